Source: an optimization exercise on an open RTL-to-GDS flow (aim: small area). Production flows keep margins and buffers that such runs may drop.
Where RTL was checked, it was by simulation tests only, not by an equivalence proof against the original.
Order is by start time. A run may have started before the one above it ended, and the first run may already hold edits.
Not every run is shown, and edits may drop behaviour that the tests do not exercise.
No functional check of the RTL was part of runs 1 to 16.

$ cat flow/design.v
module fetch
#(
    M_WIDTH = 8,
    INST_WIDTH = 16
)
(
    input rst,
    input en,
    input clk,
    input [M_WIDTH-1:0] data_in,
    input [M_WIDTH-1:0] pc,
    input mem_ready,
    output reg [M_WIDTH-1:0] addr,
    output reg [INST_WIDTH-1:0] inst_out,
    output reg mem_req,
    output reg ready
);
reg cache_we;
wire cache_hit;
wire [INST_WIDTH-1:0] cache_inst;
cache #(
    .DATA_WIDTH(INST_WIDTH),
    .ADDR_WIDTH(M_WIDTH),
    .CELL_CNT(32)
) ICache (
    .rst(rst),
    .clk(clk),
    .we(cache_we),
    .addr(pc),
    .data_in(inst_out),
    .data_out(cache_inst),
    .hit(cache_hit)
);
reg [1:0] cycle;
always @ (*) begin
    mem_req = 0;
    cache_we = 0;
    addr = pc;
    ready = cycle == 3;
    inst_out = cache_hit ? cache_inst : data_in;
    if (~rst & en) begin
        case (cycle)
            1: mem_req = 1;
            2: cache_we = 1;
            3: cache_we = 0;
        endcase
    end
end
always @ (posedge clk) begin
    if (~rst & en) begin
        case (cycle)
            0: cycle <= cache_hit ? 2 : 1;
            1: cycle <= mem_ready ? 2 : 1;
            2: cycle <= 3;
        endcase
    end
    else
        cycle <= 0;
end
endmodule
module decode
#(
    parameter M_WIDTH = 8,
    parameter OP_WIDTH = 7,
    parameter REG_ADDR_WIDTH = 4,
    parameter INST_WIDTH = 16,
    parameter OP_LUI = 7'b0110111,
    parameter OP_AUIPC = 7'b0010111,
    parameter OP_JAL = 7'b1101111,
    parameter OP_JALR = 7'b1100111,
    parameter OP_LOAD = 7'b0000011,
    parameter OP_STORE = 7'b0100011,
    parameter OP_BRANCH = 7'b1100011,
    parameter OP_INTEGER_IMM = 7'b0010011,
    parameter OP_INTEGER = 7'b0110011
)
(
    input en,
    input clk,
    input [INST_WIDTH-1:0] inst,
    output reg [OP_WIDTH-1:0] op,
    output reg [REG_ADDR_WIDTH-1:0] rd,
    output reg [REG_ADDR_WIDTH-1:0] rs1,
    output reg [REG_ADDR_WIDTH-1:0] rs2,
    output reg [M_WIDTH-1:0] imm,
    output reg [2:0] funct3,
    output reg [6:0] funct7,
    output reg ready
);
reg [M_WIDTH-1:0] imms, immi, immb, immu, immj;
always @ (*) begin
    op = inst[6:0];
    funct7 = inst[31:25];
    funct3 = inst[14:12];
    rd = inst[11:7];
    rs1 = inst[19:15];
    rs2 = inst[24:20];
    imms = {{21{inst[31]}}, inst[30:25], inst[11:7]};
    immi = {{21{inst[31]}}, inst[30:20]};
    immb = {{20{inst[31]}}, inst[7], inst[30:25], inst[11:8], 1'b0};
    immu = {inst[31:12], 12'b0};
    immj = {{12{inst[31]}}, inst[19:12], inst[20], inst[30:21], 1'b0};
    case (op)
        OP_LUI, OP_AUIPC:
            imm = immu;
        OP_JAL:
            imm = immj;
        OP_JALR, OP_LOAD, OP_INTEGER_IMM:
            imm = immi;
        OP_BRANCH:
            imm = immb;
        default:
            imm = imms;
    endcase
end
always @ (posedge clk) begin
    ready <= en;
end
endmodule
module writeback
#(
    parameter M_WIDTH = 8,
    parameter REG_CNT = 16,
    parameter REG_ADDR_WIDTH = 4,
    parameter OP_LUI = 7'b0110111,
    parameter OP_AUIPC = 7'b0010111,
    parameter OP_JAL = 7'b1101111,
    parameter OP_JALR = 7'b1100111,
    parameter OP_LOAD = 7'b0000011,
    parameter OP_BRANCH = 7'b1100011,
    parameter OP_INTEGER_IMM = 7'b0010011,
    parameter OP_INTEGER = 7'b0110011,
    parameter MEM_ACC_8 = 2'b00,
    parameter MEM_ACC_16 = 2'b01,
    parameter MEM_ACC_32 = 2'b10
)
(
    input rst,
    input clk,
    input en,
    input [6:0] op,
    input [2:0] funct3,
    input [REG_ADDR_WIDTH-1:0] reg_addr,
    input [M_WIDTH-1:0] val,
    output wire [M_WIDTH*REG_CNT-1:0] regs,
    output reg ready
);
reg [M_WIDTH-1:0] reg_file [0:REG_CNT-1];
genvar i;
generate
    for (i = 0; i < REG_CNT; i = i + 1) begin
        assign regs[M_WIDTH*i +: M_WIDTH] = reg_file[i];
    end
endgenerate
wire needs_writeback;
assign needs_writeback =
    (op == OP_LUI) ||
    (op == OP_AUIPC) ||
    (op == OP_JAL) ||
    (op == OP_JALR) ||
    (op == OP_INTEGER_IMM) ||
    (op == OP_INTEGER) ||
    (op == OP_LOAD);
integer j;
always @ (posedge clk) begin
    reg_file[0] <= 0;
    if (rst) begin
        for (j = 1; j < REG_CNT; j = j + 1)
            reg_file[j] <= 0;
        ready <= 0;
    end else begin
        if (en && needs_writeback && reg_addr != 0) begin
            casez ({op, funct3[1:0]})
                {OP_LOAD, MEM_ACC_8}: reg_file[reg_addr] <= {{24{~funct3[2] & val[7]}}, val[7:0]};
                {OP_LOAD, MEM_ACC_16}: reg_file[reg_addr] <= {{16{~funct3[2] & val[15]}}, val[15:0]};
                default: reg_file[reg_addr] <= val;
            endcase
        end
        ready <= en;
    end
end
endmodule
module cache
#(
    parameter ADDR_WIDTH = 8,
    parameter DATA_WIDTH = 8,
    parameter CELL_CNT = 4
)
(
    input rst,
    input clk,
    input we,
    input [ADDR_WIDTH-1:0] addr,
    input [DATA_WIDTH-1:0] data_in,
    output [DATA_WIDTH-1:0] data_out,
    output hit
);
reg [CELL_CNT-1:0] enables;
reg [ADDR_WIDTH+DATA_WIDTH-1:0] d_shiftin;
wire [(ADDR_WIDTH+DATA_WIDTH)*CELL_CNT-1:0] reg_data_packed;
reg [ADDR_WIDTH+DATA_WIDTH-1:0] reg_data [0:CELL_CNT-1];
integer i;
always @ (*) begin
    for (i = 0; i < CELL_CNT; i = i + 1) begin
        reg_data[i] = reg_data_packed[(ADDR_WIDTH+DATA_WIDTH)*i +: (ADDR_WIDTH+DATA_WIDTH)];
    end
end
en_shift_reg #(
    .LENGTH(CELL_CNT),
    .WIDTH(ADDR_WIDTH+DATA_WIDTH)
) ShiftReg (
    .rst(rst),
    .clk(clk),
    .en(enables),
    .d(d_shiftin),
    .q_packed(reg_data_packed)
);
reg [CELL_CNT-1:0] cmp_results;
wire [$clog2(CELL_CNT)-1:0] hit_idx;
wire [CELL_CNT-1:0] temp_enables;
prio_enabler #(
    .CELL_CNT(CELL_CNT)
) PrioEnabler (
    .cmp_results(cmp_results),
    .hit_idx(hit_idx),
    .enables(temp_enables)
);
assign hit = |cmp_results;
assign data_out = hit ? reg_data[hit_idx][DATA_WIDTH-1:0] : {DATA_WIDTH{1'b0}};
integer j;
always @ (*) begin
    for (j = 0; j < CELL_CNT; j = j + 1)
        cmp_results[j] = addr == reg_data[j][ADDR_WIDTH+DATA_WIDTH-1:DATA_WIDTH];
    enables = {CELL_CNT{1'b0}};
    d_shiftin = {addr, data_in};
    if (we)
        enables = temp_enables;
    else if (hit && |temp_enables[CELL_CNT-1:1]) begin
        d_shiftin = {addr, data_out};
        enables = temp_enables;
    end
end
endmodule
module en_shift_reg
#(
    parameter LENGTH = 8,
    parameter WIDTH = 8
)
(
    input rst,
    input clk,
    input [LENGTH-1:0] en,
    input [WIDTH-1:0] d,
    output reg [LENGTH * WIDTH - 1:0] q_packed
);
reg [WIDTH-1:0] ds [LENGTH-1:0];
reg [WIDTH-1:0] q [0:LENGTH-1];
integer i;
always @ (*) begin
    for (i = 0; i < LENGTH; i = i + 1)
        q_packed[WIDTH*i +: WIDTH] = q[i];
    ds[0] = d;
    for (i = 1; i < LENGTH; i = i + 1)
        ds[i] = q[i-1];
end
integer j;
always @ (posedge clk) begin
    if (rst) begin
        for (j = 0; j < LENGTH; j = j + 1)
            q[j] <= {WIDTH{1'b1}};
    end
    else begin
        for (j = 0; j < LENGTH; j = j + 1) begin
            if (en[j])
                q[j] <= ds[j];
        end
    end
end
endmodule
module prio_enabler
#(
    parameter CELL_CNT = 4
)
(
    input [CELL_CNT-1:0] cmp_results,
    output wire [$clog2(CELL_CNT)-1:0] hit_idx,
    output wire [CELL_CNT-1:0] enables
);
genvar i, j, k;
generate
    assign hit_idx[$clog2(CELL_CNT)-1] = |cmp_results[CELL_CNT-1:CELL_CNT/2];
    for (j = $clog2(CELL_CNT)-2; j >= 0; j = j - 1) begin
        localparam groupsize = 2**j;
        wire grouped[(CELL_CNT/(groupsize*2))-1:0];
        for (k = 0; k < CELL_CNT/(groupsize*2); k = k + 1)
            assign grouped[k] = |cmp_results[groupsize*(1+2*k) +: groupsize];
        assign hit_idx[j] = grouped[hit_idx[$clog2(CELL_CNT)-1:j+1]];
    end
    assign enables = |cmp_results ? {CELL_CNT{1'b1}} >> (CELL_CNT - 1 - hit_idx) : {CELL_CNT{1'b1}};
endgenerate
endmodule
module adder
#(
    parameter M_WIDTH = 32
)
(
    input cin,
    input [M_WIDTH-1:0] in1,
    input [M_WIDTH-1:0] in2,
    output [M_WIDTH-1:0] out
);
assign out = in1 + in2 + cin;
endmodule
module alu
#(
    parameter M_WIDTH = 32,
    parameter F3_ADD = 3'b000,
    parameter F3_SLL = 3'b001,
    parameter F3_SLT = 3'b010,
    parameter F3_SLTU = 3'b011,
    parameter F3_XOR = 3'b100,
    parameter F3_SR = 3'b101,
    parameter F3_OR = 3'b110,
    parameter F3_AND = 3'b111
)
(
    input [2:0] funct3,
    input modifier,
    input [M_WIDTH-1:0] in1,
    input [M_WIDTH-1:0] in2,
    output reg [M_WIDTH-1:0] out
);
wire [M_WIDTH-1:0] adder_out;
wire [M_WIDTH-1:0] sra_out = $signed(in1) >>> in2[4:0];
adder #(
    .M_WIDTH(M_WIDTH)
) Adder (
    .cin(modifier),
    .in1(in1),
    .in2(in2 ^ {M_WIDTH{modifier}}),
    .out(adder_out)
);
always @ (*) begin
    case (funct3)
        F3_ADD: out = adder_out;
        F3_SLL: out = in1 << in2[4:0];
        F3_SLT: out = $signed(in1) < $signed(in2);
        F3_SLTU: out = {1'b0, in1} < {1'b0, in2};
        F3_XOR: out = in1 ^ in2;
        F3_SR: out = modifier ? sra_out : (in1 >> in2[4:0]);
        F3_OR: out = in1 | in2;
        F3_AND: out = in1 & in2;
    endcase
end
endmodule
module exec
#(
    parameter M_WIDTH = 8,
    parameter OP_WIDTH = 7,
    parameter OP_LUI = 7'b0110111,
    parameter OP_AUIPC = 7'b0010111,
    parameter OP_JAL = 7'b1101111,
    parameter OP_JALR = 7'b1100111,
    parameter OP_LOAD = 7'b0000011,
    parameter OP_STORE = 7'b0100011,
    parameter OP_BRANCH = 7'b1100011,
    parameter OP_INTEGER_IMM = 7'b0010011,
    parameter OP_INTEGER = 7'b0110011,
    parameter F3_ADD = 3'b000,
    parameter F3_SLL = 3'b001,
    parameter F3_SLT = 3'b010,
    parameter F3_SLTU = 3'b011,
    parameter F3_XOR = 3'b100,
    parameter F3_SR = 3'b101,
    parameter F3_OR = 3'b110,
    parameter F3_AND = 3'b111,
    parameter F3_EQ = 3'b000,
    parameter F3_NE = 3'b001,
    parameter F3_LT = 3'b100,
    parameter F3_GE = 3'b101,
    parameter F3_LTU = 3'b110,
    parameter F3_GEU = 3'b111,
    parameter MEM_ACC_8 = 2'b00,
    parameter MEM_ACC_16 = 2'b01,
    parameter MEM_ACC_32 = 2'b10
)
(
    input en,
    input clk,
    input [OP_WIDTH-1:0] op,
    input [6:0] funct7,
    input [2:0] funct3,
    input [M_WIDTH-1:0] pc_in,
    input [M_WIDTH-1:0] rs1,
    input [M_WIDTH-1:0] rs2,
    input [M_WIDTH-1:0] imm,
    input [M_WIDTH-1:0] mem_data_in,
    input mem_ready,
    output reg [M_WIDTH-1:0] pc_out,
    output reg [M_WIDTH-1:0] val_out,
    output reg [M_WIDTH-1:0] mem_addr,
    output reg [M_WIDTH-1:0] mem_data_out,
    output reg [1:0] mem_acc_width,
    output reg mem_req,
    output reg mem_we,
    output reg flush_pipeline,
    output reg ready
);
reg [M_WIDTH-1:0] alu_in1, alu_in2;
reg [2:0] alu_funct3;
reg alu_modifier;
wire [M_WIDTH-1:0] alu_out;
alu #(
    .M_WIDTH(M_WIDTH),
    .F3_ADD(F3_ADD),
    .F3_SLL(F3_SLL),
    .F3_SLT(F3_SLT),
    .F3_SLTU(F3_SLTU),
    .F3_XOR(F3_XOR),
    .F3_SR(F3_SR),
    .F3_OR(F3_OR),
    .F3_AND(F3_AND)
) ALU (
    .funct3(alu_funct3),
    .in1(alu_in1),
    .in2(alu_in2),
    .modifier(alu_modifier),
    .out(alu_out)
);
reg [M_WIDTH-1:0] aux_adder_in1;
reg [M_WIDTH-1:0] aux_adder_in2;
wire [M_WIDTH-1:0] aux_adder_out;
adder #(
    .M_WIDTH(M_WIDTH)
) AuxAdder (
    .cin(1'b0),
    .in1(aux_adder_in1),
    .in2(aux_adder_in2),
    .out(aux_adder_out)
);
reg [M_WIDTH-1:0] val_temp;
reg cycle;
always @ (*) begin
    flush_pipeline = 0;
    alu_modifier = 0;
    val_temp = alu_out;
    alu_in1 = 0;
    alu_in2 = 0;
    alu_funct3 = F3_ADD;
    mem_req = 0;
    mem_addr = 0;
    mem_we = 0;
    mem_data_out = 0;
    mem_acc_width = funct3[1:0];
    aux_adder_in1 = imm;
    aux_adder_in2 = rs1;
    pc_out = aux_adder_out;
    ready = cycle == 1;
    if (en) begin
        if (op == OP_LOAD || op == OP_STORE) begin
            if (cycle == 0) begin
                mem_addr = aux_adder_out;
                mem_we = op == OP_STORE;
                mem_data_out = rs2;
                mem_req = 1;
                val_temp = mem_data_in;
            end else
                mem_req = 0;
        end
        else begin
            case (op)
                OP_LUI: begin
                    alu_in1 = imm;
                    alu_in2 = 0;
                end
                OP_AUIPC: begin
                    alu_in1 = imm;
                    alu_in2 = pc_in;
                end
                OP_JAL: begin
                    alu_in1 = 4;
                    alu_in2 = pc_in;
                    aux_adder_in1 = pc_in;
                    aux_adder_in2 = imm;
                    pc_out = aux_adder_out;
                    flush_pipeline = 1;
                end
                OP_JALR: begin
                    alu_in1 = 4;
                    alu_in2 = pc_in;
                    pc_out = {aux_adder_out[M_WIDTH-1:1], 1'b0};
                    flush_pipeline = 1;
                end
                OP_INTEGER_IMM: begin
                    alu_in1 = rs1;
                    alu_in2 = imm;
                    alu_funct3 = funct3;
                    alu_modifier = (funct3 == F3_SR) & imm[10];
                end
                OP_INTEGER: begin
                    alu_in1 = rs1;
                    alu_in2 = rs2;
                    alu_funct3 = funct3;
                    alu_modifier = funct7[5];
                end
                OP_BRANCH: begin
                    alu_in1 = rs1;
                    alu_in2 = rs2;
                    aux_adder_in1 = pc_in;
                    aux_adder_in2 = imm;
                    pc_out = aux_adder_out;
                    case (funct3)
                        F3_EQ: begin
                            alu_modifier = 1;
                            flush_pipeline = ~|alu_out;
                        end
                        F3_NE: begin
                            alu_modifier = 1;
                            flush_pipeline = |alu_out;
                        end
                        F3_LT: begin
                            alu_funct3 = F3_SLT;
                            flush_pipeline = |alu_out;
                        end
                        F3_GE: begin
                            alu_funct3 = F3_SLT;
                            flush_pipeline = ~|alu_out;
                        end
                        F3_LTU: begin
                            alu_funct3 = F3_SLTU;
                            flush_pipeline = |alu_out;
                        end
                        F3_GEU: begin
                            alu_funct3 = F3_SLTU;
                            flush_pipeline = ~|alu_out;
                        end
                    endcase
                end
            endcase
        end
    end
end
always @ (posedge clk) begin
    if (en) begin
        if (op == OP_LOAD || op == OP_STORE) begin
            if (cycle == 0 && mem_ready) begin
                cycle <= 1;
                val_out <= val_temp;  
            end
        end else begin
            val_out <= val_temp;
            cycle <= 1;
        end
    end else
        cycle <= 0;
end
endmodule
module mem_mux
#(
    parameter M_WIDTH = 8,
    parameter CLIENT_CNT = 2,
    parameter MEM_ACC_8 = 2'b00,
    parameter MEM_ACC_16 = 2'b01,
    parameter MEM_ACC_32 = 2'b10
)
(
    input rst,
    input clk,
    input [M_WIDTH-1:0] mem_data_in,
    input [CLIENT_CNT-1:0] client_requests,
    input [CLIENT_CNT*M_WIDTH-1:0] client_addrs_packed,
    input [CLIENT_CNT-1:0] client_wes,
    input [2*CLIENT_CNT-1:0] client_data_widths_packed,
    input [CLIENT_CNT*M_WIDTH-1:0] client_data_outs_packed,
    input mem_ready,
    output reg mem_request,
    output wire [M_WIDTH*CLIENT_CNT-1:0] client_data_ins_packed,
    output reg [CLIENT_CNT-1:0] client_readies,
    output reg [M_WIDTH-1:0] mem_data_out,
    output reg [M_WIDTH-1:0] mem_addr,
    output reg [1:0] mem_data_width,
    output reg mem_we_out
);
wire [M_WIDTH-1:0] client_addrs [0:CLIENT_CNT-1];
wire [M_WIDTH-1:0] client_data_outs [0:CLIENT_CNT-1];
wire [1:0] client_data_widths [0:CLIENT_CNT-1];
reg [$clog2(CLIENT_CNT)-1:0] mem_mux_holder;
reg [$clog2(CLIENT_CNT)-1:0] mem_mux_holder_temp;
genvar i;
generate
    for (i = 0; i < CLIENT_CNT; i = i + 1) begin
        assign client_addrs[i] = client_addrs_packed[M_WIDTH * i +: M_WIDTH];
        assign client_data_outs[i] = client_data_outs_packed[M_WIDTH * i +: M_WIDTH];
        assign client_data_widths[i] = client_data_widths_packed[2*i +: 2];
        assign client_data_ins_packed[M_WIDTH * i +: M_WIDTH] = mem_data_in;
    end
endgenerate
reg [1:0] cycle;
integer j;
always @ (*) begin
    if (rst) begin
        mem_request = 0;
        mem_data_out = 0;
        mem_addr = 0;
        mem_data_width = 0;
        mem_we_out = 0;
        client_readies = 0;
        mem_mux_holder_temp = 0;
    end else begin
        mem_mux_holder_temp = 0;
        for (j = 0; j < CLIENT_CNT; j = j + 1) begin
            if (client_requests[j])
                mem_mux_holder_temp = j;
        end
        mem_request = 0;
        mem_data_out = client_data_outs[mem_mux_holder];
        mem_addr = client_addrs[mem_mux_holder];
        mem_data_width = client_data_widths[mem_mux_holder];
        mem_we_out = client_wes[mem_mux_holder];
        client_readies = 0;
        client_readies[mem_mux_holder] = mem_ready;
        case (cycle)
            0: begin
                if (client_requests) begin
                    mem_data_out = client_data_outs[mem_mux_holder_temp];
                    mem_addr = client_addrs[mem_mux_holder_temp];
                    mem_data_width = client_data_widths[mem_mux_holder_temp];
                    mem_we_out = client_wes[mem_mux_holder_temp];
                    mem_request = 1;
                end
            end
            1: mem_request = 1;
            2: mem_request = 0;
        endcase
    end
end
always @ (posedge clk) begin
    if (rst) begin
        mem_mux_holder <= 0;
        cycle <= 0;
    end else begin
        case (cycle)
            0: if (client_requests) begin
                mem_mux_holder <= mem_mux_holder_temp;
                cycle <= 1;
            end
            1: cycle <= mem_ready ? 2 : 1;
            2: cycle <= 0;
            3: cycle <= 0;
        endcase
    end
end
endmodule
module mem_if
#(
    parameter M_WIDTH = 8,
    parameter CLIENT_CNT = 2,
    parameter MEM_ACC_8 = 2'b00,
    parameter MEM_ACC_16 = 2'b01,
    parameter MEM_ACC_32 = 2'b10
)
(
    input rst,
    input clk,
    input [CLIENT_CNT-1:0] client_requests,
    input [M_WIDTH-1:0] mem_data_in,
    input [CLIENT_CNT*M_WIDTH-1:0] client_addrs_packed,
    input [CLIENT_CNT-1:0] client_wes,
    input [2*CLIENT_CNT-1:0] client_data_widths_packed,
    input [CLIENT_CNT*M_WIDTH-1:0] client_data_outs_packed,
    output [M_WIDTH*CLIENT_CNT-1:0] client_data_ins_packed,
    output [CLIENT_CNT-1:0] client_readies,
    output reg [M_WIDTH-1:0] mem_data_out,
    output reg [M_WIDTH-$clog2(M_WIDTH/8)-1:0] mem_addr,
    output reg [M_WIDTH/8-1:0] mem_we_outs
);
reg [M_WIDTH-1:0] client_data_in;
reg client_ready;
wire client_we;
wire client_request;
wire [M_WIDTH-1:0] client_addr;
wire [1:0] client_data_width;
wire [M_WIDTH-1:0] client_data_out;
mem_mux #(
    .M_WIDTH(M_WIDTH),
    .CLIENT_CNT(CLIENT_CNT),
    .MEM_ACC_8(MEM_ACC_8),
    .MEM_ACC_16(MEM_ACC_16),
    .MEM_ACC_32(MEM_ACC_32)
) MemMux (
    .rst(rst),
    .clk(clk),
    .mem_data_in(client_data_in),
    .client_requests(client_requests),
    .client_addrs_packed(client_addrs_packed),
    .client_wes(client_wes),
    .client_data_widths_packed(client_data_widths_packed),
    .client_data_outs_packed(client_data_outs_packed),
    .mem_ready(client_ready),
    .mem_request(client_request),
    .client_data_ins_packed(client_data_ins_packed),
    .client_readies(client_readies),
    .mem_data_out(client_data_out),
    .mem_addr(client_addr),
    .mem_data_width(client_data_width),
    .mem_we_out(client_we)
);
localparam MEM_IDLE = 3'b000;
localparam MEM_ACC_H_1 = 3'b001;
localparam MEM_ACC_H_2 = 3'b010;
localparam MEM_ACC_L_1 = 3'b011;
localparam MEM_ACC_L_2 = 3'b100;
localparam MEM_READY = 3'b101;
localparam BANK_SEL_WIDTH = $clog2(M_WIDTH/8);
localparam ADDR_WIDTH = M_WIDTH-BANK_SEL_WIDTH;
reg [2:0] mem_cycle;
wire single_cycle_acc;
reg [M_WIDTH-1:0] hi_data_in;
reg [M_WIDTH-1:0] client_data_in_held;
wire [BANK_SEL_WIDTH-1:0] shift_amt_temp;
reg [BANK_SEL_WIDTH-1:0] shift_amt_lo;
reg [BANK_SEL_WIDTH-1:0] shift_amt_hi;
assign shift_amt_temp = client_addr[BANK_SEL_WIDTH-1:0];
assign single_cycle_acc = (client_data_width == MEM_ACC_8)
    || (client_data_width == MEM_ACC_16 && shift_amt_temp != 3)
    || (client_data_width == MEM_ACC_32 && shift_amt_temp == 0);
always @ (*) begin
    mem_we_outs = 0;
    mem_addr = 0;
    mem_data_out = 0;
    client_data_in = client_data_in_held;
    client_ready = 0;
    if (!rst) begin
        mem_addr = client_addr[M_WIDTH-1:BANK_SEL_WIDTH];
        case (mem_cycle)
            MEM_IDLE: if (client_request)
                client_data_in = 0;
            MEM_ACC_H_1, MEM_ACC_H_2: begin
                mem_addr = client_addr[M_WIDTH-1:BANK_SEL_WIDTH] + 1;
                mem_data_out = client_data_out >> (8*shift_amt_hi);
                client_data_in = 0;
                case (client_data_width)
                    MEM_ACC_16: mem_we_outs = {2{client_we}} >> shift_amt_hi;
                    MEM_ACC_32: mem_we_outs = {4{client_we}} >> shift_amt_hi;
                    default: mem_we_outs = 0;
                endcase
            end
            MEM_ACC_L_1, MEM_ACC_L_2: begin
                client_data_in = hi_data_in | (mem_data_in >> (8*shift_amt_lo));
                mem_data_out = client_data_out << (8*shift_amt_lo);
                case (client_data_width)
                    MEM_ACC_8: mem_we_outs = client_we << shift_amt_lo;
                    MEM_ACC_16: mem_we_outs = {2{client_we}} << shift_amt_lo;
                    MEM_ACC_32: mem_we_outs = {4{client_we}} << shift_amt_lo;
                    default: mem_we_outs = 0;
                endcase
                client_ready = mem_cycle == MEM_ACC_L_2;
            end
            default: ;
        endcase
    end
end
always @ (posedge clk) begin
    if (rst) begin
        mem_cycle <= MEM_IDLE;
        hi_data_in <= 0;
        client_data_in_held <= 0;
        shift_amt_lo <= 0;
        shift_amt_hi <= 0;
    end else begin
        client_data_in_held <= client_data_in;
        case (mem_cycle)
            MEM_IDLE: begin
                if (client_request) begin
                    mem_cycle <= single_cycle_acc ? MEM_ACC_L_1 : MEM_ACC_H_1;
                    shift_amt_lo <= shift_amt_temp;
                    shift_amt_hi <= ~shift_amt_temp + 1;
                    hi_data_in <= 0;
                end
            end
            MEM_ACC_H_1: mem_cycle <= MEM_ACC_H_2;
            MEM_ACC_H_2: begin
                mem_cycle <= MEM_ACC_L_1;
                hi_data_in <= mem_data_in << (8*shift_amt_hi);
            end
            MEM_ACC_L_1: mem_cycle <= MEM_ACC_L_2;
            MEM_ACC_L_2: mem_cycle <= MEM_READY;
            default: mem_cycle <= MEM_IDLE;
        endcase
    end
end
endmodule
module clockgen
#(
    parameter CLK_FREQ = 50000000,
    parameter BAUD_RATE = 115200,
    parameter RX_CLKS_PER_BIT = 8
) (
    input rst,
    input main_clk,
    output tx_clk_posedge,
    output rx_clk_posedge
);
reg [$clog2(CLK_FREQ/(RX_CLKS_PER_BIT*BAUD_RATE))-1:0] rx_clk_ctr;
reg [$clog2(RX_CLKS_PER_BIT)-1:0] tx_clk_ctr;
reg tx_clk, tx_clk_prev;
reg rx_clk, rx_clk_prev;
always @ (posedge main_clk) begin
    if (rst) begin
        rx_clk_ctr <= 0;
        rx_clk <= 0;
        rx_clk_prev <= 0;
        tx_clk_prev <= 0;
        tx_clk_ctr <= 0;
        tx_clk <= 0;
    end else begin
        rx_clk_prev <= rx_clk;
        tx_clk_prev <= tx_clk;
        if (rx_clk_ctr == (CLK_FREQ / (BAUD_RATE * RX_CLKS_PER_BIT)) - 1) begin
            rx_clk_ctr <= 0;
            rx_clk <= 0;
        end else
            rx_clk_ctr <= rx_clk_ctr + 1;
        if (rx_clk_ctr == CLK_FREQ / (2 * BAUD_RATE * RX_CLKS_PER_BIT)) begin
            rx_clk <= 1;
            if (tx_clk_ctr == RX_CLKS_PER_BIT - 1) begin
                tx_clk_ctr <= 0;
                tx_clk <= 0;
            end else
                tx_clk_ctr <= tx_clk_ctr + 1;
            if (tx_clk_ctr == RX_CLKS_PER_BIT/2)
                tx_clk <= 1;
        end
    end
end
assign tx_clk_posedge = ~tx_clk_prev & tx_clk;
assign rx_clk_posedge = ~rx_clk_prev & rx_clk;
endmodule
module fifo
#(
    parameter DATA_WIDTH = 8,
    parameter FIFO_DEPTH = 8
) (
    input rst,
    input clk,
    input write_en,
    input read_en,
    input [DATA_WIDTH-1:0] data_in,
    output reg [DATA_WIDTH-1:0] data_out,
    output reg full,
    output reg empty
);
localparam ADDR_WIDTH = $clog2(FIFO_DEPTH);
reg [DATA_WIDTH-1:0] fifo_mem [0:FIFO_DEPTH-1];
reg [ADDR_WIDTH-1:0] wr_ptr;
reg [ADDR_WIDTH-1:0] rd_ptr;
reg [ADDR_WIDTH:0] buffered_cnt;
wire do_write = write_en && !full;
wire do_read = read_en && !empty;
wire [ADDR_WIDTH:0] next_cnt = buffered_cnt + do_write - do_read;
always @ (posedge clk) begin
    if (rst) begin
        wr_ptr <= 0;
        rd_ptr <= 0;
        buffered_cnt <= 0;
        full <= 0;
        empty <= 1;
        data_out <= 0;
    end else begin
        if (do_write) begin
            fifo_mem[wr_ptr] <= data_in;
            wr_ptr <= wr_ptr + 1;
        end
        if (do_read) begin
            data_out <= fifo_mem[rd_ptr];
            rd_ptr <= rd_ptr + 1;
        end
        buffered_cnt <= next_cnt;
        full <= (next_cnt == FIFO_DEPTH);
        empty <= (next_cnt == 0);
    end
end
endmodule
module tx_serializer
(
    input rst,
    input clk,
    input ser_clk_posedge,
    input data_available,
    input [7:0] data,
    output reg req,
    output wire tx,
    output wire busy
);
reg [9:0] tx_byte_buf;
reg [3:0] bit_cnt;
reg data_read;
always @ (posedge clk) begin
    if (rst) begin
        bit_cnt <= 0;
        data_read <= 0;
        req <= 0;
        tx_byte_buf <= 10'b1;
    end else begin
        if (data_available & ~busy & ~data_read) begin
            req <= 1;
            data_read <= 1;
        end else
            req <= 0;
        if (ser_clk_posedge) begin
            if (bit_cnt == 0 && data_read && ~req) begin
                tx_byte_buf <= {1'b1, data, 1'b0};
                data_read <= 0;
                bit_cnt <= 10;
            end else if (bit_cnt != 0) begin
                tx_byte_buf <= {1'b1, tx_byte_buf[9:1]};
                bit_cnt <= bit_cnt - 1;
            end
        end
    end
end
assign busy = bit_cnt != 0;
assign tx = tx_byte_buf[0];
endmodule
module tx_manager
#(
    parameter M_WIDTH = 32,
    parameter MEM_ACC_8 = 2'b00,
    parameter MEM_ACC_16 = 2'b01,
    parameter MEM_ACC_32 = 2'b10
)
(
    input rst,
    input clk,
    input en,
    input ser_clk_posedge,
    input ptr_rst,
    input [M_WIDTH-1:0] dma_buf_start,
    input [M_WIDTH-1:0] ptr_rst_val,
    input [M_WIDTH-1:0] dma_buf_end,
    output wire done,
    input [M_WIDTH-1:0] mem_data_in,
    input mem_ready,
    output reg mem_req,
    output wire [M_WIDTH-1:0] mem_addr,
    output wire [1:0] mem_width,
    output wire tx
);
reg [M_WIDTH-1:0] ptr;
reg [1:0] mem_cycle;
wire tx_should_req;
localparam TX_MEM_IDLE = 0;
localparam TX_MEM_WAITING = 1;
localparam TX_MEM_READY = 2;
wire [7:0] tx_data;
wire tx_fifo_full;
wire tx_fifo_empty;
reg tx_fifo_write_en;
wire tx_phy_data_req;
wire tx_busy;
tx_serializer TX_Ser (
    .rst(rst),
    .clk(clk),
    .ser_clk_posedge(ser_clk_posedge),
    .data(tx_data),
    .data_available(~tx_fifo_empty),
    .busy(tx_busy),
    .req(tx_phy_data_req),
    .tx(tx)
);
fifo #(
    .DATA_WIDTH(8),
    .FIFO_DEPTH(8)
) TXFIFO (
    .rst(rst),
    .clk(clk),
    .data_in(mem_data_in[7:0]),
    .write_en(tx_fifo_write_en),
    .read_en(tx_phy_data_req),
    .data_out(tx_data),
    .full(tx_fifo_full),
    .empty(tx_fifo_empty)
);
assign mem_addr = ptr;
assign mem_width = MEM_ACC_8;
assign tx_should_req = ~tx_fifo_full & (mem_cycle == TX_MEM_IDLE) & (ptr != dma_buf_end);
assign done = en & (ptr == dma_buf_end) & ~tx_busy;
always @ (*) begin
    mem_req = 0;
    tx_fifo_write_en = 0;
    if (en & ~done) begin
        case (mem_cycle)
            TX_MEM_WAITING: mem_req = 1;
            TX_MEM_READY: tx_fifo_write_en = 1;
        endcase
    end
end
always @ (posedge clk) begin
    if (rst) begin
        mem_cycle <= TX_MEM_IDLE;
        ptr <= 0;
    end else begin
        if (ptr_rst) begin
            ptr <= ptr_rst_val;
            mem_cycle <= TX_MEM_IDLE;
        end else begin
            if (en & ~done) begin
                case (mem_cycle)
                    TX_MEM_IDLE: mem_cycle <= tx_should_req ? TX_MEM_WAITING : TX_MEM_IDLE;
                    TX_MEM_WAITING: mem_cycle <= mem_ready ? TX_MEM_READY : TX_MEM_WAITING;
                    TX_MEM_READY: begin
                        mem_cycle <= TX_MEM_IDLE;
                        ptr <= ptr + 1;
                    end
                endcase
            end else
                mem_cycle <= TX_MEM_IDLE;
        end
    end
end
endmodule
module rx_deserializer
#(
    RX_CLKS_PER_BIT = 8
)
(
    input rst,
    input clk,
    input rx,
    input deser_clk_posedge,
    output reg [7:0] data,
    output reg latch_data
);
localparam BITS_TO_READ = 9;  
reg [$clog2(RX_CLKS_PER_BIT)-1:0] clk_count;
reg [$clog2(BITS_TO_READ)-1:0] bit_idx;
reg line_active;
reg rx_prev;
reg data_latched;
wire should_latch_data;
assign should_latch_data = (clk_count == (RX_CLKS_PER_BIT-1)/2) && (bit_idx < BITS_TO_READ);
always @ (posedge clk) begin
    if (rst) begin
        data <= 'b0;
        latch_data <= 'b0;
        clk_count <= 'b0;
        bit_idx <= 'b0;
        line_active <= 'b0;
        rx_prev <= 'b1;
    end else begin
        rx_prev <= rx;
        if (~line_active & rx_prev & ~rx) begin
            line_active <= 'b1;
            clk_count <= 'b0;
            bit_idx <= 'b0;
            latch_data <= 'b0;
            data_latched <= 'b0;
        end
        if (deser_clk_posedge & line_active) begin
            if (should_latch_data) begin
                data <= {rx, data[7:1]};
                clk_count <= clk_count + 1'b1;
            end
            if (clk_count == RX_CLKS_PER_BIT-1) begin
                clk_count <= 'b0;
                bit_idx <= bit_idx + 1'b1;
            end else
                clk_count <= clk_count + 1'b1;
        end
    end
    if (bit_idx == BITS_TO_READ && !data_latched) begin
        latch_data <= 1'b1;
        data_latched <= 1'b1;
        line_active <= 'b0;
        clk_count <= 'b0;
        bit_idx <= 'b0;
    end else
        latch_data <= 1'b0;
end
endmodule
module rx_manager
#(
    parameter M_WIDTH = 32,
    parameter MEM_ACC_8 = 2'b00,
    parameter MEM_ACC_16 = 2'b01,
    parameter MEM_ACC_32 = 2'b10,
    parameter RX_CLKS_PER_BIT = 8
)
(
    input rst,
    input clk,
    input en,
    input deser_clk_posedge,
    input ptr_rst,
    input [M_WIDTH-1:0] dma_buf_start,
    input [M_WIDTH-1:0] ptr_rst_val,
    input [M_WIDTH-1:0] dma_buf_end,
    output wire dma_buf_full,
    output reg [M_WIDTH-1:0] ptr,
    input mem_ready,
    output reg mem_req,
    output wire [M_WIDTH-1:0] mem_addr,
    output wire [1:0] mem_width,
    output wire [M_WIDTH-1:0] mem_data_out,
    input rx
);
reg [1:0] mem_cycle;
wire should_req;
localparam RX_IDLE = 0;
localparam RX_DATA_READY = 1;
localparam RX_MEM_WAITING = 2;
localparam RX_MEM_READY = 3;
wire [7:0] deser_data;
wire [7:0] fifo_data_out;
wire fifo_full;
wire fifo_empty;
wire fifo_write_en;
reg fifo_read_en;
rx_deserializer #(
    .RX_CLKS_PER_BIT(RX_CLKS_PER_BIT)
) RX_Deser (
    .rst(rst),
    .clk(clk),
    .deser_clk_posedge(deser_clk_posedge),
    .data(deser_data),
    .latch_data(fifo_write_en),
    .rx(rx)
);
fifo #(
    .DATA_WIDTH(8),
    .FIFO_DEPTH(8)
) RXFIFO (
    .rst(~en | rst),
    .clk(clk),
    .data_in(deser_data),
    .write_en(fifo_write_en),
    .read_en(fifo_read_en),
    .data_out(fifo_data_out),
    .full(fifo_full),
    .empty(fifo_empty)
);
assign mem_addr = ptr;
assign mem_width = MEM_ACC_8;
assign mem_data_out = {24'b0, fifo_data_out};
assign dma_buf_full = en & (ptr == dma_buf_end);
assign should_req = en & ~fifo_empty & ~dma_buf_full;
always @ (*) begin
    mem_req = 0;
    fifo_read_en = 0;
    if (en) begin
        case (mem_cycle)
            RX_IDLE: fifo_read_en = should_req;
            RX_MEM_WAITING: mem_req = 1;
        endcase
    end
end
always @ (posedge clk) begin
    if (rst) begin
        mem_cycle <= RX_IDLE;
        ptr <= 0;
    end else begin
        if (ptr_rst) begin
            ptr <= ptr_rst_val;
            mem_cycle <= RX_IDLE;
        end else begin
            if (en) begin
                case (mem_cycle)
                    RX_IDLE: mem_cycle <= should_req ? RX_DATA_READY : RX_IDLE;
                    RX_DATA_READY: mem_cycle <= RX_MEM_WAITING;
                    RX_MEM_WAITING: mem_cycle <= mem_ready ? RX_MEM_READY : RX_MEM_WAITING;
                    RX_MEM_READY: begin
                        mem_cycle <= RX_IDLE;
                        ptr <= ptr + 1;
                    end
                endcase
            end else
                mem_cycle <= RX_IDLE;
        end
    end
end
endmodule
module uart #(
    parameter M_WIDTH = 32,
    parameter CLK_FREQ = 50000000,
    parameter BAUD_RATE = 1562500,
    parameter MEM_ACC_8 = 2'b00,
    parameter MEM_ACC_16 = 2'b01,
    parameter MEM_ACC_32 = 2'b10
) (
    input rst,
    input clk,
    input reg_req,
    input reg_we,
    input [M_WIDTH-1:0] reg_data_in,
    input [2:0] reg_select,
    output reg [M_WIDTH-1:0] reg_data_out,
    output reg reg_ready,
    input [M_WIDTH-1:0] tx_mem_data_in,
    input tx_mem_ready,
    output wire tx_mem_req,
    output wire [M_WIDTH-1:0] tx_mem_addr,
    output wire [1:0] tx_mem_width,
    input rx_mem_ready,
    output wire rx_mem_req,
    output wire [M_WIDTH-1:0] rx_mem_addr,
    output wire [1:0] rx_mem_width,
    output wire [M_WIDTH-1:0] rx_mem_data_out,
    input rx,
    output wire tx
);
localparam GENERAL_CFG_ADDR = 3'b000;
localparam TX_DMA_BUF_START_ADDR = 3'b001;
localparam TX_DMA_BUF_END_ADDR = 3'b010;
localparam RX_DMA_BUF_START_ADDR = 3'b011;
localparam RX_DMA_BUF_END_ADDR = 3'b100;
localparam RX_DMA_BUF_PTR_ADDR = 3'b101;
localparam TX_EN_BIT = 1;
localparam TX_DONE_BIT = 3;
localparam RX_EN_BIT = 2;
localparam RX_DMA_BUF_FULL_BIT = 4;
localparam RX_PTR_RST_BIT = 5;
localparam RX_CLKS_PER_BIT = 8;
wire [M_WIDTH-1:0] general_cfg;
reg [M_WIDTH-1:0] tx_dma_buf_start;
reg [M_WIDTH-1:0] tx_dma_buf_end;
reg [M_WIDTH-1:0] rx_dma_buf_start;
reg [M_WIDTH-1:0] rx_dma_buf_end;
reg tx_en;
wire tx_done;
reg rx_en;
wire rx_dma_buf_full;
wire tx_clk_posedge;
wire rx_clk_posedge;
clockgen #(
    .CLK_FREQ(CLK_FREQ),
    .BAUD_RATE(BAUD_RATE),
    .RX_CLKS_PER_BIT(RX_CLKS_PER_BIT)
) ClkGen (
    .rst(rst),
    .main_clk(clk),
    .tx_clk_posedge(tx_clk_posedge),
    .rx_clk_posedge(rx_clk_posedge)
);
wire tx_ptr_rst;
tx_manager #(
    .M_WIDTH(M_WIDTH),
    .MEM_ACC_8(MEM_ACC_8),
    .MEM_ACC_16(MEM_ACC_16),
    .MEM_ACC_32(MEM_ACC_32)
) TX_Manager (
    .rst(rst),
    .clk(clk),
    .en(tx_en),
    .ser_clk_posedge(tx_clk_posedge),
    .ptr_rst(tx_ptr_rst),
    .dma_buf_start(tx_dma_buf_start),
    .ptr_rst_val(reg_data_in),
    .dma_buf_end(tx_dma_buf_end),
    .done(tx_done),
    .mem_data_in(tx_mem_data_in),
    .mem_ready(tx_mem_ready),
    .mem_req(tx_mem_req),
    .mem_addr(tx_mem_addr),
    .mem_width(tx_mem_width),
    .tx(tx)
);
wire rx_ptr_rst;
wire [M_WIDTH-1:0] rx_ptr;
rx_manager #(
    .M_WIDTH(M_WIDTH),
    .MEM_ACC_8(MEM_ACC_8),
    .MEM_ACC_16(MEM_ACC_16),
    .MEM_ACC_32(MEM_ACC_32),
    .RX_CLKS_PER_BIT(RX_CLKS_PER_BIT)
) RX_Manager (
    .rst(rst),
    .clk(clk),
    .en(rx_en),
    .deser_clk_posedge(rx_clk_posedge),
    .ptr_rst(rx_ptr_rst),
    .dma_buf_start(rx_dma_buf_start),
    .ptr_rst_val((reg_select == RX_DMA_BUF_START_ADDR) ? reg_data_in : rx_dma_buf_start),
    .dma_buf_end(rx_dma_buf_end),
    .dma_buf_full(rx_dma_buf_full),
    .ptr(rx_ptr),
    .mem_ready(rx_mem_ready),
    .mem_req(rx_mem_req),
    .mem_addr(rx_mem_addr),
    .mem_width(rx_mem_width),
    .mem_data_out(rx_mem_data_out),
    .rx(rx)
);
assign general_cfg = 0 |
    (tx_en << TX_EN_BIT) |
    (rx_en << RX_EN_BIT) |
    (tx_done << TX_DONE_BIT) |
    (rx_dma_buf_full << RX_DMA_BUF_FULL_BIT);
assign tx_ptr_rst = reg_req & reg_we & (reg_select == TX_DMA_BUF_START_ADDR);
assign rx_ptr_rst = reg_req & reg_we &
    ((reg_select == RX_DMA_BUF_START_ADDR) |
    ((reg_select == GENERAL_CFG_ADDR) & reg_data_in[RX_PTR_RST_BIT]));
always @ (posedge clk) begin
    if (rst) begin
        tx_en <= 0;
        rx_en <= 0;
        tx_dma_buf_start <= 0;
        tx_dma_buf_end <= 0;
        rx_dma_buf_start <= 0;
        rx_dma_buf_end <= 0;
        reg_data_out <= 0;
        reg_ready <= 0;
    end else begin
        reg_ready <= reg_req;
        if (reg_req) begin
            case (reg_select)
                GENERAL_CFG_ADDR: begin
                    reg_data_out <= general_cfg;
                    if (reg_we) begin
                        tx_en <= reg_data_in[TX_EN_BIT];
                        rx_en <= reg_data_in[RX_EN_BIT];
                    end
                end
                TX_DMA_BUF_START_ADDR: begin
                    reg_data_out <= tx_dma_buf_start;
                    if (reg_we)
                        tx_dma_buf_start <= reg_data_in;
                end
                TX_DMA_BUF_END_ADDR: begin
                    reg_data_out <= tx_dma_buf_end;
                    if (reg_we)
                        tx_dma_buf_end <= reg_data_in;
                end
                RX_DMA_BUF_START_ADDR: begin
                    reg_data_out <= rx_dma_buf_start;
                    if (reg_we)
                        rx_dma_buf_start <= reg_data_in;
                end
                RX_DMA_BUF_END_ADDR: begin
                    reg_data_out <= rx_dma_buf_end;
                    if (reg_we)
                        rx_dma_buf_end <= reg_data_in;
                end
                RX_DMA_BUF_PTR_ADDR: reg_data_out <= rx_ptr;
                default: reg_data_out <= 0;
            endcase
        end
    end
end
endmodule
module bf8b
#(
    parameter M_WIDTH = 32,
    parameter REG_CNT = 32,
    parameter OP_LUI = 7'b0110111,
    parameter OP_AUIPC = 7'b0010111,
    parameter OP_JAL = 7'b1101111,
    parameter OP_JALR = 7'b1100111,
    parameter OP_LOAD = 7'b0000011,
    parameter OP_STORE = 7'b0100011,
    parameter OP_BRANCH = 7'b1100011,
    parameter OP_INTEGER_IMM = 7'b0010011,
    parameter OP_INTEGER = 7'b0110011,
    parameter UART_BASE_ADDR = 32'hFFFF0000
)
(
    input rst,
    input clk,
    input rx,
    input [M_WIDTH-1:0] data_in,
    output [M_WIDTH-1:0] data_out,
    output [M_WIDTH-$clog2(M_WIDTH/8)-1:0] addr,
    output [M_WIDTH/8-1:0] wes,
    output tx
);
localparam INST_WIDTH = M_WIDTH;
localparam REG_ADDR_WIDTH = $clog2(REG_CNT);
localparam OP_WIDTH = 7;
localparam STATE_IDLE = 2'b00;
localparam STATE_BUSY = 2'b10;
localparam STATE_COMPLETE = 2'b11;
localparam STATE_RESETTING = 2'b01;
localparam MEM_ACC_8 = 2'b00;
localparam MEM_ACC_16 = 2'b01;
localparam MEM_ACC_32 = 2'b10;
wire [M_WIDTH-1:0] reg_file [REG_CNT-1:0];
wire [M_WIDTH*REG_CNT-1:0] packed_reg_file;
reg [M_WIDTH-1:0] pc, pc_next;
reg fetch_en, fetch_en_next;
reg [M_WIDTH-1:0] fetch_pc, fetch_pc_next;
wire [M_WIDTH-1:0] fetch_mem_data_in;
wire fetch_mem_ready;
wire fetch_mem_req;
wire fetch_ready;
wire [M_WIDTH-1:0] fetch_addr;
wire [INST_WIDTH-1:0] fetch_inst;
wire [1:0] fetch_state;
assign fetch_state = {fetch_en, fetch_ready};
fetch #(
    .M_WIDTH(M_WIDTH),
    .INST_WIDTH(INST_WIDTH)
) Fetch (
    .rst(rst),
    .en(fetch_en),
    .clk(clk),
    .data_in(fetch_mem_data_in),
    .pc(fetch_pc),
    .mem_ready(fetch_mem_ready),
    .addr(fetch_addr),
    .inst_out(fetch_inst),
    .mem_req(fetch_mem_req),
    .ready(fetch_ready)
);
reg decode_en, decode_en_next;
reg [INST_WIDTH-1:0] decode_inst, decode_inst_next;
reg [M_WIDTH-1:0] decode_pc, decode_pc_next;
wire decode_ready;
wire [OP_WIDTH-1:0] decode_op;
wire [REG_ADDR_WIDTH-1:0] decode_rd, decode_rs1, decode_rs2;
wire [M_WIDTH-1:0] decode_imm;
wire [6:0] decode_funct7;
wire [2:0] decode_funct3;
wire [1:0] decode_state;
assign decode_state = {decode_en, decode_ready};
decode #(
    .M_WIDTH(M_WIDTH),
    .OP_WIDTH(OP_WIDTH),
    .REG_ADDR_WIDTH(REG_ADDR_WIDTH),
    .INST_WIDTH(INST_WIDTH),
    .OP_LUI(OP_LUI),
    .OP_AUIPC(OP_AUIPC),
    .OP_JAL(OP_JAL),
    .OP_JALR(OP_JALR),
    .OP_LOAD(OP_LOAD),
    .OP_STORE(OP_STORE),
    .OP_BRANCH(OP_BRANCH),
    .OP_INTEGER_IMM(OP_INTEGER_IMM),
    .OP_INTEGER(OP_INTEGER)
) Decode (
    .en(decode_en),
    .clk(clk),
    .inst(decode_inst),
    .op(decode_op),
    .rd(decode_rd),
    .rs1(decode_rs1),
    .rs2(decode_rs2),
    .imm(decode_imm),
    .funct7(decode_funct7),
    .funct3(decode_funct3),
    .ready(decode_ready)
);
reg exec_en, exec_en_next;
reg [OP_WIDTH-1:0] exec_op, exec_op_next;
reg [REG_ADDR_WIDTH-1:0] exec_wb_addr, exec_wb_addr_next;
reg [M_WIDTH-1:0] exec_pc_in, exec_pc_in_next;
reg [M_WIDTH-1:0] exec_rs1_in, exec_rs1_in_next;
reg [M_WIDTH-1:0] exec_rs2_in, exec_rs2_in_next;
reg [M_WIDTH-1:0] exec_imm_in, exec_imm_in_next;
reg [2:0] exec_funct3, exec_funct3_next;
reg [6:0] exec_funct7, exec_funct7_next;
wire [M_WIDTH-1:0] exec_data_out;
wire exec_ready;
wire [M_WIDTH-1:0] exec_mem_data_in;
wire [M_WIDTH-1:0] exec_mem_addr;
wire exec_mem_we, exec_mem_req;
wire exec_mem_ready;
wire [1:0] exec_mem_acc_width;
wire [M_WIDTH-1:0] exec_pc_out;
wire exec_flush_pipeline;
wire [M_WIDTH-1:0] exec_val_out;
wire [1:0] exec_state;
assign exec_state = {exec_en, exec_ready};
exec #(
    .M_WIDTH(M_WIDTH),
    .OP_WIDTH(OP_WIDTH),
    .OP_LUI(OP_LUI),
    .OP_AUIPC(OP_AUIPC),
    .OP_JAL(OP_JAL),
    .OP_JALR(OP_JALR),
    .OP_LOAD(OP_LOAD),
    .OP_STORE(OP_STORE),
    .OP_BRANCH(OP_BRANCH),
    .OP_INTEGER_IMM(OP_INTEGER_IMM),
    .OP_INTEGER(OP_INTEGER),
    .MEM_ACC_8(MEM_ACC_8),
    .MEM_ACC_16(MEM_ACC_16),
    .MEM_ACC_32(MEM_ACC_32)
) Execute (
    .en(exec_en),
    .clk(clk),
    .pc_in(exec_pc_in),
    .op(exec_op),
    .rs1(exec_rs1_in),
    .rs2(exec_rs2_in),
    .imm(exec_imm_in),
    .funct3(exec_funct3),
    .funct7(exec_funct7),
    .mem_ready(exec_mem_ready),
    .mem_data_in(exec_mem_data_in),
    .val_out(exec_val_out),
    .mem_addr(exec_mem_addr),
    .mem_data_out(exec_data_out),
    .mem_req(exec_mem_req),
    .mem_we(exec_mem_we),
    .mem_acc_width(exec_mem_acc_width),
    .pc_out(exec_pc_out),
    .flush_pipeline(exec_flush_pipeline),
    .ready(exec_ready)
);
reg wb_en, wb_en_next;
reg [6:0] wb_op, wb_op_next;
reg [M_WIDTH-1:0] wb_val, wb_val_next;
reg [REG_ADDR_WIDTH-1:0] wb_reg_addr, wb_reg_addr_next;
reg [2:0] wb_funct3, wb_funct3_next;
wire wb_ready;
wire [1:0] wb_state;
assign wb_state = {wb_en, wb_ready};
writeback #(
    .M_WIDTH(M_WIDTH),
    .REG_CNT(REG_CNT),
    .REG_ADDR_WIDTH(REG_ADDR_WIDTH),
    .OP_LUI(OP_LUI),
    .OP_AUIPC(OP_AUIPC),
    .OP_JAL(OP_JAL),
    .OP_JALR(OP_JALR),
    .OP_LOAD(OP_LOAD),
    .OP_BRANCH(OP_BRANCH),
    .OP_INTEGER_IMM(OP_INTEGER_IMM),
    .OP_INTEGER(OP_INTEGER),
    .MEM_ACC_8(MEM_ACC_8),
    .MEM_ACC_16(MEM_ACC_16),
    .MEM_ACC_32(MEM_ACC_32)
) Writeback (
    .rst(rst),
    .clk(clk),
    .en(wb_en),
    .op(wb_op),
    .funct3(wb_funct3),
    .reg_addr(wb_reg_addr),
    .val(wb_val),
    .regs(packed_reg_file),
    .ready(wb_ready)
);
wire [M_WIDTH-1:0] uart_reg_data_in;
wire uart_reg_ready;
wire [M_WIDTH-1:0] uart_tx_mem_data_in;
wire uart_tx_mem_ready;
wire uart_tx_mem_req;
wire [M_WIDTH-1:0] uart_tx_mem_addr;
wire [1:0] uart_tx_mem_acc_width;
wire uart_rx_mem_req;
wire [1:0] uart_rx_mem_acc_width;
wire [M_WIDTH-1:0] uart_rx_mem_addr;
wire [M_WIDTH-1:0] uart_rx_mem_data_in;  
wire [M_WIDTH-1:0] uart_rx_mem_data_out;
wire uart_rx_mem_ready;
wire uart_selected;
assign uart_selected = (exec_mem_addr >= UART_BASE_ADDR) && (exec_mem_addr < UART_BASE_ADDR + 'h100);
uart UART (
    .rst(rst),
    .clk(clk),
    .reg_req(uart_selected & exec_mem_req),
    .reg_we(exec_mem_we),
    .reg_data_in(exec_data_out),
    .reg_data_out(uart_reg_data_in),
    .reg_select(exec_mem_addr[4:2]),
    .reg_ready(uart_reg_ready),
    .tx_mem_req(uart_tx_mem_req),
    .tx_mem_width(uart_tx_mem_acc_width),
    .tx_mem_data_in(uart_tx_mem_data_in),
    .tx_mem_addr(uart_tx_mem_addr),
    .tx_mem_ready(uart_tx_mem_ready),
    .rx_mem_req(uart_rx_mem_req),
    .rx_mem_width(uart_rx_mem_acc_width),
    .rx_mem_addr(uart_rx_mem_addr),
    .rx_mem_data_out(uart_rx_mem_data_out),
    .rx_mem_ready(uart_rx_mem_ready),
    .rx(rx),
    .tx(tx)
);
wire [M_WIDTH-1:0] exec_mem_data_in_muxed;
wire exec_mem_ready_muxed;
assign exec_mem_data_in = uart_selected ? uart_reg_data_in : exec_mem_data_in_muxed;
assign exec_mem_ready = uart_selected ? uart_reg_ready : exec_mem_ready_muxed;
mem_if #(
    .M_WIDTH(M_WIDTH),
    .CLIENT_CNT(4)
) MemoryInterface (
    .rst(rst),
    .clk(clk),
    .mem_data_in(data_in),
    .client_requests({~uart_selected & exec_mem_req, fetch_mem_req, uart_rx_mem_req, uart_tx_mem_req}),
    .client_addrs_packed({exec_mem_addr, fetch_addr, uart_rx_mem_addr, uart_tx_mem_addr}),
    .client_wes({exec_mem_we, 1'b0, 1'b1, 1'b0}),
    .client_data_widths_packed({exec_mem_acc_width, MEM_ACC_32, uart_rx_mem_acc_width, uart_tx_mem_acc_width}),
    .client_data_outs_packed({exec_data_out, {M_WIDTH{1'b0}}, uart_rx_mem_data_out, {M_WIDTH{1'b0}}}),
    .client_readies({exec_mem_ready_muxed, fetch_mem_ready, uart_rx_mem_ready, uart_tx_mem_ready}),
    .client_data_ins_packed({exec_mem_data_in_muxed, fetch_mem_data_in, uart_rx_mem_data_in, uart_tx_mem_data_in}),
    .mem_data_out(data_out),
    .mem_addr(addr),
    .mem_we_outs(wes)
);
genvar i;
generate
    for (i = 0; i < REG_CNT; i = i + 1) begin
        assign reg_file[i] = packed_reg_file[M_WIDTH*i +: M_WIDTH];
    end
endgenerate
reg fetch_should_start;
reg decode_should_start;
reg exec_should_start;
reg wb_should_start;
always @ (*) begin
    fetch_should_start = fetch_state == STATE_IDLE;
    decode_should_start =
        fetch_state == STATE_COMPLETE &&
        decode_state == STATE_IDLE;
    exec_should_start =
        decode_state == STATE_COMPLETE &&
        exec_state == STATE_IDLE;
    wb_should_start =
    exec_state == STATE_COMPLETE &&
    (wb_state == STATE_IDLE || wb_state == STATE_RESETTING);
end
always @ (*) begin
    pc_next = pc;
    fetch_en_next = fetch_en;
    fetch_pc_next = fetch_pc;
    if (fetch_should_start) begin
        fetch_en_next = 1;
        fetch_pc_next = pc;
    end
    decode_en_next = decode_en;
    decode_inst_next = decode_inst;
    decode_pc_next = decode_pc;
    if (decode_should_start) begin
        decode_en_next = 1;
        decode_inst_next = fetch_inst;
        decode_pc_next = fetch_pc;
        fetch_en_next = 0;
        pc_next = pc + (INST_WIDTH / 8);
    end
    exec_en_next = exec_en;
    exec_op_next = exec_op;
    exec_pc_in_next = exec_pc_in;
    exec_wb_addr_next = exec_wb_addr;
    exec_rs1_in_next = exec_rs1_in;
    exec_rs2_in_next = exec_rs2_in;
    exec_imm_in_next = exec_imm_in;
    exec_funct3_next = exec_funct3;
    exec_funct7_next = exec_funct7;
    if (exec_should_start) begin
        exec_en_next = 1;
        exec_op_next = decode_op;
        exec_pc_in_next = decode_pc;
        exec_wb_addr_next = decode_rd;
        exec_rs1_in_next = reg_file[decode_rs1];
        exec_rs2_in_next = reg_file[decode_rs2];
        exec_imm_in_next = decode_imm;
        exec_funct3_next = decode_funct3;
        exec_funct7_next = decode_funct7;
        decode_en_next = 0;
    end
    wb_en_next = wb_en;
    wb_op_next = wb_op;
    wb_funct3_next = wb_funct3;
    wb_reg_addr_next = wb_reg_addr;
    wb_val_next = wb_val;
    if (wb_should_start) begin
        wb_op_next = exec_op;
        wb_funct3_next = exec_funct3;
        wb_reg_addr_next = exec_wb_addr;
        wb_val_next = exec_val_out;
        wb_en_next = 1;
        exec_en_next = 0;
        if (exec_flush_pipeline) begin
            pc_next = exec_pc_out;
            fetch_en_next = 0;
            decode_en_next = 0;
            exec_en_next = 1;  
        end
    end
    if (wb_state == STATE_COMPLETE) begin
        wb_en_next = 0;
        if (exec_flush_pipeline)
            exec_en_next = 0;  
    end
end
always @ (posedge clk) begin
    if (rst) begin
        pc <= 0;
        fetch_en <= 0;
        fetch_pc <= 0;
        decode_en <= 0;
        decode_inst <= 0;
        decode_pc <= 0;
        exec_en <= 0;
        exec_op <= 0;
        exec_pc_in <= 0;
        exec_wb_addr <= 0;
        exec_rs1_in <= 0;
        exec_rs2_in <= 0;
        exec_imm_in <= 0;
        exec_funct3 <= 0;
        exec_funct7 <= 0;
        wb_en <= 0;
        wb_op <= 0;
        wb_funct3 <= 0;
        wb_reg_addr <= 0;
        wb_val <= 0;
    end else begin
        pc <= pc_next;
        fetch_en <= fetch_en_next;
        fetch_pc <= fetch_pc_next;
        decode_en <= decode_en_next;
        decode_inst <= decode_inst_next;
        decode_pc <= decode_pc_next;
        exec_en <= exec_en_next;
        exec_op <= exec_op_next;
        exec_pc_in <= exec_pc_in_next;
        exec_wb_addr <= exec_wb_addr_next;
        exec_rs1_in <= exec_rs1_in_next;
        exec_rs2_in <= exec_rs2_in_next;
        exec_imm_in <= exec_imm_in_next;
        exec_funct3 <= exec_funct3_next;
        exec_funct7 <= exec_funct7_next;
        wb_en <= wb_en_next;
        wb_op <= wb_op_next;
        wb_funct3 <= wb_funct3_next;
        wb_reg_addr <= wb_reg_addr_next;
        wb_val <= wb_val_next;
    end
end
endmodule
$ cat flow/run.sh
#!/bin/bash
# synth_recipe.tcl (not shown) runs the flow's synth.tcl, then flattens the netlist and writes it again
# the make line also repeats each setting of config.mk as NAME=value (left out here)
make -C /OpenROAD-flow-scripts/flow DESIGN_CONFIG=/design/flow/config.mk WORK_HOME=/design/flow/orfs CLKGATE_MAP_FILE= SYNTH_SCRIPT=/design/flow/synth_recipe.tcl finish
$ cat flow/config.mk
export PLATFORM = sky130hd
export DESIGN_NAME = bf8b
export DESIGN_NICKNAME = bf8b
export VERILOG_FILES = /design/flow/design.v
export SDC_FILE = /design/flow/constraint.sdc
export NUM_CORES = 8
export LEC_CHECK = 0
export CAP_MARGIN = 20
export CORE_MARGIN = 2
export CORE_UTILIZATION = 35
export SLEW_MARGIN = 20
$ cat flow/constraint.sdc
create_clock -name core_clock -period 14.0 [get_ports {clk}]
set_input_delay 2.8000 -clock core_clock [delete_from_list [all_inputs] [get_ports {clk}]]
set_output_delay 2.8000 -clock core_clock [all_outputs]
set_load 0.01 [all_outputs]
==> metrics.md, run 1 <==
| Metric | Value |
|---|---|
| Max incr delay on CP | `0.62 ns` |
| All-Layer GR Usage | `0.338` |
| Filler cell count | `54300` |
| Final setup fails | `0` |
| PortBufs | `101` |
| Setup Skew | `0.156 ns` |
| Worst Setup Start Kind | `flop` |
| Tcrit/Tclk final | `0.950` |
| Netlist cell types | `109` |
| Max Slew Vio Count | `0` |
| Critical path peak fanout | `37` |
| Initial drt markers | `32500` |
| Drt pass-1 iters | `14` |
| Detailed placement HPWL | `639 mm` |
| Final hold viol count | `0` |
| Initial antenna violation count | `78` |
| Largest net degree at the start of global routing | `226` |
| DIE AREA | `0.556 mm^2` |
| Clock latency on the worst-skew pair | `1.15 ns` |
| Die Y-Extent | `745 um` |
| Via-per-instance ratio | `6.42` |
| Num CTS Buffers | `417` |
| Final min period | `13.30 ns` |
| Die width | `745 um` |
| Number of flops mapped to enable cells by yosys | `1152` |
| Buf/Inv on CP | `8` |
| Io pins | `102` |
| Crit path max-delay cell type | `nor2b_1` |
| Critical Path Source | `exec_op[4]$_SDFFE_PP0P_` |
| Yosys Warn Count | `21` |
| Setup TNS | `0 ns` |
| Share of post-route cells with drive strength above 1 | `0.0934` |
| Register area share after synthesis | `0.471` |
| HP Class | `reg -> reg` |
| R2r endpoint | `Fetch.ICache.ShiftReg.q[25][46]$_SDFFE_PP1P_` |
| Worst setup EP type | `primary output` |
| Leading cell type in the layout, fill and taps excluded | `nand2_1` |
| Fin cells | `28600` |
| Worst flop-to-flop path startpoint | `fetch_pc[31]$_SDFFE_PP0N_` |
| CP most frequent cell | `buf_4` |
| Post-Synthesis Cells | `21400` |
| Cell taking the most area after synthesis | `dfxtp_1` |
| CTS tree | `done` |
| Syn Std Cell Area | `0.192 mm^2` |
| Starting density of the core | `0.351` |
| Unrepaired setup endpoints after global routing | `no` |
| FMAX | `75.2 MHz` |
| H-tree depth | `5` |
| Yosys top cell area share | `0.291` |
| Max-slew headroom | `0.138` |
| CTS Buffer Depth | `4` |
| Reg2reg setup slack | `3.83 ns` |
| Placed cells | `27800` |
| CP top delay family | `compound AO/OA/AOI/OAI gates` |
| Vias in the first global route | `167000` |
| Worst R2R Path Depth | `21` |
| CP arrival | `10.50 ns` |
| Synth Register Bits | `3949` |
| First-pass GRT wire length | `1350 mm` |
| Area of the multi-input gates | `0.0956 mm^2` |
| Status | `timing/DRC/antenna clean` |
| Final WL | `992 mm` |
| Final nets | `21200` |
| Root Buffer | `clkbuf_16` |
| Clock sink count | `3949` |
| Most frequent cells in the layout | `nand2_1, dfxtp_1, nor2_1` |
| Data required, critical path | `11.20 ns` |
| Grt ovf | `0` |
| Final RePlAce weighted congestion | `1.03` |
| Routed wire per std cell | `34.7 um` |
| Final ANT Viol Nets | `0` |
| DR DRC count | `0` |
| Dominant cells by area after synthesis | `dfxtp_1, edfxtp_1, nand2_1` |
| Core Rows | `272` |
| Crit path kind | `reg -> out` |
| Avg Inst Size Synth | `8.98 um^2` |
| Synthesis-to-finish area growth | `13.1%` |
| Worst setup path end | `addr[18]` |
| Max cap viols | `0` |
| Register Area | `0.0907 mm^2` |
| CP Depth | `31` |
| Core area | `0.548 mm^2` |
| Worst-path clk slew | `0.06 ns` |
| Async S/R FF share, synth | `0` |
| Vias after detailed routing | `184000` |
| Dominant synthesized flop cell | `dfxtp_1` |
| Worst Tran Pin Value | `1.28 ns` |
| Worst hold slack | `0.401 ns` |
metrics by stage:
step / util / worst slack [ns] / area (um^2)
floorplan: - / 3.93 / 193000
global placement: 0.370 / 1.46 / 203000
detailed placement: 0.370 / 1.41 / 203000
CTS: 0.396 / 0.299 / 217000
global route: 0.397 / 0.252 / 217000
finish: 0.397 / 0.699 / 218000
routing by layer:
layer,vias to the layer above,share of wire,track usage
li1,75600,-,-
met1,88900,0.38,0.439
met2,15300,0.40,0.478
met3,4019,0.14,0.123
met4,38,0.074,0.200
met5,-,0.00030,0.000429
state kept, by name (all words and copies together) (netlist names), 64 cells and up:
name	flops
UART.TX_Manager.TXFIFO.fifo_mem	64
UART.RX_Manager.RXFIFO.fifo_mem	64
Fetch.ICache.ShiftReg.q	2048
Writeback.reg_file	1024
cell families after synthesis:
kind of cell / after synthesis / share of synthesized area
buffers and inverters: 2043 / 0.0431
XOR/XNOR: 1300 / 0.0592
multiplexers: 1248 / 0.0677
flip-flops: 3949 / 0.471
adder cells (fa/ha/maj): 212 / 0.0139
AND/OR/NAND/NOR: 8714 / 0.198
AO/OA/AOI/OAI: 3966 / 0.147
other: 1 / 0.0000195
Yosys cell counts (all sizes together) (58+ instances only):
library cell  instances
a21oi              1046
nor4                156
nand4               440
nand3              1293
a22oi               274
ha                  208
inv                 202
a21o                 82
a221oi              595
a211oi              196
mux2i              1116
nor3                312
mux2                100
a31oi                85
xnor2               965
nor2b                60
dfxtp              2797
a22o                515
o21ai               423
clkbuf             1473
and2                 74
nand2              4170
nor2               1698
a222oi              131
o211ai              130
and3                284
edfxtp             1152
o22ai                58
o221ai               86
xor2                335
buf                 365
how the worst min path moves through the flow:
stage                                                        from                                           end  slack (ns)  cells past startpoint
2_1_floorplan                                decode_en$_SDFF_PP0_                          Decode.ready$_DFF_P_        0.37                      0
3_3_place_gp   UART.RX_Manager.RX_Deser.data_latched$_SDFFE_PP1P_   UART.RX_Manager.RX_Deser.latch_data$_DFF_P_        0.42                      1
3_5_place_dp   UART.RX_Manager.RX_Deser.data_latched$_SDFFE_PP1P_   UART.RX_Manager.RX_Deser.latch_data$_DFF_P_        0.42                      1
4_1_cts               Fetch.ICache.ShiftReg.q[9][40]$_SDFFE_PP1P_  Fetch.ICache.ShiftReg.q[10][40]$_SDFFE_PP1P_        0.42                      2
5_1_grt                                decode_pc[25]$_SDFFE_PP0P_                   exec_pc_in[25]$_SDFFE_PP0P_        0.42                      2
6_report              Fetch.ICache.ShiftReg.q[9][40]$_SDFFE_PP1P_  Fetch.ICache.ShiftReg.q[10][40]$_SDFFE_PP1P_        0.40                      2
tightest hold or removal path: stages (launching register included):
cell     delay [ns]
dfxtp_1        0.33
nand2_1        0.07
nand3_1        0.06
final cells by class:
type | instances | share of cell area
antenna | 89 | 0.00102
timing repair buffer | 874 | 0.0324
clock buffer | 604 | 0.0555
clock inverter | 170 | 0.00963
sequential | 3949 | 0.417
inverter | 205 | 0.00357
multi-input combinational | 15500 | 0.439
tap | 7261 | 0.0417
what timing repair did:
| action | in CTS | in global routing |
|---|---|---|
| resized for setup | 0 | 2 |
| setup buffers | 0 | 6 |
| hold buffers | 0 | 0 |
| setup endpoints to repair | 0 | 6 |
| endpoints found under the hold margin | 0 | 0 |
Power of run 1 is not shown: the default activity estimate is doubtful for this run.
==> inputs of run 2 (changes only) <==
==> flow/design.v (replaced) <==
module uart (
    input rst,
    input clk,
    input [1:0] t,
    input st_go,                 
    input [2:0] sel,             
    input [7:0] st_byte,
    input dma_pass,
    input dma_rx,                
    input [7:0] ptr_byte,
    input dma_done,              
    input txcap,                 
    input [7:0] tx_in,
    output [7:0] rd_byte,        
    output [7:0] ptr_tap,        
    output reg [7:0] rx_byte,
    output dma_req,
    output rx_need,
    input rx,
    output tx
);
reg [7:0] u0 [0:3];
reg [7:0] u1 [0:3];
reg [7:0] u2 [0:3];
reg [7:0] u3 [0:3];
reg [7:0] u4 [0:3];
reg [7:0] u5 [0:3];
wire [7:0] tx_start = u0[0];
wire [7:0] tx_end = u1[0];
wire [7:0] rx_start = u2[0];
wire [7:0] rx_end = u3[0];
wire [7:0] tx_ptr = u4[0];
wire [7:0] rx_ptr = u5[0];
reg tx_en, rx_en;
reg [1:0] clr_cnt;
wire clr = rst | (clr_cnt != 0);
reg ptrrst;                      
wire ptrrst_now = (t == 0) ? st_byte[5] : ptrrst;
wire st_cfg = st_go & (sel == 3'd0);
wire w0 = st_go & (sel == 3'd1);
wire w1 = st_go & (sel == 3'd2);
wire w2 = st_go & (sel == 3'd3);
wire w3 = st_go & (sel == 3'd4);
wire w4 = w0 | (dma_pass & ~dma_rx);
wire w5 = w2 | (st_cfg & ptrrst_now) | (dma_pass & dma_rx);
wire [7:0] d4 = dma_pass ? ptr_byte : st_byte;
wire [7:0] d5 = dma_pass ? ptr_byte : (st_cfg ? rx_start : st_byte);
integer k;
always @(posedge clk) begin
    for (k = 0; k < 3; k = k + 1) begin
        u0[k] <= u0[k+1];
        u1[k] <= u1[k+1];
        u2[k] <= u2[k+1];
        u3[k] <= u3[k+1];
        u4[k] <= u4[k+1];
        u5[k] <= u5[k+1];
    end
    u0[3] <= clr ? 8'd0 : w0 ? st_byte : u0[0];
    u1[3] <= clr ? 8'd0 : w1 ? st_byte : u1[0];
    u2[3] <= clr ? 8'd0 : w2 ? st_byte : u2[0];
    u3[3] <= clr ? 8'd0 : w3 ? st_byte : u3[0];
    u4[3] <= clr ? 8'd0 : w4 ? d4 : u4[0];
    u5[3] <= clr ? 8'd0 : w5 ? d5 : u5[0];
end
reg txeq_acc, rxeq_acc, tx_eq, rx_eq;
wire txeq_now = (tx_ptr == tx_end) & ((t == 0) | txeq_acc);
wire rxeq_now = (rx_ptr == rx_end) & ((t == 0) | rxeq_acc);
reg [8:0] txs;
reg [3:0] txcnt;
reg [4:0] txbaud;
wire tx_busy = txcnt != 0;
wire tx_need = tx_en & ~tx_eq & ~tx_busy & ~txcap;
wire tx_done = tx_en & tx_eq & ~tx_busy & ~txcap;
assign tx = txs[0];
reg rx_prev, ract, rvalid;
reg [4:0] rbaud;
reg [3:0] rbit;
wire rx_full = rx_en & rx_eq;
assign rx_need = rvalid;
assign dma_req = rvalid | tx_need;
assign ptr_tap = dma_rx ? rx_ptr : tx_ptr;
always @(posedge clk) begin
    txeq_acc <= txeq_now;
    rxeq_acc <= rxeq_now;
    if (t == 2'd3) begin
        tx_eq <= txeq_now;
        rx_eq <= rxeq_now;
    end
    if (t == 0)
        ptrrst <= st_byte[5];
    if (rst) begin
        clr_cnt <= 2'd3;
        txs <= 9'h1ff;
        txcnt <= 0;
        rx_prev <= 1'b1;
        ract <= 0;
        rvalid <= 0;
        tx_en <= 0;
        rx_en <= 0;
    end else begin
        if (clr_cnt != 0)
            clr_cnt <= clr_cnt - 1'b1;
        if (txcap) begin
            txs <= {tx_in, 1'b0};
            txcnt <= 4'd10;
            txbaud <= 0;
        end else if (tx_busy) begin
            txbaud <= txbaud + 1'b1;
            if (txbaud == 5'd31) begin
                txs <= {1'b1, txs[8:1]};
                txcnt <= txcnt - 1'b1;
            end
        end
        rx_prev <= rx;
        if (!ract) begin
            if (rx_prev & ~rx) begin
                ract <= 1'b1;
                rbaud <= 0;
                rbit <= 0;
            end
        end else begin
            rbaud <= rbaud + 1'b1;
            if (rbaud == 5'd15) begin
                rbit <= rbit + 1'b1;
                if (rbit != 0)
                    rx_byte <= {rx, rx_byte[7:1]};
                if (rbit == 4'd8) begin
                    ract <= 0;
                    rvalid <= rx_en & ~rx_eq;
                end
            end
        end
        if (dma_done & dma_rx)
            rvalid <= 0;
        if (st_cfg && t == 0) begin
            tx_en <= st_byte[1];
            rx_en <= st_byte[2];
        end
    end
end
reg [7:0] rdb;
always @(*) begin
    case (sel)
        3'd0: rdb = (t == 0) ? {3'b0, rx_full, tx_done, rx_en, tx_en, 1'b0} : 8'd0;
        3'd1: rdb = tx_start;
        3'd2: rdb = tx_end;
        3'd3: rdb = rx_start;
        3'd4: rdb = rx_end;
        3'd5: rdb = rx_ptr;
        default: rdb = 8'd0;
    endcase
end
assign rd_byte = rdb;
endmodule
module bf8b (
    input rst,
    input clk,
    input rx,
    input [31:0] data_in,
    output [31:0] data_out,
    output [29:0] addr,
    output [3:0] wes,
    output tx
);
localparam P_FETCH = 2'd0;      
localparam P_EX    = 2'd1;      
localparam P_EX2   = 2'd2;      
localparam P_DMA   = 2'd3;      
localparam K_SLT   = 2'd0;
localparam K_SR    = 2'd1;
localparam K_LOAD  = 2'd2;
localparam K_STORE = 2'd3;
reg [1:0] t;
reg [1:0] pass;
reg [1:0] k2;
reg [29:0] pc;
reg [31:0] a;
reg [4:0] rlo;                   
reg [2:0] rf3;                   
reg c;                           
reg cc;                          
reg zacc;                        
reg flag;                        
reg spanf;                       
reg [1:0] off;                   
reg dsel;                        
reg txcap;                       
reg pcinc;                       
reg uflag;                       
wire t0 = t == 2'd0;
wire t3 = t == 2'd3;
wire [31:0] ir = data_in;
wire [4:0] opc = ir[6:2];
wire [2:0] f3 = ir[14:12];
wire [4:0] rd = ir[11:7];
wire [4:0] rs1 = ir[19:15];
wire [4:0] rs2 = ir[24:20];
wire is_load  = opc == 5'b00000;
wire is_opimm = opc == 5'b00100;
wire is_auipc = opc == 5'b00101;
wire is_store = opc == 5'b01000;
wire is_op    = opc == 5'b01100;
wire is_lui   = opc == 5'b01101;
wire is_br    = opc == 5'b11000;
wire is_jalr  = opc == 5'b11001;
wire is_jal   = opc == 5'b11011;
wire is_alu   = is_op | is_opimm;
wire is_slt   = is_alu & (f3[2:1] == 2'b01);
wire is_sr    = is_alu & (f3 == 3'b101);
wire is_sll   = is_alu & (f3 == 3'b001);
reg [31:0] imm;
always @(*) begin
    if (is_store)
        imm = {{20{ir[31]}}, ir[31:25], ir[11:7]};
    else if (is_br)
        imm = {{19{ir[31]}}, ir[31], ir[7], ir[30:25], ir[11:8], 1'b0};
    else if (is_lui | is_auipc)
        imm = {ir[31:12], 12'b0};
    else if (is_jal)
        imm = {{11{ir[31]}}, ir[31], ir[19:12], ir[20], ir[30:21], 1'b0};
    else
        imm = {{20{ir[31]}}, ir[31:20]};
end
wire [7:0] immb = imm[8*t +: 8];
wire [4:0] rs2x = (pass == P_EX) ? rs2 : rlo;
reg [7:0] rf [1:31][0:3];
reg [7:0] p1, p2;
integer r, j;
always @(*) begin
    p1 = 8'd0;
    p2 = 8'd0;
    for (r = 1; r < 32; r = r + 1) begin
        p1 = p1 | ({8{rs1 == r}} & rf[r][0]);
        p2 = p2 | ({8{rs2x == r}} & rf[r][0]);
    end
end
reg wen;
reg [4:0] wreg;
reg [7:0] wbyte;
always @(posedge clk) begin
    for (r = 1; r < 32; r = r + 1) begin
        for (j = 0; j < 3; j = j + 1)
            rf[r][j] <= rf[r][j+1];
        rf[r][3] <= (wen && wreg == r) ? wbyte : rf[r][0];
    end
end
wire inc_a;                      
wire [29:0] inc = (inc_a ? a[31:2] : pc) + 1'b1;
wire [31:0] pcw = {pc, 2'b00};
wire [31:0] incw = {inc, 2'b00};
wire [7:0] pcb = pcw[8*t +: 8];
wire [7:0] incb = incw[8*t +: 8];
wire [7:0] uart_ptr;
wire in_dma = pass == P_DMA;
wire use_pc = is_auipc | is_jal | is_br;
wire [7:0] ain = in_dma ? uart_ptr : use_pc ? pcb : is_lui ? 8'd0 : p1;
wire [7:0] bin = in_dma ? 8'd0 : is_op ? p2 : immb;
wire sub = ~in_dma & is_op & ir[30] & (f3 == 3'b000);
wire cin = t0 ? (sub | in_dma) : c;
wire [8:0] sum = {1'b0, ain} + {1'b0, bin ^ {8{sub}}} + cin;
wire [7:0] cb = (is_op | is_br) ? p2 : immb;
wire ccin = t0 ? 1'b1 : cc;
wire [8:0] cdiff = {1'b0, p1} + {1'b0, ~cb} + ccin;
wire ltu = ~cdiff[8];
wire lt = ltu ^ p1[7] ^ cb[7];
wire eq = (p1 == cb) & (t0 | zacc);
wire cond = f3[2] ? (f3[1] ? ltu : lt) : eq;
wire taken = cond ^ f3[0];
wire [4:0] sh = (pass == P_EX) ? ((is_op & t0) ? p2[4:0] : (is_op ? rlo : rs2)) : rlo;
wire [1:0] q = sh[4:3];
wire [2:0] rr = sh[2:0];
wire fill = ir[30] & a[31];
reg [7:0] whi, wlo;
always @(*) begin
    if (pass == P_EX) begin
        case (q)
            2'd0: begin whi = p1; wlo = a[31:24]; end
            2'd1: begin whi = a[31:24]; wlo = a[23:16]; end
            2'd2: begin whi = a[23:16]; wlo = a[15:8]; end
            default: begin whi = a[15:8]; wlo = 8'd0; end
        endcase
        if (t < q) whi = 8'd0;
        if (t < q + 1) wlo = 8'd0;
    end else begin
        case (q)
            2'd0: begin whi = a[15:8]; wlo = a[7:0]; end
            2'd1: begin whi = a[23:16]; wlo = a[15:8]; end
            2'd2: begin whi = a[31:24]; wlo = a[23:16]; end
            default: begin whi = {8{fill}}; wlo = a[31:24]; end
        endcase
    end
end
wire [3:0] samt = (pass == P_EX) ? (4'd8 - rr) : {1'b0, rr};
wire [15:0] win = {whi, wlo};
wire [15:0] wsh = win >> samt;
wire [7:0] shout = wsh[7:0];
reg [7:0] alub;
always @(*) begin
    case (f3)
        3'b001: alub = shout;
        3'b100: alub = p1 ^ bin;
        3'b110: alub = p1 | bin;
        3'b111: alub = p1 & bin;
        default: alub = sum[7:0];
    endcase
end
wire [1:0] aoff = a[1:0];
reg [31:0] ldrot;
always @(*) begin
    case (t0 ? aoff : off)
        2'd0: ldrot = data_in;
        2'd1: ldrot = {data_in[7:0], data_in[31:8]};
        2'd2: ldrot = {data_in[15:0], data_in[31:16]};
        default: ldrot = {data_in[23:0], data_in[31:24]};
    endcase
end
reg [31:0] ldmerge;
always @(*) begin
    for (j = 0; j < 4; j = j + 1)
        ldmerge[8*j +: 8] = (j + off < 4) ? a[8*j +: 8] : ldrot[8*j +: 8];
end
wire span_now = (rf3[1:0] == 2'b10 && aoff != 0) || (rf3[1:0] == 2'b01 && aoff == 2'd3);
wire [31:0] ldv = t0 ? ldrot : (t == 2'd1 && spanf) ? ldmerge : a;
reg [7:0] ldb;
always @(*) begin
    case (t)
        2'd0: ldb = ldv[7:0];
        2'd1: ldb = (rf3[1:0] == 2'b00) ? {8{ldv[7] & ~rf3[2]}} : ldv[15:8];
        2'd2: ldb = (rf3[1:0] == 2'b00) ? {8{ldv[7] & ~rf3[2]}} :
                    (rf3[1:0] == 2'b01) ? {8{ldv[15] & ~rf3[2]}} : ldv[23:16];
        default: ldb = (rf3[1:0] == 2'b00) ? {8{ldv[7] & ~rf3[2]}} :
                       (rf3[1:0] == 2'b01) ? {8{ldv[15] & ~rf3[2]}} : ldv[31:24];
    endcase
end
wire uart_ea = sum[7:0] == 8'hFF && a[31:24] == 8'hFF && a[23:16] == 8'h00;
wire [29:0] ea_now = {sum[7:0], a[31:10]};
wire [2:0] sbyte = {1'b0, aoff} + {1'b0, t};
wire [2:0] ssize = (rf3[1:0] == 2'b00) ? 3'd1 : (rf3[1:0] == 2'b01) ? 3'd2 : 3'd4;
wire b3done = rf3[1:0] == 2'b10 && aoff == 2'd0;
wire st_now = {1'b0, t} < ssize && !(t3 && b3done);
wire [7:0] uart_rd;
wire [7:0] rx_byte;
wire dma_req, rx_need;
wire dma_rx = t0 ? rx_need : dsel;
wire k_uart = pass == P_EX2 && (k2 == K_LOAD || k2 == K_STORE) && uflag;
uart UART (
    .rst(rst),
    .clk(clk),
    .t(t),
    .st_go(k_uart && k2 == K_STORE),
    .sel(a[4:2]),
    .st_byte(p2),
    .dma_pass(in_dma),
    .dma_rx(dma_rx),
    .ptr_byte(sum[7:0]),
    .dma_done(in_dma & t3),
    .txcap(txcap),
    .tx_in(ldrot[7:0]),
    .rd_byte(uart_rd),
    .ptr_tap(uart_ptr),
    .rx_byte(rx_byte),
    .dma_req(dma_req),
    .rx_need(rx_need),
    .rx(rx),
    .tx(tx)
);
reg [1:0] npass;
reg [1:0] nk2;
reg [29:0] npc;
reg [31:0] na;
reg [1:0] amux;                  
reg inc_a_r;
reg [3:0] wes_r;
reg [7:0] dbyte;
assign inc_a = inc_a_r;
task automatic advance_to(input [29:0] target, input use_inc);
    begin
        npc = target;
        if (dma_req)
            npass = P_DMA;
        else begin
            npass = P_EX;
            amux = use_inc ? 2'd1 : 2'd3;
        end
    end
endtask
always @(*) begin
    npass = pass;
    nk2 = k2;
    npc = pc;
    na = a;
    amux = 2'd0;
    inc_a_r = 1'b0;
    wes_r = 4'b0;
    wen = 1'b0;
    wreg = rd;
    wbyte = alub;
    dbyte = p2;
    case (pass)
        P_FETCH: begin
            if (t0 && pcinc)
                npc = inc;
            if (t3)
                npass = dma_req ? P_DMA : P_EX;
        end
        P_EX: begin
            if (is_alu) begin
                if (is_sll || is_sr)
                    na = {p1, a[31:8]};
                if (is_slt) begin
                    if (t3) begin
                        nk2 = K_SLT;
                        npass = P_EX2;
                    end
                end else if (is_sr) begin
                    if (t3) begin
                        nk2 = K_SR;
                        npass = P_EX2;
                    end
                end else begin
                    wen = 1'b1;
                    if (t3)
                        advance_to(inc, 1'b1);
                end
            end else if (is_lui | is_auipc) begin
                wen = 1'b1;
                wbyte = sum[7:0];
                if (t3)
                    advance_to(inc, 1'b1);
            end else if (is_jal | is_jalr | is_br) begin
                na = {sum[7:0], a[31:8]};
                if (!is_br) begin
                    wen = 1'b1;
                    wbyte = incb;
                end
                if (t3) begin
                    if (is_br && !taken)
                        advance_to(inc, 1'b1);
                    else
                        advance_to(ea_now, 1'b0);
                end
            end else begin
                na = {sum[7:0], a[31:8]};
                if (t3) begin
                    nk2 = is_load ? K_LOAD : K_STORE;
                    npass = P_EX2;
                    if (is_load)
                        amux = 2'd3;
                    else if (f3[1:0] == 2'b10 && a[9:8] == 2'b00 && !uart_ea) begin
                        amux = 2'd3;
                        wes_r = 4'b1000;
                    end
                end
            end
        end
        P_EX2: begin
            case (k2)
                K_SLT: begin
                    wen = 1'b1;
                    wbyte = t0 ? {7'b0, flag} : 8'd0;
                    if (t3)
                        advance_to(inc, 1'b1);
                end
                K_SR: begin
                    wen = 1'b1;
                    wbyte = shout;
                    na = {{8{fill}}, a[31:8]};
                    if (t3)
                        advance_to(inc, 1'b1);
                end
                K_LOAD: begin
                    wen = 1'b1;
                    wreg = rlo;
                    if (uflag) begin
                        wbyte = uart_rd;
                    end else begin
                        wbyte = ldb;
                        if (t0) begin
                            na = ldrot;
                            if (span_now) begin
                                inc_a_r = 1'b1;
                                amux = 2'd1;
                            end
                        end else if (t == 2'd1 && spanf)
                            na = ldmerge;
                    end
                    if (t3)
                        advance_to(inc, 1'b1);
                end
                default: begin
                    if (!uflag && st_now) begin
                        inc_a_r = sbyte[2];
                        amux = sbyte[2] ? 2'd1 : 2'd2;
                        wes_r = 4'b0001 << sbyte[1:0];
                    end
                    if (t3) begin
                        if (!uflag && st_now) begin
                            npass = P_FETCH;
                        end else
                            advance_to(inc, 1'b1);
                    end
                end
            endcase
        end
        default: begin
            na = {uart_ptr, a[31:8]};
            if (t3) begin
                amux = 2'd3;
                if (dsel) begin
                    wes_r = 4'b0001 << a[9:8];
                    dbyte = rx_byte;
                end
                npass = P_FETCH;
            end
        end
    endcase
end
wire [29:0] dma_ea = {uart_ptr, a[31:10]};
assign addr = (amux == 2'd0) ? pc : (amux == 2'd1) ? inc : (amux == 2'd2) ? a[31:2] :
              in_dma ? dma_ea : ea_now;
assign wes = rst ? 4'b0 : wes_r;
assign data_out = {4{dbyte}};
always @(posedge clk) begin
    if (rst) begin
        t <= 2'd0;
        pass <= P_FETCH;
        pc <= 30'd0;
        txcap <= 1'b0;
        pcinc <= 1'b0;
    end else begin
        t <= t + 1'b1;
        pass <= npass;
        pc <= npc;
        txcap <= in_dma && t3 && !dsel;
        if (pass == P_EX2 && k2 == K_STORE && t3 && !uflag && st_now)
            pcinc <= 1'b1;
        else if (pass == P_FETCH && t0)
            pcinc <= 1'b0;
    end
    k2 <= nk2;
    a <= na;
    c <= sum[8];
    cc <= cdiff[8];
    zacc <= eq;
    if (pass == P_EX && t3) begin
        flag <= f3[0] ? ltu : lt;
        uflag <= uart_ea;
    end
    if (pass == P_EX) begin
        rf3 <= f3;
        if (is_load)
            rlo <= rd;
        else if (is_op & is_sr)
            rlo <= t0 ? p2[4:0] : rlo;
        else if (is_op & is_sll)
            rlo <= t0 ? p2[4:0] : rlo;
        else
            rlo <= rs2;
    end
    if (pass == P_EX2 && t0) begin
        spanf <= span_now;
        off <= aoff;
    end
    if (in_dma && t0)
        dsel <= rx_need;
end
endmodule
==> metrics.md, run 2 <==
| Metric | Value |
|---|---|
| Via-per-instance ratio | `5.87 (-8.5%)` |
| Share of post-route cells with drive strength above 1 | `0.131 (+0.0375)` |
| Status | `timing/DRC/antenna clean` |
| Worst Tran Pin Value | `1.25 ns (-0.0312 ns)` |
| Register area share after synthesis | `0.544 (+0.0734)` |
| Yosys top cell area share | `0.501 (+0.210)` |
| Hold_sp | `rf[39][2]$_DFF_P_` |
| Most frequent cell after synthesis | `dfxtp_1` |
| Cell taking the most area after synthesis | `dfxtp_1` |
| Setup TNS | `0 ns (unchanged)` |
| FMAX | `74.1 MHz (-1.5%)` |
| First-pass GRT wire length | `310 mm (-77%)` |
| All-Layer GR Usage | `0.302 (-0.0354)` |
| Drt pass-1 iters | `7 (-7)` |
| Initial drt markers | `4858 (-85%)` |
| Final min period | `13.50 ns (+0.199 ns)` |
| PortBufs | `101 (unchanged)` |
| Io pins | `102 (unchanged)` |
| Flip-flop count of the largest register after layout | `992 (-52%)` |
| Syn Std Cell Area | `0.0498 mm^2 (-74%)` |
| CP most frequent cell | `buf_4` |
| Worst-path clk slew | `0.08 ns (+0.02 ns)` |
| Final ANT Viol Nets | `0 (unchanged)` |
| Grt ovf | `0 (unchanged)` |
| Critical Path Source | `data_in[21]` |
| Yosys Warn Count | `9 (-57%)` |
| Tcrit/Tclk final | `0.964 (+0.0142)` |
| Number of flops mapped to enable cells by yosys | `72 (-94%)` |
| Max Slew Vio Count | `0 (unchanged)` |
| CTS Hold Bufs | `0 (unchanged)` |
| Leading cell type in the layout, fill and taps excluded | `dfxtp_1` |
| Worst flop-to-flop path startpoint | `pass[0]$_SDFFE_PP0P_` |
| Avg Inst Size Synth | `10.1 um^2 (+13%)` |
| Worst setup EP type | `primary output` |
| Final nets | `5106 (-76%)` |
| Synthesis-to-finish area growth | `16.2%` |
| R2r endpoint | `rf[59][5]$_DFF_P_` |
| Largest net degree at the start of global routing | `66 (-71%)` |
| CP top delay family | `compound AO/OA/AOI/OAI gates` |
| Dominant synthesized flop cell | `dfxtp_1` |
| Crit path max-delay cell type | `a21boi_0` |
| Unrepaired setup endpoints after global routing | `no` |
| Final WL | `227 mm (-77%)` |
| Data required, critical path | `11.20 ns (about the same)` |
| H-tree depth | `4 (-1)` |
| Core Rows | `138 (-49%)` |
| Post-cts sizing count | `0 (unchanged)` |
| Vias after detailed routing | `41100 (-78%)` |
| HP Class | `reg -> reg` |
| Post-Synthesis Cells | `4930 (-77%)` |
| Most frequent cells in the layout | `dfxtp_1, nor2_1, a21oi_1` |
| Max-slew headroom | `0.165 (+0.0267)` |
| Die width | `381 um (-49%)` |
| Vias in the first global route | `38600 (-77%)` |
| Worst R2R Path Depth | `27 (+29%)` |
| Routed wire per std cell | `32.4 um (-6.4%)` |
| Root Buffer | `clkbuf_16` |
| # Post-CTS Setup Buffers | `0 (unchanged)` |
| Worst hold stages | `0 (-2)` |
| Max incr delay on CP | `0.70 ns (+0.08 ns)` |
| Synth top cells by count | `dfxtp_1, nor2_1, a21oi_1` |
| Num CTS Buffers | `131 (-69%)` |
| Clock latency on the worst-skew pair | `0.77 ns (-0.38 ns)` |
| Critical path peak fanout | `11 (-70%)` |
| Netlist cell types | `102 (-6.4%)` |
| Final hold viol count | `0 (unchanged)` |
| DIE AREA | `0.145 mm^2 (-74%)` |
| Starting density of the core | `0.352 (+0.00130)` |
| Reg2reg setup slack | `4.90 ns (+1.07 ns)` |
| Hold endpoint | `rf[38][2]$_DFF_P_` |
| Synth Register Bits | `1318 (-67%)` |
| Final setup fails | `0 (unchanged)` |
| Clock sink count | `1318 (-67%)` |
| Max cap viols | `0 (unchanged)` |
| CTS Buffer Depth | `3 (-1)` |
| CP arrival | `10.70 ns (+0.20 ns)` |
| Dominant cells by area after synthesis | `dfxtp_1, edfxtp_1, mux2i_1` |
| Buf/Inv on CP | `8 (unchanged)` |
| Setup Skew | `0.0337 ns (-0.123 ns)` |
| DR DRC count | `0 (unchanged)` |
| Initial antenna violation count | `18 (-77%)` |
| Detailed placement HPWL | `170 mm (-73%)` |
| Worst Setup Start Kind | `input pin` |
| Crit path kind | `in -> out` |
| Largest reg by FF count | `rf` |
| Async S/R FF share, synth | `0 (unchanged)` |
| Final RePlAce weighted congestion | `1.10 (+7.6%)` |
| CTS tree | `done` |
| Core area | `0.141 mm^2 (-74%)` |
| Die Y-Extent | `381 um (-49%)` |
[run 2: per-layer routing]
metal,share of wire,GRT usage,wire [um]
met3,0.083,0.0680,18900
met5,0.00057,0,129
met2,0.43,0.462,98600
met1,0.41,0.387,93200
met4,0.072,0.186,16200
[run 2: worst max path at each step]
| stage | cells past startpoint | slack (ns) | end |
|---|---|---|---|
| floorplan | 26 | 2.82 | addr[11] |
| global placement | 29 | 0.71 | addr[28] |
| detailed placement | 29 | 0.81 | addr[28] |
| CTS | 29 | 0.78 | addr[28] |
| global route | 29 | 0.16 | addr[28] |
| finish | 29 | 0.50 | addr[28] |
[run 2: logic make-up (layout without fill, tap and decap cells)]
kind of cell / Yosys count / after routing / synth area share
flops: 1318 / 1318 / 0.544
compound gates: 1316 / 1316 / 0.178
simple gates: 1288 / 1288 / 0.127
buf+inv: 506 / 684 / 0.0419
mux: 349 / 349 / 0.0781
xor+xnor: 94 / 94 / 0.0165
fa+ha+maj: 59 / 59 / 0.0151
other cells: 0 / 4 / 0
[run 2: area by class of cell]
cell class                      count  area [um^2]
Tap cell                         1890         2360
Timing Repair Buffer              332         2730
Fill cell                       13700        83500
Sequential cell                  1318        27100
Clock buffer                      176         3700
Antenna cell                        4         10.0
Inverter                          123          462
Clock inverter                     53          677
Multi-Input combinational cell   3106        20800
[run 2: per-stage QoR]
stage,std cells,util,hold slack [ns],cell area [um^2],setup WS [ns]
2_1_floorplan,4930,-,0.310,49800,2.82
3_3_place_gp,6767,0.378,0.309,53400,0.712
3_5_place_dp,6768,0.378,0.312,53500,0.811
4_1_cts,6997,0.409,0.307,57800,0.782
5_1_grt,6998,0.409,0.319,57900,0.163
6_report,7002,0.409,0.303,57900,0.499
Power of run 2 is not shown: the default activity estimate is doubtful for this run.
==> inputs of run 3 (changes only) <==
--- a/flow/design.v
+++ b/flow/design.v
@@ -169,3 +169,3 @@
 localparam K_SLT   = 2'd0;
-localparam K_SR    = 2'd1;
+localparam K_SH    = 2'd1;
 localparam K_LOAD  = 2'd2;
@@ -183,4 +183,2 @@
 reg flag;                        
-reg spanf;                       
-reg [1:0] off;                   
 reg dsel;                        
@@ -190,2 +188,3 @@
 wire t0 = t == 2'd0;
+wire t1 = t == 2'd1;
 wire t3 = t == 2'd3;
@@ -208,4 +207,3 @@
 wire is_slt   = is_alu & (f3[2:1] == 2'b01);
-wire is_sr    = is_alu & (f3 == 3'b101);
-wire is_sll   = is_alu & (f3 == 3'b001);
+wire is_sh    = is_alu & (f3[1:0] == 2'b01);
 reg [31:0] imm;
@@ -246,3 +244,3 @@
 end
-wire inc_a;                      
+reg inc_a;                       
 wire [29:0] inc = (inc_a ? a[31:2] : pc) + 1'b1;
@@ -268,29 +266,16 @@
 wire taken = cond ^ f3[0];
-wire [4:0] sh = (pass == P_EX) ? ((is_op & t0) ? p2[4:0] : (is_op ? rlo : rs2)) : rlo;
-wire [1:0] q = sh[4:3];
-wire [2:0] rr = sh[2:0];
-wire fill = ir[30] & a[31];
-reg [7:0] whi, wlo;
-always @(*) begin
-    if (pass == P_EX) begin
-        case (q)
-            2'd0: begin whi = p1; wlo = a[31:24]; end
-            2'd1: begin whi = a[31:24]; wlo = a[23:16]; end
-            2'd2: begin whi = a[23:16]; wlo = a[15:8]; end
-            default: begin whi = a[15:8]; wlo = 8'd0; end
-        endcase
-        if (t < q) whi = 8'd0;
-        if (t < q + 1) wlo = 8'd0;
-    end else begin
-        case (q)
-            2'd0: begin whi = a[15:8]; wlo = a[7:0]; end
-            2'd1: begin whi = a[23:16]; wlo = a[15:8]; end
-            2'd2: begin whi = a[31:24]; wlo = a[23:16]; end
-            default: begin whi = {8{fill}}; wlo = a[31:24]; end
-        endcase
-    end
-end
-wire [3:0] samt = (pass == P_EX) ? (4'd8 - rr) : {1'b0, rr};
-wire [15:0] win = {whi, wlo};
-wire [15:0] wsh = win >> samt;
+wire left = ~f3[2];
+wire [1:0] q = rlo[4:3];
+wire [2:0] rr = rlo[2:0];
+wire fill = ir[30] & flag;
+wire [1:0] hi_i = left ? -q : q + 2'd1;
+wire [1:0] lo_i = left ? ~q : q;
+wire [7:0] hi_b = a[8*hi_i +: 8];
+wire [7:0] lo_b = a[8*lo_i +: 8];
+wire hi_ok = left ? (t >= q) : ({1'b0, t} + q < 3'd3);
+wire lo_ok = left ? ({1'b0, t} >= q + 3'd1) : ({1'b0, t} + q < 3'd4);
+wire [7:0] hi_v = hi_ok ? hi_b : {8{fill}};
+wire [7:0] lo_v = lo_ok ? lo_b : {8{fill}};
+wire [15:0] win = left ? {1'b0, hi_v, lo_v[7:1]} : {hi_v, lo_v};
+wire [15:0] wsh = win >> (left ? ~rr : rr);
 wire [7:0] shout = wsh[7:0];
@@ -298,7 +283,6 @@
 always @(*) begin
-    case (f3)
-        3'b001: alub = shout;
-        3'b100: alub = p1 ^ bin;
-        3'b110: alub = p1 | bin;
-        3'b111: alub = p1 & bin;
+    case ({is_alu, f3})
+        4'b1100: alub = p1 ^ bin;
+        4'b1110: alub = p1 | bin;
+        4'b1111: alub = p1 & bin;
         default: alub = sum[7:0];
@@ -307,31 +291,12 @@
 wire [1:0] aoff = a[1:0];
-reg [31:0] ldrot;
-always @(*) begin
-    case (t0 ? aoff : off)
-        2'd0: ldrot = data_in;
-        2'd1: ldrot = {data_in[7:0], data_in[31:8]};
-        2'd2: ldrot = {data_in[15:0], data_in[31:16]};
-        default: ldrot = {data_in[23:0], data_in[31:24]};
-    endcase
-end
-reg [31:0] ldmerge;
-always @(*) begin
-    for (j = 0; j < 4; j = j + 1)
-        ldmerge[8*j +: 8] = (j + off < 4) ? a[8*j +: 8] : ldrot[8*j +: 8];
-end
-wire span_now = (rf3[1:0] == 2'b10 && aoff != 0) || (rf3[1:0] == 2'b01 && aoff == 2'd3);
-wire [31:0] ldv = t0 ? ldrot : (t == 2'd1 && spanf) ? ldmerge : a;
-reg [7:0] ldb;
-always @(*) begin
-    case (t)
-        2'd0: ldb = ldv[7:0];
-        2'd1: ldb = (rf3[1:0] == 2'b00) ? {8{ldv[7] & ~rf3[2]}} : ldv[15:8];
-        2'd2: ldb = (rf3[1:0] == 2'b00) ? {8{ldv[7] & ~rf3[2]}} :
-                    (rf3[1:0] == 2'b01) ? {8{ldv[15] & ~rf3[2]}} : ldv[23:16];
-        default: ldb = (rf3[1:0] == 2'b00) ? {8{ldv[7] & ~rf3[2]}} :
-                       (rf3[1:0] == 2'b01) ? {8{ldv[15] & ~rf3[2]}} : ldv[31:24];
-    endcase
-end
+wire [1:0] lm = aoff + t;
+wire [7:0] lraw = data_in[8*lm +: 8];
+wire [1:0] sgn_i = aoff + {1'b0, rf3[0]};
+wire lsgn = data_in[8*sgn_i + 7] & ~rf3[2];
+wire lext = (rf3[1:0] == 2'b00) ? ~t0 : (rf3[1:0] == 2'b01) ? t[1] : 1'b0;
+wire [7:0] ldb = lext ? {8{lsgn}} : lraw;
+wire [1:0] lsz = (rf3[1:0] == 2'b00) ? 2'd0 : (rf3[1:0] == 2'b01) ? 2'd1 : 2'd3;
+wire [1:0] tn = t + 2'd1;
+wire [2:0] lnext = {1'b0, aoff} + {1'b0, (tn < lsz) ? tn : lsz};
 wire uart_ea = sum[7:0] == 8'hFF && a[31:24] == 8'hFF && a[23:16] == 8'h00;
-wire [29:0] ea_now = {sum[7:0], a[31:10]};
 wire [2:0] sbyte = {1'b0, aoff} + {1'b0, t};
@@ -357,3 +322,3 @@
     .txcap(txcap),
-    .tx_in(ldrot[7:0]),
+    .tx_in(lraw),
     .rd_byte(uart_rd),
@@ -368,18 +333,12 @@
 reg [1:0] nk2;
-reg [29:0] npc;
+reg pc_we;                       
 reg [31:0] na;
 reg [1:0] amux;                  
-reg inc_a_r;
 reg [3:0] wes_r;
 reg [7:0] dbyte;
-assign inc_a = inc_a_r;
-task automatic advance_to(input [29:0] target, input use_inc);
+task automatic advance(input jump);
     begin
-        npc = target;
-        if (dma_req)
-            npass = P_DMA;
-        else begin
-            npass = P_EX;
-            amux = use_inc ? 2'd1 : 2'd3;
-        end
+        pc_we = 1'b1;
+        amux = jump ? 2'd3 : 2'd1;
+        npass = dma_req ? P_DMA : P_EX;
     end
@@ -389,6 +348,6 @@
     nk2 = k2;
-    npc = pc;
+    pc_we = 1'b0;
     na = a;
     amux = 2'd0;
-    inc_a_r = 1'b0;
+    inc_a = 1'b0;
     wes_r = 4'b0;
@@ -400,4 +359,6 @@
         P_FETCH: begin
-            if (t0 && pcinc)
-                npc = inc;
+            if (t0 && pcinc) begin
+                amux = 2'd1;
+                pc_we = 1'b1;
+            end
             if (t3)
@@ -406,25 +367,12 @@
         P_EX: begin
-            if (is_alu) begin
-                if (is_sll || is_sr)
-                    na = {p1, a[31:8]};
-                if (is_slt) begin
-                    if (t3) begin
-                        nk2 = K_SLT;
-                        npass = P_EX2;
-                    end
-                end else if (is_sr) begin
-                    if (t3) begin
-                        nk2 = K_SR;
-                        npass = P_EX2;
-                    end
-                end else begin
-                    wen = 1'b1;
-                    if (t3)
-                        advance_to(inc, 1'b1);
+            if (is_alu & (is_slt | is_sh)) begin
+                na = {p1, a[31:8]};
+                if (t3) begin
+                    nk2 = is_slt ? K_SLT : K_SH;
+                    npass = P_EX2;
                 end
-            end else if (is_lui | is_auipc) begin
+            end else if (is_alu | is_lui | is_auipc) begin
                 wen = 1'b1;
-                wbyte = sum[7:0];
                 if (t3)
-                    advance_to(inc, 1'b1);
+                    advance(1'b0);
             end else if (is_jal | is_jalr | is_br) begin
@@ -435,8 +383,4 @@
                 end
-                if (t3) begin
-                    if (is_br && !taken)
-                        advance_to(inc, 1'b1);
-                    else
-                        advance_to(ea_now, 1'b0);
-                end
+                if (t3)
+                    advance(!is_br || taken);
             end else begin
@@ -459,12 +403,12 @@
                     wen = 1'b1;
-                    wbyte = t0 ? {7'b0, flag} : 8'd0;
+                    wbyte = {7'b0, flag & t0};
                     if (t3)
-                        advance_to(inc, 1'b1);
+                        advance(1'b0);
                 end
-                K_SR: begin
+                K_SH: begin
                     wen = 1'b1;
                     wbyte = shout;
-                    na = {{8{fill}}, a[31:8]};
+                    na = {a[7:0], a[31:8]};
                     if (t3)
-                        advance_to(inc, 1'b1);
+                        advance(1'b0);
                 end
@@ -473,17 +417,13 @@
                     wreg = rlo;
-                    if (uflag) begin
+                    if (uflag)
                         wbyte = uart_rd;
-                    end else begin
+                    else begin
                         wbyte = ldb;
-                        if (t0) begin
-                            na = ldrot;
-                            if (span_now) begin
-                                inc_a_r = 1'b1;
-                                amux = 2'd1;
-                            end
-                        end else if (t == 2'd1 && spanf)
-                            na = ldmerge;
+                        if (!t3) begin
+                            inc_a = lnext[2];
+                            amux = lnext[2] ? 2'd1 : 2'd2;
+                        end
                     end
                     if (t3)
-                        advance_to(inc, 1'b1);
+                        advance(1'b0);
                 end
@@ -491,3 +431,3 @@
                     if (!uflag && st_now) begin
-                        inc_a_r = sbyte[2];
+                        inc_a = sbyte[2];
                         amux = sbyte[2] ? 2'd1 : 2'd2;
@@ -496,6 +436,6 @@
                     if (t3) begin
-                        if (!uflag && st_now) begin
-                            npass = P_FETCH;
-                        end else
-                            advance_to(inc, 1'b1);
+                        if (!uflag && st_now)
+                            npass = P_FETCH;     
+                        else
+                            advance(1'b0);
                     end
@@ -517,5 +457,4 @@
 end
-wire [29:0] dma_ea = {uart_ptr, a[31:10]};
-assign addr = (amux == 2'd0) ? pc : (amux == 2'd1) ? inc : (amux == 2'd2) ? a[31:2] :
-              in_dma ? dma_ea : ea_now;
+wire [29:0] ea = {in_dma ? uart_ptr : sum[7:0], a[31:10]};
+assign addr = (amux == 2'd0) ? pc : (amux == 2'd1) ? inc : (amux == 2'd2) ? a[31:2] : ea;
 assign wes = rst ? 4'b0 : wes_r;
@@ -532,3 +471,4 @@
         pass <= npass;
-        pc <= npc;
+        if (pc_we)
+            pc <= addr;
         txcap <= in_dma && t3 && !dsel;
@@ -545,3 +485,3 @@
     if (pass == P_EX && t3) begin
-        flag <= f3[0] ? ltu : lt;
+        flag <= is_slt ? (f3[0] ? ltu : lt) : p1[7];
         uflag <= uart_ea;
@@ -552,5 +492,3 @@
             rlo <= rd;
-        else if (is_op & is_sr)
-            rlo <= t0 ? p2[4:0] : rlo;
-        else if (is_op & is_sll)
+        else if (is_op & is_sh)
             rlo <= t0 ? p2[4:0] : rlo;
@@ -559,6 +497,2 @@
     end
-    if (pass == P_EX2 && t0) begin
-        spanf <= span_now;
-        off <= aoff;
-    end
     if (in_dma && t0)
==> metrics.md, run 3 <==
| Metric | Value |
|---|---|
| Die Y-Extent | `364 um (-4.5%)` |
| Synth Register Bits | `1315 (-0.23%)` |
| Worst setup EP type | `primary output` |
| Routed wire per std cell | `28.3 um (-13%)` |
| Yosys top cell area share | `0.549 (+0.0483)` |
| Drt pass-1 iters | `9 (+2)` |
| Synth top cells by count | `dfxtp_1, nand2_1, nor2_1` |
| Tcrit/Tclk final | `0.970 (+0.00529)` |
| Grt ovf | `0 (unchanged)` |
| Placed cells | `5928 (-12%)` |
| Syn Std Cell Area | `0.0454 mm^2 (-8.8%)` |
| Fin cells | `6148 (-12%)` |
| Via-per-instance ratio | `5.54 (-5.8%)` |
| Setup Skew | `0.0621 ns (+0.0284 ns)` |
| Final WL | `174 mm (-23%)` |
| Detailed placement HPWL | `128 mm (-25%)` |
| Netlist cell types | `109 (+6.9%)` |
| Critical path peak fanout | `19 (+8)` |
| # Post-CTS Setup Buffers | `0 (unchanged)` |
| Async S/R FF share, synth | `0 (unchanged)` |
| Flip-flop count of the largest register after layout | `992 (unchanged)` |
| Final hold viol count | `0 (unchanged)` |
| H-tree depth | `3 (-1)` |
| Post-cts sizing count | `0 (unchanged)` |
| Max Slew Vio Count | `0 (unchanged)` |
| Worst-path clk slew | `0.06 ns (-0.02 ns)` |
| Status | `timing/DRC/antenna clean` |
| Most frequent cells in the layout | `dfxtp_1, nand2_1, nor2_1` |
| All-Layer GR Usage | `0.257 (-0.0456)` |
| Initial antenna violation count | `9 (-9)` |
| Worst Setup Start Kind | `input pin` |
| HP Class | `reg -> reg` |
| Final ANT Viol Nets | `0 (unchanged)` |
| CTS Buffer Depth | `3 (unchanged)` |
| Core Rows | `132 (-4.3%)` |
| Vias after detailed routing | `34000 (-17%)` |
| Final nets | `4409 (-14%)` |
| Avg Inst Size Synth | `10.8 um^2 (+6.9%)` |
| DIE AREA | `0.133 mm^2 (-8.7%)` |
| CTS tree | `done` |
| Synthesis-to-finish area growth | `15.8%` |
| Starting density of the core | `0.352 (-0.000484)` |
| Most frequent cell after synthesis | `dfxtp_1` |
| Die width | `364 um (-4.5%)` |
| Number of flops mapped to enable cells by yosys | `69 (-4.2%)` |
| Register area share after synthesis | `0.595 (+0.0505)` |
| DR DRC count | `0 (unchanged)` |
| Num CTS Buffers | `121 (-7.6%)` |
| Io pins | `102 (unchanged)` |
| Final setup fails | `0 (unchanged)` |
| Root Buffer | `clkbuf_16` |
| First-pass GRT wire length | `244 mm (-21%)` |
| Crit path max-delay cell type | `clkdlybuf4s50_1` |
| CTS Hold Bufs | `0 (unchanged)` |
| Data required, critical path | `11.20 ns (about the same)` |
| Leading cell type in the layout, fill and taps excluded | `dfxtp_1` |
| Setup TNS | `0 ns (unchanged)` |
| Largest reg by FF count | `rf` |
| Post-Synthesis Cells | `4205 (-15%)` |
| Max cap viols | `0 (unchanged)` |
| Final min period | `13.57 ns (+0.0740 ns)` |
| FMAX | `73.7 MHz (-0.55%)` |
| Initial drt markers | `4035 (-17%)` |
| Core area | `0.129 mm^2 (-8.7%)` |
| Dominant cells by area after synthesis | `dfxtp_1, edfxtp_1, nand2_1` |
| Largest net degree at the start of global routing | `61 (-7.6%)` |
| PortBufs | `101 (unchanged)` |
| Vias in the first global route | `32200 (-17%)` |
| Max incr delay on CP | `0.80 ns (+0.10 ns)` |
| Worst Tran Pin Value | `1.23 ns (-0.0131 ns)` |
| Max-slew headroom | `0.177 (+0.0118)` |
| Cell taking the most area after synthesis | `dfxtp_1` |
| Unrepaired setup endpoints after global routing | `no` |
| CP arrival | `10.77 ns (+0.07 ns)` |
| Share of post-route cells with drive strength above 1 | `0.124 (-0.00691)` |
| Yosys Warn Count | `9 (unchanged)` |
| Clock latency on the worst-skew pair | `0.77 ns (about the same)` |
| Dominant synthesized flop cell | `dfxtp_1` |
| Clock sink count | `1315 (-0.23%)` |
| Final RePlAce weighted congestion | `0.997 (-9.7%)` |
| Worst hold slack | `0.297 ns (-0.00613 ns)` |
| Crit path kind | `in -> out` |
-- run 3: layer usage --
layer	track usage	vias up	part of all wire
met2	0.400	1787	0.44
met4	0.123	8	0.055
met3	0.0490	444	0.079
li1	-	15300	-
met5	0	-	0.00025
met1	0.342	16500	0.43
-- run 3: worst max-delay path, delay by kind of cell --
family | cells | cell delay [ns]
AND/OR/NAND/NOR | 10 | 3.02
buffers and inverters | 4 | 1.73
AO/OA/AOI/OAI | 9 | 2.24
adder cells (fa/ha/maj) | 1 | 0.44
multiplexers | 1 | 0.28
XOR/XNOR | 1 | 0.23
-- run 3: path summary, 6_finish.rpt --
path / to / slack [ns] / depth (start not counted) / start
min reg2reg: rf[70][3]$_DFF_P_ / 0.30 / 0 / rf[71][3]$_DFF_P_
max: addr[20] / 0.43 / 26 / data_in[22]
max reg2reg: rf[31][6]$_DFF_P_ / 6.03 / 26 / pass[1]$_SDFFE_PP0P_
min: rf[70][3]$_DFF_P_ / 0.30 / 0 / rf[71][3]$_DFF_P_
-- run 3: cell type report --
class                           count  area (um^2)
Sequential cell                  1315        27000
Fill cell                       12400        76600
Multi-Input combinational cell   2560        17100
Clock inverter                     40          507
Clock buffer                      175         3520
Antenna cell                        5         12.5
Inverter                           77          289
Timing Repair Buffer              234         2000
Tap cell                         1742         2180
-- run 3: per-stage QoR --
step | util | instance area (um^2) | setup slack (ns)
2_1_floorplan | - | 45400 | 2.83
3_3_place_gp | 0.376 | 48500 | 0.722
3_5_place_dp | 0.376 | 48600 | 0.717
4_1_cts | 0.407 | 52600 | 0.688
5_1_grt | 0.407 | 52600 | 0.133
6_report | 0.407 | 52600 | 0.425
-- run 3: cells by family after synthesis --
kind of cell,Yosys count,share of synthesized area
xor+xnor,86,0.0167
buf+inv,330,0.0321
flops,1315,0.595
simple gates,1190,0.126
compound gates,980,0.146
fa+ha+maj,65,0.0186
mux,239,0.0660
Power of run 3 is not shown: the default activity estimate is doubtful for this run.
==> inputs of run 4 (changes only) <==
--- a/flow/config.mk
+++ b/flow/config.mk
@@ -10,2 +10,3 @@
 export CORE_UTILIZATION = 35
+export CTS_BUF_LIST = sky130_fd_sc_hd__clkbuf_4
 export SLEW_MARGIN = 20
==> metrics.md, run 4 <==
| Metric | Value |
|---|---|
| Status | `timing/DRC/antenna clean` |
| CP arrival | `10.64 ns (-0.13 ns)` |
| Synth Register Bits | `1315 (unchanged)` |
| Max Slew Vio Count | `0 (unchanged)` |
| Final nets | `4618 (+4.7%)` |
| Detailed placement HPWL | `128 mm (unchanged)` |
| Leading cell type in the layout, fill and taps excluded | `dfxtp_1` |
| Via-per-instance ratio | `5.40 (-2.4%)` |
| Share of post-route cells with drive strength above 1 | `0.180 (+0.0559)` |
| HP Class | `reg -> reg` |
| Core Rows | `132 (unchanged)` |
| Root Buffer | `clkbuf_4` |
| Most frequent cells in the layout | `dfxtp_1, clkbuf_4, nand2_1` |
| H-tree depth | `5 (+2)` |
| Crit path kind | `in -> out` |
| Unrepaired setup endpoints after global routing | `no` |
| Yosys top cell area share | `0.549 (unchanged)` |
| Worst setup EP type | `primary output` |
| Setup TNS | `0 ns (unchanged)` |
| Clock latency on the worst-skew pair | `1.34 ns (+0.57 ns)` |
| Post-Synthesis Cells | `4205 (unchanged)` |
| Final hold viol count | `0 (unchanged)` |
| Worst-path clk slew | `0.07 ns (about the same)` |
| CTS tree | `done` |
| Max-slew headroom | `0.211 (+0.0346)` |
| Cell taking the most area after synthesis | `dfxtp_1` |
| Largest net degree at the start of global routing | `61 (unchanged)` |
| Critical path peak fanout | `19 (unchanged)` |
| Final min period | `13.44 ns (-0.136 ns)` |
| Max incr delay on CP | `1.11 ns (+0.31 ns)` |
| Worst slack at placement | `0.717 ns (unchanged)` |
| Num CTS Buffers | `330 (+170%)` |
| Final RePlAce weighted congestion | `0.997 (unchanged)` |
| Clock sink count | `1315 (unchanged)` |
| CP Depth | `25 (-3.8%)` |
| Buf/Inv on CP | `4 (unchanged)` |
| Worst Setup Start Kind | `input pin` |
| Avg Inst Size Synth | `10.8 um^2 (unchanged)` |
| Register area share after synthesis | `0.595 (unchanged)` |
| First-pass GRT wire length | `247 mm (+1.3%)` |
| Vias after detailed routing | `35000 (+2.9%)` |
| Filler cell count | `12700 (+1.7%)` |
| Number of flops mapped to enable cells by yosys | `69 (unchanged)` |
| Worst hold slack | `0.227 ns (-0.0700 ns)` |
| PortBufs | `101 (unchanged)` |
| Initial antenna violation count | `9 (unchanged)` |
| Async S/R FF share, synth | `0 (unchanged)` |
| Yosys Warn Count | `9 (unchanged)` |
| Post-cts sizing count | `0 (unchanged)` |
| Netlist cell types | `109 (unchanged)` |
| FMAX | `74.4 MHz (+1.0%)` |
| Tcrit/Tclk final | `0.960 (-0.00970)` |
| Final setup fails | `0 (unchanged)` |
| CTS Hold Bufs | `0 (unchanged)` |
| Util after Layout | `0.407 (about the same)` |
| Register Area | `0.0270 mm^2 (unchanged)` |
| Grt ovf | `0 (unchanged)` |
| Final ANT Viol Nets | `0 (unchanged)` |
| Data required, critical path | `11.20 ns (about the same)` |
| Final WL | `175 mm (+0.85%)` |
| Worst Tran Pin Value | `1.18 ns (-0.0563 ns)` |
| DR DRC count | `0 (unchanged)` |
| Flip-flop count of the largest register after layout | `992 (unchanged)` |
| DIE AREA | `0.133 mm^2 (unchanged)` |
| Worst hold stages | `0 (unchanged)` |
| Setup Skew | `0.198 ns (+0.135 ns)` |
| Initial drt markers | `3838 (-4.9%)` |
| Drt pass-1 iters | `8 (-1)` |
| Crit path max-delay cell type | `clkdlybuf4s50_1` |
| All-Layer GR Usage | `0.260 (+0.00307)` |
| Syn Std Cell Area | `0.0454 mm^2 (unchanged)` |
| Starting density of the core | `0.352 (unchanged)` |
| Max cap viols | `0 (unchanged)` |
| Synth top cells by count | `dfxtp_1, nand2_1, nor2_1` |
| Largest reg by FF count | `rf` |
| Die width | `364 um (unchanged)` |
| Worst R2R Path Depth | `26 (unchanged)` |
| Io pins | `102 (unchanged)` |
| Area of the multi-input gates | `0.0171 mm^2 (unchanged)` |
| Synthesis-to-finish area growth | `15.7% (about the same)` |
| Die Y-Extent | `364 um (unchanged)` |
| Dominant cells by area after synthesis | `dfxtp_1, edfxtp_1, nand2_1` |
| Most frequent cell after synthesis | `dfxtp_1` |
| Dominant synthesized flop cell | `dfxtp_1` |
| # Post-CTS Setup Buffers | `0 (unchanged)` |
| Worst setup margin | `0.561 ns (+0.136 ns)` |
| Core area | `0.129 mm^2 (unchanged)` |
| CP top delay family | `compound AO/OA/AOI/OAI gates` |
| Vias in the first global route | `33900 (+5.4%)` |
| CTS Buffer Depth | `4 (+1)` |
| Routed wire per std cell | `27.1 um (-4.4%)` |
-- run 4: cell types whose count changed in the layout (fill, tap and decap cells not counted), sizes merged --
cell	delta
clkbuf	+299
clkinv	+32
diode	+13
inv	-7
clkinvlp	-2
-- run 4: final cells by class --
class                      count  area share
antenna                       18    0.000857
clock buffer                 474      0.0677
clock inverter                63     0.00771
inverter                      77     0.00550
multi-input combinational   2560       0.325
sequential                  1315       0.514
tap                         1742      0.0415
timing repair buffer         234      0.0380
-- run 4: logic make-up after synthesis --
group,count (synthesis),synth area share
AOI/OAI and AO/OA,980,0.146
and+or+nand+nor,1190,0.126
adders and majority gates,65,0.0186
xor gates and xnor gates,86,0.0167
DFF,1315,0.595
buffers and inverters,330,0.0321
muxes,239,0.0660
-- run 4: metal layers --
layer	routed length, um	up-vias	GRT usage
met5	35	-	0
met4	9300	6	0.138
met3	12900	441	0.0562
met2	77700	1734	0.403
met1	75500	17000	0.339
li1	-	15900	-
-- run 4: stage by stage --
stage                     cells  instance area [um^2]
after global routing       6471                 52500
after global placement     5928                 48500
final                      6483                 52600
after floorplan            4205                 45400
after detailed placement   5928                 48600
after CTS                  6465                 52500
-- run 4: final timing paths --
kind,start,to,slack (ns)
worst min-delay path,rf[33][4]$_DFF_P_,rf[32][4]$_DFF_P_,0.23
worst max register to register,pass[1]$_SDFFE_PP0P_,rf[31][6]$_DFF_P_,6.10
worst max-delay path,data_in[15],addr[20],0.56
worst min register to register,rf[33][4]$_DFF_P_,rf[32][4]$_DFF_P_,0.23
Power of run 4 is not shown: the default activity estimate is doubtful for this run.
==> inputs of run 5 (changes only) <==
--- a/flow/design.v
+++ b/flow/design.v
@@ -67,12 +67,12 @@
 wire rxeq_now = (rx_ptr == rx_end) & ((t == 0) | rxeq_acc);
-reg [8:0] txs;
-reg [3:0] txcnt;
-reg [4:0] txbaud;
-wire tx_busy = txcnt != 0;
+reg [9:0] txs;
+reg [2:0] txc;
+wire tx_busy = txs != 0;
 wire tx_need = tx_en & ~tx_eq & ~tx_busy & ~txcap;
 wire tx_done = tx_en & tx_eq & ~tx_busy & ~txcap;
-assign tx = txs[0];
-reg rx_prev, ract, rvalid;
-reg [4:0] rbaud;
-reg [3:0] rbit;
+assign tx = txs[0] | ~tx_busy;
+reg rx_prev, rvalid;
+reg [9:0] rs;
+reg [2:0] rc;
+wire rx_idle = rs[0];
 wire rx_full = rx_en & rx_eq;
@@ -81,2 +81,3 @@
 assign ptr_tap = dma_rx ? rx_ptr : tx_ptr;
+always @(*) rx_byte = rs[9:2];
 always @(posedge clk) begin
@@ -92,6 +93,5 @@
         clr_cnt <= 2'd3;
-        txs <= 9'h1ff;
-        txcnt <= 0;
+        txs <= 10'd0;
         rx_prev <= 1'b1;
-        ract <= 0;
+        rs[0] <= 1'b1;
         rvalid <= 0;
@@ -103,29 +103,21 @@
         if (txcap) begin
-            txs <= {tx_in, 1'b0};
-            txcnt <= 4'd10;
-            txbaud <= 0;
-        end else if (tx_busy) begin
-            txbaud <= txbaud + 1'b1;
-            if (txbaud == 5'd31) begin
-                txs <= {1'b1, txs[8:1]};
-                txcnt <= txcnt - 1'b1;
-            end
+            txs <= {1'b1, tx_in, 1'b0};
+            txc <= 0;
+        end else if (tx_busy && t == 0) begin
+            txc <= txc + 1'b1;
+            if (txc == 3'd7)
+                txs <= {1'b0, txs[9:1]};
         end
         rx_prev <= rx;
-        if (!ract) begin
+        if (rx_idle) begin
             if (rx_prev & ~rx) begin
-                ract <= 1'b1;
-                rbaud <= 0;
-                rbit <= 0;
+                rs <= 10'b1000000000;
+                rc <= 0;
             end
-        end else begin
-            rbaud <= rbaud + 1'b1;
-            if (rbaud == 5'd15) begin
-                rbit <= rbit + 1'b1;
-                if (rbit != 0)
-                    rx_byte <= {rx, rx_byte[7:1]};
-                if (rbit == 4'd8) begin
-                    ract <= 0;
+        end else if (t == 0) begin
+            rc <= rc + 1'b1;
+            if (rc == 3'd3) begin
+                rs <= {rx, rs[9:1]};
+                if (rs[1])
                     rvalid <= rx_en & ~rx_eq;
-                end
             end
--- a/flow/config.mk
+++ b/flow/config.mk
@@ -10,3 +10,4 @@
 export CORE_UTILIZATION = 35
-export CTS_BUF_LIST = sky130_fd_sc_hd__clkbuf_4
+export CTS_CLUSTER_DIAMETER = 60
+export CTS_CLUSTER_SIZE = 25
 export SLEW_MARGIN = 20
==> metrics.md, run 5 <==
| Metric | Value |
|---|---|
| Status | `timing/DRC/antenna clean` |
| Netlist cell types | `107 (-1.8%)` |
| Most frequent cell after synthesis | `dfxtp_1` |
| Final nets | `4264 (-7.7%)` |
| Clock latency on the worst-skew pair | `0.72 ns (-0.62 ns)` |
| Post-synthesis adder-cell area fraction | `0.0175 (-0.00107)` |
| Yosys Warn Count | `9 (unchanged)` |
| Avg Inst Size Synth | `11.0 um^2 (+2.1%)` |
| Worst-path clk slew | `0.09 ns (+0.02 ns)` |
| Leading cell type in the layout, fill and taps excluded | `dfxtp_1` |
| HP Class | `reg -> reg` |
| Die width | `364 um (about the same)` |
| H-tree depth | `3 (-2)` |
| DIE AREA | `0.132 mm^2 (-0.20%)` |
| Simple logic cell fraction of the synthesized area | `0.120 (-0.00620)` |
| Vias in the first global route | `31200 (-8.1%)` |
| Final setup fails | `0 (unchanged)` |
| Worst Setup Start Kind | `input pin` |
| Async S/R FF share, synth | `0 (unchanged)` |
| Starting density of the core | `0.351 (about the same)` |
| Register area share after synthesis | `0.590 (-0.00476)` |
| Initial drt markers | `4114 (+7.2%)` |
| Clock sink count | `1305 (-0.76%)` |
| Initial antenna violation count | `5 (-4)` |
| Critical path peak fanout | `15 (-4)` |
| Data required, critical path | `11.20 ns (about the same)` |
| Setup TNS | `0 ns (unchanged)` |
| Tcrit/Tclk final | `0.982 (+0.0216)` |
| Final hold viol count | `0 (unchanged)` |
| Max-slew headroom | `0.172 (-0.0397)` |
| All-Layer GR Usage | `0.250 (-0.00966)` |
| Drt pass-1 iters | `8 (unchanged)` |
| Vias after detailed routing | `33600 (-4.0%)` |
| Most frequent cells in the layout | `dfxtp_1, nand2_1, nor2_1` |
| Yosys top cell area share | `0.549 (about the same)` |
| CTS Hold Bufs | `0 (unchanged)` |
| Mux cell area share after synthesis | `0.0803 (+0.0142)` |
| CTS Buffer Depth | `3 (-1)` |
| Largest net degree at the start of global routing | `53 (-13%)` |
| Cell taking the most area after synthesis | `dfxtp_1` |
| FMAX | `72.8 MHz (-2.2%)` |
| Worst Tran Pin Value | `1.23 ns (+0.0534 ns)` |
| Via-per-instance ratio | `5.63 (+4.3%)` |
| Setup Skew | `0.0375 ns (-0.160 ns)` |
| Synth top cells by count | `dfxtp_1, nand2_1, nor2_1` |
| Post-synthesis xor/xnor area fraction | `0.0172 (+0.000448)` |
| PortBufs | `101 (unchanged)` |
| Filler cell count | `12400 (-1.7%)` |
| Max Slew Vio Count | `0 (unchanged)` |
| Complex-gate fraction of the synthesized area | `0.145 (-0.000617)` |
| Crit path kind | `in -> out` |
| Synthesis-to-finish area growth | `13.1%` |
| Detailed placement HPWL | `126 mm (-1.9%)` |
| Worst setup EP type | `primary output` |
| Dominant synthesized flop cell | `dfxtp_1` |
| DR DRC count | `0 (unchanged)` |
| Max cap viols | `0 (unchanged)` |
| Post-cts sizing count | `0 (unchanged)` |
| CP arrival | `10.94 ns (+0.30 ns)` |
| Share of post-route cells with drive strength above 1 | `0.128 (-0.0516)` |
| Post-Synthesis Cells | `4112 (-2.2%)` |
| Final WL | `169 mm (-3.4%)` |
| Combinational family with the most area after synthesis | `compound AO/OA/AOI/OAI gates` |
| Die Y-Extent | `364 um (about the same)` |
| Final RePlAce weighted congestion | `1.03 (+2.9%)` |
| CTS tree | `done` |
| Largest reg by FF count | `rf` |
| Root Buffer | `clkbuf_16` |
| Worst flop-to-flop path startpoint | `pass[0]$_SDFFE_PP0P_` |
| Synth Register Bits | `1305 (-0.76%)` |
| Flip-flop count of the largest register after layout | `992 (unchanged)` |
| Core area | `0.129 mm^2 (-0.13%)` |
| Final min period | `13.74 ns (+0.303 ns)` |
| First-pass GRT wire length | `238 mm (-3.6%)` |
| Unrepaired setup endpoints after global routing | `no` |
| Syn Std Cell Area | `0.0453 mm^2 (-0.20%)` |
| Dominant cells by area after synthesis | `dfxtp_1, mux2_2, edfxtp_1` |
| Hold_sp | `rf[22][5]$_DFF_P_` |
| Grt ovf | `0 (unchanged)` |
| Number of flops mapped to enable cells by yosys | `62 (-10%)` |
| # Post-CTS Setup Buffers | `0 (unchanged)` |
| Num CTS Buffers | `85 (-74%)` |
| Final ANT Viol Nets | `0 (unchanged)` |
| Critical Path Source | `data_in[24]` |
| Io pins | `102 (unchanged)` |
| Routed wire per std cell | `28.4 um (+4.9%)` |
| Core Rows | `132 (unchanged)` |
-- run 5: cell count changes after synthesis, sizes merged, moves of 19 or more --
cell and delta:
a21oi -51, nor2 -27, a22o -54, mux2 +37, a22oi +29, mux2i +25, nand2 -30, a31oi +30
o21ai -75, nor3 -27, a32o +25, nand3 -19
-- run 5: layer usage --
metal  global-route usage  vias to the layer above  routed length (um)
li1                     -                    15000                   -
met1                0.345                    16600               74500
met2                0.385                     1663               73600
met3               0.0421                      387               12900
met4                0.111                        0                8380
met5                    0                        -                   0
-- run 5: worst paths after layout --
path              slack, ns  cells after the start                 end
hold / removal         0.30                      0   rf[21][5]$_DFF_P_
setup / recovery       0.26                     22            addr[22]
setup reg to reg       5.88                     22  pc[7]$_SDFFE_PP0P_
hold reg to reg        0.30                      0   rf[21][5]$_DFF_P_
-- run 5: kinds of logic after synthesis --
family / Yosys count
AO/OA/AOI/OAI: 930
XOR/XNOR: 89
adder cells (fa/ha/maj): 61
buffers and inverters: 314
flip-flops: 1305
multiplexers: 300
AND/OR/NAND/NOR: 1113
-- run 5: critical path: stages --
cell	delay (ns)
clkdlybuf4s50_1	0.90
nand4_1	0.35
nand2_1	0.37
buf_4	0.32
a32oi_1	0.21
nand2_1	0.07
nor4_1	0.41
buf_4	0.21
or4b_2	0.67
o211ai_1	0.36
xor2_1	0.13
ha_1	0.46
a21oi_1	0.15
xnor2_1	0.77
and4_1	0.34
and4_4	0.26
o211ai_4	0.12
or3_1	0.36
a32o_1	0.35
or2_1	0.28
a311oi_1	0.40
clkdlybuf4s50_1	0.61
-- run 5: metrics by stage --
stage	std cells	utilization	setup WS [ns]	hold slack (ns)	area, um^2
floorplan	4112	-	2.53	0.310	45300
global placement	5823	0.375	0.325	0.310	48400
detailed placement	5823	0.375	0.364	0.312	48400
CTS	5965	0.397	0.345	0.308	51300
global route	5965	0.398	0.0372	0.309	51300
finish	5966	0.398	0.258	0.305	51300
-- run 5: final cells by class --
cell class	count	area (um^2)	share of cell area
clock inverter	42	572	0.0112
timing repair buffer	218	1900	0.0371
multi-input combinational	2493	17400	0.339
sequential	1305	26700	0.522
tap	1742	2180	0.0425
clock buffer	100	2270	0.0442
inverter	65	244	0.00476
antenna	1	2.50	0.0000488
Power of run 5 is not shown: the default activity estimate is doubtful for this run.
==> inputs of run 6 (changes only) <==
--- a/flow/config.mk
+++ b/flow/config.mk
@@ -10,4 +10,4 @@
 export CORE_UTILIZATION = 35
-export CTS_CLUSTER_DIAMETER = 60
-export CTS_CLUSTER_SIZE = 25
+export CTS_CLUSTER_DIAMETER = 40
+export CTS_CLUSTER_SIZE = 30
 export SLEW_MARGIN = 20
==> metrics.md, run 6 <==
| Metric | Value |
|---|---|
| Synthesis-to-finish area growth | `17.8%` |
| Share of post-route cells with drive strength above 1 | `0.150 (+0.0219)` |
| Core Rows | `132 (unchanged)` |
| Util after Layout | `0.414 (+0.0164)` |
| Number of flops mapped to enable cells by yosys | `62 (unchanged)` |
| HP Class | `reg -> reg` |
| Leading cell type in the layout, fill and taps excluded | `dfxtp_1` |
| Worst setup EP type | `primary output` |
| Critical path peak fanout | `19 (+4)` |
| CP most frequent cell | `buf_4` |
| Yosys Warn Count | `9 (unchanged)` |
| Crit path max-delay cell type | `clkdlybuf4s50_1` |
| Area of the multi-input gates | `0.0174 mm^2 (about the same)` |
| Largest reg by FF count | `rf` |
| Clock sink count | `1305 (unchanged)` |
| Final WL | `171 mm (+1.0%)` |
| Initial drt markers | `4003 (-2.7%)` |
| First-pass GRT wire length | `241 mm (+1.3%)` |
| Max Slew Vio Count | `0 (unchanged)` |
| Syn Std Cell Area | `0.0453 mm^2 (unchanged)` |
| All-Layer GR Usage | `0.253 (+0.00310)` |
| Clock latency on the worst-skew pair | `0.77 ns (+0.05 ns)` |
| DR DRC count | `0 (unchanged)` |
| Final hold viol count | `0 (unchanged)` |
| Setup TNS | `0 ns (unchanged)` |
| Register Area | `0.0267 mm^2 (unchanged)` |
| Final nets | `4316 (+1.2%)` |
| PortBufs | `101 (unchanged)` |
| FMAX | `72.7 MHz (about the same)` |
| Die Y-Extent | `364 um (unchanged)` |
| Status | `timing/DRC/antenna clean` |
| Max-slew headroom | `0.181 (+0.00895)` |
| Unrepaired setup endpoints after global routing | `no` |
| CTS tree | `done` |
| Most frequent cells in the layout | `dfxtp_1, nand2_1, nor2_1` |
| Worst-path clk slew | `0.07 ns (-0.02 ns)` |
| Core area | `0.129 mm^2 (unchanged)` |
| Drt pass-1 iters | `6 (-2)` |
| Netlist cell types | `107 (unchanged)` |
| Root Buffer | `clkbuf_16` |
| CP top delay family | `simple AND/OR/NAND/NOR gates` |
| Vias in the first global route | `32100 (+2.9%)` |
| Post-Synthesis Cells | `4112 (unchanged)` |
| Max incr delay on CP | `0.91 ns (about the same)` |
| Synth Register Bits | `1305 (unchanged)` |
| Detailed placement HPWL | `126 mm (unchanged)` |
| Avg Inst Size Synth | `11.0 um^2 (unchanged)` |
| Initial antenna violation count | `4 (-1)` |
| Async S/R FF share, synth | `0 (unchanged)` |
| Dominant synthesized flop cell | `dfxtp_1` |
| Worst Tran Pin Value | `1.22 ns (-0.0133 ns)` |
| Final RePlAce weighted congestion | `1.03 (unchanged)` |
| Most frequent cell after synthesis | `dfxtp_1` |
| Final setup fails | `0 (unchanged)` |
| Crit path kind | `in -> out` |
| Data required, critical path | `11.20 ns (about the same)` |
| Yosys top cell area share | `0.549 (unchanged)` |
| CP arrival | `10.95 ns (about the same)` |
| Vias after detailed routing | `34200 (+1.6%)` |
| Dominant cells by area after synthesis | `dfxtp_1, mux2_2, edfxtp_1` |
| Filler cell count | `12200 (-1.6%)` |
| Die width | `364 um (unchanged)` |
| Routed wire per std cell | `28.2 um (-0.80%)` |
| CTS Hold Bufs | `0 (unchanged)` |
| Buf/Inv on CP | `5 (+1)` |
| Final min period | `13.75 ns (+0.00623 ns)` |
| Final ANT Viol Nets | `0 (unchanged)` |
| Io pins | `102 (unchanged)` |
| H-tree depth | `4 (+1)` |
| Register area share after synthesis | `0.590 (unchanged)` |
| Cell taking the most area after synthesis | `dfxtp_1` |
| DIE AREA | `0.132 mm^2 (unchanged)` |
| Worst Setup Start Kind | `input pin` |
| CTS Buffer Depth | `3 (unchanged)` |
| Via-per-instance ratio | `5.62 (-0.20%)` |
| Diode count | `0 (-1)` |
| Largest net degree at the start of global routing | `53 (unchanged)` |
| Grt ovf | `0 (unchanged)` |
| Starting density of the core | `0.351 (unchanged)` |
| Num CTS Buffers | `137 (+61%)` |
| Tcrit/Tclk final | `0.982 (about the same)` |
| Max cap viols | `0 (unchanged)` |
| Flip-flop count of the largest register after layout | `992 (unchanged)` |
| CP Cell Sequence | `clkdlybuf4s50_1 > nand4_1 > nand2_1 > buf_4 > a32oi_1 > nand2_1 > nor4_1 > buf_4 > or4b_2 > o211ai_1 > xor2_1 > ha_1 > a21oi_1 > xnor2_1 > and4_1 > and4_4 > o211ai_4 > or3_1 > a32o_1 > buf_4 > o21bai_1 > o221a_2 > clkdlybuf4s50_1` |
| Synth top cells by count | `dfxtp_1, nand2_1, nor2_1` |
| Setup Skew | `0.0466 ns (+0.00907 ns)` |
-- run 6: cell families after synthesis --
group	count (synthesis)	share of synthesized area
buffers and inverters	314	0.0300
AOI/OAI and AO/OA	930	0.145
and+or+nand+nor	1113	0.120
xor gates and xnor gates	89	0.0172
DFF	1305	0.590
muxes	300	0.0803
adders and majority gates	61	0.0175
-- run 6: what timing repair did --
| item | in CTS | in global routing |
|---|---|---|
| buffers inserted | 0 | 0 |
| endpoints found under the hold margin | 0 | 0 |
| setup endpoints to repair | 0 | 20 |
| resized for setup | 0 | 2 |
-- run 6: layout make-up --
| type | count | area share |
|---|---|---|
| clock inverter | 93 | 0.0234 |
| sequential | 1305 | 0.501 |
| tap | 1742 | 0.0408 |
| timing repair buffer | 218 | 0.0356 |
| inverter | 65 | 0.00457 |
| clock buffer | 160 | 0.0695 |
| multi-input combinational | 2493 | 0.325 |
-- run 6: final timing paths --
check | start | end | slack (ns) | depth (start not counted)
max | data_in[24] | addr[5] | 0.25 | 23
min | rf[42][7]$_DFF_P_ | rf[41][7]$_DFF_P_ | 0.30 | 0
max reg2reg | pass[0]$_SDFFE_PP0P_ | pc[7]$_SDFFE_PP0P_ | 5.87 | 22
min reg2reg | rf[42][7]$_DFF_P_ | rf[41][7]$_DFF_P_ | 0.30 | 0
-- run 6: per-stage QoR --
stage                     cells  hold WS (ns)  instance area (um^2)  setup slack (ns)
after detailed placement   5823         0.312                 48400             0.364
after CTS                  6076         0.298                 53400             0.345
after global routing       6076         0.311                 53400            0.0483
after global placement     5823         0.310                 48400             0.325
after floorplan            4112         0.310                 45300              2.53
final                      6076         0.304                 53400             0.252
-- run 6: metal layers --
layer  share of wire  vias to the layer above  GRT usage
met1            0.43                    16700      0.344
met4           0.052                        0      0.122
met3           0.081                      396     0.0485
met5               0                        -          0
met2            0.43                     1856      0.386
li1                -                    15200          -
Power of run 6 is not shown: the default activity estimate is doubtful for this run.
==> inputs of run 7 (changes only) <==
--- a/flow/config.mk
+++ b/flow/config.mk
@@ -10,4 +10,4 @@
 export CORE_UTILIZATION = 35
-export CTS_CLUSTER_DIAMETER = 40
-export CTS_CLUSTER_SIZE = 30
+export CTS_CLUSTER_DIAMETER = 80
+export CTS_CLUSTER_SIZE = 20
 export SLEW_MARGIN = 20
==> metrics.md, run 7 <==
| Metric | Value |
|---|---|
| Async S/R FF share, synth | `0 (unchanged)` |
| Clock latency on the worst-skew pair | `0.69 ns (-0.08 ns)` |
| CP arrival | `10.95 ns (about the same)` |
| Worst hold stages | `0 (unchanged)` |
| Unrepaired setup endpoints after global routing | `no` |
| Final WL | `169 mm (-1.0%)` |
| Placed cell area | `0.0484 mm^2 (unchanged)` |
| Final hold viol count | `0 (unchanged)` |
| Register area share after synthesis | `0.590 (unchanged)` |
| Detailed placement HPWL | `126 mm (unchanged)` |
| Via-per-instance ratio | `5.63 (+0.20%)` |
| Hold_sp | `rf[41][3]$_DFF_P_` |
| Yosys Warn Count | `9 (unchanged)` |
| Post-cts sizing count | `0 (unchanged)` |
| Vias in the first global route | `31300 (-2.3%)` |
| Max cap viols | `0 (unchanged)` |
| DR DRC count | `0 (unchanged)` |
| Util after Layout | `0.395 (-0.0194)` |
| Data required, critical path | `11.20 ns (about the same)` |
| Drt pass-1 iters | `6 (unchanged)` |
| Final RePlAce weighted congestion | `1.03 (unchanged)` |
| Max-slew headroom | `0.205 (+0.0242)` |
| First-pass GRT wire length | `238 mm (-1.1%)` |
| Most frequent cells in the layout | `dfxtp_1, nand2_1, nor2_1` |
| Tcrit/Tclk final | `0.982 (about the same)` |
| CTS Hold Bufs | `0 (unchanged)` |
| Initial antenna violation count | `5 (+1)` |
| Clock sink count | `1305 (unchanged)` |
| Root Buffer | `clkbuf_16` |
| Max Slew Vio Count | `0 (unchanged)` |
| Dominant synthesized flop cell | `dfxtp_1` |
| Number of flops mapped to enable cells by yosys | `62 (unchanged)` |
| Synth top cells by count | `dfxtp_1, nand2_1, nor2_1` |
| Share of post-route cells with drive strength above 1 | `0.123 (-0.0267)` |
| # Post-CTS Setup Buffers | `0 (unchanged)` |
| Worst Setup Start Kind | `input pin` |
| Area of the multi-input gates | `0.0174 mm^2 (unchanged)` |
| Io pins | `102 (unchanged)` |
| Max incr delay on CP | `0.89 ns (-0.02 ns)` |
| Final ANT Viol Nets | `0 (unchanged)` |
| Filler cell count | `12500 (+1.9%)` |
| Core Rows | `132 (unchanged)` |
| H-tree depth | `3 (-1)` |
| Setup Skew | `0.0418 ns (-0.00480 ns)` |
| Flip-flop count of the largest register after layout | `992 (unchanged)` |
| Final instance area | `0.0509 mm^2 (-4.7%)` |
| Vias after detailed routing | `33500 (-2.1%)` |
| Initial drt markers | `4203 (+5.0%)` |
| Netlist cell types | `107 (unchanged)` |
| Worst Tran Pin Value | `1.18 ns (-0.0360 ns)` |
| Worst R2R Path Depth | `22 (unchanged)` |
| Hold endpoint | `rf[40][3]$_DFF_P_` |
| Cell taking the most area after synthesis | `dfxtp_1` |
| Register Area | `0.0267 mm^2 (unchanged)` |
| Die width | `364 um (unchanged)` |
| CP Cell Sequence | `clkdlybuf4s50_1 > nand4_1 > nand2_1 > buf_4 > a32oi_1 > nand2_1 > nor4_1 > buf_4 > or4b_2 > o211ai_1 > xor2_1 > ha_1 > a21oi_1 > xnor2_1 > and4_1 > and4_4 > o211ai_4 > or3_1 > a32o_1 > or2_1 > a311oi_1 > clkdlybuf4s50_1` |
| Num CTS Buffers | `83 (-39%)` |
| Status | `timing/DRC/antenna clean` |
| Starting density of the core | `0.351 (unchanged)` |
| FMAX | `72.7 MHz (about the same)` |
| DIE AREA | `0.132 mm^2 (unchanged)` |
| Post-Synthesis Cells | `4112 (unchanged)` |
| Core area | `0.129 mm^2 (unchanged)` |
| Final setup fails | `0 (unchanged)` |
| Most frequent cell after synthesis | `dfxtp_1` |
| Synthesis-to-finish area growth | `12.3%` |
| R2r endpoint | `pc[3]$_SDFFE_PP0P_` |
| Final min period | `13.75 ns (+0.00586 ns)` |
| Die Y-Extent | `364 um (unchanged)` |
| Leading cell type in the layout, fill and taps excluded | `dfxtp_1` |
| Worst setup EP type | `primary output` |
| Yosys top cell area share | `0.549 (unchanged)` |
| PortBufs | `101 (unchanged)` |
| Dominant cells by area after synthesis | `dfxtp_1, mux2_2, edfxtp_1` |
| Synth Register Bits | `1305 (unchanged)` |
| Critical path peak fanout | `15 (-4)` |
| Routed wire per std cell | `28.5 um (+1.2%)` |
| Final nets | `4262 (-1.3%)` |
| Syn Std Cell Area | `0.0453 mm^2 (unchanged)` |
| All-Layer GR Usage | `0.250 (-0.00329)` |
| Largest net degree at the start of global routing | `53 (unchanged)` |
| Reg2reg setup slack | `5.89 ns (+0.02 ns)` |
| Worst-path clk slew | `0.08 ns (about the same)` |
| Grt ovf | `0 (unchanged)` |
| Crit path max-delay cell type | `clkdlybuf4s50_1` |
| CTS tree | `done` |
| Worst hold slack | `0.310 ns (+0.00596 ns)` |
| CTS Buffer Depth | `3 (unchanged)` |
| HP Class | `reg -> reg` |
| Setup TNS | `0 ns (unchanged)` |
| Crit path kind | `in -> out` |
| Largest reg by FF count | `rf` |
| Avg Inst Size Synth | `11.0 um^2 (unchanged)` |
| Worst flop-to-flop path startpoint | `pass[0]$_SDFFE_PP0P_` |
-- run 7: changes by cell type in the layout (fill, tap and decap cells not counted), sizes merged --
| cell | before | now |
|---|---|---|
| diode | 0 | 2 |
| clkinvlp | 9 | 1 |
| clkbuf | 160 | 89 |
| bufinv | 6 | 2 |
| inv | 104 | 71 |
| clkinv | 39 | 16 |
-- run 7: cell families (layout without fill, tap and decap cells) --
logic type	Yosys count	after routing	share of synthesized area
xor gates and xnor gates	89	89	0.0172
other	0	2	0
and+or+nand+nor	1113	1113	0.120
AOI/OAI and AO/OA	930	930	0.145
adders and majority gates	61	61	0.0175
buffers and inverters	314	397	0.0300
DFF	1305	1305	0.590
muxes	300	300	0.0803
-- run 7: area by class of cell --
type	count	share of cell area
timing repair buffer	218	0.0374
clock inverter	25	0.00659
clock buffer	89	0.0416
multi-input combinational	2493	0.341
sequential	1305	0.526
tap	1742	0.0428
inverter	65	0.00479
antenna	2	0.0000983
-- run 7: worst max-delay path: cells and delay by family --
| family | cells | cell delay [ns] |
|---|---|---|
| xor gates and xnor gates | 2 | 0.94 |
| and+or+nand+nor | 9 | 3.10 |
| adders and majority gates | 1 | 0.47 |
| AOI/OAI and AO/OA | 6 | 1.59 |
| buffers and inverters | 4 | 2.02 |
-- run 7: worst max path at each step --
stage	startpoint	endpoint	slack, ns	cells past startpoint
after detailed placement	data_in[18]	addr[7]	0.36	22
after global placement	data_in[18]	addr[5]	0.33	22
after global routing	data_in[23]	addr[5]	0.05	25
after CTS	data_in[18]	addr[7]	0.34	22
after floorplan	data_in[21]	addr[22]	2.53	25
final	data_in[24]	addr[22]	0.25	22
-- run 7: per-layer routing --
layer  global-route usage  share of wire  routed length (um)
met5                    0              0                   0
met4                0.116          0.050                8550
met3               0.0402          0.078               13300
met2                0.385           0.43               73400
met1                0.343           0.44               74100
-- run 7: per-stage QoR --
stage	worst slack, ns	std cells
floorplan	2.53	4112
global placement	0.325	5823
detailed placement	0.364	5823
CTS	0.345	5937
global route	0.0482	5937
finish	0.246	5939
Power of run 7 is not shown: the default activity estimate is doubtful for this run.
==> inputs of run 8 (changes only) <==
--- a/flow/config.mk
+++ b/flow/config.mk
@@ -9,5 +9,5 @@
 export CORE_MARGIN = 2
-export CORE_UTILIZATION = 35
-export CTS_CLUSTER_DIAMETER = 80
-export CTS_CLUSTER_SIZE = 20
+export CORE_UTILIZATION = 50
+export CTS_CLUSTER_DIAMETER = 40
+export CTS_CLUSTER_SIZE = 25
 export SLEW_MARGIN = 20
==> metrics.md, run 8 <==
| Metric | Value |
|---|---|
| Leading cell type in the layout, fill and taps excluded | `dfxtp_1` |
| Share of post-route cells with drive strength above 1 | `0.146 (+0.0229)` |
| Data required, critical path | `11.20 ns (about the same)` |
| Grt ovf | `0 (unchanged)` |
| Initial antenna violation count | `7 (+2)` |
| DR DRC count | `0 (unchanged)` |
| CP arrival | `10.98 ns (+0.03 ns)` |
| Post-Synthesis Cells | `4112 (unchanged)` |
| Max-slew headroom | `0.179 (-0.0257)` |
| Netlist cell types | `107 (unchanged)` |
| Worst setup EP type | `primary output` |
| Reg2reg setup slack | `5.90 ns (about the same)` |
| First-pass GRT wire length | `238 mm (-0.13%)` |
| R2r endpoint | `pc[19]$_SDFFE_PP0P_` |
| WL met3 | `14.8 mm (+11%)` |
| Most frequent cell after synthesis | `dfxtp_1` |
| Core area | `0.0899 mm^2 (-30%)` |
| Worst hold slack | `0.303 ns (-0.00635 ns)` |
| Detailed placement HPWL | `124 mm (-1.2%)` |
| Synthesis-to-finish area growth | `15.0%` |
| Worst R2R Path Depth | `23 (+4.5%)` |
| H-tree depth | `3 (unchanged)` |
| Setup Skew | `0.0327 ns (-0.00910 ns)` |
| Max layer used | `met5` |
| Initial drt markers | `4130 (-1.7%)` |
| Register area share after synthesis | `0.590 (unchanged)` |
| CTS Buffer Depth | `3 (unchanged)` |
| Metal2 WL | `73.8 mm (+0.42%)` |
| Most frequent cells in the layout | `dfxtp_1, nand2_1, nor2_1` |
| Status | `timing/DRC/antenna clean` |
| Met1 wire length | `67.5 mm (-8.9%)` |
| Met1 usage | `0.454 (+0.111)` |
| Unrepaired setup endpoints after global routing | `no` |
| Final setup fails | `0 (unchanged)` |
| CTS Hold Bufs | `0 (unchanged)` |
| Flip-flop count of the largest register after layout | `992 (unchanged)` |
| Synth top cells by count | `dfxtp_1, nand2_1, nor2_1` |
| Filler cell count | `7568 (-39%)` |
| Dominant cells by area after synthesis | `dfxtp_1, mux2_2, edfxtp_1` |
| Setup TNS | `0 ns (unchanged)` |
| Worst-path clk slew | `0.08 ns (about the same)` |
| Worst flop-to-flop path startpoint | `pass[0]$_SDFFE_PP0P_` |
| Worst hold stages | `0 (unchanged)` |
| Drt pass-1 iters | `8 (+2)` |
| Syn Std Cell Area | `0.0453 mm^2 (unchanged)` |
| GR peak layer | `met2` |
| Clock latency on the worst-skew pair | `0.74 ns (+0.05 ns)` |
| Critical path peak fanout | `19 (+4)` |
| Max cap viols | `0 (unchanged)` |
| FMAX | `72.6 MHz (-0.18%)` |
| Max Slew Vio Count | `0 (unchanged)` |
| Final min period | `13.78 ns (+0.0253 ns)` |
| Largest reg by FF count | `rf` |
| Num CTS Buffers | `118 (+42%)` |
| Met3 Use GR | `0.0824 (+0.0422)` |
| Die width | `305 um (-16%)` |
| Synth Register Bits | `1305 (unchanged)` |
| Post-cts sizing count | `0 (unchanged)` |
| Die Y-Extent | `305 um (-16%)` |
| Io pins | `102 (unchanged)` |
| Final hold viol count | `0 (unchanged)` |
| Vias in the first global route | `31900 (+1.8%)` |
| Final nets | `4295 (+0.77%)` |
| DIE AREA | `0.0931 mm^2 (-30%)` |
| HP Class | `reg -> reg` |
| Vias after detailed routing | `34200 (+2.1%)` |
| Starting density of the core | `0.504 (+0.153)` |
| All-Layer GR Usage | `0.356 (+0.106)` |
| PortBufs | `101 (unchanged)` |
| Avg Inst Size Synth | `11.0 um^2 (unchanged)` |
| Final WL | `168 mm (-0.54%)` |
| Placed cells | `5254 (-9.8%)` |
| Number of flops mapped to enable cells by yosys | `62 (unchanged)` |
| # Post-CTS Setup Buffers | `0 (unchanged)` |
| Async S/R FF share, synth | `0 (unchanged)` |
| Fin cells | `5483 (-7.7%)` |
| Util after Layout | `0.580 (+0.186)` |
| Final RePlAce weighted congestion | `1.07 (+4.3%)` |
| Cell taking the most area after synthesis | `dfxtp_1` |
| Root Buffer | `clkbuf_16` |
| Hold endpoint | `UART.u2[2][0]$_DFF_P_` |
| Via-per-instance ratio | `6.23 (+11%)` |
| Routed wire per std cell | `30.7 um (+7.7%)` |
| Largest net degree at the start of global routing | `53 (unchanged)` |
| Met2 GRT Util | `0.545 (+0.160)` |
| Yosys top cell area share | `0.549 (unchanged)` |
| Worst Tran Pin Value | `1.23 ns (+0.0439 ns)` |
| Dominant synthesized flop cell | `dfxtp_1` |
| Hold_sp | `UART.u2[3][0]$_SDFF_PP0_` |
| CTS tree | `done` |
| Clock sink count | `1305 (unchanged)` |
| Yosys Warn Count | `9 (unchanged)` |
| Final ANT Viol Nets | `0 (unchanged)` |
| Worst Setup Start Kind | `input pin` |
| Crit path kind | `in -> out` |
| Tcrit/Tclk final | `0.984 (+0.00180)` |
| Core Rows | `110 (-17%)` |
run 8: changes by cell type in the layout (fill, tap and decap cells not counted), moves of 2 or more:
| cell | delta |
|---|---|
| dlymetal6s2s_1 | -2 |
| clkinvlp_4 | +9 |
| inv_6 | +14 |
| clkinv_8 | +18 |
| bufinv_16 | +5 |
| clkdlybuf4s50_1 | +2 |
| inv_8 | +13 |
| clkinv_4 | +5 |
| inv_12 | +12 |
| clkbuf_16 | +36 |
| inv_16 | +2 |
| a2bb2oi_2 | -2 |
run 8: how the worst max path moves through the flow:
stage | startpoint | slack [ns] | end
after CTS | data_in[24] | 0.42 | addr[19]
after floorplan | data_in[21] | 2.53 | addr[22]
final | data_in[22] | 0.22 | addr[19]
after global placement | data_in[22] | 0.63 | addr[22]
after detailed placement | data_in[24] | 0.50 | addr[12]
after global routing | data_in[24] | 0.09 | addr[19]
run 8: stage by stage:
stage               instance area, um^2  worst slack [ns]
floorplan                         45300              2.53
global placement                  47700             0.634
detailed placement                47700             0.500
CTS                               52100             0.417
global route                      52100            0.0942
finish                            52100             0.221
run 8: cells by family (layout without fill, tap and decap cells):
logic type      count (synthesis)  count (layout)  share of synthesized area
flops                        1305            1305                      0.590
mux                           300             300                     0.0803
simple gates                 1113            1113                      0.120
fa+ha+maj                      61              61                     0.0175
xor+xnor                       89              89                     0.0172
other cells                     0               2                          0
compound gates                930             930                      0.145
buf+inv                       314             507                     0.0300
run 8: cell type report:
cell class | count | area, um^2 | share of cell area
diodes | 2 | 5.00 | 0.0000960
clock inverters | 101 | 1380 | 0.0265
flip-flops and latches | 1305 | 26700 | 0.513
multi-input cells | 2493 | 17400 | 0.333
well taps | 1176 | 1470 | 0.0282
clock buffers | 125 | 3030 | 0.0581
repair buffers | 216 | 1870 | 0.0359
inverters | 65 | 244 | 0.00468
run 8: worst max-delay path, cell delays in order:
cell,delay (ns)
clkdlybuf4s50_1,0.82
nand3b_1,0.50
a22oi_2,0.39
a22oi_1,0.54
nand4_1,0.18
a2111oi_1,0.85
buf_4,0.28
nand2_1,0.19
mux2_2,0.32
nand2_1,0.15
xor2_1,0.21
ha_1,0.30
o21ai_0,0.15
o21ba_2,0.22
nor3_1,0.33
buf_4,0.24
and4_4,0.25
o211ai_4,0.12
or3_1,0.48
a32o_1,0.38
buf_4,0.25
o21bai_1,0.22
a32o_1,0.22
clkdlybuf4s50_1,0.54
Power of run 8 is not shown: the default activity estimate is doubtful for this run.
==> inputs of run 9 (changes only) <==
--- a/flow/config.mk
+++ b/flow/config.mk
@@ -9,5 +9,5 @@
 export CORE_MARGIN = 2
-export CORE_UTILIZATION = 50
-export CTS_CLUSTER_DIAMETER = 40
-export CTS_CLUSTER_SIZE = 25
+export CORE_UTILIZATION = 35
+export CTS_CLUSTER_DIAMETER = 90
+export CTS_CLUSTER_SIZE = 35
 export SLEW_MARGIN = 20
==> metrics.md, run 9 <==
| Metric | Value |
|---|---|
| Most frequent cell after synthesis | `dfxtp_1` |
| Via-per-instance ratio | `5.63 (-9.6%)` |
| HP Class | `reg -> reg` |
| H-tree depth | `2 (-1)` |
| Core Rows | `132 (+20%)` |
| Most frequent cells in the layout | `dfxtp_1, nand2_1, nor2_1` |
| Async S/R FF share, synth | `0 (unchanged)` |
| Fin cells | `5902 (+7.6%)` |
| Synth top cells by count | `dfxtp_1, nand2_1, nor2_1` |
| Number of flops mapped to enable cells by yosys | `62 (unchanged)` |
| Die Y-Extent | `364 um (+19%)` |
| Final RePlAce weighted congestion | `1.03 (-4.1%)` |
| All-Layer GR Usage | `0.248 (-0.108)` |
| Max cap viols | `0 (unchanged)` |
| Initial drt markers | `4018 (-2.7%)` |
| CTS Hold Bufs | `0 (unchanged)` |
| Final nets | `4232 (-1.5%)` |
| Post-cts sizing count | `0 (unchanged)` |
| Initial antenna violation count | `7 (unchanged)` |
| Tcrit/Tclk final | `0.985 (+0.00110)` |
| Final ANT Viol Nets | `0 (unchanged)` |
| Status | `timing/DRC/antenna clean` |
| FMAX | `72.5 MHz (-0.11%)` |
| Io pins | `102 (unchanged)` |
| Worst Tran Pin Value | `1.29 ns (+0.0641 ns)` |
| Avg Inst Size Synth | `11.0 um^2 (unchanged)` |
| Synth Register Bits | `1305 (unchanged)` |
| # Post-CTS Setup Buffers | `0 (unchanged)` |
| Critical path peak fanout | `11 (-8)` |
| Core area | `0.129 mm^2 (+44%)` |
| Clock latency on the worst-skew pair | `0.72 ns (-0.02 ns)` |
| Buf/Inv on CP | `3 (-2)` |
| Num CTS Buffers | `53 (-55%)` |
| Worst setup EP type | `primary output` |
| Dominant cells by area after synthesis | `dfxtp_1, mux2_2, edfxtp_1` |
| Final hold viol count | `0 (unchanged)` |
| Netlist cell types | `107 (unchanged)` |
| Clock sink count | `1305 (unchanged)` |
| Setup Skew | `0.0446 ns (+0.0119 ns)` |
| Syn Std Cell Area | `0.0453 mm^2 (unchanged)` |
| Max-slew headroom | `0.132 (-0.0470)` |
| CTS Buffer Depth | `3 (unchanged)` |
| Yosys Warn Count | `9 (unchanged)` |
| Flip-flop count of the largest register after layout | `992 (unchanged)` |
| Share of post-route cells with drive strength above 1 | `0.116 (-0.0302)` |
| CP arrival | `10.99 ns (about the same)` |
| Final setup fails | `0 (unchanged)` |
| Worst-path clk slew | `0.12 ns (+0.04 ns)` |
| Final WL | `168 mm (-0.20%)` |
| Routed wire per std cell | `28.5 um (-7.3%)` |
| Cell taking the most area after synthesis | `dfxtp_1` |
| Largest net degree at the start of global routing | `53 (unchanged)` |
| Final min period | `13.79 ns (+0.0154 ns)` |
| Detailed placement HPWL | `126 mm (+1.2%)` |
| First-pass GRT wire length | `237 mm (-0.59%)` |
| Crit path max-delay cell type | `xnor2_1` |
| Register area share after synthesis | `0.590 (unchanged)` |
| Synthesis-to-finish area growth | `10.7%` |
| Setup TNS | `0 ns (unchanged)` |
| DIE AREA | `0.132 mm^2 (+42%)` |
| Unrepaired setup endpoints after global routing | `no` |
| Max Slew Vio Count | `0 (unchanged)` |
| Root Buffer | `clkbuf_16` |
| Filler cell count | `12500 (+66%)` |
| Data required, critical path | `11.20 ns (about the same)` |
| Grt ovf | `0 (unchanged)` |
| Worst Setup Start Kind | `input pin` |
| Starting density of the core | `0.351 (-0.153)` |
| Crit path kind | `in -> out` |
| Max incr delay on CP | `0.79 ns (-0.06 ns)` |
| CTS tree | `done` |
| CP top delay family | `simple AND/OR/NAND/NOR gates` |
| PortBufs | `101 (unchanged)` |
| Drt pass-1 iters | `10 (+2)` |
| Placed cells | `5823 (+11%)` |
| Vias after detailed routing | `33200 (-2.7%)` |
| CP most frequent cell | `clkdlybuf4s50_1` |
| DR DRC count | `0 (unchanged)` |
| Yosys top cell area share | `0.549 (unchanged)` |
| Dominant synthesized flop cell | `dfxtp_1` |
| Vias in the first global route | `30900 (-3.0%)` |
| Largest reg by FF count | `rf` |
| Die width | `364 um (+19%)` |
| CP Cell Sequence | `clkdlybuf4s50_1 > nand3b_1 > a22oi_1 > a32oi_1 > nand2_1 > nor4_1 > buf_4 > or4b_2 > o211ai_1 > xor2_1 > ha_1 > a21oi_1 > xnor2_1 > and4_1 > and4_4 > o211ai_4 > or3_1 > a32o_1 > or2_1 > a311oi_1 > clkdlybuf4s50_1` |
| Post-Synthesis Cells | `4112 (unchanged)` |
| Leading cell type in the layout, fill and taps excluded | `dfxtp_1` |
run 9: cell families after synthesis:
kind of cell | Yosys count | synth area share
flip-flops | 1305 | 0.590
AND/OR/NAND/NOR | 1113 | 0.120
AO/OA/AOI/OAI | 930 | 0.145
buffers and inverters | 314 | 0.0300
multiplexers | 300 | 0.0803
XOR/XNOR | 89 | 0.0172
adder cells (fa/ha/maj) | 61 | 0.0175
run 9: final timing paths:
| kind | startpoint | end | slack, ns | depth (start not counted) |
|---|---|---|---|---|
| worst max-delay path | data_in[23] | addr[22] | 0.21 | 21 |
| worst min register to register | rf[27][3]$_DFF_P_ | rf[26][3]$_DFF_P_ | 0.30 | 0 |
| worst min-delay path | rf[27][3]$_DFF_P_ | rf[26][3]$_DFF_P_ | 0.30 | 0 |
| worst max register to register | pass[0]$_SDFFE_PP0P_ | pc[7]$_SDFFE_PP0P_ | 5.80 | 22 |
run 9: cell type report:
cell class / instances / area [um^2] / share of cell area
Antenna cell: 1 / 2.50 / 0.0000499
Clock buffer: 59 / 1390 / 0.0277
Clock inverter: 19 / 342 / 0.00681
Inverter: 65 / 244 / 0.00486
Multi-Input combinational cell: 2493 / 17400 / 0.346
Sequential cell: 1305 / 26700 / 0.533
Tap cell: 1742 / 2180 / 0.0434
Timing Repair Buffer: 218 / 1900 / 0.0379
run 9: per-layer routing:
layer / up-vias / routed length [um] / global-route usage
met5: - / 18 / 0
met4: 2 / 8690 / 0.114
met3: 367 / 13200 / 0.0379
met2: 1694 / 72500 / 0.381
met1: 16300 / 73600 / 0.342
li1: 14800 / - / -
run 9: through the flow:
| stage | setup WS, ns | hold WS, ns | utilization | cell area (um^2) |
|---|---|---|---|---|
| 2_1_floorplan | 2.53 | 0.310 | - | 45300 |
| 3_3_place_gp | 0.325 | 0.310 | 0.375 | 48400 |
| 3_5_place_dp | 0.364 | 0.312 | 0.375 | 48400 |
| 4_1_cts | 0.345 | 0.292 | 0.389 | 50200 |
| 5_1_grt | 0.0466 | 0.294 | 0.389 | 50200 |
| 6_report | 0.206 | 0.295 | 0.389 | 50200 |
Power of run 9 is not shown: the default activity estimate is doubtful for this run.
==> inputs of run 10 (changes only) <==
--- a/flow/config.mk
+++ b/flow/config.mk
@@ -10,4 +10,4 @@
 export CORE_UTILIZATION = 35
-export CTS_CLUSTER_DIAMETER = 90
-export CTS_CLUSTER_SIZE = 35
+export CTS_CLUSTER_DIAMETER = 120
+export CTS_CLUSTER_SIZE = 28
 export SLEW_MARGIN = 20
==> metrics.md, run 10 <==
| Metric | Value |
|---|---|
| Status | `timing/DRC/antenna clean` |
| Metal2 WL | `72.8 mm (+0.45%)` |
| Setup Skew | `0.0373 ns (-0.00728 ns)` |
| CP most frequent cell | `clkdlybuf4s50_1` |
| Synth Register Bits | `1305 (unchanged)` |
| PortBufs | `101 (unchanged)` |
| HP Class | `reg -> reg` |
| Core Rows | `132 (unchanged)` |
| First-pass GRT wire length | `237 mm (+0.25%)` |
| Starting density of the core | `0.351 (unchanged)` |
| Yosys top cell area share | `0.549 (unchanged)` |
| Filler cell count | `12500 (-0.032%)` |
| Complex-gate fraction of the synthesized area | `0.145 (unchanged)` |
| DR DRC count | `0 (unchanged)` |
| Die Y-Extent | `364 um (unchanged)` |
| Worst R2R Path Depth | `22 (unchanged)` |
| Post-Synthesis Cells | `4112 (unchanged)` |
| GR peak layer | `met2` |
| Simple logic cell fraction of the synthesized area | `0.120 (unchanged)` |
| Largest net degree at the start of global routing | `53 (unchanged)` |
| Final hold viol count | `0 (unchanged)` |
| Share of post-route cells with drive strength above 1 | `0.116 (-0.000481)` |
| Worst hold stages | `0 (unchanged)` |
| Most frequent cells in the layout | `dfxtp_1, nand2_1, nor2_1` |
| Dominant synthesized flop cell | `dfxtp_1` |
| Number of flops mapped to enable cells by yosys | `62 (unchanged)` |
| Worst setup EP type | `primary output` |
| Crit path kind | `in -> out` |
| Largest reg by FF count | `rf` |
| DIE AREA | `0.132 mm^2 (unchanged)` |
| Met1 usage | `0.342 (about the same)` |
| Max cap viols | `0 (unchanged)` |
| Detailed placement HPWL | `126 mm (unchanged)` |
| Synthesis-to-finish area growth | `10.6% (about the same)` |
| Met2 GRT Util | `0.383 (+0.00172)` |
| Final nets | `4236 (+0.095%)` |
| Final min period | `13.79 ns (-0.00404 ns)` |
| Yosys Warn Count | `9 (unchanged)` |
| Worst Setup Start Kind | `input pin` |
| Grt ovf | `0 (unchanged)` |
| Unrepaired setup endpoints after global routing | `no` |
| Post-synthesis adder-cell area fraction | `0.0175 (unchanged)` |
| Io pins | `102 (unchanged)` |
| Worst flop-to-flop path startpoint | `pass[0]$_SDFFE_PP0P_` |
| CTS Hold Bufs | `0 (unchanged)` |
| Setup TNS | `0 ns (unchanged)` |
| Drt pass-1 iters | `8 (-2)` |
| Netlist cell types | `107 (unchanged)` |
| Combinational family with the most area after synthesis | `compound AO/OA/AOI/OAI gates` |
| Leading cell type in the layout, fill and taps excluded | `dfxtp_1` |
| Most frequent cell after synthesis | `dfxtp_1` |
| Met1 wire length | `74.0 mm (+0.46%)` |
| Die width | `364 um (unchanged)` |
| Syn Std Cell Area | `0.0453 mm^2 (unchanged)` |
| Data required, critical path | `11.20 ns (about the same)` |
| Clock latency on the worst-skew pair | `0.71 ns (about the same)` |
| Final RePlAce weighted congestion | `1.03 (unchanged)` |
| R2r endpoint | `pc[7]$_SDFFE_PP0P_` |
| CP top delay family | `simple AND/OR/NAND/NOR gates` |
| Clock sink count | `1305 (unchanged)` |
| Async S/R FF share, synth | `0 (unchanged)` |
| Max layer used | `met5` |
| Met3 Use GR | `0.0395 (+0.00152)` |
| Avg Inst Size Synth | `11.0 um^2 (unchanged)` |
| WL met3 | `13.3 mm (+0.70%)` |
| CTS tree | `done` |
| Worst Tran Pin Value | `1.27 ns (-0.0172 ns)` |
| Dominant cells by area after synthesis | `dfxtp_1, mux2_2, edfxtp_1` |
| Critical path peak fanout | `11 (unchanged)` |
| CTS Buffer Depth | `3 (unchanged)` |
| Register area share after synthesis | `0.590 (unchanged)` |
==> run 10: cell count changes in the layout (fill, tap and decap cells not counted), sizes merged <==
cell	change
clkbuf	+5
inv	-3
bufinv	-1
clkinv	-1
diode	+1
==> run 10: through the flow <==
step                setup slack [ns]  hold slack [ns]  instance area [um^2]   util  instances
CTS                            0.345            0.305                 50100  0.389       5901
global route                  0.0466            0.306                 50100  0.389       5901
finish                         0.210            0.304                 50100  0.389       5903
floorplan                       2.53            0.310                 45300      -       4112
global placement               0.325            0.310                 48400  0.375       5823
detailed placement             0.364            0.312                 48400  0.375       5823
==> run 10: worst max path at each step <==
stage	startpoint	slack, ns	depth (start not counted)	to
final	data_in[23]	0.21	21	addr[22]
after global routing	data_in[23]	0.05	25	addr[5]
after CTS	data_in[18]	0.34	22	addr[7]
after detailed placement	data_in[18]	0.36	22	addr[7]
after global placement	data_in[18]	0.33	22	addr[5]
after floorplan	data_in[21]	2.53	25	addr[22]
==> run 10: timing repair <==
action | 4_1_cts | 5_1_grt
setup buffers | 0 | 0
gates resized for setup | 0 | 2
setup endpoints to repair | 0 | 18
==> run 10: worst reg2reg max path, cell delays in order (launching register included) <==
cell and delay (ns):
dfxtp_1 0.48, ha_2 0.67, nand3b_1 0.63, nand2_1 0.38, and2_0 0.43, a221o_1 0.44
a2111oi_1 0.78, buf_4 0.30, nand2_1 0.08, mux2_2 0.27, nand2_1 0.23, xor2_1 0.19
ha_1 0.41, o21ai_0 0.17, nand3b_1 0.13, nand3_1 0.11, or3_1 0.42, a41o_1 0.28
a311o_1 0.45, nor3_4 0.41, buf_4 0.34, a2bb2oi_1 0.30, a311oi_1 0.13
==> run 10: cells by family (layout without fill, tap and decap cells) <==
kind of cell / Yosys count / after routing
XOR/XNOR: 89 / 89
multiplexers: 300 / 300
other: 0 / 2
buffers and inverters: 314 / 361
flip-flops: 1305 / 1305
AO/OA/AOI/OAI: 930 / 930
AND/OR/NAND/NOR: 1113 / 1113
adder cells (fa/ha/maj): 61 / 61
==> run 10: layout make-up <==
cell class / count / area [um^2] / share of cell area
diodes: 2 / 5.00 / 0.0000998
clock buffers: 64 / 1460 / 0.0292
clock inverters: 14 / 229 / 0.00457
inverters: 65 / 244 / 0.00487
multi-input cells: 2493 / 17400 / 0.346
flip-flops and latches: 1305 / 26700 / 0.534
well taps: 1742 / 2180 / 0.0435
repair buffers: 218 / 1900 / 0.0379
Power of run 10 is not shown: the default activity estimate is doubtful for this run.
==> inputs of run 11 (changes only) <==
--- a/flow/config.mk
+++ b/flow/config.mk
@@ -10,4 +10,4 @@
 export CORE_UTILIZATION = 35
-export CTS_CLUSTER_DIAMETER = 120
-export CTS_CLUSTER_SIZE = 28
+export CTS_CLUSTER_DIAMETER = 100
+export CTS_CLUSTER_SIZE = 24
 export SLEW_MARGIN = 20
==> metrics.md, run 11 <==
| Metric | Value |
|---|---|
| Starting density of the core | `0.351 (unchanged)` |
| Io pins | `102 (unchanged)` |
| Max-slew headroom | `0.195` |
| Dominant cells by area after synthesis | `dfxtp_1, mux2_2, edfxtp_1` |
| Detailed placement HPWL | `126 mm (unchanged)` |
| Data required, critical path | `11.20 ns (about the same)` |
| CTS tree | `done` |
| Tcrit/Tclk final | `0.984` |
| Grt ovf | `0 (unchanged)` |
| Max incr delay on CP | `0.89 ns` |
| Synthesis-to-finish area growth | `11.3%` |
| Diode count | `0 (-2)` |
| Status | `timing/DRC/antenna clean` |
| Unrepaired setup endpoints after global routing | `no` |
| Final setup fails | `0` |
| Post-cts sizing count | `0 (unchanged)` |
| Share of post-route cells with drive strength above 1 | `0.119 (+0.00300)` |
| Final nets | `4247 (+0.26%)` |
| Largest net degree at the start of global routing | `53 (unchanged)` |
| Syn Std Cell Area | `0.0453 mm^2 (unchanged)` |
| Final instance area | `0.0505 mm^2 (+0.66%)` |
| FMAX | `72.6 MHz` |
| CTS Hold Bufs | `0 (unchanged)` |
| Flip-flop count of the largest register after layout | `992` |
| Register Area | `0.0267 mm^2 (unchanged)` |
| Vias after detailed routing | `33500` |
| Critical path peak fanout | `15 (+4)` |
| DR DRC count | `0 (unchanged)` |
| Yosys top cell area share | `0.549 (unchanged)` |
| Final hold viol count | `0 (unchanged)` |
| Initial drt markers | `4130` |
| Synth Register Bits | `1305 (unchanged)` |
| Placed cells | `5823 (unchanged)` |
| Die width | `364 um (unchanged)` |
| Avg Inst Size Synth | `11.0 um^2 (unchanged)` |
| Routed wire per std cell | `28.6 um` |
| Worst Setup Start Kind | `input pin` |
| HP Class | `reg -> reg` |
| Final RePlAce weighted congestion | `1.03 (unchanged)` |
| First-pass GRT wire length | `238 mm (+0.23%)` |
| Worst-path clk slew | `0.09 ns` |
| Drt pass-1 iters | `9 (+1)` |
| Clock sink count | `1305 (unchanged)` |
| Cell taking the most area after synthesis | `dfxtp_1` |
| Num CTS Buffers | `68` |
| Final min period | `13.78 ns (-0.0132 ns)` |
| Setup TNS | `0 ns (unchanged)` |
| Filler cell count | `12500 (+0.080%)` |
| Yosys Warn Count | `9 (unchanged)` |
| Root Buffer | `clkbuf_16` |
| CTS Buffer Depth | `3 (unchanged)` |
| PortBufs | `101 (unchanged)` |
| Via-per-instance ratio | `5.66` |
| Most frequent cells in the layout | `dfxtp_1, nand2_1, nor2_1` |
| Synth top cells by count | `dfxtp_1, nand2_1, nor2_1` |
| Crit path kind | `in -> out` |
| Placed cell area | `0.0484 mm^2 (unchanged)` |
| # Post-CTS Setup Buffers | `0 (unchanged)` |
| H-tree depth | `3` |
| Max cap viols | `0 (unchanged)` |
| CP Cell Sequence | `clkdlybuf4s50_1 > nand4_1 > nand2_1 > buf_4 > a32oi_1 > nand2_1 > nor4_1 > buf_4 > or4b_2 > o211ai_1 > xor2_1 > ha_1 > a21oi_1 > xnor2_1 > and4_1 > and4_4 > o211ai_4 > or3_1 > a32o_1 > or2_1 > a311oi_1 > clkdlybuf4s50_1` |
| Crit path max-delay cell type | `clkdlybuf4s50_1` |
| Initial antenna violation count | `6` |
| Max Slew Vio Count | `0` |
| Core Rows | `132 (unchanged)` |
| Number of flops mapped to enable cells by yosys | `62 (unchanged)` |
| CP top delay family | `simple AND/OR/NAND/NOR gates` |
| Register area share after synthesis | `0.590 (unchanged)` |
| Setup Skew | `0.0488 ns (+0.0115 ns)` |
| Clock latency on the worst-skew pair | `0.72 ns (about the same)` |
| Largest reg by FF count | `rf` |
| DIE AREA | `0.132 mm^2 (unchanged)` |
| All-Layer GR Usage | `0.250` |
| Dominant synthesized flop cell | `dfxtp_1` |
| Vias in the first global route | `31000` |
| CP arrival | `10.98 ns` |
| Core area | `0.129 mm^2` |
| Buf/Inv on CP | `4` |
| Die Y-Extent | `364 um (unchanged)` |
| Post-Synthesis Cells | `4112 (unchanged)` |
| Leading cell type in the layout, fill and taps excluded | `dfxtp_1` |
| Final ANT Viol Nets | `0` |
| Fin cells | `5914 (+0.19%)` |
| Area of the multi-input gates | `0.0174 mm^2 (unchanged)` |
| Worst Tran Pin Value | `1.20 ns (-0.0698 ns)` |
| Netlist cell types | `107 (unchanged)` |
| Async S/R FF share, synth | `0 (unchanged)` |
| Final WL | `169 mm` |
| Most frequent cell after synthesis | `dfxtp_1` |
| Worst setup EP type | `primary output` |
## run 11: cell counts after synthesis
Identical to the previous run, type by type.
## run 11: worst register-to-register path: cells and delay by family (launching register included)
kind	cells	cell delay [ns]
compound gates	7	2.53
xor+xnor	1	0.18
fa+ha+maj	2	1.07
buf+inv	2	0.63
flops	1	0.47
mux	1	0.26
simple gates	9	2.83
## run 11: final timing paths
path	slack (ns)	to	from	depth (start not counted)
min	0.29	rf[109][0]$_DFF_P_	rf[110][0]$_DFF_P_	0
min reg2reg	0.29	rf[109][0]$_DFF_P_	rf[110][0]$_DFF_P_	0
max	0.22	addr[22]	data_in[24]	22
max reg2reg	5.91	pc[7]$_SDFFE_PP0P_	pass[0]$_SDFFE_PP0P_	22
## run 11: metal layers
metal,part of all wire,vias to the layer above,routed length [um],global-route usage
li1,-,14900,-,-
met1,0.44,16500,74500,0.343
met2,0.43,1695,73100,0.383
met3,0.076,370,12900,0.0445
met4,0.051,2,8640,0.113
met5,0.000077,-,13,0
## run 11: final cells by class
type / count / area share
Clock inverter: 15 / 0.00459
Multi-Input combinational cell: 2493 / 0.344
Sequential cell: 1305 / 0.530
Timing Repair Buffer: 218 / 0.0377
Clock buffer: 76 / 0.0356
Inverter: 65 / 0.00483
Tap cell: 1742 / 0.0432
## run 11: cells by family (layout without fill, tap and decap cells)
| kind of cell | Yosys count | in the layout | synth area share |
|---|---|---|---|
| compound gates | 930 | 930 | 0.145 |
| xor+xnor | 89 | 89 | 0.0172 |
| fa+ha+maj | 61 | 61 | 0.0175 |
| buf+inv | 314 | 374 | 0.0300 |
| flops | 1305 | 1305 | 0.590 |
| mux | 300 | 300 | 0.0803 |
| simple gates | 1113 | 1113 | 0.120 |
## run 11: metrics by stage
| step | worst slack (ns) | hold slack [ns] | util |
|---|---|---|---|
| floorplan | 2.53 | 0.310 | - |
| global placement | 0.325 | 0.310 | 0.375 |
| detailed placement | 0.364 | 0.312 | 0.375 |
| CTS | 0.345 | 0.289 | 0.391 |
| global route | 0.0466 | 0.292 | 0.391 |
| finish | 0.223 | 0.289 | 0.391 |
Power of run 11 is not shown: the default activity estimate is doubtful for this run.
==> inputs of run 12 (changes only) <==
--- a/flow/design.v
+++ b/flow/design.v
@@ -215,13 +215,17 @@
 wire [4:0] rs2x = (pass == P_EX) ? rs2 : rlo;
+wire [7:0] p1, p2;
 reg [7:0] rf [1:31][0:3];
-reg [7:0] p1, p2;
-integer r, j;
-always @(*) begin
-    p1 = 8'd0;
-    p2 = 8'd0;
-    for (r = 1; r < 32; r = r + 1) begin
-        p1 = p1 | ({8{rs1 == r}} & rf[r][0]);
-        p2 = p2 | ({8{rs2x == r}} & rf[r][0]);
+wire [31:1] sel1, sel2;
+wire [31*8-1:0] taps;
+genvar gr;
+generate
+    for (gr = 1; gr < 32; gr = gr + 1) begin : TAP
+        assign taps[8*(gr-1) +: 8] = rf[gr][0];
     end
-end
+endgenerate
+onehot5 DEC1 (.x(rs1), .y(sel1));
+onehot5 DEC2 (.x(rs2x), .y(sel2));
+rdmux RD1 (.sel(sel1), .taps(taps), .q(p1));
+rdmux RD2 (.sel(sel2), .taps(taps), .q(p2));
+integer r, j;
 reg wen;
@@ -492,2 +496,25 @@
 end
+endmodule
+module onehot5 (
+    input [4:0] x,
+    output [31:1] y
+);
+genvar i;
+generate
+    for (i = 1; i < 32; i = i + 1) begin : D
+        assign y[i] = x == i;
+    end
+endgenerate
+endmodule
+module rdmux (
+    input [31:1] sel,
+    input [31*8-1:0] taps,
+    output reg [7:0] q
+);
+integer i;
+always @(*) begin
+    q = 8'd0;
+    for (i = 1; i < 32; i = i + 1)
+        q = q | ({8{sel[i]}} & taps[8*(i-1) +: 8]);
+end
 endmodule
--- a/flow/config.mk
+++ b/flow/config.mk
@@ -10,4 +10,4 @@
 export CORE_UTILIZATION = 35
-export CTS_CLUSTER_DIAMETER = 100
-export CTS_CLUSTER_SIZE = 24
+export CTS_CLUSTER_DIAMETER = 120
+export CTS_CLUSTER_SIZE = 28
 export SLEW_MARGIN = 20
==> metrics.md, run 12 <==
| Metric | Value |
|---|---|
| Status | `timing/DRC/antenna clean` |
| Largest net degree at the start of global routing | `62 (+17%)` |
| Worst R2R Path Depth | `23 (+4.5%)` |
| Clock latency on the worst-skew pair | `0.74 ns (+0.02 ns)` |
| Reg2reg setup slack | `5.82 ns (-0.09 ns)` |
| Avg Inst Size Synth | `10.7 um^2 (-2.7%)` |
| Synth top cells by count | `dfxtp_1, nor2_1, nand2_1` |
| Async S/R FF share, synth | `0 (unchanged)` |
| PortBufs | `101 (unchanged)` |
| Final setup fails | `0 (unchanged)` |
| Largest reg by FF count | `rf` |
| DR DRC count | `0 (unchanged)` |
| Dominant cells by area after synthesis | `dfxtp_1, edfxtp_1, nor2_1` |
| Final min period | `13.65 ns (-0.129 ns)` |
| Worst flop-to-flop path startpoint | `pass[0]$_SDFFE_PP0P_` |
| Worst Setup Start Kind | `input pin` |
| Number of flops mapped to enable cells by yosys | `62 (unchanged)` |
| Netlist cell types | `95 (-11%)` |
| Yosys top cell area share | `0.558 (+0.00873)` |
| Root Buffer | `clkbuf_16` |
| Via-per-instance ratio | `5.61 (-0.81%)` |
| Hold_sp | `rf[75][0]$_DFF_P_` |
| Vias after detailed routing | `33000 (-1.2%)` |
| Yosys Warn Count | `10 (+1)` |
| Crit path kind | `in -> out` |
| Unrepaired setup endpoints after global routing | `no` |
| Grt ovf | `0 (unchanged)` |
| Initial drt markers | `4070 (-1.5%)` |
| Worst setup margin | `0.351 ns (+0.129 ns)` |
| Final nets | `4309 (+1.5%)` |
| Synthesis-to-finish area growth | `11.2% (about the same)` |
| Leading cell type in the layout, fill and taps excluded | `dfxtp_1` |
| Final WL | `173 mm (+2.1%)` |
| Final hold viol count | `0 (unchanged)` |
| R2r endpoint | `pc[6]$_SDFFE_PP0P_` |
| Cell taking the most area after synthesis | `dfxtp_1` |
| Core area | `0.127 mm^2 (-1.5%)` |
| Io pins | `102 (unchanged)` |
| Post-Synthesis Cells | `4161 (+1.2%)` |
| Drt pass-1 iters | `6 (-3)` |
| CP arrival | `10.85 ns (-0.13 ns)` |
| Flip-flop count of the largest register after layout | `992 (unchanged)` |
| Final ANT Viol Nets | `0 (unchanged)` |
| Final RePlAce weighted congestion | `1.06 (+3.5%)` |
| Dominant synthesized flop cell | `dfxtp_1` |
| Routed wire per std cell | `29.3 um (+2.6%)` |
| Critical path peak fanout | `15 (unchanged)` |
| Max-slew headroom | `0.181 (-0.0132)` |
| First-pass GRT wire length | `241 mm (+1.3%)` |
| Vias in the first global route | `30800 (-0.74%)` |
| Initial antenna violation count | `2 (-4)` |
| Register area share after synthesis | `0.599 (+0.00938)` |
| H-tree depth | `2 (-1)` |
| All-Layer GR Usage | `0.257 (+0.00684)` |
| Worst Tran Pin Value | `1.22 ns (+0.0197 ns)` |
| HP Class | `reg -> reg` |
| Max Slew Vio Count | `0 (unchanged)` |
| Core Rows | `131 (-0.76%)` |
| Die width | `361 um (-0.78%)` |
| FMAX | `73.3 MHz (+0.94%)` |
| Share of post-route cells with drive strength above 1 | `0.111 (-0.00748)` |
| Setup Skew | `0.0571 ns (+0.00830 ns)` |
| CTS Buffer Depth | `3 (unchanged)` |
| Starting density of the core | `0.351 (about the same)` |
| CTS tree | `done` |
| Worst setup EP type | `primary output` |
| Die Y-Extent | `361 um (-0.78%)` |
| Worst-path clk slew | `0.10 ns (about the same)` |
| Clock sink count | `1305 (unchanged)` |
| Worst slack at placement | `0.438 ns (+0.0743 ns)` |
| Data required, critical path | `11.20 ns (about the same)` |
| Num CTS Buffers | `58 (-15%)` |
| Diode count | `0 (unchanged)` |
| Worst hold stages | `0 (unchanged)` |
| Most frequent cell after synthesis | `dfxtp_1` |
| Setup TNS | `0 ns (unchanged)` |
| # Post-CTS Setup Buffers | `0 (unchanged)` |
| Hold endpoint | `rf[74][0]$_DFF_P_` |
| Most frequent cells in the layout | `dfxtp_1, nor2_1, nand2_1` |
| Max cap viols | `0 (unchanged)` |
| Tcrit/Tclk final | `0.975 (-0.00918)` |
| Syn Std Cell Area | `0.0446 mm^2 (-1.6%)` |
| DIE AREA | `0.130 mm^2 (-1.5%)` |
| Detailed placement HPWL | `126 mm (+0.36%)` |
| Synth Register Bits | `1305 (unchanged)` |
==> run 12: metrics by stage <==
stage	instance area (um^2)	utilization	cells	hold slack, ns
after CTS	49600	0.390	5889	0.288
final	49600	0.391	5890	0.285
after global placement	47900	0.377	5811	0.310
after global routing	49600	0.391	5890	0.287
after detailed placement	47900	0.377	5813	0.312
after floorplan	44600	-	4161	0.310
==> run 12: logic make-up (layout without fill, tap and decap cells) <==
logic type,Yosys count,in the layout,share of synthesized area
AOI/OAI and AO/OA,961,961,0.144
xor gates and xnor gates,87,87,0.0172
adders and majority gates,62,62,0.0179
buffers and inverters,330,397,0.0311
DFF,1305,1305,0.599
muxes,242,242,0.0685
and+or+nand+nor,1174,1174,0.122
==> run 12: worst max-delay path, cell delays in order <==
cell and delay [ns]:
clkdlybuf4s50_1 0.85, or3b_2 0.72, nor2_1 0.66, buf_4 0.34, a22oi_1 0.12, nand4_1 0.17, nor2_1 0.08, nand4_1 0.37
a221oi_1 0.18, a21o_1 0.22, fa_1 0.44, xor2_1 0.19, or4_1 0.43, a2111oi_2 0.29, nor4b_2 0.23, nand4_1 0.35
a31o_2 0.49, or3_1 0.65, inv_2 0.22, a221oi_2 0.09, o21ai_0 0.32, clkdlybuf4s50_1 0.61
==> run 12: per-layer routing <==
layer	wire, um	vias to the layer above	global-route usage
li1	-	14800	-
met1	73800	16100	0.345
met2	74700	1703	0.395
met3	13200	435	0.0427
met4	11000	4	0.139
met5	28	-	0
==> run 12: repair_timing <==
| action | CTS | global route |
|---|---|---|
| setup endpoints to repair | 0 | 20 |
| hold buffers | 0 | 0 |
| gates resized for setup | 0 | 2 |
==> run 12: worst max path at each step <==
| stage | start | endpoint | slack (ns) | cells after the start |
|---|---|---|---|---|
| CTS | data_in[17] | addr[2] | 0.43 | 21 |
| floorplan | data_in[24] | addr[23] | 2.42 | 22 |
| global placement | data_in[17] | addr[0] | 0.29 | 20 |
| detailed placement | data_in[17] | addr[2] | 0.44 | 21 |
| global route | data_in[24] | addr[23] | 0.07 | 25 |
| finish | data_in[17] | addr[2] | 0.35 | 22 |
==> run 12: layout make-up <==
cell class                      count  area [um^2]
Fill cell                       12300        77400
Sequential cell                  1305        26700
Multi-Input combinational cell   2526        16700
Timing Repair Buffer              252         2160
Tap cell                         1662         2080
Clock buffer                       61         1470
Inverter                           69          259
Clock inverter                     15          236
Power of run 12 is not shown: the default activity estimate is doubtful for this run.
==> inputs of run 13 (changes only) <==
==> flow/flow/run.sh (new file) <==
#!/bin/bash
# The standard layout, with two of its steps tuned for area:
#  - ports are buffered with buf_2 rather than the resizer's default delay cell;
#  - clock-tree sinks are clustered in larger groups.
set -euo pipefail
export BUFFER_PORTS_ARGS="-buffer_cell sky130_fd_sc_hd__buf_2"
export CTS_ARGS="-sink_clustering_enable -repair_clock_nets -sink_clustering_size 28 -sink_clustering_max_diameter 120"
bash standard.sh > standard.log 2>&1
==> flow/standard.sh (new file) <==
#!/bin/bash
# synth_recipe.tcl (not shown) runs the flow's synth.tcl, then flattens the netlist and writes it again
# the make line also repeats each setting of config.mk as NAME=value (left out here)
make -C /OpenROAD-flow-scripts/flow DESIGN_CONFIG=/design/flow/config.mk WORK_HOME=/design/flow/orfs CLKGATE_MAP_FILE= SYNTH_SCRIPT=/design/flow/synth_recipe.tcl "${@:-finish}"
--- a/flow/config.mk
+++ b/flow/config.mk
@@ -10,4 +10,2 @@
 export CORE_UTILIZATION = 35
-export CTS_CLUSTER_DIAMETER = 120
-export CTS_CLUSTER_SIZE = 28
 export SLEW_MARGIN = 20
removed: flow/run.sh
==> metrics.md, run 13 <==
| Metric | Value |
|---|---|
| Status | `timing/DRC/antenna clean` |
| DR DRC count | `0 (unchanged)` |
| CTS Hold Bufs | `0 (unchanged)` |
| Number of flops mapped to enable cells by yosys | `62 (unchanged)` |
| Die Y-Extent | `361 um (unchanged)` |
| Most frequent cells in the layout | `dfxtp_1, nor2_1, nand2_1` |
| Root Buffer | `clkbuf_16` |
| Dominant synthesized flop cell | `dfxtp_1` |
| FMAX | `75.0 MHz (+2.4%)` |
| Worst hold slack | `0.311 ns (+0.0260 ns)` |
| Setup TNS | `0 ns (unchanged)` |
| Io pins | `102 (unchanged)` |
| Synth Register Bits | `1305 (unchanged)` |
| Detailed placement HPWL | `124 mm (-2.0%)` |
| Avg Inst Size Synth | `10.7 um^2 (unchanged)` |
| Setup Skew | `0.0420 ns (-0.0151 ns)` |
| CP Depth | `25 (+14%)` |
| Final ANT Viol Nets | `0 (unchanged)` |
| Final hold viol count | `0 (unchanged)` |
| Clock latency on the worst-skew pair | `0.71 ns (-0.03 ns)` |
| Initial drt markers | `3952 (-2.9%)` |
| Worst setup EP type | `primary output` |
| Async S/R FF share, synth | `0 (unchanged)` |
| Max Slew Vio Count | `0 (unchanged)` |
| Max incr delay on CP | `0.81 ns (-0.04 ns)` |
| Data required, critical path | `11.20 ns (about the same)` |
| First-pass GRT wire length | `238 mm (-1.1%)` |
| Largest reg by FF count | `rf` |
| Core Rows | `131 (unchanged)` |
| Worst Tran Pin Value | `1.32 ns (+0.0964 ns)` |
| Most frequent cell after synthesis | `dfxtp_1` |
| Die width | `361 um (unchanged)` |
| DIE AREA | `0.130 mm^2 (unchanged)` |
| Via-per-instance ratio | `5.62 (about the same)` |
| Starting density of the core | `0.351 (unchanged)` |
| Leading cell type in the layout, fill and taps excluded | `dfxtp_1` |
| CTS Buffer Depth | `3 (unchanged)` |
| Final setup fails | `0 (unchanged)` |
| Unrepaired setup endpoints after global routing | `no` |
| Critical path peak fanout | `24 (+9)` |
| Synth top cells by count | `dfxtp_1, nor2_1, nand2_1` |
| Final nets | `4288 (-0.49%)` |
| Crit path max-delay cell type | `or3_1` |
| Register area share after synthesis | `0.599 (unchanged)` |
| Routed wire per std cell | `29.0 um (-1.0%)` |
| H-tree depth | `2 (unchanged)` |
| Final RePlAce weighted congestion | `1.04 (-2.2%)` |
| Flip-flop count of the largest register after layout | `992 (unchanged)` |
| Vias in the first global route | `31000 (+0.48%)` |
| Util after Layout | `0.385 (-0.00603)` |
| Drt pass-1 iters | `6 (unchanged)` |
| Initial antenna violation count | `7 (+5)` |
| Worst hold stages | `0 (unchanged)` |
| Clock sink count | `1305 (unchanged)` |
| Max-slew headroom | `0.117 (-0.0645)` |
| Vias after detailed routing | `33000 (-0.25%)` |
| Cell taking the most area after synthesis | `dfxtp_1` |
| Worst-path clk slew | `0.10 ns (about the same)` |
| Worst R2R Path Depth | `26 (+13%)` |
| Worst Setup Start Kind | `input pin` |
| Synthesis-to-finish area growth | `9.52%` |
| Netlist cell types | `95 (unchanged)` |
| HP Class | `reg -> reg` |
| All-Layer GR Usage | `0.253 (-0.00359)` |
| Largest net degree at the start of global routing | `62 (unchanged)` |
| CP top delay family | `simple AND/OR/NAND/NOR gates` |
| Dominant cells by area after synthesis | `dfxtp_1, edfxtp_1, nor2_1` |
| # Post-CTS Setup Buffers | `0 (unchanged)` |
| Num CTS Buffers | `55 (-5.2%)` |
| Syn Std Cell Area | `0.0446 mm^2 (unchanged)` |
| Post-Synthesis Cells | `4161 (unchanged)` |
| Max cap viols | `0 (unchanged)` |
| Grt ovf | `0 (unchanged)` |
| Crit path kind | `in -> out` |
| CTS tree | `done` |
| Final min period | `13.33 ns (-0.318 ns)` |
| PortBufs | `101 (unchanged)` |
| CP arrival | `10.53 ns (-0.32 ns)` |
| Yosys Warn Count | `10 (unchanged)` |
| Core area | `0.127 mm^2 (unchanged)` |
| Yosys top cell area share | `0.558 (unchanged)` |
| Tcrit/Tclk final | `0.952 (-0.0227)` |
| Post-cts sizing count | `0 (unchanged)` |
| Share of post-route cells with drive strength above 1 | `0.128 (+0.0173)` |
| Buf/Inv on CP | `4 (unchanged)` |
| Final WL | `170 mm (-1.3%)` |
==> run 13: cell types whose count changed in the layout (fill, tap and decap cells not counted), sizes merged <==
cell / delta
inv: -5
diode: +3
buf: +82
clkdlybuf4s50: -100
clkbuf: -2
clkinv: +2
==> run 13: final timing paths <==
kind | startpoint | to | slack [ns]
max | data_in[23] | addr[0] | 0.67
min | rf[6][0]$_DFF_P_ | rf[5][0]$_DFF_P_ | 0.31
max reg2reg | pass[0]$_SDFFE_PP0P_ | pc[6]$_SDFFE_PP0P_ | 5.55
min reg2reg | rf[6][0]$_DFF_P_ | rf[5][0]$_DFF_P_ | 0.31
==> run 13: cell families after synthesis <==
kind of cell / Yosys count / share of synthesized area
AOI/OAI and AO/OA: 961 / 0.144
xor gates and xnor gates: 87 / 0.0172
adders and majority gates: 62 / 0.0179
buffers and inverters: 330 / 0.0311
DFF: 1305 / 0.599
muxes: 242 / 0.0685
and+or+nand+nor: 1174 / 0.122
==> run 13: layout make-up <==
type	instances	area (um^2)
flip-flops and latches	1305	26700
clock inverters	12	199
diodes	3	7.51
fillers	12500	78200
clock buffers	59	1390
multi-input cells	2526	16700
well taps	1662	2080
inverters	69	259
repair buffers	234	1520
==> run 13: worst register-to-register path, delay by kind of cell (launching register included) <==
kind	cells	cell delay (ns)
xor gates and xnor gates	1	0.13
muxes	1	0.58
and+or+nand+nor	11	3.58
buffers and inverters	2	0.54
adders and majority gates	2	0.58
DFF	1	0.48
AOI/OAI and AO/OA	9	2.43
==> run 13: stage by stage <==
stage	worst slack, ns	area, um^2	cells
after detailed placement	0.889	47200	5794
final	0.669	48900	5870
after global placement	0.941	47200	5792
after global routing	0.359	48900	5867
after CTS	0.858	48800	5865
after floorplan	2.42	44600	4161
==> run 13: layer usage <==
layer,global-route usage,share of wire,routed length [um]
met1,0.336,0.42,72100
met2,0.393,0.43,73900
met3,0.0511,0.083,14100
met4,0.125,0.060,10200
met5,0,0.00010,17
Power of run 13 is not shown: the default activity estimate is doubtful for this run.
==> inputs of run 14 (changes only) <==
--- a/flow/flow/run.sh
+++ b/flow/flow/run.sh
@@ -6,3 +6,3 @@
 export BUFFER_PORTS_ARGS="-buffer_cell sky130_fd_sc_hd__buf_2"
-export CTS_ARGS="-sink_clustering_enable -repair_clock_nets -sink_clustering_size 28 -sink_clustering_max_diameter 120"
+export CTS_ARGS="-sink_clustering_enable -repair_clock_nets -sink_clustering_size 28 -sink_clustering_max_diameter 120 -dont_use_dummy_load"
 bash standard.sh > standard.log 2>&1
==> metrics.md, run 14 <==
| Metric | Value |
|---|---|
| Num CTS Buffers | `55 (unchanged)` |
| Leading cell type in the layout, fill and taps excluded | `dfxtp_1` |
| PortBufs | `101 (unchanged)` |
| Worst setup EP type | `primary output` |
| Status | `timing/DRC/antenna clean` |
| Routed wire per std cell | `29.1 um (+0.10%)` |
| Worst R2R Path Depth | `23 (-12%)` |
| Largest net degree at the start of global routing | `62 (unchanged)` |
| Number of flops mapped to enable cells by yosys | `62 (unchanged)` |
| Die width | `361 um (unchanged)` |
| R2r endpoint | `pc[6]$_SDFFE_PP0P_` |
| Setup TNS | `0 ns (unchanged)` |
| Vias after detailed routing | `32900 (-0.19%)` |
| Final ANT Viol Nets | `0 (unchanged)` |
| Worst flop-to-flop path startpoint | `pass[0]$_SDFFE_PP0P_` |
| Register Area | `0.0267 mm^2 (unchanged)` |
| Worst setup margin | `0.753 ns (+0.0839 ns)` |
| Register area share after synthesis | `0.599 (unchanged)` |
| CTS Buffer Depth | `3 (unchanged)` |
| DR DRC count | `0 (unchanged)` |
| Worst slack at placement | `0.889 ns (unchanged)` |
| Reg2reg setup slack | `5.63 ns (+0.08 ns)` |
| Via-per-instance ratio | `5.62 (+0.12%)` |
| First-pass GRT wire length | `238 mm (about the same)` |
| Die Y-Extent | `361 um (unchanged)` |
| Clock sink count | `1305 (unchanged)` |
| Worst hold stages | `0 (unchanged)` |
| Setup Skew | `0.0888 ns (+0.0468 ns)` |
| Crit path kind | `in -> out` |
| Buf/Inv on CP | `4 (unchanged)` |
| CP top delay family | `simple AND/OR/NAND/NOR gates` |
| Final RePlAce weighted congestion | `1.04 (unchanged)` |
| Most frequent cells in the layout | `dfxtp_1, nor2_1, nand2_1` |
| Final setup fails | `0 (unchanged)` |
| Final hold viol count | `0 (unchanged)` |
| Max-slew headroom | `0.178 (+0.0615)` |
| Hold_sp | `rf[77][2]$_DFF_P_` |
| Worst Setup Start Kind | `input pin` |
| Initial antenna violation count | `7 (unchanged)` |
| Placed cell area | `0.0472 mm^2 (unchanged)` |
| Core area | `0.127 mm^2 (unchanged)` |
| Netlist cell types | `95 (unchanged)` |
| Post-cts sizing count | `0 (unchanged)` |
| Yosys top cell area share | `0.558 (unchanged)` |
| Flip-flop count of the largest register after layout | `992 (unchanged)` |
| Initial drt markers | `4023 (+1.8%)` |
| Largest reg by FF count | `rf` |
| FMAX | `75.5 MHz (+0.63%)` |
| Worst Tran Pin Value | `1.23 ns (-0.0919 ns)` |
| Crit path max-delay cell type | `nor3_1` |
| Vias in the first global route | `30900 (-0.26%)` |
| Avg Inst Size Synth | `10.7 um^2 (unchanged)` |
| CTS Hold Bufs | `0 (unchanged)` |
| Post-Synthesis Cells | `4161 (unchanged)` |
| Dominant cells by area after synthesis | `dfxtp_1, edfxtp_1, nor2_1` |
| CP arrival | `10.45 ns (-0.08 ns)` |
| Worst-path clk slew | `0.10 ns (about the same)` |
| H-tree depth | `2 (unchanged)` |
| Unrepaired setup endpoints after global routing | `no` |
| Synth Register Bits | `1305 (unchanged)` |
| Hold endpoint | `rf[76][2]$_DFF_P_` |
| Tcrit/Tclk final | `0.946 (-0.00599)` |
| Yosys Warn Count | `10 (unchanged)` |
| Critical path peak fanout | `24 (unchanged)` |
| HP Class | `reg -> reg` |
| Detailed placement HPWL | `124 mm (unchanged)` |
| Data required, critical path | `11.20 ns (about the same)` |
| Drt pass-1 iters | `6 (unchanged)` |
| Max incr delay on CP | `0.89 ns (+0.08 ns)` |
| Worst hold slack | `0.272 ns (-0.0391 ns)` |
| Final min period | `13.25 ns (-0.0839 ns)` |
| Max cap viols | `0 (unchanged)` |
| Synth top cells by count | `dfxtp_1, nor2_1, nand2_1` |
| Clock latency on the worst-skew pair | `0.71 ns (about the same)` |
| # Post-CTS Setup Buffers | `0 (unchanged)` |
| Share of post-route cells with drive strength above 1 | `0.126 (-0.00237)` |
| Async S/R FF share, synth | `0 (unchanged)` |
| Filler cell count | `12500 (+0.18%)` |
| CTS tree | `done` |
| Synthesis-to-finish area growth | `9.04%` |
| CP Cell Sequence | `buf_2 > mux2_2 > nand2_1 > nor3_1 > buf_4 > a22oi_1 > nand4_1 > nor3_2 > a211oi_1 > xor2_1 > fa_1 > nand2b_1 > a21oi_1 > o2111ai_1 > nor4b_2 > nand4_1 > a31o_2 > or3_1 > inv_2 > o31ai_1 > o31ai_1 > buf_2` |
| Final WL | `170 mm (-0.21%)` |
| Syn Std Cell Area | `0.0446 mm^2 (unchanged)` |
| Root Buffer | `clkbuf_16` |
| DIE AREA | `0.130 mm^2 (unchanged)` |
| Area of the multi-input gates | `0.0167 mm^2 (unchanged)` |
| Max Slew Vio Count | `0 (unchanged)` |
| Final instance area | `0.0487 mm^2 (-0.44%)` |
| Cell taking the most area after synthesis | `dfxtp_1` |
| Final nets | `4288 (unchanged)` |
| Io pins | `102 (unchanged)` |
| Dominant synthesized flop cell | `dfxtp_1` |
| Grt ovf | `0 (unchanged)` |
| Starting density of the core | `0.351 (unchanged)` |
| All-Layer GR Usage | `0.253 (-0.000304)` |
| Core Rows | `131 (unchanged)` |
| Most frequent cell after synthesis | `dfxtp_1` |
-- run 14: cell counts after synthesis --
Identical to the previous run, type by type.
-- run 14: stage by stage --
| step | instances | utilization |
|---|---|---|
| floorplan | 4161 | - |
| global route | 5851 | 0.383 |
| global placement | 5792 | 0.372 |
| CTS | 5849 | 0.383 |
| finish | 5852 | 0.383 |
| detailed placement | 5794 | 0.372 |
-- run 14: worst max-delay path by stage --
stage | from | endpoint | cells after the start
6_report | data_in[23] | addr[0] | 22
2_1_floorplan | data_in[24] | addr[23] | 22
3_3_place_gp | data_in[23] | addr[0] | 25
5_1_grt | data_in[23] | addr[0] | 25
4_1_cts | data_in[23] | addr[0] | 25
3_5_place_dp | data_in[23] | addr[0] | 25
-- run 14: layer usage --
metal,GRT usage,wire [um],part of all wire,up-vias
met4,0.128,10300,0.060,2
met2,0.391,73500,0.43,1706
met5,0,17,0.00010,-
met3,0.0501,14100,0.083,403
li1,-,-,-,14800
met1,0.336,72200,0.42,16000
-- run 14: cell families after synthesis --
group | Yosys count | share of synthesized area
AOI/OAI and AO/OA | 961 | 0.144
buffers and inverters | 330 | 0.0311
adders and majority gates | 62 | 0.0179
xor gates and xnor gates | 87 | 0.0172
DFF | 1305 | 0.599
and+or+nand+nor | 1174 | 0.122
muxes | 242 | 0.0685
-- run 14: cell type report --
cell class | instances | share of cell area
timing repair buffer | 234 | 0.0313
antenna | 1 | 0.0000514
sequential | 1305 | 0.550
tap | 1662 | 0.0427
inverter | 69 | 0.00532
clock buffer | 55 | 0.0283
multi-input combinational | 2526 | 0.343
-- run 14: worst reg2reg max path, stage by stage, from the launching register on --
cell       delay, ns
dfxtp_1         0.47
ha_1            0.19
buf_4           0.28
mux2_2          0.58
nor2_1          0.67
nand2_1         0.28
nor2_1          0.61
nand2_1         0.12
o311ai_0        0.15
nor3_2          0.16
a211oi_1        0.45
xor2_1          0.17
fa_1            0.51
nand2b_1        0.24
a21oi_1         0.31
o2111ai_1       0.37
nor4b_2         0.33
nand4_1         0.37
a31o_2          0.52
or3_1           0.82
nand2_1         0.21
a21oi_1         0.06
a221oi_2        0.26
a211oi_1        0.11
Power of run 14 is not shown: the default activity estimate is doubtful for this run.
==> inputs of run 15 (changes only) <==
==> flow/flow/run.sh (replaced) <==
#!/bin/bash
# The standard layout, with three of its steps tuned for area:
#  - synthesis maps the logic with an area-oriented ABC script (flow/abc_area.script)
#    instead of ORFS's delay-oriented one; everything else in the synthesis is the
#    standard one (synth_recipe.tcl), so the registers are the same;
#  - ports are buffered with buf_2 rather than the resizer's default delay cell;
#  - clock-tree sinks are clustered in larger groups.
set -euo pipefail
here=$(pwd)
{
  echo "proc abc {args} {"
  echo "  set i [lsearch -exact \$args -script]"
  echo "  if {\$i >= 0} { lset args [expr {\$i + 1}] $here/flow/abc_area.script }"
  echo "  yosys abc {*}\$args"
  echo "}"
  cat synth_recipe.tcl
} > area_synth.tcl
sed "s#SYNTH_SCRIPT=[^ ]*#SYNTH_SCRIPT=$here/area_synth.tcl#" standard.sh > area_standard.sh
export BUFFER_PORTS_ARGS="-buffer_cell sky130_fd_sc_hd__buf_2"
export CTS_ARGS="-sink_clustering_enable -repair_clock_nets -sink_clustering_size 28 -sink_clustering_max_diameter 120"
bash area_standard.sh > standard.log 2>&1
==> flow/flow/abc_area.script (new file) <==
&get -n
&st
&dch
&nf -R 1000
&put
==> metrics.md, run 15 <==
| Metric | Value |
|---|---|
| Number of flops mapped to enable cells by yosys | `62 (unchanged)` |
| Buf/Inv on CP | `9 (+5)` |
| Io pins | `102 (unchanged)` |
| PortBufs | `101 (unchanged)` |
| Grt ovf | `0 (unchanged)` |
| Synth top cells by count | `dfxtp_1, nor2_1, a21oi_1` |
| Final WL | `126 mm (-26%)` |
| Max Slew Vio Count | `0 (unchanged)` |
| Async S/R FF share, synth | `0 (unchanged)` |
| Worst R2R Path Depth | `47 (+100%)` |
| Yosys Warn Count | `10 (unchanged)` |
| Clock sink count | `1305 (unchanged)` |
| Synth Register Bits | `1305 (unchanged)` |
| Num CTS Buffers | `53 (-3.6%)` |
| Max cap viols | `0 (unchanged)` |
| Largest net degree at the start of global routing | `49 (-21%)` |
| Initial drt markers | `3174 (-21%)` |
| Core area | `0.118 mm^2 (-7.3%)` |
| DR DRC count | `0 (unchanged)` |
| Most frequent cells in the layout | `dfxtp_1, nor2_1, a21oi_1` |
| Max-slew headroom | `0.232 (+0.0538)` |
| Via-per-instance ratio | `5.36 (-4.6%)` |
| Crit path kind | `in -> out` |
| CTS tree | `done` |
| Worst setup margin | `-0.123 ns (-0.876 ns)` |
| Synthesis-to-finish area growth | `15.3%` |
| First-pass GRT wire length | `185 mm (-22%)` |
| Starting density of the core | `0.352 (+0.000997)` |
| Initial antenna violation count | `2 (-5)` |
| Post-Synthesis Cells | `3760 (-9.6%)` |
| Largest reg by FF count | `rf` |
| Cell taking the most area after synthesis | `dfxtp_1` |
| Final RePlAce weighted congestion | `0.977 (-6.1%)` |
| Final nets | `4229 (-1.4%)` |
| Final min period | `14.12 ns (+0.876 ns)` |
| Worst Tran Pin Value | `1.14 ns (-0.0850 ns)` |
| Detailed placement HPWL | `90.4 mm (-27%)` |
| Die Y-Extent | `348 um (-3.5%)` |
| Die width | `348 um (-3.5%)` |
| Final ANT Viol Nets | `0 (unchanged)` |
| Max incr delay on CP | `0.37 ns (-0.52 ns)` |
| Worst hold stages | `0 (unchanged)` |
| CP arrival | `11.32 ns (+0.87 ns)` |
| Avg Inst Size Synth | `11.0 um^2 (+2.9%)` |
| Dominant synthesized flop cell | `dfxtp_1` |
| Worst-path clk slew | `0.11 ns (about the same)` |
| Tcrit/Tclk final | `1.01 (+0.0626)` |
| Crit path max-delay cell type | `a221o_1` |
| Flip-flop count of the largest register after layout | `992 (unchanged)` |
| Filler cell count | `11500 (-8.2%)` |
| CTS Buffer Depth | `3 (unchanged)` |
| Hold_sp | `rf[29][0]$_DFF_P_` |
| Root Buffer | `clkbuf_16` |
| Netlist cell types | `58 (-39%)` |
| DIE AREA | `0.121 mm^2 (-7.0%)` |
| Final hold viol count | `0 (unchanged)` |
| Hold endpoint | `rf[28][0]$_DFF_P_` |
| Clock latency on the worst-skew pair | `0.70 ns (about the same)` |
| HP Class | `reg -> reg` |
| Worst flop-to-flop path startpoint | `pass[0]$_SDFFE_PP0P_` |
| Most frequent cell after synthesis | `dfxtp_1` |
| Vias in the first global route | `28600 (-7.5%)` |
| Core Rows | `126 (-3.8%)` |
| Setup Skew | `0.0518 ns (-0.0369 ns)` |
| Fin cells | `5678 (-3.0%)` |
| FMAX | `70.8 MHz (-6.2%)` |
| CP top delay family | `compound AO/OA/AOI/OAI gates` |
| Fail Reasons | `setup timing` |
| Critical path peak fanout | `9 (-63%)` |
| R2r endpoint | `pc[23]$_SDFFE_PP0P_` |
| Vias after detailed routing | `30400 (-7.5%)` |
| Data required, critical path | `11.20 ns (about the same)` |
| Dominant cells by area after synthesis | `dfxtp_1, a21oi_1, nor2_1` |
| Register area share after synthesis | `0.645 (+0.0453)` |
| Worst Setup Start Kind | `input pin` |
| Reg2reg setup slack | `3.82 ns (-1.81 ns)` |
| Status | `failed layout checks` |
| CP most frequent cell | `a221o_1` |
| Drt pass-1 iters | `8 (+2)` |
| H-tree depth | `2 (unchanged)` |
| Yosys top cell area share | `0.600 (+0.0422)` |
| Worst setup EP type | `primary output` |
| Syn Std Cell Area | `0.0415 mm^2 (-7.0%)` |
| Placed cells | `5572 (-3.8%)` |
| Leading cell type in the layout, fill and taps excluded | `dfxtp_1` |
| Setup TNS | `-1.15 ns (-1.15 ns)` |
| Final setup fails | `23 (+23)` |
| Routed wire per std cell | `22.2 um (-24%)` |
| All-Layer GR Usage | `0.200 (-0.0524)` |
| Share of post-route cells with drive strength above 1 | `0.128 (+0.00191)` |
| Diode count | `0 (-1)` |
| Unrepaired setup endpoints after global routing | `yes` |
[run 15: kinds of logic after synthesis]
logic type | count (synthesis) | share of synthesized area
simple gates | 1049 | 0.111
fa+ha+maj | 62 | 0.0192
flops | 1305 | 0.645
xor+xnor | 66 | 0.0139
compound gates | 1064 | 0.162
buf+inv | 76 | 0.00905
mux | 138 | 0.0401
[run 15: cell type report]
class                      instances  area (um^2)  area share
clock inverter                     6         81.3     0.00170
tap                             1536         1920      0.0402
multi-input combinational       2379        15000       0.314
clock buffer                      59         1370      0.0286
inverter                          51          191     0.00400
sequential                      1305        26700       0.559
timing repair buffer             342         2480      0.0519
[run 15: worst register-to-register path: cells and delay by family, from the launching register on]
kind	cells	cell delay, ns
xor+xnor	2	0.36
flops	1	0.50
fa+ha+maj	2	1.07
buf+inv	7	1.05
simple gates	7	0.80
compound gates	27	5.61
mux	2	0.64
[run 15: timing repair]
item	in CTS	in global routing
endpoints found under the setup margin	30	31
pin swaps	25	49
setup buffers	22	19
gates cloned	2	2
hold buffers	0	0
resized for setup	42	79
[run 15: how the worst max path moves through the flow]
stage	from	to	cells after the start
2_1_floorplan	data_in[20]	addr[16]	41
3_3_place_gp	data_in[22]	addr[4]	41
3_5_place_dp	data_in[22]	addr[16]	41
4_1_cts	data_in[22]	addr[13]	44
5_1_grt	data_in[23]	addr[15]	45
6_report	data_in[24]	addr[8]	45
[run 15: layer usage]
layer,up-vias,part of all wire,routed length [um],track usage
met5,-,0.0015,189,0.00960
met4,6,0.039,4940,0.0762
met3,238,0.069,8730,0.0331
met2,1218,0.45,56200,0.317
met1,14700,0.44,56100,0.273
li1,14300,-,-,-
[run 15: stage by stage]
stage / cell area, um^2 / setup WS (ns) / hold WS [ns] / utilization
3_5_place_dp: 45600 / -0.360 / 0.312 / 0.387
2_1_floorplan: 41700 / -0.00119 / 0.310 / -
5_1_grt: 47800 / -0.430 / 0.318 / 0.406
6_report: 47800 / -0.123 / 0.288 / 0.406
3_3_place_gp: 45600 / -0.361 / 0.309 / 0.387
4_1_cts: 47400 / 0.00105 / 0.316 / 0.403
Power of run 15 is not shown: the default activity estimate is doubtful for this run.
==> inputs of run 16 (changes only) <==
==> flow/flow/abc_area.script (replaced) <==
&get -n
&st
&dch
&nf -R 1000
&st
&syn2
&if -g -K 6
&synch2
&nf -R 1000
&st
&syn2
&if -g -K 6
&synch2
&nf -R 1000
&st
&syn2
&if -g -K 6
&synch2
&nf -R 1000
&st
&syn2
&if -g -K 6
&synch2
&nf -R 1000
&st
&syn2
&if -g -K 6
&synch2
&nf -R 1000
&put
buffer -c
topo
stime -c
upsize -c
dnsize -c
==> metrics.md, run 16 <==
| Metric | Value |
|---|---|
| Status | `timing/DRC/antenna clean` |
| Final min period | `13.10 ns (-1.03 ns)` |
| Starting density of the core | `0.352 (about the same)` |
| Vias in the first global route | `30700 (+7.3%)` |
| Setup TNS | `0 ns (+1.15 ns)` |
| All-Layer GR Usage | `0.248 (+0.0471)` |
| Dominant cells by area after synthesis | `dfxtp_1, edfxtp_1, nor2_1` |
| Die width | `359 um (+3.1%)` |
| Avg Inst Size Synth | `10.6 um^2 (-4.3%)` |
| Clock sink count | `1305 (unchanged)` |
| Buf/Inv on CP | `5 (-4)` |
| Max cap viols | `0 (unchanged)` |
| CTS Buffer Depth | `3 (unchanged)` |
| Worst-path clk slew | `0.10 ns (about the same)` |
| Util after Layout | `0.385 (-0.0215)` |
| CP arrival | `10.30 ns (-1.02 ns)` |
| Initial antenna violation count | `10 (+8)` |
| Grt ovf | `0 (unchanged)` |
| R2r endpoint | `pc[13]$_SDFFE_PP0P_` |
| Vias after detailed routing | `32600 (+7.1%)` |
| Worst Setup Start Kind | `input pin` |
| Cell taking the most area after synthesis | `dfxtp_1` |
| Tcrit/Tclk final | `0.935 (-0.0734)` |
| Routed wire per std cell | `28.2 um (+27%)` |
| Worst setup EP type | `primary output` |
| Worst R2R Path Depth | `32 (-32%)` |
| Post-Synthesis Cells | `4179 (+11%)` |
| Worst flop-to-flop path startpoint | `pass[0]$_SDFFE_PP0P_` |
| Io pins | `102 (unchanged)` |
| HP Class | `reg -> reg` |
| Largest net degree at the start of global routing | `61 (+24%)` |
| Leading cell type in the layout, fill and taps excluded | `dfxtp_1` |
| Core Rows | `130 (+3.2%)` |
| Hold endpoint | `UART.u5[2][0]$_DFF_P_` |
| Crit path max-delay cell type | `o21a_1` |
| Max Slew Vio Count | `0 (unchanged)` |
| Async S/R FF share, synth | `0 (unchanged)` |
| Yosys Warn Count | `10 (unchanged)` |
| First-pass GRT wire length | `233 mm (+26%)` |
| Core area | `0.125 mm^2 (+6.5%)` |
| Dominant synthesized flop cell | `dfxtp_1` |
| Final ANT Viol Nets | `0 (unchanged)` |
| Drt pass-1 iters | `8 (unchanged)` |
| Synthesis-to-finish area growth | `9.25%` |
| Unrepaired setup endpoints after global routing | `no` |
| Yosys top cell area share | `0.564 (-0.0362)` |
| Number of flops mapped to enable cells by yosys | `62 (unchanged)` |
| Die Y-Extent | `359 um (+3.1%)` |
| DR DRC count | `0 (unchanged)` |
| Max incr delay on CP | `0.75 ns (+0.38 ns)` |
| Data required, critical path | `11.20 ns (about the same)` |
| Via-per-instance ratio | `5.56 (+3.6%)` |
| Reg2reg setup slack | `5.55 ns (+1.73 ns)` |
| Setup Skew | `0.0554 ns (+0.00361 ns)` |
| Max-slew headroom | `0.182 (-0.0500)` |
| PortBufs | `101 (unchanged)` |
| Critical path peak fanout | `30 (+21)` |
| Clock latency on the worst-skew pair | `0.70 ns (about the same)` |
| Netlist cell types | `94 (+62%)` |
| CTS tree | `done` |
| Syn Std Cell Area | `0.0442 mm^2 (+6.4%)` |
| Initial drt markers | `4068 (+28%)` |
| Final WL | `165 mm (+31%)` |
| Root Buffer | `clkbuf_16` |
| Final nets | `4299 (+1.7%)` |
| Synth Register Bits | `1305 (unchanged)` |
| Final hold viol count | `0 (unchanged)` |
| DIE AREA | `0.129 mm^2 (+6.3%)` |
| Largest reg by FF count | `rf` |
| Synth top cells by count | `dfxtp_1, nor2_1, nand2_1` |
| FMAX | `76.4 MHz (+7.8%)` |
| Hold_sp | `UART.u5[3][0]$_SDFF_PP0_` |
| CP top delay family | `compound AO/OA/AOI/OAI gates` |
| Num CTS Buffers | `54 (+1.9%)` |
| CTS Hold Bufs | `0 (unchanged)` |
| # Post-CTS Setup Buffers | `0 (-100%)` |
| Worst Tran Pin Value | `1.22 ns (+0.0793 ns)` |
| Worst hold stages | `0 (unchanged)` |
| Register area share after synthesis | `0.606 (-0.0389)` |
| Share of post-route cells with drive strength above 1 | `0.114 (-0.0143)` |
| Most frequent cells in the layout | `dfxtp_1, nor2_1, nand2_1` |
| Final RePlAce weighted congestion | `1.05 (+7.5%)` |
| Crit path kind | `in -> out` |
| Detailed placement HPWL | `120 mm (+33%)` |
| Final setup fails | `0 (-100%)` |
| Post-cts sizing count | `0 (-100%)` |
| Most frequent cell after synthesis | `dfxtp_1` |
| Flip-flop count of the largest register after layout | `992 (unchanged)` |
| H-tree depth | `2 (unchanged)` |
run 16: layout make-up:
cell class	count	area (um^2)
flip-flops and latches	1305	26700
repair buffers	233	1500
inverters	64	240
well taps	1650	2060
fillers	12200	77200
diodes	4	10.0
clock buffers	63	1440
clock inverters	6	108
multi-input cells	2544	16100
run 16: how the worst max path moves through the flow:
stage | start | endpoint | slack, ns | depth (start not counted)
floorplan | data_in[24] | addr[2] | 2.76 | 33
global placement | data_in[23] | addr[23] | 1.34 | 32
detailed placement | data_in[23] | addr[12] | 1.08 | 31
CTS | data_in[23] | addr[12] | 1.07 | 31
global route | data_in[23] | addr[23] | 0.55 | 33
finish | data_in[23] | addr[12] | 0.90 | 31
run 16: kinds of logic (layout without fill, tap and decap cells):
logic type	Yosys count	count (layout)	synth area share
AOI/OAI and AO/OA	984	984	0.146
adders and majority gates	62	62	0.0181
xor gates and xnor gates	94	94	0.0188
other	0	4	0
and+or+nand+nor	1213	1213	0.122
muxes	191	191	0.0562
DFF	1305	1305	0.606
buffers and inverters	330	366	0.0326
run 16: routing by layer:
metal	share of wire	global-route usage	up-vias
met1	0.43	0.330	15800
met4	0.066	0.139	6
met5	0.00022	0	-
li1	-	-	14700
met2	0.43	0.376	1636
met3	0.078	0.0478	462
run 16: through the flow:
| stage | hold slack, ns | instance area [um^2] | std cells | worst slack, ns |
|---|---|---|---|---|
| global placement | 0.310 | 46700 | 5796 | 1.34 |
| finish | 0.315 | 48200 | 5869 | 0.905 |
| CTS | 0.308 | 48200 | 5865 | 1.07 |
| detailed placement | 0.312 | 46700 | 5796 | 1.08 |
| global route | 0.323 | 48200 | 5866 | 0.553 |
| floorplan | 0.310 | 44200 | 4179 | 2.76 |
Power of run 16 is not shown: the default activity estimate is doubtful for this run.
==> inputs of run 17 (changes only) <==
--- a/flow/design.v
+++ b/flow/design.v
@@ -511,10 +511,29 @@
     input [31*8-1:0] taps,
-    output reg [7:0] q
+    output [7:0] q
 );
-integer i;
-always @(*) begin
-    q = 8'd0;
-    for (i = 1; i < 32; i = i + 1)
-        q = q | ({8{sel[i]}} & taps[8*(i-1) +: 8]);
-end
+wire [7:0] l0 [0:31];
+wire [7:0] l1 [0:15];
+wire [7:0] l2 [0:7];
+wire [7:0] l3 [0:3];
+wire [7:0] l4 [0:1];
+genvar i;
+generate
+    assign l0[0] = 8'd0;
+    for (i = 1; i < 32; i = i + 1) begin : L0
+        assign l0[i] = {8{sel[i]}} & taps[8*(i-1) +: 8];
+    end
+    for (i = 0; i < 16; i = i + 1) begin : L1
+        assign l1[i] = l0[2*i] | l0[2*i+1];
+    end
+    for (i = 0; i < 8; i = i + 1) begin : L2
+        assign l2[i] = l1[2*i] | l1[2*i+1];
+    end
+    for (i = 0; i < 4; i = i + 1) begin : L3
+        assign l3[i] = l2[2*i] | l2[2*i+1];
+    end
+    for (i = 0; i < 2; i = i + 1) begin : L4
+        assign l4[i] = l3[2*i] | l3[2*i+1];
+    end
+endgenerate
+assign q = l4[0] | l4[1];
 endmodule
--- a/flow/flow/run.sh
+++ b/flow/flow/run.sh
@@ -19,3 +19,3 @@
 export BUFFER_PORTS_ARGS="-buffer_cell sky130_fd_sc_hd__buf_2"
-export CTS_ARGS="-sink_clustering_enable -repair_clock_nets -sink_clustering_size 28 -sink_clustering_max_diameter 120"
+export CTS_ARGS="-sink_clustering_enable -repair_clock_nets -sink_clustering_size 24 -sink_clustering_max_diameter 100 -dont_use_dummy_load"
 bash area_standard.sh > standard.log 2>&1
==> flow/flow/abc_area.script (replaced) <==
&get -n
&st
&dch
&nf -R 1000
&put
==> metrics.md, run 17 <==
| Metric | Value |
|---|---|
| Placed cell area | `0.0447 mm^2 (-4.2%)` |
| First-pass GRT wire length | `209 mm (-10%)` |
| Synth top cells by count | `dfxtp_1, nor2_1, a21oi_1` |
| Worst Setup Start Kind | `input pin` |
| Fin cells | `5589 (-4.8%)` |
| Share of post-route cells with drive strength above 1 | `0.0850 (-0.0287)` |
| Final min period | `13.61 ns (+0.515 ns)` |
| Dominant synthesized flop cell | `dfxtp_1` |
| Syn Std Cell Area | `0.0414 mm^2 (-6.2%)` |
| Die width | `348 um (-3.1%)` |
| Area of the multi-input gates | `0.0144 mm^2 (-11%)` |
| CP Depth | `31 (unchanged)` |
| Worst Tran Pin Value | `1.15 ns (-0.0726 ns)` |
| CP most frequent cell | `nor2_1` |
| Io pins | `102 (unchanged)` |
| Synthesis-to-finish area growth | `12.1%` |
| Number of flops mapped to enable cells by yosys | `62 (unchanged)` |
| Dominant cells by area after synthesis | `dfxtp_1, a21oi_1, nor2_1` |
| Util after Layout | `0.394 (+0.00972)` |
| Vias after detailed routing | `30500 (-6.4%)` |
| Tcrit/Tclk final | `0.972 (+0.0368)` |
| Num CTS Buffers | `67 (+24%)` |
| Die Y-Extent | `348 um (-3.1%)` |
| Buf/Inv on CP | `4 (-1)` |
| Setup Skew | `0.0788 ns (+0.0233 ns)` |
| Simple logic cell fraction of the synthesized area | `0.108 (-0.0143)` |
| Reg2reg setup slack | `4.33 ns (-1.22 ns)` |
| CTS Buffer Depth | `3 (unchanged)` |
| Max cap viols | `0 (unchanged)` |
| Filler cell count | `11600 (-5.6%)` |
| Yosys Warn Count | `10 (unchanged)` |
| Hold_sp | `rf[89][0]$_DFF_P_` |
| Setup TNS | `0 ns (unchanged)` |
| Netlist cell types | `55 (-41%)` |
| Final setup fails | `0 (unchanged)` |
| Worst R2R Path Depth | `33 (+3.1%)` |
| Initial drt markers | `3536 (-13%)` |
| Drt pass-1 iters | `6 (-2)` |
| Crit path max-delay cell type | `nor2_1` |
| Grt ovf | `0 (unchanged)` |
| Avg Inst Size Synth | `10.9 um^2 (+3.5%)` |
| Routed wire per std cell | `26.6 um (-5.5%)` |
| CP arrival | `10.81 ns (+0.51 ns)` |
| Leading cell type in the layout, fill and taps excluded | `dfxtp_1` |
| Data required, critical path | `11.20 ns (about the same)` |
| Worst hold stages | `0 (unchanged)` |
| HP Class | `reg -> reg` |
| Combinational family with the most area after synthesis | `compound AO/OA/AOI/OAI gates` |
| Complex-gate fraction of the synthesized area | `0.164 (+0.0175)` |
| Unrepaired setup endpoints after global routing | `no` |
| Final WL | `149 mm (-10%)` |
| PortBufs | `101 (unchanged)` |
| Detailed placement HPWL | `110 mm (-8.6%)` |
| Root Buffer | `clkbuf_16` |
| CTS tree | `done` |
| Final nets | `4147 (-3.5%)` |
| Core area | `0.118 mm^2 (-6.1%)` |
| Clock latency on the worst-skew pair | `0.66 ns (-0.04 ns)` |
| Status | `timing/DRC/antenna clean` |
| Post-Synthesis Cells | `3788 (-9.4%)` |
| DIE AREA | `0.121 mm^2 (-6.1%)` |
| Starting density of the core | `0.352 (about the same)` |
| Clock sink count | `1305 (unchanged)` |
| Worst flop-to-flop path startpoint | `t[1]$_SDFF_PP0_` |
| DR DRC count | `0 (unchanged)` |
| Mux cell area share after synthesis | `0.0389 (-0.0173)` |
| Final RePlAce weighted congestion | `1.03 (-2.2%)` |
| CP top delay family | `simple AND/OR/NAND/NOR gates` |
| Cell taking the most area after synthesis | `dfxtp_1` |
| Crit path kind | `in -> out` |
| Worst setup EP type | `primary output` |
| H-tree depth | `3 (+1)` |
| # Post-CTS Setup Buffers | `0 (unchanged)` |
| Vias in the first global route | `28400 (-7.5%)` |
| Post-synthesis xor/xnor area fraction | `0.0135 (-0.00529)` |
| Final hold viol count | `0 (unchanged)` |
| Async S/R FF share, synth | `0 (unchanged)` |
| Final instance area | `0.0464 mm^2 (-3.7%)` |
| Final ANT Viol Nets | `0 (unchanged)` |
| Register area share after synthesis | `0.646 (+0.0399)` |
| All-Layer GR Usage | `0.238 (-0.00953)` |
| Via-per-instance ratio | `5.46 (-1.7%)` |
| Max incr delay on CP | `0.80 ns (+0.05 ns)` |
| Critical Path Source | `data_in[24]` |
| Critical path peak fanout | `54 (+80%)` |
| Flip-flop count of the largest register after layout | `992 (unchanged)` |
| Most frequent cell after synthesis | `dfxtp_1` |
| Worst-path clk slew | `0.09 ns (about the same)` |
| Core Rows | `126 (-3.1%)` |
| Register Area | `0.0267 mm^2 (about the same)` |
| Largest net degree at the start of global routing | `60 (-1.6%)` |
| Initial antenna violation count | `11 (+1)` |
| FMAX | `73.5 MHz (-3.8%)` |
| Largest reg by FF count | `rf` |
| Post-synthesis adder-cell area fraction | `0.0195 (+0.00137)` |
| Max-slew headroom | `0.226 (+0.0433)` |
| Max Slew Vio Count | `0 (unchanged)` |
| Synth Register Bits | `1305 (unchanged)` |
| Yosys top cell area share | `0.601 (+0.0371)` |
| Most frequent cells in the layout | `dfxtp_1, nor2_1, a21oi_1` |
| Placed cells | `5516 (-4.8%)` |
-- run 17: final timing paths --
check | to
max | addr[24]
min | rf[88][0]$_DFF_P_
max reg2reg | rf[95][4]$_DFF_P_
min reg2reg | rf[88][0]$_DFF_P_
-- run 17: repair_timing --
item | CTS | global route
hold buffers | 0 | 0
resized for setup | 0 | 1
hold endpoints to repair | 0 | 0
setup endpoints to repair | 0 | 29
-- run 17: worst reg2reg max path: cells and delay by family (launching register included) --
kind            cells  cell delay (ns)
fa+ha+maj           4             1.31
mux                 2             0.59
simple gates       17             3.82
xor+xnor            1             0.28
flops               1             0.81
compound gates      6             0.84
buf+inv             3             1.83
-- run 17: logic make-up after synthesis --
kind of cell | count (synthesis)
flops | 1305
compound gates | 1110
simple gates | 1022
mux | 130
buf+inv | 95
xor+xnor | 64
fa+ha+maj | 62
-- run 17: routing by layer --
layer	vias to the layer above	track usage	share of wire
li1	14100	-	-
met1	14700	0.309	0.42
met2	1347	0.392	0.46
met3	379	0.0355	0.066
met4	12	0.107	0.050
met5	-	0	0.00050
-- run 17: metrics by stage --
stage                     worst slack, ns  hold WS, ns
final                               0.389        0.281
after global routing               0.0322        0.278
after CTS                           0.386        0.283
after detailed placement            0.398        0.312
after global placement            -0.0218        0.310
after floorplan                     0.819        0.310
-- run 17: cell type report --
cell class | instances | share of cell area
Clock buffer | 67 | 0.0361
Sequential cell | 1305 | 0.576
Tap cell | 1536 | 0.0414
Timing Repair Buffer | 218 | 0.0298
Multi-Input combinational cell | 2388 | 0.311
Inverter | 70 | 0.00566
Antenna cell | 5 | 0.000269
Power of run 17 is not shown: the default activity estimate is doubtful for this run.
==> inputs of run 18 (changes only) <==
==> flow/flow/abc_area.script (replaced) <==
&get -n
&st
&syn2
&dch
&nf -R 1000
&put
==> metrics.md, run 18 <==
| Metric | Value |
|---|---|
| Status | `timing/DRC/antenna clean` |
| Yosys Warn Count | `10 (unchanged)` |
| Worst Setup Start Kind | `input pin` |
| Final instance area | `0.0462 mm^2 (-0.63%)` |
| Max cap viols | `0 (unchanged)` |
| # Post-CTS Setup Buffers | `0 (unchanged)` |
| PortBufs | `101 (unchanged)` |
| Buf/Inv on CP | `6 (+2)` |
| Worst Tran Pin Value | `1.07 ns (-0.0811 ns)` |
| Setup Skew | `0.0938 ns (+0.0150 ns)` |
| Yosys top cell area share | `0.601 (about the same)` |
| Worst setup margin | `0.520 ns (+0.131 ns)` |
| Dominant synthesized flop cell | `dfxtp_1` |
| Leading cell type in the layout, fill and taps excluded | `dfxtp_1` |
| Io pins | `102 (unchanged)` |
| Critical path peak fanout | `22 (-59%)` |
| Worst slack at placement | `0.785 ns (+0.387 ns)` |
| Synth Register Bits | `1305 (unchanged)` |
| First-pass GRT wire length | `208 mm (-0.59%)` |
| CP arrival | `10.68 ns (-0.13 ns)` |
| Setup TNS | `0 ns (unchanged)` |
| Detailed placement HPWL | `110 mm (-0.21%)` |
| Syn Std Cell Area | `0.0414 mm^2 (about the same)` |
| Final hold viol count | `0 (unchanged)` |
| Worst R2R Path Depth | `32 (-3.0%)` |
| Netlist cell types | `63 (+15%)` |
| Core Rows | `126 (unchanged)` |
| Max incr delay on CP | `0.85 ns (+0.05 ns)` |
| Unrepaired setup endpoints after global routing | `no` |
| Vias after detailed routing | `30800 (+1.0%)` |
| Crit path max-delay cell type | `a2111oi_0` |
| CP top delay family | `compound AO/OA/AOI/OAI gates` |
| Avg Inst Size Synth | `10.8 um^2 (-0.86%)` |
| R2r endpoint | `pc[23]$_SDFFE_PP0P_` |
| Cell taking the most area after synthesis | `dfxtp_1` |
| Synth top cells by count | `dfxtp_1, nor2_1, nand2_1` |
| Placed cells | `5513 (-0.054%)` |
| CTS tree | `done` |
| FMAX | `74.2 MHz (+0.97%)` |
| Final min period | `13.48 ns (-0.131 ns)` |
| Hold_sp | `rf[53][4]$_DFF_P_` |
| Max Slew Vio Count | `0 (unchanged)` |
| CTS Hold Bufs | `0 (unchanged)` |
| DR DRC count | `0 (unchanged)` |
| Worst flop-to-flop path startpoint | `rlo[0]$_DFFE_PP_` |
| Via-per-instance ratio | `5.52 (+1.0%)` |
| Largest reg by FF count | `rf` |
| Initial antenna violation count | `12 (+1)` |
| Most frequent cell after synthesis | `dfxtp_1` |
| Placed cell area | `0.0444 mm^2 (-0.69%)` |
| Number of flops mapped to enable cells by yosys | `62 (unchanged)` |
| Die Y-Extent | `348 um (about the same)` |
| Clock sink count | `1305 (unchanged)` |
| HP Class | `reg -> reg` |
| Final nets | `4145 (-0.048%)` |
| Crit path kind | `in -> out` |
| Data required, critical path | `11.20 ns (about the same)` |
| Root Buffer | `clkbuf_16` |
| Register area share after synthesis | `0.646 (about the same)` |
| Largest net degree at the start of global routing | `68 (+13%)` |
| Share of post-route cells with drive strength above 1 | `0.0739 (-0.0111)` |
| Hold endpoint | `rf[52][4]$_DFF_P_` |
| Async S/R FF share, synth | `0 (unchanged)` |
| Synthesis-to-finish area growth | `11.4%` |
| Clock latency on the worst-skew pair | `0.67 ns (about the same)` |
| Fin cells | `5588 (-0.018%)` |
| Post-cts sizing count | `0 (unchanged)` |
| CP most frequent cell | `o21ai_0` |
| Worst setup EP type | `primary output` |
| Dominant cells by area after synthesis | `dfxtp_1, edfxtp_1, o21ai_0` |
| DIE AREA | `0.121 mm^2 (about the same)` |
| Vias in the first global route | `28100 (-0.90%)` |
| Final ANT Viol Nets | `0 (unchanged)` |
| Tcrit/Tclk final | `0.963 (-0.00937)` |
| H-tree depth | `3 (unchanged)` |
| Drt pass-1 iters | `9 (+3)` |
| Final WL | `146 mm (-1.7%)` |
| Grt ovf | `0 (unchanged)` |
| Num CTS Buffers | `69 (+3.0%)` |
| Initial drt markers | `4070 (+15%)` |
| Most frequent cells in the layout | `dfxtp_1, nor2_1, nand2_1` |
| Reg2reg setup slack | `4.56 ns (+0.23 ns)` |
| Worst-path clk slew | `0.08 ns (about the same)` |
| Starting density of the core | `0.352 (about the same)` |
| Routed wire per std cell | `26.2 um (-1.7%)` |
| Final setup fails | `0 (unchanged)` |
| Final RePlAce weighted congestion | `1.01 (-1.3%)` |
| Die width | `348 um (about the same)` |
| Flip-flop count of the largest register after layout | `992 (unchanged)` |
| CTS Buffer Depth | `3 (unchanged)` |
| Max-slew headroom | `0.287 (+0.0614)` |
| Post-Synthesis Cells | `3820 (+0.84%)` |
| Core area | `0.118 mm^2 (unchanged)` |
| All-Layer GR Usage | `0.235 (-0.00280)` |
| Worst hold stages | `0 (unchanged)` |
-- run 18: cell count changes after synthesis, moves of 14 or more --
| cell | change |
|---|---|
| a21oi_1 | -163 |
| a221oi_1 | -33 |
| a222oi_1 | +44 |
| a22o_1 | -58 |
| a22oi_1 | -15 |
| nand2_1 | +144 |
| nand2b_1 | +14 |
| nand4_1 | -18 |
| nor2_1 | -57 |
| nor3_1 | +17 |
| nor4_1 | +14 |
| o21ai_0 | +119 |
-- run 18: cells by family (layout without fill, tap and decap cells) --
| family | after synthesis | count (layout) | synth area share |
|---|---|---|---|
| compound gates | 1041 | 1041 | 0.155 |
| xor+xnor | 66 | 66 | 0.0140 |
| fa+ha+maj | 62 | 62 | 0.0195 |
| buf+inv | 96 | 322 | 0.0109 |
| flops | 1305 | 1305 | 0.646 |
| mux | 117 | 117 | 0.0367 |
| other cells | 0 | 6 | 0 |
| simple gates | 1133 | 1133 | 0.118 |
-- run 18: per-stage QoR --
step / hold WS [ns] / utilization
after floorplan: 0.310 / -
after global placement: 0.310 / 0.377
after detailed placement: 0.312 / 0.377
after CTS: 0.250 / 0.392
after global routing: 0.262 / 0.392
final: 0.246 / 0.392
-- run 18: worst max-delay path by stage --
stage	startpoint	to	slack, ns	depth (start not counted)
floorplan	data_in[23]	addr[15]	1.81	24
global placement	data_in[19]	addr[0]	0.96	32
detailed placement	data_in[16]	addr[0]	0.78	31
CTS	data_in[16]	addr[0]	0.68	31
global route	data_in[19]	addr[0]	0.08	33
finish	data_in[19]	addr[0]	0.52	33
-- run 18: layout make-up --
type	count	area (um^2)
flip-flops and latches	1305	26700
diodes	6	15.0
repair buffers	182	1130
fillers	11500	71600
clock buffers	69	1730
inverters	71	267
multi-input cells	2419	14300
well taps	1536	1920
-- run 18: per-layer routing --
layer,share of wire,routed length [um],up-vias,global-route usage
met5,0.00040,59,-,0
met4,0.045,6630,8,0.0982
met3,0.083,12100,300,0.0398
met2,0.42,61700,1446,0.353
met1,0.45,65800,15000,0.335
li1,-,-,14100,-
Power of run 18 is not shown: the default activity estimate is doubtful for this run.
==> inputs of run 19 (changes only) <==
--- a/flow/flow/run.sh
+++ b/flow/flow/run.sh
@@ -5,3 +5,3 @@
 #    standard one (synth_recipe.tcl), so the registers are the same;
-#  - ports are buffered with buf_2 rather than the resizer's default delay cell;
+#  - ports are buffered with buf_1 rather than the resizer's default delay cell;
 #  - clock-tree sinks are clustered in larger groups.
@@ -18,3 +18,3 @@
 sed "s#SYNTH_SCRIPT=[^ ]*#SYNTH_SCRIPT=$here/area_synth.tcl#" standard.sh > area_standard.sh
-export BUFFER_PORTS_ARGS="-buffer_cell sky130_fd_sc_hd__buf_2"
+export BUFFER_PORTS_ARGS="-buffer_cell sky130_fd_sc_hd__buf_1"
 export CTS_ARGS="-sink_clustering_enable -repair_clock_nets -sink_clustering_size 24 -sink_clustering_max_diameter 100 -dont_use_dummy_load"
--- a/flow/config.mk
+++ b/flow/config.mk
@@ -9,3 +9,3 @@
 export CORE_MARGIN = 2
-export CORE_UTILIZATION = 35
+export CORE_UTILIZATION = 55
 export SLEW_MARGIN = 20
==> metrics.md, run 19 <==
| Metric | Value |
|---|---|
| All-Layer GR Usage | `0.363 (+0.128)` |
| Yosys Warn Count | `10 (unchanged)` |
| Via-per-instance ratio | `6.29 (+14%)` |
| Routed wire per std cell | `28.5 um (+8.9%)` |
| Clock latency on the worst-skew pair | `0.66 ns (about the same)` |
| FMAX | `73.9 MHz (-0.35%)` |
| Core Rows | `100 (-21%)` |
| Synthesis-to-finish area growth | `9.36%` |
| Avg Inst Size Synth | `10.8 um^2 (unchanged)` |
| DIE AREA | `0.0775 mm^2 (-36%)` |
| Hold_sp | `rf[53][3]$_DFF_P_` |
| Cell taking the most area after synthesis | `dfxtp_1` |
| Max Slew Vio Count | `0 (unchanged)` |
| Data required, critical path | `11.20 ns (about the same)` |
| Initial antenna violation count | `3 (-9)` |
| Starting density of the core | `0.556 (+0.205)` |
| Max-slew headroom | `0.193 (-0.0936)` |
| Async S/R FF share, synth | `0 (unchanged)` |
| Placed cell area | `0.0436 mm^2 (-1.8%)` |
| H-tree depth | `3 (unchanged)` |
| Worst Tran Pin Value | `1.18 ns (+0.108 ns)` |
| Max incr delay on CP | `0.85 ns (about the same)` |
| Share of post-route cells with drive strength above 1 | `0.0504 (-0.0235)` |
| CTS Buffer Depth | `3 (unchanged)` |
| Drt pass-1 iters | `10 (+1)` |
| Flip-flop count of the largest register after layout | `992 (unchanged)` |
| Dominant synthesized flop cell | `dfxtp_1` |
| Area of the multi-input gates | `0.0144 mm^2 (+0.14%)` |
| Detailed placement HPWL | `106 mm (-3.8%)` |
| Syn Std Cell Area | `0.0414 mm^2 (unchanged)` |
| Io pins | `102 (unchanged)` |
| Largest net degree at the start of global routing | `68 (unchanged)` |
| HP Class | `reg -> reg` |
| Final instance area | `0.0453 mm^2 (-1.9%)` |
| Unrepaired setup endpoints after global routing | `no` |
| Final hold viol count | `0 (unchanged)` |
| CTS Hold Bufs | `0 (unchanged)` |
| Leading cell type in the layout, fill and taps excluded | `dfxtp_1` |
| Critical Path Source | `data_in[23]` |
| Status | `timing/DRC/antenna clean` |
| Grt ovf | `0 (unchanged)` |
| Synth top cells by count | `dfxtp_1, nor2_1, nand2_1` |
| CTS tree | `done` |
| Final nets | `4148 (+0.072%)` |
| Final WL | `143 mm (-2.2%)` |
| Vias in the first global route | `30300 (+7.7%)` |
| Worst-path clk slew | `0.09 ns (about the same)` |
| Largest reg by FF count | `rf` |
| CP arrival | `10.73 ns (+0.05 ns)` |
| Register area share after synthesis | `0.646 (unchanged)` |
| PortBufs | `101 (unchanged)` |
| Setup TNS | `0 ns (unchanged)` |
| # Post-CTS Setup Buffers | `0 (unchanged)` |
| Most frequent cells in the layout | `dfxtp_1, nor2_1, nand2_1` |
| Number of flops mapped to enable cells by yosys | `62 (unchanged)` |
| Most frequent cell after synthesis | `dfxtp_1` |
| Core area | `0.0744 mm^2 (-37%)` |
| Crit path max-delay cell type | `a31oi_4` |
| Final min period | `13.53 ns (+0.0479 ns)` |
| First-pass GRT wire length | `207 mm (-0.44%)` |
| Final setup fails | `0 (unchanged)` |
| Filler cell count | `6047 (-47%)` |
| Die width | `278 um (-20%)` |
| Max cap viols | `0 (unchanged)` |
| Yosys top cell area share | `0.601 (unchanged)` |
| Reg2reg setup slack | `4.43 ns (-0.13 ns)` |
| Register Area | `0.0267 mm^2 (unchanged)` |
| Clock sink count | `1305 (unchanged)` |
| Post-Synthesis Cells | `3820 (unchanged)` |
| Post-cts sizing count | `0 (unchanged)` |
| Critical path peak fanout | `28 (+27%)` |
| Initial drt markers | `4279 (+5.1%)` |
| CP most frequent cell | `nor2_1` |
| Netlist cell types | `63 (unchanged)` |
| DR DRC count | `0 (unchanged)` |
| Crit path kind | `in -> out` |
| Synth Register Bits | `1305 (unchanged)` |
| Setup Skew | `0.0875 ns (-0.00625 ns)` |
| Tcrit/Tclk final | `0.966 (+0.00342)` |
| Worst Setup Start Kind | `input pin` |
| Num CTS Buffers | `66 (-4.3%)` |
| Die Y-Extent | `278 um (-20%)` |
| Vias after detailed routing | `31600 (+2.4%)` |
| Root Buffer | `clkbuf_16` |
| Final RePlAce weighted congestion | `1.05 (+3.3%)` |
| Worst flop-to-flop path startpoint | `pass[0]$_SDFFE_PP0P_` |
| Final ANT Viol Nets | `0 (unchanged)` |
| Worst setup EP type | `primary output` |
| Dominant cells by area after synthesis | `dfxtp_1, edfxtp_1, o21ai_0` |
[run 19: cell counts after synthesis]
No cell type changed its count.
[run 19: cell families after synthesis]
logic type      Yosys count  synth area share
simple gates           1133             0.118
fa+ha+maj                62            0.0195
flops                  1305             0.646
buf+inv                  96            0.0109
mux                     117            0.0367
xor+xnor                 66            0.0140
compound gates         1041             0.155
[run 19: worst max-delay path, delay by kind of cell]
kind	cells	cell delay [ns]
AOI/OAI and AO/OA	8	2.69
and+or+nand+nor	11	2.40
adders and majority gates	2	0.95
buffers and inverters	4	0.88
xor gates and xnor gates	2	0.53
muxes	1	0.44
[run 19: area by class of cell]
class	instances	area share
Clock buffer	66	0.0365
Antenna cell	1	0.0000553
Tap cell	969	0.0268
Inverter	71	0.00588
Timing Repair Buffer	188	0.0231
Sequential cell	1305	0.591
Multi-Input combinational cell	2419	0.317
[run 19: worst paths after layout]
check | end | depth (start not counted)
min | rf[52][3]$_DFF_P_ | 0
min reg2reg | rf[52][3]$_DFF_P_ | 0
max reg2reg | pc[6]$_SDFFE_PP0P_ | 30
max | addr[16] | 28
[run 19: metrics by stage]
step / worst slack [ns] / cells / hold WS [ns] / util
2_1_floorplan: 1.81 / 3820 / 0.310 / -
3_3_place_gp: 0.881 / 4951 / 0.310 / 0.586
3_5_place_dp: 0.780 / 4951 / 0.312 / 0.586
4_1_cts: 0.746 / 5017 / 0.283 / 0.608
5_1_grt: 0.0835 / 5018 / 0.291 / 0.608
6_report: 0.472 / 5019 / 0.302 / 0.608
[run 19: layer usage]
metal  up-vias  track usage  share of wire
met1     15300        0.460           0.39
met4         0        0.212          0.068
met2      1765        0.588           0.46
met3       428       0.0619          0.082
li1      14100            -              -
met5         -            0              0
Power of run 19 is not shown: the default activity estimate is doubtful for this run.
==> inputs of run 20 (changes only) <==
--- a/flow/design.v
+++ b/flow/design.v
@@ -160,9 +160,10 @@
 localparam P_DMA   = 2'd3;      
-localparam K_SLT   = 2'd0;
-localparam K_SH    = 2'd1;
-localparam K_LOAD  = 2'd2;
-localparam K_STORE = 2'd3;
+localparam K_SLT   = 3'd0;
+localparam K_SH    = 3'd1;
+localparam K_LOAD  = 3'd2;
+localparam K_STORE = 3'd3;
+localparam K_JMP   = 3'd4;
 reg [1:0] t;
 reg [1:0] pass;
-reg [1:0] k2;
+reg [2:0] k2;
 reg [29:0] pc;
@@ -216,16 +217,2 @@
 wire [7:0] p1, p2;
-reg [7:0] rf [1:31][0:3];
-wire [31:1] sel1, sel2;
-wire [31*8-1:0] taps;
-genvar gr;
-generate
-    for (gr = 1; gr < 32; gr = gr + 1) begin : TAP
-        assign taps[8*(gr-1) +: 8] = rf[gr][0];
-    end
-endgenerate
-onehot5 DEC1 (.x(rs1), .y(sel1));
-onehot5 DEC2 (.x(rs2x), .y(sel2));
-rdmux RD1 (.sel(sel1), .taps(taps), .q(p1));
-rdmux RD2 (.sel(sel2), .taps(taps), .q(p2));
-integer r, j;
 reg wen;
@@ -233,20 +220,25 @@
 reg [7:0] wbyte;
-always @(posedge clk) begin
-    for (r = 1; r < 32; r = r + 1) begin
-        for (j = 0; j < 3; j = j + 1)
-            rf[r][j] <= rf[r][j+1];
-        rf[r][3] <= (wen && wreg == r) ? wbyte : rf[r][0];
-    end
-end
+integer j;
+regfile RF (
+    .clk(clk),
+    .rs1(rs1),
+    .rs2(rs2x),
+    .wen(wen),
+    .wreg(wreg),
+    .wbyte(wbyte),
+    .p1(p1),
+    .p2(p2)
+);
 reg inc_a;                       
-wire [29:0] inc = (inc_a ? a[31:2] : pc) + 1'b1;
+reg cin_a;
+reg sel_ea;
+wire [29:0] inc = (inc_a ? a[31:2] : pc) + cin_a;
 wire [31:0] pcw = {pc, 2'b00};
-wire [31:0] incw = {inc, 2'b00};
 wire [7:0] pcb = pcw[8*t +: 8];
-wire [7:0] incb = incw[8*t +: 8];
 wire [7:0] uart_ptr;
 wire in_dma = pass == P_DMA;
-wire use_pc = is_auipc | is_jal | is_br;
+wire in_ex2 = pass == P_EX2;
+wire use_pc = in_ex2 | is_auipc | is_jal | is_br;
 wire [7:0] ain = in_dma ? uart_ptr : use_pc ? pcb : is_lui ? 8'd0 : p1;
-wire [7:0] bin = in_dma ? 8'd0 : is_op ? p2 : immb;
+wire [7:0] bin = in_dma ? 8'd0 : in_ex2 ? {5'd0, t0, 2'd0} : is_op ? p2 : immb;
 wire sub = ~in_dma & is_op & ir[30] & (f3 == 3'b000);
@@ -328,6 +320,5 @@
 reg [1:0] npass;
-reg [1:0] nk2;
+reg [2:0] nk2;
 reg pc_we;                       
 reg [31:0] na;
-reg [1:0] amux;                  
 reg [3:0] wes_r;
@@ -337,3 +328,4 @@
         pc_we = 1'b1;
-        amux = jump ? 2'd3 : 2'd1;
+        sel_ea = jump;
+        cin_a = 1'b1;
         npass = dma_req ? P_DMA : P_EX;
@@ -346,3 +338,4 @@
     na = a;
-    amux = 2'd0;
+    sel_ea = 1'b0;
+    cin_a = 1'b0;
     inc_a = 1'b0;
@@ -356,3 +349,3 @@
             if (t0 && pcinc) begin
-                amux = 2'd1;
+                cin_a = 1'b1;
                 pc_we = 1'b1;
@@ -373,10 +366,12 @@
                     advance(1'b0);
-            end else if (is_jal | is_jalr | is_br) begin
+            end else if (is_br) begin
                 na = {sum[7:0], a[31:8]};
-                if (!is_br) begin
-                    wen = 1'b1;
-                    wbyte = incb;
-                end
                 if (t3)
-                    advance(!is_br || taken);
+                    advance(taken);
+            end else if (is_jal | is_jalr) begin
+                na = {sum[7:0], a[31:8]};
+                if (t3) begin
+                    nk2 = K_JMP;
+                    npass = P_EX2;
+                end
             end else begin
@@ -387,5 +382,5 @@
                     if (is_load)
-                        amux = 2'd3;
+                        sel_ea = 1'b1;
                     else if (f3[1:0] == 2'b10 && a[9:8] == 2'b00 && !uart_ea) begin
-                        amux = 2'd3;
+                        sel_ea = 1'b1;
                         wes_r = 4'b1000;
@@ -403,2 +398,11 @@
                 end
+                K_JMP: begin
+                    wen = 1'b1;
+                    wbyte = sum[7:0];
+                    if (t3) begin
+                        pc_we = 1'b1;
+                        inc_a = 1'b1;
+                        npass = dma_req ? P_DMA : P_EX;
+                    end
+                end
                 K_SH: begin
@@ -418,4 +422,4 @@
                         if (!t3) begin
-                            inc_a = lnext[2];
-                            amux = lnext[2] ? 2'd1 : 2'd2;
+                            inc_a = 1'b1;
+                            cin_a = lnext[2];
                         end
@@ -427,4 +431,4 @@
                     if (!uflag && st_now) begin
-                        inc_a = sbyte[2];
-                        amux = sbyte[2] ? 2'd1 : 2'd2;
+                        inc_a = 1'b1;
+                        cin_a = sbyte[2];
                         wes_r = 4'b0001 << sbyte[1:0];
@@ -443,3 +447,3 @@
             if (t3) begin
-                amux = 2'd3;
+                sel_ea = 1'b1;
                 if (dsel) begin
@@ -454,3 +458,3 @@
 wire [29:0] ea = {in_dma ? uart_ptr : sum[7:0], a[31:10]};
-assign addr = (amux == 2'd0) ? pc : (amux == 2'd1) ? inc : (amux == 2'd2) ? a[31:2] : ea;
+assign addr = sel_ea ? ea : inc;
 assign wes = rst ? 4'b0 : wes_r;
@@ -496,2 +500,34 @@
 end
+endmodule
+module regfile (
+    input clk,
+    input [4:0] rs1,
+    input [4:0] rs2,
+    input wen,
+    input [4:0] wreg,
+    input [7:0] wbyte,
+    output [7:0] p1,
+    output [7:0] p2
+);
+reg [7:0] rf [1:31][0:3];
+wire [31:1] sel1, sel2;
+wire [31*8-1:0] taps;
+integer r, j;
+genvar gr;
+generate
+    for (gr = 1; gr < 32; gr = gr + 1) begin : TAP
+        assign taps[8*(gr-1) +: 8] = rf[gr][0];
+    end
+endgenerate
+onehot5 DEC1 (.x(rs1), .y(sel1));
+onehot5 DEC2 (.x(rs2), .y(sel2));
+rdmux RD1 (.sel(sel1), .taps(taps), .q(p1));
+rdmux RD2 (.sel(sel2), .taps(taps), .q(p2));
+always @(posedge clk) begin
+    for (r = 1; r < 32; r = r + 1) begin
+        for (j = 0; j < 3; j = j + 1)
+            rf[r][j] <= rf[r][j+1];
+        rf[r][3] <= (wen && wreg == r) ? wbyte : rf[r][0];
+    end
+end
 endmodule
==> metrics.md, run 20 <==
| Metric | Value |
|---|---|
| Largest net degree at the start of global routing | `60 (-12%)` |
| Yosys top cell area share | `0.611 (+0.0106)` |
| Synth top cells by count | `dfxtp_1, nor2_1, a21oi_1` |
| Vias in the first global route | `29900 (-1.3%)` |
| Post-Synthesis Cells | `3684 (-3.6%)` |
| Worst hold stages | `0 (unchanged)` |
| Via-per-instance ratio | `6.27 (-0.36%)` |
| CP most frequent cell | `nand2_1` |
| Dominant synthesized flop cell | `dfxtp_1` |
| Io pins | `102 (unchanged)` |
| Worst Tran Pin Value | `1.12 ns (-0.0578 ns)` |
| Netlist cell types | `64 (+1.6%)` |
| Detailed placement HPWL | `102 mm (-3.6%)` |
| Tcrit/Tclk final | `0.932 (-0.0338)` |
| Register area share after synthesis | `0.658 (+0.0121)` |
| Final hold viol count | `0 (unchanged)` |
| Initial drt markers | `3850 (-10%)` |
| Reg2reg setup slack | `5.24 ns (+0.81 ns)` |
| Worst setup EP type | `primary output` |
| Largest reg by FF count | `RF.rf` |
| Worst Setup Start Kind | `input pin` |
| Setup TNS | `0 ns (unchanged)` |
| Routed wire per std cell | `29.0 um (+1.5%)` |
| Num CTS Buffers | `61 (-7.6%)` |
| Worst R2R Path Depth | `35 (+17%)` |
| Synthesis-to-finish area growth | `9.18%` |
| Status | `timing/DRC/antenna clean` |
| Max-slew headroom | `0.253 (+0.0594)` |
| CP arrival | `10.25 ns (-0.48 ns)` |
| Die width | `276 um (-0.85%)` |
| CTS tree | `done` |
| Synth Register Bits | `1306 (+0.077%)` |
| Setup Skew | `0.107 ns (+0.0198 ns)` |
| Grt ovf | `0 (unchanged)` |
| Unrepaired setup endpoints after global routing | `no` |
| Max incr delay on CP | `0.86 ns (about the same)` |
| FMAX | `76.6 MHz (+3.6%)` |
| CP top delay family | `simple AND/OR/NAND/NOR gates` |
| Dominant cells by area after synthesis | `dfxtp_1, edfxtp_1, a21oi_1` |
| Async S/R FF share, synth | `0 (unchanged)` |
| Final nets | `4006 (-3.4%)` |
| Starting density of the core | `0.557 (+0.000589)` |
| Core area | `0.0731 mm^2 (-1.8%)` |
| DR DRC count | `0 (unchanged)` |
| Clock latency on the worst-skew pair | `0.69 ns (+0.03 ns)` |
| Post-cts sizing count | `0 (unchanged)` |
| All-Layer GR Usage | `0.361 (-0.00202)` |
| Die Y-Extent | `276 um (-0.85%)` |
| Most frequent cell after synthesis | `dfxtp_1` |
| Final setup fails | `0 (unchanged)` |
| Flip-flop count of the largest register after layout | `992 (unchanged)` |
| First-pass GRT wire length | `204 mm (-1.2%)` |
| Max cap viols | `0 (unchanged)` |
| Data required, critical path | `11.20 ns (about the same)` |
| Final WL | `141 mm (-1.5%)` |
| Filler cell count | `5777 (-4.5%)` |
| Worst-path clk slew | `0.09 ns (about the same)` |
| Most frequent cells in the layout | `dfxtp_1, nor2_1, a21oi_1` |
| CTS Buffer Depth | `3 (unchanged)` |
| Hold endpoint | `UART.u5[1][6]$_DFF_P_` |
| Buf/Inv on CP | `7 (+3)` |
| Drt pass-1 iters | `21 (+11)` |
| Core Rows | `99 (-1.0%)` |
| HP Class | `reg -> reg` |
| # Post-CTS Setup Buffers | `0 (unchanged)` |
| Final RePlAce weighted congestion | `1.03 (-1.7%)` |
| PortBufs | `101 (unchanged)` |
| Initial antenna violation count | `4 (+1)` |
| Max Slew Vio Count | `0 (unchanged)` |
| Crit path kind | `in -> out` |
| Leading cell type in the layout, fill and taps excluded | `dfxtp_1` |
| Avg Inst Size Synth | `11.0 um^2 (+1.9%)` |
| Yosys Warn Count | `11 (+1)` |
| CTS Hold Bufs | `0 (unchanged)` |
| Hold_sp | `UART.u5[2][6]$_DFF_P_` |
| Number of flops mapped to enable cells by yosys | `63 (+1.6%)` |
| Crit path max-delay cell type | `nor2_1` |
| Clock sink count | `1306 (+0.077%)` |
| Worst flop-to-flop path startpoint | `pass[1]$_SDFFE_PP0P_` |
| H-tree depth | `2 (-1)` |
| R2r endpoint | `pc[23]$_SDFFE_PP0P_` |
| Root Buffer | `clkbuf_16` |
| Final min period | `13.05 ns (-0.474 ns)` |
| Syn Std Cell Area | `0.0407 mm^2 (-1.7%)` |
| Vias after detailed routing | `30500 (-3.3%)` |
| Final ANT Viol Nets | `0 (unchanged)` |
| DIE AREA | `0.0762 mm^2 (-1.7%)` |
| Critical path peak fanout | `56 (+100%)` |
| CP Depth | `34 (+21%)` |
| Share of post-route cells with drive strength above 1 | `0.0509 (+0.000525)` |
| Cell taking the most area after synthesis | `dfxtp_1` |
run 20: routing by layer:
| metal | vias to the layer above | global-route usage | share of wire |
|---|---|---|---|
| met3 | 423 | 0.0650 | 0.080 |
| met1 | 14900 | 0.470 | 0.41 |
| li1 | 13600 | - | - |
| met2 | 1668 | 0.580 | 0.46 |
| met4 | 6 | 0.187 | 0.058 |
| met5 | - | 0 | 0.00029 |
run 20: kinds of logic (layout without fill, tap and decap cells):
kind of cell	count (synthesis)	in the layout	share of synthesized area
flops	1306	1306	0.658
simple gates	1078	1078	0.115
compound gates	999	999	0.153
mux	97	97	0.0315
buf+inv	84	309	0.00996
fa+ha+maj	60	60	0.0190
xor+xnor	60	60	0.0129
other cells	0	1	0
run 20: cell type report:
cell class | instances | area [um^2] | area share
diodes | 1 | 2.50 | 0.0000563
clock buffers | 61 | 1530 | 0.0344
inverters | 59 | 221 | 0.00498
multi-input cells | 2294 | 13700 | 0.308
flip-flops and latches | 1306 | 26800 | 0.603
well taps | 959 | 1200 | 0.0270
repair buffers | 189 | 1040 | 0.0235
run 20: per-stage QoR:
step	setup slack, ns	std cells	instance area (um^2)	utilization	hold WS, ns
floorplan	1.28	3684	40700	-	0.310
global placement	0.893	4806	42900	0.587	0.310
detailed placement	1.16	4807	42900	0.587	0.312
CTS	1.15	4868	44400	0.608	0.259
global route	0.478	4868	44400	0.608	0.246
finish	0.946	4869	44400	0.608	0.250
run 20: worst register-to-register path: cells and delay by family (launching register included):
kind	cells	cell delay (ns)
AO/OA/AOI/OAI	14	3.18
buffers and inverters	6	0.92
flip-flops	1	0.46
adder cells (fa/ha/maj)	2	0.93
AND/OR/NAND/NOR	12	2.44
XOR/XNOR	1	0.73
run 20: worst max-delay path by stage:
stage / start / endpoint / slack (ns)
after floorplan: data_in[22] / addr[10] / 1.28
after global placement: data_in[19] / addr[28] / 0.89
after detailed placement: data_in[24] / addr[28] / 1.16
after CTS: data_in[24] / addr[28] / 1.15
after global routing: data_in[20] / addr[28] / 0.48
final: data_in[24] / addr[7] / 0.95
Power of run 20 is not shown: the default activity estimate is doubtful for this run.
==> inputs of run 21 (changes only) <==
--- a/flow/flow/run.sh
+++ b/flow/flow/run.sh
@@ -5,3 +5,3 @@
 #    standard one (synth_recipe.tcl), so the registers are the same;
-#  - ports are buffered with buf_1 rather than the resizer's default delay cell;
+#  - ports are buffered with buf_2 rather than the resizer's default delay cell;
 #  - clock-tree sinks are clustered in larger groups.
@@ -18,3 +18,3 @@
 sed "s#SYNTH_SCRIPT=[^ ]*#SYNTH_SCRIPT=$here/area_synth.tcl#" standard.sh > area_standard.sh
-export BUFFER_PORTS_ARGS="-buffer_cell sky130_fd_sc_hd__buf_1"
+export BUFFER_PORTS_ARGS="-buffer_cell sky130_fd_sc_hd__buf_2"
 export CTS_ARGS="-sink_clustering_enable -repair_clock_nets -sink_clustering_size 24 -sink_clustering_max_diameter 100 -dont_use_dummy_load"
--- a/flow/config.mk
+++ b/flow/config.mk
@@ -9,3 +9,3 @@
 export CORE_MARGIN = 2
-export CORE_UTILIZATION = 55
+export CORE_UTILIZATION = 35
 export SLEW_MARGIN = 20
==> metrics.md, run 21 <==
| Metric | Value |
|---|---|
| Diode count | `0 (-1)` |
| Post-Synthesis Cells | `3684 (unchanged)` |
| Initial drt markers | `3291 (-15%)` |
| Crit path kind | `in -> out` |
| Setup Skew | `0.0699 ns (-0.0374 ns)` |
| Status | `timing/DRC/antenna clean` |
| CP most frequent cell | `a21oi_1` |
| Fin cells | `5438 (+12%)` |
| Final hold viol count | `0 (unchanged)` |
| Post-synthesis adder-cell area fraction | `0.0190 (unchanged)` |
| Num CTS Buffers | `66 (+8.2%)` |
| Final nets | `4011 (+0.12%)` |
| Cell taking the most area after synthesis | `dfxtp_1` |
| Dominant synthesized flop cell | `dfxtp_1` |
| Max cap viols | `0 (unchanged)` |
| Dominant cells by area after synthesis | `dfxtp_1, edfxtp_1, a21oi_1` |
| Worst Tran Pin Value | `1.16 ns (+0.0427 ns)` |
| Max-slew headroom | `0.206 (-0.0469)` |
| Die Y-Extent | `345 um (+25%)` |
| Vias in the first global route | `27500 (-7.8%)` |
| Critical path peak fanout | `43 (-23%)` |
| Reg2reg setup slack | `5.75 ns (+0.51 ns)` |
| Crit path max-delay cell type | `and3_1` |
| CTS Buffer Depth | `3 (unchanged)` |
| First-pass GRT wire length | `198 mm (-3.1%)` |
| Synth top cells by count | `dfxtp_1, nor2_1, a21oi_1` |
| Largest net degree at the start of global routing | `46 (-23%)` |
| Starting density of the core | `0.352 (-0.205)` |
| Final ANT Viol Nets | `0 (unchanged)` |
| Synth Register Bits | `1306 (unchanged)` |
| Most frequent cells in the layout | `dfxtp_1, nor2_1, a21oi_1` |
| Filler cell count | `11400 (+97%)` |
| Synthesis-to-finish area growth | `11.5%` |
| Leading cell type in the layout, fill and taps excluded | `dfxtp_1` |
| Async S/R FF share, synth | `0 (unchanged)` |
| Final min period | `12.74 ns (-0.314 ns)` |
| Worst setup EP type | `primary output` |
| CTS tree | `done` |
| Netlist cell types | `64 (unchanged)` |
| Placed cells | `5372 (+12%)` |
| Final setup fails | `0 (unchanged)` |
| Worst hold slack | `0.287 ns (+0.0369 ns)` |
| Worst Setup Start Kind | `input pin` |
| Vias after detailed routing | `29300 (-4.0%)` |
| Drt pass-1 iters | `10 (-52%)` |
| Number of flops mapped to enable cells by yosys | `63 (unchanged)` |
| Setup TNS | `0 ns (unchanged)` |
| Register area share after synthesis | `0.658 (unchanged)` |
| R2r endpoint | `pc[1]$_SDFFE_PP0P_` |
| Complex-gate fraction of the synthesized area | `0.153 (unchanged)` |
| Simple logic cell fraction of the synthesized area | `0.115 (unchanged)` |
| Critical Path Source | `data_in[20]` |
| CP arrival | `9.94 ns (-0.31 ns)` |
| Via-per-instance ratio | `5.39 (-14%)` |
| Grt ovf | `0 (unchanged)` |
| Core area | `0.116 mm^2 (+58%)` |
| HP Class | `reg -> reg` |
| Final RePlAce weighted congestion | `0.977 (-5.0%)` |
| Data required, critical path | `11.20 ns (about the same)` |
| Core Rows | `125 (+26%)` |
| Yosys Warn Count | `11 (unchanged)` |
| Share of post-route cells with drive strength above 1 | `0.0766 (+0.0257)` |
| Unrepaired setup endpoints after global routing | `no` |
| Routed wire per std cell | `25.1 um (-13%)` |
| Area of the multi-input gates | `0.0136 mm^2 (-0.12%)` |
| Flip-flop count of the largest register after layout | `992 (unchanged)` |
| Worst-path clk slew | `0.08 ns (about the same)` |
| DIE AREA | `0.119 mm^2 (+56%)` |
| Clock sink count | `1306 (unchanged)` |
| Worst setup path end | `addr[29]` |
| H-tree depth | `3 (+1)` |
| Max incr delay on CP | `0.56 ns (-0.30 ns)` |
| Largest reg by FF count | `RF.rf` |
| Max Slew Vio Count | `0 (unchanged)` |
| Worst R2R Path Depth | `24 (-31%)` |
| Detailed placement HPWL | `101 mm (-1.2%)` |
| Syn Std Cell Area | `0.0407 mm^2 (unchanged)` |
| Die width | `345 um (+25%)` |
| # Post-CTS Setup Buffers | `0 (unchanged)` |
| Final WL | `137 mm (-3.2%)` |
| Initial antenna violation count | `3 (-1)` |
| Yosys top cell area share | `0.611 (unchanged)` |
| Most frequent cell after synthesis | `dfxtp_1` |
| Register Area | `0.0268 mm^2 (unchanged)` |
| Tcrit/Tclk final | `0.910 (-0.0224)` |
| Io pins | `102 (unchanged)` |
| Root Buffer | `clkbuf_16` |
| DR DRC count | `0 (unchanged)` |
| PortBufs | `101 (unchanged)` |
| Worst flop-to-flop path startpoint | `pass[0]$_SDFFE_PP0P_` |
| FMAX | `78.5 MHz (+2.5%)` |
| Avg Inst Size Synth | `11.0 um^2 (unchanged)` |
| Post-synthesis xor/xnor area fraction | `0.0129 (unchanged)` |
| CTS Hold Bufs | `0 (unchanged)` |
| Clock latency on the worst-skew pair | `0.67 ns (-0.02 ns)` |
| Combinational family with the most area after synthesis | `compound AO/OA/AOI/OAI gates` |
| Post-cts sizing count | `0 (unchanged)` |
| All-Layer GR Usage | `0.224 (-0.137)` |
| Mux cell area share after synthesis | `0.0315 (unchanged)` |
## run 21: cell counts after synthesis
Identical to the previous run, type by type.
## run 21: kinds of logic after synthesis
group	Yosys count
compound gates	999
xor+xnor	60
fa+ha+maj	60
buf+inv	84
flops	1306
mux	97
simple gates	1078
## run 21: worst min-delay path by stage
stage	from	to	slack, ns	cells past startpoint
CTS	RF.rf[111][3]$_DFF_P_	RF.rf[110][3]$_DFF_P_	0.29	0
detailed placement	RF.rf[41][4]$_DFF_P_	RF.rf[40][4]$_DFF_P_	0.31	0
finish	RF.rf[111][3]$_DFF_P_	RF.rf[110][3]$_DFF_P_	0.29	0
global placement	RF.rf[47][2]$_DFF_P_	RF.rf[46][2]$_DFF_P_	0.31	0
global route	RF.rf[79][2]$_DFF_P_	RF.rf[78][2]$_DFF_P_	0.29	0
floorplan	RF.rf[1][0]$_DFF_P_	RF.rf[0][0]$_DFF_P_	0.31	0
## run 21: layout make-up
class | count | share of cell area
Multi-Input combinational cell | 2294 | 0.301
Timing Repair Buffer | 189 | 0.0257
Inverter | 59 | 0.00488
Clock buffer | 66 | 0.0364
Sequential cell | 1306 | 0.590
Tap cell | 1524 | 0.0420
## run 21: stage by stage
step	worst slack, ns	util	instance area [um^2]
4_1_cts	1.39	0.392	45400
2_1_floorplan	1.28	-	40700
6_report	1.26	0.392	45400
5_1_grt	0.626	0.392	45400
3_5_place_dp	1.42	0.378	43700
3_3_place_gp	1.54	0.378	43700
## run 21: per-layer routing
layer	share of wire	routed length, um	track usage
met3	0.071	9630	0.0329
met2	0.44	59900	0.348
met4	0.041	5620	0.0869
met1	0.45	61300	0.315
met5	0.00017	23	0
## run 21: critical path: cells and delay by family
family	cells	cell delay, ns
AO/OA/AOI/OAI	14	3.06
AND/OR/NAND/NOR	12	2.38
buffers and inverters	6	1.17
adder cells (fa/ha/maj)	1	0.28
XOR/XNOR	1	0.21
Power of run 21 is not shown: the default activity estimate is doubtful for this run.
==> inputs of run 22 (changes only) <==
--- a/flow/flow/run.sh
+++ b/flow/flow/run.sh
@@ -5,3 +5,3 @@
 #    standard one (synth_recipe.tcl), so the registers are the same;
-#  - ports are buffered with buf_2 rather than the resizer's default delay cell;
+#  - ports are buffered with buf_1 rather than the resizer's default delay cell;
 #  - clock-tree sinks are clustered in larger groups.
@@ -18,4 +18,4 @@
 sed "s#SYNTH_SCRIPT=[^ ]*#SYNTH_SCRIPT=$here/area_synth.tcl#" standard.sh > area_standard.sh
-export BUFFER_PORTS_ARGS="-buffer_cell sky130_fd_sc_hd__buf_2"
-export CTS_ARGS="-sink_clustering_enable -repair_clock_nets -sink_clustering_size 24 -sink_clustering_max_diameter 100 -dont_use_dummy_load"
+export BUFFER_PORTS_ARGS="-buffer_cell sky130_fd_sc_hd__buf_1"
+export CTS_ARGS="-sink_clustering_enable -repair_clock_nets -buf_list sky130_fd_sc_hd__clkbuf_8 -sink_clustering_size 20 -sink_clustering_max_diameter 60 -dont_use_dummy_load"
 bash area_standard.sh > standard.log 2>&1
--- a/flow/config.mk
+++ b/flow/config.mk
@@ -9,3 +9,3 @@
 export CORE_MARGIN = 2
-export CORE_UTILIZATION = 35
+export CORE_UTILIZATION = 55
 export SLEW_MARGIN = 20
==> metrics.md, run 22 <==
| Metric | Value |
|---|---|
| Io pins | `102 (unchanged)` |
| Most frequent cell after synthesis | `dfxtp_1` |
| Vias after detailed routing | `30500 (+3.9%)` |
| All-Layer GR Usage | `0.357 (+0.132)` |
| Final WL | `139 mm (+1.8%)` |
| Worst slack at placement | `1.16 ns (-0.264 ns)` |
| Flip-flop count of the largest register after layout | `992 (unchanged)` |
| Die Y-Extent | `276 um (-20%)` |
| CTS Buffer Depth | `3 (unchanged)` |
| CTS tree | `done` |
| Synth top cells by count | `dfxtp_1, nor2_1, a21oi_1` |
| Initial drt markers | `3865 (+17%)` |
| Post-Synthesis Cells | `3684 (unchanged)` |
| Max Slew Vio Count | `0 (unchanged)` |
| Max cap viols | `0 (unchanged)` |
| Dominant synthesized flop cell | `dfxtp_1` |
| CTS Hold Bufs | `0 (unchanged)` |
| # Post-CTS Setup Buffers | `0 (unchanged)` |
| Grt ovf | `0 (unchanged)` |
| Crit path max-delay cell type | `buf_1` |
| HP Class | `reg -> reg` |
| PortBufs | `101 (unchanged)` |
| Root Buffer | `clkbuf_8` |
| Core Rows | `99 (-21%)` |
| Final RePlAce weighted congestion | `1.03 (+5.3%)` |
| Worst setup EP type | `primary output` |
| Via-per-instance ratio | `6.23 (+16%)` |
| Placed cell area | `0.0429 mm^2 (-1.9%)` |
| Final min period | `13.07 ns (+0.330 ns)` |
| Cell taking the most area after synthesis | `dfxtp_1` |
| Netlist cell types | `64 (unchanged)` |
| Status | `timing/DRC/antenna clean` |
| Drt pass-1 iters | `19 (+9)` |
| Initial antenna violation count | `7 (+4)` |
| CP arrival | `10.27 ns (+0.33 ns)` |
| Routed wire per std cell | `28.4 um (+13%)` |
| Worst Setup Start Kind | `input pin` |
| Largest reg by FF count | `RF.rf` |
| Vias in the first global route | `29500 (+7.2%)` |
| Syn Std Cell Area | `0.0407 mm^2 (unchanged)` |
| Worst setup margin | `0.930 ns (-0.330 ns)` |
| Final ANT Viol Nets | `0 (unchanged)` |
| Yosys Warn Count | `11 (unchanged)` |
| Yosys top cell area share | `0.611 (unchanged)` |
| Share of post-route cells with drive strength above 1 | `0.0560 (-0.0207)` |
| Unrepaired setup endpoints after global routing | `no` |
| Clock sink count | `1306 (unchanged)` |
| FMAX | `76.5 MHz (-2.5%)` |
| Worst Tran Pin Value | `1.15 ns (-0.00975 ns)` |
| First-pass GRT wire length | `201 mm (+1.7%)` |
| Clock latency on the worst-skew pair | `0.75 ns (+0.08 ns)` |
| Setup TNS | `0 ns (unchanged)` |
| Async S/R FF share, synth | `0 (unchanged)` |
| Largest net degree at the start of global routing | `60 (+30%)` |
| Max incr delay on CP | `0.82 ns (+0.26 ns)` |
| Final hold viol count | `0 (unchanged)` |
| Leading cell type in the layout, fill and taps excluded | `dfxtp_1` |
| Worst-path clk slew | `0.11 ns (+0.03 ns)` |
| Tcrit/Tclk final | `0.934 (+0.0235)` |
| Crit path kind | `in -> out` |
| Starting density of the core | `0.557 (+0.205)` |
| Final setup fails | `0 (unchanged)` |
| Dominant cells by area after synthesis | `dfxtp_1, edfxtp_1, a21oi_1` |
| Die width | `276 um (-20%)` |
| Synth Register Bits | `1306 (unchanged)` |
| Reg2reg setup slack | `5.30 ns (-0.45 ns)` |
| CP most frequent cell | `a21oi_1` |
| Setup Skew | `0.116 ns (+0.0463 ns)` |
| Final nets | `4027 (+0.40%)` |
| Final instance area | `0.0440 mm^2 (-2.9%)` |
| H-tree depth | `3 (unchanged)` |
| Register area share after synthesis | `0.658 (unchanged)` |
| DR DRC count | `0 (unchanged)` |
| Avg Inst Size Synth | `11.0 um^2 (unchanged)` |
| Most frequent cells in the layout | `dfxtp_1, nor2_1, a21oi_1` |
| Detailed placement HPWL | `102 mm (+1.2%)` |
| Core area | `0.0731 mm^2 (-37%)` |
| Filler cell count | `5822 (-49%)` |
| Post-cts sizing count | `0 (unchanged)` |
| Data required, critical path | `11.20 ns (about the same)` |
| Max-slew headroom | `0.232 (+0.0265)` |
| Number of flops mapped to enable cells by yosys | `63 (unchanged)` |
| Synthesis-to-finish area growth | `8.21%` |
| Num CTS Buffers | `82 (+24%)` |
| Critical path peak fanout | `56 (+30%)` |
| Util after Layout | `0.603 (+0.211)` |
| DIE AREA | `0.0762 mm^2 (-36%)` |
[run 22: changes by cell type in the layout (fill, tap and decap cells not counted), moves of 2 or more]
cell | previous run | this run
clkbuf_8 | 0 | 82
or2_1 | 2 | 0
diode_2 | 0 | 3
buf_2 | 101 | 0
buf_1 | 0 | 99
clkbuf_16 | 66 | 0
clkbuf_2 | 0 | 2
[run 22: worst max-delay path: cells and delay by family]
kind,cells,cell delay [ns]
xor+xnor,1,0.31
compound gates,13,2.71
simple gates,7,1.79
fa+ha+maj,1,0.38
buf+inv,7,2.26
[run 22: cells by family (layout without fill, tap and decap cells)]
family                     after synthesis  after routing  share of synthesized area
DFF                                   1306           1306                      0.658
and+or+nand+nor                       1078           1078                      0.115
adders and majority gates               60             60                     0.0190
buffers and inverters                   84            330                    0.00996
muxes                                   97             97                     0.0315
xor gates and xnor gates                60             60                     0.0129
other                                    0              3                          0
AOI/OAI and AO/OA                      999            999                      0.153
[run 22: stage by stage]
stage | instances | hold WS [ns]
global route | 4891 | 0.233
detailed placement | 4807 | 0.312
finish | 4892 | 0.245
floorplan | 3684 | 0.310
global placement | 4806 | 0.310
CTS | 4889 | 0.250
[run 22: routing by layer]
layer / vias to the layer above / global-route usage / share of wire
met5: - / 0 / 0.00041
met4: 8 / 0.180 / 0.057
met3: 397 / 0.0632 / 0.078
met2: 1648 / 0.567 / 0.45
met1: 14800 / 0.470 / 0.41
li1: 13600 / - / -
[run 22: cell type report]
class | instances | area (um^2) | share of cell area
Antenna cell | 3 | 7.51 | 0.000170
Clock buffer | 82 | 1130 | 0.0256
Inverter | 59 | 221 | 0.00503
Multi-Input combinational cell | 2294 | 13700 | 0.310
Sequential cell | 1306 | 26800 | 0.608
Tap cell | 959 | 1200 | 0.0272
Timing Repair Buffer | 189 | 1040 | 0.0237
[run 22: worst paths after layout]
check | from | endpoint | cells after the start
worst min register to register | UART.u5[2][6]$_DFF_P_ | UART.u5[1][6]$_DFF_P_ | 0
worst max-delay path | data_in[19] | addr[28] | 29
worst max register to register | pass[1]$_SDFFE_PP0P_ | pc[23]$_SDFFE_PP0P_ | 34
worst min-delay path | UART.u5[2][6]$_DFF_P_ | UART.u5[1][6]$_DFF_P_ | 0
Power of run 22 is not shown: the default activity estimate is doubtful for this run.
==> inputs of run 23 (changes only) <==
--- a/flow/flow/run.sh
+++ b/flow/flow/run.sh
@@ -19,3 +19,3 @@
 export BUFFER_PORTS_ARGS="-buffer_cell sky130_fd_sc_hd__buf_1"
-export CTS_ARGS="-sink_clustering_enable -repair_clock_nets -buf_list sky130_fd_sc_hd__clkbuf_8 -sink_clustering_size 20 -sink_clustering_max_diameter 60 -dont_use_dummy_load"
+export CTS_ARGS="-sink_clustering_enable -repair_clock_nets -buf_list sky130_fd_sc_hd__clkbuf_8 -sink_clustering_size 16 -sink_clustering_max_diameter 60 -dont_use_dummy_load"
 bash area_standard.sh > standard.log 2>&1
--- a/flow/config.mk
+++ b/flow/config.mk
@@ -10,2 +10,3 @@
 export CORE_UTILIZATION = 55
+export GPL_TIMING_DRIVEN = 0
 export SLEW_MARGIN = 20
==> metrics.md, run 23 <==
| Metric | Value |
|---|---|
| Final setup fails | `0 (unchanged)` |
| Via-per-instance ratio | `6.14 (-1.4%)` |
| Critical Path Source | `data_in[15]` |
| Crit path kind | `in -> out` |
| Worst slack at placement | `-0.763 ns (-1.92 ns)` |
| Post-Synthesis Cells | `3684 (unchanged)` |
| HP Class | `reg -> reg` |
| CTS Hold Bufs | `0 (unchanged)` |
| Most frequent cells in the layout | `dfxtp_1, nor2_1, a21oi_1` |
| Final WL | `132 mm (-5.2%)` |
| Crit path max-delay cell type | `nor2_1` |
| Starting density of the core | `0.557 (unchanged)` |
| Register area share after synthesis | `0.658 (unchanged)` |
| Final min period | `13.56 ns (+0.489 ns)` |
| FMAX | `73.8 MHz (-3.6%)` |
| Worst Tran Pin Value | `1.24 ns (+0.0896 ns)` |
| Largest reg by FF count | `RF.rf` |
| Share of post-route cells with drive strength above 1 | `0.0816 (+0.0256)` |
| Max cap viols | `0 (unchanged)` |
| Num CTS Buffers | `100 (+22%)` |
| Final hold viol count | `0 (unchanged)` |
| First-pass GRT wire length | `192 mm (-4.6%)` |
| Die Y-Extent | `276 um (unchanged)` |
| Vias in the first global route | `29100 (-1.4%)` |
| Root Buffer | `clkbuf_8` |
| Most frequent cell after synthesis | `dfxtp_1` |
| Io pins | `102 (unchanged)` |
| Worst Setup Start Kind | `input pin` |
| Clock latency on the worst-skew pair | `0.80 ns (+0.05 ns)` |
| Core Rows | `99 (unchanged)` |
| Largest net degree at the start of global routing | `36 (-40%)` |
| Critical path peak fanout | `17 (-70%)` |
| Synth Register Bits | `1306 (unchanged)` |
| CP most frequent cell | `a21oi_1` |
| Max Slew Vio Count | `0 (unchanged)` |
| CTS Buffer Depth | `3 (unchanged)` |
| Drt pass-1 iters | `19 (unchanged)` |
| Worst-path clk slew | `0.10 ns (about the same)` |
| Leading cell type in the layout, fill and taps excluded | `dfxtp_1` |
| H-tree depth | `3 (unchanged)` |
| CP arrival | `10.76 ns (+0.49 ns)` |
| Tcrit/Tclk final | `0.969 (+0.0349)` |
| Grt ovf | `0 (unchanged)` |
| Flip-flop count of the largest register after layout | `992 (unchanged)` |
| Synth top cells by count | `dfxtp_1, nor2_1, a21oi_1` |
| Detailed placement HPWL | `95.4 mm (-6.2%)` |
| DIE AREA | `0.0762 mm^2 (unchanged)` |
| Max incr delay on CP | `0.87 ns (+0.05 ns)` |
| Cell taking the most area after synthesis | `dfxtp_1` |
| Unrepaired setup endpoints after global routing | `no` |
| Worst setup EP type | `primary output` |
| PortBufs | `101 (unchanged)` |
| Max-slew headroom | `0.170 (-0.0628)` |
| Worst setup margin | `0.441 ns (-0.489 ns)` |
| CTS tree | `done` |
| DR DRC count | `0 (unchanged)` |
| Setup Skew | `0.156 ns (+0.0397 ns)` |
| Final nets | `4045 (+0.45%)` |
| Worst flop-to-flop path startpoint | `rlo[0]$_DFFE_PP_` |
| Syn Std Cell Area | `0.0407 mm^2 (unchanged)` |
| Dominant cells by area after synthesis | `dfxtp_1, edfxtp_1, a21oi_1` |
| Final RePlAce weighted congestion | `0.977 (-5.0%)` |
| Vias after detailed routing | `30100 (-1.1%)` |
| Initial drt markers | `3385 (-12%)` |
| Yosys Warn Count | `11 (unchanged)` |
| Routed wire per std cell | `26.8 um (-5.5%)` |
| Status | `timing/DRC/antenna clean` |
| Avg Inst Size Synth | `11.0 um^2 (unchanged)` |
| Synthesis-to-finish area growth | `10.5%` |
| Die width | `276 um (unchanged)` |
| Dominant synthesized flop cell | `dfxtp_1` |
| Core area | `0.0731 mm^2 (unchanged)` |
| Yosys top cell area share | `0.611 (unchanged)` |
| Final ANT Viol Nets | `0 (unchanged)` |
| Number of flops mapped to enable cells by yosys | `63 (unchanged)` |
| Netlist cell types | `64 (unchanged)` |
| Hold_sp | `UART.u5[3][1]$_SDFF_PP0_` |
| Clock sink count | `1306 (unchanged)` |
| All-Layer GR Usage | `0.338 (-0.0186)` |
| Data required, critical path | `11.20 ns (about the same)` |
| Initial antenna violation count | `6 (-1)` |
| Filler cell count | `5976 (+2.6%)` |
| Async S/R FF share, synth | `0 (unchanged)` |
run 23: final timing paths:
| path | to | slack, ns | cells after the start |
|---|---|---|---|
| worst max register to register | pc[1]$_SDFFE_PP0P_ | 4.68 | 34 |
| worst max-delay path | addr[9] | 0.44 | 31 |
| worst min-delay path | UART.u5[2][1]$_DFF_P_ | 0.25 | 0 |
| worst min register to register | UART.u5[2][1]$_DFF_P_ | 0.25 | 0 |
run 23: metal layers:
| layer | wire length [um] | track usage | up-vias |
|---|---|---|---|
| met5 | 38 | 0 | - |
| met4 | 8260 | 0.190 | 6 |
| met3 | 10400 | 0.0556 | 399 |
| met2 | 58100 | 0.526 | 1535 |
| met1 | 55000 | 0.451 | 14500 |
| li1 | - | - | 13700 |
run 23: kinds of logic after synthesis:
family,synth area share
and+or+nand+nor,0.115
AOI/OAI and AO/OA,0.153
DFF,0.658
adders and majority gates,0.0190
buffers and inverters,0.00996
muxes,0.0315
xor gates and xnor gates,0.0129
run 23: cell type report:
cell class / instances / area [um^2] / share of cell area
flip-flops and latches: 1306 / 26800 / 0.596
multi-input cells: 2294 / 14000 / 0.311
clock buffers: 100 / 1380 / 0.0306
repair buffers: 164 / 1220 / 0.0270
well taps: 959 / 1200 / 0.0267
inverters: 59 / 221 / 0.00493
plain buffers: 25 / 184 / 0.00409
diodes: 2 / 5.00 / 0.000111
run 23: worst max-delay path: cells and delay by family:
family / cells / cell delay [ns]
multiplexers: 1 / 0.39
adder cells (fa/ha/maj): 1 / 0.37
buffers and inverters: 8 / 1.86
AO/OA/AOI/OAI: 10 / 2.22
AND/OR/NAND/NOR: 11 / 3.07
run 23: what timing repair did:
action	CTS	global route
pin swaps	0	1
setup endpoints to repair	30	30
resized for setup	7	36
setup buffers	0	9
run 23: through the flow:
stage               instances  hold slack, ns  area (um^2)  setup TNS [ns]   util
global route             4908           0.250        45000               0  0.615
global placement         4744           0.310        42300         -152.94  0.579
CTS                      4897           0.252        44700               0  0.612
finish                   4909           0.253        45000               0  0.615
detailed placement       4797           0.312        43300          -17.88  0.593
floorplan                3684           0.310        40700               0      -
Power of run 23 is not shown: the default activity estimate is doubtful for this run.
==> inputs of run 24 (changes only) <==
--- a/flow/config.mk
+++ b/flow/config.mk
@@ -10,3 +10,2 @@
 export CORE_UTILIZATION = 55
-export GPL_TIMING_DRIVEN = 0
 export SLEW_MARGIN = 20
==> metrics.md, run 24 <==
| Metric | Value |
|---|---|
| Status | `timing/DRC/antenna clean` |
| Final min period | `13.02 ns (-0.543 ns)` |
| Max cap viols | `0 (unchanged)` |
| Final ANT Viol Nets | `0 (unchanged)` |
| Die width | `276 um (unchanged)` |
| Share of post-route cells with drive strength above 1 | `0.0598 (-0.0218)` |
| Grt ovf | `0 (unchanged)` |
| CTS Buffer Depth | `3 (unchanged)` |
| Die Y-Extent | `276 um (unchanged)` |
| Initial drt markers | `3759 (+11%)` |
| Root Buffer | `clkbuf_8` |
| First-pass GRT wire length | `201 mm (+4.9%)` |
| Max-slew headroom | `0.246 (+0.0763)` |
| Vias in the first global route | `29600 (+1.8%)` |
| All-Layer GR Usage | `0.356 (+0.0185)` |
| Drt pass-1 iters | `22 (+3)` |
| CP most frequent cell | `a21oi_1` |
| Critical path peak fanout | `56 (+39)` |
| Worst Tran Pin Value | `1.13 ns (-0.110 ns)` |
| DR DRC count | `0 (unchanged)` |
| Clock sink count | `1306 (unchanged)` |
| Largest net degree at the start of global routing | `60 (+67%)` |
| Hold endpoint | `RF.rf[82][1]$_DFF_P_` |
| Avg Inst Size Synth | `11.0 um^2 (unchanged)` |
| Leading cell type in the layout, fill and taps excluded | `dfxtp_1` |
| Worst hold stages | `0 (unchanged)` |
| Hold_sp | `RF.rf[83][1]$_DFF_P_` |
| DIE AREA | `0.0762 mm^2 (unchanged)` |
| Final WL | `139 mm (+5.3%)` |
| Max incr delay on CP | `0.81 ns (-0.06 ns)` |
| Most frequent cells in the layout | `dfxtp_1, nor2_1, a21oi_1` |
| Clock latency on the worst-skew pair | `0.76 ns (-0.04 ns)` |
| Final nets | `4043 (-0.049%)` |
| Synthesis-to-finish area growth | `8.75%` |
| Tcrit/Tclk final | `0.930 (-0.0388)` |
| Most frequent cell after synthesis | `dfxtp_1` |
| Core Rows | `99 (unchanged)` |
| R2r endpoint | `pc[23]$_SDFFE_PP0P_` |
| Io pins | `102 (unchanged)` |
| Syn Std Cell Area | `0.0407 mm^2 (unchanged)` |
| Netlist cell types | `64 (unchanged)` |
| Post-cts sizing count | `0 (-7)` |
| Detailed placement HPWL | `102 mm (+6.7%)` |
| Flip-flop count of the largest register after layout | `992 (unchanged)` |
| Vias after detailed routing | `30500 (+1.3%)` |
| HP Class | `reg -> reg` |
| Data required, critical path | `11.20 ns (about the same)` |
| Dominant cells by area after synthesis | `dfxtp_1, edfxtp_1, a21oi_1` |
| Crit path kind | `in -> out` |
| # Post-CTS Setup Buffers | `0 (unchanged)` |
| CTS Hold Bufs | `0 (unchanged)` |
| Starting density of the core | `0.557 (unchanged)` |
| Initial antenna violation count | `4 (-2)` |
| Worst flop-to-flop path startpoint | `pass[1]$_SDFFE_PP0P_` |
| Num CTS Buffers | `98 (-2.0%)` |
| Post-Synthesis Cells | `3684 (unchanged)` |
| Final RePlAce weighted congestion | `1.03 (+5.3%)` |
| Worst R2R Path Depth | `35 (+2.9%)` |
| Worst setup EP type | `primary output` |
| Routed wire per std cell | `28.3 um (+5.4%)` |
| Cell taking the most area after synthesis | `dfxtp_1` |
| Register area share after synthesis | `0.658 (unchanged)` |
| Synth Register Bits | `1306 (unchanged)` |
| Setup Skew | `0.121 ns (-0.0353 ns)` |
| Yosys top cell area share | `0.611 (unchanged)` |
| Core area | `0.0731 mm^2 (unchanged)` |
| CP arrival | `10.22 ns (-0.54 ns)` |
| Synth top cells by count | `dfxtp_1, nor2_1, a21oi_1` |
| Unrepaired setup endpoints after global routing | `no` |
| Max Slew Vio Count | `0 (unchanged)` |
| Final hold viol count | `0 (unchanged)` |
| Largest reg by FF count | `RF.rf` |
| Worst Setup Start Kind | `input pin` |
| PortBufs | `101 (unchanged)` |
| Reg2reg setup slack | `5.28 ns (+0.60 ns)` |
| Dominant synthesized flop cell | `dfxtp_1` |
| Setup TNS | `0 ns (unchanged)` |
| Yosys Warn Count | `11 (unchanged)` |
| Worst-path clk slew | `0.09 ns (about the same)` |
| H-tree depth | `3 (unchanged)` |
| Via-per-instance ratio | `6.22 (+1.3%)` |
| Crit path max-delay cell type | `buf_1` |
| FMAX | `76.8 MHz (+4.2%)` |
| Async S/R FF share, synth | `0 (unchanged)` |
| Final setup fails | `0 (unchanged)` |
| CTS tree | `done` |
| Number of flops mapped to enable cells by yosys | `63 (unchanged)` |
## run 24: cell counts after synthesis
Identical to the previous run, type by type.
## run 24: cells by family (layout without fill, tap and decap cells)
logic type                 count (synthesis)  in the layout  share of synthesized area
DFF                                     1306           1306                      0.658
and+or+nand+nor                         1078           1078                      0.115
AOI/OAI and AO/OA                        999            999                      0.153
muxes                                     97             97                     0.0315
buffers and inverters                     84            346                    0.00996
adders and majority gates                 60             60                     0.0190
xor gates and xnor gates                  60             60                     0.0129
other                                      0              3                          0
## run 24: layout make-up
type / instances / area [um^2]
sequential: 1306 / 26800
inverter: 59 / 221
antenna: 3 / 7.51
timing repair buffer: 189 / 1040
tap: 959 / 1200
fill: 5802 / 28800
multi-input combinational: 2294 / 13700
clock buffer: 98 / 1350
## run 24: how the worst max path moves through the flow
| stage | startpoint | slack [ns] | cells after the start | to |
|---|---|---|---|---|
| 2_1_floorplan | data_in[22] | 1.28 | 29 | addr[10] |
| 3_3_place_gp | data_in[19] | 0.89 | 27 | addr[28] |
| 3_5_place_dp | data_in[24] | 1.16 | 35 | addr[28] |
| 4_1_cts | data_in[24] | 1.15 | 35 | addr[28] |
| 5_1_grt | data_in[20] | 0.50 | 34 | addr[28] |
| 6_report | data_in[19] | 0.98 | 29 | addr[28] |
## run 24: metrics by stage
| step | worst slack [ns] | utilization | hold WS, ns | cell area (um^2) | std cells |
|---|---|---|---|---|---|
| global route | 0.496 | 0.606 | 0.261 | 44300 | 4906 |
| CTS | 1.15 | 0.605 | 0.243 | 44200 | 4905 |
| floorplan | 1.28 | - | 0.310 | 40700 | 3684 |
| detailed placement | 1.16 | 0.587 | 0.312 | 42900 | 4807 |
| finish | 0.984 | 0.606 | 0.258 | 44300 | 4908 |
| global placement | 0.893 | 0.587 | 0.310 | 42900 | 4806 |
## run 24: worst max-delay path, delay by kind of cell
family                   cells  cell delay [ns]
AO/OA/AOI/OAI               13             2.67
XOR/XNOR                     1             0.30
adder cells (fa/ha/maj)      1             0.38
buffers and inverters        7             2.24
AND/OR/NAND/NOR              7             1.81
## run 24: layer usage
| metal | vias to the layer above | wire [um] | global-route usage | part of all wire |
|---|---|---|---|---|
| met5 | - | 24 | 0 | 0.00017 |
| met4 | 4 | 8300 | 0.185 | 0.060 |
| met3 | 427 | 10300 | 0.0619 | 0.075 |
| met2 | 1628 | 62800 | 0.569 | 0.45 |
| met1 | 14800 | 57300 | 0.468 | 0.41 |
| li1 | 13700 | - | - | - |
Power of run 24 is not shown: the default activity estimate is doubtful for this run.
==> inputs of run 25 (changes only) <==
--- a/flow/config.mk
+++ b/flow/config.mk
@@ -7,5 +7,5 @@
 export LEC_CHECK = 0
-export CAP_MARGIN = 20
+export CAP_MARGIN = 10
 export CORE_MARGIN = 2
 export CORE_UTILIZATION = 55
-export SLEW_MARGIN = 20
+export SLEW_MARGIN = 10
==> metrics.md, run 25 <==
| Metric | Value |
|---|---|
| HP Class | `reg -> reg` |
| Complex-gate fraction of the synthesized area | `0.153 (unchanged)` |
| Mux cell area share after synthesis | `0.0315 (unchanged)` |
| Netlist cell types | `64 (unchanged)` |
| Unrepaired setup endpoints after global routing | `no` |
| Simple logic cell fraction of the synthesized area | `0.115 (unchanged)` |
| Die Y-Extent | `276 um (unchanged)` |
| Async S/R FF share, synth | `0 (unchanged)` |
| Most frequent cells in the layout | `dfxtp_1, nor2_1, a21oi_1` |
| Largest net degree at the start of global routing | `60 (unchanged)` |
| # Post-CTS Setup Buffers | `0 (unchanged)` |
| CTS tree | `done` |
| Avg Inst Size Synth | `11.0 um^2 (unchanged)` |
| CP Depth | `30 (+3.4%)` |
| Number of flops mapped to enable cells by yosys | `63 (unchanged)` |
| CTS Hold Bufs | `0 (unchanged)` |
| Detailed placement HPWL | `102 mm (-0.20%)` |
| Final RePlAce weighted congestion | `1.03 (unchanged)` |
| Drt pass-1 iters | `19 (-14%)` |
| Yosys Warn Count | `11 (unchanged)` |
| Max-slew headroom | `0.167 (-0.0788)` |
| Max cap viols | `0 (unchanged)` |
| Crit path max-delay cell type | `buf_1` |
| CP top delay family | `compound AO/OA/AOI/OAI gates` |
| Starting density of the core | `0.557 (unchanged)` |
| Post-synthesis adder-cell area fraction | `0.0190 (unchanged)` |
| Vias in the first global route | `29700 (+0.25%)` |
| Post-cts sizing count | `0 (unchanged)` |
| Share of post-route cells with drive strength above 1 | `0.0588 (-0.00101)` |
| Final setup fails | `0 (unchanged)` |
| Post-Synthesis Cells | `3684 (unchanged)` |
| FMAX | `76.7 MHz (-0.16%)` |
| Buf/Inv on CP | `6 (-1)` |
| Dominant synthesized flop cell | `dfxtp_1` |
| Largest reg by FF count | `RF.rf` |
| Grt ovf | `0 (unchanged)` |
| Synth top cells by count | `dfxtp_1, nor2_1, a21oi_1` |
| Clock sink count | `1306 (unchanged)` |
| Worst-path clk slew | `0.10 ns (about the same)` |
| Root Buffer | `clkbuf_8` |
| Register area share after synthesis | `0.658 (unchanged)` |
| Max Slew Vio Count | `0 (unchanged)` |
| Status | `timing/DRC/antenna clean` |
| Crit path kind | `in -> out` |
| Final ANT Viol Nets | `0 (unchanged)` |
| Worst Tran Pin Value | `1.25 ns (+0.118 ns)` |
| Setup TNS | `0 ns (unchanged)` |
| Final min period | `13.04 ns (+0.0207 ns)` |
| Cell taking the most area after synthesis | `dfxtp_1` |
| Final nets | `4043 (unchanged)` |
| Fin cells | `4906 (-0.041%)` |
| Initial drt markers | `3878 (+3.2%)` |
| Initial antenna violation count | `5 (+1)` |
| Critical path peak fanout | `56 (unchanged)` |
| Worst R2R Path Depth | `33 (-5.7%)` |
| Clock latency on the worst-skew pair | `0.77 ns (about the same)` |
| Routed wire per std cell | `28.4 um (+0.35%)` |
| Combinational family with the most area after synthesis | `compound AO/OA/AOI/OAI gates` |
| Core area | `0.0731 mm^2 (unchanged)` |
| H-tree depth | `3 (unchanged)` |
| Final WL | `139 mm (+0.31%)` |
| Final hold viol count | `0 (unchanged)` |
| Worst hold stages | `0 (unchanged)` |
| Setup Skew | `0.117 ns (-0.00327 ns)` |
| Vias after detailed routing | `30600 (+0.31%)` |
| Via-per-instance ratio | `6.24 (+0.35%)` |
| Synthesis-to-finish area growth | `8.72% (about the same)` |
| Dominant cells by area after synthesis | `dfxtp_1, edfxtp_1, a21oi_1` |
| Yosys top cell area share | `0.611 (unchanged)` |
| Post-synthesis xor/xnor area fraction | `0.0129 (unchanged)` |
| Most frequent cell after synthesis | `dfxtp_1` |
| Placed cells | `4807 (unchanged)` |
| Data required, critical path | `11.20 ns (about the same)` |
| DR DRC count | `0 (unchanged)` |
| DIE AREA | `0.0762 mm^2 (unchanged)` |
| Worst Setup Start Kind | `input pin` |
| Synth Register Bits | `1306 (unchanged)` |
| Core Rows | `99 (unchanged)` |
| All-Layer GR Usage | `0.358 (+0.00152)` |
| Num CTS Buffers | `98 (unchanged)` |
| Flip-flop count of the largest register after layout | `992 (unchanged)` |
| Tcrit/Tclk final | `0.931 (+0.00148)` |
| Max incr delay on CP | `0.79 ns (-0.02 ns)` |
| CTS Buffer Depth | `3 (unchanged)` |
| CP arrival | `10.24 ns (+0.02 ns)` |
| First-pass GRT wire length | `202 mm (+0.48%)` |
| Syn Std Cell Area | `0.0407 mm^2 (unchanged)` |
| Worst setup EP type | `primary output` |
| Leading cell type in the layout, fill and taps excluded | `dfxtp_1` |
| Filler cell count | `5857 (+0.95%)` |
| Die width | `276 um (unchanged)` |
| Io pins | `102 (unchanged)` |
| PortBufs | `101 (unchanged)` |
## run 25: area by class of cell
class,instances,area (um^2),share of cell area
sequential,1306,26800,0.605
antenna,1,2.50,0.0000566
inverter,59,221,0.00500
multi-input combinational,2294,13700,0.309
clock buffer,98,1350,0.0305
timing repair buffer,189,1040,0.0236
tap,959,1200,0.0271
## run 25: worst paths after layout
| kind | slack (ns) | from | end |
|---|---|---|---|
| setup / recovery | 0.96 | data_in[19] | addr[28] |
| hold / removal | 0.25 | RF.rf[91][2]$_DFF_P_ | RF.rf[90][2]$_DFF_P_ |
| setup reg to reg | 5.26 | pass[1]$_SDFFE_PP0P_ | pc[23]$_SDFFE_PP0P_ |
| hold reg to reg | 0.25 | RF.rf[91][2]$_DFF_P_ | RF.rf[90][2]$_DFF_P_ |
## run 25: logic make-up (layout without fill, tap and decap cells)
logic type	count (synthesis)	after routing
AO/OA/AOI/OAI	999	999
flip-flops	1306	1306
multiplexers	97	97
other	0	1
adder cells (fa/ha/maj)	60	60
XOR/XNOR	60	60
buffers and inverters	84	346
AND/OR/NAND/NOR	1078	1078
## run 25: metal layers
layer	wire [um]	GRT usage	vias to the layer above
met5	57	0	-
met4	8550	0.192	8
met3	10200	0.0620	425
met2	63100	0.570	1614
met1	57400	0.468	14900
li1	-	-	13700
## run 25: per-stage QoR
step / hold WS, ns / util / area, um^2 / setup WS [ns]
finish: 0.253 / 0.605 / 44200 / 0.963
detailed placement: 0.312 / 0.587 / 42900 / 1.19
floorplan: 0.310 / - / 40700 / 1.28
global placement: 0.310 / 0.587 / 42900 / 0.893
CTS: 0.232 / 0.605 / 44200 / 1.16
global route: 0.252 / 0.605 / 44200 / 0.412
Power of run 25 is not shown: the default activity estimate is doubtful for this run.
==> inputs of run 26 (changes only) <==
--- a/flow/config.mk
+++ b/flow/config.mk
@@ -7,5 +7,5 @@
 export LEC_CHECK = 0
-export CAP_MARGIN = 10
+export CAP_MARGIN = 0
 export CORE_MARGIN = 2
 export CORE_UTILIZATION = 55
-export SLEW_MARGIN = 10
+export SLEW_MARGIN = 0
==> metrics.md, run 26 <==
| Metric | Value |
|---|---|
| Initial antenna violation count | `5 (unchanged)` |
| Vias after detailed routing | `30600 (-0.056%)` |
| Final hold viol count | `0 (unchanged)` |
| Final WL | `139 mm (-0.32%)` |
| Worst flop-to-flop path startpoint | `pass[1]$_SDFFE_PP0P_` |
| Die width | `276 um (unchanged)` |
| Status | `timing/DRC/antenna clean` |
| Placed cell area | `0.0429 mm^2 (about the same)` |
| Starting density of the core | `0.557 (unchanged)` |
| Worst setup path end | `addr[28]` |
| Worst setup EP type | `primary output` |
| Critical path peak fanout | `56 (unchanged)` |
| Final min period | `13.14 ns (+0.106 ns)` |
| First-pass GRT wire length | `201 mm (-0.63%)` |
| Register area share after synthesis | `0.658 (unchanged)` |
| HP Class | `reg -> reg` |
| CP arrival | `10.34 ns (+0.10 ns)` |
| Detailed placement HPWL | `102 mm (about the same)` |
| FMAX | `76.1 MHz (-0.81%)` |
| Synthesis-to-finish area growth | `8.70% (about the same)` |
| Max cap viols | `0 (unchanged)` |
| Root Buffer | `clkbuf_8` |
| Worst Tran Pin Value | `1.31 ns (+0.0636 ns)` |
| Syn Std Cell Area | `0.0407 mm^2 (unchanged)` |
| Unrepaired setup endpoints after global routing | `no` |
| Setup Skew | `0.145 ns (+0.0277 ns)` |
| Drt pass-1 iters | `19 (unchanged)` |
| Final instance area | `0.0442 mm^2 (about the same)` |
| PortBufs | `101 (unchanged)` |
| CTS Buffer Depth | `3 (unchanged)` |
| Critical Path Source | `data_in[24]` |
| Worst R2R Path Depth | `33 (unchanged)` |
| Largest net degree at the start of global routing | `60 (unchanged)` |
| Final setup fails | `0 (unchanged)` |
| CP most frequent cell | `nand2_1` |
| Clock sink count | `1306 (unchanged)` |
| Max Slew Vio Count | `0 (unchanged)` |
| Io pins | `102 (unchanged)` |
| Dominant synthesized flop cell | `dfxtp_1` |
| CTS Hold Bufs | `0 (unchanged)` |
| Yosys Warn Count | `11 (unchanged)` |
| Yosys top cell area share | `0.611 (unchanged)` |
| Worst hold slack | `0.251 ns (-0.00200 ns)` |
| Max-slew headroom | `0.118 (-0.0487)` |
| CTS tree | `done` |
| DIE AREA | `0.0762 mm^2 (unchanged)` |
| Most frequent cells in the layout | `dfxtp_1, nor2_1, a21oi_1` |
| Grt ovf | `0 (unchanged)` |
| Flip-flop count of the largest register after layout | `992 (unchanged)` |
| Cell taking the most area after synthesis | `dfxtp_1` |
| Final ANT Viol Nets | `0 (unchanged)` |
| DR DRC count | `0 (unchanged)` |
| Worst-path clk slew | `0.09 ns (about the same)` |
| Vias in the first global route | `29600 (-0.38%)` |
| Synth Register Bits | `1306 (unchanged)` |
| Post-cts sizing count | `0 (unchanged)` |
| Async S/R FF share, synth | `0 (unchanged)` |
| Routed wire per std cell | `28.3 um (-0.36%)` |
| Crit path max-delay cell type | `xnor2_1` |
| Avg Inst Size Synth | `11.0 um^2 (unchanged)` |
| Number of flops mapped to enable cells by yosys | `63 (unchanged)` |
| Via-per-instance ratio | `6.24 (about the same)` |
| Die Y-Extent | `276 um (unchanged)` |
| Max incr delay on CP | `1.02 ns (+0.23 ns)` |
| Final RePlAce weighted congestion | `1.03 (unchanged)` |
| Leading cell type in the layout, fill and taps excluded | `dfxtp_1` |
| # Post-CTS Setup Buffers | `0 (unchanged)` |
| Largest reg by FF count | `RF.rf` |
| H-tree depth | `3 (unchanged)` |
| Reg2reg setup slack | `5.13 ns (-0.13 ns)` |
| Core Rows | `99 (unchanged)` |
| Worst Setup Start Kind | `input pin` |
| Tcrit/Tclk final | `0.939 (+0.00758)` |
| Num CTS Buffers | `98 (unchanged)` |
| Share of post-route cells with drive strength above 1 | `0.0583 (-0.000507)` |
| Crit path kind | `in -> out` |
| Netlist cell types | `64 (unchanged)` |
| Synth top cells by count | `dfxtp_1, nor2_1, a21oi_1` |
| Final nets | `4043 (unchanged)` |
| R2r endpoint | `pc[7]$_SDFFE_PP0P_` |
| Core area | `0.0731 mm^2 (unchanged)` |
| Post-Synthesis Cells | `3684 (unchanged)` |
| Most frequent cell after synthesis | `dfxtp_1` |
| Dominant cells by area after synthesis | `dfxtp_1, edfxtp_1, a21oi_1` |
| Setup TNS | `0 ns (unchanged)` |
| Clock latency on the worst-skew pair | `0.78 ns (about the same)` |
| All-Layer GR Usage | `0.356 (-0.00205)` |
| Data required, critical path | `11.20 ns (about the same)` |
| Initial drt markers | `3812 (-1.7%)` |
| Hold_sp | `RF.rf[78][1]$_DFF_P_` |
-- run 26: cell count changes in the layout (fill, tap and decap cells not counted) --
cell	previous run	this run
xnor2_2	1	0
xnor2_1	20	21
diode_2	1	3
nor2_1	459	460
nor2_4	1	0
-- run 26: kinds of logic (layout without fill, tap and decap cells) --
family | after synthesis | after routing | share of synthesized area
flip-flops | 1306 | 1306 | 0.658
AND/OR/NAND/NOR | 1078 | 1078 | 0.115
AO/OA/AOI/OAI | 999 | 999 | 0.153
multiplexers | 97 | 97 | 0.0315
buffers and inverters | 84 | 346 | 0.00996
adder cells (fa/ha/maj) | 60 | 60 | 0.0190
XOR/XNOR | 60 | 60 | 0.0129
other | 0 | 3 | 0
-- run 26: worst min-delay path by stage --
stage | end | slack [ns] | cells after the start
after floorplan | RF.rf[0][0]$_DFF_P_ | 0.31 | 0
after detailed placement | RF.rf[36][3]$_DFF_P_ | 0.31 | 0
final | RF.rf[77][1]$_DFF_P_ | 0.25 | 0
after global placement | RF.rf[114][2]$_DFF_P_ | 0.31 | 0
after global routing | RF.rf[77][1]$_DFF_P_ | 0.26 | 0
after CTS | RF.rf[98][1]$_DFF_P_ | 0.24 | 0
-- run 26: per-layer routing --
layer  routed length [um]  global-route usage
met1                57300               0.467
met2                63100               0.569
met3                10200              0.0592
met4                 8170               0.187
met5                   46                   0
-- run 26: final cells by class --
class | instances | area (um^2)
Multi-Input combinational cell | 2294 | 13600
Tap cell | 959 | 1200
Sequential cell | 1306 | 26800
Fill cell | 5802 | 28800
Inverter | 59 | 221
Clock buffer | 98 | 1350
Antenna cell | 3 | 7.51
Timing Repair Buffer | 189 | 1040
-- run 26: critical path, delay by kind of cell --
family | cells | cell delay, ns
AO/OA/AOI/OAI | 13 | 2.23
XOR/XNOR | 1 | 1.02
adder cells (fa/ha/maj) | 1 | 0.50
buffers and inverters | 6 | 1.17
AND/OR/NAND/NOR | 12 | 2.61
-- run 26: through the flow --
| stage | setup slack (ns) | cells | util |
|---|---|---|---|
| 3_3_place_gp | 0.893 | 4806 | 0.587 |
| 6_report | 0.857 | 4908 | 0.605 |
| 4_1_cts | 0.985 | 4905 | 0.605 |
| 2_1_floorplan | 1.28 | 3684 | - |
| 3_5_place_dp | 0.998 | 4807 | 0.587 |
| 5_1_grt | 0.440 | 4907 | 0.605 |
Power of run 26 is not shown: the default activity estimate is doubtful for this run.
==> inputs of run 27 (changes only) <==
--- a/flow/config.mk
+++ b/flow/config.mk
@@ -7,5 +7,5 @@
 export LEC_CHECK = 0
-export CAP_MARGIN = 0
+export CAP_MARGIN = 20
 export CORE_MARGIN = 2
-export CORE_UTILIZATION = 55
-export SLEW_MARGIN = 0
+export CORE_UTILIZATION = 50
+export SLEW_MARGIN = 20
==> metrics.md, run 27 <==
| Metric | Value |
|---|---|
| Die Y-Extent | `289 um (+4.8%)` |
| Initial drt markers | `3261 (-14%)` |
| Flip-flop count of the largest register after layout | `992 (unchanged)` |
| Root Buffer | `clkbuf_8` |
| Worst setup margin | `1.30 ns (+0.447 ns)` |
| Complex-gate fraction of the synthesized area | `0.153 (unchanged)` |
| Max-slew headroom | `0.261 (+0.143)` |
| Routed wire per std cell | `26.7 um (-5.7%)` |
| Core Rows | `104 (+5.1%)` |
| Final RePlAce weighted congestion | `0.996 (-3.2%)` |
| Status | `timing/DRC/antenna clean` |
| Placed cell area | `0.0430 mm^2 (+0.23%)` |
| Critical path peak fanout | `56 (unchanged)` |
| Clock latency on the worst-skew pair | `0.78 ns (about the same)` |
| DR DRC count | `0 (unchanged)` |
| Combinational family with the most area after synthesis | `compound AO/OA/AOI/OAI gates` |
| Final instance area | `0.0444 mm^2 (+0.35%)` |
| Avg Inst Size Synth | `11.0 um^2 (unchanged)` |
| Yosys top cell area share | `0.611 (unchanged)` |
| Drt pass-1 iters | `8 (-11)` |
| Final hold viol count | `0 (unchanged)` |
| Core area | `0.0805 mm^2 (+10%)` |
| Starting density of the core | `0.505 (-0.0516)` |
| Simple logic cell fraction of the synthesized area | `0.115 (unchanged)` |
| Via-per-instance ratio | `5.89 (-5.6%)` |
| Synth top cells by count | `dfxtp_1, nor2_1, a21oi_1` |
| Crit path kind | `in -> out` |
| Final nets | `4041 (-0.049%)` |
| All-Layer GR Usage | `0.315 (-0.0410)` |
| Num CTS Buffers | `101 (+3.1%)` |
| Largest reg by FF count | `RF.rf` |
| Register area share after synthesis | `0.658 (unchanged)` |
| Synthesis-to-finish area growth | `9.08%` |
| Dominant synthesized flop cell | `dfxtp_1` |
| Cell taking the most area after synthesis | `dfxtp_1` |
| CP top delay family | `compound AO/OA/AOI/OAI gates` |
| Setup Skew | `0.176 ns (+0.0311 ns)` |
| Worst-path clk slew | `0.10 ns (about the same)` |
| CTS tree | `done` |
| Die width | `289 um (+4.8%)` |
| Max incr delay on CP | `0.70 ns (-0.32 ns)` |
| FMAX | `78.8 MHz (+3.5%)` |
| Clock sink count | `1306 (unchanged)` |
| Async S/R FF share, synth | `0 (unchanged)` |
| WL met3 | `9.92 mm (-2.3%)` |
| Final ANT Viol Nets | `0 (unchanged)` |
| Largest net degree at the start of global routing | `57 (-5.0%)` |
| PortBufs | `101 (unchanged)` |
| Metal2 WL | `59.4 mm (-5.9%)` |
| Max cap viols | `0 (unchanged)` |
| Worst Setup Start Kind | `input pin` |
| Leading cell type in the layout, fill and taps excluded | `dfxtp_1` |
| HP Class | `reg -> reg` |
| Post-synthesis adder-cell area fraction | `0.0190 (unchanged)` |
| Worst Tran Pin Value | `1.11 ns (-0.204 ns)` |
| Final setup fails | `0 (unchanged)` |
| Post-synthesis xor/xnor area fraction | `0.0129 (unchanged)` |
| Dominant cells by area after synthesis | `dfxtp_1, edfxtp_1, a21oi_1` |
| Vias in the first global route | `27200 (-8.1%)` |
| Detailed placement HPWL | `97.5 mm (-4.0%)` |
| CTS Buffer Depth | `3 (unchanged)` |
| Grt ovf | `0 (unchanged)` |
| Worst hold slack | `0.270 ns (+0.0191 ns)` |
| Data required, critical path | `11.20 ns (about the same)` |
| Tcrit/Tclk final | `0.907 (-0.0319)` |
| Synth Register Bits | `1306 (unchanged)` |
| Worst setup EP type | `primary output` |
| Max Slew Vio Count | `0 (unchanged)` |
| Netlist cell types | `64 (unchanged)` |
| CP arrival | `9.90 ns (-0.44 ns)` |
| Yosys Warn Count | `11 (unchanged)` |
| H-tree depth | `3 (unchanged)` |
| Final min period | `12.70 ns (-0.447 ns)` |
| Max layer used | `met4` |
| Share of post-route cells with drive strength above 1 | `0.0593 (+0.00104)` |
| Mux cell area share after synthesis | `0.0315 (unchanged)` |
| Post-Synthesis Cells | `3684 (unchanged)` |
| Met1 wire length | `57.3 mm (about the same)` |
| Number of flops mapped to enable cells by yosys | `63 (unchanged)` |
| Post-cts sizing count | `0 (unchanged)` |
| First-pass GRT wire length | `191 mm (-5.1%)` |
| Syn Std Cell Area | `0.0407 mm^2 (unchanged)` |
| Final WL | `134 mm (-3.8%)` |
| Crit path max-delay cell type | `a2111oi_0` |
| DIE AREA | `0.0837 mm^2 (+9.8%)` |
| Unrepaired setup endpoints after global routing | `no` |
| # Post-CTS Setup Buffers | `0 (unchanged)` |
| Most frequent cells in the layout | `dfxtp_1, nor2_1, a21oi_1` |
| Most frequent cell after synthesis | `dfxtp_1` |
| Io pins | `102 (unchanged)` |
| Vias after detailed routing | `29500 (-3.6%)` |
| CTS Hold Bufs | `0 (unchanged)` |
| Setup TNS | `0 ns (unchanged)` |
| Initial antenna violation count | `3 (-2)` |
| Worst slack at placement | `1.53 ns (+0.530 ns)` |
| Buf/Inv on CP | `5 (-1)` |
==> run 27: changes by cell type in the layout (fill, tap and decap cells not counted) <==
cell	previous run	this run
nor2b_1	43	42
nor2_2	6	8
nor2_4	0	1
a2111oi_1	2	1
diode_2	3	5
a2111oi_2	0	1
buf_4	87	82
nor2_1	460	457
or2_1	1	0
clkbuf_8	98	101
or2_2	1	2
nor2b_2	0	1
==> run 27: path summary, 6_finish.rpt <==
kind	from	endpoint	slack, ns	cells after the start
max reg2reg	rlo[0]$_DFFE_PP_	pc[7]$_SDFFE_PP0P_	5.29	34
min reg2reg	RF.rf[43][3]$_DFF_P_	RF.rf[42][3]$_DFF_P_	0.27	0
max	data_in[22]	addr[7]	1.30	29
min	RF.rf[43][3]$_DFF_P_	RF.rf[42][3]$_DFF_P_	0.27	0
==> run 27: routing by layer <==
metal  vias to the layer above  track usage
met4                         0        0.141
met5                         -            0
li1                      13700            -
met2                      1389        0.497
met3                       336       0.0544
met1                     14100        0.425
==> run 27: cell families (layout without fill, tap and decap cells) <==
family	Yosys count	in the layout
AOI/OAI and AO/OA	999	999
muxes	97	97
adders and majority gates	60	60
buffers and inverters	84	344
xor gates and xnor gates	60	60
other	0	5
DFF	1306	1306
and+or+nand+nor	1078	1078
==> run 27: per-stage QoR <==
step | utilization | cells
finish | 0.551 | 5009
global route | 0.551 | 5007
CTS | 0.551 | 5004
detailed placement | 0.534 | 4903
global placement | 0.533 | 4902
floorplan | - | 3684
==> run 27: worst register-to-register path: cells and delay by family, from the launching register on <==
kind	cells	cell delay, ns
and+or+nand+nor	14	2.44
DFF	1	0.95
buffers and inverters	5	1.14
AOI/OAI and AO/OA	13	3.59
adders and majority gates	1	0.34
xor gates and xnor gates	1	0.12
==> run 27: area by class of cell <==
| type | count | area, um^2 |
|---|---|---|
| fillers | 7220 | 36200 |
| flip-flops and latches | 1306 | 26800 |
| multi-input cells | 2294 | 13700 |
| clock buffers | 101 | 1390 |
| well taps | 1060 | 1330 |
| repair buffers | 184 | 1010 |
| inverters | 59 | 221 |
| diodes | 5 | 12.5 |
Power of run 27 is not shown: the default activity estimate is doubtful for this run.
==> inputs of run 28 (changes only) <==
--- a/flow/config.mk
+++ b/flow/config.mk
@@ -9,3 +9,3 @@
 export CORE_MARGIN = 2
-export CORE_UTILIZATION = 50
+export CORE_UTILIZATION = 60
 export SLEW_MARGIN = 20
==> metrics.md, run 28 <==
| Metric | Value |
|---|---|
| Final nets | `4041 (unchanged)` |
| DR DRC count | `0 (unchanged)` |
| Synth Register Bits | `1306 (unchanged)` |
| Crit path max-delay cell type | `and3_1` |
| Filler cell count | `4882 (-32%)` |
| Status | `timing/DRC/antenna clean` |
| Final setup fails | `0 (unchanged)` |
| Final hold viol count | `0 (unchanged)` |
| Flip-flop count of the largest register after layout | `992 (unchanged)` |
| Netlist cell types | `64 (unchanged)` |
| Max-slew headroom | `0.174 (-0.0870)` |
| # Post-CTS Setup Buffers | `0 (unchanged)` |
| H-tree depth | `3 (unchanged)` |
| Detailed placement HPWL | `101 mm (+3.5%)` |
| CP most frequent cell | `a21oi_1` |
| CTS tree | `done` |
| PortBufs | `101 (unchanged)` |
| Synthesis-to-finish area growth | `8.45%` |
| R2r endpoint | `pc[23]$_SDFFE_PP0P_` |
| Core area | `0.0672 mm^2 (-17%)` |
| Synth top cells by count | `dfxtp_1, nor2_1, a21oi_1` |
| Vias after detailed routing | `31400 (+6.5%)` |
| Initial antenna violation count | `5 (+2)` |
| CTS Hold Bufs | `0 (unchanged)` |
| Worst Setup Start Kind | `input pin` |
| Hold_sp | `UART.u4[3][6]$_SDFF_PP0_` |
| Final WL | `142 mm (+6.3%)` |
| Syn Std Cell Area | `0.0407 mm^2 (unchanged)` |
| CP arrival | `10.30 ns (+0.40 ns)` |
| Max cap viols | `0 (unchanged)` |
| Largest reg by FF count | `RF.rf` |
| Placed cells | `4719 (-3.8%)` |
| Unrepaired setup endpoints after global routing | `no` |
| Grt ovf | `0 (unchanged)` |
| Post-Synthesis Cells | `3684 (unchanged)` |
| Io pins | `102 (unchanged)` |
| Vias in the first global route | `30700 (+13%)` |
| Tcrit/Tclk final | `0.936 (+0.0290)` |
| Critical path peak fanout | `56 (unchanged)` |
| Cell taking the most area after synthesis | `dfxtp_1` |
| Worst R2R Path Depth | `36 (+5.9%)` |
| Dominant synthesized flop cell | `dfxtp_1` |
| Worst setup EP type | `primary output` |
| Final instance area | `0.0441 mm^2 (-0.57%)` |
| Routed wire per std cell | `29.4 um (+10%)` |
| HP Class | `reg -> reg` |
| Clock latency on the worst-skew pair | `0.79 ns (about the same)` |
| Data required, critical path | `11.20 ns (about the same)` |
| Register area share after synthesis | `0.658 (unchanged)` |
| Die width | `264 um (-8.6%)` |
| Avg Inst Size Synth | `11.0 um^2 (unchanged)` |
| Hold endpoint | `UART.u4[2][6]$_DFF_P_` |
| Drt pass-1 iters | `7 (-1)` |
| Share of post-route cells with drive strength above 1 | `0.0598 (+0.000507)` |
| Die Y-Extent | `264 um (-8.6%)` |
| Largest net degree at the start of global routing | `57 (unchanged)` |
| Final ANT Viol Nets | `0 (unchanged)` |
| FMAX | `76.3 MHz (-3.1%)` |
| Crit path kind | `in -> out` |
| Clock sink count | `1306 (unchanged)` |
| All-Layer GR Usage | `0.400 (+0.0853)` |
| Async S/R FF share, synth | `0 (unchanged)` |
| First-pass GRT wire length | `205 mm (+7.8%)` |
| Leading cell type in the layout, fill and taps excluded | `dfxtp_1` |
| Max Slew Vio Count | `0 (unchanged)` |
| Setup TNS | `0 ns (unchanged)` |
| Worst-path clk slew | `0.10 ns (about the same)` |
| Setup Skew | `0.120 ns (-0.0556 ns)` |
| Worst hold stages | `0 (unchanged)` |
| CTS Buffer Depth | `3 (unchanged)` |
| Number of flops mapped to enable cells by yosys | `63 (unchanged)` |
| Most frequent cell after synthesis | `dfxtp_1` |
| Placed cell area | `0.0428 mm^2 (-0.52%)` |
| Most frequent cells in the layout | `dfxtp_1, nor2_1, a21oi_1` |
| Via-per-instance ratio | `6.51 (+11%)` |
| Root Buffer | `clkbuf_8` |
| Post-cts sizing count | `0 (unchanged)` |
| Worst Tran Pin Value | `1.23 ns (+0.121 ns)` |
| Dominant cells by area after synthesis | `dfxtp_1, edfxtp_1, a21oi_1` |
| DIE AREA | `0.0699 mm^2 (-16%)` |
| Yosys Warn Count | `11 (unchanged)` |
| Yosys top cell area share | `0.611 (unchanged)` |
| Core Rows | `95 (-8.7%)` |
| Starting density of the core | `0.606 (+0.101)` |
| Final min period | `13.10 ns (+0.406 ns)` |
| Fin cells | `4824 (-3.7%)` |
| Max incr delay on CP | `0.55 ns (-0.15 ns)` |
| Worst flop-to-flop path startpoint | `rlo[0]$_DFFE_PP_` |
| Initial drt markers | `4219 (+29%)` |
| Reg2reg setup slack | `5.31 ns (+0.02 ns)` |
| Final RePlAce weighted congestion | `1.03 (+3.2%)` |
| Num CTS Buffers | `98 (-3.0%)` |
==> run 28: cell counts after synthesis <==
Identical to the previous run, type by type.
==> run 28: worst max-delay path: cells and delay by family <==
kind | cells | cell delay (ns)
AOI/OAI and AO/OA | 14 | 3.02
buffers and inverters | 7 | 1.65
adders and majority gates | 1 | 0.28
xor gates and xnor gates | 1 | 0.20
and+or+nand+nor | 13 | 2.35
==> run 28: cell type report <==
type	count	area, um^2	share of cell area
multi-input combinational	2294	13700	0.309
timing repair buffer	187	1030	0.0233
inverter	59	221	0.00502
clock buffer	98	1350	0.0306
sequential	1306	26800	0.607
antenna	7	17.5	0.000397
tap	873	1090	0.0247
==> run 28: cells by family after synthesis <==
logic type / after synthesis / synth area share
XOR/XNOR: 60 / 0.0129
multiplexers: 97 / 0.0315
AND/OR/NAND/NOR: 1078 / 0.115
flip-flops: 1306 / 0.658
adder cells (fa/ha/maj): 60 / 0.0190
buffers and inverters: 84 / 0.00996
AO/OA/AOI/OAI: 999 / 0.153
==> run 28: stage by stage <==
stage	setup WS [ns]	utilization	hold slack, ns
floorplan	1.28	-	0.310
global placement	1.31	0.636	0.310
detailed placement	1.17	0.637	0.312
CTS	1.10	0.657	0.242
global route	0.416	0.657	0.243
finish	0.898	0.657	0.252
==> run 28: metal layers <==
metal	wire (um)	global-route usage	up-vias	part of all wire
met3	13000	0.0719	537	0.092
met5	37	0	-	0.00026
met4	9490	0.238	6	0.067
li1	-	-	13700	-
met1	55000	0.513	15100	0.39
met2	64400	0.638	2092	0.45
==> run 28: worst max-delay path by stage <==
| stage | from | endpoint | slack (ns) | cells after the start |
|---|---|---|---|---|
| 2_1_floorplan | data_in[22] | addr[10] | 1.28 | 29 |
| 3_3_place_gp | data_in[20] | addr[29] | 1.31 | 36 |
| 3_5_place_dp | data_in[20] | addr[29] | 1.17 | 36 |
| 4_1_cts | data_in[20] | addr[29] | 1.10 | 36 |
| 5_1_grt | data_in[20] | addr[7] | 0.42 | 35 |
| 6_report | data_in[20] | addr[29] | 0.90 | 36 |
Power of run 28 is not shown: the default activity estimate is doubtful for this run.
==> inputs of run 29 (changes only) <==
--- a/flow/flow/run.sh
+++ b/flow/flow/run.sh
@@ -19,3 +19,3 @@
 export BUFFER_PORTS_ARGS="-buffer_cell sky130_fd_sc_hd__buf_1"
-export CTS_ARGS="-sink_clustering_enable -repair_clock_nets -buf_list sky130_fd_sc_hd__clkbuf_8 -sink_clustering_size 16 -sink_clustering_max_diameter 60 -dont_use_dummy_load"
+export CTS_ARGS="-sink_clustering_enable -repair_clock_nets -buf_list sky130_fd_sc_hd__clkbuf_4 -sink_clustering_size 10 -sink_clustering_max_diameter 40 -dont_use_dummy_load"
 bash area_standard.sh > standard.log 2>&1
--- a/flow/config.mk
+++ b/flow/config.mk
@@ -9,3 +9,3 @@
 export CORE_MARGIN = 2
-export CORE_UTILIZATION = 60
+export CORE_UTILIZATION = 50
 export SLEW_MARGIN = 20
==> metrics.md, run 29 <==
| Metric | Value |
|---|---|
| DIE AREA | `0.0837 mm^2 (+20%)` |
| Worst hold stages | `0 (unchanged)` |
| Final hold viol count | `0 (unchanged)` |
| Leading cell type in the layout, fill and taps excluded | `dfxtp_1` |
| Worst-path clk slew | `0.10 ns (about the same)` |
| Most frequent cell after synthesis | `dfxtp_1` |
| Core area | `0.0805 mm^2 (+20%)` |
| Largest reg by FF count | `RF.rf` |
| Dominant cells by area after synthesis | `dfxtp_1, edfxtp_1, a21oi_1` |
| Hold_sp | `RF.rf[86][7]$_DFF_P_` |
| Drt pass-1 iters | `9 (+2)` |
| # Post-CTS Setup Buffers | `0 (unchanged)` |
| Grt ovf | `0 (unchanged)` |
| Worst Setup Start Kind | `input pin` |
| Synthesis-to-finish area growth | `8.72%` |
| Synth Register Bits | `1306 (unchanged)` |
| Final RePlAce weighted congestion | `0.996 (-3.1%)` |
| Starting density of the core | `0.505 (-0.101)` |
| Crit path max-delay cell type | `a2111oi_0` |
| CTS Hold Bufs | `0 (unchanged)` |
| Unrepaired setup endpoints after global routing | `no` |
| Dominant synthesized flop cell | `dfxtp_1` |
| Worst flop-to-flop path startpoint | `rlo[0]$_DFFE_PP_` |
| CTS tree | `done` |
| Die width | `289 um (+9.4%)` |
| HP Class | `reg -> reg` |
| Setup Skew | `0.147 ns (+0.0262 ns)` |
| Worst setup EP type | `primary output` |
| Clock latency on the worst-skew pair | `1.02 ns (+0.23 ns)` |
| FMAX | `79.0 MHz (+3.5%)` |
| Routed wire per std cell | `26.5 um (-9.9%)` |
| Netlist cell types | `64 (unchanged)` |
| Post-Synthesis Cells | `3684 (unchanged)` |
| Root Buffer | `clkbuf_4` |
| Crit path kind | `in -> out` |
| Max Slew Vio Count | `0 (unchanged)` |
| CTS Buffer Depth | `3 (unchanged)` |
| Largest net degree at the start of global routing | `57 (unchanged)` |
| Status | `timing/DRC/antenna clean` |
| Final ANT Viol Nets | `0 (unchanged)` |
| Avg Inst Size Synth | `11.0 um^2 (unchanged)` |
| Num CTS Buffers | `167 (+70%)` |
| Synth top cells by count | `dfxtp_1, nor2_1, a21oi_1` |
| Post-cts sizing count | `0 (unchanged)` |
| Cell taking the most area after synthesis | `dfxtp_1` |
| Syn Std Cell Area | `0.0407 mm^2 (unchanged)` |
| CP arrival | `9.86 ns (-0.44 ns)` |
| Clock sink count | `1306 (unchanged)` |
| Most frequent cells in the layout | `dfxtp_1, nor2_1, a21oi_1` |
| R2r endpoint | `pc[12]$_SDFFE_PP0P_` |
| Final WL | `134 mm (-5.2%)` |
| Setup TNS | `0 ns (unchanged)` |
| Worst Tran Pin Value | `1.13 ns (-0.0991 ns)` |
| Io pins | `102 (unchanged)` |
| Hold endpoint | `RF.rf[85][7]$_DFF_P_` |
| Flip-flop count of the largest register after layout | `992 (unchanged)` |
| Via-per-instance ratio | `5.89 (-9.5%)` |
| Detailed placement HPWL | `97.5 mm (-3.4%)` |
| Vias after detailed routing | `29900 (-4.8%)` |
| Final setup fails | `0 (unchanged)` |
| Yosys top cell area share | `0.611 (unchanged)` |
| PortBufs | `101 (unchanged)` |
| Async S/R FF share, synth | `0 (unchanged)` |
| Data required, critical path | `11.20 ns (about the same)` |
| Core Rows | `104 (+9.5%)` |
| Reg2reg setup slack | `5.42 ns (+0.11 ns)` |
| Final min period | `12.66 ns (-0.440 ns)` |
| Tcrit/Tclk final | `0.904 (-0.0314)` |
| Register area share after synthesis | `0.658 (unchanged)` |
| Share of post-route cells with drive strength above 1 | `0.0748 (+0.0150)` |
| Vias in the first global route | `27900 (-9.2%)` |
| Max incr delay on CP | `0.68 ns (+0.13 ns)` |
| Worst slack at placement | `1.53 ns (+0.356 ns)` |
| Max-slew headroom | `0.246 (+0.0723)` |
| H-tree depth | `4 (+1)` |
| Max cap viols | `0 (unchanged)` |
| Worst R2R Path Depth | `34 (-5.6%)` |
| First-pass GRT wire length | `192 mm (-6.3%)` |
| All-Layer GR Usage | `0.319 (-0.0811)` |
| Final nets | `4108 (+1.7%)` |
| Number of flops mapped to enable cells by yosys | `63 (unchanged)` |
| Initial drt markers | `3152 (-25%)` |
| Die Y-Extent | `289 um (+9.4%)` |
| Yosys Warn Count | `11 (unchanged)` |
| Initial antenna violation count | `4 (-1)` |
| DR DRC count | `0 (unchanged)` |
| Worst setup margin | `1.34 ns (+0.440 ns)` |
| Critical path peak fanout | `56 (unchanged)` |
==> run 29: kinds of logic after synthesis <==
kind of cell             Yosys count  share of synthesized area
adder cells (fa/ha/maj)           60                     0.0190
flip-flops                      1306                      0.658
buffers and inverters             84                    0.00996
multiplexers                      97                     0.0315
XOR/XNOR                          60                     0.0129
AO/OA/AOI/OAI                    999                      0.153
AND/OR/NAND/NOR                 1078                      0.115
==> run 29: how the worst max path moves through the flow <==
stage,start,to,slack [ns]
CTS,data_in[22],addr[7],1.52
detailed placement,data_in[22],addr[7],1.53
finish,data_in[22],addr[7],1.34
global placement,data_in[15],addr[7],0.83
floorplan,data_in[22],addr[10],1.28
global route,data_in[22],addr[7],0.79
==> run 29: stage by stage <==
step | instances | hold WS, ns | area (um^2) | util
after global routing | 5072 | 0.242 | 44200 | 0.549
after CTS | 5070 | 0.237 | 44200 | 0.549
after floorplan | 3684 | 0.310 | 40700 | -
after detailed placement | 4903 | 0.312 | 43000 | 0.534
final | 5073 | 0.232 | 44300 | 0.549
after global placement | 4902 | 0.309 | 43000 | 0.533
==> run 29: per-layer routing <==
metal	global-route usage	vias up	part of all wire
li1	-	13900	-
met1	0.426	14200	0.43
met2	0.494	1467	0.44
met3	0.0614	324	0.079
met4	0.164	0	0.053
met5	0	-	0
==> run 29: worst max-delay path, delay by kind of cell <==
| kind | cells | cell delay [ns] |
|---|---|---|
| multiplexers | 1 | 0.40 |
| adder cells (fa/ha/maj) | 1 | 0.28 |
| XOR/XNOR | 1 | 0.19 |
| AO/OA/AOI/OAI | 11 | 3.04 |
| AND/OR/NAND/NOR | 10 | 2.18 |
| buffers and inverters | 5 | 0.90 |
==> run 29: layout make-up <==
class | count | area [um^2]
clock buffer | 167 | 1250
inverter | 59 | 221
timing repair buffer | 185 | 1010
multi-input combinational | 2294 | 13700
fill | 7268 | 36300
sequential | 1306 | 26800
antenna | 2 | 5.00
tap | 1060 | 1330
Power of run 29 is not shown: the default activity estimate is doubtful for this run.
==> inputs of run 30 (changes only) <==
--- a/flow/flow/run.sh
+++ b/flow/flow/run.sh
@@ -19,3 +19,3 @@
 export BUFFER_PORTS_ARGS="-buffer_cell sky130_fd_sc_hd__buf_1"
-export CTS_ARGS="-sink_clustering_enable -repair_clock_nets -buf_list sky130_fd_sc_hd__clkbuf_4 -sink_clustering_size 10 -sink_clustering_max_diameter 40 -dont_use_dummy_load"
+export CTS_ARGS="-sink_clustering_enable -repair_clock_nets -buf_list {sky130_fd_sc_hd__clkbuf_4 sky130_fd_sc_hd__clkbuf_8} -sink_clustering_size 10 -sink_clustering_max_diameter 40 -dont_use_dummy_load"
 bash area_standard.sh > standard.log 2>&1
==> metrics.md, run 30 <==
| Metric | Value |
|---|---|
| DIE AREA | `0.0837 mm^2 (unchanged)` |
| Starting density of the core | `0.505 (unchanged)` |
| Leading cell type in the layout, fill and taps excluded | `dfxtp_1` |
| Root Buffer | `clkbuf_8` |
| Crit path max-delay cell type | `a2111oi_0` |
| Final setup fails | `0 (unchanged)` |
| Core Rows | `104 (unchanged)` |
| Setup TNS | `0 ns (unchanged)` |
| Unrepaired setup endpoints after global routing | `no` |
| Drt pass-1 iters | `8 (-1)` |
| Data required, critical path | `11.20 ns (about the same)` |
| Core area | `0.0805 mm^2 (unchanged)` |
| Worst Setup Start Kind | `input pin` |
| Via-per-instance ratio | `5.89 (about the same)` |
| Filler cell count | `7133 (-1.9%)` |
| Vias after detailed routing | `29900 (+0.027%)` |
| R2r endpoint | `pc[12]$_SDFFE_PP0P_` |
| PortBufs | `101 (unchanged)` |
| H-tree depth | `4 (unchanged)` |
| Worst flop-to-flop path startpoint | `rlo[0]$_DFFE_PP_` |
| Initial antenna violation count | `3 (-1)` |
| Final nets | `4107 (-0.024%)` |
| Yosys Warn Count | `11 (unchanged)` |
| Max incr delay on CP | `0.68 ns (about the same)` |
| Final ANT Viol Nets | `0 (unchanged)` |
| Worst slack at placement | `1.53 ns (unchanged)` |
| Grt ovf | `0 (unchanged)` |
| Post-cts sizing count | `0 (unchanged)` |
| CTS tree | `done` |
| Post-Synthesis Cells | `3684 (unchanged)` |
| Status | `timing/DRC/antenna clean` |
| Cell taking the most area after synthesis | `dfxtp_1` |
| Reg2reg setup slack | `5.39 ns (-0.03 ns)` |
| Number of flops mapped to enable cells by yosys | `63 (unchanged)` |
| # Post-CTS Setup Buffers | `0 (unchanged)` |
| Final RePlAce weighted congestion | `0.996 (unchanged)` |
| Worst setup EP type | `primary output` |
| CTS Buffer Depth | `3 (unchanged)` |
| Clock sink count | `1306 (unchanged)` |
| Worst Tran Pin Value | `1.12 ns (-0.00640 ns)` |
| Critical path peak fanout | `56 (unchanged)` |
| Dominant cells by area after synthesis | `dfxtp_1, edfxtp_1, a21oi_1` |
| HP Class | `reg -> reg` |
| Crit path kind | `in -> out` |
| Max cap viols | `0 (unchanged)` |
| CP arrival | `9.83 ns (-0.03 ns)` |
| Io pins | `102 (unchanged)` |
| Avg Inst Size Synth | `11.0 um^2 (unchanged)` |
| Synth top cells by count | `dfxtp_1, nor2_1, a21oi_1` |
| Most frequent cells in the layout | `dfxtp_1, nor2_1, a21oi_1` |
| Worst-path clk slew | `0.07 ns (-0.03 ns)` |
| All-Layer GR Usage | `0.321 (+0.00152)` |
| Clock latency on the worst-skew pair | `0.82 ns (-0.20 ns)` |
| Worst hold slack | `0.260 ns (+0.0281 ns)` |
| Synth Register Bits | `1306 (unchanged)` |
| Worst R2R Path Depth | `34 (unchanged)` |
| Hold_sp | `RF.rf[86][7]$_DFF_P_` |
| Final min period | `12.63 ns (-0.0282 ns)` |
| Worst setup margin | `1.37 ns (+0.0282 ns)` |
| Async S/R FF share, synth | `0 (unchanged)` |
| Max Slew Vio Count | `0 (unchanged)` |
| Dominant synthesized flop cell | `dfxtp_1` |
| Register area share after synthesis | `0.658 (unchanged)` |
| Netlist cell types | `64 (unchanged)` |
| Largest net degree at the start of global routing | `57 (unchanged)` |
| CTS Hold Bufs | `0 (unchanged)` |
| Final WL | `135 mm (+0.27%)` |
| Largest reg by FF count | `RF.rf` |
| Most frequent cell after synthesis | `dfxtp_1` |
| Flip-flop count of the largest register after layout | `992 (unchanged)` |
| Worst hold stages | `0 (unchanged)` |
| FMAX | `79.2 MHz (+0.22%)` |
| DR DRC count | `0 (unchanged)` |
| Final hold viol count | `0 (unchanged)` |
| CP top delay family | `compound AO/OA/AOI/OAI gates` |
| Vias in the first global route | `27900 (+0.14%)` |
| Die Y-Extent | `289 um (unchanged)` |
| Die width | `289 um (unchanged)` |
| Synthesis-to-finish area growth | `11.3%` |
| Hold endpoint | `RF.rf[85][7]$_DFF_P_` |
| Detailed placement HPWL | `97.5 mm (unchanged)` |
| Max-slew headroom | `0.251 (+0.00427)` |
| Syn Std Cell Area | `0.0407 mm^2 (unchanged)` |
| Tcrit/Tclk final | `0.902 (-0.00202)` |
| Setup Skew | `0.107 ns (-0.0392 ns)` |
| Routed wire per std cell | `26.6 um (+0.27%)` |
| Initial drt markers | `3257 (+3.3%)` |
| Buf/Inv on CP | `5 (unchanged)` |
| Yosys top cell area share | `0.611 (unchanged)` |
| Share of post-route cells with drive strength above 1 | `0.0748 (about the same)` |
| Num CTS Buffers | `167 (unchanged)` |
| First-pass GRT wire length | `193 mm (+0.49%)` |
-- run 30: how the worst max path moves through the flow --
stage	startpoint	to	slack, ns	cells past startpoint
floorplan	data_in[22]	addr[10]	1.28	29
global placement	data_in[15]	addr[7]	0.83	28
detailed placement	data_in[22]	addr[7]	1.53	29
CTS	data_in[22]	addr[7]	1.49	29
global route	data_in[22]	addr[7]	0.81	29
finish	data_in[22]	addr[7]	1.37	29
-- run 30: metal layers --
layer / routed length, um / GRT usage / vias to the layer above
met2: 60000 / 0.500 / 1450
li1: - / - / 13800
met4: 6980 / 0.162 / 0
met1: 57800 / 0.428 / 14300
met3: 10000 / 0.0598 / 337
met5: 0 / 0 / -
-- run 30: cell families after synthesis --
group,Yosys count,synth area share
buffers and inverters,84,0.00996
AOI/OAI and AO/OA,999,0.153
DFF,1306,0.658
xor gates and xnor gates,60,0.0129
adders and majority gates,60,0.0190
muxes,97,0.0315
and+or+nand+nor,1078,0.115
-- run 30: final cells by class --
type / instances / area [um^2] / share of cell area
Antenna cell: 3 / 7.51 / 0.000166
Clock buffer: 167 / 2300 / 0.0507
Inverter: 59 / 221 / 0.00489
Multi-Input combinational cell: 2294 / 13700 / 0.302
Sequential cell: 1306 / 26800 / 0.591
Tap cell: 1060 / 1330 / 0.0293
Timing Repair Buffer: 184 / 1010 / 0.0222
-- run 30: metrics by stage --
step	instances	util	instance area (um^2)
after CTS	5070	0.562	45300
final	5073	0.562	45300
after detailed placement	4903	0.534	43000
after global routing	5071	0.562	45300
after floorplan	3684	-	40700
after global placement	4902	0.533	43000
Power of run 30 is not shown: the default activity estimate is doubtful for this run.
==> inputs of run 31 (changes only) <==
--- a/flow/flow/run.sh
+++ b/flow/flow/run.sh
@@ -19,3 +19,3 @@
 export BUFFER_PORTS_ARGS="-buffer_cell sky130_fd_sc_hd__buf_1"
-export CTS_ARGS="-sink_clustering_enable -repair_clock_nets -buf_list {sky130_fd_sc_hd__clkbuf_4 sky130_fd_sc_hd__clkbuf_8} -sink_clustering_size 10 -sink_clustering_max_diameter 40 -dont_use_dummy_load"
+export CTS_ARGS="-sink_clustering_enable -repair_clock_nets -buf_list {sky130_fd_sc_hd__clkbuf_4 sky130_fd_sc_hd__clkbuf_8} -sink_clustering_size 12 -sink_clustering_max_diameter 40 -dont_use_dummy_load"
 bash area_standard.sh > standard.log 2>&1
==> metrics.md, run 31 <==
| Metric | Value |
|---|---|
| Flip-flop count of the largest register after layout | `992 (unchanged)` |
| # Post-CTS Setup Buffers | `0 (unchanged)` |
| Worst R2R Path Depth | `34 (unchanged)` |
| Io pins | `102 (unchanged)` |
| Max cap viols | `0 (unchanged)` |
| Worst Tran Pin Value | `1.11 ns (-0.0132 ns)` |
| Most frequent cell after synthesis | `dfxtp_1` |
| Share of post-route cells with drive strength above 1 | `0.0704 (-0.00440)` |
| Crit path kind | `in -> out` |
| Worst setup path end | `addr[7]` |
| Core Rows | `104 (unchanged)` |
| Max-slew headroom | `0.255 (+0.00474)` |
| Setup TNS | `0 ns (unchanged)` |
| Max incr delay on CP | `0.67 ns (about the same)` |
| Post-cts sizing count | `0 (unchanged)` |
| Post-Synthesis Cells | `3684 (unchanged)` |
| Reg2reg setup slack | `5.30 ns (-0.09 ns)` |
| Detailed placement HPWL | `97.5 mm (unchanged)` |
| Final min period | `12.63 ns (-0.00606 ns)` |
| Initial antenna violation count | `3 (unchanged)` |
| Yosys top cell area share | `0.611 (unchanged)` |
| Clock latency on the worst-skew pair | `0.81 ns (about the same)` |
| Starting density of the core | `0.505 (unchanged)` |
| Die Y-Extent | `289 um (unchanged)` |
| Vias after detailed routing | `29900 (+0.11%)` |
| Register area share after synthesis | `0.658 (unchanged)` |
| Dominant cells by area after synthesis | `dfxtp_1, edfxtp_1, a21oi_1` |
| Worst flop-to-flop path startpoint | `rlo[0]$_DFFE_PP_` |
| HP Class | `reg -> reg` |
| Yosys Warn Count | `11 (unchanged)` |
| CTS tree | `done` |
| FMAX | `79.2 MHz (about the same)` |
| Final setup fails | `0 (unchanged)` |
| Worst hold stages | `0 (unchanged)` |
| Final WL | `135 mm (about the same)` |
| Via-per-instance ratio | `5.92 (+0.50%)` |
| First-pass GRT wire length | `192 mm (-0.55%)` |
| Data required, critical path | `11.20 ns (about the same)` |
| Final ANT Viol Nets | `0 (unchanged)` |
| Largest reg by FF count | `RF.rf` |
| Final instance area | `0.0450 mm^2 (-0.58%)` |
| Critical path peak fanout | `56 (unchanged)` |
| Crit path max-delay cell type | `a2111oi_0` |
| Leading cell type in the layout, fill and taps excluded | `dfxtp_1` |
| R2r endpoint | `pc[7]$_SDFFE_PP0P_` |
| Core area | `0.0805 mm^2 (unchanged)` |
| Worst Setup Start Kind | `input pin` |
| Synth Register Bits | `1306 (unchanged)` |
| H-tree depth | `4 (unchanged)` |
| Setup Skew | `0.136 ns (+0.0282 ns)` |
| Final hold viol count | `0 (unchanged)` |
| Async S/R FF share, synth | `0 (unchanged)` |
| Max Slew Vio Count | `0 (unchanged)` |
| Dominant synthesized flop cell | `dfxtp_1` |
| Drt pass-1 iters | `8 (unchanged)` |
| PortBufs | `101 (unchanged)` |
| All-Layer GR Usage | `0.319 (-0.00192)` |
| Tcrit/Tclk final | `0.902 (about the same)` |
| Most frequent cells in the layout | `dfxtp_1, nor2_1, a21oi_1` |
| Avg Inst Size Synth | `11.0 um^2 (unchanged)` |
| Number of flops mapped to enable cells by yosys | `63 (unchanged)` |
| Unrepaired setup endpoints after global routing | `no` |
| Clock sink count | `1306 (unchanged)` |
| Netlist cell types | `64 (unchanged)` |
| Root Buffer | `clkbuf_8` |
| Num CTS Buffers | `148 (-11%)` |
| Routed wire per std cell | `26.7 um (+0.39%)` |
| CP arrival | `9.83 ns (about the same)` |
| Status | `timing/DRC/antenna clean` |
| Fin cells | `5053 (-0.39%)` |
| Die width | `289 um (unchanged)` |
| Cell taking the most area after synthesis | `dfxtp_1` |
| Synth top cells by count | `dfxtp_1, nor2_1, a21oi_1` |
| Placed cell area | `0.0430 mm^2 (unchanged)` |
| Largest net degree at the start of global routing | `57 (unchanged)` |
| CTS Buffer Depth | `3 (unchanged)` |
| Synthesis-to-finish area growth | `10.6%` |
| Worst-path clk slew | `0.07 ns (about the same)` |
| Placed cells | `4903 (unchanged)` |
| DIE AREA | `0.0837 mm^2 (unchanged)` |
| DR DRC count | `0 (unchanged)` |
| Worst setup EP type | `primary output` |
| Grt ovf | `0 (unchanged)` |
| Vias in the first global route | `27600 (-0.97%)` |
| Final RePlAce weighted congestion | `0.996 (unchanged)` |
| Final nets | `4088 (-0.46%)` |
| Initial drt markers | `3449 (+5.9%)` |
| CTS Hold Bufs | `0 (unchanged)` |
| Syn Std Cell Area | `0.0407 mm^2 (unchanged)` |
| Worst hold slack | `0.250 ns (-0.0101 ns)` |
| Critical Path Source | `data_in[22]` |
run 31: cell counts after synthesis:
No cell type changed its count.
run 31: how the worst min path moves through the flow:
stage	slack (ns)	startpoint	end
floorplan	0.31	RF.rf[1][0]$_DFF_P_	RF.rf[0][0]$_DFF_P_
global placement	0.31	RF.rf[19][6]$_DFF_P_	RF.rf[18][6]$_DFF_P_
detailed placement	0.31	RF.rf[1][0]$_DFF_P_	RF.rf[0][0]$_DFF_P_
CTS	0.25	RF.rf[7][1]$_DFF_P_	RF.rf[6][1]$_DFF_P_
global route	0.25	RF.rf[47][1]$_DFF_P_	RF.rf[46][1]$_DFF_P_
finish	0.25	RF.rf[47][1]$_DFF_P_	RF.rf[46][1]$_DFF_P_
run 31: through the flow:
stage | setup WS, ns | util
finish | 1.37 | 0.559
global route | 0.769 | 0.559
CTS | 1.52 | 0.559
detailed placement | 1.53 | 0.534
global placement | 0.828 | 0.533
floorplan | 1.28 | -
run 31: final cells by class:
type,instances,area (um^2)
antenna,2,5.00
inverter,59,221
sequential,1306,26800
fill,7144,35500
multi-input combinational,2294,13700
clock buffer,148,2040
tap,1060,1330
timing repair buffer,184,1010
run 31: kinds of logic after synthesis:
logic type | after synthesis | synth area share
multiplexers | 97 | 0.0315
XOR/XNOR | 60 | 0.0129
AND/OR/NAND/NOR | 1078 | 0.115
flip-flops | 1306 | 0.658
AO/OA/AOI/OAI | 999 | 0.153
adder cells (fa/ha/maj) | 60 | 0.0190
buffers and inverters | 84 | 0.00996
run 31: metal layers:
layer / track usage / part of all wire / vias to the layer above / wire length (um)
li1: - / - / 13800 / -
met1: 0.428 / 0.43 / 14300 / 57800
met2: 0.504 / 0.45 / 1492 / 60400
met4: 0.145 / 0.051 / 0 / 6820
met5: 0 / 0 / - / 0
met3: 0.0561 / 0.073 / 372 / 9860
run 31: critical path: cells and delay by family:
family | cells | cell delay [ns]
compound gates | 11 | 3.04
simple gates | 10 | 2.17
buf+inv | 5 | 0.91
mux | 1 | 0.40
fa+ha+maj | 1 | 0.29
xor+xnor | 1 | 0.19
Power of run 31 is not shown: the default activity estimate is doubtful for this run.
==> inputs of run 32 (changes only) <==
--- a/flow/design.v
+++ b/flow/design.v
@@ -4,2 +4,3 @@
     input [1:0] t,
+    output clr,
     input st_go,                 
@@ -35,3 +36,3 @@
 reg [1:0] clr_cnt;
-wire clr = rst | (clr_cnt != 0);
+assign clr = rst | (clr_cnt != 0);
 reg ptrrst;                      
@@ -39,6 +40,6 @@
 wire st_cfg = st_go & (sel == 3'd0);
-wire w0 = st_go & (sel == 3'd1);
-wire w1 = st_go & (sel == 3'd2);
-wire w2 = st_go & (sel == 3'd3);
-wire w3 = st_go & (sel == 3'd4);
+wire w0 = clr | (st_go & (sel == 3'd1));
+wire w1 = clr | (st_go & (sel == 3'd2));
+wire w2 = clr | (st_go & (sel == 3'd3));
+wire w3 = clr | (st_go & (sel == 3'd4));
 wire w4 = w0 | (dma_pass & ~dma_rx);
@@ -57,8 +58,8 @@
     end
-    u0[3] <= clr ? 8'd0 : w0 ? st_byte : u0[0];
-    u1[3] <= clr ? 8'd0 : w1 ? st_byte : u1[0];
-    u2[3] <= clr ? 8'd0 : w2 ? st_byte : u2[0];
-    u3[3] <= clr ? 8'd0 : w3 ? st_byte : u3[0];
-    u4[3] <= clr ? 8'd0 : w4 ? d4 : u4[0];
-    u5[3] <= clr ? 8'd0 : w5 ? d5 : u5[0];
+    u0[3] <= w0 ? st_byte : u0[0];
+    u1[3] <= w1 ? st_byte : u1[0];
+    u2[3] <= w2 ? st_byte : u2[0];
+    u3[3] <= w3 ? st_byte : u3[0];
+    u4[3] <= w4 ? d4 : u4[0];
+    u5[3] <= w5 ? d5 : u5[0];
 end
@@ -215,3 +216,4 @@
 wire [7:0] immb = imm[8*t +: 8];
-wire [4:0] rs2x = (pass == P_EX) ? rs2 : rlo;
+wire uart_clr;
+wire [4:0] rs2x = uart_clr ? 5'd0 : (pass == P_EX) ? rs2 : rlo;
 wire [7:0] p1, p2;
@@ -302,2 +304,3 @@
     .t(t),
+    .clr(uart_clr),
     .st_go(k_uart && k2 == K_STORE),
--- a/flow/flow/run.sh
+++ b/flow/flow/run.sh
@@ -19,3 +19,3 @@
 export BUFFER_PORTS_ARGS="-buffer_cell sky130_fd_sc_hd__buf_1"
-export CTS_ARGS="-sink_clustering_enable -repair_clock_nets -buf_list {sky130_fd_sc_hd__clkbuf_4 sky130_fd_sc_hd__clkbuf_8} -sink_clustering_size 12 -sink_clustering_max_diameter 40 -dont_use_dummy_load"
+export CTS_ARGS="-sink_clustering_enable -repair_clock_nets -buf_list sky130_fd_sc_hd__clkbuf_4 -sink_clustering_size 9 -sink_clustering_max_diameter 40 -dont_use_dummy_load"
 bash area_standard.sh > standard.log 2>&1
==> metrics.md, run 32 <==
| Metric | Value |
|---|---|
| Root Buffer | `clkbuf_4` |
| All-Layer GR Usage | `0.331 (+0.0121)` |
| Yosys Warn Count | `11 (unchanged)` |
| Met1 usage | `0.431 (+0.00293)` |
| Detailed placement HPWL | `102 mm (+4.8%)` |
| Clock sink count | `1306 (unchanged)` |
| Synthesis-to-finish area growth | `9.09%` |
| DR DRC count | `0 (unchanged)` |
| Max-slew headroom | `0.261 (+0.00602)` |
| Die Y-Extent | `289 um (about the same)` |
| Post-cts sizing count | `0 (unchanged)` |
| Final min period | `13.07 ns (+0.446 ns)` |
| Met2 GRT Util | `0.520 (+0.0163)` |
| Worst setup EP type | `primary output` |
| Cell taking the most area after synthesis | `dfxtp_1` |
| Final nets | `4080 (-0.20%)` |
| Worst-path clk slew | `0.10 ns (+0.03 ns)` |
| Most frequent cells in the layout | `dfxtp_1, nor2_1, a21oi_1` |
| Tcrit/Tclk final | `0.934 (+0.0319)` |
| Worst Setup Start Kind | `input pin` |
| Via-per-instance ratio | `5.87 (-0.91%)` |
| Flip-flop count of the largest register after layout | `992 (unchanged)` |
| Number of flops mapped to enable cells by yosys | `63 (unchanged)` |
| Largest net degree at the start of global routing | `58 (+1.8%)` |
| Register area share after synthesis | `0.659 (+0.00113)` |
| Core Rows | `104 (unchanged)` |
| CP arrival | `10.27 ns (+0.44 ns)` |
| Final RePlAce weighted congestion | `1.06 (+6.1%)` |
| Io pins | `102 (unchanged)` |
| Max Slew Vio Count | `0 (unchanged)` |
| Setup TNS | `0 ns (unchanged)` |
| Met3 Use GR | `0.0674 (+0.0113)` |
| HP Class | `reg -> reg` |
| Unrepaired setup endpoints after global routing | `no` |
| PortBufs | `101 (unchanged)` |
| # Post-CTS Setup Buffers | `0 (unchanged)` |
| Setup Skew | `0.167 ns (+0.0314 ns)` |
| CTS Buffer Depth | `3 (unchanged)` |
| Largest reg by FF count | `RF.rf` |
| CTS Hold Bufs | `0 (unchanged)` |
| Clock latency on the worst-skew pair | `1.10 ns (+0.29 ns)` |
| Share of post-route cells with drive strength above 1 | `0.0791 (+0.00868)` |
| Synth Register Bits | `1306 (unchanged)` |
| Dominant cells by area after synthesis | `dfxtp_1, edfxtp_1, a21oi_1` |
| Avg Inst Size Synth | `11.2 um^2 (+1.2%)` |
| Num CTS Buffers | `176 (+19%)` |
| H-tree depth | `4 (unchanged)` |
| Starting density of the core | `0.504 (-0.000870)` |
| Vias in the first global route | `27600 (+0.0036%)` |
| Crit path max-delay cell type | `or3_1` |
| FMAX | `76.5 MHz (-3.4%)` |
| CTS tree | `done` |
| Leading cell type in the layout, fill and taps excluded | `dfxtp_1` |
| Worst Tran Pin Value | `1.10 ns (-0.00672 ns)` |
| Data required, critical path | `11.20 ns (about the same)` |
| Initial antenna violation count | `3 (unchanged)` |
| Final WL | `139 mm (+2.8%)` |
| Syn Std Cell Area | `0.0406 mm^2 (-0.17%)` |
| Async S/R FF share, synth | `0 (unchanged)` |
| Critical path peak fanout | `57 (+1.8%)` |
| Core area | `0.0805 mm^2 (unchanged)` |
| Most frequent cell after synthesis | `dfxtp_1` |
| Die width | `289 um (about the same)` |
| Vias after detailed routing | `29600 (-0.97%)` |
| Dominant synthesized flop cell | `dfxtp_1` |
| Max cap viols | `0 (unchanged)` |
| DIE AREA | `0.0836 mm^2 (-0.17%)` |
| Grt ovf | `0 (unchanged)` |
| Final ANT Viol Nets | `0 (unchanged)` |
| Max incr delay on CP | `0.63 ns (-0.04 ns)` |
| First-pass GRT wire length | `197 mm (+2.6%)` |
| Drt pass-1 iters | `7 (-1)` |
| GR peak layer | `met2` |
| Yosys top cell area share | `0.612 (+0.00105)` |
| Final setup fails | `0 (unchanged)` |
| Crit path kind | `in -> out` |
| Netlist cell types | `60 (-6.3%)` |
| Synth top cells by count | `dfxtp_1, nor2_1, a21oi_1` |
| Final hold viol count | `0 (unchanged)` |
| Status | `timing/DRC/antenna clean` |
| Routed wire per std cell | `27.5 um (+2.9%)` |
| Initial drt markers | `3311 (-4.0%)` |
| Post-Synthesis Cells | `3634 (-1.4%)` |
run 32: cell types whose count changed in the layout (fill, tap and decap cells not counted), moves of 14 or more:
cell,previous run,this run
clkbuf_4,0,176
a211oi_1,31,15
a222oi_1,28,13
a22oi_1,126,151
mux2_1,18,43
buf_4,82,97
nor2b_1,42,28
a21oi_1,356,329
clkbuf_8,148,0
nor2_1,457,419
run 32: per-layer routing:
layer	wire length [um]	share of wire
met2	62700	0.45
met3	10200	0.074
met5	0	0
met1	57800	0.42
met4	7950	0.057
run 32: worst paths after layout:
path | start | endpoint | slack, ns | cells after the start
max | rst | addr[1] | 0.93 | 30
min | RF.rf[75][2]$_DFF_P_ | RF.rf[74][2]$_DFF_P_ | 0.23 | 0
max reg2reg | UART.clr_cnt[0]$_SDFFE_PP1P_ | pc[1]$_SDFFE_PP0P_ | 5.81 | 33
min reg2reg | RF.rf[75][2]$_DFF_P_ | RF.rf[74][2]$_DFF_P_ | 0.23 | 0
run 32: kinds of logic after synthesis:
group	Yosys count	share of synthesized area
flip-flops	1306	0.659
AND/OR/NAND/NOR	1042	0.113
AO/OA/AOI/OAI	953	0.146
multiplexers	122	0.0385
buffers and inverters	84	0.00998
XOR/XNOR	67	0.0144
adder cells (fa/ha/maj)	60	0.0190
run 32: layout make-up:
cell class                      instances  area [um^2]
Tap cell                             1060         1330
Antenna cell                            7         17.5
Fill cell                            7223        36200
Inverter                               59          221
Sequential cell                      1306        26800
Timing Repair Buffer                  198         1110
Clock buffer                          176         1320
Multi-Input combinational cell       2244        13600
run 32: worst max-delay path: cells and delay by family:
| family | cells | cell delay (ns) |
|---|---|---|
| adder cells (fa/ha/maj) | 1 | 0.45 |
| buffers and inverters | 4 | 0.75 |
| AND/OR/NAND/NOR | 13 | 3.45 |
| XOR/XNOR | 2 | 0.55 |
| AO/OA/AOI/OAI | 9 | 1.79 |
| multiplexers | 1 | 0.40 |
run 32: per-stage QoR:
| stage | worst slack (ns) | hold WS, ns | utilization | cells | area (um^2) |
|---|---|---|---|---|---|
| 5_1_grt | 0.236 | 0.241 | 0.550 | 5049 | 44300 |
| 3_5_place_dp | 1.12 | 0.312 | 0.533 | 4867 | 43000 |
| 3_3_place_gp | 1.35 | 0.309 | 0.533 | 4866 | 43000 |
| 2_1_floorplan | 2.05 | 0.310 | - | 3634 | 40600 |
| 6_report | 0.926 | 0.226 | 0.550 | 5050 | 44300 |
| 4_1_cts | 1.12 | 0.240 | 0.550 | 5043 | 44300 |
Power of run 32 is not shown: the default activity estimate is doubtful for this run.
==> inputs of run 33 (changes only) <==
--- a/flow/flow/run.sh
+++ b/flow/flow/run.sh
@@ -19,3 +19,3 @@
 export BUFFER_PORTS_ARGS="-buffer_cell sky130_fd_sc_hd__buf_1"
-export CTS_ARGS="-sink_clustering_enable -repair_clock_nets -buf_list sky130_fd_sc_hd__clkbuf_4 -sink_clustering_size 9 -sink_clustering_max_diameter 40 -dont_use_dummy_load"
+export CTS_ARGS="-sink_clustering_enable -repair_clock_nets -buf_list sky130_fd_sc_hd__clkbuf_4 -sink_clustering_size 10 -sink_clustering_max_diameter 40 -dont_use_dummy_load"
 bash area_standard.sh > standard.log 2>&1
==> metrics.md, run 33 <==
| Metric | Value |
|---|---|
| Status | `timing/DRC/antenna clean` |
| Vias in the first global route | `27400 (-0.84%)` |
| Synth top cells by count | `dfxtp_1, nor2_1, a21oi_1` |
| Max Slew Vio Count | `0 (unchanged)` |
| DIE AREA | `0.0836 mm^2 (unchanged)` |
| Max incr delay on CP | `0.62 ns (about the same)` |
| Combinational family with the most area after synthesis | `compound AO/OA/AOI/OAI gates` |
| Num CTS Buffers | `162 (-8.0%)` |
| Clock latency on the worst-skew pair | `1.09 ns (about the same)` |
| Share of post-route cells with drive strength above 1 | `0.0758 (-0.00325)` |
| Number of flops mapped to enable cells by yosys | `63 (unchanged)` |
| Final setup fails | `0 (unchanged)` |
| Final min period | `13.07 ns (-0.00102 ns)` |
| Post-synthesis xor/xnor area fraction | `0.0144 (unchanged)` |
| Largest net degree at the start of global routing | `58 (unchanged)` |
| Worst R2R Path Depth | `34 (+3.0%)` |
| Critical path peak fanout | `57 (unchanged)` |
| Clock sink count | `1306 (unchanged)` |
| Post-Synthesis Cells | `3634 (unchanged)` |
| Worst hold stages | `0 (unchanged)` |
| Reg2reg setup slack | `5.86 ns (+0.05 ns)` |
| Initial antenna violation count | `4 (+1)` |
| Drt pass-1 iters | `7 (unchanged)` |
| All-Layer GR Usage | `0.330 (-0.000883)` |
| Fin cells | `5035 (-0.30%)` |
| Final WL | `139 mm (about the same)` |
| Io pins | `102 (unchanged)` |
| Max-slew headroom | `0.264 (+0.00272)` |
| Avg Inst Size Synth | `11.2 um^2 (unchanged)` |
| Worst flop-to-flop path startpoint | `UART.clr_cnt[0]$_SDFFE_PP1P_` |
| Hold endpoint | `RF.rf[29][7]$_DFF_P_` |
| Placed cell area | `0.0430 mm^2 (unchanged)` |
| Largest reg by FF count | `RF.rf` |
| Routed wire per std cell | `27.5 um (+0.29%)` |
| Setup Skew | `0.172 ns (+0.00470 ns)` |
| Buf/Inv on CP | `4 (unchanged)` |
| Synth Register Bits | `1306 (unchanged)` |
| Final instance area | `0.0442 mm^2 (-0.24%)` |
| Final ANT Viol Nets | `0 (unchanged)` |
| PortBufs | `101 (unchanged)` |
| Die width | `289 um (unchanged)` |
| Hold_sp | `RF.rf[30][7]$_DFF_P_` |
| Synthesis-to-finish area growth | `8.83%` |
| Yosys Warn Count | `11 (unchanged)` |
| Detailed placement HPWL | `102 mm (unchanged)` |
| First-pass GRT wire length | `196 mm (-0.43%)` |
| HP Class | `reg -> reg` |
| CTS Hold Bufs | `0 (unchanged)` |
| Most frequent cell after synthesis | `dfxtp_1` |
| Post-synthesis adder-cell area fraction | `0.0190 (unchanged)` |
| CTS tree | `done` |
| Via-per-instance ratio | `5.86 (-0.21%)` |
| Leading cell type in the layout, fill and taps excluded | `dfxtp_1` |
| Final nets | `4066 (-0.34%)` |
| Vias after detailed routing | `29500 (-0.50%)` |
| Dominant synthesized flop cell | `dfxtp_1` |
| Core area | `0.0805 mm^2 (unchanged)` |
| Post-cts sizing count | `0 (unchanged)` |
| Initial drt markers | `3347 (+1.1%)` |
| Complex-gate fraction of the synthesized area | `0.146 (unchanged)` |
| Register area share after synthesis | `0.659 (unchanged)` |
| FMAX | `76.5 MHz (about the same)` |
| Flip-flop count of the largest register after layout | `992 (unchanged)` |
| Placed cells | `4867 (unchanged)` |
| Worst setup EP type | `primary output` |
| Syn Std Cell Area | `0.0406 mm^2 (unchanged)` |
| Starting density of the core | `0.504 (unchanged)` |
| Crit path kind | `in -> out` |
| CP arrival | `10.27 ns (about the same)` |
| Async S/R FF share, synth | `0 (unchanged)` |
| CP top delay family | `simple AND/OR/NAND/NOR gates` |
| Filler cell count | `7207 (-0.22%)` |
| Worst-path clk slew | `0.09 ns (about the same)` |
| R2r endpoint | `pc[29]$_SDFFE_PP0P_` |
| H-tree depth | `4 (unchanged)` |
| CP Depth | `30 (unchanged)` |
| Simple logic cell fraction of the synthesized area | `0.113 (unchanged)` |
| Die Y-Extent | `289 um (unchanged)` |
| CTS Buffer Depth | `3 (unchanged)` |
| Dominant cells by area after synthesis | `dfxtp_1, edfxtp_1, a21oi_1` |
| Final RePlAce weighted congestion | `1.06 (unchanged)` |
| Unrepaired setup endpoints after global routing | `no` |
| Cell taking the most area after synthesis | `dfxtp_1` |
| Mux cell area share after synthesis | `0.0385 (unchanged)` |
| Netlist cell types | `60 (unchanged)` |
| Worst Tran Pin Value | `1.07 ns (-0.0310 ns)` |
| Root Buffer | `clkbuf_4` |
| Grt ovf | `0 (unchanged)` |
| Data required, critical path | `11.20 ns (about the same)` |
| Max cap viols | `0 (unchanged)` |
| # Post-CTS Setup Buffers | `0 (unchanged)` |
| Setup TNS | `0 ns (unchanged)` |
| DR DRC count | `0 (unchanged)` |
| Core Rows | `104 (unchanged)` |
| Final hold viol count | `0 (unchanged)` |
| Crit path max-delay cell type | `or3_1` |
| Yosys top cell area share | `0.612 (unchanged)` |
| Worst Setup Start Kind | `input pin` |
| Tcrit/Tclk final | `0.934 (about the same)` |
| Most frequent cells in the layout | `dfxtp_1, nor2_1, a21oi_1` |
run 33: cell counts after synthesis:
Identical to the previous run, type by type.
run 33: final cells by class:
type / count / area [um^2] / share of cell area
repair buffers: 198 / 1110 / 0.0251
clock buffers: 162 / 1220 / 0.0275
flip-flops and latches: 1306 / 26800 / 0.606
well taps: 1060 / 1330 / 0.0300
multi-input cells: 2244 / 13600 / 0.306
inverters: 59 / 221 / 0.00501
diodes: 6 / 15.0 / 0.000340
run 33: worst max path at each step:
stage	from	end	slack [ns]
floorplan	rst	addr[10]	2.05
global placement	rst	addr[1]	1.35
detailed placement	rst	addr[1]	1.12
CTS	rst	addr[1]	1.12
global route	rst	addr[25]	0.24
finish	rst	addr[1]	0.93
run 33: kinds of logic after synthesis:
logic type,Yosys count
AOI/OAI and AO/OA,953
DFF,1306
and+or+nand+nor,1042
xor gates and xnor gates,67
adders and majority gates,60
buffers and inverters,84
muxes,122
run 33: routing by layer:
| metal | track usage | up-vias | wire length (um) |
|---|---|---|---|
| met5 | 0 | - | 12 |
| met4 | 0.176 | 2 | 8190 |
| met3 | 0.0647 | 381 | 9990 |
| met2 | 0.519 | 1433 | 62300 |
| met1 | 0.432 | 14000 | 58200 |
| li1 | - | 13700 | - |
run 33: through the flow:
step	hold slack, ns	setup slack [ns]	utilization
finish	0.255	0.927	0.549
global route	0.268	0.236	0.549
CTS	0.233	1.12	0.548
detailed placement	0.312	1.12	0.533
global placement	0.309	1.35	0.533
floorplan	0.310	2.05	-
Power of run 33 is not shown: the default activity estimate is doubtful for this run.
==> inputs of run 34 (changes only) <==
--- a/flow/config.mk
+++ b/flow/config.mk
@@ -10,2 +10,3 @@
 export CORE_UTILIZATION = 50
+export PLACE_DENSITY = 0.75
 export SLEW_MARGIN = 20
==> metrics.md, run 34 <==
| Metric | Value |
|---|---|
| Status | `timing/DRC/antenna clean` |
| Final setup fails | `0 (unchanged)` |
| Largest net degree at the start of global routing | `58 (unchanged)` |
| Worst flop-to-flop path startpoint | `pass[1]$_SDFFE_PP0P_` |
| Syn Std Cell Area | `0.0406 mm^2 (unchanged)` |
| Dominant synthesized flop cell | `dfxtp_1` |
| DIE AREA | `0.0836 mm^2 (unchanged)` |
| Tcrit/Tclk final | `0.957 (+0.0233)` |
| Worst R2R Path Depth | `34 (unchanged)` |
| Io pins | `102 (unchanged)` |
| Util after Layout | `0.549 (about the same)` |
| Initial drt markers | `3331 (-0.48%)` |
| Register area share after synthesis | `0.659 (unchanged)` |
| CP top delay family | `simple AND/OR/NAND/NOR gates` |
| Async S/R FF share, synth | `0 (unchanged)` |
| First-pass GRT wire length | `194 mm (-1.2%)` |
| Final hold viol count | `0 (unchanged)` |
| Grt ovf | `0 (unchanged)` |
| Reg2reg setup slack | `5.43 ns (-0.43 ns)` |
| Synth top cells by count | `dfxtp_1, nor2_1, a21oi_1` |
| R2r endpoint | `pc[26]$_SDFFE_PP0P_` |
| Worst Setup Start Kind | `input pin` |
| CTS tree | `done` |
| Final RePlAce weighted congestion | `1.07 (+1.1%)` |
| Avg Inst Size Synth | `11.2 um^2 (unchanged)` |
| Synth Register Bits | `1306 (unchanged)` |
| Vias in the first global route | `28500 (+4.0%)` |
| Worst hold slack | `0.259 ns (+0.00345 ns)` |
| Core area | `0.0805 mm^2 (unchanged)` |
| Max Slew Vio Count | `0 (unchanged)` |
| Unrepaired setup endpoints after global routing | `no` |
| Routed wire per std cell | `27.0 um (-2.1%)` |
| Post-Synthesis Cells | `3634 (unchanged)` |
| CP arrival | `10.60 ns (+0.33 ns)` |
| Core Rows | `104 (unchanged)` |
| Number of flops mapped to enable cells by yosys | `63 (unchanged)` |
| Share of post-route cells with drive strength above 1 | `0.0776 (+0.00178)` |
| Critical Path Source | `rst` |
| Die width | `289 um (unchanged)` |
| Clock latency on the worst-skew pair | `1.03 ns (-0.06 ns)` |
| Final ANT Viol Nets | `0 (unchanged)` |
| Final WL | `136 mm (-2.1%)` |
| Clock sink count | `1306 (unchanged)` |
| Max-slew headroom | `0.264 (+0.000405)` |
| Final min period | `13.40 ns (+0.327 ns)` |
| Max incr delay on CP | `0.61 ns (about the same)` |
| Post-cts sizing count | `0 (unchanged)` |
| Initial antenna violation count | `3 (-1)` |
| Critical path peak fanout | `57 (unchanged)` |
| Starting density of the core | `0.504 (unchanged)` |
| Via-per-instance ratio | `5.95 (+1.6%)` |
| Setup Skew | `0.106 ns (-0.0654 ns)` |
| Yosys Warn Count | `11 (unchanged)` |
| Worst-path clk slew | `0.09 ns (about the same)` |
| HP Class | `reg -> reg` |
| CTS Buffer Depth | `3 (unchanged)` |
| Cell taking the most area after synthesis | `dfxtp_1` |
| Vias after detailed routing | `29900 (+1.5%)` |
| CP Depth | `32 (+6.7%)` |
| Num CTS Buffers | `162 (unchanged)` |
| Buf/Inv on CP | `5 (+1)` |
| CP most frequent cell | `o21ai_0` |
| # Post-CTS Setup Buffers | `0 (unchanged)` |
| Root Buffer | `clkbuf_4` |
| PortBufs | `101 (unchanged)` |
| Leading cell type in the layout, fill and taps excluded | `dfxtp_1` |
| Worst Tran Pin Value | `1.10 ns (+0.0274 ns)` |
| All-Layer GR Usage | `0.323 (-0.00676)` |
| Yosys top cell area share | `0.612 (unchanged)` |
| Netlist cell types | `60 (unchanged)` |
| Crit path kind | `in -> out` |
| H-tree depth | `4 (unchanged)` |
| Data required, critical path | `11.20 ns (about the same)` |
| Die Y-Extent | `289 um (unchanged)` |
| CTS Hold Bufs | `0 (unchanged)` |
| Setup TNS | `0 ns (unchanged)` |
| Worst setup EP type | `primary output` |
| Most frequent cell after synthesis | `dfxtp_1` |
| Detailed placement HPWL | `99.9 mm (-2.2%)` |
| Flip-flop count of the largest register after layout | `992 (unchanged)` |
| Largest reg by FF count | `RF.rf` |
| Most frequent cells in the layout | `dfxtp_1, nor2_1, a21oi_1` |
| Synthesis-to-finish area growth | `8.86% (about the same)` |
| Max cap viols | `0 (unchanged)` |
| Final nets | `4065 (-0.025%)` |
| FMAX | `74.6 MHz (-2.4%)` |
| Crit path max-delay cell type | `nor2_1` |
| Drt pass-1 iters | `6 (-1)` |
| DR DRC count | `0 (unchanged)` |
| Worst setup path end | `addr[29]` |
| Dominant cells by area after synthesis | `dfxtp_1, edfxtp_1, a21oi_1` |
-- run 34: cell counts after synthesis --
No cell type changed its count.
-- run 34: area by class of cell --
class,count,area [um^2]
well taps,1060,1330
flip-flops and latches,1306,26800
inverters,59,221
fillers,7003,36300
multi-input cells,2244,13600
repair buffers,197,1100
clock buffers,162,1220
diodes,4,10.0
-- run 34: kinds of logic (layout without fill, tap and decap cells) --
logic type      count (synthesis)  in the layout  share of synthesized area
buf+inv                        84            418                    0.00998
compound gates                953            953                      0.146
flops                        1306           1306                      0.659
xor+xnor                       67             67                     0.0144
simple gates                 1042           1042                      0.113
other cells                     0              4                          0
fa+ha+maj                      60             60                     0.0190
mux                           122            122                     0.0385
-- run 34: stage by stage --
stage / instance area [um^2] / instances / worst slack (ns)
global placement: 43000 / 4864 / 1.06
floorplan: 40600 / 3634 / 2.05
CTS: 44200 / 5026 / 0.723
detailed placement: 43000 / 4864 / 0.776
global route: 44200 / 5031 / 0.0176
finish: 44200 / 5032 / 0.601
-- run 34: worst min-delay path by stage --
stage / from / to / slack [ns] / cells after the start
2_1_floorplan: RF.rf[1][0]$_DFF_P_ / RF.rf[0][0]$_DFF_P_ / 0.31 / 0
3_3_place_gp: RF.rf[65][2]$_DFF_P_ / RF.rf[64][2]$_DFF_P_ / 0.31 / 0
3_5_place_dp: RF.rf[109][5]$_DFF_P_ / RF.rf[108][5]$_DFF_P_ / 0.31 / 0
4_1_cts: RF.rf[74][1]$_DFF_P_ / RF.rf[73][1]$_DFF_P_ / 0.21 / 0
5_1_grt: UART.u5[2][1]$_DFF_P_ / UART.u5[1][1]$_DFF_P_ / 0.22 / 0
6_report: UART.u5[2][1]$_DFF_P_ / UART.u5[1][1]$_DFF_P_ / 0.26 / 0
-- run 34: worst register-to-register path, delay by kind of cell (launching register included) --
family	cells	cell delay, ns
AO/OA/AOI/OAI	12	3.22
XOR/XNOR	2	0.37
buffers and inverters	4	0.91
adder cells (fa/ha/maj)	2	0.79
flip-flops	1	0.43
AND/OR/NAND/NOR	14	2.74
-- run 34: routing by layer --
layer | up-vias | part of all wire | wire length (um) | global-route usage
met2 | 1638 | 0.44 | 60000 | 0.502
li1 | 13700 | - | - | -
met3 | 444 | 0.085 | 11600 | 0.0724
met5 | - | 0 | 0 | 0
met4 | 0 | 0.069 | 9410 | 0.205
met1 | 14200 | 0.40 | 54700 | 0.410
Power of run 34 is not shown: the default activity estimate is doubtful for this run.
==> inputs of run 35 (changes only) <==
--- a/flow/config.mk
+++ b/flow/config.mk
@@ -10,3 +10,3 @@
 export CORE_UTILIZATION = 50
-export PLACE_DENSITY = 0.75
+export PLACE_DENSITY = 0.45
 export SLEW_MARGIN = 20
==> metrics.md, run 35 <==
| Metric | Value |
|---|---|
| Post-Synthesis Cells | `3634 (unchanged)` |
| Detailed placement HPWL | `111 mm (+11%)` |
| Yosys top cell area share | `0.612 (unchanged)` |
| DIE AREA | `0.0836 mm^2 (unchanged)` |
| Leading cell type in the layout, fill and taps excluded | `dfxtp_1` |
| DR DRC count | `0 (unchanged)` |
| Io pins | `102 (unchanged)` |
| PortBufs | `101 (unchanged)` |
| Via-per-instance ratio | `6.04 (+1.5%)` |
| Initial drt markers | `2909 (-13%)` |
| Initial antenna violation count | `3 (unchanged)` |
| CTS Hold Bufs | `0 (unchanged)` |
| Data required, critical path | `11.20 ns (about the same)` |
| Drt pass-1 iters | `8 (+2)` |
| CP most frequent cell | `o21ai_0` |
| First-pass GRT wire length | `210 mm (+8.1%)` |
| Register area share after synthesis | `0.659 (unchanged)` |
| H-tree depth | `4 (unchanged)` |
| Core Rows | `104 (unchanged)` |
| Max cap viols | `0 (unchanged)` |
| Core area | `0.0805 mm^2 (unchanged)` |
| Worst-path clk slew | `0.10 ns (about the same)` |
| Final hold viol count | `0 (unchanged)` |
| Crit path max-delay cell type | `nor2_1` |
| Final min period | `13.16 ns (-0.236 ns)` |
| Placed cell area | `0.0431 mm^2 (+0.41%)` |
| Synth top cells by count | `dfxtp_1, nor2_1, a21oi_1` |
| Avg Inst Size Synth | `11.2 um^2 (unchanged)` |
| Syn Std Cell Area | `0.0406 mm^2 (unchanged)` |
| Crit path kind | `in -> out` |
| Setup TNS | `0 ns (unchanged)` |
| All-Layer GR Usage | `0.354 (+0.0304)` |
| Number of flops mapped to enable cells by yosys | `63 (unchanged)` |
| Netlist cell types | `60 (unchanged)` |
| Vias in the first global route | `29500 (+3.5%)` |
| Most frequent cells in the layout | `dfxtp_1, nor2_1, a21oi_1` |
| Die Y-Extent | `289 um (unchanged)` |
| Synth Register Bits | `1306 (unchanged)` |
| Cell taking the most area after synthesis | `dfxtp_1` |
| Worst Tran Pin Value | `1.15 ns (+0.0509 ns)` |
| Dominant synthesized flop cell | `dfxtp_1` |
| HP Class | `reg -> reg` |
| CTS tree | `done` |
| Yosys Warn Count | `11 (unchanged)` |
| Most frequent cell after synthesis | `dfxtp_1` |
| Filler cell count | `6871 (-1.9%)` |
| Clock sink count | `1306 (unchanged)` |
| Die width | `289 um (unchanged)` |
| Clock latency on the worst-skew pair | `1.09 ns (+0.06 ns)` |
| Starting density of the core | `0.504 (unchanged)` |
| Final instance area | `0.0444 mm^2 (+0.35%)` |
| # Post-CTS Setup Buffers | `0 (unchanged)` |
| Max incr delay on CP | `0.72 ns (+0.11 ns)` |
| Num CTS Buffers | `162 (unchanged)` |
| Final WL | `149 mm (+9.7%)` |
| Final nets | `4085 (+0.49%)` |
| Post-cts sizing count | `0 (unchanged)` |
| CP arrival | `10.36 ns (-0.24 ns)` |
| Worst Setup Start Kind | `input pin` |
| Largest reg by FF count | `RF.rf` |
| Share of post-route cells with drive strength above 1 | `0.0822 (+0.00463)` |
| Final RePlAce weighted congestion | `1.04 (-3.1%)` |
| Synthesis-to-finish area growth | `9.24%` |
| Setup Skew | `0.160 ns (+0.0537 ns)` |
| Flip-flop count of the largest register after layout | `992 (unchanged)` |
| FMAX | `76.0 MHz (+1.8%)` |
| Dominant cells by area after synthesis | `dfxtp_1, edfxtp_1, a21oi_1` |
| Routed wire per std cell | `29.5 um (+9.2%)` |
| Tcrit/Tclk final | `0.940 (-0.0169)` |
| Worst setup EP type | `primary output` |
| Final ANT Viol Nets | `0 (unchanged)` |
| Status | `timing/DRC/antenna clean` |
| Grt ovf | `0 (unchanged)` |
| Max Slew Vio Count | `0 (unchanged)` |
| Root Buffer | `clkbuf_4` |
| Largest net degree at the start of global routing | `58 (unchanged)` |
| Critical path peak fanout | `57 (unchanged)` |
| Unrepaired setup endpoints after global routing | `no` |
| Final setup fails | `0 (unchanged)` |
| Async S/R FF share, synth | `0 (unchanged)` |
| Max-slew headroom | `0.232 (-0.0322)` |
| Vias after detailed routing | `30500 (+1.9%)` |
| CTS Buffer Depth | `3 (unchanged)` |
==> run 35: cell count changes in the layout (fill, tap and decap cells not counted), sizes merged <==
| cell | delta |
|---|---|
| buf | +20 |
==> run 35: cell type report <==
| type | instances | area [um^2] | area share |
|---|---|---|---|
| antenna | 4 | 10.0 | 0.000226 |
| multi-input combinational | 2244 | 13600 | 0.306 |
| tap | 1060 | 1330 | 0.0299 |
| timing repair buffer | 217 | 1250 | 0.0282 |
| clock buffer | 162 | 1220 | 0.0274 |
| sequential | 1306 | 26800 | 0.603 |
| inverter | 59 | 221 | 0.00499 |
==> run 35: stage by stage <==
| stage | hold slack [ns] | setup WS (ns) | util | std cells |
|---|---|---|---|---|
| 6_report | 0.198 | 0.837 | 0.551 | 5052 |
| 3_5_place_dp | 0.312 | 0.931 | 0.535 | 4886 |
| 4_1_cts | 0.191 | 0.926 | 0.551 | 5048 |
| 5_1_grt | 0.189 | 0.290 | 0.551 | 5051 |
| 2_1_floorplan | 0.310 | 2.05 | - | 3634 |
| 3_3_place_gp | 0.310 | 1.28 | 0.535 | 4884 |
==> run 35: final timing paths <==
check,from,to,slack [ns],depth (start not counted)
hold / removal,RF.rf[5][3]$_DFF_P_,RF.rf[4][3]$_DFF_P_,0.20,0
setup reg to reg,UART.clr_cnt[0]$_SDFFE_PP1P_,pc[29]$_SDFFE_PP0P_,5.71,33
setup / recovery,rst,addr[1],0.84,30
hold reg to reg,RF.rf[5][3]$_DFF_P_,RF.rf[4][3]$_DFF_P_,0.20,0
==> run 35: worst max-delay path, delay by kind of cell <==
kind                       cells  cell delay (ns)
and+or+nand+nor               12             3.30
AOI/OAI and AO/OA             10             2.48
buffers and inverters          4             0.78
muxes                          1             0.41
adders and majority gates      1             0.33
xor gates and xnor gates       2             0.23
==> run 35: metal layers <==
| layer | global-route usage | routed length, um |
|---|---|---|
| met4 | 0.213 | 9830 |
| met2 | 0.579 | 69500 |
| met3 | 0.0645 | 10100 |
| met5 | 0 | 0 |
| met1 | 0.437 | 59400 |
==> run 35: kinds of logic after synthesis <==
| logic type | Yosys count | share of synthesized area |
|---|---|---|
| AND/OR/NAND/NOR | 1042 | 0.113 |
| AO/OA/AOI/OAI | 953 | 0.146 |
| adder cells (fa/ha/maj) | 60 | 0.0190 |
| buffers and inverters | 84 | 0.00998 |
| flip-flops | 1306 | 0.659 |
| multiplexers | 122 | 0.0385 |
| XOR/XNOR | 67 | 0.0144 |
Power of run 35 is not shown: the default activity estimate is doubtful for this run.
==> inputs of run 36 (changes only) <==
--- a/flow/flow/run.sh
+++ b/flow/flow/run.sh
@@ -18,2 +18,3 @@
 sed "s#SYNTH_SCRIPT=[^ ]*#SYNTH_SCRIPT=$here/area_synth.tcl#" standard.sh > area_standard.sh
+export DONT_USE_CELLS="sky130_fd_sc_hd__buf_4 sky130_fd_sc_hd__buf_6 sky130_fd_sc_hd__buf_8 sky130_fd_sc_hd__buf_12 sky130_fd_sc_hd__buf_16"
 export BUFFER_PORTS_ARGS="-buffer_cell sky130_fd_sc_hd__buf_1"
--- a/flow/config.mk
+++ b/flow/config.mk
@@ -10,3 +10,2 @@
 export CORE_UTILIZATION = 50
-export PLACE_DENSITY = 0.45
 export SLEW_MARGIN = 20
==> metrics.md, run 36 <==
| Metric | Value |
|---|---|
| H-tree depth | `4 (unchanged)` |
| Largest reg by FF count | `RF.rf` |
| Combinational family with the most area after synthesis | `compound AO/OA/AOI/OAI gates` |
| Simple logic cell fraction of the synthesized area | `0.113 (unchanged)` |
| Leading cell type in the layout, fill and taps excluded | `dfxtp_1` |
| Worst setup EP type | `primary output` |
| Met2 GRT Util | `0.519 (-0.0602)` |
| Grt ovf | `0 (unchanged)` |
| Detailed placement HPWL | `102 mm (-8.1%)` |
| CTS Buffer Depth | `3 (unchanged)` |
| Mux cell area share after synthesis | `0.0385 (unchanged)` |
| Die Y-Extent | `289 um (unchanged)` |
| Final hold viol count | `0 (unchanged)` |
| Worst Tran Pin Value | `1.07 ns (-0.0784 ns)` |
| Routed wire per std cell | `27.5 um (-6.5%)` |
| DR DRC count | `0 (unchanged)` |
| Cell taking the most area after synthesis | `dfxtp_1` |
| Drt pass-1 iters | `7 (-1)` |
| Register Area | `0.0268 mm^2 (unchanged)` |
| Initial antenna violation count | `4 (+1)` |
| Starting density of the core | `0.504 (unchanged)` |
| CP arrival | `10.27 ns (-0.09 ns)` |
| Setup TNS | `0 ns (unchanged)` |
| Netlist cell types | `60 (unchanged)` |
| Met3 Use GR | `0.0647 (+0.000236)` |
| Dominant synthesized flop cell | `dfxtp_1` |
| Share of post-route cells with drive strength above 1 | `0.0758 (-0.00641)` |
| Post-Synthesis Cells | `3634 (unchanged)` |
| Placed cell area | `0.0430 mm^2 (-0.39%)` |
| CTS Hold Bufs | `0 (unchanged)` |
| Worst flop-to-flop path startpoint | `UART.clr_cnt[0]$_SDFFE_PP1P_` |
| Data required, critical path | `11.20 ns (about the same)` |
| Syn Std Cell Area | `0.0406 mm^2 (unchanged)` |
| Post-cts sizing count | `0 (unchanged)` |
| Number of flops mapped to enable cells by yosys | `63 (unchanged)` |
| Unrepaired setup endpoints after global routing | `no` |
| Final nets | `4066 (-0.47%)` |
| PortBufs | `101 (unchanged)` |
| Worst hold slack | `0.255 ns (+0.0573 ns)` |
| Reg2reg setup slack | `5.86 ns (+0.15 ns)` |
| Complex-gate fraction of the synthesized area | `0.146 (unchanged)` |
| Post-synthesis xor/xnor area fraction | `0.0144 (unchanged)` |
| Largest net degree at the start of global routing | `58 (unchanged)` |
| First-pass GRT wire length | `196 mm (-6.4%)` |
| HP Class | `reg -> reg` |
| Status | `timing/DRC/antenna clean` |
| Setup Skew | `0.172 ns (+0.0117 ns)` |
| Final setup fails | `0 (unchanged)` |
| Max Slew Vio Count | `0 (unchanged)` |
| Dominant cells by area after synthesis | `dfxtp_1, edfxtp_1, a21oi_1` |
| Tcrit/Tclk final | `0.934 (-0.00647)` |
| Worst R2R Path Depth | `34 (+3.0%)` |
| Final instance area | `0.0442 mm^2 (-0.38%)` |
| Max-slew headroom | `0.264 (+0.0318)` |
| Worst hold stages | `0 (unchanged)` |
| FMAX | `76.5 MHz (+0.69%)` |
| Worst Setup Start Kind | `input pin` |
| Worst-path clk slew | `0.09 ns (about the same)` |
| Io pins | `102 (unchanged)` |
| # Post-CTS Setup Buffers | `0 (unchanged)` |
| Yosys top cell area share | `0.612 (unchanged)` |
| Synthesis-to-finish area growth | `8.83%` |
| Most frequent cells in the layout | `dfxtp_1, nor2_1, a21oi_1` |
| Core area | `0.0805 mm^2 (unchanged)` |
| Met1 usage | `0.432 (-0.00478)` |
| Async S/R FF share, synth | `0 (unchanged)` |
| Final ANT Viol Nets | `0 (unchanged)` |
| Hold_sp | `RF.rf[30][7]$_DFF_P_` |
| Synth Register Bits | `1306 (unchanged)` |
| Avg Inst Size Synth | `11.2 um^2 (unchanged)` |
| Vias in the first global route | `27400 (-7.1%)` |
| Vias after detailed routing | `29500 (-3.3%)` |
| Initial drt markers | `3347 (+15%)` |
| Num CTS Buffers | `162 (unchanged)` |
| Critical path peak fanout | `57 (unchanged)` |
| All-Layer GR Usage | `0.330 (-0.0236)` |
| Via-per-instance ratio | `5.86 (-3.0%)` |
| Hold endpoint | `RF.rf[29][7]$_DFF_P_` |
| Clock sink count | `1306 (unchanged)` |
| CTS tree | `done` |
| DIE AREA | `0.0836 mm^2 (unchanged)` |
| Max incr delay on CP | `0.62 ns (-0.10 ns)` |
| Root Buffer | `clkbuf_4` |
| Final min period | `13.07 ns (-0.0905 ns)` |
| Crit path kind | `in -> out` |
| R2r endpoint | `pc[29]$_SDFFE_PP0P_` |
| Die width | `289 um (unchanged)` |
| Core Rows | `104 (unchanged)` |
| Post-synthesis adder-cell area fraction | `0.0190 (unchanged)` |
| Max cap viols | `0 (unchanged)` |
| Crit path max-delay cell type | `or3_1` |
| Synth top cells by count | `dfxtp_1, nor2_1, a21oi_1` |
| Register area share after synthesis | `0.659 (unchanged)` |
| Yosys Warn Count | `11 (unchanged)` |
| Most frequent cell after synthesis | `dfxtp_1` |
| Final RePlAce weighted congestion | `1.06 (+2.0%)` |
| Clock latency on the worst-skew pair | `1.09 ns (about the same)` |
| Flip-flop count of the largest register after layout | `992 (unchanged)` |
| Final WL | `139 mm (-6.8%)` |
| Area of the multi-input gates | `0.0136 mm^2 (-0.26%)` |
| Filler cell count | `7207 (+4.9%)` |
| GR peak layer | `met2` |
run 36: worst max-delay path by stage:
stage          startpoint  endpoint  slack [ns]  cells past startpoint
2_1_floorplan         rst  addr[10]        2.05                     29
3_3_place_gp          rst   addr[1]        1.35                     30
3_5_place_dp          rst   addr[1]        1.12                     30
4_1_cts               rst   addr[1]        1.12                     30
5_1_grt               rst  addr[25]        0.24                     32
6_report              rst   addr[1]        0.93                     30
run 36: kinds of logic after synthesis:
group | Yosys count
AO/OA/AOI/OAI | 953
XOR/XNOR | 67
AND/OR/NAND/NOR | 1042
multiplexers | 122
flip-flops | 1306
adder cells (fa/ha/maj) | 60
buffers and inverters | 84
run 36: through the flow:
step | util | std cells | worst slack, ns
final | 0.549 | 5035 | 0.927
after global routing | 0.549 | 5032 | 0.236
after CTS | 0.548 | 5029 | 1.12
after detailed placement | 0.533 | 4867 | 1.12
after global placement | 0.533 | 4866 | 1.35
after floorplan | - | 3634 | 2.05
run 36: layer usage:
layer | vias up | part of all wire
met2 | 1433 | 0.45
met4 | 2 | 0.059
met3 | 381 | 0.072
li1 | 13700 | -
met5 | - | 0.000087
met1 | 14000 | 0.42
run 36: area by class of cell:
type                       count  area share
inverter                      59     0.00501
clock buffer                 162      0.0275
timing repair buffer         198      0.0251
multi-input combinational   2244       0.306
sequential                  1306       0.606
antenna                        6    0.000340
tap                         1060      0.0300
run 36: worst max-delay path: cells and delay by family:
| family | cells | cell delay, ns |
|---|---|---|
| adders and majority gates | 1 | 0.45 |
| and+or+nand+nor | 13 | 3.44 |
| xor gates and xnor gates | 2 | 0.55 |
| muxes | 1 | 0.41 |
| buffers and inverters | 4 | 0.75 |
| AOI/OAI and AO/OA | 9 | 1.81 |
Power of run 36 is not shown: the default activity estimate is doubtful for this run.
==> inputs of run 37 (changes only) <==
--- a/flow/design.v
+++ b/flow/design.v
@@ -166,2 +166,3 @@
 localparam K_JMP   = 3'd4;
+localparam K_ROT   = 3'd5;
 reg [1:0] t;
@@ -260,6 +261,5 @@
 wire fill = ir[30] & flag;
-wire [1:0] hi_i = left ? -q : q + 2'd1;
-wire [1:0] lo_i = left ? ~q : q;
-wire [7:0] hi_b = a[8*hi_i +: 8];
-wire [7:0] lo_b = a[8*lo_i +: 8];
+wire [1:0] rot_n = left ? -q : q;
+wire [7:0] hi_b = left ? a[7:0] : a[15:8];
+wire [7:0] lo_b = left ? a[31:24] : a[7:0];
 wire hi_ok = left ? (t >= q) : ({1'b0, t} + q < 3'd3);
@@ -362,3 +362,3 @@
                 if (t3) begin
-                    nk2 = is_slt ? K_SLT : K_SH;
+                    nk2 = is_slt ? K_SLT : K_ROT;
                     npass = P_EX2;
@@ -401,2 +401,8 @@
                 end
+                K_ROT: begin
+                    if (t < rot_n)
+                        na = {a[7:0], a[31:8]};
+                    if (t3)
+                        nk2 = K_SH;
+                end
                 K_JMP: begin
--- a/flow/flow/run.sh
+++ b/flow/flow/run.sh
@@ -18,3 +18,2 @@
 sed "s#SYNTH_SCRIPT=[^ ]*#SYNTH_SCRIPT=$here/area_synth.tcl#" standard.sh > area_standard.sh
-export DONT_USE_CELLS="sky130_fd_sc_hd__buf_4 sky130_fd_sc_hd__buf_6 sky130_fd_sc_hd__buf_8 sky130_fd_sc_hd__buf_12 sky130_fd_sc_hd__buf_16"
 export BUFFER_PORTS_ARGS="-buffer_cell sky130_fd_sc_hd__buf_1"
==> metrics.md, run 37 <==
| Metric | Value |
|---|---|
| Final min period | `13.25 ns (+0.179 ns)` |
| FMAX | `75.5 MHz (-1.4%)` |
| Hold endpoint | `RF.rf[20][7]$_DFF_P_` |
| Via-per-instance ratio | `5.81 (-0.85%)` |
| Syn Std Cell Area | `0.0403 mm^2 (-0.84%)` |
| Largest net degree at the start of global routing | `57 (-1.7%)` |
| Setup Skew | `0.118 ns (-0.0540 ns)` |
| Register Area | `0.0268 mm^2 (unchanged)` |
| H-tree depth | `4 (unchanged)` |
| Worst R2R Path Depth | `32 (-5.9%)` |
| Io pins | `102 (unchanged)` |
| Number of flops mapped to enable cells by yosys | `63 (unchanged)` |
| Detailed placement HPWL | `101 mm (-0.79%)` |
| Data required, critical path | `11.20 ns (about the same)` |
| All-Layer GR Usage | `0.327 (-0.00265)` |
| Die Y-Extent | `288 um (-0.42%)` |
| Num CTS Buffers | `164 (+1.2%)` |
| Dominant synthesized flop cell | `dfxtp_1` |
| Crit path max-delay cell type | `nor2_1` |
| Largest reg by FF count | `RF.rf` |
| Register area share after synthesis | `0.665 (+0.00559)` |
| Combinational family with the most area after synthesis | `compound AO/OA/AOI/OAI gates` |
| Filler cell count | `7133 (-1.0%)` |
| Async S/R FF share, synth | `0 (unchanged)` |
| Area of the multi-input gates | `0.0133 mm^2 (-2.2%)` |
| Clock latency on the worst-skew pair | `1.07 ns (-0.02 ns)` |
| Worst Tran Pin Value | `1.23 ns (+0.158 ns)` |
| Setup TNS | `0 ns (unchanged)` |
| Crit path kind | `in -> out` |
| Worst hold stages | `0 (unchanged)` |
| Max-slew headroom | `0.173 (-0.0911)` |
| Leading cell type in the layout, fill and taps excluded | `dfxtp_1` |
| Max cap viols | `0 (unchanged)` |
| Most frequent cell after synthesis | `dfxtp_1` |
| Avg Inst Size Synth | `11.2 um^2 (about the same)` |
| Max Slew Vio Count | `0 (unchanged)` |
| Initial antenna violation count | `2 (-2)` |
| Grt ovf | `0 (unchanged)` |
| DIE AREA | `0.0829 mm^2 (-0.83%)` |
| Mux cell area share after synthesis | `0.0325 (-0.00601)` |
| Post-synthesis xor/xnor area fraction | `0.0148 (+0.000340)` |
| Final ANT Viol Nets | `0 (unchanged)` |
| First-pass GRT wire length | `193 mm (-1.6%)` |
| Drt pass-1 iters | `10 (+3)` |
| Max layer used | `met4` |
| Synth Register Bits | `1306 (unchanged)` |
| Root Buffer | `clkbuf_4` |
| Worst-path clk slew | `0.10 ns (about the same)` |
| R2r endpoint | `pc[10]$_SDFFE_PP0P_` |
| Post-cts sizing count | `0 (unchanged)` |
| CTS tree | `done` |
| Reg2reg setup slack | `5.79 ns (-0.07 ns)` |
| Final setup fails | `0 (unchanged)` |
| Final WL | `137 mm (-1.3%)` |
| Critical path peak fanout | `56 (-1.8%)` |
| DR DRC count | `0 (unchanged)` |
| WL met3 | `10.3 mm (+3.6%)` |
| # Post-CTS Setup Buffers | `0 (unchanged)` |
| Starting density of the core | `0.503 (-0.00180)` |
| Flip-flop count of the largest register after layout | `992 (unchanged)` |
| CP top delay family | `simple AND/OR/NAND/NOR gates` |
| Worst flop-to-flop path startpoint | `UART.clr_cnt[0]$_SDFFE_PP1P_` |
| Final hold viol count | `0 (unchanged)` |
| CP arrival | `10.45 ns (+0.18 ns)` |
| Vias after detailed routing | `29000 (-1.6%)` |
| Post-Synthesis Cells | `3603 (-0.85%)` |
| Dominant cells by area after synthesis | `dfxtp_1, edfxtp_1, o21ai_0` |
| Simple logic cell fraction of the synthesized area | `0.112 (-0.000410)` |
| Worst Setup Start Kind | `input pin` |
| Vias in the first global route | `27100 (-1.0%)` |
| Tcrit/Tclk final | `0.947 (+0.0128)` |
| PortBufs | `101 (unchanged)` |
| Die width | `288 um (-0.42%)` |
| Complex-gate fraction of the synthesized area | `0.147 (+0.000587)` |
| Final RePlAce weighted congestion | `1.06 (+0.52%)` |
| CTS Hold Bufs | `0 (unchanged)` |
| Initial drt markers | `3586 (+7.1%)` |
| HP Class | `reg -> reg` |
| Core area | `0.0802 mm^2 (-0.48%)` |
| Cell taking the most area after synthesis | `dfxtp_1` |
| Max incr delay on CP | `0.62 ns (about the same)` |
| Synthesis-to-finish area growth | `8.85% (about the same)` |
| Buf/Inv on CP | `4 (unchanged)` |
| Status | `timing/DRC/antenna clean` |
| Most frequent cells in the layout | `dfxtp_1, nand2_1, nor2_1` |
| CTS Buffer Depth | `3 (unchanged)` |
| Core Rows | `104 (unchanged)` |
| Synth top cells by count | `dfxtp_1, nand2_1, nor2_1` |
| Yosys top cell area share | `0.618 (+0.00519)` |
| Worst setup EP type | `primary output` |
| Routed wire per std cell | `27.4 um (-0.59%)` |
| Metal2 WL | `62.0 mm (-0.49%)` |
| Netlist cell types | `57 (-5.0%)` |
| Met1 wire length | `56.6 mm (-2.7%)` |
| Unrepaired setup endpoints after global routing | `no` |
| Yosys Warn Count | `11 (unchanged)` |
| Hold_sp | `RF.rf[21][7]$_DFF_P_` |
| Post-synthesis adder-cell area fraction | `0.0195 (+0.000472)` |
| Share of post-route cells with drive strength above 1 | `0.0740 (-0.00185)` |
| Final nets | `4031 (-0.86%)` |
| Clock sink count | `1306 (unchanged)` |
[run 37: worst max-delay path by stage]
stage                     slack [ns]  cells after the start       startpoint       end
final                           0.75                     31              rst  addr[26]
after CTS                       0.95                     31              rst  addr[26]
after detailed placement        1.01                     31              rst  addr[26]
after global routing            0.33                     32              rst  addr[26]
after floorplan                 1.77                     19  t[0]$_SDFF_PP0_  addr[29]
after global placement          1.31                     32              rst  addr[26]
[run 37: metal layers]
layer / up-vias / global-route usage
met2: 1387 / 0.519
met4: 0 / 0.178
met5: - / 0
met3: 365 / 0.0665
li1: 13500 / -
met1: 13700 / 0.421
[run 37: area by class of cell]
| type | count | area share |
|---|---|---|
| flip-flops and latches | 1306 | 0.611 |
| inverters | 52 | 0.00445 |
| diodes | 4 | 0.000228 |
| well taps | 1060 | 0.0302 |
| clock buffers | 164 | 0.0281 |
| repair buffers | 191 | 0.0241 |
| multi-input cells | 2220 | 0.302 |
[run 37: kinds of logic after synthesis]
group,after synthesis
AO/OA/AOI/OAI,940
XOR/XNOR,68
adder cells (fa/ha/maj),61
buffers and inverters,77
flip-flops,1306
multiplexers,108
AND/OR/NAND/NOR,1043
[run 37: through the flow]
stage	hold WS, ns	worst slack [ns]	cell area, um^2	util	std cells
floorplan	0.310	1.77	40300	-	3603
global placement	0.310	1.31	42600	0.531	4829
detailed placement	0.312	1.01	42600	0.531	4829
CTS	0.228	0.945	43800	0.547	4993
global route	0.258	0.328	43900	0.547	4996
finish	0.259	0.748	43900	0.547	4997
Power of run 37 is not shown: the default activity estimate is doubtful for this run.
==> inputs of run 38 (changes only) <==
--- a/flow/flow/run.sh
+++ b/flow/flow/run.sh
@@ -19,3 +19,3 @@
 export BUFFER_PORTS_ARGS="-buffer_cell sky130_fd_sc_hd__buf_1"
-export CTS_ARGS="-sink_clustering_enable -repair_clock_nets -buf_list sky130_fd_sc_hd__clkbuf_4 -sink_clustering_size 10 -sink_clustering_max_diameter 40 -dont_use_dummy_load"
+export CTS_ARGS="-sink_clustering_enable -repair_clock_nets -buf_list sky130_fd_sc_hd__clkbuf_4 -sink_clustering_size 9 -sink_clustering_max_diameter 40 -dont_use_dummy_load"
 bash area_standard.sh > standard.log 2>&1
==> metrics.md, run 38 <==
| Metric | Value |
|---|---|
| Final RePlAce weighted congestion | `1.06 (unchanged)` |
| Crit path kind | `in -> out` |
| Data required, critical path | `11.20 ns (about the same)` |
| Vias after detailed routing | `29100 (+0.45%)` |
| Worst Setup Start Kind | `input pin` |
| Unrepaired setup endpoints after global routing | `no` |
| FMAX | `75.1 MHz (-0.47%)` |
| Largest reg by FF count | `RF.rf` |
| Post-Synthesis Cells | `3603 (unchanged)` |
| Initial drt markers | `3557 (-0.81%)` |
| PortBufs | `101 (unchanged)` |
| Synth Register Bits | `1306 (unchanged)` |
| Starting density of the core | `0.503 (unchanged)` |
| Final nets | `4046 (+0.37%)` |
| Synth top cells by count | `dfxtp_1, nand2_1, nor2_1` |
| Clock latency on the worst-skew pair | `1.13 ns (+0.06 ns)` |
| CP arrival | `10.51 ns (+0.06 ns)` |
| Core Rows | `104 (unchanged)` |
| Cell taking the most area after synthesis | `dfxtp_1` |
| Grt ovf | `0 (unchanged)` |
| Vias in the first global route | `27200 (+0.085%)` |
| Final instance area | `0.0440 mm^2 (+0.26%)` |
| Crit path max-delay cell type | `a211oi_1` |
| Largest net degree at the start of global routing | `57 (unchanged)` |
| CTS Buffer Depth | `3 (unchanged)` |
| CTS tree | `done` |
| Avg Inst Size Synth | `11.2 um^2 (unchanged)` |
| Most frequent cell after synthesis | `dfxtp_1` |
| HP Class | `reg -> reg` |
| Util after Layout | `0.549 (+0.00140)` |
| Status | `timing/DRC/antenna clean` |
| Setup Skew | `0.163 ns (+0.0454 ns)` |
| Clock sink count | `1306 (unchanged)` |
| # Post-CTS Setup Buffers | `0 (unchanged)` |
| Final setup fails | `0 (unchanged)` |
| H-tree depth | `4 (unchanged)` |
| Most frequent cells in the layout | `dfxtp_1, nand2_1, nor2_1` |
| All-Layer GR Usage | `0.328 (+0.000567)` |
| Placed cells | `4829 (unchanged)` |
| Synthesis-to-finish area growth | `9.13%` |
| DR DRC count | `0 (unchanged)` |
| Root Buffer | `clkbuf_4` |
| Register area share after synthesis | `0.665 (unchanged)` |
| Routed wire per std cell | `27.3 um (-0.19%)` |
| Drt pass-1 iters | `8 (-2)` |
| Critical path peak fanout | `56 (unchanged)` |
| Die Y-Extent | `288 um (unchanged)` |
| Io pins | `102 (unchanged)` |
| Via-per-instance ratio | `5.81 (+0.13%)` |
| Worst-path clk slew | `0.09 ns (about the same)` |
| Post-cts sizing count | `0 (unchanged)` |
| Final hold viol count | `0 (unchanged)` |
| Initial antenna violation count | `4 (+2)` |
| DIE AREA | `0.0829 mm^2 (unchanged)` |
| Share of post-route cells with drive strength above 1 | `0.0773 (+0.00326)` |
| Max cap viols | `0 (unchanged)` |
| Dominant synthesized flop cell | `dfxtp_1` |
| Yosys Warn Count | `11 (unchanged)` |
| Syn Std Cell Area | `0.0403 mm^2 (unchanged)` |
| Netlist cell types | `57 (unchanged)` |
| Num CTS Buffers | `178 (+8.5%)` |
| Final ANT Viol Nets | `0 (unchanged)` |
| Final min period | `13.31 ns (+0.0623 ns)` |
| Detailed placement HPWL | `101 mm (unchanged)` |
| Flip-flop count of the largest register after layout | `992 (unchanged)` |
| Yosys top cell area share | `0.618 (unchanged)` |
| Worst setup EP type | `primary output` |
| Async S/R FF share, synth | `0 (unchanged)` |
| Worst Tran Pin Value | `1.21 ns (-0.0169 ns)` |
| Number of flops mapped to enable cells by yosys | `63 (unchanged)` |
| Max-slew headroom | `0.184 (+0.0113)` |
| First-pass GRT wire length | `194 mm (+0.17%)` |
| Placed cell area | `0.0426 mm^2 (unchanged)` |
| Max Slew Vio Count | `0 (unchanged)` |
| Dominant cells by area after synthesis | `dfxtp_1, edfxtp_1, o21ai_0` |
| Setup TNS | `0 ns (unchanged)` |
| Tcrit/Tclk final | `0.951 (+0.00445)` |
| Core area | `0.0802 mm^2 (unchanged)` |
| Reg2reg setup slack | `5.76 ns (-0.03 ns)` |
| Max incr delay on CP | `0.64 ns (+0.02 ns)` |
| Final WL | `137 mm (+0.13%)` |
| Fin cells | `5013 (+0.32%)` |
| CTS Hold Bufs | `0 (unchanged)` |
| Leading cell type in the layout, fill and taps excluded | `dfxtp_1` |
| Die width | `288 um (unchanged)` |
==> run 38: cell types whose count changed in the layout (fill, tap and decap cells not counted) <==
cell,before,now
nor2_2,7,6
diode_2,4,5
nor2_1,352,353
buf_4,90,91
clkbuf_4,164,178
==> run 38: per-stage QoR <==
stage | hold WS, ns | worst slack (ns)
finish | 0.246 | 0.686
global route | 0.221 | 0.311
CTS | 0.213 | 0.945
detailed placement | 0.312 | 1.01
global placement | 0.310 | 1.31
floorplan | 0.310 | 1.77
==> run 38: cells by family after synthesis <==
kind of cell / Yosys count / synth area share
AOI/OAI and AO/OA: 940 / 0.147
xor gates and xnor gates: 68 / 0.0148
adders and majority gates: 61 / 0.0195
buffers and inverters: 77 / 0.00941
DFF: 1306 / 0.665
muxes: 108 / 0.0325
and+or+nand+nor: 1043 / 0.112
==> run 38: cell type report <==
type | instances | area [um^2]
fill | 7153 | 36200
sequential | 1306 | 26800
multi-input combinational | 2220 | 13300
clock buffer | 178 | 1340
tap | 1060 | 1330
timing repair buffer | 192 | 1060
inverter | 52 | 195
antenna | 5 | 12.5
==> run 38: path summary, 6_finish.rpt <==
check                                                  start  depth (start not counted)                    to
worst max-delay path                                     rst                         31              addr[26]
worst min-delay path                    RF.rf[93][2]$_DFF_P_                          0  RF.rf[92][2]$_DFF_P_
worst max register to register  UART.clr_cnt[0]$_SDFFE_PP1P_                         32   pc[20]$_SDFFE_PP0P_
worst min register to register          RF.rf[93][2]$_DFF_P_                          0  RF.rf[92][2]$_DFF_P_
==> run 38: per-layer routing <==
layer  wire [um]  vias to the layer above  GRT usage
li1            -                    13500          -
met1       57200                    13900      0.424
met2       62700                     1406      0.523
met3        9590                      337     0.0632
met4        7470                        4      0.171
met5          23                        -          0
==> run 38: worst max-delay path, delay by kind of cell <==
| kind | cells | cell delay [ns] |
|---|---|---|
| adders and majority gates | 1 | 0.47 |
| AOI/OAI and AO/OA | 10 | 2.30 |
| and+or+nand+nor | 14 | 3.32 |
| buffers and inverters | 4 | 1.12 |
| xor gates and xnor gates | 2 | 0.46 |
Power of run 38 is not shown: the default activity estimate is doubtful for this run.
==> inputs of run 39 (changes only) <==
--- a/flow/flow/run.sh
+++ b/flow/flow/run.sh
@@ -19,3 +19,3 @@
 export BUFFER_PORTS_ARGS="-buffer_cell sky130_fd_sc_hd__buf_1"
-export CTS_ARGS="-sink_clustering_enable -repair_clock_nets -buf_list sky130_fd_sc_hd__clkbuf_4 -sink_clustering_size 9 -sink_clustering_max_diameter 40 -dont_use_dummy_load"
+export CTS_ARGS="-sink_clustering_enable -repair_clock_nets -buf_list sky130_fd_sc_hd__clkbuf_8 -sink_clustering_size 16 -sink_clustering_max_diameter 60 -dont_use_dummy_load"
 bash area_standard.sh > standard.log 2>&1
==> metrics.md, run 39 <==
| Metric | Value |
|---|---|
| Status | `timing/DRC/antenna clean` |
| Number of flops mapped to enable cells by yosys | `63 (unchanged)` |
| Syn Std Cell Area | `0.0403 mm^2 (unchanged)` |
| Grt ovf | `0 (unchanged)` |
| Register area share after synthesis | `0.665 (unchanged)` |
| Setup TNS | `0 ns (unchanged)` |
| CTS Buffer Depth | `3 (unchanged)` |
| Most frequent cells in the layout | `dfxtp_1, nand2_1, nor2_1` |
| Max-slew headroom | `0.204 (+0.0193)` |
| Worst Setup Start Kind | `input pin` |
| Avg Inst Size Synth | `11.2 um^2 (unchanged)` |
| Final ANT Viol Nets | `0 (unchanged)` |
| All-Layer GR Usage | `0.324 (-0.00439)` |
| Die width | `288 um (unchanged)` |
| Flip-flop count of the largest register after layout | `992 (unchanged)` |
| Initial drt markers | `3364 (-5.4%)` |
| DIE AREA | `0.0829 mm^2 (unchanged)` |
| Tcrit/Tclk final | `0.954 (+0.00341)` |
| Setup Skew | `0.140 ns (-0.0230 ns)` |
| Async S/R FF share, synth | `0 (unchanged)` |
| Final min period | `13.36 ns (+0.0477 ns)` |
| Final hold viol count | `0 (unchanged)` |
| # Post-CTS Setup Buffers | `0 (unchanged)` |
| Max cap viols | `0 (unchanged)` |
| Vias after detailed routing | `28600 (-2.0%)` |
| Clock latency on the worst-skew pair | `0.77 ns (-0.36 ns)` |
| Data required, critical path | `11.20 ns (about the same)` |
| Leading cell type in the layout, fill and taps excluded | `dfxtp_1` |
| HP Class | `reg -> reg` |
| Most frequent cell after synthesis | `dfxtp_1` |
| Final WL | `136 mm (-0.88%)` |
| Clock sink count | `1306 (unchanged)` |
| PortBufs | `101 (unchanged)` |
| Via-per-instance ratio | `5.79 (-0.36%)` |
| Crit path kind | `in -> out` |
| Post-Synthesis Cells | `3603 (unchanged)` |
| Routed wire per std cell | `27.5 um (+0.79%)` |
| Dominant synthesized flop cell | `dfxtp_1` |
| CP arrival | `10.56 ns (+0.05 ns)` |
| Root Buffer | `clkbuf_8` |
| Io pins | `102 (unchanged)` |
| Yosys top cell area share | `0.618 (unchanged)` |
| Synthesis-to-finish area growth | `9.14% (about the same)` |
| Crit path max-delay cell type | `nor2_1` |
| Die Y-Extent | `288 um (unchanged)` |
| Worst Tran Pin Value | `1.19 ns (-0.0287 ns)` |
| Post-cts sizing count | `0 (unchanged)` |
| Worst setup EP type | `primary output` |
| CP top delay family | `simple AND/OR/NAND/NOR gates` |
| Largest net degree at the start of global routing | `57 (unchanged)` |
| Dominant cells by area after synthesis | `dfxtp_1, edfxtp_1, o21ai_0` |
| Final nets | `3965 (-2.0%)` |
| Netlist cell types | `57 (unchanged)` |
| Worst-path clk slew | `0.09 ns (about the same)` |
| Detailed placement HPWL | `101 mm (unchanged)` |
| Buf/Inv on CP | `4 (unchanged)` |
| First-pass GRT wire length | `192 mm (-0.94%)` |
| Initial antenna violation count | `2 (-2)` |
| DR DRC count | `0 (unchanged)` |
| Synth top cells by count | `dfxtp_1, nand2_1, nor2_1` |
| Critical path peak fanout | `56 (unchanged)` |
| Max incr delay on CP | `0.65 ns (about the same)` |
| Core area | `0.0802 mm^2 (unchanged)` |
| Unrepaired setup endpoints after global routing | `no` |
| Vias in the first global route | `26600 (-2.0%)` |
| Drt pass-1 iters | `9 (+1)` |
| FMAX | `74.8 MHz (-0.36%)` |
| Yosys Warn Count | `11 (unchanged)` |
| Largest reg by FF count | `RF.rf` |
| Max Slew Vio Count | `0 (unchanged)` |
| Final setup fails | `0 (unchanged)` |
| CTS tree | `done` |
| Num CTS Buffers | `98 (-45%)` |
| Core Rows | `104 (unchanged)` |
| H-tree depth | `3 (-1)` |
| Cell taking the most area after synthesis | `dfxtp_1` |
| Final RePlAce weighted congestion | `1.06 (unchanged)` |
| Synth Register Bits | `1306 (unchanged)` |
| Starting density of the core | `0.503 (unchanged)` |
| CTS Hold Bufs | `0 (unchanged)` |
| Share of post-route cells with drive strength above 1 | `0.0582 (-0.0191)` |
-- run 39: cell count changes in the layout (fill, tap and decap cells not counted) --
cell      before  now
nor2_2         6    7
clkbuf_8       0   98
diode_2        5    3
nor2_1       353  352
clkbuf_4     178    0
buf_4         91   90
-- run 39: layout make-up --
class                   count  area [um^2]
repair buffers            191         1060
multi-input cells        2220        13300
inverters                  52          195
well taps                1060         1330
diodes                      3         7.51
fillers                  7120        36200
flip-flops and latches   1306        26800
clock buffers              98         1350
-- run 39: metrics by stage --
stage / worst slack (ns) / util / area (um^2) / hold WS, ns / cells
final: 0.638 / 0.549 / 44000 / 0.240 / 4930
after global routing: 0.303 / 0.549 / 44000 / 0.237 / 4929
after global placement: 1.31 / 0.531 / 42600 / 0.310 / 4829
after floorplan: 1.77 / - / 40300 / 0.310 / 3603
after detailed placement: 1.01 / 0.531 / 42600 / 0.312 / 4829
after CTS: 0.945 / 0.548 / 43900 / 0.216 / 4927
-- run 39: kinds of logic after synthesis --
kind of cell / count (synthesis) / share of synthesized area
AO/OA/AOI/OAI: 940 / 0.147
buffers and inverters: 77 / 0.00941
XOR/XNOR: 68 / 0.0148
AND/OR/NAND/NOR: 1043 / 0.112
multiplexers: 108 / 0.0325
adder cells (fa/ha/maj): 61 / 0.0195
flip-flops: 1306 / 0.665
-- run 39: routing by layer --
metal	vias up	global-route usage	part of all wire
li1	13300	-	-
met1	13500	0.424	0.42
met2	1346	0.520	0.46
met3	347	0.0525	0.073
met4	0	0.162	0.055
met5	-	0	0
-- run 39: path summary, 6_finish.rpt --
check                                    start  slack [ns]                     to  cells after the start
setup / recovery                           rst        0.64               addr[26]                     31
setup reg to reg  UART.clr_cnt[0]$_SDFFE_PP1P_        5.70     pc[1]$_SDFFE_PP0P_                     32
hold reg to reg          RF.rf[123][6]$_DFF_P_        0.24  RF.rf[122][6]$_DFF_P_                      0
hold / removal           RF.rf[123][6]$_DFF_P_        0.24  RF.rf[122][6]$_DFF_P_                      0
Power of run 39 is not shown: the default activity estimate is doubtful for this run.
==> inputs of run 40 (changes only) <==
==> flow/flow/abc_area.script (replaced) <==
&get -n
&st
&syn2
&dch
&nf -R 1000
&st
&dch
&nf -R 1000
&put
==> metrics.md, run 40 <==
| Metric | Value |
|---|---|
| Status | `timing/DRC/antenna clean` |
| DR DRC count | `0 (unchanged)` |
| Leading cell type in the layout, fill and taps excluded | `dfxtp_1` |
| Synthesis-to-finish area growth | `9.64%` |
| Worst setup EP type | `primary output` |
| Tcrit/Tclk final | `0.954 (about the same)` |
| Unrepaired setup endpoints after global routing | `no` |
| Drt pass-1 iters | `8 (-1)` |
| R2r endpoint | `pc[28]$_SDFFE_PP0P_` |
| Largest net degree at the start of global routing | `62 (+8.8%)` |
| Starting density of the core | `0.507 (+0.00444)` |
| Dominant synthesized flop cell | `dfxtp_1` |
| Data required, critical path | `11.20 ns (about the same)` |
| Setup Skew | `0.0842 ns (-0.0559 ns)` |
| Synth top cells by count | `dfxtp_1, nand2_1, nor2_1` |
| Num CTS Buffers | `95 (-3.1%)` |
| Yosys top cell area share | `0.619 (+0.00154)` |
| Post-cts sizing count | `0 (unchanged)` |
| HP Class | `reg -> reg` |
| Reg2reg setup slack | `5.60 ns (-0.10 ns)` |
| Clock sink count | `1306 (unchanged)` |
| Crit path kind | `in -> out` |
| Hold_sp | `RF.rf[54][6]$_DFF_P_` |
| CTS tree | `done` |
| Max-slew headroom | `0.191 (-0.0123)` |
| Max incr delay on CP | `0.75 ns (+0.10 ns)` |
| Via-per-instance ratio | `6.20 (+7.1%)` |
| Grt ovf | `0 (unchanged)` |
| Most frequent cell after synthesis | `dfxtp_1` |
| Max Slew Vio Count | `0 (unchanged)` |
| Async S/R FF share, synth | `0 (unchanged)` |
| Crit path max-delay cell type | `nor2_1` |
| Final nets | `3924 (-1.0%)` |
| Core Rows | `103 (-0.96%)` |
| CTS Buffer Depth | `3 (unchanged)` |
| Worst R2R Path Depth | `33 (+3.1%)` |
| Flip-flop count of the largest register after layout | `992 (unchanged)` |
| Initial drt markers | `3845 (+14%)` |
| Avg Inst Size Synth | `11.4 um^2 (+1.6%)` |
| # Post-CTS Setup Buffers | `0 (unchanged)` |
| Most frequent cells in the layout | `dfxtp_1, nand2_1, nor2_1` |
| CP arrival | `10.55 ns (about the same)` |
| Vias in the first global route | `29700 (+12%)` |
| Largest reg by FF count | `RF.rf` |
| Worst-path clk slew | `0.10 ns (about the same)` |
| DIE AREA | `0.0827 mm^2 (-0.24%)` |
| All-Layer GR Usage | `0.385 (+0.0614)` |
| Die Y-Extent | `288 um (-0.12%)` |
| Worst flop-to-flop path startpoint | `UART.clr_cnt[0]$_SDFFE_PP1P_` |
| CTS Hold Bufs | `0 (unchanged)` |
| Worst Setup Start Kind | `input pin` |
| H-tree depth | `3 (unchanged)` |
| Syn Std Cell Area | `0.0402 mm^2 (-0.25%)` |
| Worst Tran Pin Value | `1.20 ns (+0.0184 ns)` |
| Vias after detailed routing | `30300 (+6.0%)` |
| Critical path peak fanout | `34 (-39%)` |
| Io pins | `102 (unchanged)` |
| Filler cell count | `6597 (-7.3%)` |
| Setup TNS | `0 ns (unchanged)` |
| Worst hold stages | `0 (unchanged)` |
| PortBufs | `101 (unchanged)` |
| Max cap viols | `0 (unchanged)` |
| Routed wire per std cell | `32.8 um (+19%)` |
| Dominant cells by area after synthesis | `dfxtp_1, edfxtp_1, o21ai_0` |
| Synth Register Bits | `1306 (unchanged)` |
| Hold endpoint | `RF.rf[53][6]$_DFF_P_` |
| First-pass GRT wire length | `224 mm (+17%)` |
| Root Buffer | `clkbuf_8` |
| Core area | `0.0793 mm^2 (-1.1%)` |
| Final min period | `13.35 ns (-0.0111 ns)` |
| Final setup fails | `0 (unchanged)` |
| Number of flops mapped to enable cells by yosys | `63 (unchanged)` |
| Register area share after synthesis | `0.666 (+0.00166)` |
| Die width | `288 um (-0.12%)` |
| Final ANT Viol Nets | `0 (unchanged)` |
| Detailed placement HPWL | `119 mm (+18%)` |
| Cell taking the most area after synthesis | `dfxtp_1` |
| FMAX | `74.9 MHz (about the same)` |
| Yosys Warn Count | `11 (unchanged)` |
| Initial antenna violation count | `6 (+4)` |
| Clock latency on the worst-skew pair | `0.75 ns (-0.02 ns)` |
| Share of post-route cells with drive strength above 1 | `0.0664 (+0.00820)` |
| Netlist cell types | `60 (+5.3%)` |
| Worst hold slack | `0.285 ns (+0.0444 ns)` |
| Final hold viol count | `0 (unchanged)` |
| Final RePlAce weighted congestion | `1.09 (+2.3%)` |
| Post-Synthesis Cells | `3537 (-1.8%)` |
| Final WL | `160 mm (+18%)` |
==> run 40: cell types whose count changed in the layout (fill, tap and decap cells not counted), sizes merged, moves of 39 or more <==
cell	change
a222oi	+69
nand2	-46
a22o	-42
a221oi	-39
a21oi	+40
nor2	-47
==> run 40: cell families (layout without fill, tap and decap cells) <==
kind of cell,count (synthesis),in the layout,synth area share
DFF,1306,1306,0.666
and+or+nand+nor,963,963,0.107
AOI/OAI and AO/OA,909,909,0.143
muxes,141,141,0.0412
buffers and inverters,106,395,0.0121
adders and majority gates,61,61,0.0196
xor gates and xnor gates,51,51,0.0111
other,0,5,0
==> run 40: stage by stage <==
stage	instance area, um^2	setup WS (ns)	utilization	cells
floorplan	40200	1.66	-	3537
global route	44100	0.201	0.556	4878
CTS	44000	0.985	0.555	4874
detailed placement	42700	1.01	0.539	4779
finish	44100	0.649	0.556	4881
global placement	42700	1.15	0.538	4778
==> run 40: final cells by class <==
type | instances | area, um^2 | share of cell area
diodes | 5 | 12.5 | 0.000284
clock buffers | 95 | 1310 | 0.0297
flip-flops and latches | 1306 | 26800 | 0.608
multi-input cells | 2125 | 13100 | 0.296
repair buffers | 219 | 1300 | 0.0295
inverters | 81 | 304 | 0.00690
well taps | 1050 | 1310 | 0.0298
==> run 40: how the worst max path moves through the flow <==
stage / from / endpoint / slack, ns / depth (start not counted)
detailed placement: rst / addr[16] / 1.01 / 34
global placement: rst / addr[12] / 1.15 / 34
CTS: rst / addr[16] / 0.99 / 34
global route: rst / addr[19] / 0.20 / 32
finish: rst / addr[17] / 0.65 / 32
floorplan: rst / addr[23] / 1.66 / 31
==> run 40: per-layer routing <==
layer / GRT usage / part of all wire / wire length [um] / up-vias
met5: 0 / 0 / 0 / -
met4: 0.264 / 0.080 / 12800 / 0
met3: 0.0644 / 0.078 / 12500 / 493
met2: 0.624 / 0.46 / 74000 / 1708
met1: 0.470 / 0.38 / 60800 / 14900
li1: - / - / - / 13200
==> run 40: critical path, delay by kind of cell <==
| kind | cells | cell delay [ns] |
|---|---|---|
| and+or+nand+nor | 13 | 3.58 |
| AOI/OAI and AO/OA | 9 | 1.82 |
| buffers and inverters | 7 | 1.37 |
| adders and majority gates | 1 | 0.29 |
| xor gates and xnor gates | 1 | 0.29 |
| muxes | 1 | 0.35 |
Power of run 40 is not shown: the default activity estimate is doubtful for this run.
==> inputs of run 41 (changes only) <==
--- a/flow/flow/run.sh
+++ b/flow/flow/run.sh
@@ -19,3 +19,3 @@
 export BUFFER_PORTS_ARGS="-buffer_cell sky130_fd_sc_hd__buf_1"
-export CTS_ARGS="-sink_clustering_enable -repair_clock_nets -buf_list sky130_fd_sc_hd__clkbuf_8 -sink_clustering_size 16 -sink_clustering_max_diameter 60 -dont_use_dummy_load"
+export CTS_ARGS="-sink_clustering_enable -repair_clock_nets -buf_list sky130_fd_sc_hd__clkbuf_8 -sink_clustering_size 18 -sink_clustering_max_diameter 50 -dont_use_dummy_load"
 bash area_standard.sh > standard.log 2>&1
==> flow/flow/abc_area.script (replaced) <==
&get -n
&st
&syn2
&dch
&nf -R 1000
&put
==> metrics.md, run 41 <==
| Metric | Value |
|---|---|
| Status | `timing/DRC/antenna clean` |
| Final ANT Viol Nets | `0 (unchanged)` |
| Grt ovf | `0 (unchanged)` |
| Worst-path clk slew | `0.10 ns (about the same)` |
| Setup Skew | `0.152 ns (+0.0676 ns)` |
| First-pass GRT wire length | `192 mm (-14%)` |
| Critical path peak fanout | `56 (+65%)` |
| Routed wire per std cell | `27.6 um (-16%)` |
| DIE AREA | `0.0829 mm^2 (+0.24%)` |
| Vias in the first global route | `26600 (-11%)` |
| Unrepaired setup endpoints after global routing | `no` |
| CP arrival | `10.49 ns (-0.06 ns)` |
| Num CTS Buffers | `101 (+6.3%)` |
| Most frequent cells in the layout | `dfxtp_1, nand2_1, nor2_1` |
| Clock sink count | `1306 (unchanged)` |
| DR DRC count | `0 (unchanged)` |
| Dominant cells by area after synthesis | `dfxtp_1, edfxtp_1, o21ai_0` |
| Max Slew Vio Count | `0 (unchanged)` |
| Max-slew headroom | `0.202 (+0.0105)` |
| Max incr delay on CP | `0.66 ns (-0.09 ns)` |
| Async S/R FF share, synth | `0 (unchanged)` |
| Max cap viols | `0 (unchanged)` |
| Final WL | `136 mm (-15%)` |
| Tcrit/Tclk final | `0.949 (-0.00425)` |
| Leading cell type in the layout, fill and taps excluded | `dfxtp_1` |
| Final RePlAce weighted congestion | `1.06 (-2.2%)` |
| Final hold viol count | `0 (unchanged)` |
| Initial drt markers | `3213 (-16%)` |
| Synth top cells by count | `dfxtp_1, nand2_1, nor2_1` |
| Worst Tran Pin Value | `1.19 ns (-0.0157 ns)` |
| Worst hold slack | `0.259 ns (-0.0260 ns)` |
| HP Class | `reg -> reg` |
| Clock latency on the worst-skew pair | `0.78 ns (+0.03 ns)` |
| Io pins | `102 (unchanged)` |
| CTS Hold Bufs | `0 (unchanged)` |
| Vias after detailed routing | `28500 (-5.8%)` |
| Dominant synthesized flop cell | `dfxtp_1` |
| CTS Buffer Depth | `3 (unchanged)` |
| Synthesis-to-finish area growth | `9.24%` |
| Root Buffer | `clkbuf_8` |
| Most frequent cell after synthesis | `dfxtp_1` |
| Final setup fails | `0 (unchanged)` |
| Worst Setup Start Kind | `input pin` |
| Die Y-Extent | `288 um (+0.12%)` |
| Crit path max-delay cell type | `a211oi_1` |
| Drt pass-1 iters | `8 (unchanged)` |
| FMAX | `75.2 MHz (+0.45%)` |
| Post-cts sizing count | `0 (unchanged)` |
| Yosys Warn Count | `11 (unchanged)` |
| Number of flops mapped to enable cells by yosys | `63 (unchanged)` |
| All-Layer GR Usage | `0.324 (-0.0612)` |
| PortBufs | `101 (unchanged)` |
| Yosys top cell area share | `0.618 (-0.00154)` |
| Largest reg by FF count | `RF.rf` |
| Die width | `288 um (+0.12%)` |
| Starting density of the core | `0.503 (-0.00444)` |
| Netlist cell types | `57 (-5.0%)` |
| Data required, critical path | `11.20 ns (about the same)` |
| Crit path kind | `in -> out` |
| # Post-CTS Setup Buffers | `0 (unchanged)` |
| Initial antenna violation count | `3 (-3)` |
| Setup TNS | `0 ns (unchanged)` |
| Share of post-route cells with drive strength above 1 | `0.0589 (-0.00747)` |
| Detailed placement HPWL | `101 mm (-15%)` |
| Core Rows | `104 (+0.97%)` |
| Core area | `0.0802 mm^2 (+1.1%)` |
| Syn Std Cell Area | `0.0403 mm^2 (+0.25%)` |
| Flip-flop count of the largest register after layout | `992 (unchanged)` |
| H-tree depth | `3 (unchanged)` |
| Post-Synthesis Cells | `3603 (+1.9%)` |
| Register area share after synthesis | `0.665 (-0.00166)` |
| Avg Inst Size Synth | `11.2 um^2 (-1.6%)` |
| Via-per-instance ratio | `5.78 (-6.8%)` |
| Cell taking the most area after synthesis | `dfxtp_1` |
| Final nets | `3968 (+1.1%)` |
| CTS tree | `done` |
| Largest net degree at the start of global routing | `57 (-8.1%)` |
| Worst setup EP type | `primary output` |
| Final min period | `13.29 ns (-0.0595 ns)` |
| Synth Register Bits | `1306 (unchanged)` |
run 41: cell families after synthesis:
group,share of synthesized area
AOI/OAI and AO/OA,0.147
xor gates and xnor gates,0.0148
adders and majority gates,0.0195
buffers and inverters,0.00941
DFF,0.665
muxes,0.0325
and+or+nand+nor,0.112
run 41: layout make-up:
type                            count  area (um^2)
Fill cell                        7119        36100
Sequential cell                  1306        26800
Multi-Input combinational cell   2220        13300
Clock buffer                      101         1390
Tap cell                         1060         1330
Timing Repair Buffer              191         1060
Inverter                           52          195
Antenna cell                        3         7.51
run 41: worst paths after layout:
path,endpoint,from,cells past startpoint,slack [ns]
worst min-delay path,RF.rf[122][6]$_DFF_P_,RF.rf[123][6]$_DFF_P_,0,0.26
worst max register to register,pc[1]$_SDFFE_PP0P_,UART.clr_cnt[0]$_SDFFE_PP1P_,32,5.76
worst max-delay path,addr[26],rst,31,0.71
worst min register to register,RF.rf[122][6]$_DFF_P_,RF.rf[123][6]$_DFF_P_,0,0.26
run 41: per-layer routing:
layer / vias up / part of all wire / GRT usage / routed length [um]
li1: 13300 / - / - / -
met1: 13500 / 0.42 / 0.421 / 56600
met2: 1358 / 0.45 / 0.519 / 61800
met3: 361 / 0.073 / 0.0567 / 9930
met4: 2 / 0.057 / 0.165 / 7740
met5: - / 0.000096 / 0 / 13
run 41: critical path: cells and delay by family:
kind,cells,cell delay (ns)
fa+ha+maj,1,0.47
compound gates,10,2.30
simple gates,14,3.32
buf+inv,4,1.10
xor+xnor,2,0.47
run 41: stage by stage:
step	util	std cells	cell area, um^2	setup WS [ns]
3_3_place_gp	0.531	4829	42600	1.31
5_1_grt	0.549	4932	44000	0.328
3_5_place_dp	0.531	4829	42600	1.01
2_1_floorplan	-	3603	40300	1.77
6_report	0.549	4933	44000	0.709
4_1_cts	0.549	4930	44000	0.945
Power of run 41 is not shown: the default activity estimate is doubtful for this run.
==> inputs of run 42 (changes only) <==
--- a/flow/flow/run.sh
+++ b/flow/flow/run.sh
@@ -19,3 +19,3 @@
 export BUFFER_PORTS_ARGS="-buffer_cell sky130_fd_sc_hd__buf_1"
-export CTS_ARGS="-sink_clustering_enable -repair_clock_nets -buf_list sky130_fd_sc_hd__clkbuf_8 -sink_clustering_size 18 -sink_clustering_max_diameter 50 -dont_use_dummy_load"
+export CTS_ARGS="-sink_clustering_enable -repair_clock_nets -buf_list sky130_fd_sc_hd__clkbuf_8 -sink_clustering_size 14 -sink_clustering_max_diameter 80 -dont_use_dummy_load"
 bash area_standard.sh > standard.log 2>&1
==> metrics.md, run 42 <==
| Metric | Value |
|---|---|
| Worst flop-to-flop path startpoint | `UART.clr_cnt[0]$_SDFFE_PP1P_` |
| Avg Inst Size Synth | `11.2 um^2 (unchanged)` |
| DIE AREA | `0.0829 mm^2 (unchanged)` |
| FMAX | `74.7 MHz (-0.76%)` |
| Root Buffer | `clkbuf_8` |
| CP arrival | `10.59 ns (+0.10 ns)` |
| Most frequent cell after synthesis | `dfxtp_1` |
| First-pass GRT wire length | `192 mm (+0.16%)` |
| Worst-path clk slew | `0.08 ns (-0.02 ns)` |
| Hold_sp | `UART.u3[2][2]$_DFF_P_` |
| Final ANT Viol Nets | `0 (unchanged)` |
| Unrepaired setup endpoints after global routing | `no` |
| Final hold viol count | `0 (unchanged)` |
| Dominant synthesized flop cell | `dfxtp_1` |
| Num CTS Buffers | `105 (+4.0%)` |
| Yosys Warn Count | `11 (unchanged)` |
| Crit path kind | `in -> out` |
| Setup Skew | `0.121 ns (-0.0310 ns)` |
| Max Slew Vio Count | `0 (unchanged)` |
| HP Class | `reg -> reg` |
| Worst setup EP type | `primary output` |
| Die width | `288 um (unchanged)` |
| Final setup fails | `0 (unchanged)` |
| PortBufs | `101 (unchanged)` |
| Tcrit/Tclk final | `0.957 (+0.00727)` |
| Final min period | `13.39 ns (+0.102 ns)` |
| Final RePlAce weighted congestion | `1.06 (unchanged)` |
| Io pins | `102 (unchanged)` |
| Setup TNS | `0 ns (unchanged)` |
| CTS tree | `done` |
| Flip-flop count of the largest register after layout | `992 (unchanged)` |
| Initial drt markers | `3286 (+2.3%)` |
| Detailed placement HPWL | `101 mm (unchanged)` |
| Synth Register Bits | `1306 (unchanged)` |
| Largest reg by FF count | `RF.rf` |
| Data required, critical path | `11.20 ns (about the same)` |
| Grt ovf | `0 (unchanged)` |
| Register area share after synthesis | `0.665 (unchanged)` |
| Core area | `0.0802 mm^2 (unchanged)` |
| Synthesis-to-finish area growth | `9.39%` |
| Status | `timing/DRC/antenna clean` |
| Die Y-Extent | `288 um (unchanged)` |
| Largest net degree at the start of global routing | `57 (unchanged)` |
| Final nets | `3973 (+0.13%)` |
| Final WL | `136 mm (+0.28%)` |
| Dominant cells by area after synthesis | `dfxtp_1, edfxtp_1, o21ai_0` |
| Post-Synthesis Cells | `3603 (unchanged)` |
| Routed wire per std cell | `27.6 um (+0.16%)` |
| Max cap viols | `0 (unchanged)` |
| Leading cell type in the layout, fill and taps excluded | `dfxtp_1` |
| # Post-CTS Setup Buffers | `0 (unchanged)` |
| Clock sink count | `1306 (unchanged)` |
| CTS Buffer Depth | `3 (unchanged)` |
| DR DRC count | `0 (unchanged)` |
| CTS Hold Bufs | `0 (unchanged)` |
| Synth top cells by count | `dfxtp_1, nand2_1, nor2_1` |
| Netlist cell types | `57 (unchanged)` |
| Vias in the first global route | `26700 (+0.44%)` |
| Initial antenna violation count | `2 (-1)` |
| Starting density of the core | `0.503 (unchanged)` |
| Number of flops mapped to enable cells by yosys | `63 (unchanged)` |
| Max incr delay on CP | `0.67 ns (about the same)` |
| Core Rows | `104 (unchanged)` |
| Critical path peak fanout | `56 (unchanged)` |
| Reg2reg setup slack | `5.63 ns (-0.13 ns)` |
| Via-per-instance ratio | `5.79 (+0.14%)` |
| Crit path max-delay cell type | `nor2_1` |
| Worst Tran Pin Value | `1.27 ns (+0.0843 ns)` |
| Clock latency on the worst-skew pair | `0.79 ns (about the same)` |
| H-tree depth | `3 (unchanged)` |
| Most frequent cells in the layout | `dfxtp_1, nand2_1, nor2_1` |
| Critical Path Source | `rst` |
| All-Layer GR Usage | `0.324 (+0.000768)` |
| Cell taking the most area after synthesis | `dfxtp_1` |
| Max-slew headroom | `0.145 (-0.0567)` |
| Yosys top cell area share | `0.618 (unchanged)` |
| Vias after detailed routing | `28600 (+0.26%)` |
| Syn Std Cell Area | `0.0403 mm^2 (unchanged)` |
| Share of post-route cells with drive strength above 1 | `0.0599 (+0.000956)` |
| Drt pass-1 iters | `10 (+2)` |
| Worst Setup Start Kind | `input pin` |
| Async S/R FF share, synth | `0 (unchanged)` |
| Post-cts sizing count | `0 (unchanged)` |
[run 42: cell types whose count changed in the layout (fill, tap and decap cells not counted), sizes merged]
cell,delta
buf,+1
clkbuf,+4
diode,+1
[run 42: metal layers]
layer	vias up	track usage	part of all wire	wire, um
met3	380	0.0551	0.070	9540
met1	13500	0.423	0.42	57200
met4	0	0.166	0.059	8110
met5	-	0	0	0
li1	13300	-	-	-
met2	1357	0.521	0.45	61600
[run 42: logic make-up (layout without fill, tap and decap cells)]
| logic type | count (synthesis) | count (layout) | synth area share |
|---|---|---|---|
| other | 0 | 4 | 0 |
| XOR/XNOR | 68 | 68 | 0.0148 |
| multiplexers | 108 | 108 | 0.0325 |
| flip-flops | 1306 | 1306 | 0.665 |
| buffers and inverters | 77 | 349 | 0.00941 |
| AND/OR/NAND/NOR | 1043 | 1043 | 0.112 |
| AO/OA/AOI/OAI | 940 | 940 | 0.147 |
| adder cells (fa/ha/maj) | 61 | 61 | 0.0195 |
[run 42: final timing paths]
| check | endpoint | depth (start not counted) |
|---|---|---|
| hold / removal | UART.u3[1][2]$_DFF_P_ | 0 |
| setup / recovery | addr[26] | 31 |
| setup reg to reg | pc[12]$_SDFFE_PP0P_ | 32 |
| hold reg to reg | UART.u3[1][2]$_DFF_P_ | 0 |
[run 42: per-stage QoR]
stage           util  worst slack, ns  hold slack [ns]  area, um^2  instances
2_1_floorplan      -             1.77            0.310       40300       3603
3_3_place_gp   0.531             1.31            0.310       42600       4829
3_5_place_dp   0.531             1.01            0.312       42600       4829
4_1_cts        0.549            0.945            0.255       44000       4934
5_1_grt        0.550            0.329            0.258       44100       4937
6_report       0.550            0.607            0.256       44100       4939
[run 42: layout make-up]
type | instances | area [um^2]
well taps | 1060 | 1330
repair buffers | 192 | 1060
clock buffers | 105 | 1450
flip-flops and latches | 1306 | 26800
fillers | 7098 | 36100
multi-input cells | 2220 | 13300
diodes | 4 | 10.0
inverters | 52 | 195
[run 42: critical path: cells and delay by family]
| kind | cells | cell delay (ns) |
|---|---|---|
| XOR/XNOR | 2 | 0.47 |
| adder cells (fa/ha/maj) | 1 | 0.47 |
| buffers and inverters | 4 | 1.12 |
| AO/OA/AOI/OAI | 10 | 2.31 |
| AND/OR/NAND/NOR | 14 | 3.38 |
Power of run 42 is not shown: the default activity estimate is doubtful for this run.
==> inputs of run 43 (changes only) <==
--- a/flow/design.v
+++ b/flow/design.v
@@ -161,8 +161,8 @@
 localparam P_DMA   = 2'd3;      
-localparam K_SLT   = 3'd0;
-localparam K_SH    = 3'd1;
-localparam K_LOAD  = 3'd2;
-localparam K_STORE = 3'd3;
-localparam K_JMP   = 3'd4;
-localparam K_ROT   = 3'd5;
+localparam K_SLT   = 3'd0;      
+localparam K_SH    = 3'd1;      
+localparam K_LOAD  = 3'd2;      
+localparam K_STORE = 3'd3;      
+localparam K_JMP   = 3'd4;      
+localparam K_ROT   = 3'd5;      
 reg [1:0] t;
@@ -183,3 +183,2 @@
 wire t0 = t == 2'd0;
-wire t1 = t == 2'd1;
 wire t3 = t == 2'd3;
--- a/flow/flow/run.sh
+++ b/flow/flow/run.sh
@@ -19,3 +19,3 @@
 export BUFFER_PORTS_ARGS="-buffer_cell sky130_fd_sc_hd__buf_1"
-export CTS_ARGS="-sink_clustering_enable -repair_clock_nets -buf_list sky130_fd_sc_hd__clkbuf_8 -sink_clustering_size 14 -sink_clustering_max_diameter 80 -dont_use_dummy_load"
+export CTS_ARGS="-sink_clustering_enable -repair_clock_nets -buf_list sky130_fd_sc_hd__clkbuf_8 -sink_clustering_size 16 -sink_clustering_max_diameter 60 -dont_use_dummy_load"
 bash area_standard.sh > standard.log 2>&1
==> metrics.md, run 43 <==
| Metric | Value |
|---|---|
| Dominant synthesized flop cell | `dfxtp_1` |
| Status | `timing/DRC/antenna clean` |
| Synth Register Bits | `1306 (unchanged)` |
| Crit path max-delay cell type | `nor2_1` |
| Max incr delay on CP | `0.65 ns (-0.02 ns)` |
| Max-slew headroom | `0.204 (+0.0584)` |
| Clock latency on the worst-skew pair | `0.77 ns (-0.02 ns)` |
| All-Layer GR Usage | `0.324 (-0.000894)` |
| CP arrival | `10.56 ns (-0.03 ns)` |
| Setup TNS | `0 ns (unchanged)` |
| Die Y-Extent | `288 um (unchanged)` |
| Final hold viol count | `0 (unchanged)` |
| Data required, critical path | `11.20 ns (about the same)` |
| GR peak layer | `met2` |
| Num CTS Buffers | `98 (-6.7%)` |
| Final min period | `13.36 ns (-0.0311 ns)` |
| Drt pass-1 iters | `9 (-1)` |
| Unrepaired setup endpoints after global routing | `no` |
| Buf/Inv on CP | `4 (unchanged)` |
| Root Buffer | `clkbuf_8` |
| DIE AREA | `0.0829 mm^2 (unchanged)` |
| Yosys Warn Count | `11 (unchanged)` |
| Final nets | `3965 (-0.20%)` |
| Grt ovf | `0 (unchanged)` |
| CTS Buffer Depth | `3 (unchanged)` |
| Via-per-instance ratio | `5.79 (about the same)` |
| Most frequent cell after synthesis | `dfxtp_1` |
| R2r endpoint | `pc[1]$_SDFFE_PP0P_` |
| Cell taking the most area after synthesis | `dfxtp_1` |
| Met3 Use GR | `0.0525 (-0.00254)` |
| Flip-flop count of the largest register after layout | `992 (unchanged)` |
| Worst-path clk slew | `0.09 ns (about the same)` |
| Met1 usage | `0.424 (+0.000617)` |
| Crit path kind | `in -> out` |
| # Post-CTS Setup Buffers | `0 (unchanged)` |
| Worst flop-to-flop path startpoint | `UART.clr_cnt[0]$_SDFFE_PP1P_` |
| FMAX | `74.8 MHz (+0.23%)` |
| Met2 GRT Util | `0.520 (about the same)` |
| Final WL | `136 mm (-0.48%)` |
| Die width | `288 um (unchanged)` |
| Vias after detailed routing | `28600 (-0.17%)` |
| Worst setup EP type | `primary output` |
| Vias in the first global route | `26600 (-0.34%)` |
| Async S/R FF share, synth | `0 (unchanged)` |
| H-tree depth | `3 (unchanged)` |
| Routed wire per std cell | `27.5 um (-0.30%)` |
| Dominant cells by area after synthesis | `dfxtp_1, edfxtp_1, o21ai_0` |
| First-pass GRT wire length | `192 mm (-0.30%)` |
| Post-cts sizing count | `0 (unchanged)` |
| Worst Tran Pin Value | `1.19 ns (-0.0870 ns)` |
| Final RePlAce weighted congestion | `1.06 (unchanged)` |
| Final setup fails | `0 (unchanged)` |
| Post-Synthesis Cells | `3603 (unchanged)` |
| Io pins | `102 (unchanged)` |
| Leading cell type in the layout, fill and taps excluded | `dfxtp_1` |
| Detailed placement HPWL | `101 mm (unchanged)` |
| Hold endpoint | `RF.rf[122][6]$_DFF_P_` |
| Initial drt markers | `3364 (+2.4%)` |
| Reg2reg setup slack | `5.70 ns (+0.07 ns)` |
| Final ANT Viol Nets | `0 (unchanged)` |
| Core area | `0.0802 mm^2 (unchanged)` |
| PortBufs | `101 (unchanged)` |
| Netlist cell types | `57 (unchanged)` |
| Worst hold stages | `0 (unchanged)` |
| CP top delay family | `simple AND/OR/NAND/NOR gates` |
| HP Class | `reg -> reg` |
| Largest net degree at the start of global routing | `57 (unchanged)` |
| Initial antenna violation count | `2 (unchanged)` |
| Clock sink count | `1306 (unchanged)` |
| Yosys top cell area share | `0.618 (unchanged)` |
| Number of flops mapped to enable cells by yosys | `63 (unchanged)` |
| Worst Setup Start Kind | `input pin` |
| Largest reg by FF count | `RF.rf` |
| Max cap viols | `0 (unchanged)` |
| Register area share after synthesis | `0.665 (unchanged)` |
| Avg Inst Size Synth | `11.2 um^2 (unchanged)` |
| Core Rows | `104 (unchanged)` |
| Most frequent cells in the layout | `dfxtp_1, nand2_1, nor2_1` |
| Setup Skew | `0.140 ns (+0.0192 ns)` |
| Worst R2R Path Depth | `32 (unchanged)` |
| Synthesis-to-finish area growth | `9.14%` |
| Syn Std Cell Area | `0.0403 mm^2 (unchanged)` |
| Starting density of the core | `0.503 (unchanged)` |
| Hold_sp | `RF.rf[123][6]$_DFF_P_` |
| DR DRC count | `0 (unchanged)` |
| Share of post-route cells with drive strength above 1 | `0.0582 (-0.00169)` |
| Tcrit/Tclk final | `0.954 (-0.00222)` |
| CP Depth | `31 (unchanged)` |
| Critical path peak fanout | `56 (unchanged)` |
| CTS Hold Bufs | `0 (unchanged)` |
| Max Slew Vio Count | `0 (unchanged)` |
| CTS tree | `done` |
| Synth top cells by count | `dfxtp_1, nand2_1, nor2_1` |
-- run 43: cell types whose count changed in the layout (fill, tap and decap cells not counted), sizes merged --
cell,delta
clkbuf,-7
buf,-1
diode,-1
-- run 43: logic make-up after synthesis --
group	count (synthesis)	synth area share
adder cells (fa/ha/maj)	61	0.0195
XOR/XNOR	68	0.0148
AND/OR/NAND/NOR	1043	0.112
flip-flops	1306	0.665
buffers and inverters	77	0.00941
AO/OA/AOI/OAI	940	0.147
multiplexers	108	0.0325
-- run 43: cell type report --
type	instances	area (um^2)
diodes	3	7.51
multi-input cells	2220	13300
clock buffers	98	1350
flip-flops and latches	1306	26800
repair buffers	191	1060
inverters	52	195
fillers	7120	36200
well taps	1060	1330
-- run 43: per-stage QoR --
stage	hold WS, ns	std cells	utilization	cell area, um^2	setup WS [ns]
floorplan	0.310	3603	-	40300	1.77
global placement	0.310	4829	0.531	42600	1.31
detailed placement	0.312	4829	0.531	42600	1.01
CTS	0.216	4927	0.548	43900	0.945
global route	0.237	4929	0.549	44000	0.303
finish	0.240	4930	0.549	44000	0.638
-- run 43: how the worst max path moves through the flow --
| stage | end | slack (ns) | startpoint |
|---|---|---|---|
| after floorplan | addr[29] | 1.77 | t[0]$_SDFF_PP0_ |
| after global placement | addr[26] | 1.31 | rst |
| after detailed placement | addr[26] | 1.01 | rst |
| after CTS | addr[26] | 0.95 | rst |
| after global routing | addr[26] | 0.30 | rst |
| final | addr[26] | 0.64 | rst |
-- run 43: layer usage --
layer / share of wire / wire (um)
met5: 0 / 0
met4: 0.055 / 7510
met3: 0.073 / 9910
met2: 0.46 / 61800
met1: 0.42 / 56500
Power of run 43 is not shown: the default activity estimate is doubtful for this run.
==> inputs of run 44 (changes only) <==
--- a/flow/flow/run.sh
+++ b/flow/flow/run.sh
@@ -19,3 +19,3 @@
 export BUFFER_PORTS_ARGS="-buffer_cell sky130_fd_sc_hd__buf_1"
-export CTS_ARGS="-sink_clustering_enable -repair_clock_nets -buf_list sky130_fd_sc_hd__clkbuf_8 -sink_clustering_size 16 -sink_clustering_max_diameter 60 -dont_use_dummy_load"
+export CTS_ARGS="-sink_clustering_enable -repair_clock_nets -buf_list {sky130_fd_sc_hd__clkbuf_4 sky130_fd_sc_hd__clkbuf_8} -sink_clustering_buffer sky130_fd_sc_hd__clkbuf_8 -sink_clustering_size 16 -sink_clustering_max_diameter 60 -dont_use_dummy_load"
 bash area_standard.sh > standard.log 2>&1
==> metrics.md, run 44 <==
| Metric | Value |
|---|---|
| Yosys top cell area share | `0.618 (unchanged)` |
| Final setup fails | `0 (unchanged)` |
| Vias in the first global route | `26600 (unchanged)` |
| Final hold viol count | `0 (unchanged)` |
| CTS Hold Bufs | `0 (unchanged)` |
| HP Class | `reg -> reg` |
| Routed wire per std cell | `27.5 um (unchanged)` |
| Worst setup EP type | `primary output` |
| Worst flop-to-flop path startpoint | `UART.clr_cnt[0]$_SDFFE_PP1P_` |
| Max cap viols | `0 (unchanged)` |
| Die Y-Extent | `288 um (unchanged)` |
| PortBufs | `101 (unchanged)` |
| Unrepaired setup endpoints after global routing | `no` |
| Clock latency on the worst-skew pair | `0.77 ns (about the same)` |
| CTS Buffer Depth | `3 (unchanged)` |
| CTS tree | `done` |
| Synth top cells by count | `dfxtp_1, nand2_1, nor2_1` |
| DIE AREA | `0.0829 mm^2 (unchanged)` |
| Final WL | `136 mm (unchanged)` |
| Die width | `288 um (unchanged)` |
| Hold endpoint | `RF.rf[122][6]$_DFF_P_` |
| Max-slew headroom | `0.204 (unchanged)` |
| Leading cell type in the layout, fill and taps excluded | `dfxtp_1` |
| Status | `timing/DRC/antenna clean` |
| Via-per-instance ratio | `5.79 (unchanged)` |
| Number of flops mapped to enable cells by yosys | `63 (unchanged)` |
| Largest net degree at the start of global routing | `57 (unchanged)` |
| Dominant cells by area after synthesis | `dfxtp_1, edfxtp_1, o21ai_0` |
| Core Rows | `104 (unchanged)` |
| Reg2reg setup slack | `5.70 ns (about the same)` |
| Critical path peak fanout | `56 (unchanged)` |
| Hold_sp | `RF.rf[123][6]$_DFF_P_` |
| Worst Tran Pin Value | `1.19 ns (unchanged)` |
| First-pass GRT wire length | `192 mm (unchanged)` |
| Max Slew Vio Count | `0 (unchanged)` |
| Worst hold stages | `0 (unchanged)` |
| CP arrival | `10.56 ns (about the same)` |
| Post-Synthesis Cells | `3603 (unchanged)` |
| Grt ovf | `0 (unchanged)` |
| DR DRC count | `0 (unchanged)` |
| All-Layer GR Usage | `0.324 (unchanged)` |
| Setup Skew | `0.140 ns (unchanged)` |
| Worst R2R Path Depth | `32 (unchanged)` |
| Syn Std Cell Area | `0.0403 mm^2 (unchanged)` |
| Data required, critical path | `11.20 ns (about the same)` |
| Tcrit/Tclk final | `0.954 (unchanged)` |
| Synth Register Bits | `1306 (unchanged)` |
| Initial antenna violation count | `2 (unchanged)` |
| Initial drt markers | `3364 (unchanged)` |
| Dominant synthesized flop cell | `dfxtp_1` |
| Root Buffer | `clkbuf_8` |
| Async S/R FF share, synth | `0 (unchanged)` |
| H-tree depth | `3 (unchanged)` |
| Most frequent cell after synthesis | `dfxtp_1` |
| Crit path kind | `in -> out` |
| Vias after detailed routing | `28600 (unchanged)` |
| Detailed placement HPWL | `101 mm (unchanged)` |
| Netlist cell types | `57 (unchanged)` |
| Cell taking the most area after synthesis | `dfxtp_1` |
| Largest reg by FF count | `RF.rf` |
| Avg Inst Size Synth | `11.2 um^2 (unchanged)` |
| Num CTS Buffers | `98 (unchanged)` |
| # Post-CTS Setup Buffers | `0 (unchanged)` |
| Io pins | `102 (unchanged)` |
| Final min period | `13.36 ns (unchanged)` |
| R2r endpoint | `pc[1]$_SDFFE_PP0P_` |
| Final ANT Viol Nets | `0 (unchanged)` |
| Drt pass-1 iters | `9 (unchanged)` |
| Share of post-route cells with drive strength above 1 | `0.0582 (unchanged)` |
| Flip-flop count of the largest register after layout | `992 (unchanged)` |
| Setup TNS | `0 ns (unchanged)` |
| Clock sink count | `1306 (unchanged)` |
| Worst-path clk slew | `0.09 ns (about the same)` |
| Worst Setup Start Kind | `input pin` |
| Register area share after synthesis | `0.665 (unchanged)` |
| Starting density of the core | `0.503 (unchanged)` |
| Final RePlAce weighted congestion | `1.06 (unchanged)` |
| FMAX | `74.8 MHz (unchanged)` |
| Post-cts sizing count | `0 (unchanged)` |
| Core area | `0.0802 mm^2 (unchanged)` |
| Max incr delay on CP | `0.65 ns (about the same)` |
| Synthesis-to-finish area growth | `9.14% (unchanged)` |
| Crit path max-delay cell type | `nor2_1` |
| Final nets | `3965 (unchanged)` |
| Yosys Warn Count | `11 (unchanged)` |
| Most frequent cells in the layout | `dfxtp_1, nand2_1, nor2_1` |
run 44: cell counts after synthesis:
Identical to the previous run, type by type.
run 44: through the flow:
stage           util  hold WS, ns  cell area [um^2]  cells  setup slack (ns)
2_1_floorplan      -        0.310             40300   3603              1.77
3_3_place_gp   0.531        0.310             42600   4829              1.31
3_5_place_dp   0.531        0.312             42600   4829              1.01
4_1_cts        0.548        0.216             43900   4927             0.945
5_1_grt        0.549        0.237             44000   4929             0.303
6_report       0.549        0.240             44000   4930             0.638
run 44: worst max path at each step:
stage / slack, ns / cells past startpoint / start / end
after floorplan: 1.77 / 19 / t[0]$_SDFF_PP0_ / addr[29]
after global placement: 1.31 / 32 / rst / addr[26]
after detailed placement: 1.01 / 31 / rst / addr[26]
after CTS: 0.95 / 31 / rst / addr[26]
after global routing: 0.30 / 32 / rst / addr[26]
final: 0.64 / 31 / rst / addr[26]
run 44: worst max-delay path, delay by kind of cell:
| family | cells | cell delay (ns) |
|---|---|---|
| adder cells (fa/ha/maj) | 1 | 0.47 |
| AND/OR/NAND/NOR | 14 | 3.36 |
| buffers and inverters | 4 | 1.14 |
| AO/OA/AOI/OAI | 10 | 2.32 |
| XOR/XNOR | 2 | 0.46 |
run 44: metal layers:
layer	track usage	wire length, um
met1	0.424	56500
met2	0.520	61800
met3	0.0525	9910
met4	0.162	7510
met5	0	0
run 44: logic make-up (layout without fill, tap and decap cells):
| group | after synthesis | count (layout) | synth area share |
|---|---|---|---|
| AO/OA/AOI/OAI | 940 | 940 | 0.147 |
| XOR/XNOR | 68 | 68 | 0.0148 |
| adder cells (fa/ha/maj) | 61 | 61 | 0.0195 |
| buffers and inverters | 77 | 341 | 0.00941 |
| flip-flops | 1306 | 1306 | 0.665 |
| multiplexers | 108 | 108 | 0.0325 |
| other | 0 | 3 | 0 |
| AND/OR/NAND/NOR | 1043 | 1043 | 0.112 |
run 44: area by class of cell:
cell class | count | area (um^2)
Antenna cell | 3 | 7.51
Clock buffer | 98 | 1350
Fill cell | 7120 | 36200
Inverter | 52 | 195
Multi-Input combinational cell | 2220 | 13300
Sequential cell | 1306 | 26800
Tap cell | 1060 | 1330
Timing Repair Buffer | 191 | 1060
Power of run 44 is not shown: the default activity estimate is doubtful for this run.
==> inputs of run 45 (changes only) <==
--- a/flow/flow/run.sh
+++ b/flow/flow/run.sh
@@ -19,3 +19,3 @@
 export BUFFER_PORTS_ARGS="-buffer_cell sky130_fd_sc_hd__buf_1"
-export CTS_ARGS="-sink_clustering_enable -repair_clock_nets -buf_list {sky130_fd_sc_hd__clkbuf_4 sky130_fd_sc_hd__clkbuf_8} -sink_clustering_buffer sky130_fd_sc_hd__clkbuf_8 -sink_clustering_size 16 -sink_clustering_max_diameter 60 -dont_use_dummy_load"
+export CTS_ARGS="-sink_clustering_enable -repair_clock_nets -buf_list sky130_fd_sc_hd__clkbuf_4 -sink_clustering_buffer sky130_fd_sc_hd__clkbuf_8 -sink_clustering_size 16 -sink_clustering_max_diameter 60 -dont_use_dummy_load"
 bash area_standard.sh > standard.log 2>&1
==> metrics.md, run 45 <==
| Metric | Value |
|---|---|
| First-pass GRT wire length | `192 mm (about the same)` |
| All-Layer GR Usage | `0.324 (about the same)` |
| R2r endpoint | `pc[10]$_SDFFE_PP0P_` |
| CTS tree | `done` |
| Via-per-instance ratio | `5.81 (+0.24%)` |
| Final WL | `136 mm (about the same)` |
| Final instance area | `0.0439 mm^2 (-0.12%)` |
| Final RePlAce weighted congestion | `1.06 (unchanged)` |
| HP Class | `reg -> reg` |
| Placed cell area | `0.0426 mm^2 (unchanged)` |
| Final hold viol count | `0 (unchanged)` |
| Root Buffer | `clkbuf_4` |
| Fin cells | `4931 (+0.020%)` |
| Core Rows | `104 (unchanged)` |
| Crit path kind | `in -> out` |
| Worst flop-to-flop path startpoint | `UART.clr_cnt[0]$_SDFFE_PP1P_` |
| CP arrival | `10.44 ns (-0.12 ns)` |
| Core area | `0.0802 mm^2 (unchanged)` |
| Num CTS Buffers | `98 (unchanged)` |
| Synth top cells by count | `dfxtp_1, nand2_1, nor2_1` |
| Avg Inst Size Synth | `11.2 um^2 (unchanged)` |
| Final ANT Viol Nets | `0 (unchanged)` |
| Hold_sp | `RF.rf[123][6]$_DFF_P_` |
| Worst-path clk slew | `0.09 ns (about the same)` |
| Post-cts sizing count | `0 (unchanged)` |
| Worst setup EP type | `primary output` |
| Setup TNS | `0 ns (unchanged)` |
| Starting density of the core | `0.503 (unchanged)` |
| Crit path max-delay cell type | `a211oi_1` |
| Vias after detailed routing | `28600 (+0.26%)` |
| Vias in the first global route | `26600 (-0.12%)` |
| Critical Path Source | `rst` |
| Grt ovf | `0 (unchanged)` |
| Largest net degree at the start of global routing | `57 (unchanged)` |
| FMAX | `75.6 MHz (+0.96%)` |
| Setup Skew | `0.203 ns (+0.0629 ns)` |
| Leading cell type in the layout, fill and taps excluded | `dfxtp_1` |
| Io pins | `102 (unchanged)` |
| Reg2reg setup slack | `5.81 ns (+0.11 ns)` |
| Final min period | `13.24 ns (-0.127 ns)` |
| # Post-CTS Setup Buffers | `0 (unchanged)` |
| Max Slew Vio Count | `0 (unchanged)` |
| Clock sink count | `1306 (unchanged)` |
| Yosys Warn Count | `11 (unchanged)` |
| CTS Hold Bufs | `0 (unchanged)` |
| Most frequent cells in the layout | `dfxtp_1, nand2_1, nor2_1` |
| Worst hold stages | `0 (unchanged)` |
| Dominant cells by area after synthesis | `dfxtp_1, edfxtp_1, o21ai_0` |
| Register area share after synthesis | `0.665 (unchanged)` |
| Largest reg by FF count | `RF.rf` |
| Final setup fails | `0 (unchanged)` |
| Dominant synthesized flop cell | `dfxtp_1` |
| Tcrit/Tclk final | `0.945 (-0.00906)` |
| Async S/R FF share, synth | `0 (unchanged)` |
| Die Y-Extent | `288 um (unchanged)` |
| Share of post-route cells with drive strength above 1 | `0.0582 (unchanged)` |
| Die width | `288 um (unchanged)` |
| Critical path peak fanout | `56 (unchanged)` |
| Hold endpoint | `RF.rf[122][6]$_DFF_P_` |
| Worst Tran Pin Value | `1.20 ns (+0.0161 ns)` |
| Worst R2R Path Depth | `32 (unchanged)` |
| Netlist cell types | `57 (unchanged)` |
| PortBufs | `101 (unchanged)` |
| Yosys top cell area share | `0.618 (unchanged)` |
| Drt pass-1 iters | `8 (-1)` |
| CTS Buffer Depth | `3 (unchanged)` |
| DIE AREA | `0.0829 mm^2 (unchanged)` |
| Post-Synthesis Cells | `3603 (unchanged)` |
| DR DRC count | `0 (unchanged)` |
| Max incr delay on CP | `0.61 ns (-0.04 ns)` |
| Most frequent cell after synthesis | `dfxtp_1` |
| Flip-flop count of the largest register after layout | `992 (unchanged)` |
| Max-slew headroom | `0.193 (-0.0108)` |
| Synth Register Bits | `1306 (unchanged)` |
| Worst Setup Start Kind | `input pin` |
| Syn Std Cell Area | `0.0403 mm^2 (unchanged)` |
| Max cap viols | `0 (unchanged)` |
| Routed wire per std cell | `27.5 um (about the same)` |
| Number of flops mapped to enable cells by yosys | `63 (unchanged)` |
| Data required, critical path | `11.20 ns (about the same)` |
| Unrepaired setup endpoints after global routing | `no` |
| Placed cells | `4829 (unchanged)` |
| Cell taking the most area after synthesis | `dfxtp_1` |
| Status | `timing/DRC/antenna clean` |
| Synthesis-to-finish area growth | `9.00%` |
| Detailed placement HPWL | `101 mm (unchanged)` |
| Initial antenna violation count | `3 (+1)` |
| Final nets | `3965 (unchanged)` |
| Initial drt markers | `3245 (-3.5%)` |
| Clock latency on the worst-skew pair | `1.01 ns (+0.24 ns)` |
| H-tree depth | `3 (unchanged)` |
-- run 45: routing by layer --
layer / track usage / part of all wire
met1: 0.424 / 0.42
met2: 0.521 / 0.46
met3: 0.0573 / 0.073
met4: 0.153 / 0.055
met5: 0 / 0.000096
-- run 45: worst max-delay path, delay by kind of cell --
kind            cells  cell delay [ns]
compound gates     10             2.30
xor+xnor            2             0.46
fa+ha+maj           1             0.46
simple gates       14             3.25
buf+inv             4             1.10
-- run 45: how the worst max path moves through the flow --
stage	to
floorplan	addr[29]
global placement	addr[26]
detailed placement	addr[26]
CTS	addr[26]
global route	addr[26]
finish	addr[26]
-- run 45: cell type report --
type	instances	area, um^2
multi-input combinational	2220	13300
tap	1060	1330
fill	7124	36200
clock buffer	98	1290
antenna	4	10.0
inverter	52	195
sequential	1306	26800
timing repair buffer	191	1060
-- run 45: cell families (layout without fill, tap and decap cells) --
family                     count (synthesis)  after routing  share of synthesized area
DFF                                     1306           1306                      0.665
and+or+nand+nor                         1043           1043                      0.112
AOI/OAI and AO/OA                        940            940                      0.147
muxes                                    108            108                     0.0325
buffers and inverters                     77            341                    0.00941
xor gates and xnor gates                  68             68                     0.0148
adders and majority gates                 61             61                     0.0195
other                                      0              4                          0
-- run 45: stage by stage --
stage,utilization,setup WS [ns],hold WS (ns)
floorplan,-,1.77,0.310
global placement,0.531,1.31,0.310
detailed placement,0.531,1.01,0.312
CTS,0.548,0.945,0.179
global route,0.548,0.313,0.207
finish,0.548,0.765,0.220
Power of run 45 is not shown: the default activity estimate is doubtful for this run.
==> inputs of run 46 (changes only) <==
--- a/flow/config.mk
+++ b/flow/config.mk
@@ -10,2 +10,3 @@
 export CORE_UTILIZATION = 50
+export GPL_ROUTABILITY_DRIVEN = 0
 export SLEW_MARGIN = 20
==> metrics.md, run 46 <==
| Metric | Value |
|---|---|
| HP Class | `reg -> reg` |
| Setup Skew | `0.174 ns (-0.0294 ns)` |
| Final ANT Viol Nets | `0 (unchanged)` |
| Most frequent cells in the layout | `dfxtp_1, nand2_1, nor2_1` |
| Status | `timing/DRC/antenna clean` |
| Leading cell type in the layout, fill and taps excluded | `dfxtp_1` |
| Share of post-route cells with drive strength above 1 | `0.0538 (-0.00440)` |
| Via-per-instance ratio | `5.92 (+2.0%)` |
| All-Layer GR Usage | `0.301 (-0.0230)` |
| Post-Synthesis Cells | `3603 (unchanged)` |
| # Post-CTS Setup Buffers | `0 (unchanged)` |
| FMAX | `76.1 MHz (+0.66%)` |
| DIE AREA | `0.0829 mm^2 (unchanged)` |
| Worst-path clk slew | `0.10 ns (about the same)` |
| PortBufs | `101 (unchanged)` |
| Reg2reg setup slack | `5.85 ns (+0.04 ns)` |
| Max cap viols | `0 (unchanged)` |
| Combinational family with the most area after synthesis | `compound AO/OA/AOI/OAI gates` |
| Clock latency on the worst-skew pair | `1.03 ns (+0.02 ns)` |
| Post-synthesis adder-cell area fraction | `0.0195 (unchanged)` |
| Flip-flop count of the largest register after layout | `992 (unchanged)` |
| Core Rows | `104 (unchanged)` |
| Core area | `0.0802 mm^2 (unchanged)` |
| CTS Buffer Depth | `3 (unchanged)` |
| CP arrival | `10.35 ns (-0.09 ns)` |
| Complex-gate fraction of the synthesized area | `0.147 (unchanged)` |
| Root Buffer | `clkbuf_4` |
| Area of the multi-input gates | `0.0133 mm^2 (about the same)` |
| Starting density of the core | `0.503 (unchanged)` |
| Util after Layout | `0.546 (-0.00148)` |
| Routed wire per std cell | `25.8 um (-6.2%)` |
| Avg Inst Size Synth | `11.2 um^2 (unchanged)` |
| Worst Setup Start Kind | `input pin` |
| Fin cells | `4914 (-0.34%)` |
| Yosys top cell area share | `0.618 (unchanged)` |
| Critical path peak fanout | `56 (unchanged)` |
| First-pass GRT wire length | `182 mm (-5.3%)` |
| Die width | `288 um (unchanged)` |
| Vias after detailed routing | `29100 (+1.6%)` |
| Syn Std Cell Area | `0.0403 mm^2 (unchanged)` |
| Data required, critical path | `11.20 ns (about the same)` |
| Largest net degree at the start of global routing | `57 (unchanged)` |
| Tcrit/Tclk final | `0.939 (-0.00623)` |
| Grt ovf | `0 (unchanged)` |
| Number of flops mapped to enable cells by yosys | `63 (unchanged)` |
| Die Y-Extent | `288 um (unchanged)` |
| Io pins | `102 (unchanged)` |
| Worst setup EP type | `primary output` |
| Dominant cells by area after synthesis | `dfxtp_1, edfxtp_1, o21ai_0` |
| Final hold viol count | `0 (unchanged)` |
| Post-synthesis xor/xnor area fraction | `0.0148 (unchanged)` |
| Detailed placement HPWL | `91.8 mm (-9.4%)` |
| Max Slew Vio Count | `0 (unchanged)` |
| Netlist cell types | `57 (unchanged)` |
| Placed cells | `4808 (-0.43%)` |
| Initial antenna violation count | `10 (+7)` |
| Cell taking the most area after synthesis | `dfxtp_1` |
| Worst Tran Pin Value | `1.27 ns (+0.0665 ns)` |
| Final WL | `127 mm (-6.5%)` |
| Mux cell area share after synthesis | `0.0325 (unchanged)` |
| Clock sink count | `1306 (unchanged)` |
| Simple logic cell fraction of the synthesized area | `0.112 (unchanged)` |
| Synth top cells by count | `dfxtp_1, nand2_1, nor2_1` |
| H-tree depth | `3 (unchanged)` |
| DR DRC count | `0 (unchanged)` |
| Num CTS Buffers | `100 (+2.0%)` |
| Final nets | `3947 (-0.45%)` |
| Async S/R FF share, synth | `0 (unchanged)` |
| Unrepaired setup endpoints after global routing | `no` |
| CTS tree | `done` |
| Yosys Warn Count | `11 (unchanged)` |
| Final min period | `13.15 ns (-0.0872 ns)` |
| Largest reg by FF count | `RF.rf` |
| Register Area | `0.0268 mm^2 (unchanged)` |
| Synth Register Bits | `1306 (unchanged)` |
| Crit path kind | `in -> out` |
| Synthesis-to-finish area growth | `8.71%` |
| Setup TNS | `0 ns (unchanged)` |
| CTS Hold Bufs | `0 (unchanged)` |
| Final setup fails | `0 (unchanged)` |
| Filler cell count | `7199 (+1.1%)` |
| Most frequent cell after synthesis | `dfxtp_1` |
| Drt pass-1 iters | `17 (+9)` |
| Post-cts sizing count | `0 (unchanged)` |
| Initial drt markers | `4484 (+38%)` |
| Vias in the first global route | `26500 (-0.18%)` |
| Register area share after synthesis | `0.665 (unchanged)` |
| Max-slew headroom | `0.155 (-0.0382)` |
| Dominant synthesized flop cell | `dfxtp_1` |
==> run 46: cells by family after synthesis <==
| logic type | Yosys count |
|---|---|
| flops | 1306 |
| fa+ha+maj | 61 |
| simple gates | 1043 |
| compound gates | 940 |
| buf+inv | 77 |
| mux | 108 |
| xor+xnor | 68 |
==> run 46: through the flow <==
step                cell area [um^2]  hold WS [ns]  setup slack, ns
floorplan                      40300         0.310             1.77
CTS                            43800         0.210             1.31
global placement               42400         0.310             1.56
detailed placement             42400         0.312             1.33
global route                   43800         0.208            0.461
finish                         43800         0.189            0.852
==> run 46: area by class of cell <==
| cell class | count | share of cell area |
|---|---|---|
| sequential | 1306 | 0.611 |
| timing repair buffer | 171 | 0.0206 |
| multi-input combinational | 2220 | 0.303 |
| tap | 1060 | 0.0303 |
| antenna | 5 | 0.000286 |
| clock buffer | 100 | 0.0301 |
| inverter | 52 | 0.00446 |
==> run 46: path summary, 6_finish.rpt <==
kind,start,endpoint,cells past startpoint
min,RF.rf[73][0]$_DFF_P_,RF.rf[72][0]$_DFF_P_,0
max reg2reg,UART.clr_cnt[0]$_SDFFE_PP1P_,pc[12]$_SDFFE_PP0P_,32
max,data_in[18],addr[27],22
min reg2reg,RF.rf[73][0]$_DFF_P_,RF.rf[72][0]$_DFF_P_,0
==> run 46: critical path: stages <==
cell,delay (ns)
buf_1,0.55
nand2b_1,0.49
nor2_1,0.30
a222oi_1,0.95
nand4_1,0.53
a2111oi_0,0.81
nand4_1,0.69
ha_1,0.57
a21oi_1,0.13
o21ai_0,0.11
a21o_1,0.25
xnor2_1,0.20
xnor2_1,0.17
nor2_1,0.06
a211oi_1,0.22
a21oi_1,0.10
xor2_1,0.18
o211ai_1,0.21
buf_4,0.45
o211ai_1,0.19
o21ai_0,0.15
buf_1,0.18
==> run 46: layer usage <==
metal	track usage	wire length, um	up-vias
met3	0.0996	13200	484
met4	0.144	7640	16
met1	0.379	50600	13600
met5	0.00407	216	-
li1	-	-	13300
met2	0.465	55400	1668
Power of run 46 is not shown: the default activity estimate is doubtful for this run.
==> inputs of run 47 (changes only) <==
--- a/flow/config.mk
+++ b/flow/config.mk
@@ -9,3 +9,3 @@
 export CORE_MARGIN = 2
-export CORE_UTILIZATION = 50
+export CORE_UTILIZATION = 40
 export GPL_ROUTABILITY_DRIVEN = 0
==> metrics.md, run 47 <==
| Metric | Value |
|---|---|
| Initial antenna violation count | `6 (-4)` |
| Vias after detailed routing | `29200 (+0.47%)` |
| All-Layer GR Usage | `0.239 (-0.0617)` |
| Core area | `0.100 mm^2 (+25%)` |
| Status | `timing/DRC/antenna clean` |
| Leading cell type in the layout, fill and taps excluded | `dfxtp_1` |
| Final min period | `13.21 ns (+0.0588 ns)` |
| Dominant cells by area after synthesis | `dfxtp_1, edfxtp_1, o21ai_0` |
| First-pass GRT wire length | `182 mm (+0.32%)` |
| Die width | `321 um (+12%)` |
| Most frequent cell after synthesis | `dfxtp_1` |
| Worst-path clk slew | `0.09 ns (about the same)` |
| Num CTS Buffers | `99 (-1.0%)` |
| CTS Buffer Depth | `3 (unchanged)` |
| CTS tree | `done` |
| Reg2reg setup slack | `5.41 ns (-0.44 ns)` |
| Netlist cell types | `57 (unchanged)` |
| H-tree depth | `3 (unchanged)` |
| Critical path peak fanout | `56 (unchanged)` |
| Crit path kind | `in -> out` |
| Register area share after synthesis | `0.665 (unchanged)` |
| Unrepaired setup endpoints after global routing | `no` |
| Clock sink count | `1306 (unchanged)` |
| Grt ovf | `0 (unchanged)` |
| Worst Setup Start Kind | `input pin` |
| Final ANT Viol Nets | `0 (unchanged)` |
| Synthesis-to-finish area growth | `9.48%` |
| Dominant synthesized flop cell | `dfxtp_1` |
| Synth top cells by count | `dfxtp_1, nand2_1, nor2_1` |
| # Post-CTS Setup Buffers | `0 (unchanged)` |
| Max cap viols | `0 (unchanged)` |
| CP arrival | `10.41 ns (+0.06 ns)` |
| Via-per-instance ratio | `5.66 (-4.3%)` |
| Share of post-route cells with drive strength above 1 | `0.0542 (+0.000449)` |
| DIE AREA | `0.103 mm^2 (+25%)` |
| Setup TNS | `0 ns (unchanged)` |
| Max-slew headroom | `0.163 (+0.00822)` |
| DR DRC count | `0 (unchanged)` |
| Final nets | `3952 (+0.13%)` |
| Worst setup EP type | `primary output` |
| Worst hold slack | `0.189 ns (-0.0000710 ns)` |
| Yosys top cell area share | `0.618 (unchanged)` |
| PortBufs | `101 (unchanged)` |
| Routed wire per std cell | `24.5 um (-5.2%)` |
| Data required, critical path | `11.20 ns (about the same)` |
| Vias in the first global route | `26800 (+1.1%)` |
| Max Slew Vio Count | `0 (unchanged)` |
| Die Y-Extent | `321 um (+12%)` |
| Worst Tran Pin Value | `1.25 ns (-0.0149 ns)` |
| Final setup fails | `0 (unchanged)` |
| Post-Synthesis Cells | `3603 (unchanged)` |
| Most frequent cells in the layout | `dfxtp_1, nand2_1, nor2_1` |
| Synth Register Bits | `1306 (unchanged)` |
| Filler cell count | `9406 (+31%)` |
| Largest reg by FF count | `RF.rf` |
| CTS Hold Bufs | `0 (unchanged)` |
| Clock latency on the worst-skew pair | `1.03 ns (about the same)` |
| Flip-flop count of the largest register after layout | `992 (unchanged)` |
| Post-cts sizing count | `0 (unchanged)` |
| Io pins | `102 (unchanged)` |
| Cell taking the most area after synthesis | `dfxtp_1` |
| Core Rows | `116 (+12%)` |
| Starting density of the core | `0.403 (-0.0997)` |
| Detailed placement HPWL | `92.1 mm (+0.31%)` |
| HP Class | `reg -> reg` |
| Yosys Warn Count | `11 (unchanged)` |
| Number of flops mapped to enable cells by yosys | `63 (unchanged)` |
| Root Buffer | `clkbuf_4` |
| Avg Inst Size Synth | `11.2 um^2 (unchanged)` |
| Final WL | `126 mm (-0.44%)` |
| Drt pass-1 iters | `20 (+3)` |
| FMAX | `75.7 MHz (-0.44%)` |
| Async S/R FF share, synth | `0 (unchanged)` |
| Initial drt markers | `4221 (-5.9%)` |
| Final hold viol count | `0 (unchanged)` |
| Largest net degree at the start of global routing | `57 (unchanged)` |
| Syn Std Cell Area | `0.0403 mm^2 (unchanged)` |
| Setup Skew | `0.140 ns (-0.0331 ns)` |
| Tcrit/Tclk final | `0.943 (+0.00420)` |
-- run 47: cells by family after synthesis --
family                   Yosys count  share of synthesized area
flip-flops                      1306                      0.665
AND/OR/NAND/NOR                 1043                      0.112
AO/OA/AOI/OAI                    940                      0.147
multiplexers                     108                     0.0325
buffers and inverters             77                    0.00941
XOR/XNOR                          68                     0.0148
adder cells (fa/ha/maj)           61                     0.0195
-- run 47: metrics by stage --
step / instance area [um^2] / setup WS, ns / util / instances
after floorplan: 40300 / 1.77 / - / 3603
after global placement: 42800 / 1.39 / 0.428 / 5051
after detailed placement: 42800 / 1.16 / 0.428 / 5052
after CTS: 44100 / 1.13 / 0.441 / 5151
after global routing: 44100 / 0.242 / 0.441 / 5153
final: 44100 / 0.793 / 0.441 / 5160
-- run 47: cell type report --
cell class / instances / area [um^2] / share of cell area
sequential: 1306 / 26800 / 0.607
tap: 1298 / 1620 / 0.0368
timing repair buffer: 177 / 952 / 0.0216
clock buffer: 99 / 1310 / 0.0296
multi-input combinational: 2220 / 13200 / 0.300
inverter: 52 / 195 / 0.00443
antenna: 8 / 20.0 / 0.000454
-- run 47: routing by layer --
| layer | up-vias | share of wire | GRT usage |
|---|---|---|---|
| li1 | 13300 | - | - |
| met1 | 13600 | 0.41 | 0.305 |
| met2 | 1748 | 0.42 | 0.364 |
| met3 | 523 | 0.10 | 0.0776 |
| met4 | 10 | 0.063 | 0.118 |
| met5 | - | 0.0021 | 0.000946 |
-- run 47: path summary, 6_finish.rpt --
kind                                 from  cells after the start                   end
min reg2reg          RF.rf[89][2]$_DFF_P_                      0  RF.rf[88][2]$_DFF_P_
max reg2reg  UART.clr_cnt[0]$_SDFFE_PP1P_                     31   pc[26]$_SDFFE_PP0P_
min                  RF.rf[89][2]$_DFF_P_                      0  RF.rf[88][2]$_DFF_P_
max                                   rst                     28              addr[29]
-- run 47: critical path, stage by stage --
cell	delay (ns)
clkbuf_2	0.16
nor2b_1	0.40
o21ai_0	0.17
a21oi_1	0.53
clkinv_1	0.27
or3_1	0.47
nor2_1	0.48
a22oi_1	0.18
nand4_1	0.21
nor2_1	0.13
nand2_1	0.29
nor2_1	0.08
a211oi_1	0.57
xor2_1	0.18
fa_1	0.46
xor2_1	0.17
buf_4	0.17
or4_1	0.41
nor4_1	0.52
nand4_1	0.16
nor3_1	0.17
and2_0	0.18
nor4_1	0.07
o21ai_0	0.19
o211ai_1	0.11
buf_4	0.30
o21ai_0	0.37
buf_1	0.20
Power of run 47 is not shown: the default activity estimate is doubtful for this run.
==> inputs of run 48 (changes only) <==
--- a/flow/flow/run.sh
+++ b/flow/flow/run.sh
@@ -19,3 +19,3 @@
 export BUFFER_PORTS_ARGS="-buffer_cell sky130_fd_sc_hd__buf_1"
-export CTS_ARGS="-sink_clustering_enable -repair_clock_nets -buf_list sky130_fd_sc_hd__clkbuf_4 -sink_clustering_buffer sky130_fd_sc_hd__clkbuf_8 -sink_clustering_size 16 -sink_clustering_max_diameter 60 -dont_use_dummy_load"
+export CTS_ARGS="-sink_clustering_enable -repair_clock_nets -buf_list sky130_fd_sc_hd__clkbuf_4 -sink_clustering_size 10 -sink_clustering_max_diameter 40 -dont_use_dummy_load"
 bash area_standard.sh > standard.log 2>&1
--- a/flow/config.mk
+++ b/flow/config.mk
@@ -9,3 +9,3 @@
 export CORE_MARGIN = 2
-export CORE_UTILIZATION = 40
+export CORE_UTILIZATION = 50
 export GPL_ROUTABILITY_DRIVEN = 0
==> metrics.md, run 48 <==
| Metric | Value |
|---|---|
| Final nets | `4012 (+1.5%)` |
| Dominant cells by area after synthesis | `dfxtp_1, edfxtp_1, o21ai_0` |
| Hold_sp | `RF.rf[89][6]$_DFF_P_` |
| Met3 Use GR | `0.103 (+0.0254)` |
| Starting density of the core | `0.503 (+0.0997)` |
| Complex-gate fraction of the synthesized area | `0.147 (unchanged)` |
| Post-synthesis xor/xnor area fraction | `0.0148 (unchanged)` |
| Met2 GRT Util | `0.461 (+0.0969)` |
| Leading cell type in the layout, fill and taps excluded | `dfxtp_1` |
| Largest reg by FF count | `RF.rf` |
| Core area | `0.0802 mm^2 (-20%)` |
| Tcrit/Tclk final | `0.947 (+0.00352)` |
| CTS Hold Bufs | `0 (unchanged)` |
| Final WL | `127 mm (+0.44%)` |
| GR peak layer | `met2` |
| CP Depth | `23 (-18%)` |
| DIE AREA | `0.0829 mm^2 (-20%)` |
| Die width | `288 um (-10%)` |
| Max incr delay on CP | `0.99 ns (+0.42 ns)` |
| Avg Inst Size Synth | `11.2 um^2 (unchanged)` |
| Register Area | `0.0268 mm^2 (unchanged)` |
| Detailed placement HPWL | `91.8 mm (-0.31%)` |
| CP top delay family | `compound AO/OA/AOI/OAI gates` |
| Die Y-Extent | `288 um (-10%)` |
| Share of post-route cells with drive strength above 1 | `0.0695 (+0.0153)` |
| Post-synthesis adder-cell area fraction | `0.0195 (unchanged)` |
| PortBufs | `101 (unchanged)` |
| Clock latency on the worst-skew pair | `1.08 ns (+0.05 ns)` |
| Initial drt markers | `4285 (+1.5%)` |
| Max-slew headroom | `0.198 (+0.0351)` |
| Max cap viols | `0 (unchanged)` |
| Data required, critical path | `11.20 ns (about the same)` |
| Worst hold stages | `0 (unchanged)` |
| Most frequent cell after synthesis | `dfxtp_1` |
| Grt ovf | `0 (unchanged)` |
| Crit path kind | `in -> out` |
| Unrepaired setup endpoints after global routing | `no` |
| Filler cell count | `7209 (-23%)` |
| Worst Tran Pin Value | `1.20 ns (-0.0501 ns)` |
| Met1 usage | `0.377 (+0.0724)` |
| CP arrival | `10.46 ns (+0.05 ns)` |
| Fin cells | `4979 (-3.5%)` |
| Post-cts sizing count | `0 (unchanged)` |
| Core Rows | `104 (-10%)` |
| Number of flops mapped to enable cells by yosys | `63 (unchanged)` |
| First-pass GRT wire length | `183 mm (+0.23%)` |
| Initial antenna violation count | `11 (+5)` |
| Worst Setup Start Kind | `input pin` |
| Vias after detailed routing | `29400 (+0.65%)` |
| FMAX | `75.4 MHz (-0.37%)` |
| Final ANT Viol Nets | `0 (unchanged)` |
| Flip-flop count of the largest register after layout | `992 (unchanged)` |
| Netlist cell types | `57 (unchanged)` |
| Status | `timing/DRC/antenna clean` |
| Largest net degree at the start of global routing | `57 (unchanged)` |
| Worst R2R Path Depth | `32 (+3.2%)` |
| Routed wire per std cell | `25.5 um (+4.1%)` |
| Final min period | `13.26 ns (+0.0492 ns)` |
| Max Slew Vio Count | `0 (unchanged)` |
| H-tree depth | `4 (+1)` |
| Num CTS Buffers | `165 (+67%)` |
| Worst slack at placement | `1.33 ns (+0.170 ns)` |
| Combinational family with the most area after synthesis | `compound AO/OA/AOI/OAI gates` |
| Drt pass-1 iters | `29 (+45%)` |
| Synthesis-to-finish area growth | `8.51%` |
| Buf/Inv on CP | `4 (-1)` |
| Simple logic cell fraction of the synthesized area | `0.112 (unchanged)` |
| Post-Synthesis Cells | `3603 (unchanged)` |
| Clock sink count | `1306 (unchanged)` |
| Placed cells | `4808 (-4.8%)` |
| Final setup fails | `0 (unchanged)` |
| CTS tree | `done` |
| Yosys Warn Count | `11 (unchanged)` |
| CTS Buffer Depth | `3 (unchanged)` |
| Register area share after synthesis | `0.665 (unchanged)` |
| Critical path peak fanout | `56 (unchanged)` |
| Io pins | `102 (unchanged)` |
| Worst flop-to-flop path startpoint | `UART.clr_cnt[0]$_SDFFE_PP1P_` |
| Vias in the first global route | `27200 (+1.4%)` |
| Worst setup EP type | `primary output` |
| Via-per-instance ratio | `5.91 (+4.3%)` |
| Worst setup margin | `0.744 ns (-0.0492 ns)` |
| Critical Path Source | `data_in[17]` |
| Crit path max-delay cell type | `a222oi_1` |
| Setup TNS | `0 ns (unchanged)` |
| Final hold viol count | `0 (unchanged)` |
| CP Cell Sequence | `buf_1 > nand2b_1 > nor4_1 > buf_4 > a222oi_1 > nand4_1 > a2111oi_0 > nand4_1 > ha_1 > a21oi_1 > o21ai_0 > a21o_1 > xnor2_1 > xnor2_1 > nor2_1 > a211oi_1 > a21oi_1 > xor2_1 > o211ai_1 > buf_4 > o211ai_1 > o21ai_0 > buf_1` |
| HP Class | `reg -> reg` |
| Synth Register Bits | `1306 (unchanged)` |
| Root Buffer | `clkbuf_4` |
| Area of the multi-input gates | `0.0133 mm^2 (+0.21%)` |
| Setup Skew | `0.140 ns (-0.000469 ns)` |
| Mux cell area share after synthesis | `0.0325 (unchanged)` |
| Async S/R FF share, synth | `0 (unchanged)` |
| Util after Layout | `0.545 (+0.104)` |
| Worst-path clk slew | `0.09 ns (about the same)` |
| Syn Std Cell Area | `0.0403 mm^2 (unchanged)` |
| Most frequent cells in the layout | `dfxtp_1, nand2_1, nor2_1` |
| Yosys top cell area share | `0.618 (unchanged)` |
| Cell taking the most area after synthesis | `dfxtp_1` |
| Synth top cells by count | `dfxtp_1, nand2_1, nor2_1` |
| Dominant synthesized flop cell | `dfxtp_1` |
| # Post-CTS Setup Buffers | `0 (unchanged)` |
| DR DRC count | `0 (unchanged)` |
| All-Layer GR Usage | `0.304 (+0.0650)` |
==> run 48: changes by cell type in the layout (fill, tap and decap cells not counted), moves of 2 or more <==
cell / before / now
nor2_2: 5 / 7
clkbuf_4: 10 / 165
clkbuf_8: 90 / 0
diode_2: 8 / 5
nor2_1: 354 / 352
buf_4: 75 / 69
==> run 48: cell type report <==
cell class                 count  share of cell area
sequential                  1306               0.612
multi-input combinational   2220               0.303
timing repair buffer         171              0.0207
tap                         1060              0.0303
clock buffer                 165              0.0283
antenna                        5            0.000286
inverter                      52             0.00446
==> run 48: worst reg2reg max path: cells and delay by family, from the launching register on <==
kind	cells	cell delay, ns
compound gates	12	2.62
xor+xnor	2	0.30
fa+ha+maj	2	0.59
buf+inv	3	0.75
flops	1	0.34
mux	1	0.43
simple gates	12	3.06
==> run 48: logic make-up after synthesis <==
kind of cell / Yosys count
AO/OA/AOI/OAI: 940
multiplexers: 108
adder cells (fa/ha/maj): 61
buffers and inverters: 77
flip-flops: 1306
AND/OR/NAND/NOR: 1043
XOR/XNOR: 68
==> run 48: final timing paths <==
path / slack [ns] / endpoint
min reg2reg: 0.25 / RF.rf[88][6]$_DFF_P_
min: 0.25 / RF.rf[88][6]$_DFF_P_
max: 0.74 / addr[27]
max reg2reg: 5.84 / pc[1]$_SDFFE_PP0P_
==> run 48: per-stage QoR <==
step	hold slack (ns)	area (um^2)
after floorplan	0.310	40300
after global placement	0.310	42400
after detailed placement	0.312	42400
after CTS	0.232	43700
after global routing	0.242	43700
final	0.245	43700
==> run 48: metal layers <==
layer	share of wire	wire (um)	vias up
met5	0.0012	154	-
met4	0.065	8210	14
met3	0.11	14100	529
met2	0.43	54600	1789
met1	0.39	49900	13600
li1	-	-	13500
Power of run 48 is not shown: the default activity estimate is doubtful for this run.

[port drivers added, routing unchanged]
In the flow no input, the clock included, has a driving cell. The finished layouts below were timed again as built, in two steps. Step 1 (the two cells are an assumption about what drives the block):
set clk [get_ports {clk}]
set_driving_cell -lib_cell sky130_fd_sc_hd__clkbuf_16 $clk
set_driving_cell -lib_cell sky130_fd_sc_hd__buf_2 [delete_from_list [all_inputs] $clk]
Step 2 adds t to the input delays and takes it off the output delays; t is the mean of the earliest and latest rising clock arrival at the registers after step 1. Input paths then give back, and output paths get back, about the clock's delay inside the block. Three values: ideal, step 1, step 2; two values: the first two.
run	shift t [ns]	setup WS [ns]	worst data-port slew with drivers (ns)
run 1	1.199	0.699 / 0.568 / 1.767	0.12
run 2	0.828	0.499 / 0.477 / 0.477	0.12
run 3	0.815	0.425 / 0.398 / 0.398	0.20
run 4	1.308	0.561 / 0.533 / 0.533	0.21
run 5	0.775	0.258 / 0.228 / 0.228	0.18
run 6	0.821	0.252 / 0.221 / 0.221	0.17
run 7	0.750	0.246 / 0.216 / 0.216	0.17
run 8	0.788	0.221 / 0.183 / 0.183	0.17
run 9	0.769	0.206 / 0.182 / 0.181	0.18
run 10	0.768	0.210 / 0.186 / 0.186	0.18
run 11	0.766	0.223 / 0.192 / 0.192	0.18
run 12	0.787	0.351 / 0.312 / 0.312	0.12
run 13	0.764	0.669 / 0.630 / 0.630	0.09
run 14	0.738	0.753 / 0.709 / 0.709	0.09
run 15	0.741	-0.123 / -0.152 / -0.152	0.09
run 16	0.746	0.905 / 0.879 / 0.879	0.17
run 17	0.688	0.389 / 0.251 / 0.251	0.15
run 18	0.699	0.520 / 0.487 / 0.487	0.14
run 19	0.688	0.472 / 0.451 / 0.451	0.11
run 20	0.711	0.946 / 0.883 / 0.883	0.09
run 21	0.703	1.260 / 1.235 / 1.235	0.18
run 22	0.756	0.930 / 0.840 / 0.840	0.08
run 23	0.790	0.441 / 0.394 / 0.394	0.09
run 24	0.766	0.984 / 0.883 / 0.883	0.09
run 25	0.782	0.963 / 0.870 / 0.870	0.08
run 26	0.776	0.857 / 0.826 / 0.826	0.09
run 27	0.758	1.304 / 1.281 / 1.281	0.08
run 28	0.801	0.898 / 0.869 / 0.869	0.14
run 29	1.012	1.338 / 1.316 / 1.316	0.08
run 30	0.831	1.366 / 1.345 / 1.345	0.09
run 31	0.804	1.372 / 1.350 / 1.350	0.09
run 32	1.081	0.926 / 0.904 / 0.904	0.05
run 33	1.068	0.927 / 0.905 / 0.905	0.05
run 34	1.030	0.601 / 0.577 / 0.577	0.06
run 35	1.082	0.837 / 0.812 / 0.812	0.05
run 36	1.068	0.927 / 0.905 / 0.905	0.05
run 37	1.079	0.748 / 0.728 / 0.728	0.06
run 38	1.114	0.686 / 0.665 / 0.665	0.06
run 39	0.764	0.638 / 0.618 / 0.618	0.06
run 40	0.778	0.649 / 0.629 / 0.629	0.04
run 41	0.770	0.709 / 0.688 / 0.688	0.06
run 42	0.798	0.607 / 0.587 / 0.587	0.06
run 43	0.764	0.638 / 0.618 / 0.618	0.06
run 44	0.764	0.638 / 0.618 / 0.618	0.06
run 45	0.974	0.765 / 0.745 / 0.745	0.06
run 46	1.010	0.852 / 0.788 / 0.788	0.09
run 47	1.028	0.793 / 0.772 / 0.772	0.10
run 48	1.069	0.744 / 0.711 / 0.711	0.09
For run 17, which loses most, drivers alone change the setup slack by -0.138 ns; drivers and shift together by -0.138 ns.
